From an optimization exercise on the open Yosys and OpenROAD flow, aimed at small area and a short achievable clock period; shortcuts taken in it are not production practice.
At most, simulation tests tie the RTL to the original design; equivalence was not proved.
Order is by start time. A run may have started before the one above it ended, and the first run may already hold edits.
The series may have gaps, and a smaller design here may also do less where the tests do not look.
No functional check of the RTL was part of runs 2 to 5, 10 to 15, 19, 20, 23, 24, 57 and 58.
No activity file was given, so power comes from the tool's default toggle rates.

### flow/run.sh
#!/bin/bash
# synth_recipe.tcl (not shown) runs the flow's synth.tcl, then flattens the netlist and writes it again
# the make line also repeats each setting of config.mk as NAME=value (left out here)
make -C /OpenROAD-flow-scripts/flow DESIGN_CONFIG=/design/flow/config.mk WORK_HOME=/design/flow/orfs CLKGATE_MAP_FILE= SYNTH_SCRIPT=/design/flow/synth_recipe.tcl finish
### flow/design.v
module TMDS_Encoder (
    input  wire       PixelClk,
    output reg  [9:0] pDataOutRaw,    
    input  wire [7:0] pDataOut,       
    input  wire       pC0,
    input  wire       pC1,
    input  wire       pVde
);
localparam [9:0] kCtlTkn0 = 10'b1101010100;
localparam [9:0] kCtlTkn1 = 10'b0010101011;
localparam [9:0] kCtlTkn2 = 10'b0101010100;
localparam [9:0] kCtlTkn3 = 10'b1010101011;
function [3:0] sum_bits8;
    input [7:0] u;
    integer i;
    begin
        sum_bits8 = 4'd0;
        for (i = 0; i < 8; i = i + 1)
            sum_bits8 = sum_bits8 + {3'b000, u[i]};
    end
endfunction
reg  [7:0] pDataOut_1;
reg  [3:0] n1d_1;
reg        pC0_1, pC1_1, pVde_1;
reg  [8:0] q_m_2;
reg  [3:0] n1q_m_2, n0q_m_2;
reg        pC0_2, pC1_2, pVde_2;
reg  signed [4:0] cnt_t_3;
wire [8:0] q_m_xor_1, q_m_xnor_1, q_m_1;
wire [3:0] n1q_m_1;
always @(posedge PixelClk) begin
    pVde_1     <= pVde;
    n1d_1      <= sum_bits8(pDataOut);
    pDataOut_1 <= pDataOut;
    pC0_1      <= pC0;
    pC1_1      <= pC1;
end
assign q_m_xor_1[0]  = pDataOut_1[0];
assign q_m_xnor_1[0] = pDataOut_1[0];
genvar gi;
generate
    for (gi = 1; gi < 8; gi = gi + 1) begin : encode
        assign q_m_xor_1[gi]  = q_m_xor_1[gi-1] ^ pDataOut_1[gi];
        assign q_m_xnor_1[gi] = ~(q_m_xnor_1[gi-1] ^ pDataOut_1[gi]);
    end
endgenerate
assign q_m_xor_1[8]  = 1'b1;
assign q_m_xnor_1[8] = 1'b0;
assign q_m_1 = (n1d_1 > 4'd4 || (n1d_1 == 4'd4 && pDataOut_1[0] == 1'b0)) ?
               q_m_xnor_1 : q_m_xor_1;
assign n1q_m_1 = sum_bits8(q_m_1[7:0]);
always @(posedge PixelClk) begin
    n1q_m_2 <= n1q_m_1;
    n0q_m_2 <= 4'd8 - n1q_m_1;
    q_m_2   <= q_m_1;
    pC0_2   <= pC0_1;
    pC1_2   <= pC1_1;
    pVde_2  <= pVde_1;
end
wire cond_balanced_2     = (cnt_t_3 == 5'sd0) || (n1q_m_2 == 4'd4);
wire cond_not_balanced_2 = (cnt_t_3 > 5'sd0 && n1q_m_2 > 4'd4) ||
                           (cnt_t_3 < 5'sd0 && n1q_m_2 < 4'd4);
wire [9:0] control_token_2 = (!pC1_2 && !pC0_2) ? kCtlTkn0 :
                             (!pC1_2 &&  pC0_2) ? kCtlTkn1 :
                             ( pC1_2 && !pC0_2) ? kCtlTkn2 :
                                                  kCtlTkn3;
wire [9:0] q_out_2 =
    !pVde_2                            ? control_token_2 :
    (cond_balanced_2 && !q_m_2[8])     ? {~q_m_2[8], q_m_2[8], ~q_m_2[7:0]} :
    (cond_balanced_2 &&  q_m_2[8])     ? {~q_m_2[8], q_m_2[8],  q_m_2[7:0]} :
    cond_not_balanced_2                ? {1'b1,      q_m_2[8], ~q_m_2[7:0]} :
                                         {1'b0,      q_m_2[8],  q_m_2[7:0]};
wire signed [4:0] dc_bias_2 = $signed({1'b0, n0q_m_2}) - $signed({1'b0, n1q_m_2});
wire signed [4:0] cnt_t_2 =
    !pVde_2                        ? 5'sd0 :
    (cond_balanced_2 && !q_m_2[8]) ? cnt_t_3 + dc_bias_2 :
    (cond_balanced_2 &&  q_m_2[8]) ? cnt_t_3 - dc_bias_2 :
    cond_not_balanced_2            ? cnt_t_3 + $signed({3'b000,  q_m_2[8], 1'b0}) + dc_bias_2 :
                                     cnt_t_3 - $signed({3'b000, ~q_m_2[8], 1'b0}) - dc_bias_2;
always @(posedge PixelClk) begin
    cnt_t_3     <= cnt_t_2;
    pDataOutRaw <= q_out_2;    
end
endmodule
module rgb2dvi (
    input  wire        PixelClk,
    input  wire [23:0] vid_pData,
    input  wire        vid_pVDE,
    input  wire        vid_pHSync,
    input  wire        vid_pVSync,
    output wire [9:0]  pDataOutRaw0,    
    output wire [9:0]  pDataOutRaw1,    
    output wire [9:0]  pDataOutRaw2     
);
TMDS_Encoder DataEncoder0 (
    .PixelClk(PixelClk), .pDataOutRaw(pDataOutRaw0),
    .pDataOut(vid_pData[15:8]), .pC0(vid_pHSync), .pC1(vid_pVSync), .pVde(vid_pVDE));
TMDS_Encoder DataEncoder1 (
    .PixelClk(PixelClk), .pDataOutRaw(pDataOutRaw1),
    .pDataOut(vid_pData[7:0]), .pC0(1'b0), .pC1(1'b0), .pVde(vid_pVDE));
TMDS_Encoder DataEncoder2 (
    .PixelClk(PixelClk), .pDataOutRaw(pDataOutRaw2),
    .pDataOut(vid_pData[23:16]), .pC0(1'b0), .pC1(1'b0), .pVde(vid_pVDE));
endmodule
### flow/constraint.sdc
create_clock -name core_clock -period 4.0 [get_ports {PixelClk}]
set_input_delay 0.8000 -clock core_clock [delete_from_list [all_inputs] [get_ports {PixelClk}]]
set_output_delay 0.8000 -clock core_clock [all_outputs]
set_load 0.01 [all_outputs]
### flow/config.mk
export PLATFORM = sky130hd
export DESIGN_NAME = rgb2dvi
export DESIGN_NICKNAME = rgb2dvi
export VERILOG_FILES = /design/flow/design.v
export SDC_FILE = /design/flow/constraint.sdc
export NUM_CORES = 4
export LEC_CHECK = 0
export CAP_MARGIN = 20
export CORE_MARGIN = 2
export CORE_UTILIZATION = 40
export SLEW_MARGIN = 20
==> out/results.ini, run 1 <==
[global_route]
antenna_found_initial=0
grt.overflow.total=0
grt_use_total_pct=14.6
grt_pass1_vias=5200
grt_max_degree=33
grt_pass1_wl_um=23300

[synthesis]
synth_top_area_share_pct=36.8
yosysTopAreaCell=dfxtp_1
synth_ff_type=dfxtp_1
synth_cell_types=59
seq_area_frac_synth_pct=36.8
postSynthCellCount=722
async_flop_share_pct=0
avgSynthCellArea_um2=10.2
yosysMostFrequentCell=dfxtp_1
synth_edf_count=0
yosys_warnings=1
synthTopCellsByArea=dfxtp_1 37%, ha_1 15%, fa_1 9.8%
synth_common_cells=135 x dfxtp_1, 123 x inv_1, 87 x ha_1
synth_nets=873
ys_seq_elements=135
netlist_area_mm2=0.00735

[sta]
relSlewSlack_pct=39.5
finalCritPeriodShare_pct=94.0
rsz0062_at_grt=false
slew_viol_final=0
skew_ns=0.00764
timing.fmax_mhz=266
finalSetupViolCount=0
setup_tns_ns=0
tightest_slew_ns=0.907
post-route-min-period_ns=3.76
finalHoldViolCount=0

[min_path]
hold_path_startpoint=DataEncoder0.pC1_1
hold_path_end=DataEncoder0.pC1_2
hp-class=reg -> reg
whs_path_depth=0

[floorplanning]
fp.dieH_um=140
start_util_pct=40.8
die_x_um=140
num_io_pins=58
row_count=49
die_area_mm2=0.0195
core_area_mm2=0.0180

[critical_path]
reg2reg_from=DataEncoder1.pDataOut_1[0]
worstSetupStartpointType=flop
path_buf_inv=2
endpoint_kind=flop
cp_max_fo=4
cp_top_family=adder cells
crit_path_frequent_cell=fa_1
cp_slowest_cell=fa_1
max_stage_delay_ns=0.54
r2r_end=DataEncoder1.n0q_m_2[3]
critical_path.cell_chain=nand2_1 > a21oi_2 > xnor2_1 > ha_1 > fa_1 > inv_1 > fa_1 > fa_1 > fa_1 > inv_1 > nor3_1 > xor2_1
reg2regPathDepth=12
arrival_ns=4.10
required_ns=4.34
path_class=reg -> reg
reg2reg_setup_slack_ns=0.24
crit_start=DataEncoder1.pDataOut_1[0]

[clock_network]
ctsLongestPathBuffers=2
htree_levels=4
cts_root_buf=clkbuf_16
cts_tree=built
cts_sinks=135
cts_hold_buf=0
cts_inserted_buffers=17
cts.reportedPaths.clkPinSlew_ns=0.06
clk_latency_ns=0.41

[final_layout]
final_nets=948
antenna_cells=0
multi_input_area_mm2=0.00416
syn2layout_area_growth_pct=19.8
register_area_mm2=0.00270
drive_above_1_share_pct=7.78
fill_cells=1675

[place]
hpwl_um=10400
port_buffers=57
gp_congestion=0.815

[detailed_routing]
postRouteAntennaNets=0
drt-initial-drc-count=243
drc_errors=0
wl_um=13300
avgRoutedWirePerCell_um=12.8
vias=4816
first_pass_iters=4
viasPerCell=4.64

[run]
maxCapViolCount=0

[outcome]
status=finished clean

-- registers in the layout, summed over array words and instances, names as in the netlist, 8 cells and up, named ones only --
name	count
DataEncoder2.q_m_2	9
DataEncoder0.q_m_2	9
DataEncoder1.q_m_2	9
DataEncoder2.pDataOut_1	8
DataEncoder2.pDataOutRaw	10
DataEncoder1.pDataOutRaw	10
DataEncoder0.pDataOutRaw	10
DataEncoder0.pDataOut_1	8
DataEncoder1.pDataOut_1	8
-- what timing repair did --
item                                    CTS  global route
gates resized for setup                   0             4
endpoints found under the setup margin    0             2
buffers inserted                          0             1
-- metal layers --
metal / up-vias / routed length, um / global-route usage [%]
met4: 0 / 205 / 5.37
li1: 2463 / - / -
met1: 2288 / 5950 / 17.2
met3: 16 / 325 / 3.13
met5: - / 0 / 0
met2: 49 / 6850 / 26.2
-- worst max path at each step --
stage | end | depth (start not counted) | slack (ns)
floorplan | DataEncoder1.n0q_m_2[3] | 12 | 0.20
global placement | DataEncoder0.n0q_m_2[3] | 12 | 0.29
detailed placement | DataEncoder0.n0q_m_2[3] | 12 | 0.12
CTS | DataEncoder0.n0q_m_2[3] | 12 | 0.12
global route | DataEncoder1.n0q_m_2[3] | 12 | 0.03
finish | DataEncoder1.n0q_m_2[3] | 12 | 0.24
-- worst register-to-register path, delay by kind of cell (launching register included) --
family                     cells  cell delay (ns)
DFF                            1             0.41
adders and majority gates      5             2.34
AOI/OAI and AO/OA              1             0.19
and+or+nand+nor                2             0.33
xor gates and xnor gates       2             0.32
buffers and inverters          2             0.12
-- cells by family (layout without fill, tap and decap cells) --
group                      count (synthesis)  in the layout  synth area share (%)
AOI/OAI and AO/OA                         99             99                  8.94
and+or+nand+nor                          127            127                  8.63
adders and majority gates                123            123                  24.6
muxes                                      7              7                 0.988
xor gates and xnor gates                  99             99                  13.2
buffers and inverters                    132            220                  6.81
DFF                                      135            135                  36.8
-- layout by cell type, fill, tap and decap left out, types with 5 or more instances in the layout --
master	count
nor2b_1	12
clkbuf_16	17
a21oi_1	22
clkdlybuf4s50_1	57
o21a_1	8
nand2_1	32
xor2_1	41
nor3_1	12
nor3b_1	5
nand2b_1	5
nor2_1	39
ha_1	87
fa_1	36
o21ai_0	21
inv_1	123
mux2i_1	5
xnor2_1	46
buf_4	7
dfxtp_1	134
o211ai_1	5
nand3_1	5
xnor2_2	6
a21o_1	7
-- metrics by stage --
step | util [%] | hold WS (ns) | instances | worst slack, ns | area (um^2)
floorplan | - | 0.310 | 722 | 0.199 | 7350
global placement | 45.6 | 0.313 | 1006 | 0.294 | 8220
detailed placement | 45.6 | 0.316 | 1006 | 0.120 | 8220
CTS | 48.7 | 0.336 | 1038 | 0.117 | 8780
global route | 48.8 | 0.340 | 1039 | 0.0272 | 8800
finish | 48.8 | 0.331 | 1039 | 0.241 | 8800
-- area by class of cell --
type                       instances  share of cell area, %
multi-input combinational        455                   47.3
sequential                       135                   30.7
timing repair buffer              64                   7.08
inverter                         124                   5.29
clock buffer                      20                   5.07
tap                              229                   3.25
clock inverter                    12                   1.35
Power of run 1 is not shown: default switching activity piles up to over one toggle a cycle in this logic, so the estimate is an artifact.
==> run 2, diff against run 1 <==
==> flow/design.v (replaced) <==
module TMDS_Encoder #(
    parameter SYNC = 0               
) (
    input  wire       PixelClk,
    output reg  [9:0] pDataOutRaw,
    input  wire [7:0] pDataOut,
    input  wire       pC0,
    input  wire       pC1,
    input  wire       pVde,          
    input  wire       pVde_1,        
    input  wire       pVde_2         
);
function [3:0] sum_bits8;
    input [7:0] u;
    integer i;
    begin
        sum_bits8 = 4'd0;
        for (i = 0; i < 8; i = i + 1)
            sum_bits8 = sum_bits8 + {3'b000, u[i]};
    end
endfunction
wire [3:0] n1d = sum_bits8(pDataOut);
wire       xn  = (n1d > 4'd4) || (n1d == 4'd4 && !pDataOut[0]);
wire [7:0] q_m;
assign q_m[0] = pDataOut[0];
genvar gi;
generate
    for (gi = 1; gi < 8; gi = gi + 1) begin : encode
        assign q_m[gi] = q_m[gi-1] ^ pDataOut[gi] ^ xn;
    end
endgenerate
reg [8:0] q_m_1;
always @(posedge PixelClk) begin
    q_m_1[8]   <= ~xn;
    q_m_1[7:2] <= q_m[7:2];
    if (SYNC && !pVde) q_m_1[1:0] <= {pC1, pC0};
    else               q_m_1[1:0] <= q_m[1:0];
end
reg [8:0]        q_m_2;
reg signed [3:0] h_2;
always @(posedge PixelClk) begin
    q_m_2 <= q_m_1;
    h_2   <= $signed(sum_bits8(q_m_1[7:0]) - 4'd4);
end
reg signed [3:0] c_3;
wire c_zero = (c_3 == 4'sd0);
wire h_zero = (h_2 == 4'sd0);
wire q8     = q_m_2[8];
wire inv    = (c_zero || h_zero) ? ~q8 : (c_3[3] == h_2[3]);
wire signed [3:0] delta = inv ? ($signed({3'b000, q8}) - h_2)
                              : (h_2 - $signed({3'b000, ~q8}));
wire [9:0] tok = {~(q_m_2[1] ^ q_m_2[0]), ~q_m_2[0], {8'b01010100 ^ {8{q_m_2[0]}}}};
wire [9:0] tok0 = 10'b1101010100;
always @(posedge PixelClk) begin
    c_3 <= pVde_2 ? c_3 + delta : 4'sd0;
    if (pVde_2)
        pDataOutRaw <= {inv, q8, q_m_2[7:0] ^ {8{inv}}};
    else
        pDataOutRaw <= SYNC ? tok : tok0;
end
endmodule
module rgb2dvi (
    input  wire        PixelClk,
    input  wire [23:0] vid_pData,
    input  wire        vid_pVDE,
    input  wire        vid_pHSync,
    input  wire        vid_pVSync,
    output wire [9:0]  pDataOutRaw0,    
    output wire [9:0]  pDataOutRaw1,    
    output wire [9:0]  pDataOutRaw2     
);
reg pVde_1, pVde_2;
always @(posedge PixelClk) begin
    pVde_1 <= vid_pVDE;
    pVde_2 <= pVde_1;
end
TMDS_Encoder #(.SYNC(1)) DataEncoder0 (
    .PixelClk(PixelClk), .pDataOutRaw(pDataOutRaw0),
    .pDataOut(vid_pData[15:8]), .pC0(vid_pHSync), .pC1(vid_pVSync),
    .pVde(vid_pVDE), .pVde_1(pVde_1), .pVde_2(pVde_2));
TMDS_Encoder #(.SYNC(0)) DataEncoder1 (
    .PixelClk(PixelClk), .pDataOutRaw(pDataOutRaw1),
    .pDataOut(vid_pData[7:0]), .pC0(1'b0), .pC1(1'b0),
    .pVde(vid_pVDE), .pVde_1(pVde_1), .pVde_2(pVde_2));
TMDS_Encoder #(.SYNC(0)) DataEncoder2 (
    .PixelClk(PixelClk), .pDataOutRaw(pDataOutRaw2),
    .pDataOut(vid_pData[23:16]), .pC0(1'b0), .pC1(1'b0),
    .pVde(vid_pVDE), .pVde_1(pVde_1), .pVde_2(pVde_2));
endmodule
==> run 2 against run 1 <==
Net effect:
- synthesized cell count down 40%
- register-to-register slack improved by 0.80 ns
- still clean on timing, DRC and antenna
- largest cell class unchanged
- utilization grew 2.0 points
==> out/results.ini, run 2 <==
[outcome]
status=finished clean  ; unchanged

[floorplanning]
num_io_pins=58  ; unchanged
core_area_mm2=0.0120  ; was 0.0180 mm^2
die_x_um=115  ; was 140 um
row_count=40  ; was 49
start_util_pct=40.9  ; was 40.8%

[detailed_routing]
postRouteAntennaNets=0  ; unchanged
first_pass_iters=4  ; unchanged
wl_um=7700  ; was 13,300 um
drt-initial-drc-count=75  ; was 243
met1_length_um=3330  ; was 5950 um
avgRoutedWirePerCell_um=11.6  ; was 12.8 um
wl_met2_um=3970  ; was 6850 um
viasPerCell=4.48  ; was 4.64
met3_length_um=236  ; was 325 um
drc_errors=0  ; unchanged
highest_layer=met4  ; unchanged

[sta]
finalSetupViolCount=0  ; unchanged
setup_tns_ns=0  ; unchanged
finalHoldViolCount=0  ; unchanged
rsz0062_at_grt=false  ; unchanged
timing.fmax_mhz=258  ; was 266 MHz
tightest_slew_ns=0.480  ; was 0.907 ns
relSlewSlack_pct=67.7  ; was 39.5%
skew_ns=0.00655  ; was 0.00764 ns
finalCritPeriodShare_pct=96.7  ; was 94.0%
post-route-min-period_ns=3.87  ; was 3.76 ns
slew_viol_final=0  ; unchanged

[synthesis]
async_flop_share_pct=0  ; unchanged
synth_common_cells=110 x dfxtp_1, 65 x inv_1, 39 x ha_1  ; was 135 x dfxtp_1, 123 x inv_1, 87 x ha_1
yosysMostFrequentCell=dfxtp_1  ; unchanged
synthTopCellsByArea=dfxtp_1 45%, fa_1 12%, ha_1 9.9%  ; was dfxtp_1 37%, ha_1 15%, fa_1 9.8%
synth_top_area_share_pct=44.8  ; was 36.8%
synth_nets=533  ; was 873
yosys_warnings=3  ; was 1
ys_seq_elements=110  ; was 135
postSynthCellCount=436  ; was 722
avgSynthCellArea_um2=11.3  ; was 10.2 um^2
netlist_area_mm2=0.00492  ; was 0.00735 mm^2
synth_edf_count=0  ; unchanged

[global_route]
antenna_found_initial=0  ; unchanged
grt_pass1_wl_um=13400  ; was 23,300 um
grt.overflow.total=0  ; unchanged
grt_max_degree=45  ; was 33
grt_pass1_vias=3099  ; was 5,200

[place]
gp_congestion=0.828  ; was 0.815
dp_worst_setup_slack_ns=-0.414  ; was 0.120 ns

[final_layout]
mostFrequentLayoutCell=dfxtp_1  ; unchanged
syn2layout_area_growth_pct=24.1  ; was 19.8%
drive_above_1_share_pct=10.5  ; was 7.78%
final_nets=608  ; was 948
final_cell_mix=110 x dfxtp_1, 65 x inv_1, 53 x clkdlybuf4s50_1, 38 x xnor2_1, 36 x ha_1  ; was 134 x dfxtp_1, 123 x inv_1, 87 x ha_1, 57 x clkdlybuf4s50_1, 46 x xnor2_1
largest_registers=DataEncoder0.pDataOutRaw: 10 flops, DataEncoder1.pDataOutRaw: 10 flops, DataEncoder2.pDataOutRaw: 10 flops  ; unchanged
antenna_cells=0  ; unchanged

[critical_path]
arrival_ns=4.09  ; was 4.10 ns
critical_path.cell_chain=clkdlybuf4s50_1 > ha_4 > inv_1 > fa_1 > fa_1 > inv_1 > fa_2 > fa_1 > nor3b_2 > nor3b_1 > a21oi_2 > buf_4 > xor2_1  ; was nand2_1 > a21oi_2 > xnor2_1 > ha_1 > fa_1 > inv_1 > fa_1 > fa_1 > fa_1 > inv_1 > nor3_1 > xor2_1
worstSetupStartpointType=primary input  ; was flop
path_class=in -> reg  ; was reg -> reg
cp_max_fo=4  ; unchanged
endpoint_kind=flop  ; unchanged
cp_slowest_cell=fa_1  ; unchanged

[clock_network]
ctsLongestPathBuffers=2  ; unchanged
cts_root_buf=clkbuf_16  ; unchanged
cts_inserted_buffers=9  ; was 17
cts.reportedPaths.clkPinSlew_ns=0.07  ; was 0.06 ns
cts_tree=built  ; unchanged
htree_levels=3  ; was 4
clk_latency_ns=0.34  ; was 0.41 ns
cts_sinks=110  ; was 135

[min_path]
hp-class=reg -> reg  ; unchanged

[run]
maxCapViolCount=0  ; unchanged

run 2: per-layer routing:
layer | GRT usage (%) | vias to the layer above
met5 | 0 | -
li1 | - | 1517
met1 | 15.1 | 1389
met2 | 22.0 | 44
met3 | 3.64 | 14
met4 | 5.54 | 0
run 2: metrics by stage:
step | cells | cell area (um^2)
after global placement | 646 | 5730
after floorplan | 436 | 4930
after global routing | 662 | 6100
final | 662 | 6100
after detailed placement | 646 | 5730
after CTS | 661 | 6040
run 2: logic make-up after synthesis:
kind of cell               synth area share, %
adders and majority gates                 22.1
xor gates and xnor gates                  12.5
and+or+nand+nor                           8.40
AOI/OAI and AO/OA                         5.27
buffers and inverters                     6.49
DFF                                       44.8
muxes                                    0.458
run 2: worst paths after layout:
kind | startpoint | end | slack (ns) | cells after the start
min reg2reg | DataEncoder1.q_m_1[8] | DataEncoder1.q_m_2[8] | 0.33 | 0
min | DataEncoder1.q_m_1[8] | DataEncoder1.q_m_2[8] | 0.33 | 0
max reg2reg | DataEncoder1.c_3[1] | DataEncoder1.c_3[3] | 1.04 | 10
max | vid_pData[17] | DataEncoder2.q_m_1[5] | 0.13 | 13
run 2: timing repair:
item                                    4_1_cts  5_1_grt
endpoints found under the setup margin        8       12
pin swaps                                     2        9
gates resized for setup                       4       12
hold buffers                                  0        0
buffers inserted                              0        1
run 2: final cells by class:
| cell class | instances | area, um^2 |
|---|---|---|
| clock buffers | 9 | 225 |
| clock inverters | 6 | 71.3 |
| fillers | 1090 | 5910 |
| inverters | 65 | 244 |
| multi-input cells | 251 | 2470 |
| flip-flops and latches | 110 | 2200 |
| well taps | 147 | 184 |
| repair buffers | 74 | 708 |
Power of run 2 is not shown: the default activity estimate is doubtful for this run.
==> run 3, diff against run 2 <==
--- a/flow/config.mk
+++ b/flow/config.mk
@@ -5,7 +5,8 @@
 export SDC_FILE = /design/flow/constraint.sdc
 export NUM_CORES = 4
 export LEC_CHECK = 0
+export ABC_CLOCK_PERIOD_IN_PS = 1500
 export CAP_MARGIN = 20
 export CORE_MARGIN = 2
-export CORE_UTILIZATION = 40
+export CORE_UTILIZATION = 60
 export SLEW_MARGIN = 20
==> run 3 against run 2 <==
Net effect:
- synthesized cell count unchanged
- largest cell class unchanged
- final cell count is 6.0% lower
- critical path depth up 1
- via count fell by 1.7%
- worst hold slack improved by 0.0027 ns
- still clean
- critical endpoint is now DataEncoder0.q_m_1[7]
==> out/results.ini, run 3 <==
[synthesis]
synth_cell_types=32  ; unchanged
synth_nets=533  ; unchanged
synth_ff_type=dfxtp_1  ; unchanged
async_flop_share_pct=0  ; unchanged
yosys_warnings=3  ; unchanged
postSynthCellCount=436  ; unchanged
synth_top_area_share_pct=44.8  ; unchanged
synth_common_cells=110 x dfxtp_1, 65 x inv_1, 39 x ha_1  ; unchanged
avgSynthCellArea_um2=11.3  ; unchanged
netlist_area_mm2=0.00492  ; unchanged
yosysTopAreaCell=dfxtp_1  ; unchanged
synthTopCellsByArea=dfxtp_1 45%, fa_1 12%, ha_1 9.9%  ; unchanged
synth_edf_count=0  ; unchanged

[clock_network]
ctsLongestPathBuffers=2  ; unchanged
cts_inserted_buffers=9  ; unchanged
cts_sinks=110  ; unchanged
cts_hold_buf=0  ; unchanged
clk_latency_ns=0.36  ; was 0.34 ns
cts_root_buf=clkbuf_8  ; was clkbuf_16
cts_tree=built  ; unchanged

[critical_path]
crit_end=DataEncoder0.q_m_1[7]  ; was DataEncoder2.q_m_1[5]
r2r_end=DataEncoder1.c_3[3]  ; unchanged
crit_start=vid_pData[8]  ; was vid_pData[17]
reg2regPathDepth=10  ; unchanged
path_class=in -> reg  ; unchanged
arrival_ns=4.18  ; was 4.09 ns
worstSetupStartpointType=primary input  ; unchanged
cp_max_fo=3  ; was 4
endpoint_kind=flop  ; unchanged
reg2reg_from=DataEncoder1.c_3[1]  ; unchanged

[floorplanning]
num_io_pins=58  ; unchanged
die_x_um=94.5  ; was 115 um
core_area_mm2=0.00809  ; was 0.0120 mm^2
start_util_pct=60.8  ; was 40.9%
fp.dieH_um=94.5  ; was 115 um
row_count=33  ; was 40

[min_path]
hold_path_end=DataEncoder1.q_m_2[8]  ; unchanged
hp-class=reg -> reg  ; unchanged
whs_path_depth=0  ; unchanged

[outcome]
status=finished clean  ; unchanged

[sta]
rsz0062_at_grt=false  ; unchanged
skew_ns=0.0130  ; was 0.00655 ns
hold_slack_ns=0.332  ; was 0.330 ns
tightest_slew_ns=0.478  ; was 0.480 ns
slew_viol_final=0  ; unchanged
setup_tns_ns=0  ; unchanged
post-route-min-period_ns=3.88  ; was 3.87 ns
relSlewSlack_pct=68.1  ; was 67.7%
finalHoldViolCount=0  ; unchanged

[detailed_routing]
first_pass_iters=6  ; was 4
drt-initial-drc-count=32  ; was 75
drc_errors=0  ; unchanged
wl_um=7840  ; was 7700 um
vias=2914  ; was 2,964
avgRoutedWirePerCell_um=12.6  ; was 11.6 um
viasPerCell=4.68  ; was 4.48

[final_layout]
drive_above_1_share_pct=10.6  ; was 10.5%
antenna_cells=0  ; unchanged
final_cell_mix=110 x dfxtp_1, 64 x inv_1, 55 x clkdlybuf4s50_1, 38 x xnor2_1, 38 x ha_1  ; was 110 x dfxtp_1, 65 x inv_1, 53 x clkdlybuf4s50_1, 38 x xnor2_1, 36 x ha_1
syn2layout_area_growth_pct=20.6  ; was 24.1%
largest_registers=DataEncoder0.pDataOutRaw: 10 flops, DataEncoder1.pDataOutRaw: 10 flops, DataEncoder2.pDataOutRaw: 10 flops  ; unchanged
mostFrequentLayoutCell=dfxtp_1  ; unchanged

[place]
dp_worst_setup_slack_ns=-0.475  ; was -0.414 ns
hpwl_um=6040  ; was 6010 um
gp_congestion=0.842  ; was 0.828

[global_route]
grt_max_degree=32  ; was 45
grt_use_total_pct=19.0  ; was 12.9%
grt_pass1_vias=3060  ; was 3,099
antenna_found_initial=0  ; unchanged
grt_pass1_wl_um=13000  ; was 13,400 um
grt.overflow.total=0  ; unchanged

run 3: timing repair:
action / in CTS / in global routing
cloned: 0 / 0
pin swaps: 9 / 10
gates resized for setup: 7 / 8
endpoints found under the setup margin: 3 / 13
buffers inserted: 1 / 0
run 3: metrics by stage:
| stage | instance area (um^2) | instances | util [%] |
|---|---|---|---|
| 2_1_floorplan | 4930 | 436 | - |
| 3_3_place_gp | 5680 | 605 | 70.2 |
| 3_5_place_dp | 5680 | 605 | 70.2 |
| 4_1_cts | 5910 | 622 | 73.0 |
| 5_1_grt | 5930 | 622 | 73.3 |
| 6_report | 5930 | 622 | 73.3 |
run 3: layout make-up:
type                    instances  area [um^2]
clock inverters                 6         68.8
inverters                      65          244
multi-input cells             251         2450
repair buffers                 75          707
well taps                     105          131
fillers                       620         2160
clock buffers                  10          128
flip-flops and latches        110         2200
run 3: kinds of logic after synthesis:
kind of cell | Yosys count | share of synthesized area, %
DFF | 110 | 44.8
adders and majority gates | 69 | 22.1
muxes | 2 | 0.458
buffers and inverters | 75 | 6.49
AOI/OAI and AO/OA | 42 | 5.27
xor gates and xnor gates | 70 | 12.5
and+or+nand+nor | 68 | 8.40
run 3: routing by layer:
metal / global-route usage, % / part of all wire [%] / up-vias
met2: 31.4 / 47 / 48
met1: 24.0 / 48 / 1335
met4: 7.85 / 1.7 / 0
met5: 0 / 0 / -
met3: 4.47 / 3.2 / 10
li1: - / - / 1521
run 3: critical path: stages:
cell and delay [ns]:
dlygate4sd2_1 0.26, ha_4 0.28, inv_2 0.03, fa_1 0.47, fa_1 0.56, inv_1 0.05, fa_2 0.35, fa_1 0.46
nor3b_2 0.25, o21ai_1 0.11, a21oi_2 0.17, buf_4 0.15, xnor2_1 0.12, xnor2_1 0.12
Power of run 3 is not shown: the default activity estimate is doubtful for this run.
==> run 4, diff against run 3 <==
--- a/flow/config.mk
+++ b/flow/config.mk
@@ -9,4 +9,5 @@
 export CAP_MARGIN = 20
 export CORE_MARGIN = 2
 export CORE_UTILIZATION = 60
+export SETUP_SLACK_MARGIN = 2.2
 export SLEW_MARGIN = 20
==> run 4 against run 3 <==
Net effect:
- synthesized cell count stayed put
- maximum frequency grew 6.5%
- worst setup slack improved by 0.24 ns
- utilization up 11 points
- die area did not move
- sequential cell count stayed put
==> out/results.ini, run 4 <==
[outcome]
status=finished clean  ; unchanged

[place]
gp_congestion=0.868  ; was 0.842
dp_worst_setup_slack_ns=-0.385  ; was -0.475 ns
dp_cells=602  ; was 605
hpwl_um=6300  ; was 6040 um
port_buffers=57  ; unchanged

[final_layout]
final_nets=645  ; was 609
antenna_cells=0  ; unchanged
drive_above_1_share_pct=35.3  ; was 10.6%
utilization_pct=84.7  ; was 73.3%
finalInstanceArea_mm2=0.00686  ; was 0.00593 mm^2
final_cell_mix=97 x dfxtp_1, 50 x inv_1, 44 x buf_4, 27 x dlygate4sd2_1, 26 x xor2_1  ; was 110 x dfxtp_1, 64 x inv_1, 55 x clkdlybuf4s50_1, 38 x xnor2_1, 38 x ha_1
syn2layout_area_growth_pct=39.4  ; was 20.6%
mostFrequentLayoutCell=dfxtp_1  ; unchanged
fill_cells=453  ; was 620
largest_registers=DataEncoder0.pDataOutRaw: 10 flops, DataEncoder1.pDataOutRaw: 10 flops, DataEncoder2.pDataOutRaw: 10 flops  ; unchanged

[synthesis]
async_flop_share_pct=0  ; unchanged
synth_cell_types=32  ; unchanged
synth_common_cells=110 x dfxtp_1, 65 x inv_1, 39 x ha_1  ; unchanged
synth_nets=533  ; unchanged
yosysTopAreaCell=dfxtp_1  ; unchanged
netlist_area_mm2=0.00492  ; unchanged
synth_ff_type=dfxtp_1  ; unchanged
synth_edf_count=0  ; unchanged
ys_seq_elements=110  ; unchanged
seq_area_frac_synth_pct=44.8  ; unchanged
yosysMostFrequentCell=dfxtp_1  ; unchanged

[clock_network]
cts_hold_buf=0  ; unchanged
cts_root_buf=clkbuf_8  ; unchanged
cts_inserted_buffers=9  ; unchanged
cts_sinks=110  ; unchanged
cts_tree=built  ; unchanged
htree_levels=3  ; unchanged

[critical_path]
endpoint_kind=flop  ; unchanged
r2r_end=DataEncoder1.h_2[2]  ; was DataEncoder1.c_3[3]
reg2reg_from=DataEncoder1.q_m_1[1]  ; was DataEncoder1.c_3[1]
path_class=in -> reg  ; unchanged
worstSetupStartpointType=primary input  ; unchanged
cp_max_fo=3  ; unchanged
crit_path_frequent_cell=fa_1  ; unchanged
reg2regPathDepth=8  ; was 10
arrival_ns=3.91  ; was 4.18 ns
reg2reg_setup_slack_ns=1.37  ; was 1.02 ns
cp_slowest_cell=fa_1  ; unchanged

[run]
maxCapViolCount=0  ; unchanged

[global_route]
antenna_found_initial=0  ; unchanged
grt_pass1_wl_um=15000  ; was 13,000 um
grt.overflow.total=0  ; unchanged
grt-busiest-layer=met2  ; unchanged
grt_use_total_pct=21.9  ; was 19.0%
met2_usage_pct=40.4  ; was 31.4%

[detailed_routing]
wl_um=9780  ; was 7840 um
vias=3202  ; was 2,914
viasPerCell=4.87  ; was 4.68
drt-initial-drc-count=62  ; was 32
avgRoutedWirePerCell_um=14.9  ; was 12.6 um

[floorplanning]
row_count=33  ; unchanged
core_area_mm2=0.00809  ; unchanged
start_util_pct=60.8  ; unchanged
die_x_um=94.5  ; unchanged
num_io_pins=58  ; unchanged
fp.dieH_um=94.5  ; unchanged
die_area_mm2=0.00894  ; unchanged

[min_path]
hp-class=reg -> reg  ; unchanged
hold_path_startpoint=pVde_1  ; was DataEncoder1.q_m_1[8]

[sta]
hold_slack_ns=0.336  ; was 0.332 ns
rsz0062_at_grt=true  ; was false
setup_tns_ns=0  ; unchanged
slew_viol_final=0  ; unchanged
finalSetupViolCount=0  ; unchanged
fin_ws_ns=0.356  ; was 0.120 ns

-- run 4: timing repair --
| action | in CTS | in global routing |
|---|---|---|
| pin swaps | 57 | 46 |
| endpoints found under the setup margin | 75 | 62 |
| setup buffers | 29 | 11 |
| endpoints found under the hold margin | 0 | 0 |
| gates resized for setup | 112 | 52 |
-- run 4: critical path, delay by kind of cell --
kind	cells	cell delay (ns)
adder cells (fa/ha/maj)	5	2.03
multiplexers	1	0.25
AND/OR/NAND/NOR	1	0.23
buffers and inverters	3	0.17
AO/OA/AOI/OAI	2	0.33
XOR/XNOR	1	0.09
-- run 4: worst max path at each step --
stage	end	slack (ns)	start	cells past startpoint
global route	DataEncoder0.q_m_1[1]	0.27	vid_pData[8]	13
floorplan	DataEncoder0.q_m_1[1]	0.18	vid_pData[9]	12
detailed placement	DataEncoder0.q_m_1[1]	-0.39	vid_pData[8]	13
finish	DataEncoder0.q_m_1[1]	0.36	vid_pData[8]	13
global placement	DataEncoder0.q_m_1[1]	-0.28	vid_pData[8]	13
CTS	DataEncoder0.q_m_1[1]	0.21	vid_pData[8]	13
-- run 4: cell families (layout without fill, tap and decap cells) --
family	after synthesis	in the layout	share of synthesized area [%]
flip-flops	110	110	44.8
buffers and inverters	75	192	6.49
XOR/XNOR	70	70	12.5
adder cells (fa/ha/maj)	69	69	22.1
AND/OR/NAND/NOR	68	68	8.40
AO/OA/AOI/OAI	42	42	5.27
multiplexers	2	2	0.458
-- run 4: final cells by class --
class / instances / area [um^2] / share of cell area [%]
inverters: 65 / 244 / 3.56
clock buffers: 9 / 124 / 1.81
clock inverters: 7 / 72.6 / 1.06
well taps: 105 / 131 / 1.92
flip-flops and latches: 110 / 2230 / 32.5
repair buffers: 111 / 1000 / 14.6
multi-input cells: 251 / 3050 / 44.5
-- run 4: per-layer routing --
layer	vias to the layer above	routed length [um]
li1	1586	-
met1	1548	3940
met2	51	5370
met3	17	265
met4	0	210
met5	-	0
Power of run 4 is not shown: the default activity estimate is doubtful for this run.
==> run 5, diff against run 4 <==
==> flow/design.v (replaced) <==
module TMDS_Encoder #(
    parameter SYNC = 0               
) (
    input  wire       PixelClk,
    output reg  [9:0] pDataOutRaw,
    input  wire [7:0] pDataOut,
    input  wire       pC0,
    input  wire       pC1,
    input  wire       pVde,          
    input  wire       pVde_1,        
    input  wire       pVde_2         
);
function [3:0] hfun;
    input [7:0] q;
    begin
        case (q)
        8'd0: hfun = 4'd12;
        8'd1: hfun = 4'd13;
        8'd2: hfun = 4'd13;
        8'd3: hfun = 4'd14;
        8'd4: hfun = 4'd13;
        8'd5: hfun = 4'd14;
        8'd6: hfun = 4'd14;
        8'd7: hfun = 4'd15;
        8'd8: hfun = 4'd13;
        8'd9: hfun = 4'd14;
        8'd10: hfun = 4'd14;
        8'd11: hfun = 4'd15;
        8'd12: hfun = 4'd14;
        8'd13: hfun = 4'd15;
        8'd14: hfun = 4'd15;
        8'd15: hfun = 4'd0;
        8'd16: hfun = 4'd13;
        8'd17: hfun = 4'd14;
        8'd18: hfun = 4'd14;
        8'd19: hfun = 4'd15;
        8'd20: hfun = 4'd14;
        8'd21: hfun = 4'd15;
        8'd22: hfun = 4'd15;
        8'd23: hfun = 4'd0;
        8'd24: hfun = 4'd14;
        8'd25: hfun = 4'd15;
        8'd26: hfun = 4'd15;
        8'd27: hfun = 4'd0;
        8'd28: hfun = 4'd15;
        8'd29: hfun = 4'd0;
        8'd30: hfun = 4'd0;
        8'd31: hfun = 4'd1;
        8'd32: hfun = 4'd13;
        8'd33: hfun = 4'd14;
        8'd34: hfun = 4'd14;
        8'd35: hfun = 4'd15;
        8'd36: hfun = 4'd14;
        8'd37: hfun = 4'd15;
        8'd38: hfun = 4'd15;
        8'd39: hfun = 4'd0;
        8'd40: hfun = 4'd14;
        8'd41: hfun = 4'd15;
        8'd42: hfun = 4'd15;
        8'd43: hfun = 4'd0;
        8'd44: hfun = 4'd15;
        8'd45: hfun = 4'd0;
        8'd46: hfun = 4'd0;
        8'd47: hfun = 4'd1;
        8'd48: hfun = 4'd14;
        8'd49: hfun = 4'd15;
        8'd50: hfun = 4'd15;
        8'd51: hfun = 4'd0;
        8'd52: hfun = 4'd15;
        8'd53: hfun = 4'd0;
        8'd54: hfun = 4'd0;
        8'd55: hfun = 4'd1;
        8'd56: hfun = 4'd15;
        8'd57: hfun = 4'd0;
        8'd58: hfun = 4'd0;
        8'd59: hfun = 4'd1;
        8'd60: hfun = 4'd0;
        8'd61: hfun = 4'd1;
        8'd62: hfun = 4'd1;
        8'd63: hfun = 4'd2;
        8'd64: hfun = 4'd13;
        8'd65: hfun = 4'd14;
        8'd66: hfun = 4'd14;
        8'd67: hfun = 4'd15;
        8'd68: hfun = 4'd14;
        8'd69: hfun = 4'd15;
        8'd70: hfun = 4'd15;
        8'd71: hfun = 4'd0;
        8'd72: hfun = 4'd14;
        8'd73: hfun = 4'd15;
        8'd74: hfun = 4'd15;
        8'd75: hfun = 4'd0;
        8'd76: hfun = 4'd15;
        8'd77: hfun = 4'd0;
        8'd78: hfun = 4'd0;
        8'd79: hfun = 4'd1;
        8'd80: hfun = 4'd14;
        8'd81: hfun = 4'd15;
        8'd82: hfun = 4'd15;
        8'd83: hfun = 4'd0;
        8'd84: hfun = 4'd15;
        8'd85: hfun = 4'd0;
        8'd86: hfun = 4'd0;
        8'd87: hfun = 4'd1;
        8'd88: hfun = 4'd15;
        8'd89: hfun = 4'd0;
        8'd90: hfun = 4'd0;
        8'd91: hfun = 4'd1;
        8'd92: hfun = 4'd0;
        8'd93: hfun = 4'd1;
        8'd94: hfun = 4'd1;
        8'd95: hfun = 4'd2;
        8'd96: hfun = 4'd14;
        8'd97: hfun = 4'd15;
        8'd98: hfun = 4'd15;
        8'd99: hfun = 4'd0;
        8'd100: hfun = 4'd15;
        8'd101: hfun = 4'd0;
        8'd102: hfun = 4'd0;
        8'd103: hfun = 4'd1;
        8'd104: hfun = 4'd15;
        8'd105: hfun = 4'd0;
        8'd106: hfun = 4'd0;
        8'd107: hfun = 4'd1;
        8'd108: hfun = 4'd0;
        8'd109: hfun = 4'd1;
        8'd110: hfun = 4'd1;
        8'd111: hfun = 4'd2;
        8'd112: hfun = 4'd15;
        8'd113: hfun = 4'd0;
        8'd114: hfun = 4'd0;
        8'd115: hfun = 4'd1;
        8'd116: hfun = 4'd0;
        8'd117: hfun = 4'd1;
        8'd118: hfun = 4'd1;
        8'd119: hfun = 4'd2;
        8'd120: hfun = 4'd0;
        8'd121: hfun = 4'd1;
        8'd122: hfun = 4'd1;
        8'd123: hfun = 4'd2;
        8'd124: hfun = 4'd1;
        8'd125: hfun = 4'd2;
        8'd126: hfun = 4'd2;
        8'd127: hfun = 4'd3;
        8'd128: hfun = 4'd13;
        8'd129: hfun = 4'd14;
        8'd130: hfun = 4'd14;
        8'd131: hfun = 4'd15;
        8'd132: hfun = 4'd14;
        8'd133: hfun = 4'd15;
        8'd134: hfun = 4'd15;
        8'd135: hfun = 4'd0;
        8'd136: hfun = 4'd14;
        8'd137: hfun = 4'd15;
        8'd138: hfun = 4'd15;
        8'd139: hfun = 4'd0;
        8'd140: hfun = 4'd15;
        8'd141: hfun = 4'd0;
        8'd142: hfun = 4'd0;
        8'd143: hfun = 4'd1;
        8'd144: hfun = 4'd14;
        8'd145: hfun = 4'd15;
        8'd146: hfun = 4'd15;
        8'd147: hfun = 4'd0;
        8'd148: hfun = 4'd15;
        8'd149: hfun = 4'd0;
        8'd150: hfun = 4'd0;
        8'd151: hfun = 4'd1;
        8'd152: hfun = 4'd15;
        8'd153: hfun = 4'd0;
        8'd154: hfun = 4'd0;
        8'd155: hfun = 4'd1;
        8'd156: hfun = 4'd0;
        8'd157: hfun = 4'd1;
        8'd158: hfun = 4'd1;
        8'd159: hfun = 4'd2;
        8'd160: hfun = 4'd14;
        8'd161: hfun = 4'd15;
        8'd162: hfun = 4'd15;
        8'd163: hfun = 4'd0;
        8'd164: hfun = 4'd15;
        8'd165: hfun = 4'd0;
        8'd166: hfun = 4'd0;
        8'd167: hfun = 4'd1;
        8'd168: hfun = 4'd15;
        8'd169: hfun = 4'd0;
        8'd170: hfun = 4'd0;
        8'd171: hfun = 4'd1;
        8'd172: hfun = 4'd0;
        8'd173: hfun = 4'd1;
        8'd174: hfun = 4'd1;
        8'd175: hfun = 4'd2;
        8'd176: hfun = 4'd15;
        8'd177: hfun = 4'd0;
        8'd178: hfun = 4'd0;
        8'd179: hfun = 4'd1;
        8'd180: hfun = 4'd0;
        8'd181: hfun = 4'd1;
        8'd182: hfun = 4'd1;
        8'd183: hfun = 4'd2;
        8'd184: hfun = 4'd0;
        8'd185: hfun = 4'd1;
        8'd186: hfun = 4'd1;
        8'd187: hfun = 4'd2;
        8'd188: hfun = 4'd1;
        8'd189: hfun = 4'd2;
        8'd190: hfun = 4'd2;
        8'd191: hfun = 4'd3;
        8'd192: hfun = 4'd14;
        8'd193: hfun = 4'd15;
        8'd194: hfun = 4'd15;
        8'd195: hfun = 4'd0;
        8'd196: hfun = 4'd15;
        8'd197: hfun = 4'd0;
        8'd198: hfun = 4'd0;
        8'd199: hfun = 4'd1;
        8'd200: hfun = 4'd15;
        8'd201: hfun = 4'd0;
        8'd202: hfun = 4'd0;
        8'd203: hfun = 4'd1;
        8'd204: hfun = 4'd0;
        8'd205: hfun = 4'd1;
        8'd206: hfun = 4'd1;
        8'd207: hfun = 4'd2;
        8'd208: hfun = 4'd15;
        8'd209: hfun = 4'd0;
        8'd210: hfun = 4'd0;
        8'd211: hfun = 4'd1;
        8'd212: hfun = 4'd0;
        8'd213: hfun = 4'd1;
        8'd214: hfun = 4'd1;
        8'd215: hfun = 4'd2;
        8'd216: hfun = 4'd0;
        8'd217: hfun = 4'd1;
        8'd218: hfun = 4'd1;
        8'd219: hfun = 4'd2;
        8'd220: hfun = 4'd1;
        8'd221: hfun = 4'd2;
        8'd222: hfun = 4'd2;
        8'd223: hfun = 4'd3;
        8'd224: hfun = 4'd15;
        8'd225: hfun = 4'd0;
        8'd226: hfun = 4'd0;
        8'd227: hfun = 4'd1;
        8'd228: hfun = 4'd0;
        8'd229: hfun = 4'd1;
        8'd230: hfun = 4'd1;
        8'd231: hfun = 4'd2;
        8'd232: hfun = 4'd0;
        8'd233: hfun = 4'd1;
        8'd234: hfun = 4'd1;
        8'd235: hfun = 4'd2;
        8'd236: hfun = 4'd1;
        8'd237: hfun = 4'd2;
        8'd238: hfun = 4'd2;
        8'd239: hfun = 4'd3;
        8'd240: hfun = 4'd0;
        8'd241: hfun = 4'd1;
        8'd242: hfun = 4'd1;
        8'd243: hfun = 4'd2;
        8'd244: hfun = 4'd1;
        8'd245: hfun = 4'd2;
        8'd246: hfun = 4'd2;
        8'd247: hfun = 4'd3;
        8'd248: hfun = 4'd1;
        8'd249: hfun = 4'd2;
        8'd250: hfun = 4'd2;
        8'd251: hfun = 4'd3;
        8'd252: hfun = 4'd2;
        8'd253: hfun = 4'd3;
        8'd254: hfun = 4'd3;
        8'd255: hfun = 4'd4;
        default: hfun = 4'd0;
        endcase
    end
endfunction
function [4:0] lfun;
    input [8:0] a;
    begin
        case (a)
        9'd0: lfun = 5'd16;
        9'd1: lfun = 5'd0;
        9'd2: lfun = 5'd31;
        9'd3: lfun = 5'd1;
        9'd4: lfun = 5'd30;
        9'd5: lfun = 5'd2;
        9'd6: lfun = 5'd29;
        9'd7: lfun = 5'd3;
        9'd8: lfun = 5'd28;
        9'd9: lfun = 5'd4;
        9'd10: lfun = 5'd27;
        9'd11: lfun = 5'd5;
        9'd12: lfun = 5'd26;
        9'd13: lfun = 5'd6;
        9'd14: lfun = 5'd25;
        9'd15: lfun = 5'd7;
        9'd16: lfun = 5'd24;
        9'd17: lfun = 5'd8;
        9'd18: lfun = 5'd23;
        9'd19: lfun = 5'd9;
        9'd20: lfun = 5'd22;
        9'd21: lfun = 5'd10;
        9'd22: lfun = 5'd21;
        9'd23: lfun = 5'd11;
        9'd24: lfun = 5'd20;
        9'd25: lfun = 5'd12;
        9'd26: lfun = 5'd19;
        9'd27: lfun = 5'd13;
        9'd28: lfun = 5'd18;
        9'd29: lfun = 5'd14;
        9'd30: lfun = 5'd17;
        9'd31: lfun = 5'd15;
        9'd32: lfun = 5'd17;
        9'd33: lfun = 5'd1;
        9'd34: lfun = 5'd16;
        9'd35: lfun = 5'd17;
        9'd36: lfun = 5'd31;
        9'd37: lfun = 5'd16;
        9'd38: lfun = 5'd30;
        9'd39: lfun = 5'd31;
        9'd40: lfun = 5'd29;
        9'd41: lfun = 5'd30;
        9'd42: lfun = 5'd28;
        9'd43: lfun = 5'd29;
        9'd44: lfun = 5'd27;
        9'd45: lfun = 5'd28;
        9'd46: lfun = 5'd26;
        9'd47: lfun = 5'd27;
        9'd48: lfun = 5'd8;
        9'd49: lfun = 5'd9;
        9'd50: lfun = 5'd9;
        9'd51: lfun = 5'd10;
        9'd52: lfun = 5'd10;
        9'd53: lfun = 5'd11;
        9'd54: lfun = 5'd11;
        9'd55: lfun = 5'd12;
        9'd56: lfun = 5'd12;
        9'd57: lfun = 5'd13;
        9'd58: lfun = 5'd13;
        9'd59: lfun = 5'd14;
        9'd60: lfun = 5'd14;
        9'd61: lfun = 5'd15;
        9'd62: lfun = 5'd15;
        9'd63: lfun = 5'd0;
        9'd64: lfun = 5'd18;
        9'd65: lfun = 5'd2;
        9'd66: lfun = 5'd17;
        9'd67: lfun = 5'd18;
        9'd68: lfun = 5'd16;
        9'd69: lfun = 5'd17;
        9'd70: lfun = 5'd31;
        9'd71: lfun = 5'd16;
        9'd72: lfun = 5'd30;
        9'd73: lfun = 5'd31;
        9'd74: lfun = 5'd29;
        9'd75: lfun = 5'd30;
        9'd76: lfun = 5'd28;
        9'd77: lfun = 5'd29;
        9'd78: lfun = 5'd27;
        9'd79: lfun = 5'd28;
        9'd80: lfun = 5'd9;
        9'd81: lfun = 5'd10;
        9'd82: lfun = 5'd10;
        9'd83: lfun = 5'd11;
        9'd84: lfun = 5'd11;
        9'd85: lfun = 5'd12;
        9'd86: lfun = 5'd12;
        9'd87: lfun = 5'd13;
        9'd88: lfun = 5'd13;
        9'd89: lfun = 5'd14;
        9'd90: lfun = 5'd14;
        9'd91: lfun = 5'd15;
        9'd92: lfun = 5'd15;
        9'd93: lfun = 5'd0;
        9'd94: lfun = 5'd0;
        9'd95: lfun = 5'd1;
        9'd96: lfun = 5'd19;
        9'd97: lfun = 5'd3;
        9'd98: lfun = 5'd18;
        9'd99: lfun = 5'd19;
        9'd100: lfun = 5'd17;
        9'd101: lfun = 5'd18;
        9'd102: lfun = 5'd16;
        9'd103: lfun = 5'd17;
        9'd104: lfun = 5'd31;
        9'd105: lfun = 5'd16;
        9'd106: lfun = 5'd30;
        9'd107: lfun = 5'd31;
        9'd108: lfun = 5'd29;
        9'd109: lfun = 5'd30;
        9'd110: lfun = 5'd28;
        9'd111: lfun = 5'd29;
        9'd112: lfun = 5'd10;
        9'd113: lfun = 5'd11;
        9'd114: lfun = 5'd11;
        9'd115: lfun = 5'd12;
        9'd116: lfun = 5'd12;
        9'd117: lfun = 5'd13;
        9'd118: lfun = 5'd13;
        9'd119: lfun = 5'd14;
        9'd120: lfun = 5'd14;
        9'd121: lfun = 5'd15;
        9'd122: lfun = 5'd15;
        9'd123: lfun = 5'd0;
        9'd124: lfun = 5'd0;
        9'd125: lfun = 5'd1;
        9'd126: lfun = 5'd1;
        9'd127: lfun = 5'd2;
        9'd128: lfun = 5'd20;
        9'd129: lfun = 5'd4;
        9'd130: lfun = 5'd19;
        9'd131: lfun = 5'd20;
        9'd132: lfun = 5'd18;
        9'd133: lfun = 5'd19;
        9'd134: lfun = 5'd17;
        9'd135: lfun = 5'd18;
        9'd136: lfun = 5'd16;
        9'd137: lfun = 5'd17;
        9'd138: lfun = 5'd31;
        9'd139: lfun = 5'd16;
        9'd140: lfun = 5'd30;
        9'd141: lfun = 5'd31;
        9'd142: lfun = 5'd29;
        9'd143: lfun = 5'd30;
        9'd144: lfun = 5'd11;
        9'd145: lfun = 5'd12;
        9'd146: lfun = 5'd12;
        9'd147: lfun = 5'd13;
        9'd148: lfun = 5'd13;
        9'd149: lfun = 5'd14;
        9'd150: lfun = 5'd14;
        9'd151: lfun = 5'd15;
        9'd152: lfun = 5'd15;
        9'd153: lfun = 5'd0;
        9'd154: lfun = 5'd0;
        9'd155: lfun = 5'd1;
        9'd156: lfun = 5'd1;
        9'd157: lfun = 5'd2;
        9'd158: lfun = 5'd2;
        9'd159: lfun = 5'd3;
        9'd160: lfun = 5'd21;
        9'd161: lfun = 5'd5;
        9'd162: lfun = 5'd20;
        9'd163: lfun = 5'd21;
        9'd164: lfun = 5'd19;
        9'd165: lfun = 5'd20;
        9'd166: lfun = 5'd18;
        9'd167: lfun = 5'd19;
        9'd168: lfun = 5'd17;
        9'd169: lfun = 5'd18;
        9'd170: lfun = 5'd16;
        9'd171: lfun = 5'd17;
        9'd172: lfun = 5'd31;
        9'd173: lfun = 5'd16;
        9'd174: lfun = 5'd30;
        9'd175: lfun = 5'd31;
        9'd176: lfun = 5'd12;
        9'd177: lfun = 5'd13;
        9'd178: lfun = 5'd13;
        9'd179: lfun = 5'd14;
        9'd180: lfun = 5'd14;
        9'd181: lfun = 5'd15;
        9'd182: lfun = 5'd15;
        9'd183: lfun = 5'd0;
        9'd184: lfun = 5'd0;
        9'd185: lfun = 5'd1;
        9'd186: lfun = 5'd1;
        9'd187: lfun = 5'd2;
        9'd188: lfun = 5'd2;
        9'd189: lfun = 5'd3;
        9'd190: lfun = 5'd3;
        9'd191: lfun = 5'd4;
        9'd192: lfun = 5'd22;
        9'd193: lfun = 5'd6;
        9'd194: lfun = 5'd21;
        9'd195: lfun = 5'd22;
        9'd196: lfun = 5'd20;
        9'd197: lfun = 5'd21;
        9'd198: lfun = 5'd19;
        9'd199: lfun = 5'd20;
        9'd200: lfun = 5'd18;
        9'd201: lfun = 5'd19;
        9'd202: lfun = 5'd17;
        9'd203: lfun = 5'd18;
        9'd204: lfun = 5'd16;
        9'd205: lfun = 5'd17;
        9'd206: lfun = 5'd31;
        9'd207: lfun = 5'd16;
        9'd208: lfun = 5'd13;
        9'd209: lfun = 5'd14;
        9'd210: lfun = 5'd14;
        9'd211: lfun = 5'd15;
        9'd212: lfun = 5'd15;
        9'd213: lfun = 5'd0;
        9'd214: lfun = 5'd0;
        9'd215: lfun = 5'd1;
        9'd216: lfun = 5'd1;
        9'd217: lfun = 5'd2;
        9'd218: lfun = 5'd2;
        9'd219: lfun = 5'd3;
        9'd220: lfun = 5'd3;
        9'd221: lfun = 5'd4;
        9'd222: lfun = 5'd4;
        9'd223: lfun = 5'd5;
        9'd224: lfun = 5'd23;
        9'd225: lfun = 5'd7;
        9'd226: lfun = 5'd22;
        9'd227: lfun = 5'd23;
        9'd228: lfun = 5'd21;
        9'd229: lfun = 5'd22;
        9'd230: lfun = 5'd20;
        9'd231: lfun = 5'd21;
        9'd232: lfun = 5'd19;
        9'd233: lfun = 5'd20;
        9'd234: lfun = 5'd18;
        9'd235: lfun = 5'd19;
        9'd236: lfun = 5'd17;
        9'd237: lfun = 5'd18;
        9'd238: lfun = 5'd16;
        9'd239: lfun = 5'd17;
        9'd240: lfun = 5'd14;
        9'd241: lfun = 5'd15;
        9'd242: lfun = 5'd15;
        9'd243: lfun = 5'd0;
        9'd244: lfun = 5'd0;
        9'd245: lfun = 5'd1;
        9'd246: lfun = 5'd1;
        9'd247: lfun = 5'd2;
        9'd248: lfun = 5'd2;
        9'd249: lfun = 5'd3;
        9'd250: lfun = 5'd3;
        9'd251: lfun = 5'd4;
        9'd252: lfun = 5'd4;
        9'd253: lfun = 5'd5;
        9'd254: lfun = 5'd5;
        9'd255: lfun = 5'd6;
        9'd256: lfun = 5'd24;
        9'd257: lfun = 5'd8;
        9'd258: lfun = 5'd8;
        9'd259: lfun = 5'd9;
        9'd260: lfun = 5'd9;
        9'd261: lfun = 5'd10;
        9'd262: lfun = 5'd10;
        9'd263: lfun = 5'd11;
        9'd264: lfun = 5'd11;
        9'd265: lfun = 5'd12;
        9'd266: lfun = 5'd12;
        9'd267: lfun = 5'd13;
        9'd268: lfun = 5'd13;
        9'd269: lfun = 5'd14;
        9'd270: lfun = 5'd14;
        9'd271: lfun = 5'd15;
        9'd272: lfun = 5'd16;
        9'd273: lfun = 5'd17;
        9'd274: lfun = 5'd31;
        9'd275: lfun = 5'd16;
        9'd276: lfun = 5'd30;
        9'd277: lfun = 5'd31;
        9'd278: lfun = 5'd29;
        9'd279: lfun = 5'd30;
        9'd280: lfun = 5'd28;
        9'd281: lfun = 5'd29;
        9'd282: lfun = 5'd27;
        9'd283: lfun = 5'd28;
        9'd284: lfun = 5'd26;
        9'd285: lfun = 5'd27;
        9'd286: lfun = 5'd25;
        9'd287: lfun = 5'd26;
        9'd288: lfun = 5'd25;
        9'd289: lfun = 5'd9;
        9'd290: lfun = 5'd9;
        9'd291: lfun = 5'd10;
        9'd292: lfun = 5'd10;
        9'd293: lfun = 5'd11;
        9'd294: lfun = 5'd11;
        9'd295: lfun = 5'd12;
        9'd296: lfun = 5'd12;
        9'd297: lfun = 5'd13;
        9'd298: lfun = 5'd13;
        9'd299: lfun = 5'd14;
        9'd300: lfun = 5'd14;
        9'd301: lfun = 5'd15;
        9'd302: lfun = 5'd15;
        9'd303: lfun = 5'd0;
        9'd304: lfun = 5'd17;
        9'd305: lfun = 5'd18;
        9'd306: lfun = 5'd16;
        9'd307: lfun = 5'd17;
        9'd308: lfun = 5'd31;
        9'd309: lfun = 5'd16;
        9'd310: lfun = 5'd30;
        9'd311: lfun = 5'd31;
        9'd312: lfun = 5'd29;
        9'd313: lfun = 5'd30;
        9'd314: lfun = 5'd28;
        9'd315: lfun = 5'd29;
        9'd316: lfun = 5'd27;
        9'd317: lfun = 5'd28;
        9'd318: lfun = 5'd26;
        9'd319: lfun = 5'd27;
        9'd320: lfun = 5'd26;
        9'd321: lfun = 5'd10;
        9'd322: lfun = 5'd10;
        9'd323: lfun = 5'd11;
        9'd324: lfun = 5'd11;
        9'd325: lfun = 5'd12;
        9'd326: lfun = 5'd12;
        9'd327: lfun = 5'd13;
        9'd328: lfun = 5'd13;
        9'd329: lfun = 5'd14;
        9'd330: lfun = 5'd14;
        9'd331: lfun = 5'd15;
        9'd332: lfun = 5'd15;
        9'd333: lfun = 5'd0;
        9'd334: lfun = 5'd0;
        9'd335: lfun = 5'd1;
        9'd336: lfun = 5'd18;
        9'd337: lfun = 5'd19;
        9'd338: lfun = 5'd17;
        9'd339: lfun = 5'd18;
        9'd340: lfun = 5'd16;
        9'd341: lfun = 5'd17;
        9'd342: lfun = 5'd31;
        9'd343: lfun = 5'd16;
        9'd344: lfun = 5'd30;
        9'd345: lfun = 5'd31;
        9'd346: lfun = 5'd29;
        9'd347: lfun = 5'd30;
        9'd348: lfun = 5'd28;
        9'd349: lfun = 5'd29;
        9'd350: lfun = 5'd27;
        9'd351: lfun = 5'd28;
        9'd352: lfun = 5'd27;
        9'd353: lfun = 5'd11;
        9'd354: lfun = 5'd11;
        9'd355: lfun = 5'd12;
        9'd356: lfun = 5'd12;
        9'd357: lfun = 5'd13;
        9'd358: lfun = 5'd13;
        9'd359: lfun = 5'd14;
        9'd360: lfun = 5'd14;
        9'd361: lfun = 5'd15;
        9'd362: lfun = 5'd15;
        9'd363: lfun = 5'd0;
        9'd364: lfun = 5'd0;
        9'd365: lfun = 5'd1;
        9'd366: lfun = 5'd1;
        9'd367: lfun = 5'd2;
        9'd368: lfun = 5'd19;
        9'd369: lfun = 5'd20;
        9'd370: lfun = 5'd18;
        9'd371: lfun = 5'd19;
        9'd372: lfun = 5'd17;
        9'd373: lfun = 5'd18;
        9'd374: lfun = 5'd16;
        9'd375: lfun = 5'd17;
        9'd376: lfun = 5'd31;
        9'd377: lfun = 5'd16;
        9'd378: lfun = 5'd30;
        9'd379: lfun = 5'd31;
        9'd380: lfun = 5'd29;
        9'd381: lfun = 5'd30;
        9'd382: lfun = 5'd28;
        9'd383: lfun = 5'd29;
        9'd384: lfun = 5'd28;
        9'd385: lfun = 5'd12;
        9'd386: lfun = 5'd12;
        9'd387: lfun = 5'd13;
        9'd388: lfun = 5'd13;
        9'd389: lfun = 5'd14;
        9'd390: lfun = 5'd14;
        9'd391: lfun = 5'd15;
        9'd392: lfun = 5'd15;
        9'd393: lfun = 5'd0;
        9'd394: lfun = 5'd0;
        9'd395: lfun = 5'd1;
        9'd396: lfun = 5'd1;
        9'd397: lfun = 5'd2;
        9'd398: lfun = 5'd2;
        9'd399: lfun = 5'd3;
        9'd400: lfun = 5'd20;
        9'd401: lfun = 5'd21;
        9'd402: lfun = 5'd19;
        9'd403: lfun = 5'd20;
        9'd404: lfun = 5'd18;
        9'd405: lfun = 5'd19;
        9'd406: lfun = 5'd17;
        9'd407: lfun = 5'd18;
        9'd408: lfun = 5'd16;
        9'd409: lfun = 5'd17;
        9'd410: lfun = 5'd31;
        9'd411: lfun = 5'd16;
        9'd412: lfun = 5'd30;
        9'd413: lfun = 5'd31;
        9'd414: lfun = 5'd29;
        9'd415: lfun = 5'd30;
        9'd416: lfun = 5'd29;
        9'd417: lfun = 5'd13;
        9'd418: lfun = 5'd13;
        9'd419: lfun = 5'd14;
        9'd420: lfun = 5'd14;
        9'd421: lfun = 5'd15;
        9'd422: lfun = 5'd15;
        9'd423: lfun = 5'd0;
        9'd424: lfun = 5'd0;
        9'd425: lfun = 5'd1;
        9'd426: lfun = 5'd1;
        9'd427: lfun = 5'd2;
        9'd428: lfun = 5'd2;
        9'd429: lfun = 5'd3;
        9'd430: lfun = 5'd3;
        9'd431: lfun = 5'd4;
        9'd432: lfun = 5'd21;
        9'd433: lfun = 5'd22;
        9'd434: lfun = 5'd20;
        9'd435: lfun = 5'd21;
        9'd436: lfun = 5'd19;
        9'd437: lfun = 5'd20;
        9'd438: lfun = 5'd18;
        9'd439: lfun = 5'd19;
        9'd440: lfun = 5'd17;
        9'd441: lfun = 5'd18;
        9'd442: lfun = 5'd16;
        9'd443: lfun = 5'd17;
        9'd444: lfun = 5'd31;
        9'd445: lfun = 5'd16;
        9'd446: lfun = 5'd30;
        9'd447: lfun = 5'd31;
        9'd448: lfun = 5'd30;
        9'd449: lfun = 5'd14;
        9'd450: lfun = 5'd14;
        9'd451: lfun = 5'd15;
        9'd452: lfun = 5'd15;
        9'd453: lfun = 5'd0;
        9'd454: lfun = 5'd0;
        9'd455: lfun = 5'd1;
        9'd456: lfun = 5'd1;
        9'd457: lfun = 5'd2;
        9'd458: lfun = 5'd2;
        9'd459: lfun = 5'd3;
        9'd460: lfun = 5'd3;
        9'd461: lfun = 5'd4;
        9'd462: lfun = 5'd4;
        9'd463: lfun = 5'd5;
        9'd464: lfun = 5'd22;
        9'd465: lfun = 5'd23;
        9'd466: lfun = 5'd21;
        9'd467: lfun = 5'd22;
        9'd468: lfun = 5'd20;
        9'd469: lfun = 5'd21;
        9'd470: lfun = 5'd19;
        9'd471: lfun = 5'd20;
        9'd472: lfun = 5'd18;
        9'd473: lfun = 5'd19;
        9'd474: lfun = 5'd17;
        9'd475: lfun = 5'd18;
        9'd476: lfun = 5'd16;
        9'd477: lfun = 5'd17;
        9'd478: lfun = 5'd31;
        9'd479: lfun = 5'd16;
        9'd480: lfun = 5'd31;
        9'd481: lfun = 5'd15;
        9'd482: lfun = 5'd15;
        9'd483: lfun = 5'd0;
        9'd484: lfun = 5'd0;
        9'd485: lfun = 5'd1;
        9'd486: lfun = 5'd1;
        9'd487: lfun = 5'd2;
        9'd488: lfun = 5'd2;
        9'd489: lfun = 5'd3;
        9'd490: lfun = 5'd3;
        9'd491: lfun = 5'd4;
        9'd492: lfun = 5'd4;
        9'd493: lfun = 5'd5;
        9'd494: lfun = 5'd5;
        9'd495: lfun = 5'd6;
        9'd496: lfun = 5'd23;
        9'd497: lfun = 5'd24;
        9'd498: lfun = 5'd22;
        9'd499: lfun = 5'd23;
        9'd500: lfun = 5'd21;
        9'd501: lfun = 5'd22;
        9'd502: lfun = 5'd20;
        9'd503: lfun = 5'd21;
        9'd504: lfun = 5'd19;
        9'd505: lfun = 5'd20;
        9'd506: lfun = 5'd18;
        9'd507: lfun = 5'd19;
        9'd508: lfun = 5'd17;
        9'd509: lfun = 5'd18;
        9'd510: lfun = 5'd16;
        9'd511: lfun = 5'd17;
        default: lfun = 5'd0;
        endcase
    end
endfunction
function mfun;
    input [6:0] u;
    begin
        case (u)
        7'd0: mfun = 1'b0;
        7'd1: mfun = 1'b0;
        7'd2: mfun = 1'b0;
        7'd3: mfun = 1'b0;
        7'd4: mfun = 1'b0;
        7'd5: mfun = 1'b0;
        7'd6: mfun = 1'b0;
        7'd7: mfun = 1'b0;
        7'd8: mfun = 1'b0;
        7'd9: mfun = 1'b0;
        7'd10: mfun = 1'b0;
        7'd11: mfun = 1'b0;
        7'd12: mfun = 1'b0;
        7'd13: mfun = 1'b0;
        7'd14: mfun = 1'b0;
        7'd15: mfun = 1'b1;
        7'd16: mfun = 1'b0;
        7'd17: mfun = 1'b0;
        7'd18: mfun = 1'b0;
        7'd19: mfun = 1'b0;
        7'd20: mfun = 1'b0;
        7'd21: mfun = 1'b0;
        7'd22: mfun = 1'b0;
        7'd23: mfun = 1'b1;
        7'd24: mfun = 1'b0;
        7'd25: mfun = 1'b0;
        7'd26: mfun = 1'b0;
        7'd27: mfun = 1'b1;
        7'd28: mfun = 1'b0;
        7'd29: mfun = 1'b1;
        7'd30: mfun = 1'b1;
        7'd31: mfun = 1'b1;
        7'd32: mfun = 1'b0;
        7'd33: mfun = 1'b0;
        7'd34: mfun = 1'b0;
        7'd35: mfun = 1'b0;
        7'd36: mfun = 1'b0;
        7'd37: mfun = 1'b0;
        7'd38: mfun = 1'b0;
        7'd39: mfun = 1'b1;
        7'd40: mfun = 1'b0;
        7'd41: mfun = 1'b0;
        7'd42: mfun = 1'b0;
        7'd43: mfun = 1'b1;
        7'd44: mfun = 1'b0;
        7'd45: mfun = 1'b1;
        7'd46: mfun = 1'b1;
        7'd47: mfun = 1'b1;
        7'd48: mfun = 1'b0;
        7'd49: mfun = 1'b0;
        7'd50: mfun = 1'b0;
        7'd51: mfun = 1'b1;
        7'd52: mfun = 1'b0;
        7'd53: mfun = 1'b1;
        7'd54: mfun = 1'b1;
        7'd55: mfun = 1'b1;
        7'd56: mfun = 1'b0;
        7'd57: mfun = 1'b1;
        7'd58: mfun = 1'b1;
        7'd59: mfun = 1'b1;
        7'd60: mfun = 1'b1;
        7'd61: mfun = 1'b1;
        7'd62: mfun = 1'b1;
        7'd63: mfun = 1'b1;
        7'd64: mfun = 1'b0;
        7'd65: mfun = 1'b0;
        7'd66: mfun = 1'b0;
        7'd67: mfun = 1'b0;
        7'd68: mfun = 1'b0;
        7'd69: mfun = 1'b0;
        7'd70: mfun = 1'b0;
        7'd71: mfun = 1'b1;
        7'd72: mfun = 1'b0;
        7'd73: mfun = 1'b0;
        7'd74: mfun = 1'b0;
        7'd75: mfun = 1'b1;
        7'd76: mfun = 1'b0;
        7'd77: mfun = 1'b1;
        7'd78: mfun = 1'b1;
        7'd79: mfun = 1'b1;
        7'd80: mfun = 1'b0;
        7'd81: mfun = 1'b0;
        7'd82: mfun = 1'b0;
        7'd83: mfun = 1'b1;
        7'd84: mfun = 1'b0;
        7'd85: mfun = 1'b1;
        7'd86: mfun = 1'b1;
        7'd87: mfun = 1'b1;
        7'd88: mfun = 1'b0;
        7'd89: mfun = 1'b1;
        7'd90: mfun = 1'b1;
        7'd91: mfun = 1'b1;
        7'd92: mfun = 1'b1;
        7'd93: mfun = 1'b1;
        7'd94: mfun = 1'b1;
        7'd95: mfun = 1'b1;
        7'd96: mfun = 1'b0;
        7'd97: mfun = 1'b0;
        7'd98: mfun = 1'b0;
        7'd99: mfun = 1'b1;
        7'd100: mfun = 1'b0;
        7'd101: mfun = 1'b1;
        7'd102: mfun = 1'b1;
        7'd103: mfun = 1'b1;
        7'd104: mfun = 1'b0;
        7'd105: mfun = 1'b1;
        7'd106: mfun = 1'b1;
        7'd107: mfun = 1'b1;
        7'd108: mfun = 1'b1;
        7'd109: mfun = 1'b1;
        7'd110: mfun = 1'b1;
        7'd111: mfun = 1'b1;
        7'd112: mfun = 1'b0;
        7'd113: mfun = 1'b1;
        7'd114: mfun = 1'b1;
        7'd115: mfun = 1'b1;
        7'd116: mfun = 1'b1;
        7'd117: mfun = 1'b1;
        7'd118: mfun = 1'b1;
        7'd119: mfun = 1'b1;
        7'd120: mfun = 1'b1;
        7'd121: mfun = 1'b1;
        7'd122: mfun = 1'b1;
        7'd123: mfun = 1'b1;
        7'd124: mfun = 1'b1;
        7'd125: mfun = 1'b1;
        7'd126: mfun = 1'b1;
        7'd127: mfun = 1'b1;
        default: mfun = 1'b0;
        endcase
    end
endfunction
wire       xn = mfun(pDataOut[7:1]);
wire [7:0] q_m;
assign q_m[0] = pDataOut[0];
genvar gi;
generate
    for (gi = 1; gi < 8; gi = gi + 1) begin : encode
        assign q_m[gi] = ^pDataOut[gi:0] ^ (xn & gi[0]);
    end
endgenerate
reg [8:0] q_m_1;
always @(posedge PixelClk) begin
    q_m_1[8]   <= ~xn;
    q_m_1[7:2] <= q_m[7:2];
    if (SYNC && !pVde) q_m_1[1:0] <= {pC1, pC0};
    else               q_m_1[1:0] <= q_m[1:0];
end
reg [8:0] q_m_2;
reg [3:0] h_2;
always @(posedge PixelClk) begin
    q_m_2 <= q_m_1;
    h_2   <= hfun(q_m_1[7:0]);
end
reg  [3:0] c_3;
wire [4:0] upd = lfun({c_3, h_2, q_m_2[8]});
wire       inv = upd[4];
wire [9:0] tok  = {~(q_m_2[1] ^ q_m_2[0]), ~q_m_2[0], {8'b01010100 ^ {8{q_m_2[0]}}}};
wire [9:0] tok0 = 10'b1101010100;
always @(posedge PixelClk) begin
    c_3 <= pVde_2 ? upd[3:0] : 4'd0;
    if (pVde_2)
        pDataOutRaw <= {inv, q_m_2[8], q_m_2[7:0] ^ {8{inv}}};
    else
        pDataOutRaw <= SYNC ? tok : tok0;
end
endmodule
module rgb2dvi (
    input  wire        PixelClk,
    input  wire [23:0] vid_pData,
    input  wire        vid_pVDE,
    input  wire        vid_pHSync,
    input  wire        vid_pVSync,
    output wire [9:0]  pDataOutRaw0,    
    output wire [9:0]  pDataOutRaw1,    
    output wire [9:0]  pDataOutRaw2     
);
reg pVde_1, pVde_2;
always @(posedge PixelClk) begin
    pVde_1 <= vid_pVDE;
    pVde_2 <= pVde_1;
end
TMDS_Encoder #(.SYNC(1)) DataEncoder0 (
    .PixelClk(PixelClk), .pDataOutRaw(pDataOutRaw0),
    .pDataOut(vid_pData[15:8]), .pC0(vid_pHSync), .pC1(vid_pVSync),
    .pVde(vid_pVDE), .pVde_1(pVde_1), .pVde_2(pVde_2));
TMDS_Encoder #(.SYNC(0)) DataEncoder1 (
    .PixelClk(PixelClk), .pDataOutRaw(pDataOutRaw1),
    .pDataOut(vid_pData[7:0]), .pC0(1'b0), .pC1(1'b0),
    .pVde(vid_pVDE), .pVde_1(pVde_1), .pVde_2(pVde_2));
TMDS_Encoder #(.SYNC(0)) DataEncoder2 (
    .PixelClk(PixelClk), .pDataOutRaw(pDataOutRaw2),
    .pDataOut(vid_pData[23:16]), .pC0(1'b0), .pC1(1'b0),
    .pVde(vid_pVDE), .pVde_1(pVde_1), .pVde_2(pVde_2));
endmodule
==> flow/config.mk (replaced) <==
export PLATFORM = sky130hd
export DESIGN_NAME = rgb2dvi
export DESIGN_NICKNAME = rgb2dvi
export VERILOG_FILES = /design/flow/design.v
export SDC_FILE = /design/flow/constraint.sdc
export NUM_CORES = 4
export LEC_CHECK = 0
export CAP_MARGIN = 20
export CORE_MARGIN = 2
export CORE_UTILIZATION = 60
export SLEW_MARGIN = 20
==> run 5 against run 4 <==
Net effect:
- non-clock buffer count fell by 39
- final cell count rose by 100%
- wire length rose by 140%
- global-route usage rose by 6.4 points
- utilization fell by 18 points
- synthesized cell count rose to 2.7 times the previous value
- sequential share of layout area fell by 11 points
- synthesized area rose by 89%
==> out/results.ini, run 5 <==
[global_route]
antenna_found_initial=1  ; was 0
grt_pass1_vias=7675  ; was 3,336
grt_pass1_wl_um=38100  ; was 15,000 um
grt_use_total_pct=28.2  ; was 21.9%

[synthesis]
synth_edf_count=0  ; unchanged
synth_nets=1223  ; was 533
synth_common_cells=110 x dfxtp_1, 88 x a21oi_1, 84 x nand2_1  ; was 110 x dfxtp_1, 65 x inv_1, 39 x ha_1
yosysTopAreaCell=dfxtp_1  ; unchanged
avgSynthCellArea_um2=8.03  ; was 11.3 um^2
yosysMostFrequentCell=dfxtp_1  ; unchanged
postSynthCellCount=1159  ; was 436
async_flop_share_pct=0  ; unchanged
synth_mux_area_share_pct=7.66  ; was 0.458%
yosys_warnings=3  ; unchanged
netlist_area_mm2=0.00931  ; was 0.00492 mm^2
ys_seq_elements=110  ; unchanged
synth_compound_area_share_pct=30.1  ; was 5.27%

[place]
dp_cells=1311  ; was 602
gp_congestion=0.905  ; was 0.868

[floorplanning]
row_count=45  ; was 33
num_io_pins=58  ; unchanged
start_util_pct=61.2  ; was 60.8%
die_area_mm2=0.0165  ; was 0.00894 mm^2
core_area_mm2=0.0152  ; was 0.00809 mm^2

[detailed_routing]
avgRoutedWirePerCell_um=17.5  ; was 14.9 um
wl_um=23300  ; was 9780 um
vias=8722  ; was 3,202
postRouteAntennaNets=0  ; unchanged
viasPerCell=6.58  ; was 4.87

[outcome]
status=finished clean  ; unchanged

[critical_path]
path_buf_inv=1  ; was 3
path_class=reg -> reg  ; was in -> reg
cp_slowest_cell=dfxtp_1  ; was fa_1
cp_top_family=compound AO/OA/AOI/OAI gates  ; was adder cells
crit_start=DataEncoder0.q_m_2[8]  ; was vid_pData[8]
reg2reg_from=DataEncoder0.q_m_2[8]  ; was DataEncoder1.q_m_1[1]

[clock_network]
cts_root_buf=clkbuf_16  ; was clkbuf_8
ctsLongestPathBuffers=2  ; unchanged
cts_resized=0  ; was 112
postCtsSetupBuffers=0  ; was 29

[final_layout]
stdcell_count=1326  ; was 658
final_nets=1198  ; was 645
final_cell_mix=110 x dfxtp_1, 88 x a21oi_1, 84 x nand2_1, 81 x nor2_1, 62 x o21ai_0  ; was 97 x dfxtp_1, 50 x inv_1, 44 x buf_4, 27 x dlygate4sd2_1, 26 x xor2_1

[run]
maxCapViolCount=0  ; unchanged

[sta]
finalSetupViolCount=0  ; unchanged
slew_viol_final=0  ; unchanged
tightest_slew_ns=1.01  ; was 0.413 ns
rsz0062_at_grt=false  ; was true

[min_path]
hold_path_startpoint=pVde_1  ; unchanged

## run 5: cell types whose count changed after synthesis, sizes merged, moves of 35 or more
cell    change
nor2       +79
o21ai      +47
buf        +35
a21oi      +80
clkbuf     +63
nand2      +70
## run 5: cell type report
cell class,instances,area [um^2],share of cell area (%)
inverter,49,184,1.82
timing repair buffer,72,683,6.78
clock inverter,6,71.3,0.707
clock buffer,9,225,2.23
tap,188,235,2.33
multi-input combinational,892,6480,64.3
sequential,110,2200,21.8
## run 5: worst max path at each step
stage	endpoint	slack, ns	cells after the start
3_5_place_dp	DataEncoder2.q_m_1[3]	1.07	7
5_1_grt	DataEncoder2.c_3[2]	1.22	6
3_3_place_gp	DataEncoder2.q_m_1[1]	1.14	7
2_1_floorplan	DataEncoder2.q_m_1[5]	1.71	6
6_report	DataEncoder0.c_3[2]	1.36	8
4_1_cts	DataEncoder2.c_3[2]	1.39	6
## run 5: kinds of logic after synthesis
logic type / count (synthesis)
flops: 110
mux: 42
fa+ha+maj: 45
compound gates: 395
xor+xnor: 74
simple gates: 336
buf+inv: 157
## run 5: through the flow
step                      hold WS [ns]  power, mW  utilization [%]  instance area [um^2]  setup slack [ns]
after floorplan                  0.310       6.58                -                  9310              1.71
after global placement           0.311       7.84             64.4                  9780              1.14
after detailed placement         0.316       7.86             64.4                  9780              1.07
after CTS                        0.333       8.79             66.3                 10100              1.39
after global routing             0.335       9.57             66.3                 10100              1.22
final                            0.332       8.87             66.3                 10100              1.36
## run 5: report_power, final
part | leakage, nW | switching (mW) | internal (mW)
combinational | 2.73 | 3.04 | 2.65
clock | 0.143 | 0.417 | 0.488
sequential | 0.925 | 0.762 | 1.51
total | 3.80 | 4.22 | 4.65
## run 5: layer usage
layer	wire (um)	track usage, %	part of all wire [%]
met3	1930	6.44	8.3
met2	10600	45.6	46
met1	10200	38.2	44
met5	13	0	0.056
met4	529	8.12	2.3
==> run 6, diff against run 5 <==
==> flow/design.v (replaced) <==
module TMDS_Encoder #(
    parameter SYNC = 0               
) (
    input  wire       PixelClk,
    output reg  [9:0] pDataOutRaw,
    input  wire [7:0] pDataOut,
    input  wire       pC0,
    input  wire       pC1,
    input  wire       pVde,          
    input  wire       pVde_1,        
    input  wire       pVde_2         
);
wire [7:0] d = pDataOut;
wire a1 = d[1] | d[2] | d[3];
wire a2 = (d[1] & d[2]) | (d[1] & d[3]) | (d[2] & d[3]);
wire a3 = d[1] & d[2] & d[3];
wire b1 = d[4] | d[5] | d[6] | d[7];
wire b2 = ((d[4] | d[5]) & (d[6] | d[7])) | (d[4] & d[5]) | (d[6] & d[7]);
wire b3 = ((d[4] & d[5]) & (d[6] | d[7])) | ((d[6] & d[7]) & (d[4] | d[5]));
wire b4 = d[4] & d[5] & d[6] & d[7];
wire sel = b4 | (a1 & b3) | (a2 & b2) | (a3 & b1);
wire [7:0] P;
genvar gi;
generate
    for (gi = 0; gi < 8; gi = gi + 1) begin : parity
        assign P[gi] = ^d[gi:0];
    end
endgenerate
reg [7:0] P_1;
reg       sel_1;
always @(posedge PixelClk) begin
    sel_1    <= sel;
    P_1[7:2] <= P[7:2];
    if (SYNC && !pVde) P_1[1:0] <= {pC1, pC0};
    else               P_1[1:0] <= P[1:0];
end
wire [7:0] q1 = P_1 ^ {4{sel_1, 1'b0}};
wire [3:0] n1 = q1[0] + q1[1] + q1[2] + q1[3] + q1[4] + q1[5] + q1[6] + q1[7];
reg [7:0] P_2;
reg       sel_2;
reg [3:0] X_2;
always @(posedge PixelClk) begin
    P_2   <= P_1;
    sel_2 <= sel_1;
    X_2   <= 4'd4 - n1;
end
reg  [3:0] c_3;
wire       q8  = ~sel_2;
wire       z   = (c_3 == 4'd0) || (X_2 == 4'd0);
wire       inv = z ? sel_2 : (c_3[3] ^ X_2[3]);
wire [3:0] Y   = X_2 ^ {4{~inv}};
wire [3:0] c_n = c_3 + Y + {3'b000, q8};
wire [7:0] q2   = P_2 ^ {4{sel_2, 1'b0}};
wire [9:0] tok  = {~(P_2[1] ^ P_2[0]), ~P_2[0], {8'b01010100 ^ {8{P_2[0]}}}};
wire [9:0] tok0 = 10'b1101010100;
always @(posedge PixelClk) begin
    c_3 <= pVde_2 ? c_n : 4'd0;
    if (pVde_2)
        pDataOutRaw <= {inv, q8, q2 ^ {8{inv}}};
    else
        pDataOutRaw <= SYNC ? tok : tok0;
end
endmodule
module rgb2dvi (
    input  wire        PixelClk,
    input  wire [23:0] vid_pData,
    input  wire        vid_pVDE,
    input  wire        vid_pHSync,
    input  wire        vid_pVSync,
    output wire [9:0]  pDataOutRaw0,    
    output wire [9:0]  pDataOutRaw1,    
    output wire [9:0]  pDataOutRaw2     
);
reg pVde_1, pVde_2;
always @(posedge PixelClk) begin
    pVde_1 <= vid_pVDE;
    pVde_2 <= pVde_1;
end
TMDS_Encoder #(.SYNC(1)) DataEncoder0 (
    .PixelClk(PixelClk), .pDataOutRaw(pDataOutRaw0),
    .pDataOut(vid_pData[15:8]), .pC0(vid_pHSync), .pC1(vid_pVSync),
    .pVde(vid_pVDE), .pVde_1(pVde_1), .pVde_2(pVde_2));
TMDS_Encoder #(.SYNC(0)) DataEncoder1 (
    .PixelClk(PixelClk), .pDataOutRaw(pDataOutRaw1),
    .pDataOut(vid_pData[7:0]), .pC0(1'b0), .pC1(1'b0),
    .pVde(vid_pVDE), .pVde_1(pVde_1), .pVde_2(pVde_2));
TMDS_Encoder #(.SYNC(0)) DataEncoder2 (
    .PixelClk(PixelClk), .pDataOutRaw(pDataOutRaw2),
    .pDataOut(vid_pData[23:16]), .pC0(1'b0), .pC1(1'b0),
    .pVde(vid_pVDE), .pVde_1(pVde_1), .pVde_2(pVde_2));
endmodule
==> run 6 against run 5 <==
Net effect:
- critical endpoint is now DataEncoder0.X_2[2]
- clock skew rose by 0.0055 ns
- die area down 46%
- final cell count shrank 53%
- worst hold slack improved by 0.0061 ns
- largest power group unchanged
- still clean
- first-iteration DRC count decreased by 90%
- highest routed layer is now met4
- sequential share of layout area is 17 points higher
- non-clock buffer count fell by 13
- clock power is 33% lower
- clock-buffer cell count is the same
==> out/results.ini, run 6 <==
[outcome]
status=finished clean  ; unchanged

[detailed_routing]
avgRoutedWirePerCell_um=12.9  ; was 17.5 um
viasPerCell=5.06  ; was 6.58
postRouteAntennaNets=0  ; unchanged
wl_um=8060  ; was 23,300 um
first_pass_iters=4  ; was 6
drt-initial-drc-count=95  ; was 956
vias=3155  ; was 8,722
drc_errors=0  ; unchanged

[synthesis]
seq_area_frac_synth_pct=45.0  ; was 23.7%
avgSynthCellArea_um2=10.8  ; was 8.03 um^2
synth_nets=540  ; was 1,223
synth_edf_count=0  ; unchanged
synth_top_area_share_pct=45.0  ; was 23.7%
synth_common_cells=110 x dfxtp_1, 59 x inv_1, 39 x ha_1  ; was 110 x dfxtp_1, 88 x a21oi_1, 84 x nand2_1
postSynthCellCount=455  ; was 1,159
async_flop_share_pct=0  ; unchanged
yosysMostFrequentCell=dfxtp_1  ; unchanged
synthTopCellsByArea=dfxtp_1 45%, ha_1 10%, fa_1 7.4%  ; was dfxtp_1 24%, mux4_2 5.6%, ha_1 4.8%
netlist_area_mm2=0.00489  ; was 0.00931 mm^2
synth_ff_type=dfxtp_1  ; unchanged
synth_cell_types=43  ; was 82

[critical_path]
cp_top_family=adder cells  ; was compound AO/OA/AOI/OAI gates
path_class=reg -> reg  ; unchanged
cp_max_fo=5  ; was 8
path_buf_inv=2  ; was 1
worstSetupStartpointType=flop  ; unchanged
endpoint_kind=flop  ; unchanged
crit_path_frequent_cell=fa_1
max_stage_delay_ns=0.50  ; was 0.55 ns

[final_layout]
mostFrequentLayoutCell=dfxtp_1  ; unchanged
finalInstanceArea_mm2=0.00574  ; was 0.0101 mm^2
syn2layout_area_growth_pct=17.4  ; was 8.28%
final_nets=603  ; was 1,198
largest_registers=DataEncoder0.pDataOutRaw: 10 flops, DataEncoder1.pDataOutRaw: 10 flops, DataEncoder2.pDataOutRaw: 10 flops  ; unchanged
stdcell_count=624  ; was 1,326
final_cell_mix=110 x dfxtp_1, 59 x inv_1, 57 x clkdlybuf4s50_1, 39 x ha_1, 33 x xnor2_1  ; was 110 x dfxtp_1, 88 x a21oi_1, 84 x nand2_1, 81 x nor2_1, 62 x o21ai_0

[clock_network]
cts_resized=0  ; unchanged
cts_sinks=110  ; unchanged
cts_tree=built  ; unchanged
cts_root_buf=clkbuf_8  ; was clkbuf_16
cts.reportedPaths.clkPinSlew_ns=0.11  ; was 0.07 ns
cts_hold_buf=0  ; unchanged
htree_levels=3  ; unchanged
postCtsSetupBuffers=0  ; unchanged

[floorplanning]
die_area_mm2=0.00889  ; was 0.0165 mm^2
core_area_mm2=0.00781  ; was 0.0152 mm^2
row_count=32  ; was 45
start_util_pct=62.7  ; was 61.2%
die_x_um=94.3  ; was 129 um

[sta]
finalSetupViolCount=0  ; unchanged
finalCritPeriodShare_pct=70.2  ; was 66.0%
skew_ns=0.0165  ; was 0.0109 ns
tightest_slew_ns=1.03  ; was 1.01 ns
fin_ws_ns=1.19  ; was 1.36 ns
setup_tns_ns=0  ; unchanged
post-route-min-period_ns=2.81  ; was 2.64 ns
rsz0062_at_grt=false  ; unchanged
finalHoldViolCount=0  ; unchanged
relSlewSlack_pct=31.2  ; was 32.9%
timing.fmax_mhz=356  ; was 379 MHz

[min_path]
hp-class=reg -> reg  ; unchanged

[power_and_ir_drop]
power_mw=4.85  ; was 8.87 mW

[global_route]
antenna_found_initial=0  ; was 1
grt_pass1_vias=3163  ; was 7,675
grt_use_total_pct=19.6  ; was 28.2%
grt_pass1_wl_um=13700  ; was 38,100 um
grt.overflow.total=0  ; unchanged

[place]
dp_worst_setup_slack_ns=1.19  ; was 1.07 ns
gp_congestion=0.783  ; was 0.905

[run]
maxCapViolCount=0  ; unchanged

## run 6: cell types whose count changed after synthesis, moves of 23 or more
cell,delta
mux4_2,-23
nand2_1,-62
nor2_1,-70
nor2b_1,-35
a21oi_1,-72
o21ai_0,-44
clkbuf_1,-63
a211oi_1,-24
buf_2,-28
## run 6: power by group
group	internal, mW	switching, mW
clock network	0.235	0.373
logic	1.28	1.19
registers	1.51	0.259
total	3.03	1.82
## run 6: per-stage QoR
step	util (%)	hold WS, ns
3_5_place_dp	71.2	0.319
2_1_floorplan	-	0.310
4_1_cts	73.5	0.342
3_3_place_gp	71.2	0.313
5_1_grt	73.5	0.344
6_report	73.5	0.338
## run 6: final cells by class
class	count	area [um^2]
Clock buffer	9	124
Clock inverter	6	56.3
Fill cell	558	2070
Inverter	59	221
Multi-Input combinational cell	279	2420
Sequential cell	110	2200
Tap cell	102	128
Timing Repair Buffer	59	586
## run 6: logic make-up after synthesis
group	after synthesis	synth area share (%)
adders and majority gates	57	17.3
muxes	17	3.66
and+or+nand+nor	91	10.4
DFF	110	45.0
xor gates and xnor gates	57	10.6
AOI/OAI and AO/OA	57	7.57
buffers and inverters	66	5.42
## run 6: final timing paths
kind	from	endpoint	slack, ns	depth (start not counted)
max	DataEncoder0.sel_1	DataEncoder0.X_2[2]	1.19	8
min	pVde_1	pVde_2	0.34	0
max reg2reg	DataEncoder0.sel_1	DataEncoder0.X_2[2]	1.19	8
min reg2reg	pVde_1	pVde_2	0.34	0
## run 6: per-layer routing
layer  up-vias  global-route usage [%]  wire length (um)
met5         -                       0                 0
met2        55                    33.7              3800
met3         8                    4.57               301
li1       1617                       -                 -
met1      1475                    25.1              3860
met4         0                    4.83                92
==> run 7, diff against run 6 <==
--- a/flow/config.mk
+++ b/flow/config.mk
@@ -8,4 +8,5 @@
 export CAP_MARGIN = 20
 export CORE_MARGIN = 2
 export CORE_UTILIZATION = 60
+export SETUP_SLACK_MARGIN = 2.2
 export SLEW_MARGIN = 20
==> run 7 against run 6 <==
Net effect:
- still clean on timing, DRC and antenna
- worst setup slack better by 0.17 ns
- final cell count is 5.3% higher
- cell area grew 12%
- first-iteration DRC count is 9.5% lower
- sequential power up 3%
- largest power group unchanged
==> out/results.ini, run 7 <==
[outcome]
status=finished clean  ; unchanged

[sta]
tightest_slew_ns=0.538  ; was 1.03 ns
hold_slack_ns=0.344  ; was 0.338 ns
slew_viol_final=0  ; unchanged
finalHoldViolCount=0  ; unchanged
relSlewSlack_pct=63.9  ; was 31.2%
timing.fmax_mhz=380  ; was 356 MHz
finalSetupViolCount=0  ; unchanged
post-route-min-period_ns=2.63  ; was 2.81 ns

[final_layout]
final_nets=635  ; was 603
syn2layout_area_growth_pct=30.9  ; was 17.4%
final_cell_mix=88 x dfxtp_1, 53 x inv_1, 36 x dlygate4sd2_1, 30 x ha_1, 23 x xnor2_1  ; was 110 x dfxtp_1, 59 x inv_1, 57 x clkdlybuf4s50_1, 39 x ha_1, 33 x xnor2_1
largest_registers=DataEncoder0.pDataOutRaw: 10 flops, DataEncoder1.pDataOutRaw: 10 flops, DataEncoder2.pDataOutRaw: 10 flops  ; unchanged
drive_above_1_share_pct=26.7  ; was 7.09%
antenna_cells=0  ; unchanged
mostFrequentLayoutCell=dfxtp_1  ; unchanged

[power_and_ir_drop]
switching_share_pct=37.6  ; was 37.5%
p_seq_share_pct=32.1  ; was 36.5%
internal_power_mw=3.56  ; was 3.03 mW
clockPowerShare_pct=11.9  ; was 12.5%
power_switching_mw=2.15  ; was 1.82 mW
combPwrFrac_pct=56.0  ; was 51.0%

[critical_path]
endpoint_kind=flop  ; unchanged
reg2reg_setup_slack_ns=1.37  ; was 1.19 ns
path_class=reg -> reg  ; unchanged
reg2reg_from=DataEncoder2.sel_1  ; was DataEncoder0.sel_1
critical_path.cell_chain=xnor2_2 > fa_1 > inv_2 > ha_4 > fa_1 > inv_2 > fa_2 > fa_2  ; was xnor2_1 > fa_1 > ha_1 > inv_1 > fa_1 > inv_1 > fa_1 > fa_1
cp_top_family=adder cells  ; unchanged
path_buf_inv=2  ; unchanged
worstSetupStartpointType=flop  ; unchanged
crit_start=DataEncoder2.sel_1  ; was DataEncoder0.sel_1
arrival_ns=2.94  ; was 3.06 ns
crit_end=DataEncoder2.X_2[2]  ; was DataEncoder0.X_2[2]
cp_max_fo=3  ; was 5
r2r_end=DataEncoder2.X_2[2]  ; was DataEncoder0.X_2[2]

[clock_network]
cts_root_buf=clkbuf_8  ; unchanged
cts_tree=built  ; unchanged
cts_sinks=110  ; unchanged
clk_latency_ns=0.36  ; about the same
cts_inserted_buffers=9  ; unchanged

[floorplanning]
start_util_pct=62.7  ; unchanged
num_io_pins=58  ; unchanged
die_x_um=94.3  ; unchanged

[global_route]
grt_pass1_wl_um=15200  ; was 13,700 um
grt_max_degree=32  ; was 30
grt_use_total_pct=22.4  ; was 19.6%
grt_pass1_vias=3417  ; was 3,163

[min_path]
whs_path_depth=0  ; unchanged

[synthesis]
seq_area_frac_synth_pct=45.0  ; unchanged
netlist_area_mm2=0.00489  ; unchanged
postSynthCellCount=455  ; unchanged
yosys_warnings=3  ; unchanged
synth_top_area_share_pct=45.0  ; unchanged
synth_edf_count=0  ; unchanged
yosysTopAreaCell=dfxtp_1  ; unchanged
synth_nets=540  ; unchanged
async_flop_share_pct=0  ; unchanged
synth_ff_type=dfxtp_1  ; unchanged
synthTopCellsByArea=dfxtp_1 45%, ha_1 10%, fa_1 7.4%  ; unchanged
avgSynthCellArea_um2=10.8  ; unchanged

[detailed_routing]
drc_errors=0  ; unchanged
wl_um=9430  ; was 8060 um
avgRoutedWirePerCell_um=14.4  ; was 12.9 um
viasPerCell=5.16  ; was 5.06
vias=3387  ; was 3,155
first_pass_iters=4  ; unchanged
postRouteAntennaNets=0  ; unchanged

[run]
maxCapViolCount=0  ; unchanged

[place]
port_buffers=57  ; unchanged
gp_congestion=0.800  ; was 0.783
hpwl_um=6370  ; was 6500 um

==> run 7: stage by stage <==
step	total power [mW]	worst slack [ns]	utilization [%]	area (um^2)	std cells
floorplan	3.67	1.46	-	5040	455
global placement	4.28	1.44	73.1	5700	608
detailed placement	4.41	1.35	73.1	5700	608
CTS	5.43	1.36	80.0	6240	650
global route	6.16	1.30	82.0	6400	657
finish	5.71	1.37	82.0	6400	657
==> run 7: repair_timing <==
| item | 4_1_cts | 5_1_grt |
|---|---|---|
| resized for setup | 95 | 41 |
| buffers inserted | 26 | 7 |
| pin swaps | 26 | 8 |
| endpoints found under the setup margin | 72 | 52 |
==> run 7: cell families after synthesis <==
group	count (synthesis)	share of synthesized area (%)
AOI/OAI and AO/OA	57	7.57
muxes	17	3.66
DFF	110	45.0
buffers and inverters	66	5.42
adders and majority gates	57	17.3
and+or+nand+nor	91	10.4
xor gates and xnor gates	57	10.6
==> run 7: routing by layer <==
layer	up-vias	routed length [um]	GRT usage (%)
li1	1673	-	-
met1	1622	4260	27.5
met2	76	4650	38.6
met3	16	361	4.90
met4	0	162	7.97
met5	-	0	0
==> run 7: power groups by stage <==
stage | sequential (mW) | clock, mW | combinational (mW)
5_1_grt | 1.88 | 0.742 | 3.54
4_1_cts | 1.82 | 0.691 | 2.92
3_3_place_gp | 1.82 | 0 | 2.46
2_1_floorplan | 1.84 | 0 | 1.84
6_report | 1.83 | 0.680 | 3.20
3_5_place_dp | 1.84 | 0 | 2.57
==> run 7: how the worst min path moves through the flow <==
stage	from	to	slack, ns
finish	pVde_1	pVde_2	0.34
global route	pVde_1	pVde_2	0.36
CTS	pVde_1	pVde_2	0.36
detailed placement	pVde_1	pVde_2	0.33
global placement	pVde_1	pVde_2	0.31
floorplan	pVde_1	pVde_2	0.31
==> run 7: area by class of cell <==
cell class	instances	area share (%)
inverters	59	3.46
clock buffers	10	1.99
repair buffers	91	12.9
clock inverters	6	1.19
well taps	102	1.99
flip-flops and latches	110	35.0
multi-input cells	279	43.4
==> run 8, diff against run 7 <==
==> flow/flow/run.sh (new file) <==
#!/bin/bash
# Standard layout, with the adder cells left out of synthesis (plain gates
# for ABC) and ABC's area script.
set -e
bash standard.sh ADDER_MAP_FILE= ABC_AREA=1 > standard.log 2>&1
==> flow/standard.sh (new file) <==
#!/bin/bash
# synth_recipe.tcl (not shown) runs the flow's synth.tcl, then flattens the netlist and writes it again
# the make line also repeats each setting of config.mk as NAME=value (left out here)
make -C /OpenROAD-flow-scripts/flow DESIGN_CONFIG=/design/flow/config.mk WORK_HOME=/design/flow/orfs CLKGATE_MAP_FILE= SYNTH_SCRIPT=/design/flow/synth_recipe.tcl "${@:-finish}"
--- a/flow/config.mk
+++ b/flow/config.mk
@@ -8,5 +8,4 @@
 export CAP_MARGIN = 20
 export CORE_MARGIN = 2
 export CORE_UTILIZATION = 60
-export SETUP_SLACK_MARGIN = 2.2
 export SLEW_MARGIN = 20
removed: flow/run.sh
==> run 8 against run 7 <==
Net effect:
- worst hold slack got worse by 0.0093 ns
- utilization is 9.8 points lower
- clock power increased by 2%
- register-to-register slack better by 0.55 ns
- synthesized cell count rose by 50%
- sequential share of layout area increased by 2.5 points
- sequential power shrank 7%
- first-iteration DRC count up 70%
- final cell count rose by 29%
- largest power group unchanged
==> out/results.ini, run 8 <==
[clock_network]
htree_levels=3  ; unchanged
cts_inserted_buffers=9  ; unchanged
cts_tree=built  ; unchanged
ctsLongestPathBuffers=2  ; unchanged
cts_hold_buf=0  ; unchanged
postCtsSetupBuffers=0  ; was 26
cts_sinks=110  ; unchanged
cts_resized=0  ; was 95

[critical_path]
reg2reg_from=DataEncoder1.c_3[3]  ; was DataEncoder2.sel_1
required_ns=4.30  ; was 4.31 ns
cp_max_fo=4  ; was 3
reg2regPathDepth=12  ; was 8
path_class=in -> reg  ; was reg -> reg
crit_start=vid_pData[17]  ; was DataEncoder2.sel_1
endpoint_kind=flop  ; unchanged
worstSetupStartpointType=primary input  ; was flop
arrival_ns=2.47  ; was 2.94 ns

[run]
maxCapViolCount=0  ; unchanged

[global_route]
grt_pass1_wl_um=15700  ; was 15,200 um
grt_use_total_pct=21.7  ; was 22.4%
grt_max_degree=44  ; was 32
antenna_found_initial=0  ; unchanged

[floorplanning]
core_area_mm2=0.00813  ; was 0.00781 mm^2
row_count=33  ; was 32
fp.dieH_um=95.4  ; was 94.3 um
start_util_pct=61.6  ; was 62.7%
num_io_pins=58  ; unchanged
die_x_um=95.4  ; was 94.3 um

[power_and_ir_drop]
p_seq_mw=1.70  ; was 1.83 mW
switching_share_pct=42.6  ; was 37.6%
power_switching_mw=2.08  ; was 2.15 mW
comb_power_mw=2.51  ; was 3.20 mW
clockPowerShare_pct=14.1  ; was 11.9%
clock_power_uw=692  ; was 680 uW
combPwrFrac_pct=51.2  ; was 56.0%
internal_power_mw=2.81  ; was 3.56 mW
p_seq_share_pct=34.6  ; was 32.1%

[detailed_routing]
viasPerCell=5.02  ; was 5.16
drt-initial-drc-count=146  ; was 86
wl_um=9180  ; was 9430 um
postRouteAntennaNets=0  ; unchanged
first_pass_iters=4  ; unchanged

[final_layout]
antenna_cells=0  ; unchanged
mostFrequentLayoutCell=nand2_1  ; was dfxtp_1
syn2layout_area_growth_pct=17.3  ; was 30.9%
final_nets=765  ; was 635

[synthesis]
synth_common_cells=196 x nand2_1, 110 x dfxtp_1, 82 x inv_1  ; was 110 x dfxtp_1, 59 x inv_1, 39 x ha_1
synth_edf_count=0  ; unchanged
async_flop_share_pct=0  ; unchanged
yosysTopAreaCell=dfxtp_1  ; unchanged
netlist_area_mm2=0.00501  ; was 0.00489 mm^2
synth_cell_types=28  ; was 43
yosys_warnings=3  ; unchanged
yosysMostFrequentCell=nand2_1  ; was dfxtp_1
synth_nets=710  ; was 540
synth_top_area_share_pct=44.0  ; was 45.0%

[min_path]
hp-class=reg -> reg  ; unchanged
whs_path_depth=0  ; unchanged
hold_path_end=pVde_2  ; unchanged

[sta]
hold_slack_ns=0.335  ; was 0.344 ns
relSlewSlack_pct=71.7  ; was 63.9%
finalHoldViolCount=0  ; unchanged
tightest_slew_ns=0.420  ; was 0.538 ns
post-route-min-period_ns=2.17  ; was 2.63 ns
rsz0062_at_grt=false  ; was true
skew_ns=0.0110  ; was 0.00906 ns
setup_tns_ns=0  ; unchanged

[outcome]
status=finished clean  ; unchanged

[place]
gp_congestion=0.883  ; was 0.800
hpwl_um=6980  ; was 6370 um
port_buffers=57  ; unchanged

==> run 8: final cells by class <==
cell class / instances / area [um^2]
clock buffer: 11 / 151
tap: 105 / 131
timing repair buffer: 58 / 578
clock inverter: 5 / 63.8
fill: 653 / 2260
multi-input combinational: 476 / 2440
sequential: 110 / 2200
inverter: 82 / 308
==> run 8: per-layer routing <==
metal  wire [um]  vias up  global-route usage [%]
li1            -     2259                       -
met1        3990     1897                    24.0
met2        4740       86                    40.7
met3         330       10                    3.64
met4         121        0                    8.82
met5           0        -                       0
==> run 8: stage by stage <==
| step | cell area [um^2] | total power, mW | utilization, % | setup slack [ns] |
|---|---|---|---|---|
| 2_1_floorplan | 5010 | 3.58 | - | 2.08 |
| 3_3_place_gp | 5660 | 4.10 | 69.6 | 1.53 |
| 3_5_place_dp | 5660 | 4.21 | 69.6 | 1.43 |
| 4_1_cts | 5870 | 4.91 | 72.2 | 1.83 |
| 5_1_grt | 5870 | 5.40 | 72.2 | 1.66 |
| 6_report | 5870 | 4.90 | 72.2 | 1.83 |
==> run 8: worst max path at each step <==
stage / depth (start not counted) / slack [ns] / endpoint
floorplan: 5 / 2.08 / DataEncoder0.P_1[7]
global placement: 6 / 1.53 / DataEncoder0.P_1[7]
detailed placement: 6 / 1.43 / DataEncoder1.P_1[6]
CTS: 6 / 1.83 / DataEncoder1.P_1[6]
global route: 12 / 1.66 / DataEncoder2.c_3[3]
finish: 6 / 1.83 / DataEncoder2.P_1[6]
==> run 8: critical path, cell delays in order <==
cell and delay, ns:
clkdlybuf4s50_1 0.58, xor2_2 0.22, xor2_2 0.21, xor2_2 0.26
xor2_2 0.23, xor2_1 0.18
==> run 8: cells by family after synthesis <==
group / synth area share, %
buffers and inverters: 7.34
adders and majority gates: 0.400
AOI/OAI and AO/OA: 9.89
xor gates and xnor gates: 11.1
DFF: 44.0
and+or+nand+nor: 27.3
==> run 9, diff against run 8 <==
==> flow/flow/run.sh (replaced) <==
#!/bin/bash
# Standard layout, with the adder cells left out of synthesis (plain gates
# for ABC), ABC's area script, and the smallest buffer on the ports.
set -e
bash standard.sh ADDER_MAP_FILE= ABC_AREA=1 "BUFFER_PORTS_ARGS=-buffer_cell sky130_fd_sc_hd__buf_1" > standard.log 2>&1
==> run 9 against run 8 <==
Net effect:
- die area unchanged
- via count down 1.8%
- sequential share of layout area up 2.5 points
- critical path depth up 6
- critical path type is now reg -> reg
- first-iteration DRC count down 6.2%
- register-to-register slack about the same
- final cell count unchanged
- highest routed layer unchanged
- largest cell class unchanged
- clock skew down 0.00094 ns
- worst setup slack better by 0.099 ns
- synthesized area unchanged
==> out/results.ini, run 9 <==
[place]
dpl-instance-area_mm2=0.00530  ; was 0.00566 mm^2
hpwl_um=6720  ; was 6980 um
dp_cells=831  ; unchanged
gp_congestion=0.845  ; was 0.883
port_buffers=57  ; unchanged
dp_worst_setup_slack_ns=1.81  ; was 1.43 ns

[synthesis]
seq_area_frac_synth_pct=44.0  ; unchanged
yosys_warnings=3  ; unchanged
postSynthCellCount=682  ; unchanged
synth_edf_count=0  ; unchanged
synth_cell_types=28  ; unchanged
synth_top_area_share_pct=44.0  ; unchanged
async_flop_share_pct=0  ; unchanged
synthTopCellsByArea=dfxtp_1 44%, nand2_1 15%, inv_1 6.1%  ; unchanged
avgSynthCellArea_um2=7.34  ; unchanged
synth_common_cells=196 x nand2_1, 110 x dfxtp_1, 82 x inv_1  ; unchanged
netlist_area_mm2=0.00501  ; unchanged
yosysMostFrequentCell=nand2_1  ; unchanged

[detailed_routing]
wl_um=8620  ; was 9180 um
vias=4176  ; was 4,252
first_pass_iters=7  ; was 4
drc_errors=0  ; unchanged
drt-initial-drc-count=137  ; was 146
avgRoutedWirePerCell_um=10.2  ; was 10.8 um

[clock_network]
htree_levels=3  ; unchanged
clk_latency_ns=0.37  ; about the same
cts_hold_buf=0  ; unchanged
cts_tree=built  ; unchanged
cts.reportedPaths.clkPinSlew_ns=0.10  ; about the same
ctsLongestPathBuffers=2  ; unchanged
cts_resized=0  ; unchanged

[global_route]
antenna_found_initial=0  ; unchanged
grt_pass1_wl_um=15100  ; was 15,700 um
grt.overflow.total=0  ; unchanged
grt_pass1_vias=3730  ; was 3,932
grt_use_total_pct=20.7  ; was 21.7%
grt_max_degree=23  ; was 44

[floorplanning]
num_io_pins=58  ; unchanged
row_count=33  ; unchanged
die_x_um=95.4  ; unchanged

[final_layout]
fill_cells=686  ; was 653
antenna_cells=0  ; unchanged
drive_above_1_share_pct=4.99  ; was 5.12%
final_nets=765  ; unchanged
final_cell_mix=196 x nand2_1, 110 x dfxtp_1, 82 x inv_1, 61 x nand3_1, 57 x buf_1  ; was 196 x nand2_1, 110 x dfxtp_1, 82 x inv_1, 61 x nand3_1, 57 x clkdlybuf4s50_1
mostFrequentLayoutCell=nand2_1  ; unchanged
utilization_pct=67.6  ; was 72.2%
syn2layout_area_growth_pct=9.82  ; was 17.3%
stdcell_count=847  ; unchanged

[critical_path]
required_ns=4.27  ; was 4.30 ns
cp_slowest_cell=o21ai_0  ; was clkdlybuf4s50_1
max_stage_delay_ns=0.38  ; was 0.58 ns
path_class=reg -> reg  ; was in -> reg
critical_path.cell_chain=nor2_1 > nand3_1 > nand2_1 > nand2_1 > nand2_1 > nand2_1 > nand2_1 > nor2_1 > o21ai_0 > nand2_1 > a21oi_1 > nor2_1  ; was clkdlybuf4s50_1 > xor2_2 > xor2_2 > xor2_2 > xor2_2 > xor2_1
cp_max_fo=11  ; was 4
cp_top_family=simple AND/OR/NAND/NOR gates  ; was XOR/XNOR gates
arrival_ns=2.34  ; was 2.47 ns
crit_path_frequent_cell=nand2_1  ; was xor2_2

[sta]
rsz0062_at_grt=false  ; unchanged
relSlewSlack_pct=51.6  ; was 71.7%
finalHoldViolCount=0  ; unchanged
tightest_slew_ns=0.725  ; was 0.420 ns
slew_viol_final=0  ; unchanged
setup_tns_ns=0  ; unchanged
finalCritPeriodShare_pct=51.8  ; was 54.3%
fin_ws_ns=1.93  ; was 1.83 ns
timing.fmax_mhz=483  ; was 461 MHz

[run]
maxCapViolCount=0  ; unchanged

[min_path]
hp-class=reg -> reg  ; unchanged

[outcome]
status=finished clean  ; unchanged

[power_and_ir_drop]
power_mw=4.68  ; was 4.90 mW

## run 9: cell counts after synthesis
Identical to the previous run, type by type.
## run 9: where the power goes
group / internal [mW] / total (mW) / switching [mW] / leakage (nW)
Clock: 0.295 / 0.660 / 0.364 / 0.0984
Sequential: 1.48 / 1.69 / 0.204 / 0.926
Combinational: 0.824 / 2.33 / 1.51 / 1.71
## run 9: cell type report
type	instances	area (um^2)	area share (%)
multi-input combinational	476	2440	44.3
inverter	82	308	5.60
clock inverter	6	71.3	1.30
tap	105	131	2.39
sequential	110	2200	40.0
timing repair buffer	58	221	4.03
clock buffer	10	128	2.32
## run 9: cell families after synthesis
group / count (synthesis) / synth area share (%)
adders and majority gates: 2 / 0.400
and+or+nand+nor: 328 / 27.3
xor gates and xnor gates: 56 / 11.1
DFF: 110 / 44.0
buffers and inverters: 96 / 7.34
AOI/OAI and AO/OA: 90 / 9.89
## run 9: final timing paths
| check | startpoint | endpoint | slack, ns | cells after the start |
|---|---|---|---|---|
| hold / removal | pVde_1 | pVde_2 | 0.34 | 0 |
| setup / recovery | DataEncoder2.X_2[3] | DataEncoder2.c_3[3] | 1.93 | 12 |
| setup reg to reg | DataEncoder2.X_2[3] | DataEncoder2.c_3[3] | 1.93 | 12 |
| hold reg to reg | pVde_1 | pVde_2 | 0.34 | 0 |
## run 9: worst register-to-register path: stages (launching register included)
cell and delay [ns]:
dfxtp_1 0.35, nor2_1 0.12, nand3_1 0.12, nand2_1 0.10, nand2_1 0.07, nand2_1 0.26, nand2_1 0.09, nand2_1 0.09
nor2_1 0.06, o21ai_0 0.38, nand2_1 0.15, a21oi_1 0.15, nor2_1 0.05
## run 9: metal layers
metal / vias to the layer above / routed length, um / track usage, %
met5: - / 0 / 0
met2: 71 / 3990 / 36.4
li1: 2254 / - / -
met4: 0 / 159 / 8.57
met3: 14 / 299 / 3.40
met1: 1837 / 4160 / 25.0
==> run 10, diff against run 9 <==
--- a/flow/design.v
+++ b/flow/design.v
@@ -19,44 +19,59 @@
 wire b3 = ((d[4] & d[5]) & (d[6] | d[7])) | ((d[6] & d[7]) & (d[4] | d[5]));
 wire b4 = d[4] & d[5] & d[6] & d[7];
 wire sel = b4 | (a1 & b3) | (a2 & b2) | (a3 & b1);
-wire [7:0] P;
-genvar gi;
+wire x12 = d[1] ^ d[2];
+wire x34 = d[3] ^ d[4];
+wire x56 = d[5] ^ d[6];
+wire p2  = d[0] ^ x12;
+wire p4  = p2 ^ x34;
+wire p6  = p2 ^ (x34 ^ x56);
+reg [3:0] pe_1;      
+reg [3:0] do_1;      
+reg       sel_1;
+always @(posedge PixelClk) begin
+    sel_1     <= sel;
+    pe_1[3:1] <= {p6, p4, p2};
+    do_1[3:1] <= {d[7], d[5], d[3]};
+    if (SYNC && !pVde) {do_1[0], pe_1[0]} <= {pC1, pC0};
+    else               {do_1[0], pe_1[0]} <= {d[1], d[0]};
+end
+wire [3:0] nz  = ~(do_1 ^ {4{sel_1}});      
+wire [3:0] pos = nz & ~pe_1;
+wire [3:0] neg = nz &  pe_1;
+wire [2:0] npos = pos[0] + pos[1] + pos[2] + pos[3];
+wire [2:0] nneg = neg[0] + neg[1] + neg[2] + neg[3];
+wire [3:0] X    = {1'b0, npos} - {1'b0, nneg};
+wire [7:0] q1;
+genvar gk;
 generate
-    for (gi = 0; gi < 8; gi = gi + 1) begin : parity
-        assign P[gi] = ^d[gi:0];
+    for (gk = 0; gk < 4; gk = gk + 1) begin : qm
+        assign q1[2*gk]   = pe_1[gk];
+        assign q1[2*gk+1] = pe_1[gk] ^ do_1[gk] ^ sel_1;
     end
 endgenerate
-reg [7:0] P_1;
-reg       sel_1;
-always @(posedge PixelClk) begin
-    sel_1    <= sel;
-    P_1[7:2] <= P[7:2];
-    if (SYNC && !pVde) P_1[1:0] <= {pC1, pC0};
-    else               P_1[1:0] <= P[1:0];
-end
-wire [7:0] q1 = P_1 ^ {4{sel_1, 1'b0}};
-wire [3:0] n1 = q1[0] + q1[1] + q1[2] + q1[3] + q1[4] + q1[5] + q1[6] + q1[7];
-reg [7:0] P_2;
+reg [7:0] q_2;
 reg       sel_2;
 reg [3:0] X_2;
 always @(posedge PixelClk) begin
-    P_2   <= P_1;
-    sel_2 <= sel_1;
-    X_2   <= 4'd4 - n1;
+    sel_2   <= sel_1;
+    X_2     <= X;
+    q_2[0]  <= q1[0];
+    q_2[7:2] <= q1[7:2];
+    if (SYNC && !pVde_1) q_2[1] <= do_1[0];    
+    else                 q_2[1] <= q1[1];
 end
 reg  [3:0] c_3;
 wire       q8  = ~sel_2;
 wire       z   = (c_3 == 4'd0) || (X_2 == 4'd0);
 wire       inv = z ? sel_2 : (c_3[3] ^ X_2[3]);
-wire [3:0] Y   = X_2 ^ {4{~inv}};
-wire [3:0] c_n = c_3 + Y + {3'b000, q8};
-wire [7:0] q2   = P_2 ^ {4{sel_2, 1'b0}};
-wire [9:0] tok  = {~(P_2[1] ^ P_2[0]), ~P_2[0], {8'b01010100 ^ {8{P_2[0]}}}};
+wire [3:0] s1  = c_3 + X_2 + {3'b000, q8};
+wire [3:0] s0  = c_3 + ~X_2 + {3'b000, q8};
+wire [9:0] tok  = {~(q_2[1] ^ q_2[0]), ~q_2[0], {8'b01010100 ^ {8{q_2[0]}}}};
 wire [9:0] tok0 = 10'b1101010100;
 always @(posedge PixelClk) begin
-    c_3 <= pVde_2 ? c_n : 4'd0;
+    c_3 <= pVde_2 ? (inv ? s1 : s0) : 4'd0;
     if (pVde_2)
-        pDataOutRaw <= {inv, q8, q2 ^ {8{inv}}};
+        pDataOutRaw <= {inv, q8, q_2 ^ {8{inv}}};
     else
         pDataOutRaw <= SYNC ? tok : tok0;
 end
==> flow/flow/run.sh (replaced) <==
#!/bin/bash
# Standard layout, with the adder cells left out of synthesis (plain gates
# for ABC), ABC run with flow/abc.script, and the smallest buffer on the ports.
set -e
SD=$PWD/scripts_abc
rm -rf "$SD"
cp -r "$FLOW_HOME/scripts" "$SD"
cp flow/abc.script "$SD/abc_area.script"
bash standard.sh SCRIPTS_DIR="$SD" ADDER_MAP_FILE= ABC_AREA=1 "BUFFER_PORTS_ARGS=-buffer_cell sky130_fd_sc_hd__buf_1" > standard.log 2>&1
==> flow/flow/abc.script (new file) <==
strash
dc2
dch -f
amap
--- a/flow/config.mk
+++ b/flow/config.mk
@@ -8,4 +8,5 @@
 export CAP_MARGIN = 20
 export CORE_MARGIN = 2
 export CORE_UTILIZATION = 60
+export SETUP_SLACK_MARGIN = 2.3
 export SLEW_MARGIN = 20
==> run 10 against run 9 <==
Net effect:
- clock skew rose by 0.012 ns
- non-clock buffer count rose by 71
- worst setup slack got worse by 0.59 ns
==> out/results.ini, run 10 <==
[critical_path]
path_buf_inv=2  ; was 0
reg2regPathDepth=15  ; was 12
path_class=reg -> reg  ; unchanged

[synthesis]
synth_ff_type=dfxtp_1  ; unchanged
synth_edf_count=0  ; unchanged
synthTopCellsByArea=dfxtp_1 51%, nor2_1 6.8%, nand2_1 6.1%  ; was dfxtp_1 44%, nand2_1 15%, inv_1 6.1%
postSynthCellCount=534  ; was 682
synth_nets=562  ; was 710
seq_area_frac_synth_pct=50.8  ; was 44.0%
post_synth_and_or_nand_nor_area_fraction_pct=18.0  ; was 27.3%
synth_mux_area_share_pct=0  ; unchanged
async_flop_share_pct=0  ; unchanged
synth_common_cells=110 x dfxtp_1, 78 x nor2_1, 70 x nand2_1  ; was 196 x nand2_1, 110 x dfxtp_1, 82 x inv_1
synth_top_area_share_pct=50.8  ; was 44.0%
avgSynthCellArea_um2=8.12  ; was 7.34 um^2

[sta]
finalSetupViolCount=0  ; unchanged
finalHoldViolCount=0  ; unchanged
tightest_slew_ns=0.687  ; was 0.725 ns
hold_slack_ns=0.378  ; was 0.338 ns
timing.fmax_mhz=376  ; was 483 MHz

[final_layout]
largest_registers=DataEncoder0.pDataOutRaw: 10 flops, DataEncoder1.pDataOutRaw: 10 flops, DataEncoder2.pDataOutRaw: 10 flops  ; unchanged
final_cell_mix=84 x dfxtp_1, 64 x buf_4, 50 x nor2_1, 47 x buf_1, 40 x nand2_1  ; was 196 x nand2_1, 110 x dfxtp_1, 82 x inv_1, 61 x nand3_1, 57 x buf_1
utilization_pct=92.6  ; was 67.6%
multi_input_area_mm2=0.00277  ; was 0.00244 mm^2
syn2layout_area_growth_pct=47.5  ; was 9.82%

[global_route]
antenna_found_initial=0  ; unchanged
grt_max_degree=24  ; was 23
grt_pass1_wl_um=18500  ; was 15,100 um

[power_and_ir_drop]
switching_share_pct=44.6  ; was 44.3%
comb_power_mw=2.97  ; was 2.33 mW
combPwrFrac_pct=54.2  ; was 49.8%
p_seq_mw=1.81  ; was 1.69 mW
power_leader=combinational cells  ; unchanged
p_seq_share_pct=33.1  ; was 36.1%

[clock_network]
cts_inserted_buffers=9  ; unchanged
cts_hold_buf=0  ; unchanged
cts_root_buf=clkbuf_8  ; unchanged
cts_sinks=110  ; unchanged
htree_levels=3  ; unchanged
ctsLongestPathBuffers=2  ; unchanged
clk_latency_ns=0.39  ; was 0.37 ns

[detailed_routing]
first_pass_iters=5  ; was 7
wl_um=16700  ; was 8620 um
drc_errors=0  ; unchanged
drt-initial-drc-count=437  ; was 137

[min_path]
hold_path_startpoint=DataEncoder1.sel_1  ; was pVde_1

[outcome]
status=finished clean  ; unchanged

[floorplanning]
num_io_pins=58  ; unchanged
row_count=30  ; was 33

==> run 10: routing by layer <==
| layer | wire (um) | global-route usage, % | share of wire (%) | up-vias |
|---|---|---|---|---|
| met4 | 1140 | 11.5 | 6.8 | 0 |
| met2 | 8390 | 54.1 | 50 | 423 |
| li1 | - | - | - | 2156 |
| met5 | 0 | 0 | 0 | - |
| met3 | 1250 | 5.45 | 7.5 | 120 |
| met1 | 5890 | 34.8 | 35 | 2334 |
==> run 10: final cells by class <==
| type | instances | share of cell area, % |
|---|---|---|
| multi-input combinational | 373 | 43.3 |
| sequential | 110 | 35.3 |
| timing repair buffer | 129 | 12.6 |
| inverter | 51 | 3.87 |
| clock inverter | 4 | 0.861 |
| tap | 96 | 1.88 |
| clock buffer | 11 | 2.21 |
==> run 10: logic make-up (layout without fill, tap and decap cells) <==
| logic type | after synthesis | in the layout |
|---|---|---|
| AO/OA/AOI/OAI | 185 | 185 |
| flip-flops | 110 | 110 |
| XOR/XNOR | 3 | 3 |
| AND/OR/NAND/NOR | 185 | 185 |
| buffers and inverters | 51 | 195 |
==> run 10: timing repair <==
action                     4_1_cts  5_1_grt
setup buffers                   43       29
pin swaps                       43       58
resized for setup               83      172
setup endpoints to repair       30       45
==> run 10: worst max-delay path by stage <==
stage / slack (ns) / to / cells after the start / startpoint
after CTS: 1.69 / DataEncoder1.X_2[3] / 17 / DataEncoder1.sel_1
final: 1.34 / DataEncoder1.X_2[3] / 15 / DataEncoder1.sel_1
after detailed placement: 1.57 / DataEncoder0.X_2[3] / 16 / DataEncoder0.sel_1
after global placement: 1.74 / DataEncoder0.X_2[3] / 16 / DataEncoder0.sel_1
after floorplan: 1.87 / DataEncoder0.X_2[3] / 16 / DataEncoder0.sel_1
after global routing: 1.31 / DataEncoder1.X_2[3] / 15 / DataEncoder1.sel_1
==> run 11, diff against run 10 <==
==> flow/flow/abc.script (replaced) <==
strash
dc2
&get -n
&dch -f
&nf
&put
buffer -c
topo
stime -c
upsize -c
dnsize -c
--- a/flow/config.mk
+++ b/flow/config.mk
@@ -8,5 +8,4 @@
 export CAP_MARGIN = 20
 export CORE_MARGIN = 2
 export CORE_UTILIZATION = 60
-export SETUP_SLACK_MARGIN = 2.3
 export SLEW_MARGIN = 20
==> run 11 against run 10 <==
Net effect:
- still clean on timing, DRC and antenna
- synthesized area increased by 8.9%
- clock-buffer cell count is the same
- sequential cell count did not move
- clock skew fell by 0.013 ns
- cell area fell by 18%
- clock power fell by 1%
==> out/results.ini, run 11 <==
[synthesis]
synth_nets=480  ; was 562
synth_top_area_share_pct=46.6  ; was 50.8%
synth_cell_types=41  ; was 26
async_flop_share_pct=0  ; unchanged
yosys_warnings=3  ; unchanged
avgSynthCellArea_um2=10.5  ; was 8.12 um^2
yosysTopAreaCell=dfxtp_1  ; unchanged
postSynthCellCount=452  ; was 534
synthTopCellsByArea=dfxtp_1 47%, xnor2_1 12%, o21ai_0 3.6%  ; was dfxtp_1 51%, nor2_1 6.8%, nand2_1 6.1%
ys_seq_elements=110  ; unchanged
seq_area_frac_synth_pct=46.6  ; was 50.8%
netlist_area_mm2=0.00472  ; was 0.00434 mm^2

[critical_path]
reg2reg_from=DataEncoder1.sel_1  ; unchanged
worstSetupStartpointType=flop  ; unchanged
r2r_end=DataEncoder1.X_2[3]  ; unchanged
required_ns=4.30  ; was 4.33 ns
endpoint_kind=flop  ; unchanged
crit_end=DataEncoder1.X_2[3]  ; unchanged
reg2reg_setup_slack_ns=1.69  ; was 1.34 ns
crit_start=DataEncoder1.sel_1  ; unchanged
cp_max_fo=6  ; was 7
reg2regPathDepth=7  ; was 15
path_class=reg -> reg  ; unchanged

[detailed_routing]
wl_um=7680  ; was 16,700 um
highest_layer=met4  ; unchanged
first_pass_iters=4  ; was 5
met3_length_um=245  ; was 1250 um
drt-initial-drc-count=60  ; was 437
postRouteAntennaNets=0  ; unchanged
met1_length_um=3680  ; was 5890 um
avgRoutedWirePerCell_um=12.5  ; was 21.5 um

[sta]
timing.fmax_mhz=433  ; was 376 MHz
post-route-min-period_ns=2.31  ; was 2.66 ns
tightest_slew_ns=0.785  ; was 0.687 ns
finalHoldViolCount=0  ; unchanged
slew_viol_final=0  ; unchanged
skew_ns=0.00914  ; was 0.0220 ns
setup_tns_ns=0  ; unchanged
rsz0062_at_grt=false  ; was true
relSlewSlack_pct=47.6  ; was 54.0%

[global_route]
grt_max_degree=25  ; was 24
grt_pass1_vias=3003  ; was 4,094
antenna_found_initial=0  ; unchanged
grt.overflow.total=0  ; unchanged
grt_use_total_pct=19.7  ; was 29.8%
grt_use_met1_pct=24.7  ; was 34.8%

[power_and_ir_drop]
switching_share_pct=37.0  ; was 44.6%
clockPowerShare_pct=15.9  ; was 12.8%
p_seq_share_pct=39.9  ; was 33.1%
internal_power_mw=2.73  ; was 3.03 mW

[clock_network]
clk_latency_ns=0.37  ; was 0.39 ns
cts.reportedPaths.clkPinSlew_ns=0.10  ; was 0.12 ns
cts_hold_buf=0  ; unchanged
postCtsSetupBuffers=0  ; was 43
cts_resized=0  ; was 83

[final_layout]
largest_registers=DataEncoder0.pDataOutRaw: 10 flops, DataEncoder1.pDataOutRaw: 10 flops, DataEncoder2.pDataOutRaw: 10 flops  ; unchanged
multi_input_area_mm2=0.00239  ; was 0.00277 mm^2
final_cell_mix=110 x dfxtp_1, 66 x xnor2_1, 57 x buf_1, 34 x o21ai_0, 33 x a21oi_1  ; was 84 x dfxtp_1, 64 x buf_4, 50 x nor2_1, 47 x buf_1, 40 x nand2_1
mostFrequentLayoutCell=dfxtp_1  ; unchanged
syn2layout_area_growth_pct=10.8  ; was 47.5%
register_area_mm2=0.00220  ; was 0.00226 mm^2

[floorplanning]
die_x_um=92.7  ; was 89.0 um
fp.dieH_um=92.7  ; was 89.0 um
core_area_mm2=0.00769  ; was 0.00691 mm^2
start_util_pct=61.5  ; was 62.8%
row_count=32  ; was 30
die_area_mm2=0.00860  ; was 0.00792 mm^2

[outcome]
status=finished clean  ; unchanged

[min_path]
hp-class=reg -> reg  ; unchanged

[place]
hpwl_um=5820  ; was 6480 um
gp_congestion=0.831  ; was 0.834

run 11: cell types whose count changed in the layout (fill, tap and decap cells not counted), sizes merged, moves of 12 or more:
cell	previous run	this run
clkinv	33	2
o22ai	24	3
xnor2	2	72
o21a	21	3
a21oi	45	33
maj3	0	21
nand2	70	31
nor2	78	8
o21ai	47	35
buf	119	60
xor2	1	22
a211oi	21	0
run 11: layout make-up:
type / count / area share [%]
tap: 102 / 2.44
inverter: 17 / 1.22
timing repair buffer: 60 / 4.52
clock inverter: 5 / 1.24
clock buffer: 11 / 2.89
multi-input combinational: 312 / 45.6
sequential: 110 / 42.1
run 11: stage by stage:
stage	hold slack [ns]	std cells	instance area [um^2]	utilization (%)	setup WS, ns
after floorplan	0.351	452	4720	-	2.00
after global placement	0.357	601	5020	65.3	1.84
after detailed placement	0.365	601	5020	65.3	1.75
after CTS	0.379	617	5240	68.1	1.69
after global routing	0.387	617	5240	68.1	1.56
final	0.379	617	5240	68.1	1.69
run 11: worst max-delay path, stage by stage, from the launching register on:
cell	delay [ns]
dfxtp_1	0.60
xnor2_1	0.24
nor2b_1	0.31
xnor3_2	0.33
xor2_2	0.21
nand2_2	0.09
maj3_2	0.33
a21boi_2	0.13
run 11: power groups by stage:
stage | clock, mW | combinational (mW) | sequential [mW]
2_1_floorplan | 0 | 1.52 | 1.76
3_3_place_gp | 0 | 1.86 | 1.75
3_5_place_dp | 0 | 1.92 | 1.76
4_1_cts | 0.713 | 1.93 | 1.74
5_1_grt | 0.761 | 2.16 | 1.79
6_report | 0.689 | 1.91 | 1.73
run 11: logic make-up after synthesis:
logic type | synth area share [%]
muxes | 2.70
AOI/OAI and AO/OA | 10.6
and+or+nand+nor | 10.2
xor gates and xnor gates | 22.3
buffers and inverters | 2.91
DFF | 46.6
adders and majority gates | 4.63
run 11: worst min-delay path by stage:
stage	to	depth (start not counted)
after CTS	pVde_2	0
after floorplan	DataEncoder0.sel_2	0
after global routing	pVde_2	0
after global placement	pVde_2	0
final	pVde_2	0
after detailed placement	pVde_2	0
==> run 12, diff against run 11 <==
--- a/flow/config.mk
+++ b/flow/config.mk
@@ -8,4 +8,5 @@
 export CAP_MARGIN = 20
 export CORE_MARGIN = 2
 export CORE_UTILIZATION = 60
+export SETUP_SLACK_MARGIN = 2.3
 export SLEW_MARGIN = 20
==> run 12 against run 11 <==
Net effect:
- synthesized area stayed put
- first-iteration DRC count is 27% higher
- worst hold slack improved by 0.0025 ns
- largest cell class unchanged
- maximum frequency is 14% higher
- still clean on timing, DRC and antenna
- worst setup slack better by 0.29 ns
- largest power group unchanged
- register-to-register slack improved by 0.29 ns
==> out/results.ini, run 12 <==
[outcome]
status=finished clean  ; unchanged

[global_route]
grt_pass1_vias=3170  ; was 3,003
use_met3_pct=3.25  ; was 4.39%
grt.overflow.total=0  ; unchanged
grt-busiest-layer=met2  ; unchanged
grt_pass1_wl_um=14400  ; was 13,500 um
grt_use_met1_pct=25.1  ; was 24.7%

[min_path]
hold_path_end=pVde_2  ; unchanged
hp-class=reg -> reg  ; unchanged
whs_path_depth=0  ; unchanged

[synthesis]
yosys_warnings=3  ; unchanged
yosysTopAreaCell=dfxtp_1  ; unchanged
avgSynthCellArea_um2=10.5  ; unchanged
ys_seq_elements=110  ; unchanged
synth_cell_types=41  ; unchanged
seq_area_frac_synth_pct=46.6  ; unchanged
synth_edf_count=0  ; unchanged
synth_top_area_share_pct=46.6  ; unchanged
netlist_area_mm2=0.00472  ; unchanged
synthTopCellsByArea=dfxtp_1 47%, xnor2_1 12%, o21ai_0 3.6%  ; unchanged
async_flop_share_pct=0  ; unchanged

[place]
dpl-instance-area_mm2=0.00513  ; was 0.00502 mm^2
hpwl_um=5890  ; was 5820 um
port_buffers=57  ; unchanged
dp_cells=601  ; unchanged

[floorplanning]
core_area_mm2=0.00769  ; unchanged
fp.dieH_um=92.7  ; unchanged
die_x_um=92.7  ; unchanged
die_area_mm2=0.00860  ; unchanged
num_io_pins=58  ; unchanged

[power_and_ir_drop]
power_mw=5.19  ; was 4.33 mW
switching_share_pct=38.1  ; was 37.0%
internal_power_mw=3.21  ; was 2.73 mW
combPwrFrac_pct=52.8  ; was 44.2%
clockPowerShare_pct=12.0  ; was 15.9%
p_seq_share_pct=35.2  ; was 39.9%

[sta]
slew_viol_final=0  ; unchanged
timing.fmax_mhz=496  ; was 433 MHz
finalSetupViolCount=0  ; unchanged
relSlewSlack_pct=66.0  ; was 47.6%
finalHoldViolCount=0  ; unchanged
fin_ws_ns=1.98  ; was 1.69 ns
hold_slack_ns=0.381  ; was 0.379 ns
setup_tns_ns=0  ; unchanged

[critical_path]
crit_start=DataEncoder0.do_1[1]  ; was DataEncoder1.sel_1
path_class=reg -> reg  ; unchanged
worstSetupStartpointType=flop  ; unchanged
crit_end=DataEncoder0.X_2[3]  ; was DataEncoder1.X_2[3]
reg2reg_from=DataEncoder0.do_1[1]  ; was DataEncoder1.sel_1
arrival_ns=2.33  ; was 2.61 ns
r2r_end=DataEncoder0.X_2[3]  ; was DataEncoder1.X_2[3]
endpoint_kind=flop  ; unchanged
reg2regPathDepth=7  ; unchanged
required_ns=4.31  ; was 4.30 ns
cp_max_fo=3  ; was 6

[clock_network]
cts_tree=built  ; unchanged
cts.reportedPaths.clkPinSlew_ns=0.10  ; about the same
htree_levels=3  ; unchanged
cts_inserted_buffers=9  ; unchanged
ctsLongestPathBuffers=2  ; unchanged

[detailed_routing]
viasPerCell=5.13  ; was 5.08
wl_um=9350  ; was 7680 um
postRouteAntennaNets=0  ; unchanged
vias=3361  ; was 3,133

[final_layout]
syn2layout_area_growth_pct=26.6  ; was 10.8%
antenna_cells=0  ; unchanged
final_cell_mix=90 x dfxtp_1, 53 x xnor2_1, 52 x buf_1, 32 x buf_4, 31 x a21oi_1  ; was 110 x dfxtp_1, 66 x xnor2_1, 57 x buf_1, 34 x o21ai_0, 33 x a21oi_1
utilization_pct=77.8  ; was 68.1%
final_nets=576  ; was 538
drive_above_1_share_pct=30.9  ; was 11.1%
largest_registers=DataEncoder0.pDataOutRaw: 10 flops, DataEncoder1.pDataOutRaw: 10 flops, DataEncoder2.pDataOutRaw: 10 flops  ; unchanged

## run 12: cell types whose count changed in the layout (fill, tap and decap cells not counted), moves of 7 or more
cell,change
buf_4,+29
buf_6,+7
dfxtp_1,-20
dfxtp_2,+14
maj3_1,-7
maj3_2,+7
o21ai_0,-10
xnor2_1,-13
xnor2_4,+9
## run 12: timing repair
item	4_1_cts	5_1_grt
cloned	0	1
hold buffers	0	0
gates resized for setup	41	53
endpoints found under the hold margin	0	0
setup buffers	27	10
pin swaps	18	18
endpoints found under the setup margin	34	50
## run 12: layout make-up
type,count,area [um^2],share of cell area (%)
sequential,110,2240,37.5
timing repair buffer,98,579,9.69
clock buffer,9,124,2.07
multi-input combinational,312,2790,46.6
clock inverter,7,55.1,0.921
inverter,17,63.8,1.07
tap,102,128,2.13
## run 12: worst max-delay path, cell delays in order, from the launching register on
cell      delay (ns)
dfxtp_1         0.43
xnor2_4         0.15
nor2b_4         0.19
xnor3_2         0.47
xor2_2          0.20
nand2_2         0.08
maj3_2          0.33
a21boi_2        0.11
## run 12: cells by family (layout without fill, tap and decap cells)
logic type	count (synthesis)	after routing	share of synthesized area [%]
fa+ha+maj	21	21	4.63
mux	12	12	2.70
compound gates	88	88	10.6
simple gates	91	91	10.2
flops	110	110	46.6
xor+xnor	100	100	22.3
buf+inv	30	131	2.91
## run 12: power by group through the flow
stage	Combinational (mW)	Sequential, mW	Clock [mW]
final	2.74	1.83	0.621
after global routing	2.97	1.87	0.680
after CTS	2.27	1.79	0.636
after detailed placement	1.95	1.78	0
after global placement	1.90	1.77	0
after floorplan	1.57	1.78	0
## run 12: per-layer routing
metal / vias up / wire length (um)
li1: 1736 / -
met1: 1558 / 3930
met2: 55 / 5040
met3: 12 / 235
met4: 0 / 149
met5: - / 0
==> run 13, diff against run 12 <==
--- a/flow/design.v
+++ b/flow/design.v
@@ -36,11 +36,13 @@
     else               {do_1[0], pe_1[0]} <= {d[1], d[0]};
 end
 wire [3:0] nz  = ~(do_1 ^ {4{sel_1}});      
-wire [3:0] pos = nz & ~pe_1;
-wire [3:0] neg = nz &  pe_1;
-wire [2:0] npos = pos[0] + pos[1] + pos[2] + pos[3];
-wire [2:0] nneg = neg[0] + neg[1] + neg[2] + neg[3];
-wire [3:0] X    = {1'b0, npos} - {1'b0, nneg};
+wire [3:0] neg = nz & pe_1;
+wire       m0  = ^nz;
+wire       m1  = (nz[0] & nz[1]) ^ (nz[2] & nz[3]) ^ ((nz[0] ^ nz[1]) & (nz[2] ^ nz[3]));
+wire       m2  = &nz;
+wire [2:0] n   = neg[0] + neg[1] + neg[2] + neg[3];
+wire [2:0] xh  = {1'b0, m2, m1} - n;
+wire [3:0] X   = {xh, m0};
 wire [7:0] q1;
 genvar gk;
 generate
==> flow/flow/run.sh (replaced) <==
#!/bin/bash
# Standard layout (standard.sh) with these ORFS settings on top:
#  ADDER_MAP_FILE= : no adder cells in synthesis, ABC maps the adders as plain gates
#  ABC_AREA=1 with a copy of ORFS's scripts whose abc_area.script is flow/abc.script
#  BUFFER_PORTS_ARGS : the smallest buffer on each port
set -e
SD=$PWD/scripts_abc
rm -rf "$SD"
cp -r "$FLOW_HOME/scripts" "$SD"
cp flow/abc.script "$SD/abc_area.script"
bash standard.sh SCRIPTS_DIR="$SD" ADDER_MAP_FILE= ABC_AREA=1 "BUFFER_PORTS_ARGS=-buffer_cell sky130_fd_sc_hd__buf_1" > standard.log 2>&1
==> flow/flow/abc.script (replaced) <==
strash
dc2
dch -f
amap
--- a/flow/config.mk
+++ b/flow/config.mk
@@ -8,5 +8,4 @@
 export CAP_MARGIN = 20
 export CORE_MARGIN = 2
 export CORE_UTILIZATION = 60
-export SETUP_SLACK_MARGIN = 2.3
 export SLEW_MARGIN = 20
==> run 13 against run 12 <==
Net effect:
- global-route usage increased by 0.99 points
- sequential cell count unchanged
- clock skew is essentially flat
- register-to-register slack worse by 0.45 ns
- largest power group is now registers
- still clean
- worst setup slack worse by 0.45 ns
==> out/results.ini, run 13 <==
[global_route]
grt.overflow.total=0  ; unchanged
antenna_found_initial=0  ; unchanged
grt_use_total_pct=22.0  ; was 21.0%
grt_pass1_wl_um=13500  ; was 14,400 um
grt_pass1_vias=3244  ; was 3,170

[final_layout]
syn2layout_area_growth_pct=14.2  ; was 26.6%
final_nets=635  ; was 576
stdcell_count=708  ; was 655
antenna_cells=0  ; unchanged
finalInstanceArea_mm2=0.00490  ; was 0.00598 mm^2

[sta]
finalHoldViolCount=0  ; unchanged
hold_slack_ns=0.372  ; was 0.381 ns
rsz0062_at_grt=false  ; was true
tightest_slew_ns=0.655  ; was 0.508 ns
fin_ws_ns=1.53  ; was 1.98 ns
relSlewSlack_pct=56.1  ; was 66.0%
setup_tns_ns=0  ; unchanged
timing.fmax_mhz=405  ; was 496 MHz
slew_viol_final=0  ; unchanged
finalSetupViolCount=0  ; unchanged

[clock_network]
cts_sinks=110  ; unchanged
postCtsSetupBuffers=0  ; was 27
cts_tree=built  ; unchanged
cts.reportedPaths.clkPinSlew_ns=0.10  ; about the same
cts_resized=0  ; was 41
cts_root_buf=clkbuf_8  ; unchanged
cts_hold_buf=0  ; unchanged
ctsLongestPathBuffers=2  ; unchanged
clk_latency_ns=0.37  ; about the same

[detailed_routing]
vias=3743  ; was 3,361
drt-initial-drc-count=168  ; was 76
viasPerCell=5.29  ; was 5.13
postRouteAntennaNets=0  ; unchanged
avgRoutedWirePerCell_um=11.3  ; was 14.3 um

[power_and_ir_drop]
power_switching_mw=1.43  ; was 1.98 mW
power_mw=3.80  ; was 5.19 mW
power_leader=registers  ; was combinational cells
p_seq_mw=1.59  ; was 1.83 mW
internal_power_mw=2.37  ; was 3.21 mW
clock_power_uw=778  ; was 621 uW

[synthesis]
synth_nets=563  ; was 480
seq_area_frac_synth_pct=51.3  ; was 46.6%
synth_cell_types=28  ; was 41
synth_edf_count=0  ; unchanged
yosys_warnings=3  ; unchanged
avgSynthCellArea_um2=8.02  ; was 10.5 um^2
synthTopCellsByArea=dfxtp_1 51%, nor2_1 7.0%, o21ai_0 7.0%  ; was dfxtp_1 47%, xnor2_1 12%, o21ai_0 3.6%
netlist_area_mm2=0.00429  ; was 0.00472 mm^2
synth_top_area_share_pct=51.3  ; was 46.6%
postSynthCellCount=535  ; was 452
synth_common_cells=110 x dfxtp_1, 80 x nor2_1, 72 x nand2_1  ; was 110 x dfxtp_1, 66 x xnor2_1, 34 x o21ai_0
yosysTopAreaCell=dfxtp_1  ; unchanged

[min_path]
hp-class=reg -> reg  ; unchanged
hold_path_startpoint=DataEncoder0.pe_1[3]  ; was pVde_1

[floorplanning]
row_count=30  ; was 32
start_util_pct=62.4  ; was 61.5%
die_x_um=88.6  ; was 92.7 um
num_io_pins=58  ; unchanged
die_area_mm2=0.00784  ; was 0.00860 mm^2

[place]
port_buffers=57  ; unchanged
dp_worst_setup_slack_ns=1.61  ; was 1.75 ns
gp_congestion=0.856  ; was 0.834
hpwl_um=5940  ; was 5890 um
dpl-instance-area_mm2=0.00465  ; was 0.00513 mm^2
dp_cells=692  ; was 601

[outcome]
status=finished clean  ; unchanged

[critical_path]
cp_max_fo=7  ; was 3
endpoint_kind=flop  ; unchanged
reg2reg_setup_slack_ns=1.53  ; was 1.98 ns
required_ns=4.27  ; was 4.31 ns
arrival_ns=2.74  ; was 2.33 ns

## run 13: changes by cell type in the layout (fill, tap and decap cells not counted), moves of 21 or more
cell | previous run | this run
o22ai_1 | 3 | 27
xnor2_1 | 53 | 1
clkinv_1 | 0 | 52
o21ai_0 | 24 | 59
nor2_1 | 7 | 80
buf_4 | 32 | 4
a21oi_1 | 31 | 52
nand2_1 | 27 | 72
a211oi_1 | 0 | 21
## run 13: layout make-up
| cell class | count | area (um^2) | area share (%) |
|---|---|---|---|
| clock buffers | 9 | 124 | 2.53 |
| clock inverters | 7 | 120 | 2.45 |
| inverters | 52 | 195 | 3.99 |
| multi-input cells | 373 | 1890 | 38.6 |
| flip-flops and latches | 110 | 2200 | 45.0 |
| well taps | 96 | 120 | 2.45 |
| repair buffers | 61 | 244 | 4.98 |
## run 13: per-layer routing
metal | up-vias | wire length (um) | GRT usage [%]
li1 | 2048 | - | -
met4 | 0 | 118 | 10.2
met1 | 1608 | 3760 | 26.7
met5 | - | 0 | 0
met3 | 12 | 360 | 5.13
met2 | 75 | 3740 | 37.0
## run 13: worst max-delay path, stage by stage, from the launching register on
cell and delay (ns):
dfxtp_1 0.37, clkinv_1 0.16, a21oi_1 0.35, nand4_1 0.31, nor2_1 0.18, a21oi_1 0.06
o21ai_0 0.29, o21ai_0 0.18, o22ai_1 0.20, and2_0 0.19, o21ai_0 0.07
## run 13: worst paths after layout
kind / endpoint / cells past startpoint
worst min-delay path: DataEncoder0.q_2[6] / 0
worst max-delay path: DataEncoder2.X_2[3] / 10
worst min register to register: DataEncoder0.q_2[6] / 0
worst max register to register: DataEncoder2.X_2[3] / 10
## run 13: cells by family after synthesis
| kind of cell | synth area share, % |
|---|---|
| simple gates | 16.5 |
| compound gates | 27.5 |
| xor+xnor | 0.204 |
| buf+inv | 4.55 |
| flops | 51.3 |
==> run 14, diff against run 13 <==
--- a/flow/config.mk
+++ b/flow/config.mk
@@ -8,4 +8,5 @@
 export CAP_MARGIN = 20
 export CORE_MARGIN = 2
 export CORE_UTILIZATION = 60
+export SETUP_SLACK_MARGIN = 2.2
 export SLEW_MARGIN = 20
==> run 14 against run 13 <==
Net effect:
- synthesized area unchanged
- still clean on timing, DRC and antenna
- synthesized cell count unchanged
- utilization up 12 points
- maximum frequency up 22%
- register-to-register slack better by 0.45 ns
- clock-buffer cell count up 1
- combinational power up 45%
- sequential share of layout area down 5.7 points
- clock power down 15%
- critical path type unchanged
- die area unchanged
- cell area up 16%
- critical path depth up 2
==> out/results.ini, run 14 <==
[clock_network]
ctsLongestPathBuffers=2  ; unchanged
cts_inserted_buffers=9  ; unchanged
cts.reportedPaths.clkPinSlew_ns=0.10  ; about the same
cts_sinks=110  ; unchanged
cts_root_buf=clkbuf_8  ; unchanged

[floorplanning]
start_util_pct=62.4  ; unchanged
core_area_mm2=0.00687  ; unchanged
die_area_mm2=0.00784  ; unchanged
row_count=30  ; unchanged

[min_path]
hold_path_startpoint=DataEncoder1.pe_1[1]  ; was DataEncoder0.pe_1[3]
hp-class=reg -> reg  ; unchanged

[sta]
finalCritPeriodShare_pct=50.6  ; was 61.7%
fin_ws_ns=1.98  ; was 1.53 ns
tightest_slew_ns=0.471  ; was 0.655 ns
finalSetupViolCount=0  ; unchanged

[power_and_ir_drop]
power_switching_mw=1.85  ; was 1.43 mW
power_leader=combinational cells  ; was registers
p_seq_share_pct=38.1  ; was 42.0%
combPwrFrac_pct=46.9  ; was 37.6%
internal_power_mw=2.56  ; was 2.37 mW
comb_power_mw=2.07  ; was 1.43 mW
p_seq_mw=1.68  ; was 1.59 mW

[synthesis]
ys_seq_elements=110  ; unchanged
yosys_warnings=3  ; unchanged
async_flop_share_pct=0  ; unchanged
synth_nets=563  ; unchanged
yosysMostFrequentCell=dfxtp_1  ; unchanged
postSynthCellCount=535  ; unchanged

[global_route]
grt.overflow.total=0  ; unchanged
grt_pass1_wl_um=15700  ; was 13,500 um
grt_max_degree=24  ; unchanged
antenna_found_initial=0  ; unchanged

[critical_path]
max_stage_delay_ns=0.39  ; was 0.37 ns
cp_max_fo=5  ; was 7
crit_path_frequent_cell=o21ai_2  ; was o21ai_0
crit_start=DataEncoder2.sel_1  ; unchanged
endpoint_kind=flop  ; unchanged
arrival_ns=2.32  ; was 2.74 ns
path_class=reg -> reg  ; unchanged

[place]
dp_worst_setup_slack_ns=1.74  ; was 1.61 ns
gp_congestion=0.762  ; was 0.856
hpwl_um=6720  ; was 5940 um
port_buffers=57  ; unchanged

[final_layout]
largest_registers=DataEncoder0.pDataOutRaw: 10 flops, DataEncoder1.pDataOutRaw: 10 flops, DataEncoder2.pDataOutRaw: 10 flops  ; unchanged
register_area_mm2=0.00224  ; was 0.00220 mm^2

[detailed_routing]
vias=4178  ; was 3,743
wl_um=10800  ; was 7980 um
avgRoutedWirePerCell_um=14.7  ; was 11.3 um

[outcome]
status=finished clean  ; unchanged

-- run 14: path summary, 6_finish.rpt --
path / end / slack, ns / cells past startpoint
min reg2reg: DataEncoder1.q_2[2] / 0.37 / 0
max reg2reg: DataEncoder2.X_2[3] / 1.98 / 12
max: DataEncoder2.X_2[3] / 1.98 / 12
min: DataEncoder1.q_2[2] / 0.37 / 0
-- run 14: worst max-delay path: cells and delay by family, from the launching register on --
kind,cells,cell delay (ns)
and+or+nand+nor,5,0.75
AOI/OAI and AO/OA,7,0.83
DFF,1,0.39
-- run 14: cells by family (layout without fill, tap and decap cells) --
group / after synthesis / after routing / share of synthesized area [%]
buffers and inverters: 52 / 156 / 4.55
flip-flops: 110 / 110 / 51.3
AND/OR/NAND/NOR: 174 / 174 / 16.5
AO/OA/AOI/OAI: 198 / 198 / 27.5
XOR/XNOR: 1 / 1 / 0.204
-- run 14: area by class of cell --
cell class,count,share of cell area [%]
flip-flops and latches,110,39.3
inverters,52,4.05
multi-input cells,373,43.1
clock inverters,6,1.23
repair buffers,88,7.92
clock buffers,10,2.24
well taps,96,2.11
-- run 14: metrics by stage --
stage                     power (mW)  cell area, um^2  utilization, %  hold WS, ns  std cells
after floorplan                 2.74             4510               -        0.346        535
after global placement          3.04             4850            70.6        0.355        689
after detailed placement        3.11             4850            70.6        0.355        689
after CTS                       3.95             5310            77.3        0.364        722
after global routing            4.68             5690            82.8        0.385        735
final                           4.41             5690            82.8        0.370        735
-- run 14: metal layers --
layer / up-vias / GRT usage, % / wire length (um)
li1: 2102 / - / -
met1: 1937 / 28.0 / 4170
met2: 115 / 48.3 / 5930
met3: 24 / 6.34 / 437
met4: 0 / 7.58 / 233
met5: - / 0 / 0
-- run 14: repair_timing --
action,in CTS,in global routing
pin swaps,32,36
resized for setup,30,88
setup endpoints to repair,29,26
setup buffers,17,13
==> run 15, diff against run 14 <==
==> flow/flow/abc.script (replaced) <==
strash
dc2
&get -n
&dch -f
&nf
&put
buffer -c
topo
stime -c
upsize -c
dnsize -c
--- a/flow/config.mk
+++ b/flow/config.mk
@@ -8,5 +8,4 @@
 export CAP_MARGIN = 20
 export CORE_MARGIN = 2
 export CORE_UTILIZATION = 60
-export SETUP_SLACK_MARGIN = 2.2
 export SLEW_MARGIN = 20
==> run 15 against run 14 <==
Net effect:
- still clean
- clock power down 8.0%
- die area up 6.9%
- final cell count down 17%
- clock-buffer cell count down 1
- synthesized area up 7.3%
- combinational power down 19%
- first-iteration DRC count down 60%
- worst setup slack worse by 0.073 ns
- critical path type unchanged
- largest power group is now registers
- highest routed layer unchanged
==> out/results.ini, run 15 <==
[outcome]
status=finished clean  ; unchanged

[final_layout]
antenna_cells=0  ; unchanged
syn2layout_area_growth_pct=10.3  ; was 32.7%
utilization_pct=69.2  ; was 82.8%
largest_registers=DataEncoder0.pDataOutRaw: 10 flops, DataEncoder1.pDataOutRaw: 10 flops, DataEncoder2.pDataOutRaw: 10 flops  ; unchanged
mostFrequentLayoutCell=dfxtp_1  ; unchanged
drive_above_1_share_pct=9.23  ; was 26.4%
final_nets=532  ; was 662

[sta]
timing.fmax_mhz=477  ; was 494 MHz
skew_ns=0.0123  ; was 0.0118 ns
finalCritPeriodShare_pct=52.4  ; was 50.6%
setup_tns_ns=0  ; unchanged
tightest_slew_ns=0.731  ; was 0.471 ns
finalSetupViolCount=0  ; unchanged
hold_slack_ns=0.386  ; was 0.370 ns

[clock_network]
cts_hold_buf=0  ; unchanged
cts_resized=0  ; was 30
cts.reportedPaths.clkPinSlew_ns=0.11  ; was 0.10 ns
cts_root_buf=clkbuf_8  ; unchanged
cts_tree=built  ; unchanged
ctsLongestPathBuffers=2  ; unchanged
htree_levels=3  ; unchanged

[global_route]
grt.overflow.total=0  ; unchanged
grt_max_degree=23  ; was 24
grt_pass1_wl_um=13400  ; was 15,700 um
grt_pass1_vias=3049  ; was 3,725
antenna_found_initial=0  ; unchanged

[power_and_ir_drop]
power_switching_mw=1.51  ; was 1.85 mW
p_seq_share_pct=42.8  ; was 38.1%
clockPowerShare_pct=15.2  ; was 15.0%
internal_power_mw=2.48  ; was 2.56 mW
switching_share_pct=37.9  ; was 42.0%
power_mw=3.99  ; was 4.41 mW
combPwrFrac_pct=42.0  ; was 46.9%

[critical_path]
required_ns=4.25  ; was 4.30 ns
cp_max_fo=5  ; unchanged
reg2reg_setup_slack_ns=1.90  ; was 1.98 ns
endpoint_kind=flop  ; unchanged
arrival_ns=2.35  ; was 2.32 ns

[place]
hpwl_um=5930  ; was 6720 um
gp_congestion=0.875  ; was 0.762
dp_worst_setup_slack_ns=1.95  ; was 1.74 ns
dpl-instance-area_mm2=0.00489  ; was 0.00485 mm^2
port_buffers=57  ; unchanged
dp_cells=592  ; was 689

[detailed_routing]
wl_um=7810  ; was 10,800 um
postRouteAntennaNets=0  ; unchanged
vias=3168  ; was 4,178
avgRoutedWirePerCell_um=12.8  ; was 14.7 um
drc_errors=0  ; unchanged

[floorplanning]
num_io_pins=58  ; unchanged
die_area_mm2=0.00838  ; was 0.00784 mm^2
die_x_um=91.6  ; was 88.6 um
core_area_mm2=0.00733  ; was 0.00687 mm^2
start_util_pct=62.8  ; was 62.4%
fp.dieH_um=91.6  ; was 88.6 um

[synthesis]
avgSynthCellArea_um2=10.3  ; was 8.02 um^2
synth_top_area_share_pct=47.9  ; was 51.3%
seq_area_frac_synth_pct=47.9  ; was 51.3%
yosysMostFrequentCell=dfxtp_1  ; unchanged
synth_nets=475  ; was 563
yosys_warnings=3  ; unchanged
netlist_area_mm2=0.00460  ; was 0.00429 mm^2
synthTopCellsByArea=dfxtp_1 48%, xnor2_1 13%, xor2_1 3.8%  ; was dfxtp_1 51%, nor2_1 7.0%, o21ai_0 7.0%
synth_common_cells=110 x dfxtp_1, 67 x xnor2_1, 34 x a21oi_1  ; was 110 x dfxtp_1, 80 x nor2_1, 72 x nand2_1
synth_cell_types=56  ; was 28
ys_seq_elements=110  ; unchanged
postSynthCellCount=447  ; was 535
async_flop_share_pct=0  ; unchanged

[run]
maxCapViolCount=0  ; unchanged

[min_path]
hp-class=reg -> reg  ; unchanged

run 15: cell types whose count changed in the layout (fill, tap and decap cells not counted), sizes merged, moves of 29 or more:
cell / before / now
o21ai: 60 / 31
xnor2: 1 / 75
nor2: 80 / 21
nand2: 72 / 28
clkinv: 42 / 2
buf: 88 / 58
run 15: worst paths after layout:
kind,to,cells past startpoint,startpoint
setup / recovery,DataEncoder2.X_2[3],7,DataEncoder2.sel_1
hold / removal,DataEncoder0.q_2[0],0,DataEncoder0.pe_1[0]
hold reg to reg,DataEncoder0.q_2[0],0,DataEncoder0.pe_1[0]
setup reg to reg,DataEncoder2.X_2[3],7,DataEncoder2.sel_1
run 15: cell families after synthesis:
group | after synthesis | synth area share [%]
buffers and inverters | 23 | 2.09
AO/OA/AOI/OAI | 93 | 11.9
multiplexers | 12 | 2.91
flip-flops | 110 | 47.9
adder cells (fa/ha/maj) | 14 | 3.18
XOR/XNOR | 101 | 21.9
AND/OR/NAND/NOR | 94 | 10.2
run 15: final cells by class:
type | count | area (um^2)
clock inverter | 7 | 57.6
clock buffer | 9 | 124
multi-input combinational | 314 | 2300
timing repair buffer | 58 | 221
fill | 580 | 2260
sequential | 110 | 2200
tap | 99 | 124
inverter | 11 | 41.3
run 15: per-layer routing:
metal,up-vias,share of wire [%],GRT usage (%)
li1,1645,-,-
met1,1462,45,23.9
met2,46,50,34.6
met3,15,2.7,4.15
met4,0,2.2,8.71
met5,-,0,0
run 15: worst max-delay path, cell delays in order (launching register included):
cell,delay (ns)
dfxtp_1,0.51
xnor2_1,0.23
nand2_1,0.16
xor2_1,0.35
xnor2_1,0.15
or2_0,0.26
a21oi_1,0.22
o32ai_1,0.10
run 15: power groups by stage:
stage / clock network (mW) / logic, mW / registers (mW)
floorplan: 0 / 1.33 / 1.74
global placement: 0 / 1.63 / 1.73
detailed placement: 0 / 1.68 / 1.74
CTS: 0.624 / 1.69 / 1.71
global route: 0.671 / 1.89 / 1.76
finish: 0.608 / 1.68 / 1.71
==> run 16, diff against run 15 <==
--- a/flow/design.v
+++ b/flow/design.v
@@ -26,20 +26,21 @@
 wire p4  = p2 ^ x34;
 wire p6  = p2 ^ (x34 ^ x56);
 reg [3:0] pe_1;      
-reg [3:0] do_1;      
+reg [3:0] nz_1;      
 reg       sel_1;
+wire [3:0] nz = ~({d[7], d[5], d[3], d[1]} ^ {4{sel}});
 always @(posedge PixelClk) begin
     sel_1     <= sel;
     pe_1[3:1] <= {p6, p4, p2};
-    do_1[3:1] <= {d[7], d[5], d[3]};
-    if (SYNC && !pVde) {do_1[0], pe_1[0]} <= {pC1, pC0};
-    else               {do_1[0], pe_1[0]} <= {d[1], d[0]};
+    nz_1[3:1] <= nz[3:1];
+    if (SYNC && !pVde) {nz_1[0], pe_1[0]} <= {pC1, pC0};
+    else               {nz_1[0], pe_1[0]} <= {nz[0], d[0]};
 end
-wire [3:0] nz  = ~(do_1 ^ {4{sel_1}});      
-wire [3:0] neg = nz & pe_1;
-wire       m0  = ^nz;
-wire       m1  = (nz[0] & nz[1]) ^ (nz[2] & nz[3]) ^ ((nz[0] ^ nz[1]) & (nz[2] ^ nz[3]));
-wire       m2  = &nz;
+wire [3:0] nz2 = nz_1;
+wire [3:0] neg = nz2 & pe_1;
+wire       m0  = ^nz2;
+wire       m1  = (nz2[0] & nz2[1]) ^ (nz2[2] & nz2[3]) ^ ((nz2[0] ^ nz2[1]) & (nz2[2] ^ nz2[3]));
+wire       m2  = &nz2;
 wire [2:0] n   = neg[0] + neg[1] + neg[2] + neg[3];
 wire [2:0] xh  = {1'b0, m2, m1} - n;
 wire [3:0] X   = {xh, m0};
@@ -48,7 +49,7 @@
 generate
     for (gk = 0; gk < 4; gk = gk + 1) begin : qm
         assign q1[2*gk]   = pe_1[gk];
-        assign q1[2*gk+1] = pe_1[gk] ^ do_1[gk] ^ sel_1;
+        assign q1[2*gk+1] = ~(pe_1[gk] ^ nz_1[gk]);
     end
 endgenerate
 reg [7:0] q_2;
@@ -59,7 +60,7 @@
     X_2     <= X;
     q_2[0]  <= q1[0];
     q_2[7:2] <= q1[7:2];
-    if (SYNC && !pVde_1) q_2[1] <= do_1[0];    
+    if (SYNC && !pVde_1) q_2[1] <= nz_1[0];    
     else                 q_2[1] <= q1[1];
 end
 reg  [3:0] c_3;
==> flow/flow/abc.script (replaced) <==
strash
dc2
dch -f
amap
==> run 16 against run 15 <==
Net effect:
- still clean
- synthesized cell count grew 20%
- non-clock buffer count rose by 3
- sequential share of layout area increased by 1.7 points
- via count rose by 19%
- register-to-register slack worse by 0.20 ns
- combinational power decreased by 19%
- critical endpoint is now DataEncoder0.nz_1[0]
- largest cell class is now sequential cells
==> out/results.ini, run 16 <==
[synthesis]
synthTopCellsByArea=dfxtp_1 51%, nor2_1 7.6%, nand2_1 6.4%  ; was dfxtp_1 48%, xnor2_1 13%, xor2_1 3.8%
post_synth_and_or_nand_nor_area_fraction_pct=16.2  ; was 10.2%
yosysTopAreaCell=dfxtp_1  ; unchanged
avgSynthCellArea_um2=8.03  ; was 10.3 um^2
ys_seq_elements=110  ; unchanged
synth_top_family_by_area=compound AO/OA/AOI/OAI gates  ; was XOR/XNOR gates
synth_edf_count=0  ; unchanged
seq_area_frac_synth_pct=51.1  ; was 47.9%
async_flop_share_pct=0  ; unchanged

[clock_network]
cts_tree=built  ; unchanged
ctsLongestPathBuffers=2  ; unchanged
cts_root_buf=clkbuf_8  ; unchanged
postCtsSetupBuffers=0  ; unchanged
cts_hold_buf=0  ; unchanged

[power_and_ir_drop]
p_seq_share_pct=44.1  ; was 42.8%
internal_power_mw=2.26  ; was 2.48 mW
power_mw=3.64  ; was 3.99 mW
power_leader=registers  ; unchanged

[final_layout]
final_cell_mix=110 x dfxtp_1, 87 x nor2_1, 73 x nand2_1, 57 x buf_1, 56 x clkinv_1  ; was 110 x dfxtp_1, 67 x xnor2_1, 57 x buf_1, 34 x a21oi_1, 28 x o21ai_0
multi_input_area_mm2=0.00189  ; was 0.00230 mm^2
finalInstanceArea_mm2=0.00488  ; was 0.00507 mm^2
final_nets=636  ; was 532
register_area_mm2=0.00220  ; unchanged
syn2layout_area_growth_pct=13.4  ; was 10.3%

[critical_path]
critical_path.cell_chain=buf_1 > nor2_1 > nor2_1 > o32a_1 > a211oi_1 > clkinv_1 > o22ai_1 > a21oi_1  ; was xnor2_1 > nand2_1 > xor2_1 > xnor2_1 > or2_0 > a21oi_1 > o32ai_1
path_class=in -> reg  ; was reg -> reg
worstSetupStartpointType=primary input  ; was flop
arrival_ns=2.58  ; was 2.35 ns
max_stage_delay_ns=0.54  ; was 0.51 ns
endpoint_kind=flop  ; unchanged

[floorplanning]
row_count=30  ; was 31
start_util_pct=62.7  ; was 62.8%

[sta]
rsz0062_at_grt=false  ; unchanged
timing.fmax_mhz=430  ; was 477 MHz
finalCritPeriodShare_pct=58.2  ; was 52.4%
skew_ns=0.00826  ; was 0.0123 ns
slew_viol_final=0  ; unchanged

[detailed_routing]
wl_um=8000  ; was 7810 um
vias=3756  ; was 3,168
drt-initial-drc-count=193  ; was 69
met3_length_um=335  ; was 210 um
first_pass_iters=5  ; was 4
wl_met2_um=3580  ; was 3890 um

[min_path]
hp-class=reg -> reg  ; unchanged

[place]
port_buffers=57  ; unchanged
hpwl_um=6020  ; was 5930 um

[global_route]
grt_max_degree=27  ; was 23
grt.overflow.total=0  ; unchanged

[outcome]
status=finished clean  ; unchanged

-- run 16: changes by cell type after synthesis, moves of 9 or more --
cell,previous run,this run
maj3_1,9,0
nand2_1,26,73
a211oi_1,1,23
clkinv_1,0,56
o22ai_1,4,33
inv_1,10,0
xnor2_1,67,0
nor2_1,21,87
o21ai_0,28,54
xor2_1,20,0
-- run 16: cell type report --
cell class	count	share of cell area [%]
Inverter	56	4.31
Sequential cell	110	45.1
Clock buffer	14	3.54
Multi-Input combinational cell	370	38.8
Tap cell	96	2.46
Clock inverter	2	0.795
Timing Repair Buffer	61	5.00
-- run 16: worst paths after layout --
check | endpoint | from | slack, ns | cells after the start
worst max register to register | DataEncoder0.c_3[2] | DataEncoder0.X_2[1] | 1.70 | 7
worst min-delay path | DataEncoder1.sel_2 | DataEncoder1.sel_1 | 0.33 | 0
worst max-delay path | DataEncoder0.nz_1[0] | vid_pData[15] | 1.67 | 8
worst min register to register | DataEncoder1.sel_2 | DataEncoder1.sel_1 | 0.33 | 0
-- run 16: layer usage --
layer | track usage [%] | vias to the layer above
met5 | 0 | -
li1 | - | 2058
met2 | 35.2 | 88
met1 | 28.6 | 1597
met3 | 4.01 | 13
met4 | 9.78 | 0
-- run 16: stage by stage --
step           cells  setup slack, ns  hold WS [ns]  util [%]
2_1_floorplan    536             1.33         0.310         -
3_3_place_gp     693             1.44         0.311      68.0
3_5_place_dp     693             1.32         0.312      68.0
4_1_cts          709             1.73         0.332      71.1
5_1_grt          709             1.42         0.341      71.1
6_report         709             1.67         0.333      71.1
-- run 16: critical path: cells and delay by family --
kind,cells,cell delay [ns]
AO/OA/AOI/OAI,4,1.13
AND/OR/NAND/NOR,2,0.26
buffers and inverters,2,0.39
-- run 16: logic make-up (layout without fill, tap and decap cells) --
kind of cell           Yosys count  after routing
AOI/OAI and AO/OA              194            194
and+or+nand+nor                176            176
DFF                            110            110
buffers and inverters           56            133
==> run 17, diff against run 16 <==
==> flow/flow/abc.script (replaced) <==
strash
dc2
&get -n
&dch -f
&nf
&put
buffer -c
topo
stime -c
upsize -c
dnsize -c
==> run 17 against run 16 <==
Net effect:
- final cell count fell by 13%
- synthesized cell count fell by 13%
- critical path type is now reg -> reg
- sequential cell count did not move
- via count is 12% lower
- still clean
- sequential share of layout area decreased by 1.1 points
- cell area increased by 2.5%
- non-clock buffer count decreased by 4
- wire length shrank 0.46%
- die area rose by 6.3%
- combinational power grew 25%
- synthesized area is 6.6% higher
==> out/results.ini, run 17 <==
[sta]
setup_tns_ns=0  ; unchanged
fin_ws_ns=2.05  ; was 1.67 ns
tightest_slew_ns=0.717  ; was 0.728 ns
rsz0062_at_grt=false  ; unchanged
relSlewSlack_pct=50.8  ; was 51.4%
finalHoldViolCount=0  ; unchanged
finalSetupViolCount=0  ; unchanged
timing.fmax_mhz=514  ; was 430 MHz
hold_slack_ns=0.333  ; about the same
skew_ns=0.0123  ; was 0.00826 ns

[place]
gp_congestion=0.820  ; was 0.810
dp_worst_setup_slack_ns=1.72  ; was 1.32 ns
port_buffers=57  ; unchanged

[power_and_ir_drop]
p_seq_mw=1.78  ; was 1.60 mW
comb_power_mw=1.70  ; was 1.36 mW
power_leader=registers  ; unchanged
combPwrFrac_pct=42.0  ; was 37.3%
switching_share_pct=38.2  ; was 37.9%
clockPowerShare_pct=13.8  ; was 18.6%
power_switching_mw=1.54  ; was 1.38 mW

[critical_path]
cp_max_fo=7  ; was 5
reg2regPathDepth=6  ; was 7
worstSetupStartpointType=flop  ; was primary input
arrival_ns=2.19  ; was 2.58 ns
endpoint_kind=flop  ; unchanged

[final_layout]
mostFrequentLayoutCell=dfxtp_1  ; unchanged
final_nets=542  ; was 636
register_area_mm2=0.00220  ; about the same
largest_registers=DataEncoder0.pDataOutRaw: 10 flops, DataEncoder1.pDataOutRaw: 10 flops, DataEncoder2.pDataOutRaw: 10 flops  ; unchanged
finalInstanceArea_mm2=0.00500  ; was 0.00488 mm^2
multi_input_area_mm2=0.00226  ; was 0.00189 mm^2
fill_cells=634  ; was 585
syn2layout_area_growth_pct=9.02  ; was 13.4%

[detailed_routing]
wl_um=7970  ; was 8000 um
met3_length_um=203  ; was 335 um
viasPerCell=5.38  ; was 5.30
highest_layer=met4  ; unchanged
met1_length_um=3750  ; was 3930 um
first_pass_iters=4  ; was 5
postRouteAntennaNets=0  ; unchanged
wl_met2_um=3820  ; was 3580 um

[floorplanning]
die_area_mm2=0.00836  ; was 0.00787 mm^2
num_io_pins=58  ; unchanged
fp.dieH_um=91.5  ; was 88.7 um
core_area_mm2=0.00733  ; was 0.00687 mm^2

[clock_network]
cts_sinks=110  ; unchanged
cts_hold_buf=0  ; unchanged
cts_resized=0  ; unchanged
postCtsSetupBuffers=0  ; unchanged
clk_latency_ns=0.36  ; about the same
cts_root_buf=clkbuf_8  ; unchanged
htree_levels=3  ; unchanged
cts_inserted_buffers=9  ; unchanged
ctsLongestPathBuffers=2  ; unchanged

[outcome]
status=finished clean  ; unchanged

[synthesis]
synth_edf_count=0  ; unchanged
synth_top_area_share_pct=48.0  ; was 51.1%
postSynthCellCount=464  ; was 536
avgSynthCellArea_um2=9.89  ; was 8.03 um^2
async_flop_share_pct=0  ; unchanged
synth_nets=492  ; was 564
yosys_warnings=3  ; unchanged
ys_seq_elements=110  ; unchanged
yosysTopAreaCell=dfxtp_1  ; unchanged
yosysMostFrequentCell=dfxtp_1  ; unchanged
netlist_area_mm2=0.00459  ; was 0.00431 mm^2
synth_cell_types=47  ; was 28

[global_route]
grt_max_degree=36  ; was 27
antenna_found_initial=0  ; unchanged

[run]
maxCapViolCount=0  ; unchanged

[min_path]
hp-class=reg -> reg  ; unchanged

==> run 17: changes by cell type in the layout (fill, tap and decap cells not counted), moves of 7 or more <==
cell	delta
nor2_1	-67
o22ai_1	-26
mux2i_1	+9
nand2_1	-44
inv_1	+11
o21ai_0	-17
a211oi_1	-23
xor2_1	+31
o21a_1	-8
maj3_1	+7
and2_1	+7
clkinv_1	-55
xnor2_1	+56
==> run 17: worst paths after layout <==
path | startpoint | endpoint | slack (ns)
max reg2reg | DataEncoder2.nz_1[1] | DataEncoder2.X_2[3] | 2.05
min | DataEncoder2.sel_1 | DataEncoder2.sel_2 | 0.33
max | DataEncoder2.nz_1[1] | DataEncoder2.X_2[3] | 2.05
min reg2reg | DataEncoder2.sel_1 | DataEncoder2.sel_2 | 0.33
==> run 17: layout make-up <==
cell class | instances | share of cell area [%]
inverter | 12 | 0.900
clock buffer | 11 | 2.63
tap | 99 | 2.48
timing repair buffer | 57 | 4.28
multi-input combinational | 324 | 45.2
sequential | 110 | 44.0
clock inverter | 3 | 0.475
==> run 17: per-layer routing <==
metal / global-route usage [%] / vias to the layer above
li1: - / 1713
met1: 25.1 / 1544
met2: 34.1 / 43
met3: 4.98 / 15
met4: 8.46 / 0
met5: 0 / -
==> run 17: kinds of logic after synthesis <==
group	share of synthesized area (%)
flops	48.0
buf+inv	2.73
mux	3.24
xor+xnor	18.1
simple gates	10.0
compound gates	15.2
fa+ha+maj	2.75
==> run 17: worst max-delay path, cell delays in order (launching register included) <==
cell and delay [ns]:
dfxtp_1 0.48, nand4_1 0.24, and2_1 0.25, maj3_1 0.41
xnor2_1 0.16, a21oi_1 0.20, o22ai_1 0.10
==> run 17: metrics by stage <==
step	cells	util, %
floorplan	464	-
global placement	602	66.1
detailed placement	602	66.1
CTS	616	68.2
global route	616	68.3
finish	616	68.3
==> run 18, diff against run 17 <==
--- a/flow/flow/run.sh
+++ b/flow/flow/run.sh
@@ -8,4 +8,4 @@
 rm -rf "$SD"
 cp -r "$FLOW_HOME/scripts" "$SD"
 cp flow/abc.script "$SD/abc_area.script"
-bash standard.sh SCRIPTS_DIR="$SD" ADDER_MAP_FILE= ABC_AREA=1 "BUFFER_PORTS_ARGS=-buffer_cell sky130_fd_sc_hd__buf_1" > standard.log 2>&1
+bash standard.sh SCRIPTS_DIR="$SD" ADDER_MAP_FILE= ABC_AREA=1 "BUFFER_PORTS_ARGS=-buffer_cell sky130_fd_sc_hd__buf_1" "CTS_ARGS=-sink_clustering_enable -repair_clock_nets -dont_use_dummy_load -sink_clustering_size 28" > standard.log 2>&1
==> run 18 against run 17 <==
Net effect:
- clock power down 8.8%
- critical path type unchanged
- worst setup slack better by 0.019 ns
- global-route usage about the same
- maximum frequency up 1.0%
- clock skew up 0.013 ns
- critical endpoint is now DataEncoder0.X_2[3]
- register-to-register slack better by 0.02 ns
- via count down 0.87%
- clock-buffer cell count down 2
- highest routed layer unchanged
- sequential cell count unchanged
- sequential power about the same
- synthesized cell count unchanged
==> out/results.ini, run 18 <==
[outcome]
status=finished clean  ; unchanged

[detailed_routing]
drc_errors=0  ; unchanged
avgRoutedWirePerCell_um=12.9  ; about the same
postRouteAntennaNets=0  ; unchanged
wl_um=7890  ; was 7970 um
drt-initial-drc-count=80  ; was 77
vias=3286  ; was 3,315

[min_path]
hp-class=reg -> reg  ; unchanged
hold_path_end=DataEncoder1.sel_2  ; was DataEncoder2.sel_2

[synthesis]
post_synth_and_or_nand_nor_area_fraction_pct=10.0  ; unchanged
yosysMostFrequentCell=dfxtp_1  ; unchanged
synth_compound_area_share_pct=15.2  ; unchanged
netlist_area_mm2=0.00459  ; unchanged
synth_common_cells=110 x dfxtp_1, 56 x xnor2_1, 44 x a21oi_1  ; unchanged
synth_adder_area_share_pct=2.75  ; unchanged
synth_mux_area_share_pct=3.24  ; unchanged
synth_nets=492  ; unchanged
postSynthCellCount=464  ; unchanged
synth_edf_count=0  ; unchanged
seq_area_frac_synth_pct=48.0  ; unchanged
synth_xor_area_share_pct=18.1  ; unchanged
synth_ff_type=dfxtp_1  ; unchanged
synth_top_area_share_pct=48.0  ; unchanged
synth_cell_types=47  ; unchanged
synthTopCellsByArea=dfxtp_1 48%, xnor2_1 11%, xor2_1 5.9%  ; unchanged
avgSynthCellArea_um2=9.89  ; unchanged

[critical_path]
reg2reg_setup_slack_ns=2.07  ; was 2.05 ns
worstSetupStartpointType=flop  ; unchanged
reg2regPathDepth=6  ; unchanged
cp_max_fo=7  ; unchanged
arrival_ns=2.15  ; was 2.19 ns
endpoint_kind=flop  ; unchanged

[sta]
timing.fmax_mhz=519  ; was 514 MHz
fin_ws_ns=2.07  ; was 2.05 ns
relSlewSlack_pct=51.0  ; was 50.8%
slew_viol_final=0  ; unchanged
tightest_slew_ns=0.715  ; was 0.717 ns
post-route-min-period_ns=1.93  ; was 1.95 ns
finalCritPeriodShare_pct=48.2  ; was 48.6%
rsz0062_at_grt=false  ; unchanged

[clock_network]
clk_latency_ns=0.37  ; was 0.36 ns
htree_levels=3  ; unchanged
cts.reportedPaths.clkPinSlew_ns=0.09  ; about the same
cts_inserted_buffers=9  ; unchanged
ctsLongestPathBuffers=2  ; unchanged
cts_sinks=110  ; unchanged
cts_root_buf=clkbuf_8  ; unchanged
postCtsSetupBuffers=0  ; unchanged

[floorplanning]
num_io_pins=58  ; unchanged
start_util_pct=62.6  ; unchanged
die_x_um=91.5  ; unchanged
die_area_mm2=0.00836  ; unchanged
taps=99  ; unchanged
core_area_mm2=0.00733  ; unchanged

[final_layout]
syn2layout_area_growth_pct=8.34  ; was 9.02%
register_area_mm2=0.00220  ; unchanged
multi_input_gates=324  ; unchanged
final_nets=542  ; unchanged
antenna_cells=0  ; unchanged
final_cell_mix=109 x dfxtp_1, 57 x buf_1, 56 x xnor2_1, 44 x a21oi_1, 37 x o21ai_0  ; unchanged
inverters=12  ; unchanged
fill_cells=639  ; was 634
seq_share_pct=44.3  ; was 44.0%

[global_route]
antenna_found_initial=0  ; unchanged
grt.overflow.total=0  ; unchanged
grt_max_degree=36  ; unchanged
grt_use_total_pct=20.4  ; about the same
grt_pass1_wl_um=13800  ; about the same

[place]
gp_congestion=0.820  ; unchanged
dp_worst_setup_slack_ns=1.72  ; unchanged

[run]
maxCapViolCount=0  ; unchanged

run 18: stage by stage:
step	power (mW)	instance area, um^2	hold slack [ns]	utilization [%]	cells
floorplan	3.13	4590	0.310	-	464
global placement	3.44	4850	0.312	66.1	602
detailed placement	3.50	4850	0.318	66.1	602
CTS	4.01	4970	0.334	67.8	611
global route	4.32	4970	0.340	67.8	611
finish	3.99	4970	0.330	67.8	611
run 18: layer usage:
| layer | global-route usage, % | vias up | routed length, um |
|---|---|---|---|
| met5 | 0 | - | 0 |
| met4 | 6.82 | 0 | 153 |
| met3 | 5.98 | 14 | 249 |
| met2 | 34.1 | 47 | 3800 |
| met1 | 25.1 | 1519 | 3690 |
| li1 | - | 1706 | - |
run 18: worst max path at each step:
stage | startpoint | endpoint | depth (start not counted) | slack (ns)
2_1_floorplan | vid_pData[10] | DataEncoder0.nz_1[0] | 5 | 2.01
3_3_place_gp | vid_pData[9] | DataEncoder0.nz_1[0] | 6 | 1.83
3_5_place_dp | pVde_2 | DataEncoder2.pDataOutRaw[2] | 3 | 1.72
4_1_cts | pVde_2 | DataEncoder2.pDataOutRaw[2] | 3 | 1.72
5_1_grt | DataEncoder0.nz_1[2] | DataEncoder0.X_2[3] | 6 | 1.89
6_report | DataEncoder0.nz_1[2] | DataEncoder0.X_2[3] | 6 | 2.07
run 18: cell families after synthesis:
kind of cell	count (synthesis)
fa+ha+maj	12
buf+inv	30
xor+xnor	90
flops	110
simple gates	91
mux	14
compound gates	117
run 18: where the power goes:
group          switching, mW  leakage (nW)  internal, mW
clock network          0.308        0.0647         0.203
logic                  0.906         0.902         0.788
registers              0.292         0.926          1.49
total                   1.51          1.89          2.48
run 18: critical path, cell delays in order, from the launching register on:
cell     delay, ns
dfxtp_1       0.48
nand4_1       0.23
and2_1        0.24
maj3_1        0.38
xnor2_1       0.15
a21oi_1       0.19
o32ai_1       0.11
==> run 19, diff against run 18 <==
--- a/flow/design.v
+++ b/flow/design.v
@@ -64,15 +64,20 @@
     else                 q_2[1] <= q1[1];
 end
 reg  [3:0] c_3;
-wire       q8  = ~sel_2;
-wire       z   = (c_3 == 4'd0) || (X_2 == 4'd0);
-wire       inv = z ? sel_2 : (c_3[3] ^ X_2[3]);
-wire [3:0] s1  = c_3 + X_2 + {3'b000, q8};
-wire [3:0] s0  = c_3 + ~X_2 + {3'b000, q8};
+wire       q8   = ~sel_2;
+wire       cz   = (c_3 == 4'd0);
+wire       xz   = (X_2 == 4'd0);
+wire       invb = xz ? sel_2 : (c_3[3] ^ X_2[3]);
+wire       inv  = cz ? sel_2 : invb;
+wire [3:0] s1   = c_3 + X_2 + {3'b000, q8};
+wire [3:0] s0   = c_3 + ~X_2 + {3'b000, q8};
+wire [3:0] cnb  = invb ? s1 : s0;
+wire [3:0] cnz  = sel_2 ? X_2 : (4'd0 - X_2);
+wire [3:0] c_n  = cz ? cnz : cnb;
 wire [9:0] tok  = {~(q_2[1] ^ q_2[0]), ~q_2[0], {8'b01010100 ^ {8{q_2[0]}}}};
 wire [9:0] tok0 = 10'b1101010100;
 always @(posedge PixelClk) begin
-    c_3 <= pVde_2 ? (inv ? s1 : s0) : 4'd0;
+    c_3 <= pVde_2 ? c_n : 4'd0;
     if (pVde_2)
         pDataOutRaw <= {inv, q8, q_2 ^ {8{inv}}};
     else
==> run 19 against run 18 <==
Net effect:
- sequential cell count did not move
- clock-buffer cell count did not move
- worst setup slack got worse by 0.19 ns
- maximum frequency fell by 9.1%
- utilization fell by 1.0 points
- sequential share of layout area fell by 2.1 points
- synthesized cell count rose by 14%
- final cell count rose by 9.8%
- sequential power rose by 2%
- first-iteration DRC count rose by 94%
- non-clock buffer count rose by 1
- critical path type unchanged
- largest cell class unchanged
==> out/results.ini, run 19 <==
[clock_network]
cts_resized=0  ; unchanged
cts_hold_buf=0  ; unchanged
cts.reportedPaths.clkPinSlew_ns=0.08  ; was 0.09 ns
ctsLongestPathBuffers=2  ; unchanged
cts_inserted_buffers=9  ; unchanged
htree_levels=3  ; unchanged
postCtsSetupBuffers=0  ; unchanged
clk_latency_ns=0.36  ; was 0.37 ns
cts_tree=built  ; unchanged
cts_sinks=110  ; unchanged

[critical_path]
cp_top_family=simple AND/OR/NAND/NOR gates  ; was flip-flops
worstSetupStartpointType=flop  ; unchanged
cp_slowest_cell=mux2i_1  ; was dfxtp_1
path_depth=6  ; unchanged
endpoint_kind=flop  ; unchanged
max_stage_delay_ns=0.50  ; was 0.48 ns
required_ns=4.21  ; was 4.22 ns
path_class=reg -> reg  ; unchanged
reg2reg_from=DataEncoder1.X_2[0]  ; was DataEncoder0.nz_1[2]
crit_start=DataEncoder1.X_2[0]  ; was DataEncoder0.nz_1[2]
critical_path.cell_chain=nor4_1 > mux2i_1 > nand2_1 > o21a_1 > xnor2_1 > nand2_1  ; was nand4_1 > and2_1 > maj3_1 > xnor2_1 > a21oi_1 > o32ai_1
r2r_end=DataEncoder1.pDataOutRaw[6]  ; was DataEncoder0.X_2[3]
path_buf_inv=0  ; unchanged

[final_layout]
final_nets=599  ; was 542
fill_cells=687  ; was 639
register_area_mm2=0.00220  ; about the same
drive_above_1_share_pct=4.57  ; was 5.08%
syn2layout_area_growth_pct=7.25  ; was 8.34%
mostFrequentLayoutCell=dfxtp_1  ; unchanged
largest_registers=DataEncoder0.pDataOutRaw: 10 flops, DataEncoder1.pDataOutRaw: 10 flops, DataEncoder2.pDataOutRaw: 10 flops  ; unchanged
stdcell_count=671  ; was 611
multi_input_area_mm2=0.00249  ; was 0.00226 mm^2

[detailed_routing]
avgRoutedWirePerCell_um=12.5  ; was 12.9 um
wl_um=8360  ; was 7890 um
vias=3607  ; was 3,286
drc_errors=0  ; unchanged
postRouteAntennaNets=0  ; unchanged
first_pass_iters=4  ; was 5

[floorplanning]
num_io_pins=58  ; unchanged
core_area_mm2=0.00781  ; was 0.00733 mm^2
row_count=32  ; was 31
fp.dieH_um=94.0  ; was 91.5 um
die_x_um=94.0  ; was 91.5 um
start_util_pct=62.3  ; was 62.6%

[sta]
relSlewSlack_pct=53.1  ; was 51.0%
timing.fmax_mhz=472  ; was 519 MHz
slew_viol_final=0  ; unchanged
rsz0062_at_grt=false  ; unchanged
post-route-min-period_ns=2.12  ; was 1.93 ns
finalCritPeriodShare_pct=53.0  ; was 48.2%
skew_ns=0.0234  ; was 0.0256 ns

[global_route]
antenna_found_initial=0  ; unchanged
grt_pass1_wl_um=14500  ; was 13,800 um
grt.overflow.total=0  ; unchanged

[synthesis]
postSynthCellCount=528  ; was 464
synth_nets=556  ; was 492
ys_seq_elements=110  ; unchanged
synthTopCellsByArea=dfxtp_1 45%, xnor2_1 12%, xor2_1 7.2%  ; was dfxtp_1 48%, xnor2_1 11%, xor2_1 5.9%
synth_top_area_share_pct=45.3  ; was 48.0%
yosysTopAreaCell=dfxtp_1  ; unchanged
yosys_warnings=3  ; unchanged
yosysMostFrequentCell=dfxtp_1  ; unchanged

[min_path]
hold_path_end=DataEncoder2.sel_2  ; was DataEncoder1.sel_2
whs_path_depth=0  ; unchanged
hp-class=reg -> reg  ; unchanged

[place]
port_buffers=57  ; unchanged
gp_congestion=0.880  ; was 0.820
hpwl_um=6220  ; was 5940 um
dp_cells=662  ; was 602

[run]
maxCapViolCount=0  ; unchanged

[outcome]
status=finished clean  ; unchanged

==> run 19: changes by cell type after synthesis, sizes merged, moves of 7 or more <==
cell	before	now
mux2i	10	3
nand2	29	44
nor2	20	40
xnor2	56	64
xor2	31	40
==> run 19: kinds of logic (layout without fill, tap and decap cells) <==
family | after synthesis | count (layout) | synth area share (%)
AO/OA/AOI/OAI | 125 | 125 | 15.6
XOR/XNOR | 104 | 104 | 18.7
adder cells (fa/ha/maj) | 10 | 10 | 2.13
buffers and inverters | 39 | 80 | 3.47
flip-flops | 110 | 110 | 45.3
multiplexers | 6 | 6 | 1.31
AND/OR/NAND/NOR | 134 | 134 | 13.5
==> run 19: through the flow <==
step | util [%] | setup WS (ns) | cell area, um^2
after floorplan | - | 2.05 | 4860
after global placement | 65.2 | 1.92 | 5090
after detailed placement | 65.2 | 1.85 | 5090
after CTS | 66.8 | 1.84 | 5220
after global routing | 66.8 | 1.61 | 5220
final | 66.8 | 1.88 | 5220
==> run 19: worst max path at each step <==
| stage | end | slack (ns) |
|---|---|---|
| finish | DataEncoder1.pDataOutRaw[6] | 1.88 |
| global route | DataEncoder1.pDataOutRaw[2] | 1.61 |
| CTS | DataEncoder1.pDataOutRaw[6] | 1.84 |
| detailed placement | DataEncoder0.nz_1[0] | 1.85 |
| global placement | DataEncoder1.nz_1[1] | 1.92 |
| floorplan | DataEncoder0.nz_1[0] | 2.05 |
==> run 19: cell type report <==
class                   count  share of cell area [%]
clock buffers               9                    2.37
inverters                  13                   0.935
multi-input cells         379                    47.8
flip-flops and latches    110                    42.2
well taps                 102                    2.45
repair buffers             58                    4.24
==> run 19: per-layer routing <==
metal	wire length, um	share of wire [%]	GRT usage, %
met5	0	0	0
met4	87	1.0	7.25
met3	324	3.9	3.93
met2	4110	49	36.1
met1	3840	46	24.1
==> run 19: report_power, final <==
part           switching (mW)  total (mW)  internal (mW)
Combinational            1.07        1.96          0.882
Clock                   0.304       0.506          0.203
Sequential              0.332        1.82           1.48
==> run 20, diff against run 19 <==
--- a/flow/design.v
+++ b/flow/design.v
@@ -36,14 +36,18 @@
     if (SYNC && !pVde) {nz_1[0], pe_1[0]} <= {pC1, pC0};
     else               {nz_1[0], pe_1[0]} <= {nz[0], d[0]};
 end
-wire [3:0] nz2 = nz_1;
-wire [3:0] neg = nz2 & pe_1;
-wire       m0  = ^nz2;
-wire       m1  = (nz2[0] & nz2[1]) ^ (nz2[2] & nz2[3]) ^ ((nz2[0] ^ nz2[1]) & (nz2[2] ^ nz2[3]));
-wire       m2  = &nz2;
-wire [2:0] n   = neg[0] + neg[1] + neg[2] + neg[3];
-wire [2:0] xh  = {1'b0, m2, m1} - n;
-wire [3:0] X   = {xh, m0};
+function [2:0] psum;
+    input [1:0] nz;
+    input [1:0] pe;
+    begin
+        psum[0] = nz[0] ^ nz[1];
+        psum[2] = (nz[0] & pe[0] & (~nz[1] | pe[1])) | (nz[1] & pe[1] & (~nz[0] | pe[0]));
+        psum[1] = (nz[0] & nz[1] & ~(pe[0] ^ pe[1])) | (psum[0] & (nz[0] ? pe[0] : pe[1]));
+    end
+endfunction
+wire [2:0] wa = psum(nz_1[1:0], pe_1[1:0]);
+wire [2:0] wb = psum(nz_1[3:2], pe_1[3:2]);
+wire [3:0] X  = {wa[2], wa} + {wb[2], wb};
 wire [7:0] q1;
 genvar gk;
 generate
==> run 20 against run 19 <==
Net effect:
- first-iteration DRC count shrank 21%
- register-to-register slack about the same
- clock power increased by 1%
- critical path type unchanged
==> out/results.ini, run 20 <==
[final_layout]
final_nets=593  ; was 599
stdcell_count=665  ; was 671
syn2layout_area_growth_pct=8.32  ; was 7.25%
final_cell_mix=110 x dfxtp_1, 60 x xnor2_1, 57 x buf_1, 56 x a21oi_1, 35 x nor2_1  ; was 110 x dfxtp_1, 64 x xnor2_1, 57 x buf_1, 47 x a21oi_1, 44 x nand2_1
finalInstanceArea_mm2=0.00523  ; was 0.00522 mm^2
largest_registers=DataEncoder0.pDataOutRaw: 10 flops, DataEncoder1.pDataOutRaw: 10 flops, DataEncoder2.pDataOutRaw: 10 flops  ; unchanged
antenna_cells=0  ; unchanged

[synthesis]
synth_top_area_share_pct=45.6  ; was 45.3%
ys_seq_elements=110  ; unchanged
synth_xor_area_share_pct=16.7  ; was 18.7%
synth_compound_area_share_pct=17.2  ; was 15.6%
async_flop_share_pct=0  ; unchanged
synth_ff_type=dfxtp_1  ; unchanged
synth_edf_count=0  ; unchanged
synth_top_family_by_area=compound AO/OA/AOI/OAI gates  ; was XOR/XNOR gates
netlist_area_mm2=0.00483  ; was 0.00486 mm^2
synth_nets=536  ; was 556
yosysTopAreaCell=dfxtp_1  ; unchanged
synth_common_cells=110 x dfxtp_1, 60 x xnor2_1, 56 x a21oi_1  ; was 110 x dfxtp_1, 64 x xnor2_1, 47 x a21oi_1
synth_cell_types=55  ; was 47
synth_adder_area_share_pct=1.50  ; was 2.13%
synth_mux_area_share_pct=1.32  ; was 1.31%
post_synth_and_or_nand_nor_area_fraction_pct=14.6  ; was 13.5%
avgSynthCellArea_um2=9.50  ; was 9.21 um^2
yosysMostFrequentCell=dfxtp_1  ; unchanged
seq_area_frac_synth_pct=45.6  ; was 45.3%

[critical_path]
worstSetupStartpointType=flop  ; unchanged
required_ns=4.24  ; was 4.21 ns
cp_max_fo=10  ; was 14
reg2reg_from=DataEncoder0.X_2[0]  ; was DataEncoder1.X_2[0]
endpoint_kind=flop  ; unchanged
max_stage_delay_ns=0.53  ; was 0.50 ns
path_class=reg -> reg  ; unchanged
crit_start=DataEncoder0.X_2[0]  ; was DataEncoder1.X_2[0]

[floorplanning]
num_io_pins=58  ; unchanged
row_count=32  ; unchanged
core_area_mm2=0.00777  ; was 0.00781 mm^2
die_area_mm2=0.00878  ; was 0.00884 mm^2
start_util_pct=62.2  ; was 62.3%

[sta]
post-route-min-period_ns=2.11  ; was 2.12 ns
hold_slack_ns=0.345  ; was 0.346 ns
setup_tns_ns=0  ; unchanged
finalCritPeriodShare_pct=52.7  ; was 53.0%
timing.fmax_mhz=475  ; was 472 MHz
tightest_slew_ns=0.800  ; was 0.697 ns
relSlewSlack_pct=46.6  ; was 53.1%
skew_ns=0.0381  ; was 0.0234 ns

[global_route]
grt.overflow.total=0  ; unchanged
antenna_found_initial=0  ; unchanged
grt_max_degree=27  ; was 23
grt_use_total_pct=19.4  ; was 20.2%

[place]
gp_congestion=0.824  ; was 0.880
dpl-instance-area_mm2=0.00511  ; was 0.00509 mm^2
hpwl_um=5830  ; was 6220 um
dp_cells=656  ; was 662

[clock_network]
cts_hold_buf=0  ; unchanged
ctsLongestPathBuffers=2  ; unchanged
cts_resized=0  ; unchanged
postCtsSetupBuffers=0  ; unchanged
cts.reportedPaths.clkPinSlew_ns=0.09  ; was 0.08 ns
cts_tree=built  ; unchanged
htree_levels=3  ; unchanged
cts_root_buf=clkbuf_8  ; unchanged

[detailed_routing]
vias=3501  ; was 3,607
avgRoutedWirePerCell_um=12.1  ; was 12.5 um
wl_um=8040  ; was 8360 um
first_pass_iters=4  ; unchanged
drc_errors=0  ; unchanged
drt-initial-drc-count=123  ; was 155

[power_and_ir_drop]
power_mw=4.37  ; was 4.28 mW

[outcome]
status=finished clean  ; unchanged

[run 20: changes by cell type in the layout (fill, tap and decap cells not counted), sizes merged, moves of 5 or more]
cell | before | now
nor2b | 6 | 18
nand2 | 44 | 34
xor2 | 40 | 30
a21oi | 49 | 58
nand4 | 9 | 0
inv | 13 | 21
nand2b | 4 | 12
a211oi | 4 | 10
a22oi | 6 | 0
o21ai | 33 | 39
o22ai | 10 | 5
[run 20: final timing paths]
check | cells past startpoint | to | slack, ns
worst max-delay path | 7 | DataEncoder0.pDataOutRaw[7] | 1.89
worst min-delay path | 0 | DataEncoder0.sel_2 | 0.35
worst max register to register | 7 | DataEncoder0.pDataOutRaw[7] | 1.89
worst min register to register | 0 | DataEncoder0.sel_2 | 0.35
[run 20: power breakdown]
| group | leakage (nW) | total (mW) | switching, mW | internal (mW) |
|---|---|---|---|---|
| Combinational | 1.00 | 2.06 | 1.11 | 0.946 |
| Sequential | 0.925 | 1.80 | 0.318 | 1.48 |
| Clock | 0.0647 | 0.511 | 0.309 | 0.203 |
[run 20: kinds of logic (layout without fill, tap and decap cells)]
group | after synthesis | after routing
flops | 110 | 110
fa+ha+maj | 7 | 7
buf+inv | 33 | 88
xor+xnor | 91 | 91
compound gates | 132 | 132
simple gates | 130 | 130
mux | 5 | 5
[run 20: cell type report]
type,instances,area [um^2]
Sequential cell,110,2200
Clock buffer,9,124
Fill cell,668,2540
Multi-Input combinational cell,365,2480
Tap cell,102,128
Timing Repair Buffer,58,221
Inverter,21,78.8
[run 20: per-layer routing]
metal | vias up | track usage, % | part of all wire [%]
li1 | 1825 | - | -
met2 | 64 | 33.2 | 47
met5 | - | 0 | 0
met1 | 1598 | 23.5 | 47
met3 | 14 | 4.74 | 4.3
met4 | 0 | 7.61 | 1.5
[run 20: critical path, delay by kind of cell, from the launching register on]
| family | cells | cell delay (ns) |
|---|---|---|
| DFF | 1 | 0.41 |
| muxes | 1 | 0.53 |
| AOI/OAI and AO/OA | 3 | 0.48 |
| and+or+nand+nor | 3 | 0.58 |
==> run 21, diff against run 20 <==
--- a/flow/design.v
+++ b/flow/design.v
@@ -36,18 +36,14 @@
     if (SYNC && !pVde) {nz_1[0], pe_1[0]} <= {pC1, pC0};
     else               {nz_1[0], pe_1[0]} <= {nz[0], d[0]};
 end
-function [2:0] psum;
-    input [1:0] nz;
-    input [1:0] pe;
-    begin
-        psum[0] = nz[0] ^ nz[1];
-        psum[2] = (nz[0] & pe[0] & (~nz[1] | pe[1])) | (nz[1] & pe[1] & (~nz[0] | pe[0]));
-        psum[1] = (nz[0] & nz[1] & ~(pe[0] ^ pe[1])) | (psum[0] & (nz[0] ? pe[0] : pe[1]));
-    end
-endfunction
-wire [2:0] wa = psum(nz_1[1:0], pe_1[1:0]);
-wire [2:0] wb = psum(nz_1[3:2], pe_1[3:2]);
-wire [3:0] X  = {wa[2], wa} + {wb[2], wb};
+wire [3:0] nz2 = nz_1;
+wire [3:0] neg = nz2 & pe_1;
+wire       m0  = ^nz2;
+wire       m1  = (nz2[0] & nz2[1]) ^ (nz2[2] & nz2[3]) ^ ((nz2[0] ^ nz2[1]) & (nz2[2] ^ nz2[3]));
+wire       m2  = &nz2;
+wire [2:0] n   = neg[0] + neg[1] + neg[2] + neg[3];
+wire [2:0] xh  = {1'b0, m2, m1} - n;
+wire [3:0] X   = {xh, m0};
 wire [7:0] q1;
 genvar gk;
 generate
@@ -68,20 +64,15 @@
     else                 q_2[1] <= q1[1];
 end
 reg  [3:0] c_3;
-wire       q8   = ~sel_2;
-wire       cz   = (c_3 == 4'd0);
-wire       xz   = (X_2 == 4'd0);
-wire       invb = xz ? sel_2 : (c_3[3] ^ X_2[3]);
-wire       inv  = cz ? sel_2 : invb;
-wire [3:0] s1   = c_3 + X_2 + {3'b000, q8};
-wire [3:0] s0   = c_3 + ~X_2 + {3'b000, q8};
-wire [3:0] cnb  = invb ? s1 : s0;
-wire [3:0] cnz  = sel_2 ? X_2 : (4'd0 - X_2);
-wire [3:0] c_n  = cz ? cnz : cnb;
+wire       q8  = ~sel_2;
+wire       z   = (c_3 == 4'd0) || (X_2 == 4'd0);
+wire       inv = z ? sel_2 : (c_3[3] ^ X_2[3]);
+wire [3:0] s1  = c_3 + X_2 + {3'b000, q8};
+wire [3:0] s0  = c_3 + ~X_2 + {3'b000, q8};
 wire [9:0] tok  = {~(q_2[1] ^ q_2[0]), ~q_2[0], {8'b01010100 ^ {8{q_2[0]}}}};
 wire [9:0] tok0 = 10'b1101010100;
 always @(posedge PixelClk) begin
-    c_3 <= pVde_2 ? c_n : 4'd0;
+    c_3 <= pVde_2 ? (inv ? s1 : s0) : 4'd0;
     if (pVde_2)
         pDataOutRaw <= {inv, q8, q_2 ^ {8{inv}}};
     else
--- a/flow/config.mk
+++ b/flow/config.mk
@@ -8,4 +8,5 @@
 export CAP_MARGIN = 20
 export CORE_MARGIN = 2
 export CORE_UTILIZATION = 60
+export SETUP_SLACK_MARGIN = 2.1
 export SLEW_MARGIN = 20
==> run 21 against run 20 <==
Net effect:
- non-clock buffer count up 6
- clock power about the same
- wire length about the same
- maximum frequency up 15%
- largest power group unchanged
- highest routed layer unchanged
- combinational power down 9%
- register-to-register slack better by 0.28 ns
- utilization up 2.9 points
- largest cell class unchanged
- clock skew down 0.021 ns
- first-iteration DRC count down 20%
==> out/results.ini, run 21 <==
[synthesis]
synth_top_area_share_pct=48.0  ; was 45.6%
netlist_area_mm2=0.00459  ; was 0.00483 mm^2
ys_seq_elements=110  ; unchanged
synth_common_cells=110 x dfxtp_1, 56 x xnor2_1, 44 x a21oi_1  ; was 110 x dfxtp_1, 60 x xnor2_1, 56 x a21oi_1
synthTopCellsByArea=dfxtp_1 48%, xnor2_1 11%, xor2_1 5.9%  ; was dfxtp_1 46%, xnor2_1 11%, a21oi_1 5.8%
synth_cell_types=47  ; was 55
yosysTopAreaCell=dfxtp_1  ; unchanged
synth_edf_count=0  ; unchanged
yosysMostFrequentCell=dfxtp_1  ; unchanged
postSynthCellCount=464  ; was 508
synth_ff_type=dfxtp_1  ; unchanged

[outcome]
status=finished clean  ; unchanged

[clock_network]
clk_latency_ns=0.36  ; was 0.37 ns
cts.reportedPaths.clkPinSlew_ns=0.08  ; was 0.09 ns
htree_levels=3  ; unchanged
cts_root_buf=clkbuf_8  ; unchanged

[detailed_routing]
viasPerCell=5.35  ; was 5.26
postRouteAntennaNets=0  ; unchanged
wl_um=8040  ; about the same
drc_errors=0  ; unchanged
vias=3309  ; was 3,501
avgRoutedWirePerCell_um=13.0  ; was 12.1 um
drt-initial-drc-count=98  ; was 123

[critical_path]
crit_start=DataEncoder2.c_3[0]  ; was DataEncoder0.X_2[0]
worstSetupStartpointType=flop  ; unchanged
critical_path.cell_chain=xnor2_2 > o21ai_0 > maj3_1 > a211o_1 > a21oi_1 > nor3b_2  ; was nor4_4 > mux2i_2 > nor2_2 > a21oi_2 > nor2b_2 > a211oi_2 > a21oi_1
crit_end=DataEncoder2.c_3[3]  ; was DataEncoder0.pDataOutRaw[7]
r2r_end=DataEncoder2.c_3[3]  ; was DataEncoder0.pDataOutRaw[7]
max_stage_delay_ns=0.43  ; was 0.53 ns
arrival_ns=2.07  ; was 2.35 ns
reg2regPathDepth=6  ; was 7
cp_slowest_cell=maj3_1  ; was mux2i_2

[final_layout]
drive_above_1_share_pct=12.5  ; was 7.46%
syn2layout_area_growth_pct=12.2  ; was 8.32%
antenna_cells=0  ; unchanged
register_area_mm2=0.00223  ; was 0.00220 mm^2
stdcell_count=618  ; was 665
finalInstanceArea_mm2=0.00515  ; was 0.00523 mm^2
largest_registers=DataEncoder0.pDataOutRaw: 10 flops, DataEncoder1.pDataOutRaw: 10 flops, DataEncoder2.pDataOutRaw: 10 flops  ; unchanged
mostFrequentLayoutCell=dfxtp_1  ; unchanged

[place]
dp_cells=602  ; was 656
port_buffers=57  ; unchanged
hpwl_um=5730  ; was 5830 um
dp_worst_setup_slack_ns=1.87  ; was 1.78 ns

[power_and_ir_drop]
p_seq_share_pct=43.3  ; was 41.2%
power_switching_mw=1.60  ; was 1.74 mW
combPwrFrac_pct=44.5  ; was 47.1%
power_mw=4.20  ; was 4.37 mW
switching_share_pct=37.9  ; was 39.8%

[sta]
tightest_slew_ns=0.606  ; was 0.800 ns
relSlewSlack_pct=59.6  ; was 46.6%
finalHoldViolCount=0  ; unchanged
finalCritPeriodShare_pct=45.8  ; was 52.7%
slew_viol_final=0  ; unchanged
timing.fmax_mhz=546  ; was 475 MHz
post-route-min-period_ns=1.83  ; was 2.11 ns
hold_slack_ns=0.331  ; was 0.345 ns
finalSetupViolCount=0  ; unchanged
fin_ws_ns=2.17  ; was 1.89 ns

[floorplanning]
die_x_um=91.5  ; was 93.7 um
fp.dieH_um=91.5  ; was 93.7 um
start_util_pct=62.6  ; was 62.2%
core_area_mm2=0.00733  ; was 0.00777 mm^2
row_count=31  ; was 32
num_io_pins=58  ; unchanged

[global_route]
grt.overflow.total=0  ; unchanged
grt_max_degree=36  ; was 27
antenna_found_initial=0  ; unchanged

[run]
maxCapViolCount=0  ; unchanged

[min_path]
hold_path_end=DataEncoder1.sel_2  ; was DataEncoder0.sel_2
hp-class=reg -> reg  ; unchanged

-- run 21: changes by cell type in the layout (fill, tap and decap cells not counted), sizes merged, moves of 7 or more --
cell | before | now
nor2 | 36 | 20
nor2b | 18 | 2
a21oi | 58 | 44
inv | 21 | 11
a211oi | 10 | 2
nand4 | 0 | 8
mux2i | 3 | 10
-- run 21: what timing repair did --
item | CTS | global route
pin swaps | 0 | 5
setup buffers | 0 | 7
setup endpoints to repair | 11 | 20
resized for setup | 3 | 34
-- run 21: final cells by class --
cell class	count	area share [%]
multi-input cells	324	45.9
flip-flops and latches	110	43.3
repair buffers	64	5.18
clock buffers	9	2.41
well taps	99	2.41
inverters	12	0.875
-- run 21: cell families after synthesis --
group,share of synthesized area [%]
simple gates,10.0
buf+inv,2.73
fa+ha+maj,2.75
mux,3.24
compound gates,15.2
xor+xnor,18.1
flops,48.0
-- run 21: routing by layer --
metal	global-route usage [%]	up-vias	share of wire, %
met5	0	-	0
met2	33.1	58	48
li1	-	1712	-
met4	8.59	0	2.1
met3	3.90	15	2.8
met1	25.9	1524	47
-- run 21: critical path: cells and delay by family (launching register included) --
family                   cells  cell delay, ns
XOR/XNOR                     1            0.19
AO/OA/AOI/OAI                3            0.67
adder cells (fa/ha/maj)      1            0.43
AND/OR/NAND/NOR              1            0.06
flip-flops                   1            0.38
-- run 21: power groups by stage --
stage / logic [mW] / clock network (mW) / registers, mW
2_1_floorplan: 1.36 / 0 / 1.77
3_3_place_gp: 1.64 / 0 / 1.80
3_5_place_dp: 1.69 / 0 / 1.80
4_1_cts: 1.72 / 0.527 / 1.78
5_1_grt: 2.09 / 0.568 / 1.88
6_report: 1.87 / 0.514 / 1.82
==> run 22, diff against run 21 <==
--- a/flow/config.mk
+++ b/flow/config.mk
@@ -8,5 +8,5 @@
 export CAP_MARGIN = 20
 export CORE_MARGIN = 2
 export CORE_UTILIZATION = 60
-export SETUP_SLACK_MARGIN = 2.1
+export SETUP_SLACK_MARGIN = 2.25
 export SLEW_MARGIN = 20
==> run 22 against run 21 <==
Net effect:
- register-to-register slack improved by 0.04 ns
- synthesized area unchanged
- cell area increased by 6.8%
- sequential cell count unchanged
- sequential share of layout area decreased by 2.3 points
- maximum frequency increased by 2.5%
- synthesized cell count unchanged
- total power increased by 5.9%
- sequential power increased by 2%
- critical path depth unchanged
- combinational power increased by 11%
- utilization increased by 4.7 points
- critical path type unchanged
- critical endpoint is now DataEncoder0.c_3[3]
==> out/results.ini, run 22 <==
[sta]
finalCritPeriodShare_pct=44.6  ; was 45.8%
finalSetupViolCount=0  ; unchanged
setup_tns_ns=0  ; unchanged
finalHoldViolCount=0  ; unchanged
timing.fmax_mhz=560  ; was 546 MHz
fin_ws_ns=2.21  ; was 2.17 ns

[synthesis]
seq_area_frac_synth_pct=48.0  ; unchanged
yosysTopAreaCell=dfxtp_1  ; unchanged
synth_cell_types=47  ; unchanged
avgSynthCellArea_um2=9.89  ; unchanged
synthTopCellsByArea=dfxtp_1 48%, xnor2_1 11%, xor2_1 5.9%  ; unchanged
synth_common_cells=110 x dfxtp_1, 56 x xnor2_1, 44 x a21oi_1  ; unchanged
async_flop_share_pct=0  ; unchanged
synth_ff_type=dfxtp_1  ; unchanged
synth_edf_count=0  ; unchanged

[critical_path]
cp_max_fo=5  ; was 4
critical_path.cell_chain=inv_2 > maj3_2 > maj3_2 > maj3_2 > a211oi_2 > nor3b_2  ; was xnor2_2 > o21ai_0 > maj3_1 > a211o_1 > a21oi_1 > nor3b_2
reg2reg_setup_slack_ns=2.21  ; was 2.17 ns
path_buf_inv=1  ; was 0
endpoint_kind=flop  ; unchanged
cp_slowest_cell=dfxtp_4  ; was maj3_1
crit_path_frequent_cell=maj3_2

[min_path]
hold_path_end=DataEncoder2.sel_2  ; was DataEncoder1.sel_2

[final_layout]
largest_registers=DataEncoder0.pDataOutRaw: 10 flops, DataEncoder1.pDataOutRaw: 10 flops, DataEncoder2.pDataOutRaw: 10 flops  ; unchanged
finalInstanceArea_mm2=0.00550  ; was 0.00515 mm^2
fill_cells=522  ; was 562
mostFrequentLayoutCell=dfxtp_1  ; unchanged
antenna_cells=0  ; unchanged
multi_input_area_mm2=0.00255  ; was 0.00236 mm^2

[global_route]
grt_use_met1_pct=22.1  ; was 25.9%
grt_pass1_wl_um=13300  ; was 13,800 um
grt_max_degree=36  ; unchanged
met2_usage_pct=36.0  ; was 33.1%

[place]
gp_congestion=0.853  ; was 0.850
port_buffers=57  ; unchanged

[detailed_routing]
drt-initial-drc-count=105  ; was 98
first_pass_iters=4  ; unchanged
drc_errors=0  ; unchanged
wl_um=8550  ; was 8040 um

[clock_network]
ctsLongestPathBuffers=2  ; unchanged
clk_latency_ns=0.35  ; was 0.36 ns
cts.reportedPaths.clkPinSlew_ns=0.09  ; was 0.08 ns
htree_levels=3  ; unchanged
cts_sinks=110  ; unchanged

[floorplanning]
start_util_pct=62.6  ; unchanged
die_area_mm2=0.00836  ; unchanged
core_area_mm2=0.00733  ; unchanged
row_count=31  ; unchanged

[outcome]
status=finished clean  ; unchanged

## run 22: cell counts after synthesis
Identical to the previous run, type by type.
## run 22: worst max-delay path by stage
stage	depth (start not counted)	end	slack, ns
finish	6	DataEncoder0.c_3[3]	2.21
floorplan	5	DataEncoder0.nz_1[0]	2.08
detailed placement	6	DataEncoder0.nz_1[0]	1.89
CTS	6	DataEncoder1.c_3[2]	2.17
global placement	6	DataEncoder0.nz_1[0]	1.92
global route	6	DataEncoder0.c_3[3]	2.16
## run 22: layout make-up
| cell class | instances | share of cell area [%] |
|---|---|---|
| Sequential cell | 110 | 41.0 |
| Timing Repair Buffer | 78 | 7.24 |
| Clock buffer | 9 | 2.25 |
| Tap cell | 99 | 2.25 |
| Inverter | 12 | 0.819 |
| Multi-Input combinational cell | 324 | 46.4 |
## run 22: kinds of logic (layout without fill, tap and decap cells)
logic type	after synthesis	after routing	synth area share (%)
adder cells (fa/ha/maj)	12	12	2.75
AND/OR/NAND/NOR	91	91	10.0
multiplexers	14	14	3.24
AO/OA/AOI/OAI	117	117	15.2
flip-flops	110	110	48.0
buffers and inverters	30	99	2.73
XOR/XNOR	90	90	18.1
## run 22: power by group
| group | internal [mW] | total (mW) | switching [mW] |
|---|---|---|---|
| Sequential | 1.52 | 1.86 | 0.343 |
| Clock | 0.203 | 0.507 | 0.305 |
| Combinational | 1.04 | 2.08 | 1.04 |
| Total | 2.76 | 4.45 | 1.69 |
## run 22: what timing repair did
action,CTS,global route
setup endpoints to repair,17,35
gates resized for setup,30,74
setup buffers,2,18
pin swaps,3,32
## run 22: per-stage QoR
step	cells	hold slack (ns)	utilization (%)
2_1_floorplan	464	0.310	-
3_3_place_gp	603	0.318	66.6
3_5_place_dp	603	0.322	66.6
4_1_cts	614	0.318	69.6
5_1_grt	632	0.325	75.0
6_report	632	0.323	75.0
## run 22: metal layers
metal | part of all wire (%) | routed length, um
met5 | 0 | 0
met3 | 3.1 | 261
met1 | 43 | 3710
met2 | 51 | 4400
met4 | 2.0 | 175
==> run 23, diff against run 22 <==
--- a/flow/design.v
+++ b/flow/design.v
@@ -55,9 +55,11 @@
 reg [7:0] q_2;
 reg       sel_2;
 reg [3:0] X_2;
+reg       xz_2;      
 always @(posedge PixelClk) begin
     sel_2   <= sel_1;
     X_2     <= X;
+    xz_2    <= (X == 4'd0);
     q_2[0]  <= q1[0];
     q_2[7:2] <= q1[7:2];
     if (SYNC && !pVde_1) q_2[1] <= nz_1[0];    
@@ -65,14 +67,17 @@
 end
 reg  [3:0] c_3;
 wire       q8  = ~sel_2;
-wire       z   = (c_3 == 4'd0) || (X_2 == 4'd0);
-wire       inv = z ? sel_2 : (c_3[3] ^ X_2[3]);
+wire       z   = (c_3 == 4'd0) || xz_2;
+wire       t   = c_3[3] ^ X_2[3];
+wire       inv = z ? sel_2 : t;
 wire [3:0] s1  = c_3 + X_2 + {3'b000, q8};
 wire [3:0] s0  = c_3 + ~X_2 + {3'b000, q8};
+wire [3:0] sa  = sel_2 ? s1 : s0;      
+wire [3:0] sb  = t ? s1 : s0;          
 wire [9:0] tok  = {~(q_2[1] ^ q_2[0]), ~q_2[0], {8'b01010100 ^ {8{q_2[0]}}}};
 wire [9:0] tok0 = 10'b1101010100;
 always @(posedge PixelClk) begin
-    c_3 <= pVde_2 ? (inv ? s1 : s0) : 4'd0;
+    c_3 <= pVde_2 ? (z ? sa : sb) : 4'd0;
     if (pVde_2)
         pDataOutRaw <= {inv, q8, q_2 ^ {8{inv}}};
     else
--- a/flow/config.mk
+++ b/flow/config.mk
@@ -8,5 +8,4 @@
 export CAP_MARGIN = 20
 export CORE_MARGIN = 2
 export CORE_UTILIZATION = 60
-export SETUP_SLACK_MARGIN = 2.25
 export SLEW_MARGIN = 20
==> run 23 against run 22 <==
Net effect:
- maximum frequency decreased by 18%
- cell area decreased by 0.86%
- critical path depth unchanged
- die area increased by 4.3%
- register-to-register slack got worse by 0.38 ns
- synthesized area increased by 4.6%
- highest routed layer unchanged
- non-clock buffer count decreased by 20
- global-route usage increased by 1.0 points
- final cell count increased by 2.8%
- sequential power decreased by 3%
- worst setup slack got worse by 0.38 ns
- utilization decreased by 4.5 points
==> out/results.ini, run 23 <==
[outcome]
status=finished clean  ; unchanged

[global_route]
grt_max_degree=38  ; was 36
grt.overflow.total=0  ; unchanged
grt_pass1_wl_um=14100  ; was 13,300 um

[clock_network]
cts_hold_buf=0  ; unchanged
cts.reportedPaths.clkPinSlew_ns=0.05  ; was 0.09 ns
cts_sinks=113  ; was 110

[sta]
post-route-min-period_ns=2.17  ; was 1.79 ns
setup_tns_ns=0  ; unchanged
finalSetupViolCount=0  ; unchanged
skew_ns=0.0174  ; was 0.0169 ns
timing.fmax_mhz=461  ; was 560 MHz
finalHoldViolCount=0  ; unchanged
relSlewSlack_pct=48.0  ; was 61.1%
slew_viol_final=0  ; unchanged

[final_layout]
stdcell_count=650  ; was 632
fill_cells=607  ; was 522
final_cell_mix=113 x dfxtp_1, 57 x buf_1, 54 x xnor2_1, 43 x xor2_1, 39 x a21oi_1  ; was 81 x dfxtp_1, 51 x xnor2_1, 51 x buf_1, 40 x a21oi_1, 33 x o21ai_0
largest_registers=DataEncoder0.pDataOutRaw: 10 flops, DataEncoder1.pDataOutRaw: 10 flops, DataEncoder2.pDataOutRaw: 10 flops  ; unchanged
mostFrequentLayoutCell=dfxtp_1  ; unchanged
antenna_cells=0  ; unchanged
multi_input_area_mm2=0.00237  ; was 0.00255 mm^2

[synthesis]
ys_seq_elements=113  ; was 110
synth_edf_count=0  ; unchanged
yosysTopAreaCell=dfxtp_1  ; unchanged
avgSynthCellArea_um2=9.65  ; was 9.89 um^2
synth_cell_types=52  ; was 47
synth_top_area_share_pct=47.1  ; was 48.0%
yosysMostFrequentCell=dfxtp_1  ; unchanged
synth_common_cells=113 x dfxtp_1, 54 x xnor2_1, 43 x xor2_1  ; was 110 x dfxtp_1, 56 x xnor2_1, 44 x a21oi_1
synthTopCellsByArea=dfxtp_1 47%, xnor2_1 9.9%, xor2_1 7.8%  ; was dfxtp_1 48%, xnor2_1 11%, xor2_1 5.9%

[detailed_routing]
drc_errors=0  ; unchanged
viasPerCell=5.36  ; was 5.33

[floorplanning]
row_count=32  ; was 31
fp.dieH_um=93.4  ; was 91.5 um
num_io_pins=58  ; unchanged
die_area_mm2=0.00873  ; was 0.00836 mm^2
die_x_um=93.4  ; was 91.5 um

[power_and_ir_drop]
power_mw=4.81  ; was 4.45 mW

[min_path]
hp-class=reg -> reg  ; unchanged

[place]
hpwl_um=5920  ; was 5730 um
dp_cells=633  ; was 603

[critical_path]
required_ns=4.34  ; was 4.23 ns
reg2reg_from=DataEncoder0.c_3[1]  ; was DataEncoder0.c_3[0]
cp_max_fo=8  ; was 5
arrival_ns=2.51  ; was 2.02 ns
crit_start=DataEncoder0.c_3[1]  ; was DataEncoder0.c_3[0]
max_stage_delay_ns=0.61  ; was 0.39 ns

[run]
maxCapViolCount=0  ; unchanged

[run 23: cell types whose count changed after synthesis, moves of 5 or more]
cell,change
nor2_1,+5
o21ai_0,-12
nand2_1,+9
xor2_1,+12
a21oi_1,-5
nor3_1,+9
mux2i_1,-5
[run 23: where the power goes]
group	switching (mW)	internal, mW	total [mW]
registers	0.277	1.53	1.81
clock network	0.398	0.698	1.10
logic	1.03	0.876	1.91
[run 23: final timing paths]
path | to | slack (ns) | cells past startpoint
setup / recovery | DataEncoder0.pDataOutRaw[0] | 1.83 | 6
hold / removal | DataEncoder0.sel_2 | 0.32 | 0
hold reg to reg | DataEncoder0.sel_2 | 0.32 | 0
setup reg to reg | DataEncoder0.pDataOutRaw[0] | 1.83 | 6
[run 23: kinds of logic (layout without fill, tap and decap cells)]
logic type	count (synthesis)	in the layout	share of synthesized area, %
buf+inv	38	89	3.52
compound gates	113	113	14.5
simple gates	115	115	11.7
mux	6	6	1.30
xor+xnor	100	100	19.1
flops	113	113	47.1
fa+ha+maj	12	12	2.66
[run 23: layer usage]
| metal | routed length [um] | global-route usage [%] | vias to the layer above | part of all wire [%] |
|---|---|---|---|---|
| met1 | 3620 | 23.3 | 1594 | 45 |
| met2 | 4170 | 35.8 | 80 | 51 |
| met3 | 268 | 6.12 | 4 | 3.3 |
| li1 | - | - | 1806 | - |
| met5 | 0 | 0 | - | 0 |
| met4 | 59 | 8.70 | 0 | 0.73 |
[run 23: through the flow]
| step | hold WS, ns | setup WS, ns |
|---|---|---|
| 2_1_floorplan | 0.310 | 1.91 |
| 3_3_place_gp | 0.313 | 1.70 |
| 3_5_place_dp | 0.313 | 1.59 |
| 4_1_cts | 0.324 | 1.81 |
| 5_1_grt | 0.328 | 1.66 |
| 6_report | 0.324 | 1.83 |
[run 23: cell type report]
class	instances	share of cell area (%)
Timing Repair Buffer	58	4.06
Inverter	14	0.964
Multi-Input combinational cell	346	43.5
Clock buffer	17	7.60
Tap cell	102	2.34
Sequential cell	113	41.5
==> run 24, diff against run 23 <==
--- a/flow/config.mk
+++ b/flow/config.mk
@@ -8,4 +8,5 @@
 export CAP_MARGIN = 20
 export CORE_MARGIN = 2
 export CORE_UTILIZATION = 60
+export SETUP_SLACK_MARGIN = 2.1
 export SLEW_MARGIN = 20
==> run 24 against run 23 <==
Net effect:
- combinational power is 7% higher
- synthesized area unchanged
- still clean on timing, DRC and antenna
- largest power group unchanged
- synthesized cell count is the same
- highest routed layer unchanged
==> out/results.ini, run 24 <==
[power_and_ir_drop]
switching_share_pct=36.0  ; was 35.5%
power_leader=combinational cells  ; unchanged
clockPowerShare_pct=22.1  ; was 22.8%
clock_power_mw=1.10  ; about the same
combPwrFrac_pct=41.2  ; was 39.6%

[sta]
relSlewSlack_pct=64.0  ; was 48.0%
fin_ws_ns=2.06  ; was 1.83 ns
rsz0062_at_grt=true  ; was false
hold_slack_ns=0.324  ; about the same
post-route-min-period_ns=1.94  ; was 2.17 ns
slew_viol_final=0  ; unchanged
setup_tns_ns=0  ; unchanged
finalHoldViolCount=0  ; unchanged
tightest_slew_ns=0.538  ; was 0.779 ns
timing.fmax_mhz=516  ; was 461 MHz

[final_layout]
register_area_mm2=0.00229  ; was 0.00226 mm^2
antenna_cells=0  ; unchanged
syn2layout_area_growth_pct=17.0  ; was 13.6%
utilization_pct=72.7  ; was 70.5%
multi_input_area_mm2=0.00247  ; was 0.00237 mm^2
mostFrequentLayoutCell=dfxtp_1  ; unchanged
stdcell_count=655  ; was 650

[critical_path]
r2r_end=DataEncoder0.c_3[3]  ; was DataEncoder0.pDataOutRaw[0]
reg2regPathDepth=6  ; unchanged
cp_slowest_cell=dfxtp_2  ; was a21oi_1
cp_top_family=adder cells  ; was compound AO/OA/AOI/OAI gates
arrival_ns=2.31  ; was 2.51 ns
crit_start=DataEncoder0.sel_2  ; was DataEncoder0.c_3[1]
critical_path.cell_chain=maj3_2 > maj3_2 > maj3_2 > a211o_1 > nand3_1 > a21oi_1  ; was nor3_1 > a21o_1 > nor2b_1 > a21oi_1 > nor2_1 > xor2_1
endpoint_kind=flop  ; unchanged
max_stage_delay_ns=0.37  ; was 0.61 ns
reg2reg_from=DataEncoder0.sel_2  ; was DataEncoder0.c_3[1]
cp_max_fo=7  ; was 8

[run]
maxCapViolCount=0  ; unchanged

[floorplanning]
die_area_mm2=0.00873  ; unchanged
die_x_um=93.4  ; unchanged
start_util_pct=62.1  ; unchanged
num_io_pins=58  ; unchanged
core_area_mm2=0.00773  ; unchanged

[synthesis]
postSynthCellCount=497  ; unchanged
synthTopCellsByArea=dfxtp_1 47%, xnor2_1 9.9%, xor2_1 7.8%  ; unchanged
yosysTopAreaCell=dfxtp_1  ; unchanged
async_flop_share_pct=0  ; unchanged
yosys_warnings=3  ; unchanged
synth_top_area_share_pct=47.1  ; unchanged
seq_area_frac_synth_pct=47.1  ; unchanged
ys_seq_elements=113  ; unchanged
yosysMostFrequentCell=dfxtp_1  ; unchanged
synth_common_cells=113 x dfxtp_1, 54 x xnor2_1, 43 x xor2_1  ; unchanged
synth_nets=525  ; unchanged
synth_cell_types=52  ; unchanged

[place]
dp_cells=633  ; unchanged
hpwl_um=6120  ; was 5920 um
port_buffers=57  ; unchanged
gp_congestion=0.875  ; was 0.892

[clock_network]
cts_hold_buf=0  ; unchanged
cts_root_buf=clkbuf_8  ; unchanged
cts_sinks=113  ; unchanged
clk_latency_ns=0.51  ; was 0.49 ns
cts_tree=built  ; unchanged
htree_levels=4  ; unchanged

[global_route]
grt_pass1_vias=3333  ; was 3,315
grt_max_degree=38  ; unchanged
grt_use_total_pct=20.9  ; was 20.6%
antenna_found_initial=0  ; unchanged
grt.overflow.total=0  ; unchanged

[detailed_routing]
viasPerCell=5.36  ; about the same
avgRoutedWirePerCell_um=12.9  ; was 12.5 um
drt-initial-drc-count=127  ; was 124
drc_errors=0  ; unchanged

[outcome]
status=finished clean  ; unchanged

run 24: metal layers:
metal / track usage (%) / wire [um] / vias to the layer above / part of all wire (%)
met5: 0 / 0 / - / 0
met4: 8.95 / 120 / 0 / 1.4
met3: 6.12 / 331 / 11 / 3.9
met2: 35.6 / 4170 / 63 / 49
met1: 24.5 / 3850 / 1619 / 45
li1: - / - / 1817 / -
run 24: how the worst max path moves through the flow:
| stage | endpoint | slack (ns) | cells past startpoint |
|---|---|---|---|
| 2_1_floorplan | DataEncoder1.nz_1[0] | 2.04 | 5 |
| 3_3_place_gp | DataEncoder1.nz_1[2] | 1.84 | 6 |
| 3_5_place_dp | DataEncoder1.nz_1[1] | 1.78 | 6 |
| 4_1_cts | DataEncoder0.c_3[3] | 2.09 | 6 |
| 5_1_grt | DataEncoder0.xz_2 | 1.99 | 7 |
| 6_report | DataEncoder0.c_3[3] | 2.06 | 6 |
run 24: cells by family (layout without fill, tap and decap cells):
kind of cell / Yosys count / count (layout) / synth area share (%)
DFF: 113 / 113 / 47.1
and+or+nand+nor: 115 / 115 / 11.7
muxes: 6 / 6 / 1.30
AOI/OAI and AO/OA: 113 / 113 / 14.5
adders and majority gates: 12 / 12 / 2.66
buffers and inverters: 38 / 94 / 3.52
xor gates and xnor gates: 100 / 100 / 19.1
run 24: what timing repair did:
action                                  CTS  global route
resized for setup                        17            21
endpoints found under the setup margin   23            17
setup buffers                             4             1
pin swaps                                 6             5
run 24: layout make-up:
type	instances	share of cell area, %
Timing Repair Buffer	63	4.61
Sequential cell	113	40.8
Inverter	14	0.936
Multi-Input combinational cell	346	44.0
Clock buffer	17	7.38
Tap cell	102	2.27
run 24: stage by stage:
step                instance area (um^2)  total power, mW
floorplan                           4820             3.35
global placement                    5050             3.67
detailed placement                  5050             3.74
CTS                                 5540             4.92
global route                        5620             5.34
finish                              5620             4.98
==> run 25, diff against run 24 <==
--- a/flow/design.v
+++ b/flow/design.v
@@ -55,11 +55,9 @@
 reg [7:0] q_2;
 reg       sel_2;
 reg [3:0] X_2;
-reg       xz_2;      
 always @(posedge PixelClk) begin
     sel_2   <= sel_1;
     X_2     <= X;
-    xz_2    <= (X == 4'd0);
     q_2[0]  <= q1[0];
     q_2[7:2] <= q1[7:2];
     if (SYNC && !pVde_1) q_2[1] <= nz_1[0];    
@@ -67,17 +65,14 @@
 end
 reg  [3:0] c_3;
 wire       q8  = ~sel_2;
-wire       z   = (c_3 == 4'd0) || xz_2;
-wire       t   = c_3[3] ^ X_2[3];
-wire       inv = z ? sel_2 : t;
+wire       z   = (c_3 == 4'd0) || (X_2 == 4'd0);
+wire       inv = z ? sel_2 : (c_3[3] ^ X_2[3]);
 wire [3:0] s1  = c_3 + X_2 + {3'b000, q8};
 wire [3:0] s0  = c_3 + ~X_2 + {3'b000, q8};
-wire [3:0] sa  = sel_2 ? s1 : s0;      
-wire [3:0] sb  = t ? s1 : s0;          
 wire [9:0] tok  = {~(q_2[1] ^ q_2[0]), ~q_2[0], {8'b01010100 ^ {8{q_2[0]}}}};
 wire [9:0] tok0 = 10'b1101010100;
 always @(posedge PixelClk) begin
-    c_3 <= pVde_2 ? (z ? sa : sb) : 4'd0;
+    c_3 <= pVde_2 ? (inv ? s1 : s0) : 4'd0;
     if (pVde_2)
         pDataOutRaw <= {inv, q8, q_2 ^ {8{inv}}};
     else
--- a/flow/flow/run.sh
+++ b/flow/flow/run.sh
@@ -8,4 +8,4 @@
 rm -rf "$SD"
 cp -r "$FLOW_HOME/scripts" "$SD"
 cp flow/abc.script "$SD/abc_area.script"
-bash standard.sh SCRIPTS_DIR="$SD" ADDER_MAP_FILE= ABC_AREA=1 "BUFFER_PORTS_ARGS=-buffer_cell sky130_fd_sc_hd__buf_1" "CTS_ARGS=-sink_clustering_enable -repair_clock_nets -dont_use_dummy_load -sink_clustering_size 28" > standard.log 2>&1
+bash standard.sh SCRIPTS_DIR="$SD" ADDER_MAP_FILE= ABC_AREA=1 "BUFFER_PORTS_ARGS=-buffer_cell sky130_fd_sc_hd__buf_1" "CTS_ARGS=-repair_clock_nets -dont_use_dummy_load" > standard.log 2>&1
==> run 25 against run 24 <==
Net effect:
- worst setup slack improved by 0.11 ns
- worst hold slack gained 0.0068 ns
- largest cell class unchanged
- largest power group unchanged
- critical path depth unchanged
- clock-buffer cell count is 8 lower
==> out/results.ini, run 25 <==
[floorplanning]
num_io_pins=58  ; unchanged
core_area_mm2=0.00733  ; was 0.00773 mm^2
row_count=31  ; was 32
start_util_pct=62.6  ; was 62.1%
fp.dieH_um=91.5  ; was 93.4 um
die_x_um=91.5  ; was 93.4 um

[critical_path]
arrival_ns=2.07  ; was 2.31 ns
required_ns=4.24  ; was 4.37 ns
endpoint_kind=flop  ; unchanged
path_class=reg -> reg  ; unchanged
max_stage_delay_ns=0.43  ; was 0.37 ns
path_buf_inv=0  ; unchanged
critical_path.cell_chain=xnor2_2 > o21ai_0 > maj3_1 > a211o_1 > a21oi_1 > nor3b_2  ; was maj3_2 > maj3_2 > maj3_2 > a211o_1 > nand3_1 > a21oi_1
cp_max_fo=4  ; was 7
cp_top_family=compound AO/OA/AOI/OAI gates  ; was adder cells
worstSetupStartpointType=flop  ; unchanged
cp_slowest_cell=maj3_1  ; was dfxtp_2

[synthesis]
synth_edf_count=0  ; unchanged
synth_cell_types=47  ; was 52
netlist_area_mm2=0.00459  ; was 0.00480 mm^2
yosys_warnings=3  ; unchanged
synth_ff_type=dfxtp_1  ; unchanged
yosysTopAreaCell=dfxtp_1  ; unchanged
synth_nets=492  ; was 525
synthTopCellsByArea=dfxtp_1 48%, xnor2_1 11%, xor2_1 5.9%  ; was dfxtp_1 47%, xnor2_1 9.9%, xor2_1 7.8%
async_flop_share_pct=0  ; unchanged
ys_seq_elements=110  ; was 113
synth_top_area_share_pct=48.0  ; was 47.1%
synth_common_cells=110 x dfxtp_1, 56 x xnor2_1, 44 x a21oi_1  ; was 113 x dfxtp_1, 54 x xnor2_1, 43 x xor2_1
postSynthCellCount=464  ; was 497

[outcome]
status=finished clean  ; unchanged

[detailed_routing]
postRouteAntennaNets=0  ; unchanged
avgRoutedWirePerCell_um=13.0  ; was 12.9 um
first_pass_iters=4  ; was 5
viasPerCell=5.35  ; was 5.36
wl_um=8040  ; was 8470 um
vias=3309  ; was 3,510

[global_route]
grt_use_total_pct=20.2  ; was 20.9%
grt_pass1_wl_um=13800  ; was 14,300 um
grt_pass1_vias=3093  ; was 3,333

[sta]
hold_slack_ns=0.331  ; was 0.324 ns
setup_tns_ns=0  ; unchanged
timing.fmax_mhz=546  ; was 516 MHz
finalCritPeriodShare_pct=45.8  ; was 48.4%
tightest_slew_ns=0.606  ; was 0.538 ns
fin_ws_ns=2.17  ; was 2.06 ns
finalSetupViolCount=0  ; unchanged
finalHoldViolCount=0  ; unchanged
post-route-min-period_ns=1.83  ; was 1.94 ns
relSlewSlack_pct=59.6  ; was 64.0%
slew_viol_final=0  ; unchanged
rsz0062_at_grt=false  ; was true

[min_path]
hp-class=reg -> reg  ; unchanged

[clock_network]
cts_sinks=110  ; was 113
cts.reportedPaths.clkPinSlew_ns=0.08  ; was 0.05 ns
clk_latency_ns=0.36  ; was 0.51 ns
cts_root_buf=clkbuf_8  ; unchanged
cts_hold_buf=0  ; unchanged
cts_tree=built  ; unchanged
ctsLongestPathBuffers=2  ; unchanged
htree_levels=3  ; was 4

[final_layout]
utilization_pct=70.2  ; was 72.7%
final_cell_mix=91 x dfxtp_1, 57 x buf_1, 53 x xnor2_1, 43 x a21oi_1, 37 x o21ai_0  ; was 94 x dfxtp_1, 57 x buf_1, 50 x xnor2_1, 43 x xor2_1, 38 x nand2_1
antenna_cells=0  ; unchanged
syn2layout_area_growth_pct=12.2  ; was 17.0%
drive_above_1_share_pct=12.5  ; was 14.1%
mostFrequentLayoutCell=dfxtp_1  ; unchanged
fill_cells=562  ; was 574

[place]
gp_congestion=0.850  ; was 0.875
hpwl_um=5730  ; was 6120 um
dp_worst_setup_slack_ns=1.87  ; was 1.78 ns

## run 25: area by class of cell
| class | count | area [um^2] | area share [%] |
|---|---|---|---|
| tap | 99 | 124 | 2.41 |
| sequential | 110 | 2230 | 43.3 |
| clock buffer | 9 | 124 | 2.41 |
| timing repair buffer | 64 | 267 | 5.18 |
| multi-input combinational | 324 | 2360 | 45.9 |
| inverter | 12 | 45.0 | 0.875 |
## run 25: path summary, 6_finish.rpt
kind              depth (start not counted)           startpoint  slack (ns)                   to
setup / recovery                          6  DataEncoder2.c_3[0]        2.17  DataEncoder2.c_3[3]
hold / removal                            0   DataEncoder1.sel_1        0.33   DataEncoder1.sel_2
setup reg to reg                          6  DataEncoder2.c_3[0]        2.17  DataEncoder2.c_3[3]
hold reg to reg                           0   DataEncoder1.sel_1        0.33   DataEncoder1.sel_2
## run 25: cells by family (layout without fill, tap and decap cells)
kind of cell | count (synthesis) | after routing | synth area share, %
simple gates | 91 | 91 | 10.0
buf+inv | 30 | 85 | 2.73
xor+xnor | 90 | 90 | 18.1
compound gates | 117 | 117 | 15.2
flops | 110 | 110 | 48.0
fa+ha+maj | 12 | 12 | 2.75
mux | 14 | 14 | 3.24
## run 25: per-stage QoR
stage / power [mW] / cell area [um^2] / cells
global placement: 3.44 / 4860 / 602
CTS: 4.02 / 4990 / 611
detailed placement: 3.50 / 4860 / 602
global route: 4.53 / 5150 / 618
floorplan: 3.13 / 4600 / 464
finish: 4.20 / 5150 / 618
## run 25: what timing repair did
action	in CTS	in global routing
setup buffers	0	7
setup endpoints to repair	11	20
resized for setup	3	34
pin swaps	0	5
## run 25: where the power goes
group	internal [mW]	leakage (nW)	switching [mW]
clock network	0.203	0.0647	0.311
logic	0.904	0.959	0.967
registers	1.50	0.926	0.317
## run 25: metal layers
layer  share of wire, %  GRT usage, %  vias up
met5                  0             0        -
met4                2.1          8.59        0
met3                2.8          3.90       15
met1                 47          25.9     1524
li1                   -             -     1712
met2                 48          33.1       58
==> run 26, diff against run 25 <==
--- a/flow/flow/run.sh
+++ b/flow/flow/run.sh
@@ -8,4 +8,4 @@
 rm -rf "$SD"
 cp -r "$FLOW_HOME/scripts" "$SD"
 cp flow/abc.script "$SD/abc_area.script"
-bash standard.sh SCRIPTS_DIR="$SD" ADDER_MAP_FILE= ABC_AREA=1 "BUFFER_PORTS_ARGS=-buffer_cell sky130_fd_sc_hd__buf_1" "CTS_ARGS=-repair_clock_nets -dont_use_dummy_load" > standard.log 2>&1
+bash standard.sh SCRIPTS_DIR="$SD" ADDER_MAP_FILE= ABC_AREA=1 "BUFFER_PORTS_ARGS=-buffer_cell sky130_fd_sc_hd__buf_1" "CTS_ARGS=-sink_clustering_enable -repair_clock_nets -dont_use_dummy_load -sink_clustering_size 40 -sink_clustering_max_diameter 300" > standard.log 2>&1
==> run 26 against run 25 <==
Net effect:
- worst setup slack unchanged
- highest routed layer unchanged
- via count unchanged
- global-route usage unchanged
- critical path depth unchanged
- largest power group unchanged
- wire length unchanged
- combinational power about the same
- cell area unchanged
- worst hold slack unchanged
- synthesized area unchanged
- maximum frequency unchanged
- final cell count unchanged
- clock-buffer cell count unchanged
==> out/results.ini, run 26 <==
[outcome]
status=finished clean  ; unchanged

[detailed_routing]
avgRoutedWirePerCell_um=13.0  ; unchanged
first_pass_iters=4  ; unchanged
viasPerCell=5.35  ; unchanged
drt-initial-drc-count=98  ; unchanged
wl_um=8040  ; unchanged
postRouteAntennaNets=0  ; unchanged
drc_errors=0  ; unchanged

[final_layout]
multi_input_area_mm2=0.00236  ; unchanged
drive_above_1_share_pct=12.5  ; unchanged
final_nets=549  ; unchanged
finalInstanceArea_mm2=0.00515  ; unchanged
register_area_mm2=0.00223  ; unchanged
final_cell_mix=91 x dfxtp_1, 57 x buf_1, 53 x xnor2_1, 43 x a21oi_1, 37 x o21ai_0  ; unchanged
largest_registers=DataEncoder0.pDataOutRaw: 10 flops, DataEncoder1.pDataOutRaw: 10 flops, DataEncoder2.pDataOutRaw: 10 flops  ; unchanged
fill_cells=562  ; unchanged
mostFrequentLayoutCell=dfxtp_1  ; unchanged
syn2layout_area_growth_pct=12.2  ; unchanged

[critical_path]
endpoint_kind=flop  ; unchanged
arrival_ns=2.07  ; about the same
required_ns=4.24  ; about the same
path_class=reg -> reg  ; unchanged
worstSetupStartpointType=flop  ; unchanged
cp_max_fo=4  ; unchanged

[sta]
finalSetupViolCount=0  ; unchanged
timing.fmax_mhz=546  ; unchanged
rsz0062_at_grt=false  ; unchanged
tightest_slew_ns=0.606  ; unchanged
setup_tns_ns=0  ; unchanged
slew_viol_final=0  ; unchanged
relSlewSlack_pct=59.6  ; unchanged
finalHoldViolCount=0  ; unchanged
skew_ns=0.0170  ; unchanged

[synthesis]
seq_area_frac_synth_pct=48.0  ; unchanged
synth_cell_types=47  ; unchanged
yosys_warnings=3  ; unchanged
synth_edf_count=0  ; unchanged
synth_nets=492  ; unchanged
synth_common_cells=110 x dfxtp_1, 56 x xnor2_1, 44 x a21oi_1  ; unchanged
synth_ff_type=dfxtp_1  ; unchanged
yosysTopAreaCell=dfxtp_1  ; unchanged
avgSynthCellArea_um2=9.89  ; unchanged
postSynthCellCount=464  ; unchanged
synth_top_area_share_pct=48.0  ; unchanged
synthTopCellsByArea=dfxtp_1 48%, xnor2_1 11%, xor2_1 5.9%  ; unchanged
yosysMostFrequentCell=dfxtp_1  ; unchanged
async_flop_share_pct=0  ; unchanged
ys_seq_elements=110  ; unchanged

[floorplanning]
row_count=31  ; unchanged
die_area_mm2=0.00836  ; unchanged
start_util_pct=62.6  ; unchanged
die_x_um=91.5  ; unchanged
core_area_mm2=0.00733  ; unchanged
num_io_pins=58  ; unchanged

[global_route]
grt_use_total_pct=20.2  ; unchanged
grt_max_degree=36  ; unchanged
grt_pass1_wl_um=13800  ; unchanged
grt.overflow.total=0  ; unchanged
grt_pass1_vias=3093  ; unchanged

[min_path]
hp-class=reg -> reg  ; unchanged

[place]
dpl-instance-area_mm2=0.00486  ; unchanged
gp_congestion=0.850  ; unchanged
hpwl_um=5730  ; unchanged

[clock_network]
htree_levels=3  ; unchanged
cts_inserted_buffers=9  ; unchanged
cts_tree=built  ; unchanged
ctsLongestPathBuffers=2  ; unchanged
cts_root_buf=clkbuf_8  ; unchanged
cts_sinks=110  ; unchanged
cts.reportedPaths.clkPinSlew_ns=0.08  ; about the same

[run]
maxCapViolCount=0  ; unchanged

-- run 26: kinds of logic after synthesis --
logic type / synth area share [%]
fa+ha+maj: 2.75
flops: 48.0
xor+xnor: 18.1
compound gates: 15.2
buf+inv: 2.73
mux: 3.24
simple gates: 10.0
-- run 26: per-stage QoR --
step,setup slack [ns],utilization [%],power [mW],cells
2_1_floorplan,2.08,-,3.13,464
3_3_place_gp,1.91,66.3,3.44,602
3_5_place_dp,1.87,66.3,3.50,602
4_1_cts,2.12,68.1,4.02,611
5_1_grt,2.06,70.2,4.53,618
6_report,2.17,70.2,4.20,618
-- run 26: area by class of cell --
cell class              instances  share of cell area, %
clock buffers                   9                   2.41
inverters                      12                  0.875
multi-input cells             324                   45.9
flip-flops and latches        110                   43.3
well taps                      99                   2.41
repair buffers                 64                   5.18
-- run 26: power breakdown --
part	switching (mW)	internal, mW
clock	0.311	0.203
combinational	0.967	0.904
sequential	0.317	1.50
total	1.60	2.61
-- run 26: timing repair --
action,4_1_cts,5_1_grt
resized for setup,3,34
buffers inserted,0,7
pin swaps,0,5
hold buffers,0,0
setup endpoints to repair,11,20
-- run 26: critical path: stages, from the launching register on --
cell	delay, ns
dfxtp_4	0.38
xnor2_2	0.19
o21ai_0	0.16
maj3_1	0.43
a211o_1	0.33
a21oi_1	0.18
nor3b_2	0.06
-- run 26: per-layer routing --
layer  part of all wire, %  track usage, %
met1                    47            25.9
met5                     0               0
met4                   2.1            8.59
met3                   2.8            3.90
met2                    48            33.1
-- run 26: worst paths after layout --
path / start / to / slack, ns / depth (start not counted)
hold / removal: DataEncoder1.sel_1 / DataEncoder1.sel_2 / 0.33 / 0
setup / recovery: DataEncoder2.c_3[0] / DataEncoder2.c_3[3] / 2.17 / 6
setup reg to reg: DataEncoder2.c_3[0] / DataEncoder2.c_3[3] / 2.17 / 6
hold reg to reg: DataEncoder1.sel_1 / DataEncoder1.sel_2 / 0.33 / 0
==> run 27, diff against run 26 <==
==> flow/flow/run.sh (replaced) <==
#!/bin/bash
# Standard layout (standard.sh) with these ORFS settings on top:
#  ADDER_MAP_FILE= : no adder cells in synthesis, ABC maps the adders as plain gates
#  ABC_AREA=1 with a copy of ORFS's scripts whose abc_area.script is flow/abc.script
#  BUFFER_PORTS_ARGS : the smallest buffer on each port
set -e
SD=$PWD/scripts_abc
rm -rf "$SD"
cp -r "$FLOW_HOME/scripts" "$SD"
cp flow/abc.script "$SD/abc_area.script"
bash standard.sh SCRIPTS_DIR="$SD" ADDER_MAP_FILE= ABC_AREA=1 "BUFFER_PORTS_ARGS=-buffer_cell sky130_fd_sc_hd__buf_1" "CTS_ARGS=-sink_clustering_enable -repair_clock_nets -dont_use_dummy_load -sink_clustering_size 28 -buf_list {sky130_fd_sc_hd__clkbuf_4 sky130_fd_sc_hd__clkbuf_8}" > standard.log 2>&1
==> run 27 against run 26 <==
Net effect:
- synthesized cell count is the same
- register-to-register slack is essentially flat
- via count is the same
- synthesized area is the same
- cell area is the same
- clock skew is the same
- final cell count is the same
- worst hold slack is the same
- utilization is the same
- combinational power is essentially flat
- maximum frequency is the same
- sequential share of layout area is the same
- critical path type unchanged
- critical endpoint unchanged
- largest power group unchanged
- highest routed layer unchanged
==> out/results.ini, run 27 <==
[outcome]
status=finished clean  ; unchanged

[sta]
finalHoldViolCount=0  ; unchanged
finalSetupViolCount=0  ; unchanged
skew_ns=0.0170  ; unchanged
relSlewSlack_pct=59.6  ; unchanged
timing.fmax_mhz=546  ; unchanged
finalCritPeriodShare_pct=45.8  ; unchanged
post-route-min-period_ns=1.83  ; unchanged
fin_ws_ns=2.17  ; unchanged
rsz0062_at_grt=false  ; unchanged
setup_tns_ns=0  ; unchanged
tightest_slew_ns=0.606  ; unchanged
slew_viol_final=0  ; unchanged

[critical_path]
cp_max_fo=4  ; unchanged
max_stage_delay_ns=0.43  ; about the same
arrival_ns=2.07  ; about the same
reg2reg_from=DataEncoder2.c_3[0]  ; unchanged
cp_slowest_cell=maj3_1  ; unchanged
critical_path.cell_chain=xnor2_2 > o21ai_0 > maj3_1 > a211o_1 > a21oi_1 > nor3b_2  ; unchanged
path_class=reg -> reg  ; unchanged
reg2regPathDepth=6  ; unchanged
endpoint_kind=flop  ; unchanged
worstSetupStartpointType=flop  ; unchanged
required_ns=4.24  ; about the same

[global_route]
grt_use_total_pct=20.2  ; unchanged
grt_pass1_wl_um=13800  ; unchanged
grt_max_degree=36  ; unchanged
grt.overflow.total=0  ; unchanged
antenna_found_initial=0  ; unchanged

[place]
gp_congestion=0.850  ; unchanged
hpwl_um=5730  ; unchanged
dpl-instance-area_mm2=0.00486  ; unchanged
dp_worst_setup_slack_ns=1.87  ; unchanged

[power_and_ir_drop]
switching_share_pct=37.9  ; unchanged
power_mw=4.20  ; unchanged
combPwrFrac_pct=44.5  ; about the same
power_switching_mw=1.60  ; unchanged
p_seq_mw=1.82  ; about the same
clock_power_uw=514  ; about the same

[floorplanning]
core_area_mm2=0.00733  ; unchanged
fp.dieH_um=91.5  ; unchanged
num_io_pins=58  ; unchanged
start_util_pct=62.6  ; unchanged

[synthesis]
synth_cell_types=47  ; unchanged
netlist_area_mm2=0.00459  ; unchanged
synthTopCellsByArea=dfxtp_1 48%, xnor2_1 11%, xor2_1 5.9%  ; unchanged
avgSynthCellArea_um2=9.89  ; unchanged
synth_edf_count=0  ; unchanged
yosysMostFrequentCell=dfxtp_1  ; unchanged
postSynthCellCount=464  ; unchanged
yosysTopAreaCell=dfxtp_1  ; unchanged
synth_ff_type=dfxtp_1  ; unchanged

[final_layout]
largest_registers=DataEncoder0.pDataOutRaw: 10 flops, DataEncoder1.pDataOutRaw: 10 flops, DataEncoder2.pDataOutRaw: 10 flops  ; unchanged
final_nets=549  ; unchanged
mostFrequentLayoutCell=dfxtp_1  ; unchanged
multi_input_area_mm2=0.00236  ; unchanged
register_area_mm2=0.00223  ; unchanged
stdcell_count=618  ; unchanged
antenna_cells=0  ; unchanged
final_cell_mix=91 x dfxtp_1, 57 x buf_1, 53 x xnor2_1, 43 x a21oi_1, 37 x o21ai_0  ; unchanged

[min_path]
hold_path_end=DataEncoder1.sel_2  ; unchanged

[clock_network]
cts_root_buf=clkbuf_8  ; unchanged
clk_latency_ns=0.36  ; about the same
cts.reportedPaths.clkPinSlew_ns=0.08  ; about the same
cts_tree=built  ; unchanged

[detailed_routing]
first_pass_iters=4  ; unchanged
vias=3309  ; unchanged
drc_errors=0  ; unchanged
wl_um=8040  ; unchanged
postRouteAntennaNets=0  ; unchanged
avgRoutedWirePerCell_um=13.0  ; unchanged

==> run 27: cell counts after synthesis <==
Identical to the previous run, type by type.
==> run 27: layout make-up <==
class | instances | area share, %
clock buffer | 9 | 2.41
sequential | 110 | 43.3
multi-input combinational | 324 | 45.9
timing repair buffer | 64 | 5.18
inverter | 12 | 0.875
tap | 99 | 2.41
==> run 27: layer usage <==
layer / part of all wire (%) / up-vias / global-route usage, % / routed length (um)
met1: 47 / 1524 / 25.9 / 3770
met4: 2.1 / 0 / 8.59 / 170
li1: - / 1712 / - / -
met2: 48 / 58 / 33.1 / 3870
met5: 0 / - / 0 / 0
met3: 2.8 / 15 / 3.90 / 225
==> run 27: worst max-delay path: cells and delay by family (launching register included) <==
family	cells	cell delay, ns
AOI/OAI and AO/OA	3	0.67
adders and majority gates	1	0.43
DFF	1	0.38
xor gates and xnor gates	1	0.19
and+or+nand+nor	1	0.06
==> run 27: worst max path at each step <==
| stage | start | to | slack (ns) | depth (start not counted) |
|---|---|---|---|---|
| global placement | vid_pData[9] | DataEncoder0.nz_1[0] | 1.91 | 6 |
| finish | DataEncoder2.c_3[0] | DataEncoder2.c_3[3] | 2.17 | 6 |
| CTS | DataEncoder0.nz_1[3] | DataEncoder0.X_2[3] | 2.12 | 6 |
| detailed placement | pVde_2 | DataEncoder1.pDataOutRaw[6] | 1.87 | 3 |
| global route | DataEncoder0.c_3[2] | DataEncoder0.c_3[3] | 2.06 | 6 |
| floorplan | vid_pData[10] | DataEncoder0.nz_1[0] | 2.08 | 5 |
==> run 27: repair_timing <==
item                       4_1_cts  5_1_grt
pin swaps                        0        5
setup endpoints to repair       11       20
gates resized for setup          3       34
setup buffers                    0        7
==> run 27: logic make-up after synthesis <==
family	share of synthesized area, %
compound gates	15.2
flops	48.0
simple gates	10.0
xor+xnor	18.1
buf+inv	2.73
mux	3.24
fa+ha+maj	2.75
==> run 28, diff against run 27 <==
--- a/flow/design.v
+++ b/flow/design.v
@@ -31,10 +31,10 @@
 wire [3:0] nz = ~({d[7], d[5], d[3], d[1]} ^ {4{sel}});
 always @(posedge PixelClk) begin
     sel_1     <= sel;
-    pe_1[3:1] <= {p6, p4, p2};
-    nz_1[3:1] <= nz[3:1];
-    if (SYNC && !pVde) {nz_1[0], pe_1[0]} <= {pC1, pC0};
-    else               {nz_1[0], pe_1[0]} <= {nz[0], d[0]};
+    pe_1[3:2] <= {p6, p4};
+    nz_1      <= nz;
+    if (SYNC && !pVde) pe_1[1:0] <= {pC1, pC0};
+    else               pe_1[1:0] <= {p2, d[0]};
 end
 wire [3:0] nz2 = nz_1;
 wire [3:0] neg = nz2 & pe_1;
@@ -60,7 +60,7 @@
     X_2     <= X;
     q_2[0]  <= q1[0];
     q_2[7:2] <= q1[7:2];
-    if (SYNC && !pVde_1) q_2[1] <= nz_1[0];    
+    if (SYNC && !pVde_1) q_2[1] <= pe_1[1];    
     else                 q_2[1] <= q1[1];
 end
 reg  [3:0] c_3;
==> flow/flow/run.sh (replaced) <==
#!/bin/bash
# Standard layout (standard.sh) with these ORFS settings on top:
#  ADDER_MAP_FILE= : no adder cells in synthesis, ABC maps the adders as plain gates
#  ABC_AREA=1 with a copy of ORFS's scripts whose abc_area.script is flow/abc.script
#  BUFFER_PORTS_ARGS : the smallest buffer on each port
set -e
SD=$PWD/scripts_abc
rm -rf "$SD"
cp -r "$FLOW_HOME/scripts" "$SD"
cp flow/abc.script "$SD/abc_area.script"
bash standard.sh SCRIPTS_DIR="$SD" ADDER_MAP_FILE= ABC_AREA=1 "BUFFER_PORTS_ARGS=-buffer_cell sky130_fd_sc_hd__buf_1" > standard.log 2>&1
==> run 28 against run 27 <==
Net effect:
- non-clock buffer count is 1 lower
- synthesized cell count stayed put
- critical path type unchanged
- critical path depth stayed put
- largest power group unchanged
==> out/results.ini, run 28 <==
[outcome]
status=finished clean  ; unchanged

[synthesis]
synth_xor_area_share_pct=18.2  ; was 18.1%
synth_ff_type=dfxtp_1  ; unchanged
synth_common_cells=110 x dfxtp_1, 53 x xnor2_1, 41 x a21oi_1  ; was 110 x dfxtp_1, 56 x xnor2_1, 44 x a21oi_1
synth_nets=492  ; unchanged
synthTopCellsByArea=dfxtp_1 48%, xnor2_1 10%, xor2_1 6.7%  ; was dfxtp_1 48%, xnor2_1 11%, xor2_1 5.9%
async_flop_share_pct=0  ; unchanged
synth_mux_area_share_pct=2.86  ; was 3.24%
yosysMostFrequentCell=dfxtp_1  ; unchanged
postSynthCellCount=464  ; unchanged
synth_top_area_share_pct=47.9  ; was 48.0%
ys_seq_elements=110  ; unchanged
synth_compound_area_share_pct=15.0  ; was 15.2%
synth_top_family_by_area=XOR/XNOR gates  ; unchanged
synth_cell_types=49  ; was 47
yosysTopAreaCell=dfxtp_1  ; unchanged
synth_edf_count=0  ; unchanged
seq_area_frac_synth_pct=47.9  ; was 48.0%

[final_layout]
antenna_cells=0  ; unchanged
finalInstanceArea_mm2=0.00522  ; was 0.00515 mm^2
fill_cells=577  ; was 562
syn2layout_area_growth_pct=13.4  ; was 12.2%
mostFrequentLayoutCell=dfxtp_1  ; unchanged
final_cell_mix=98 x dfxtp_1, 57 x buf_1, 52 x xnor2_1, 40 x a21oi_1, 35 x xor2_1  ; was 91 x dfxtp_1, 57 x buf_1, 53 x xnor2_1, 43 x a21oi_1, 37 x o21ai_0
stdcell_count=621  ; was 618
drive_above_1_share_pct=11.9  ; was 12.5%

[clock_network]
cts_tree=built  ; unchanged
cts_root_buf=clkbuf_8  ; unchanged
cts_hold_buf=0  ; unchanged
cts_inserted_buffers=9  ; unchanged
cts_sinks=110  ; unchanged
clk_latency_ns=0.37  ; was 0.36 ns

[sta]
finalHoldViolCount=0  ; unchanged
hold_slack_ns=0.334  ; was 0.331 ns
finalCritPeriodShare_pct=45.1  ; was 45.8%
timing.fmax_mhz=554  ; was 546 MHz
post-route-min-period_ns=1.80  ; was 1.83 ns
rsz0062_at_grt=true  ; was false
setup_tns_ns=0  ; unchanged
slew_viol_final=0  ; unchanged

[place]
dpl-instance-area_mm2=0.00486  ; unchanged
port_buffers=57  ; unchanged
hpwl_um=5810  ; was 5730 um

[floorplanning]
core_area_mm2=0.00733  ; unchanged
num_io_pins=58  ; unchanged
fp.dieH_um=91.6  ; was 91.5 um
start_util_pct=62.8  ; was 62.6%

[critical_path]
cp_max_fo=4  ; unchanged
path_class=reg -> reg  ; unchanged
worstSetupStartpointType=flop  ; unchanged
arrival_ns=2.09  ; was 2.07 ns

[global_route]
grt-busiest-layer=met2  ; unchanged
use_met3_pct=5.23  ; was 3.90%
grt_max_degree=22  ; was 36
grt.overflow.total=0  ; unchanged
grt_pass1_wl_um=13200  ; was 13,800 um

[detailed_routing]
postRouteAntennaNets=0  ; unchanged
drc_errors=0  ; unchanged
first_pass_iters=6  ; was 4
wl_met2_um=3920  ; was 3870 um
viasPerCell=5.32  ; was 5.35
highest_layer=met4  ; unchanged
avgRoutedWirePerCell_um=12.9  ; was 13.0 um
drt-initial-drc-count=112  ; was 98
met1_length_um=3700  ; was 3770 um
wl_um=8040  ; about the same

[power_and_ir_drop]
combPwrFrac_pct=42.3  ; was 44.5%
clockPowerShare_pct=16.2  ; was 12.2%
internal_power_mw=2.75  ; was 2.61 mW
power_switching_mw=1.65  ; was 1.60 mW

[run]
maxCapViolCount=0  ; unchanged

[run 28: cell types whose count changed after synthesis, moves of 3 or more]
cell | previous run | this run
a21oi_1 | 44 | 41
inv_1 | 11 | 8
maj3_1 | 7 | 4
xnor2_1 | 56 | 53
xor2_1 | 31 | 35
[run 28: worst max-delay path, stage by stage (launching register included)]
cell and delay [ns]:
dfxtp_1 0.35, nor4_1 0.37, nor2_2 0.12, mux2_4 0.33
a221o_1 0.29, nand3_1 0.09, nor3b_1 0.18
[run 28: layout make-up]
type | instances | area share, %
clock buffers | 10 | 2.64
inverters | 10 | 0.719
well taps | 99 | 2.37
repair buffers | 63 | 4.96
multi-input cells | 324 | 45.2
clock inverters | 5 | 1.61
flip-flops and latches | 110 | 42.5
[run 28: final timing paths]
check | from | slack [ns] | cells past startpoint | end
worst max-delay path | DataEncoder1.c_3[1] | 2.20 | 6 | DataEncoder1.c_3[3]
worst min-delay path | DataEncoder0.sel_1 | 0.33 | 0 | DataEncoder0.sel_2
worst max register to register | DataEncoder1.c_3[1] | 2.20 | 6 | DataEncoder1.c_3[3]
worst min register to register | DataEncoder0.sel_1 | 0.33 | 0 | DataEncoder0.sel_2
[run 28: cells by family after synthesis]
logic type	count (synthesis)
AO/OA/AOI/OAI	114
multiplexers	12
adder cells (fa/ha/maj)	11
buffers and inverters	30
XOR/XNOR	91
flip-flops	110
AND/OR/NAND/NOR	96
[run 28: power by group through the flow]
stage	Sequential [mW]	Combinational, mW	Clock, mW
6_report	1.82	1.86	0.714
5_1_grt	1.87	2.07	0.780
4_1_cts	1.79	1.74	0.735
3_5_place_dp	1.81	1.72	0
3_3_place_gp	1.80	1.66	0
2_1_floorplan	1.78	1.38	0
[run 28: timing repair]
action                                 CTS  global route
resized for setup                        1            26
pin swaps                                0             3
endpoints found under the hold margin    0             0
buffers inserted                         0             5
setup endpoints to repair                1            15
==> run 29, diff against run 28 <==
--- a/flow/flow/run.sh
+++ b/flow/flow/run.sh
@@ -8,4 +8,4 @@
 rm -rf "$SD"
 cp -r "$FLOW_HOME/scripts" "$SD"
 cp flow/abc.script "$SD/abc_area.script"
-bash standard.sh SCRIPTS_DIR="$SD" ADDER_MAP_FILE= ABC_AREA=1 "BUFFER_PORTS_ARGS=-buffer_cell sky130_fd_sc_hd__buf_1" > standard.log 2>&1
+bash standard.sh SCRIPTS_DIR="$SD" ADDER_MAP_FILE= ABC_AREA=1 "BUFFER_PORTS_ARGS=-buffer_cell sky130_fd_sc_hd__buf_1" "DONT_USE_CELLS=sky130_fd_sc_hd__probe_p_8 sky130_fd_sc_hd__probec_p_8 sky130_fd_sc_hd__lpflow_bleeder_1 sky130_fd_sc_hd__lpflow_clkbufkapwr_1 sky130_fd_sc_hd__lpflow_clkbufkapwr_16 sky130_fd_sc_hd__lpflow_clkbufkapwr_2 sky130_fd_sc_hd__lpflow_clkbufkapwr_4 sky130_fd_sc_hd__lpflow_clkbufkapwr_8 sky130_fd_sc_hd__lpflow_clkinvkapwr_1 sky130_fd_sc_hd__lpflow_clkinvkapwr_16 sky130_fd_sc_hd__lpflow_clkinvkapwr_2 sky130_fd_sc_hd__lpflow_clkinvkapwr_4 sky130_fd_sc_hd__lpflow_clkinvkapwr_8 sky130_fd_sc_hd__lpflow_decapkapwr_12 sky130_fd_sc_hd__lpflow_decapkapwr_3 sky130_fd_sc_hd__lpflow_decapkapwr_4 sky130_fd_sc_hd__lpflow_decapkapwr_6 sky130_fd_sc_hd__lpflow_decapkapwr_8 sky130_fd_sc_hd__lpflow_inputiso0n_1 sky130_fd_sc_hd__lpflow_inputiso0p_1 sky130_fd_sc_hd__lpflow_inputiso1n_1 sky130_fd_sc_hd__lpflow_inputiso1p_1 sky130_fd_sc_hd__lpflow_inputisolatch_1 sky130_fd_sc_hd__lpflow_isobufsrc_1 sky130_fd_sc_hd__lpflow_isobufsrc_16 sky130_fd_sc_hd__lpflow_isobufsrc_2 sky130_fd_sc_hd__lpflow_isobufsrc_4 sky130_fd_sc_hd__lpflow_isobufsrc_8 sky130_fd_sc_hd__lpflow_isobufsrckapwr_16 sky130_fd_sc_hd__lpflow_lsbuf_lh_hl_isowell_tap_1 sky130_fd_sc_hd__lpflow_lsbuf_lh_hl_isowell_tap_2 sky130_fd_sc_hd__lpflow_lsbuf_lh_hl_isowell_tap_4 sky130_fd_sc_hd__lpflow_lsbuf_lh_isowell_4 sky130_fd_sc_hd__lpflow_lsbuf_lh_isowell_tap_1 sky130_fd_sc_hd__lpflow_lsbuf_lh_isowell_tap_2 sky130_fd_sc_hd__lpflow_lsbuf_lh_isowell_tap_4 sky130_fd_sc_hd__fill_1 sky130_fd_sc_hd__fill_2 sky130_fd_sc_hd__fill_4 sky130_fd_sc_hd__fill_8  sky130_fd_sc_hd__maj3_1 sky130_fd_sc_hd__maj3_2 sky130_fd_sc_hd__maj3_4" > standard.log 2>&1
==> run 29 against run 28 <==
Net effect:
- cell area is 2.2% lower
- critical path depth is 1 lower
- register-to-register slack worse by 0.08 ns
- via count is 1.7% higher
- sequential share of layout area is 0.64 points higher
- global-route usage is 0.55 points lower
- combinational power hardly changed
- wire length stayed put
- worst setup slack worse by 0.080 ns
- critical path type unchanged
==> out/results.ini, run 29 <==
[synthesis]
synth_ff_type=dfxtp_1  ; unchanged
ys_seq_elements=110  ; unchanged
seq_area_frac_synth_pct=48.2  ; was 47.9%
avgSynthCellArea_um2=9.45  ; was 9.92 um^2
yosysTopAreaCell=dfxtp_1  ; unchanged
netlist_area_mm2=0.00457  ; was 0.00460 mm^2
synth_common_cells=110 x dfxtp_1, 56 x xnor2_1, 49 x o21ai_0  ; was 110 x dfxtp_1, 53 x xnor2_1, 41 x a21oi_1
synth_edf_count=0  ; unchanged
synth_top_area_share_pct=48.2  ; was 47.9%
synth_nets=511  ; was 492
synth_cell_types=45  ; was 49
async_flop_share_pct=0  ; unchanged
postSynthCellCount=483  ; was 464

[critical_path]
cp_top_family=compound AO/OA/AOI/OAI gates  ; was simple AND/OR/NAND/NOR gates
critical_path.cell_chain=xnor2_1 > o31ai_4 > a221oi_1 > o21ai_0 > nor3b_1  ; was nor4_1 > nor2_2 > mux2_4 > a221o_1 > nand3_1 > nor3b_1
required_ns=4.26  ; was 4.28 ns
cp_slowest_cell=xnor2_1  ; was nor4_1
arrival_ns=2.15  ; was 2.09 ns
endpoint_kind=flop  ; unchanged
path_class=reg -> reg  ; unchanged
max_stage_delay_ns=0.52  ; was 0.37 ns
cp_max_fo=11  ; was 4
path_buf_inv=0  ; unchanged
worstSetupStartpointType=flop  ; unchanged

[global_route]
grt_use_total_pct=19.2  ; was 19.7%
grt_pass1_vias=2979  ; was 2,984

[detailed_routing]
first_pass_iters=4  ; was 6
viasPerCell=5.23  ; was 5.32
met3_length_um=272  ; was 280 um
drc_errors=0  ; unchanged
wl_met2_um=4010  ; was 3920 um
wl_um=8040  ; unchanged
avgRoutedWirePerCell_um=12.5  ; was 12.9 um
postRouteAntennaNets=0  ; unchanged
highest_layer=met4  ; unchanged

[sta]
finalSetupViolCount=0  ; unchanged
slew_viol_final=0  ; unchanged
post-route-min-period_ns=1.88  ; was 1.80 ns
hold_slack_ns=0.335  ; was 0.334 ns
tightest_slew_ns=0.790  ; was 0.584 ns
finalHoldViolCount=0  ; unchanged
skew_ns=0.00693  ; was 0.0112 ns
finalCritPeriodShare_pct=47.1  ; was 45.1%
timing.fmax_mhz=531  ; was 554 MHz
rsz0062_at_grt=true  ; unchanged

[clock_network]
cts_hold_buf=0  ; unchanged
cts_root_buf=clkbuf_8  ; unchanged
cts_inserted_buffers=9  ; unchanged
clk_latency_ns=0.37  ; about the same
cts_sinks=110  ; unchanged
cts_tree=built  ; unchanged
postCtsSetupBuffers=0  ; unchanged
ctsLongestPathBuffers=2  ; unchanged
htree_levels=3  ; unchanged

[power_and_ir_drop]
power_mw=4.23  ; was 4.40 mW

[final_layout]
finalInstanceArea_mm2=0.00510  ; was 0.00522 mm^2
drive_above_1_share_pct=6.45  ; was 11.9%
final_cell_mix=110 x dfxtp_1, 57 x buf_1, 56 x xnor2_1, 47 x o21ai_0, 43 x nand2_1  ; was 98 x dfxtp_1, 57 x buf_1, 52 x xnor2_1, 40 x a21oi_1, 35 x xor2_1
final_nets=567  ; was 546
largest_registers=DataEncoder0.pDataOutRaw: 10 flops, DataEncoder1.pDataOutRaw: 10 flops, DataEncoder2.pDataOutRaw: 10 flops  ; unchanged
syn2layout_area_growth_pct=11.8  ; was 13.4%
stdcell_count=642  ; was 621

[floorplanning]
fp.dieH_um=91.2  ; was 91.6 um
die_x_um=91.2  ; was 91.6 um
num_io_pins=58  ; unchanged
row_count=31  ; unchanged
start_util_pct=62.6  ; was 62.8%

[outcome]
status=finished clean  ; unchanged

[place]
port_buffers=57  ; unchanged
dp_cells=626  ; was 601
dpl-instance-area_mm2=0.00486  ; about the same

==> run 29: final cells by class <==
class	instances	area, um^2
clock inverters	6	47.5
clock buffers	9	124
flip-flops and latches	110	2200
inverters	5	18.8
well taps	99	124
fillers	603	2190
repair buffers	59	233
multi-input cells	354	2360
==> run 29: timing repair <==
item	CTS	global route
setup endpoints to repair	2	4
gates cloned	0	1
pin swaps	0	1
gates resized for setup	2	10
hold endpoints to repair	0	0
==> run 29: report_power, final <==
part | total [mW] | switching (mW) | internal, mW
Combinational | 1.84 | 0.996 | 0.843
Sequential | 1.80 | 0.311 | 1.49
Clock | 0.591 | 0.363 | 0.228
Total | 4.23 | 1.67 | 2.56
==> run 29: routing by layer <==
metal	global-route usage [%]	vias to the layer above
li1	-	1775
met1	22.8	1511
met2	33.3	62
met3	4.07	11
met4	8.33	0
met5	0	-
==> run 29: final timing paths <==
| check | startpoint | to | slack, ns | cells after the start |
|---|---|---|---|---|
| max reg2reg | DataEncoder1.X_2[3] | DataEncoder1.c_3[3] | 2.12 | 5 |
| max | DataEncoder1.X_2[3] | DataEncoder1.c_3[3] | 2.12 | 5 |
| min reg2reg | DataEncoder1.sel_1 | DataEncoder1.sel_2 | 0.34 | 0 |
| min | DataEncoder1.sel_1 | DataEncoder1.sel_2 | 0.34 | 0 |
==> run 29: kinds of logic (layout without fill, tap and decap cells) <==
family          after synthesis  in the layout  share of synthesized area, %
simple gates                126            126                          13.8
compound gates              124            125                          15.7
flops                       110            110                          48.2
xor+xnor                     95             95                          18.2
buf+inv                      20             79                          2.14
mux                           8              8                          1.89
==> run 30, diff against run 29 <==
==> flow/flow/run.sh (replaced) <==
#!/bin/bash
# Standard layout (standard.sh) with these ORFS settings on top:
#  ADDER_MAP_FILE= : no adder cells in synthesis, ABC maps the adders as plain gates
#  ABC_AREA=1 with a copy of ORFS's scripts whose abc_area.script is flow/abc.script
#  BUFFER_PORTS_ARGS : the smallest buffer on each port
set -e
SD=$PWD/scripts_abc
rm -rf "$SD"
cp -r "$FLOW_HOME/scripts" "$SD"
cp flow/abc.script "$SD/abc_area.script"
bash standard.sh SCRIPTS_DIR="$SD" ADDER_MAP_FILE= ABC_AREA=1 "BUFFER_PORTS_ARGS=-buffer_cell sky130_fd_sc_hd__buf_1" > standard.log 2>&1
==> flow/flow/abc.script (replaced) <==
strash
dc2
dch -f
amap
==> run 30 against run 29 <==
Net effect:
- sequential share of layout area shrank 0.49 points
- highest routed layer unchanged
- sequential cell count is the same
- wire length is 13% higher
- combinational power down 9%
- non-clock buffer count is 8 higher
- total power down 5.5%
==> out/results.ini, run 30 <==
[clock_network]
cts_sinks=110  ; unchanged
cts.reportedPaths.clkPinSlew_ns=0.10  ; about the same
cts_root_buf=clkbuf_8  ; unchanged
cts_tree=built  ; unchanged
ctsLongestPathBuffers=2  ; unchanged
cts_hold_buf=0  ; unchanged
cts_inserted_buffers=9  ; unchanged

[sta]
relSlewSlack_pct=69.3  ; was 47.0%
rsz0062_at_grt=true  ; unchanged
setup_tns_ns=0  ; unchanged
skew_ns=0.0130  ; was 0.00693 ns
tightest_slew_ns=0.461  ; was 0.790 ns
hold_slack_ns=0.331  ; was 0.335 ns
timing.fmax_mhz=550  ; was 531 MHz

[global_route]
grt_pass1_wl_um=14600  ; was 12,800 um
antenna_found_initial=0  ; unchanged
grt_use_total_pct=23.6  ; was 19.2%
grt_pass1_vias=3379  ; was 2,979
grt.overflow.total=0  ; unchanged

[place]
port_buffers=57  ; unchanged
gp_congestion=0.884  ; was 0.808
hpwl_um=6290  ; was 5780 um
dp_worst_setup_slack_ns=1.60  ; was 1.90 ns
dpl-instance-area_mm2=0.00468  ; was 0.00486 mm^2
dp_cells=686  ; was 626

[min_path]
hp-class=reg -> reg  ; unchanged

[final_layout]
utilization_pct=75.9  ; was 70.0%
final_cell_mix=94 x dfxtp_1, 76 x nor2_1, 66 x nand2_1, 57 x buf_1, 43 x clkinv_1  ; was 110 x dfxtp_1, 57 x buf_1, 56 x xnor2_1, 47 x o21ai_0, 43 x nand2_1
antenna_cells=0  ; unchanged
multi_input_area_mm2=0.00216  ; was 0.00236 mm^2
stdcell_count=711  ; was 642
final_nets=638  ; was 567
register_area_mm2=0.00222  ; was 0.00220 mm^2
fill_cells=504  ; was 603
mostFrequentLayoutCell=dfxtp_1  ; unchanged

[synthesis]
synth_top_area_share_pct=51.2  ; was 48.2%
synth_common_cells=110 x dfxtp_1, 87 x nor2_1, 70 x nand2_1  ; was 110 x dfxtp_1, 56 x xnor2_1, 49 x o21ai_0
ys_seq_elements=110  ; unchanged
yosysMostFrequentCell=dfxtp_1  ; unchanged
synth_adder_area_share_pct=0  ; unchanged
avgSynthCellArea_um2=8.08  ; was 9.45 um^2
seq_area_frac_synth_pct=51.2  ; was 48.2%
synth_edf_count=0  ; unchanged
yosysTopAreaCell=dfxtp_1  ; unchanged
postSynthCellCount=532  ; was 483
synth_nets=560  ; was 511
synth_xor_area_share_pct=0  ; was 18.2%
yosys_warnings=3  ; unchanged
synthTopCellsByArea=dfxtp_1 51%, nor2_1 7.6%, nand2_1 6.1%  ; was dfxtp_1 48%, xnor2_1 11%, xor2_1 7.5%
post_synth_and_or_nand_nor_area_fraction_pct=15.8  ; was 13.8%
async_flop_share_pct=0  ; unchanged

[detailed_routing]
vias=3978  ; was 3,359
drc_errors=0  ; unchanged
wl_um=9070  ; was 8040 um
viasPerCell=5.59  ; was 5.23

[floorplanning]
row_count=30  ; was 31
start_util_pct=62.6  ; about the same
die_x_um=88.6  ; was 91.2 um
fp.dieH_um=88.6  ; was 91.2 um
num_io_pins=58  ; unchanged

[outcome]
status=finished clean  ; unchanged

[critical_path]
max_stage_delay_ns=0.35  ; was 0.52 ns
cp_slowest_cell=dfxtp_1  ; was xnor2_1
worstSetupStartpointType=flop  ; unchanged
path_buf_inv=0  ; unchanged
reg2reg_setup_slack_ns=2.18  ; was 2.12 ns
cp_top_family=simple AND/OR/NAND/NOR gates  ; was compound AO/OA/AOI/OAI gates
endpoint_kind=flop  ; unchanged
cp_max_fo=3  ; was 11
required_ns=4.29  ; was 4.26 ns
reg2reg_from=DataEncoder2.pe_1[2]  ; was DataEncoder1.X_2[3]

## run 30: changes by cell type in the layout (fill, tap and decap cells not counted), moves of 21 or more
cell | previous run | this run
xnor2_1 | 56 | 0
nand2_1 | 43 | 66
xor2_1 | 39 | 0
nor2_1 | 27 | 76
a211oi_1 | 0 | 21
clkinv_1 | 0 | 43
o22ai_1 | 4 | 30
## run 30: logic make-up (layout without fill, tap and decap cells)
| kind of cell | after synthesis | after routing |
|---|---|---|
| AND/OR/NAND/NOR | 172 | 172 |
| AO/OA/AOI/OAI | 195 | 195 |
| flip-flops | 110 | 110 |
| buffers and inverters | 55 | 138 |
## run 30: worst paths after layout
| check | endpoint | cells after the start |
|---|---|---|
| setup reg to reg | DataEncoder2.X_2[2] | 12 |
| hold / removal | DataEncoder2.sel_2 | 0 |
| setup / recovery | DataEncoder2.X_2[2] | 12 |
| hold reg to reg | DataEncoder2.sel_2 | 0 |
## run 30: final cells by class
class	instances	area share, %
inverter	55	4.15
timing repair buffer	67	5.54
sequential	110	42.6
clock inverter	6	1.34
multi-input combinational	367	41.4
clock buffer	10	2.64
tap	96	2.30
## run 30: timing repair
item / CTS / global route
gates resized for setup: 16 / 71
buffers inserted: 5 / 4
setup endpoints to repair: 23 / 33
pin swaps: 3 / 10
## run 30: power breakdown
| part | switching, mW | internal (mW) | leakage, nW | total [mW] |
|---|---|---|---|---|
| clock | 0.357 | 0.311 | 0.107 | 0.668 |
| combinational | 1.02 | 0.656 | 0.914 | 1.68 |
| sequential | 0.227 | 1.42 | 0.926 | 1.65 |
## run 30: per-layer routing
layer | GRT usage (%) | share of wire [%]
met5 | 0 | 0
met4 | 7.99 | 1.8
met3 | 6.44 | 5.5
met2 | 39.1 | 48
met1 | 29.7 | 44
==> run 31, diff against run 30 <==
==> flow/flow/abc.script (replaced) <==
strash
&get -n
&st
&syn2
&b -d
&dch -f
&nf
&put
buffer -c
topo
stime -c
upsize -c
dnsize -c
--- a/flow/config.mk
+++ b/flow/config.mk
@@ -8,5 +8,4 @@
 export CAP_MARGIN = 20
 export CORE_MARGIN = 2
 export CORE_UTILIZATION = 60
-export SETUP_SLACK_MARGIN = 2.1
 export SLEW_MARGIN = 20
==> run 31 against run 30 <==
Net effect:
- die area up 4.3%
- non-clock buffer count down 9
- synthesized cell count shrank 13%
- maximum frequency shrank 9.4%
- total power is 9.0% higher
- utilization shrank 6.8 points
- sequential share of layout area increased by 1.3 points
- critical path type unchanged
- clock skew is 0.0061 ns lower
- register-to-register slack worse by 0.19 ns
- largest cell class unchanged
- via count down 20%
- sequential cell count unchanged
==> out/results.ini, run 31 <==
[clock_network]
htree_levels=3  ; unchanged
cts_sinks=110  ; unchanged
cts_tree=built  ; unchanged
clk_latency_ns=0.37  ; about the same
cts_inserted_buffers=9  ; unchanged
cts.reportedPaths.clkPinSlew_ns=0.10  ; about the same
cts_hold_buf=0  ; unchanged
cts_root_buf=clkbuf_8  ; unchanged

[place]
hpwl_um=5560  ; was 6290 um
gp_congestion=0.855  ; was 0.884

[final_layout]
nFlopsAndLatches=110  ; unchanged
antenna_cells=0  ; unchanged
multi_input_area_mm2=0.00220  ; was 0.00216 mm^2
clkbuf_count=9  ; was 10
mostFrequentLayoutCell=dfxtp_1  ; unchanged
nonClockBufferCount=58  ; was 67
drive_above_1_share_pct=5.33  ; was 16.3%
seq_share_pct=43.9  ; was 42.6%
inverters=7  ; was 55
clkCellAreaFrac_pct=4.79  ; was 3.98%

[floorplanning]
row_count=31  ; was 30
core_area_mm2=0.00725  ; was 0.00687 mm^2
fp.dieH_um=90.5  ; was 88.6 um
die_area_mm2=0.00819  ; was 0.00786 mm^2
num_io_pins=58  ; unchanged
taps=99  ; was 96
start_util_pct=61.9  ; was 62.6%
die_x_um=90.5  ; was 88.6 um

[synthesis]
netlist_area_mm2=0.00449  ; was 0.00430 mm^2
synth_top_area_share_pct=49.1  ; was 51.2%
yosys_warnings=3  ; unchanged
seq_area_frac_synth_pct=49.1  ; was 51.2%
yosysMostFrequentCell=dfxtp_1  ; unchanged
synth_ff_type=dfxtp_1  ; unchanged
synth_nets=491  ; was 560
avgSynthCellArea_um2=9.70  ; was 8.08 um^2
yosysTopAreaCell=dfxtp_1  ; unchanged
async_flop_share_pct=0  ; unchanged
synthTopCellsByArea=dfxtp_1 49%, xnor2_1 12%, xor2_1 9.0%  ; was dfxtp_1 51%, nor2_1 7.6%, nand2_1 6.1%

[power_and_ir_drop]
power_mw=4.36  ; was 4.00 mW
power_leader=combinational cells  ; unchanged
internal_power_mw=2.75  ; was 2.39 mW
comb_power_mw=1.82  ; was 1.68 mW
p_seq_mw=1.76  ; was 1.65 mW
switching_share_pct=36.9  ; was 40.1%
clock_power_uw=776  ; was 668 uW

[sta]
setup_tns_ns=0  ; unchanged
finalSetupViolCount=0  ; unchanged
timing.fmax_mhz=498  ; was 550 MHz
finalHoldViolCount=0  ; unchanged
tightest_slew_ns=0.735  ; was 0.461 ns
rsz0062_at_grt=false  ; was true
skew_ns=0.00695  ; was 0.0130 ns
finalCritPeriodShare_pct=50.2  ; was 45.4%

[critical_path]
required_ns=4.30  ; was 4.29 ns
cp_max_fo=13  ; was 3
max_stage_delay_ns=0.58  ; was 0.35 ns
endpoint_kind=flop  ; unchanged
arrival_ns=2.31  ; was 2.11 ns

[detailed_routing]
wl_um=7560  ; was 9070 um
drc_errors=0  ; unchanged
vias=3172  ; was 3,978
first_pass_iters=4  ; unchanged
viasPerCell=5.08  ; was 5.59
drt-initial-drc-count=88  ; was 187

[run]
maxCapViolCount=0  ; unchanged

[outcome]
status=finished clean  ; unchanged

[min_path]
hp-class=reg -> reg  ; unchanged

[global_route]
grt_max_degree=30  ; was 28
grt_pass1_wl_um=12700  ; was 14,600 um
grt.overflow.total=0  ; unchanged

[run 31: changes by cell type in the layout (fill, tap and decap cells not counted), moves of 17 or more]
cell / previous run / this run
o21ai_0: 40 / 13
a211oi_1: 21 / 2
nor2_1: 76 / 38
xnor2_1: 0 / 61
o22ai_1: 30 / 5
xor2_1: 0 / 46
clkinv_1: 43 / 0
a21oi_1: 35 / 18
[run 31: cells by family (layout without fill, tap and decap cells)]
kind of cell | Yosys count | after routing | synth area share, %
DFF | 110 | 110 | 49.1
and+or+nand+nor | 136 | 136 | 13.6
xor gates and xnor gates | 107 | 107 | 20.9
adders and majority gates | 7 | 7 | 1.56
buffers and inverters | 18 | 80 | 1.92
AOI/OAI and AO/OA | 80 | 80 | 11.8
muxes | 5 | 5 | 1.25
[run 31: worst paths after layout]
kind	start	slack [ns]	endpoint
worst max-delay path	DataEncoder1.c_3[0]	1.99	DataEncoder1.c_3[2]
worst min-delay path	DataEncoder0.sel_1	0.35	DataEncoder0.sel_2
worst max register to register	DataEncoder1.c_3[0]	1.99	DataEncoder1.c_3[2]
worst min register to register	DataEncoder0.sel_1	0.35	DataEncoder0.sel_2
[run 31: per-layer routing]
metal | vias up | part of all wire [%] | track usage (%)
met2 | 63 | 51 | 35.0
met3 | 6 | 3.7 | 5.26
met4 | 0 | 0.93 | 6.15
met1 | 1437 | 44 | 21.8
met5 | - | 0 | 0
li1 | 1666 | - | -
[run 31: stage by stage]
step | setup slack [ns] | cell area [um^2] | hold WS, ns | cells | utilization, %
floorplan | 2.08 | 4490 | 0.310 | 463 | -
finish | 1.99 | 5010 | 0.353 | 624 | 69.1
CTS | 1.96 | 5010 | 0.353 | 624 | 69.1
global placement | 1.88 | 4770 | 0.337 | 609 | 65.8
global route | 1.72 | 5010 | 0.355 | 624 | 69.1
detailed placement | 1.77 | 4770 | 0.332 | 609 | 65.8
[run 31: critical path, delay by kind of cell, from the launching register on]
family	cells	cell delay (ns)
flops	1	0.39
simple gates	2	0.43
mux	1	0.32
compound gates	3	0.81
==> run 32, diff against run 31 <==
--- a/flow/config.mk
+++ b/flow/config.mk
@@ -8,4 +8,5 @@
 export CAP_MARGIN = 20
 export CORE_MARGIN = 2
 export CORE_UTILIZATION = 60
+export SETUP_SLACK_MARGIN = 2.1
 export SLEW_MARGIN = 20
==> run 32 against run 31 <==
Net effect:
- utilization fell by 0.12 points
- largest cell class is now multi-input gates
- clock skew rose by 0.0046 ns
- synthesized cell count did not move
- worst setup slack improved by 0.23 ns
- total power fell by 2.2%
- maximum frequency rose by 13%
- worst hold slack got worse by 0.010 ns
- global-route usage fell by 0.54 points
==> out/results.ini, run 32 <==
[synthesis]
yosysTopAreaCell=dfxtp_1  ; unchanged
postSynthCellCount=463  ; unchanged
synthTopCellsByArea=dfxtp_1 49%, xnor2_1 12%, xor2_1 9.0%  ; unchanged
synth_nets=491  ; unchanged
synth_common_cells=110 x dfxtp_1, 62 x nand2_1, 61 x xnor2_1  ; unchanged
seq_area_frac_synth_pct=49.1  ; unchanged
synth_cell_types=46  ; unchanged
yosysMostFrequentCell=dfxtp_1  ; unchanged
synth_edf_count=0  ; unchanged
yosys_warnings=3  ; unchanged
avgSynthCellArea_um2=9.70  ; unchanged
synth_top_area_share_pct=49.1  ; unchanged

[clock_network]
cts.reportedPaths.clkPinSlew_ns=0.10  ; about the same
ctsLongestPathBuffers=2  ; unchanged
htree_levels=3  ; unchanged
cts_inserted_buffers=9  ; unchanged
clk_latency_ns=0.36  ; was 0.37 ns
cts_hold_buf=0  ; unchanged
cts_sinks=110  ; unchanged
postCtsSetupBuffers=0  ; unchanged

[global_route]
antenna_found_initial=0  ; unchanged
use_met3_pct=5.09  ; was 5.26%
grt_use_total_pct=18.7  ; was 19.3%
grt-busiest-layer=met2  ; unchanged
grt.overflow.total=0  ; unchanged
grt_pass1_vias=2879  ; was 2,936

[critical_path]
required_ns=4.25  ; was 4.30 ns
arrival_ns=2.03  ; was 2.31 ns
crit_start=vid_pData[11]  ; was DataEncoder1.c_3[0]
worstSetupStartpointType=primary input  ; was flop
reg2regPathDepth=6  ; unchanged
reg2reg_from=DataEncoder0.c_3[2]  ; was DataEncoder1.c_3[0]
reg2reg_setup_slack_ns=2.24  ; was 1.99 ns

[place]
dp_cells=609  ; unchanged
hpwl_um=5550  ; was 5560 um
gp_congestion=0.836  ; was 0.855
dp_worst_setup_slack_ns=1.81  ; was 1.77 ns

[final_layout]
antenna_cells=0  ; unchanged
final_cell_mix=110 x dfxtp_1, 62 x nand2_1, 61 x xnor2_1, 56 x buf_1, 46 x xor2_1  ; was 110 x dfxtp_1, 62 x nand2_1, 61 x xnor2_1, 57 x buf_1, 46 x xor2_1
stdcell_count=630  ; was 624
mostFrequentLayoutCell=dfxtp_1  ; unchanged
utilization_pct=69.0  ; was 69.1%
largest_registers=DataEncoder0.pDataOutRaw: 10 flops, DataEncoder1.pDataOutRaw: 10 flops, DataEncoder2.pDataOutRaw: 10 flops  ; unchanged
drive_above_1_share_pct=7.16  ; was 5.33%

[sta]
finalSetupViolCount=0  ; unchanged
relSlewSlack_pct=61.3  ; was 51.0%
fin_ws_ns=2.22  ; was 1.99 ns
setup_tns_ns=0  ; unchanged
timing.fmax_mhz=562  ; was 498 MHz

[detailed_routing]
viasPerCell=5.05  ; was 5.08
wl_um=7380  ; was 7560 um
drc_errors=0  ; unchanged
met3_length_um=263  ; was 281 um
first_pass_iters=4  ; unchanged
drt-initial-drc-count=128  ; was 88
met1_length_um=3280  ; was 3320 um
highest_layer=met4  ; unchanged

[power_and_ir_drop]
internal_power_mw=2.64  ; was 2.75 mW
clockPowerShare_pct=13.6  ; was 17.8%
combPwrFrac_pct=45.0  ; was 41.7%
power_switching_mw=1.62  ; was 1.61 mW

[min_path]
hold_path_end=DataEncoder2.sel_2  ; was DataEncoder0.sel_2
hp-class=reg -> reg  ; unchanged
hold_path_startpoint=DataEncoder2.sel_1  ; was DataEncoder0.sel_1
whs_path_depth=0  ; unchanged

[outcome]
status=finished clean  ; unchanged

[floorplanning]
core_area_mm2=0.00725  ; unchanged
row_count=31  ; unchanged
fp.dieH_um=90.5  ; unchanged
num_io_pins=58  ; unchanged

[run]
maxCapViolCount=0  ; unchanged

## run 32: cell count changes in the layout (fill, tap and decap cells not counted), moves of 2 or more
cell / change
o21ai_4: +2
o21a_2: +3
bufinv_16: -3
o21a_1: -3
clkinvlp_4: +3
buf_4: +5
o21ai_2: -2
clkinv_2: +2
## run 32: cell families (layout without fill, tap and decap cells)
| kind of cell | after synthesis | count (layout) | share of synthesized area [%] |
|---|---|---|---|
| and+or+nand+nor | 136 | 136 | 13.6 |
| DFF | 110 | 110 | 49.1 |
| xor gates and xnor gates | 107 | 107 | 20.9 |
| AOI/OAI and AO/OA | 80 | 80 | 11.8 |
| buffers and inverters | 18 | 86 | 1.92 |
| adders and majority gates | 7 | 7 | 1.56 |
| muxes | 5 | 5 | 1.25 |
## run 32: through the flow
step | cell area (um^2) | power, mW | hold slack (ns)
after floorplan | 4490 | 3.30 | 0.310
final | 5010 | 4.26 | 0.343
after CTS | 4970 | 4.21 | 0.348
after detailed placement | 4780 | 3.61 | 0.325
after global placement | 4780 | 3.54 | 0.316
after global routing | 5010 | 4.61 | 0.352
## run 32: worst max-delay path, cell delays in order
cell and delay [ns]:
buf_1 0.21, maj3_1 0.24, o21ai_0 0.10, a22oi_1 0.20, a31oi_1 0.06, o21a_2 0.27, xor2_1 0.15
## run 32: final cells by class
cell class / count / area, um^2
Fill cell: 601 / 2250
Clock buffer: 9 / 124
Tap cell: 99 / 124
Multi-Input combinational cell: 335 / 2220
Clock inverter: 7 / 50.0
Sequential cell: 110 / 2200
Timing Repair Buffer: 63 / 260
Inverter: 7 / 26.3
## run 32: power by group through the flow
stage               clock network, mW  logic [mW]  registers [mW]
finish                          0.581        1.92            1.76
global route                    0.642        2.16            1.80
CTS                             0.599        1.85            1.76
detailed placement                  0        1.82            1.79
global placement                    0        1.76            1.78
floorplan                           0        1.52            1.78
==> run 33, diff against run 32 <==
--- a/flow/config.mk
+++ b/flow/config.mk
@@ -8,5 +8,5 @@
 export CAP_MARGIN = 20
 export CORE_MARGIN = 2
 export CORE_UTILIZATION = 60
-export SETUP_SLACK_MARGIN = 2.1
+export SETUP_SLACK_MARGIN = 2.3
 export SLEW_MARGIN = 20
==> run 33 against run 32 <==
Net effect:
- still clean
- worst setup slack improved by 0.090 ns
- clock skew shrank 0.0032 ns
- maximum frequency is 5.3% higher
- synthesized cell count did not move
- register-to-register slack improved by 0.10 ns
- total power increased by 12%
- sequential share of layout area down 2.9 points
- sequential power is 5% higher
- synthesized area is the same
- non-clock buffer count grew 5
- critical endpoint is now DataEncoder2.nz_1[1]
- largest cell class unchanged
- largest power group unchanged
==> out/results.ini, run 33 <==
[detailed_routing]
first_pass_iters=4  ; unchanged
highest_layer=met4  ; unchanged
met3_length_um=290  ; was 263 um
avgRoutedWirePerCell_um=12.7  ; was 11.7 um
drt-initial-drc-count=108  ; was 128
vias=3300  ; was 3,180
drc_errors=0  ; unchanged
viasPerCell=5.20  ; was 5.05
wl_um=8070  ; was 7380 um

[critical_path]
max_stage_delay_ns=0.30  ; was 0.27 ns
critical_path.cell_chain=buf_8 > maj3_2 > o21ai_1 > a22oi_1 > a31oi_1 > o21a_2 > xor2_1  ; was buf_1 > maj3_1 > o21ai_0 > a22oi_1 > a31oi_1 > o21a_2 > xor2_1
reg2reg_setup_slack_ns=2.34  ; was 2.24 ns
arrival_ns=1.98  ; was 2.03 ns
cp_slowest_cell=maj3_2  ; was o21a_2
worstSetupStartpointType=primary input  ; unchanged
required_ns=4.29  ; was 4.25 ns
endpoint_kind=flop  ; unchanged

[synthesis]
synth_edf_count=0  ; unchanged
postSynthCellCount=463  ; unchanged
synth_nets=491  ; unchanged
async_flop_share_pct=0  ; unchanged
ys_seq_elements=110  ; unchanged
synth_top_area_share_pct=49.1  ; unchanged
synth_common_cells=110 x dfxtp_1, 62 x nand2_1, 61 x xnor2_1  ; unchanged
yosysMostFrequentCell=dfxtp_1  ; unchanged
avgSynthCellArea_um2=9.70  ; unchanged
yosysTopAreaCell=dfxtp_1  ; unchanged
synth_cell_types=46  ; unchanged
netlist_area_mm2=0.00449  ; unchanged
seq_area_frac_synth_pct=49.1  ; unchanged

[floorplanning]
fp.dieH_um=90.5  ; unchanged
die_x_um=90.5  ; unchanged
die_area_mm2=0.00819  ; unchanged
core_area_mm2=0.00725  ; unchanged
row_count=31  ; unchanged
start_util_pct=61.9  ; unchanged

[global_route]
grt.overflow.total=0  ; unchanged
use_met3_pct=5.01  ; was 5.09%
grt_pass1_vias=3014  ; was 2,879
grt_max_degree=29  ; unchanged
grt_use_total_pct=19.2  ; was 18.7%
grt_pass1_wl_um=13000  ; was 12,500 um
grt_use_met1_pct=21.5  ; was 21.2%
met2_usage_pct=35.6  ; was 33.8%

[final_layout]
finalInstanceArea_mm2=0.00541  ; was 0.00501 mm^2
final_nets=559  ; was 554
stdcell_count=635  ; was 630
largest_registers=DataEncoder0.pDataOutRaw: 10 flops, DataEncoder1.pDataOutRaw: 10 flops, DataEncoder2.pDataOutRaw: 10 flops  ; unchanged
final_cell_mix=94 x dfxtp_1, 62 x nand2_1, 55 x xnor2_1, 47 x buf_1, 41 x xor2_1  ; was 110 x dfxtp_1, 62 x nand2_1, 61 x xnor2_1, 56 x buf_1, 46 x xor2_1
syn2layout_area_growth_pct=20.5  ; was 11.5%
drive_above_1_share_pct=18.3  ; was 7.16%
mostFrequentLayoutCell=dfxtp_1  ; unchanged
antenna_cells=0  ; unchanged

[sta]
relSlewSlack_pct=61.0  ; was 61.3%
skew_ns=0.00837  ; was 0.0115 ns
finalCritPeriodShare_pct=42.2  ; was 44.5%
tightest_slew_ns=0.584  ; was 0.580 ns
rsz0062_at_grt=true  ; was false
finalHoldViolCount=0  ; unchanged
timing.fmax_mhz=592  ; was 562 MHz

[clock_network]
cts_inserted_buffers=9  ; unchanged
postCtsSetupBuffers=8  ; was 0
htree_levels=3  ; unchanged
cts_resized=16  ; was 2
cts.reportedPaths.clkPinSlew_ns=0.10  ; about the same
cts_hold_buf=0  ; unchanged
cts_tree=built  ; unchanged
ctsLongestPathBuffers=2  ; unchanged

[place]
hpwl_um=5520  ; was 5550 um
gp_congestion=0.849  ; was 0.836

[outcome]
status=finished clean  ; unchanged

==> run 33: logic make-up (layout without fill, tap and decap cells) <==
| family | after synthesis | count (layout) | synth area share [%] |
|---|---|---|---|
| AOI/OAI and AO/OA | 80 | 80 | 11.8 |
| xor gates and xnor gates | 107 | 107 | 20.9 |
| adders and majority gates | 7 | 7 | 1.56 |
| buffers and inverters | 18 | 91 | 1.92 |
| DFF | 110 | 110 | 49.1 |
| muxes | 5 | 5 | 1.25 |
| and+or+nand+nor | 136 | 136 | 13.6 |
==> run 33: worst paths after layout <==
kind | depth (start not counted) | startpoint | end
max reg2reg | 5 | DataEncoder1.X_2[1] | DataEncoder1.c_3[3]
min | 0 | DataEncoder2.sel_1 | DataEncoder2.sel_2
max | 7 | vid_pData[18] | DataEncoder2.nz_1[1]
min reg2reg | 0 | DataEncoder2.sel_1 | DataEncoder2.sel_2
==> run 33: area by class of cell <==
class,instances,area [um^2]
fillers,542,1840
inverters,7,26.3
repair buffers,68,382
flip-flops and latches,110,2220
clock buffers,10,138
multi-input cells,335,2430
clock inverters,6,92.6
well taps,99,124
==> run 33: per-stage QoR <==
stage / power (mW) / hold WS [ns] / utilization (%) / worst slack [ns]
CTS: 4.53 / 0.344 / 70.7 / 2.30
finish: 4.78 / 0.336 / 74.6 / 2.31
floorplan: 3.30 / 0.310 / - / 2.22
global placement: 3.54 / 0.321 / 65.9 / 1.93
detailed placement: 3.61 / 0.321 / 65.9 / 1.84
global route: 5.11 / 0.350 / 74.6 / 2.20
==> run 33: worst register-to-register path: stages (launching register included) <==
cell	delay, ns
dfxtp_1	0.46
xnor2_1	0.21
a21oi_1	0.15
maj3_1	0.39
xnor2_1	0.13
a211oi_1	0.24
==> run 33: power breakdown <==
part           switching (mW)  leakage [nW]  internal (mW)
logic                    1.08          1.08           1.13
registers               0.343         0.927           1.50
clock network           0.350         0.110          0.374
total                    1.77          2.11           3.00
==> run 34, diff against run 33 <==
==> flow/flow/abc.script (replaced) <==
strash
&get -n
&st
&dc2
&b -d
&dch -f
&nf -R 1000
&put
buffer -c
topo
stime -c
upsize -c
dnsize -c
==> run 34 against run 33 <==
Net effect:
- critical path depth increased by 1
- register-to-register slack got worse by 0.02 ns
- largest cell class unchanged
- total power is 2.6% lower
- combinational power about the same
- non-clock buffer count rose by 11
- still clean on timing, DRC and antenna
- critical endpoint is now DataEncoder0.c_3[1]
- synthesized cell count is 1.5% higher
- utilization about the same
- synthesized area increased by 1.0%
- worst setup slack gained 0.0070 ns
==> out/results.ini, run 34 <==
[run]
maxCapViolCount=0  ; unchanged

[sta]
tightest_slew_ns=0.631  ; was 0.584 ns
slew_viol_final=0  ; unchanged
hold_slack_ns=0.331  ; was 0.336 ns
skew_ns=0.0133  ; was 0.00837 ns
post-route-min-period_ns=1.68  ; was 1.69 ns
finalSetupViolCount=0  ; unchanged
timing.fmax_mhz=594  ; was 592 MHz
rsz0062_at_grt=true  ; unchanged

[final_layout]
register_area_mm2=0.00225  ; was 0.00222 mm^2
drive_above_1_share_pct=21.6  ; was 18.3%
multi_input_area_share_pct=43.8  ; was 44.8%
mostFrequentLayoutCell=dfxtp_1  ; unchanged
finalInstanceArea_mm2=0.00544  ; was 0.00541 mm^2
syn2layout_area_growth_pct=19.9  ; was 20.5%
antenna_cells=0  ; unchanged
nonClockBufferCount=79  ; was 68
nFlopsAndLatches=110  ; unchanged
utilization_pct=74.6  ; about the same
clkbuf_count=10  ; unchanged
largest_registers=DataEncoder0.pDataOutRaw: 10 flops, DataEncoder1.pDataOutRaw: 10 flops, DataEncoder2.pDataOutRaw: 10 flops  ; unchanged
multi_input_gates=321  ; was 335

[detailed_routing]
met1_length_um=3490  ; was 3240 um
wl_met2_um=4030  ; was 4390 um
avgRoutedWirePerCell_um=12.1  ; was 12.7 um
first_pass_iters=4  ; unchanged
highest_layer=met4  ; unchanged
postRouteAntennaNets=0  ; unchanged
drc_errors=0  ; unchanged
viasPerCell=5.09  ; was 5.20

[critical_path]
worstSetupStartpointType=flop  ; was primary input
max_stage_delay_ns=0.36  ; was 0.30 ns
arrival_ns=1.99  ; was 1.98 ns
cp_max_fo=4  ; was 5
cp_top_family=simple AND/OR/NAND/NOR gates  ; was compound AO/OA/AOI/OAI gates
crit_path_frequent_cell=a21oi_1
path_buf_inv=1  ; unchanged
critical_path.cell_chain=nor4_4 > nor2_4 > mux2i_4 > buf_4 > nor2_1 > a21oi_1 > o21ai_0 > a21oi_1  ; was buf_8 > maj3_2 > o21ai_1 > a22oi_1 > a31oi_1 > o21a_2 > xor2_1
cp_slowest_cell=dfxtp_1  ; was maj3_2
path_class=reg -> reg  ; was in -> reg

[synthesis]
synth_nets=498  ; was 491
synth_ff_type=dfxtp_1  ; unchanged
synth_edf_count=0  ; unchanged
synth_cell_types=42  ; was 46
ys_seq_elements=110  ; unchanged
avgSynthCellArea_um2=9.65  ; was 9.70 um^2
async_flop_share_pct=0  ; unchanged

[floorplanning]
row_count=31  ; unchanged
core_area_mm2=0.00729  ; was 0.00725 mm^2
die_x_um=90.9  ; was 90.5 um
fp.dieH_um=90.9  ; was 90.5 um
start_util_pct=62.2  ; was 61.9%

[global_route]
grt_pass1_vias=2892  ; was 3,014
antenna_found_initial=0  ; unchanged
grt_max_degree=44  ; was 29
grt.overflow.total=0  ; unchanged
grt_use_total_pct=18.5  ; was 19.2%
grt-busiest-layer=met2  ; unchanged
grt_pass1_wl_um=12300  ; was 13,000 um

[clock_network]
cts_tree=built  ; unchanged
cts_root_buf=clkbuf_8  ; unchanged
clk_latency_ns=0.37  ; was 0.36 ns
cts_inserted_buffers=9  ; unchanged
ctsLongestPathBuffers=2  ; unchanged

[place]
gp_congestion=0.840  ; was 0.849
port_buffers=57  ; unchanged

[power_and_ir_drop]
combPwrFrac_pct=47.7  ; was 46.2%
power_switching_mw=1.82  ; was 1.77 mW
power_mw=4.65  ; was 4.78 mW

[min_path]
hp-class=reg -> reg  ; unchanged

[outcome]
status=finished clean  ; unchanged

-- run 34: power by group through the flow --
stage | registers [mW] | clock network (mW) | logic [mW]
after global placement | 1.77 | 0 | 1.73
final | 1.84 | 0.592 | 2.22
after floorplan | 1.79 | 0 | 1.45
after CTS | 1.77 | 0.607 | 2.01
after global routing | 1.89 | 0.645 | 2.44
after detailed placement | 1.78 | 0 | 1.78
-- run 34: cells by family (layout without fill, tap and decap cells) --
| group | Yosys count | in the layout | share of synthesized area (%) |
|---|---|---|---|
| flip-flops | 110 | 110 | 48.6 |
| AO/OA/AOI/OAI | 109 | 109 | 13.5 |
| XOR/XNOR | 95 | 95 | 19.5 |
| AND/OR/NAND/NOR | 94 | 94 | 9.35 |
| buffers and inverters | 40 | 124 | 3.89 |
| adder cells (fa/ha/maj) | 15 | 15 | 3.50 |
| multiplexers | 7 | 8 | 1.66 |
-- run 34: through the flow --
stage,instances,setup WS (ns)
final,654,2.32
after global routing,654,2.21
after CTS,642,2.31
after detailed placement,618,1.97
after global placement,618,2.03
after floorplan,470,2.28
-- run 34: repair_timing --
item                       in CTS  in global routing
pin swaps                       3                 19
buffers inserted                7                 12
resized for setup              14                 59
setup endpoints to repair      21                 42
cloned                          1                  0
-- run 34: worst paths after layout --
path / from / end / cells past startpoint
hold reg to reg: DataEncoder1.sel_1 / DataEncoder1.sel_2 / 0
hold / removal: DataEncoder1.sel_1 / DataEncoder1.sel_2 / 0
setup / recovery: DataEncoder0.c_3[3] / DataEncoder0.c_3[1] / 8
setup reg to reg: DataEncoder0.c_3[3] / DataEncoder0.c_3[1] / 8
-- run 34: worst register-to-register path, stage by stage, from the launching register on --
cell and delay, ns:
dfxtp_1 0.36, nor4_4 0.35, nor2_4 0.09, mux2i_4 0.23, buf_4 0.17, nor2_1 0.04, a21oi_1 0.16, o21ai_0 0.10
a21oi_1 0.13
==> run 35, diff against run 34 <==
--- a/flow/config.mk
+++ b/flow/config.mk
@@ -8,5 +8,5 @@
 export CAP_MARGIN = 20
 export CORE_MARGIN = 2
 export CORE_UTILIZATION = 60
-export SETUP_SLACK_MARGIN = 2.3
+export SETUP_SLACK_MARGIN = 2.2
 export SLEW_MARGIN = 20
==> run 35 against run 34 <==
Net effect:
- still clean on timing, DRC and antenna
- clock skew is 0.0050 ns higher
- synthesized area stayed put
- register-to-register slack worse by 0.05 ns
- critical path type unchanged
- largest cell class unchanged
- highest routed layer unchanged
==> out/results.ini, run 35 <==
[outcome]
status=finished clean  ; unchanged

[sta]
tightest_slew_ns=0.643  ; was 0.631 ns
slew_viol_final=0  ; unchanged
post-route-min-period_ns=1.73  ; was 1.68 ns
relSlewSlack_pct=57.0  ; was 57.8%
setup_tns_ns=0  ; unchanged
timing.fmax_mhz=578  ; was 594 MHz
hold_slack_ns=0.335  ; was 0.331 ns
skew_ns=0.0183  ; was 0.0133 ns
finalSetupViolCount=0  ; unchanged
finalCritPeriodShare_pct=43.2  ; was 42.1%
rsz0062_at_grt=true  ; unchanged

[final_layout]
fill_cells=562  ; was 544
stdcell_count=643  ; was 654
largest_registers=DataEncoder0.pDataOutRaw: 10 flops, DataEncoder1.pDataOutRaw: 10 flops, DataEncoder2.pDataOutRaw: 10 flops  ; unchanged
drive_above_1_share_pct=15.4  ; was 21.6%
antenna_cells=0  ; unchanged
final_cell_mix=95 x dfxtp_1, 57 x buf_1, 45 x a21oi_1, 44 x xor2_1, 42 x xnor2_1  ; was 84 x dfxtp_1, 55 x buf_1, 43 x xor2_1, 43 x a21oi_1, 41 x xnor2_1
syn2layout_area_growth_pct=15.7  ; was 19.9%
final_nets=567  ; was 578
utilization_pct=72.0  ; was 74.6%
finalInstanceArea_mm2=0.00525  ; was 0.00544 mm^2

[synthesis]
yosysMostFrequentCell=dfxtp_1  ; unchanged
async_flop_share_pct=0  ; unchanged
yosys_warnings=3  ; unchanged
ys_seq_elements=110  ; unchanged
synthTopCellsByArea=dfxtp_1 49%, xnor2_1 8.5%, xor2_1 8.5%  ; unchanged
synth_edf_count=0  ; unchanged
synth_nets=498  ; unchanged
synth_cell_types=42  ; unchanged
seq_area_frac_synth_pct=48.6  ; unchanged
synth_top_area_share_pct=48.6  ; unchanged
netlist_area_mm2=0.00454  ; unchanged
yosysTopAreaCell=dfxtp_1  ; unchanged
synth_common_cells=110 x dfxtp_1, 47 x a21oi_1, 44 x xnor2_1, 44 x xor2_1, 40 x nand2_1  ; unchanged

[global_route]
grt-busiest-layer=met2  ; unchanged
use_met3_pct=3.24  ; unchanged
grt_pass1_wl_um=12500  ; was 12,300 um
met2_usage_pct=33.4  ; was 32.0%
grt_pass1_vias=2970  ; was 2,892
grt_max_degree=44  ; unchanged
grt_use_met1_pct=21.7  ; was 21.8%

[floorplanning]
die_area_mm2=0.00827  ; unchanged
num_io_pins=58  ; unchanged
fp.dieH_um=90.9  ; unchanged
start_util_pct=62.2  ; unchanged
core_area_mm2=0.00729  ; unchanged
die_x_um=90.9  ; unchanged

[place]
port_buffers=57  ; unchanged
hpwl_um=5530  ; was 5360 um
dp_cells=618  ; unchanged

[clock_network]
cts_sinks=110  ; unchanged
cts_inserted_buffers=9  ; unchanged
cts_tree=built  ; unchanged
cts_root_buf=clkbuf_8  ; unchanged
ctsLongestPathBuffers=2  ; unchanged

[detailed_routing]
avgRoutedWirePerCell_um=12.2  ; was 12.1 um
vias=3297  ; was 3,329
wl_um=7850  ; was 7940 um
postRouteAntennaNets=0  ; unchanged
drc_errors=0  ; unchanged
drt-initial-drc-count=115  ; was 94
highest_layer=met4  ; unchanged
viasPerCell=5.13  ; was 5.09

[min_path]
hp-class=reg -> reg  ; unchanged

[critical_path]
cp_max_fo=5  ; was 4
required_ns=4.24  ; was 4.31 ns
path_class=reg -> reg  ; unchanged
worstSetupStartpointType=flop  ; unchanged
endpoint_kind=flop  ; unchanged

[run]
maxCapViolCount=0  ; unchanged

-- run 35: cell type report --
type | instances | area, um^2 | share of cell area [%]
Clock buffer | 11 | 131 | 2.50
Clock inverter | 5 | 36.3 | 0.691
Inverter | 29 | 109 | 2.07
Multi-Input combinational cell | 320 | 2310 | 44.1
Sequential cell | 110 | 2220 | 42.4
Tap cell | 99 | 124 | 2.36
Timing Repair Buffer | 69 | 312 | 5.94
-- run 35: final timing paths --
| check | start | to | slack (ns) | cells past startpoint |
|---|---|---|---|---|
| worst max register to register | DataEncoder2.X_2[1] | DataEncoder2.c_3[3] | 2.27 | 9 |
| worst min-delay path | DataEncoder1.sel_1 | DataEncoder1.sel_2 | 0.33 | 0 |
| worst min register to register | DataEncoder1.sel_1 | DataEncoder1.sel_2 | 0.33 | 0 |
| worst max-delay path | DataEncoder2.X_2[1] | DataEncoder2.c_3[3] | 2.27 | 9 |
-- run 35: logic make-up (layout without fill, tap and decap cells) --
family / after synthesis / after routing / share of synthesized area [%]
AND/OR/NAND/NOR: 94 / 94 / 9.35
adder cells (fa/ha/maj): 15 / 15 / 3.50
buffers and inverters: 40 / 114 / 3.89
XOR/XNOR: 95 / 95 / 19.5
flip-flops: 110 / 110 / 48.6
multiplexers: 7 / 7 / 1.66
AO/OA/AOI/OAI: 109 / 109 / 13.5
-- run 35: what timing repair did --
item,in CTS,in global routing
endpoints found under the setup margin,12,28
hold buffers,0,0
buffers inserted,4,5
pin swaps,0,8
gates resized for setup,7,33
-- run 35: critical path, cell delays in order (launching register included) --
cell	delay [ns]
dfxtp_2	0.36
nor4_4	0.38
o21ai_2	0.13
o31ai_4	0.11
buf_6	0.17
o21ai_0	0.07
nor2_1	0.16
a21oi_2	0.06
o21ai_1	0.13
a21oi_1	0.05
-- run 35: report_power, final --
group	leakage (nW)	total, mW	internal [mW]	switching (mW)
combinational	1.12	2.06	0.983	1.08
sequential	0.927	1.82	1.50	0.316
clock	0.0755	0.579	0.227	0.352
==> run 36, diff against run 35 <==
==> flow/flow/abc.script (replaced) <==
strash
&get -n
&st
&syn2
&b -d
&dch -f
&nf
&put
buffer -c
topo
stime -c
upsize -c
dnsize -c
==> run 36 against run 35 <==
Net effect:
- sequential share of layout area is 0.94 points higher
- still clean
- sequential power is 2% lower
- critical path depth is 2 lower
- utilization is 1.7 points lower
- non-clock buffer count is 4 lower
- wire length is 5.7% lower
- first-iteration DRC count is 5.2% higher
- clock power is 8.1% higher
- largest power group unchanged
- synthesized area is 1.0% lower
- cell area is 2.9% lower
- via count is 1.5% lower
==> out/results.ini, run 36 <==
[final_layout]
final_nets=556  ; was 567
drive_above_1_share_pct=10.7  ; was 15.4%
stdcell_count=632  ; was 643
mostFrequentLayoutCell=dfxtp_1  ; unchanged
syn2layout_area_growth_pct=13.5  ; was 15.7%
antenna_cells=0  ; unchanged
fill_cells=589  ; was 562
final_cell_mix=107 x dfxtp_1, 62 x nand2_1, 60 x xnor2_1, 51 x buf_1, 46 x xor2_1  ; was 95 x dfxtp_1, 57 x buf_1, 45 x a21oi_1, 44 x xor2_1, 42 x xnor2_1
multi_input_area_mm2=0.00225  ; was 0.00231 mm^2
register_area_mm2=0.00221  ; was 0.00222 mm^2

[synthesis]
synth_mux_area_share_pct=1.25  ; was 1.66%
synthTopCellsByArea=dfxtp_1 49%, xnor2_1 12%, xor2_1 9.0%  ; was dfxtp_1 49%, xnor2_1 8.5%, xor2_1 8.5%
avgSynthCellArea_um2=9.70  ; was 9.65 um^2
yosysTopAreaCell=dfxtp_1  ; unchanged
synth_adder_area_share_pct=1.56  ; was 3.50%
post_synth_and_or_nand_nor_area_fraction_pct=13.6  ; was 9.35%
async_flop_share_pct=0  ; unchanged
synth_top_area_share_pct=49.1  ; was 48.6%
synth_edf_count=0  ; unchanged
synth_nets=491  ; was 498
synth_top_family_by_area=XOR/XNOR gates  ; unchanged
postSynthCellCount=463  ; was 470
netlist_area_mm2=0.00449  ; was 0.00454 mm^2
synth_cell_types=46  ; was 42
seq_area_frac_synth_pct=49.1  ; was 48.6%
yosysMostFrequentCell=dfxtp_1  ; unchanged

[critical_path]
required_ns=4.26  ; was 4.24 ns
endpoint_kind=flop  ; unchanged
cp_max_fo=5  ; unchanged
reg2reg_setup_slack_ns=2.32  ; was 2.27 ns
reg2reg_from=DataEncoder2.c_3[1]  ; was DataEncoder2.X_2[1]
worstSetupStartpointType=primary input  ; was flop
arrival_ns=1.96  ; was 1.97 ns

[outcome]
status=finished clean  ; unchanged

[sta]
skew_ns=0.0156  ; was 0.0183 ns
setup_tns_ns=0  ; unchanged
relSlewSlack_pct=60.0  ; was 57.0%
tightest_slew_ns=0.599  ; was 0.643 ns
timing.fmax_mhz=589  ; was 578 MHz
hold_slack_ns=0.342  ; was 0.335 ns
finalHoldViolCount=0  ; unchanged

[place]
gp_congestion=0.842  ; was 0.818

[clock_network]
clk_latency_ns=0.37  ; about the same
cts_root_buf=clkbuf_8  ; unchanged
cts_resized=3  ; was 7
cts_hold_buf=0  ; unchanged
cts_sinks=110  ; unchanged
cts.reportedPaths.clkPinSlew_ns=0.11  ; was 0.09 ns
cts_tree=built  ; unchanged
cts_inserted_buffers=9  ; unchanged

[detailed_routing]
viasPerCell=5.14  ; was 5.13
met3_length_um=292  ; was 226 um
first_pass_iters=4  ; unchanged
met1_length_um=3240  ; was 3500 um
wl_um=7400  ; was 7850 um
postRouteAntennaNets=0  ; unchanged
wl_met2_um=3730  ; was 3960 um

[min_path]
whs_path_depth=0  ; unchanged
hp-class=reg -> reg  ; unchanged

[floorplanning]
core_area_mm2=0.00725  ; was 0.00729 mm^2
num_io_pins=58  ; unchanged
row_count=31  ; unchanged
die_x_um=90.5  ; was 90.9 um

[run]
maxCapViolCount=0  ; unchanged

[global_route]
met2_usage_pct=32.3  ; was 33.4%
use_met3_pct=3.84  ; was 3.24%
grt_pass1_wl_um=12200  ; was 12,500 um
grt_use_total_pct=18.4  ; was 18.7%
grt_use_met1_pct=21.0  ; was 21.7%
grt_max_degree=30  ; was 44
grt-busiest-layer=met2  ; unchanged

[run 36: cell types whose count changed after synthesis, moves of 9 or more]
cell,before,now
a21oi_1,47,18
inv_1,29,7
nand2_1,40,62
o21ai_0,33,13
xnor2_1,44,61
nor2_1,27,38
nor2b_1,1,10
[run 36: power by group]
part           internal, mW  switching, mW
logic                  1.00           1.00
registers              1.49          0.290
clock network         0.253          0.373
total                  2.74           1.66
[run 36: kinds of logic (layout without fill, tap and decap cells)]
| kind of cell | count (synthesis) | after routing |
|---|---|---|
| DFF | 110 | 110 |
| and+or+nand+nor | 136 | 136 |
| muxes | 5 | 5 |
| AOI/OAI and AO/OA | 80 | 80 |
| adders and majority gates | 7 | 7 |
| xor gates and xnor gates | 107 | 107 |
| buffers and inverters | 18 | 88 |
[run 36: per-stage QoR]
step                util [%]  setup slack [ns]
global placement        65.9              1.92
finish                  70.2              2.30
CTS                     69.4              2.23
floorplan                  -              2.22
global route            70.2              2.18
detailed placement      65.9              1.81
[run 36: worst max-delay path by stage]
stage / startpoint / to / slack (ns) / cells after the start
final: vid_pData[2] / DataEncoder1.nz_1[3] / 2.30 / 7
after global routing: DataEncoder0.c_3[2] / DataEncoder0.pDataOutRaw[5] / 2.18 / 6
after CTS: vid_pData[1] / DataEncoder1.nz_1[3] / 2.23 / 7
after detailed placement: vid_pData[3] / DataEncoder1.nz_1[1] / 1.81 / 7
after global placement: vid_pData[3] / DataEncoder1.nz_1[1] / 1.92 / 7
after floorplan: vid_pData[11] / DataEncoder0.nz_1[0] / 2.22 / 6
[run 36: layout make-up]
class                           instances  share of cell area [%]
Inverter                                7                   0.516
Tap cell                               99                    2.43
Sequential cell                       110                    43.3
Multi-Input combinational cell        335                    44.3
Clock buffer                           10                    2.70
Timing Repair Buffer                   65                    5.77
Clock inverter                          6                    1.03
[run 36: worst max-delay path: stages]
cell	delay, ns
buf_1	0.16
maj3_2	0.22
o21ai_1	0.06
a22oi_1	0.21
a31oi_1	0.07
o21a_2	0.26
xor2_1	0.17
==> run 37, diff against run 36 <==
--- a/flow/config.mk
+++ b/flow/config.mk
@@ -8,5 +8,5 @@
 export CAP_MARGIN = 20
 export CORE_MARGIN = 2
 export CORE_UTILIZATION = 60
-export SETUP_SLACK_MARGIN = 2.2
+export SETUP_SLACK_MARGIN = 2.15
 export SLEW_MARGIN = 20
==> run 37 against run 36 <==
Net effect:
- non-clock buffer count decreased by 1
- maximum frequency down 2.7%
- sequential cell count is the same
- via count down 2.6%
- die area is the same
- sequential share of layout area up 0.37 points
- synthesized cell count stayed put
- worst setup slack worse by 0.047 ns
- cell area decreased by 0.91%
- total power is 2.2% lower
- clock-buffer cell count increased by 1
==> out/results.ini, run 37 <==
[outcome]
status=finished clean  ; unchanged

[global_route]
grt_use_total_pct=18.4  ; about the same
grt_use_met1_pct=22.6  ; was 21.0%
antenna_found_initial=0  ; unchanged
grt-busiest-layer=met2  ; unchanged

[synthesis]
post_synth_and_or_nand_nor_area_fraction_pct=13.6  ; unchanged
ys_seq_elements=110  ; unchanged
synth_ff_type=dfxtp_1  ; unchanged
postSynthCellCount=463  ; unchanged
synth_compound_area_share_pct=11.8  ; unchanged
avgSynthCellArea_um2=9.70  ; unchanged
yosys_warnings=3  ; unchanged
netlist_area_mm2=0.00449  ; unchanged
synth_cell_types=46  ; unchanged
yosysMostFrequentCell=dfxtp_1  ; unchanged
seq_area_frac_synth_pct=49.1  ; unchanged
synth_xor_area_share_pct=20.9  ; unchanged
synth_adder_area_share_pct=1.56  ; unchanged
synth_top_area_share_pct=49.1  ; unchanged
synth_common_cells=110 x dfxtp_1, 62 x nand2_1, 61 x xnor2_1  ; unchanged

[sta]
hold_slack_ns=0.345  ; was 0.342 ns
tightest_slew_ns=0.574  ; was 0.599 ns
timing.fmax_mhz=573  ; was 589 MHz
finalSetupViolCount=0  ; unchanged
finalCritPeriodShare_pct=43.7  ; was 42.5%
finalHoldViolCount=0  ; unchanged
slew_viol_final=0  ; unchanged
fin_ws_ns=2.25  ; was 2.30 ns

[floorplanning]
core_area_mm2=0.00725  ; unchanged
fp.dieH_um=90.5  ; unchanged
num_io_pins=58  ; unchanged
die_x_um=90.5  ; unchanged

[critical_path]
reg2reg_from=DataEncoder0.c_3[1]  ; was DataEncoder2.c_3[1]
path_class=in -> reg  ; unchanged
crit_start=vid_pData[11]  ; was vid_pData[2]
crit_end=DataEncoder0.nz_1[2]  ; was DataEncoder1.nz_1[3]
worstSetupStartpointType=primary input  ; unchanged
reg2reg_setup_slack_ns=2.30  ; was 2.32 ns
arrival_ns=2.04  ; was 1.96 ns
r2r_end=DataEncoder0.c_3[3]  ; was DataEncoder2.pDataOutRaw[3]

[final_layout]
antenna_cells=0  ; unchanged
mostFrequentLayoutCell=dfxtp_1  ; unchanged
fill_cells=602  ; was 589
final_cell_mix=108 x dfxtp_1, 62 x nand2_1, 61 x xnor2_1, 54 x buf_1, 46 x xor2_1  ; was 107 x dfxtp_1, 62 x nand2_1, 60 x xnor2_1, 51 x buf_1, 46 x xor2_1
finalInstanceArea_mm2=0.00505  ; was 0.00509 mm^2
drive_above_1_share_pct=8.46  ; was 10.7%
stdcell_count=631  ; was 632

[detailed_routing]
first_pass_iters=4  ; unchanged
drt-initial-drc-count=103  ; was 121
wl_um=7290  ; was 7400 um
vias=3164  ; was 3,247
postRouteAntennaNets=0  ; unchanged
drc_errors=0  ; unchanged
avgRoutedWirePerCell_um=11.6  ; was 11.7 um
viasPerCell=5.01  ; was 5.14

[power_and_ir_drop]
clock_power_uw=604  ; was 626 uW
p_seq_share_pct=41.1  ; was 40.3%
power_switching_mw=1.62  ; was 1.66 mW
clockPowerShare_pct=14.0  ; was 14.2%
power_mw=4.31  ; was 4.40 mW
p_seq_mw=1.77  ; was 1.78 mW
power_leader=combinational cells  ; unchanged

[place]
dpl-instance-area_mm2=0.00478  ; about the same
hpwl_um=5420  ; was 5430 um
port_buffers=57  ; unchanged

[clock_network]
clk_latency_ns=0.36  ; was 0.37 ns
cts_tree=built  ; unchanged
cts_hold_buf=0  ; unchanged

[run]
maxCapViolCount=0  ; unchanged

[min_path]
whs_path_depth=0  ; unchanged
hp-class=reg -> reg  ; unchanged

-- run 37: final cells by class --
class | instances | area [um^2] | share of cell area, %
Clock buffer | 11 | 141 | 2.80
Clock inverter | 5 | 43.8 | 0.867
Inverter | 7 | 26.3 | 0.520
Multi-Input combinational cell | 335 | 2240 | 44.3
Sequential cell | 110 | 2200 | 43.7
Tap cell | 99 | 124 | 2.45
Timing Repair Buffer | 64 | 270 | 5.35
-- run 37: how the worst min path moves through the flow --
stage	slack (ns)	start	end
2_1_floorplan	0.31	DataEncoder0.sel_1	DataEncoder0.sel_2
5_1_grt	0.35	DataEncoder2.sel_1	DataEncoder2.sel_2
3_3_place_gp	0.33	DataEncoder2.sel_1	DataEncoder2.sel_2
6_report	0.35	DataEncoder2.sel_1	DataEncoder2.sel_2
3_5_place_dp	0.33	DataEncoder2.sel_1	DataEncoder2.sel_2
4_1_cts	0.35	DataEncoder2.sel_1	DataEncoder2.sel_2
-- run 37: what timing repair did --
action | 4_1_cts | 5_1_grt
pin swaps | 0 | 4
hold endpoints to repair | 0 | 0
setup buffers | 0 | 6
endpoints found under the setup margin | 5 | 22
resized for setup | 2 | 8
-- run 37: per-layer routing --
metal / wire length (um) / part of all wire, %
met4: 115 / 1.6
met2: 3610 / 49
met5: 0 / 0
met3: 237 / 3.3
met1: 3330 / 46
-- run 37: cells by family (layout without fill, tap and decap cells) --
logic type               count (synthesis)  in the layout
AND/OR/NAND/NOR                        136            136
multiplexers                             5              5
buffers and inverters                   18             87
adder cells (fa/ha/maj)                  7              7
flip-flops                             110            110
AO/OA/AOI/OAI                           80             80
XOR/XNOR                               107            107
-- run 37: worst max-delay path, stage by stage --
cell and delay [ns]:
clkbuf_2 0.13, maj3_1 0.38, o21ai_1 0.10, a22oi_1 0.11, a31oi_1 0.15, o21a_2 0.23
xor2_1 0.15
==> run 38, diff against run 37 <==
--- a/flow/config.mk
+++ b/flow/config.mk
@@ -8,5 +8,5 @@
 export CAP_MARGIN = 20
 export CORE_MARGIN = 2
 export CORE_UTILIZATION = 60
-export SETUP_SLACK_MARGIN = 2.15
+export SETUP_SLACK_MARGIN = 2.25
 export SLEW_MARGIN = 20
==> run 38 against run 37 <==
Net effect:
- sequential share of layout area fell by 1.4 points
- worst hold slack lost 0.010 ns
- die area did not move
- cell area rose by 3.7%
- largest cell class unchanged
- clock-buffer cell count fell by 1
- clock power up about 20%
- final cell count is 0.32% higher
- wire length rose by 4.9%
- maximum frequency up 0.90%
- clock skew rose by 0.0026 ns
- synthesized cell count unchanged
==> out/results.ini, run 38 <==
[clock_network]
ctsLongestPathBuffers=2  ; unchanged
cts_root_buf=clkbuf_8  ; unchanged
postCtsSetupBuffers=8  ; was 0
cts_hold_buf=0  ; unchanged
cts_resized=6  ; was 2
cts_tree=built  ; unchanged
clk_latency_ns=0.36  ; about the same
htree_levels=3  ; unchanged
cts_inserted_buffers=9  ; unchanged
cts.reportedPaths.clkPinSlew_ns=0.10  ; was 0.09 ns

[synthesis]
synth_common_cells=110 x dfxtp_1, 62 x nand2_1, 61 x xnor2_1  ; unchanged
synth_top_area_share_pct=49.1  ; unchanged
avgSynthCellArea_um2=9.70  ; unchanged
postSynthCellCount=463  ; unchanged
synth_cell_types=46  ; unchanged
yosys_warnings=3  ; unchanged
yosysTopAreaCell=dfxtp_1  ; unchanged
synth_edf_count=0  ; unchanged
yosysMostFrequentCell=dfxtp_1  ; unchanged
seq_area_frac_synth_pct=49.1  ; unchanged
ys_seq_elements=110  ; unchanged
synth_ff_type=dfxtp_1  ; unchanged
synthTopCellsByArea=dfxtp_1 49%, xnor2_1 12%, xor2_1 9.0%  ; unchanged
async_flop_share_pct=0  ; unchanged

[global_route]
grt_pass1_wl_um=13000  ; was 12,300 um
antenna_found_initial=0  ; unchanged
grt_use_total_pct=19.1  ; was 18.4%
grt_max_degree=29  ; was 30
grt_pass1_vias=2995  ; was 2,832
grt.overflow.total=0  ; unchanged

[sta]
tightest_slew_ns=0.587  ; was 0.574 ns
post-route-min-period_ns=1.73  ; was 1.75 ns
timing.fmax_mhz=578  ; was 573 MHz
setup_tns_ns=0  ; unchanged
relSlewSlack_pct=60.8  ; was 61.7%
rsz0062_at_grt=true  ; was false
skew_ns=0.00834  ; was 0.00575 ns
slew_viol_final=0  ; unchanged

[final_layout]
largest_registers=DataEncoder0.pDataOutRaw: 10 flops, DataEncoder1.pDataOutRaw: 10 flops, DataEncoder2.pDataOutRaw: 10 flops  ; unchanged
drive_above_1_share_pct=14.2  ; was 8.46%
mostFrequentLayoutCell=dfxtp_1  ; unchanged
finalInstanceArea_mm2=0.00524  ; was 0.00505 mm^2
antenna_cells=0  ; unchanged
utilization_pct=72.2  ; was 69.6%
final_nets=557  ; was 555
final_cell_mix=101 x dfxtp_1, 61 x nand2_1, 59 x xnor2_1, 48 x buf_1, 44 x xor2_1  ; was 108 x dfxtp_1, 62 x nand2_1, 61 x xnor2_1, 54 x buf_1, 46 x xor2_1

[critical_path]
path_class=in -> reg  ; unchanged
endpoint_kind=flop  ; unchanged
cp_max_fo=5  ; unchanged
required_ns=4.29  ; was 4.30 ns
arrival_ns=2.02  ; was 2.04 ns

[place]
dp_worst_setup_slack_ns=1.84  ; was 1.88 ns
port_buffers=57  ; unchanged
hpwl_um=5520  ; was 5420 um
dpl-instance-area_mm2=0.00478  ; about the same

[detailed_routing]
wl_um=7650  ; was 7290 um
vias=3267  ; was 3,164
postRouteAntennaNets=0  ; unchanged
viasPerCell=5.16  ; was 5.01
avgRoutedWirePerCell_um=12.1  ; was 11.6 um
first_pass_iters=4  ; unchanged
drc_errors=0  ; unchanged
drt-initial-drc-count=99  ; was 103

[floorplanning]
die_x_um=90.5  ; unchanged
die_area_mm2=0.00819  ; unchanged
core_area_mm2=0.00725  ; unchanged
fp.dieH_um=90.5  ; unchanged
row_count=31  ; unchanged
start_util_pct=61.9  ; unchanged

[run]
maxCapViolCount=0  ; unchanged

[outcome]
status=finished clean  ; unchanged

-- run 38: stage by stage --
step	power (mW)	hold slack, ns	std cells
3_5_place_dp	3.61	0.321	609
2_1_floorplan	3.30	0.310	463
3_3_place_gp	3.54	0.321	609
5_1_grt	4.97	0.350	633
6_report	4.63	0.335	633
4_1_cts	4.52	0.344	633
-- run 38: power breakdown --
| part | total, mW | switching [mW] | internal, mW | leakage (nW) |
|---|---|---|---|---|
| clock network | 0.725 | 0.351 | 0.374 | 0.110 |
| logic | 2.09 | 1.04 | 1.05 | 1.01 |
| registers | 1.81 | 0.319 | 1.49 | 0.926 |
-- run 38: cells by family (layout without fill, tap and decap cells) --
logic type	count (synthesis)	in the layout	synth area share (%)
AO/OA/AOI/OAI	80	80	11.8
XOR/XNOR	107	107	20.9
adder cells (fa/ha/maj)	7	7	1.56
buffers and inverters	18	89	1.92
flip-flops	110	110	49.1
multiplexers	5	5	1.25
AND/OR/NAND/NOR	136	136	13.6
-- run 38: path summary, 6_finish.rpt --
path	startpoint	endpoint	slack, ns	depth (start not counted)
max	vid_pData[19]	DataEncoder2.nz_1[1]	2.27	7
min	DataEncoder2.sel_1	DataEncoder2.sel_2	0.34	0
max reg2reg	DataEncoder0.X_2[3]	DataEncoder0.c_3[1]	2.30	5
min reg2reg	DataEncoder2.sel_1	DataEncoder2.sel_2	0.34	0
-- run 38: worst max-delay path, stage by stage --
cell and delay (ns):
buf_4 0.13, maj3_2 0.33, o21ai_2 0.07, a22oi_2 0.09, a31oi_1 0.18, o21a_2 0.24, xor2_1 0.16
-- run 38: layout make-up --
class	instances	area, um^2
Sequential cell	110	2210
Inverter	7	26.3
Clock inverter	6	92.6
Tap cell	99	124
Timing Repair Buffer	66	310
Clock buffer	10	138
Fill cell	573	2020
Multi-Input combinational cell	335	2330
-- run 38: per-layer routing --
metal  GRT usage, %  vias up  part of all wire (%)
li1               -     1680                     -
met5              0        -                     0
met2           35.3       56                    53
met1           21.6     1525                    43
met4           5.64        0                  0.89
met3           5.01        6                   3.2
==> run 39, diff against run 38 <==
--- a/flow/config.mk
+++ b/flow/config.mk
@@ -7,6 +7,6 @@
 export LEC_CHECK = 0
 export CAP_MARGIN = 20
 export CORE_MARGIN = 2
-export CORE_UTILIZATION = 60
-export SETUP_SLACK_MARGIN = 2.25
+export CORE_UTILIZATION = 70
+export SETUP_SLACK_MARGIN = 2.2
 export SLEW_MARGIN = 20
==> run 39 against run 38 <==
Net effect:
- utilization rose by 9.0 points
- total power fell by 1.9%
- worst setup slack barely moved
- non-clock buffer count fell by 2
- sequential share of layout area rose by 0.98 points
- final cell count fell by 3.9%
- synthesized cell count did not move
- cell area fell by 2.6%
- clock power fell by 3.6%
- worst hold slack barely moved
- sequential cell count did not move
- highest routed layer unchanged
==> out/results.ini, run 39 <==
[final_layout]
syn2layout_area_growth_pct=13.6  ; was 16.6%
final_nets=555  ; was 557
mostFrequentLayoutCell=dfxtp_1  ; unchanged
finalInstanceArea_mm2=0.00510  ; was 0.00524 mm^2
largest_registers=DataEncoder0.pDataOutRaw: 10 flops, DataEncoder1.pDataOutRaw: 10 flops, DataEncoder2.pDataOutRaw: 10 flops  ; unchanged
antenna_cells=0  ; unchanged
utilization_pct=81.2  ; was 72.2%
fill_cells=416  ; was 573
stdcell_count=608  ; was 633

[floorplanning]
die_area_mm2=0.00707  ; was 0.00819 mm^2
die_x_um=84.1  ; was 90.5 um
row_count=29  ; was 31
start_util_pct=71.5  ; was 61.9%

[sta]
fin_ws_ns=2.27  ; about the same
slew_viol_final=0  ; unchanged
tightest_slew_ns=0.581  ; was 0.587 ns
relSlewSlack_pct=61.2  ; was 60.8%
timing.fmax_mhz=578  ; about the same
hold_slack_ns=0.336  ; was 0.335 ns
finalHoldViolCount=0  ; unchanged
post-route-min-period_ns=1.73  ; about the same
skew_ns=0.0107  ; was 0.00834 ns
setup_tns_ns=0  ; unchanged
rsz0062_at_grt=false  ; was true

[detailed_routing]
postRouteAntennaNets=0  ; unchanged
wl_met2_um=4120  ; was 4060 um
wl_um=7830  ; was 7650 um
met3_length_um=267  ; was 242 um
drc_errors=0  ; unchanged
highest_layer=met4  ; unchanged
first_pass_iters=6  ; was 4

[critical_path]
critical_path.cell_chain=buf_1 > maj3_2 > o21ai_1 > a22oi_1 > a31oi_1 > o21a_2 > xor2_1  ; was buf_4 > maj3_2 > o21ai_2 > a22oi_2 > a31oi_1 > o21a_2 > xor2_1
path_buf_inv=1  ; unchanged
path_class=in -> reg  ; unchanged
worstSetupStartpointType=primary input  ; unchanged
max_stage_delay_ns=0.26  ; was 0.33 ns
cp_max_fo=5  ; unchanged
cp_top_family=compound AO/OA/AOI/OAI gates  ; unchanged
cp_slowest_cell=o21a_2  ; was maj3_2
arrival_ns=1.97  ; was 2.02 ns
required_ns=4.24  ; was 4.29 ns

[synthesis]
async_flop_share_pct=0  ; unchanged
ys_seq_elements=110  ; unchanged
synth_nets=491  ; unchanged
synth_ff_type=dfxtp_1  ; unchanged
synth_top_area_share_pct=49.1  ; unchanged
seq_area_frac_synth_pct=49.1  ; unchanged
yosysTopAreaCell=dfxtp_1  ; unchanged
synth_edf_count=0  ; unchanged
netlist_area_mm2=0.00449  ; unchanged
synth_cell_types=46  ; unchanged
synthTopCellsByArea=dfxtp_1 49%, xnor2_1 12%, xor2_1 9.0%  ; unchanged
yosysMostFrequentCell=dfxtp_1  ; unchanged
avgSynthCellArea_um2=9.70  ; unchanged
postSynthCellCount=463  ; unchanged

[global_route]
grt_max_degree=29  ; unchanged
grt.overflow.total=0  ; unchanged
grt_use_total_pct=22.5  ; was 19.1%
grt_pass1_vias=3134  ; was 2,995

[place]
port_buffers=57  ; unchanged
dpl-instance-area_mm2=0.00475  ; was 0.00478 mm^2
dp_worst_setup_slack_ns=1.83  ; was 1.84 ns
dp_cells=587  ; was 609
hpwl_um=5460  ; was 5520 um

[clock_network]
cts_root_buf=clkbuf_8  ; unchanged
cts_hold_buf=0  ; unchanged
cts.reportedPaths.clkPinSlew_ns=0.09  ; was 0.10 ns
htree_levels=3  ; unchanged

[outcome]
status=finished clean  ; unchanged

[power_and_ir_drop]
power_mw=4.54  ; was 4.63 mW

[min_path]
hp-class=reg -> reg  ; unchanged

## run 39: cell counts after synthesis
No cell type changed its count.
## run 39: cell families (layout without fill, tap and decap cells)
kind of cell / after synthesis / count (layout) / share of synthesized area (%)
AO/OA/AOI/OAI: 80 / 80 / 11.8
multiplexers: 5 / 5 / 1.25
AND/OR/NAND/NOR: 136 / 136 / 13.6
adder cells (fa/ha/maj): 7 / 7 / 1.56
flip-flops: 110 / 110 / 49.1
XOR/XNOR: 107 / 107 / 20.9
buffers and inverters: 18 / 86 / 1.92
## run 39: metal layers
metal,up-vias,GRT usage (%)
li1,1675,-
met1,1516,25.2
met2,76,41.2
met3,12,5.84
met4,0,7.48
met5,-,0
## run 39: final timing paths
check | from | endpoint | slack (ns) | depth (start not counted)
setup / recovery | vid_pData[10] | DataEncoder0.nz_1[3] | 2.27 | 7
setup reg to reg | DataEncoder0.X_2[2] | DataEncoder0.c_3[2] | 2.29 | 6
hold reg to reg | DataEncoder1.sel_1 | DataEncoder1.sel_2 | 0.34 | 0
hold / removal | DataEncoder1.sel_1 | DataEncoder1.sel_2 | 0.34 | 0
## run 39: layout make-up
class                      instances  area [um^2]  share of cell area (%)
tap                               77         96.3                    1.89
clock inverter                     3         68.8                    1.35
timing repair buffer              64          299                    5.87
sequential                       110         2210                    43.3
clock buffer                      12          145                    2.85
multi-input combinational        335         2260                    44.3
inverter                           7         26.3                   0.515
## run 39: worst register-to-register path, delay by kind of cell (launching register included)
family          cells  cell delay [ns]
simple gates        2             0.46
compound gates      2             0.24
mux                 2             0.54
flops               1             0.37
## run 39: what timing repair did
action	4_1_cts	5_1_grt
buffers inserted	3	3
gates resized for setup	2	15
endpoints found under the setup margin	11	25
pin swaps	2	0
## run 39: power by group
group / switching, mW / internal, mW / total [mW]
sequential: 0.295 / 1.49 / 1.78
combinational: 1.04 / 1.02 / 2.06
clock: 0.331 / 0.368 / 0.699
total: 1.67 / 2.87 / 4.54
==> run 40, diff against run 39 <==
==> flow/flow/abc.script (replaced) <==
strash
&get -n
&st
&syn2
&b
&dch -f
&nf
&put
buffer -c
topo
stime -c
upsize -c
dnsize -c
--- a/flow/config.mk
+++ b/flow/config.mk
@@ -7,6 +7,6 @@
 export LEC_CHECK = 0
 export CAP_MARGIN = 20
 export CORE_MARGIN = 2
-export CORE_UTILIZATION = 70
+export CORE_UTILIZATION = 60
 export SETUP_SLACK_MARGIN = 2.2
 export SLEW_MARGIN = 20
==> run 40 against run 39 <==
Net effect:
- global-route usage shrank 2.6 points
- via count is 0.18% higher
- utilization is 9.9 points lower
- maximum frequency down 4.5%
- clock-buffer cell count down 2
- total power grew 0.95%
- first-iteration DRC count fell by 53%
- critical path type is now reg -> reg
- critical endpoint is now DataEncoder0.c_3[3]
==> out/results.ini, run 40 <==
[outcome]
status=finished clean  ; unchanged

[critical_path]
path_buf_inv=0  ; was 1
arrival_ns=2.10  ; was 1.97 ns
cp_max_fo=6  ; was 5
required_ns=4.29  ; was 4.24 ns
path_depth=6  ; was 7
cp_top_family=multiplexers  ; was compound AO/OA/AOI/OAI gates

[power_and_ir_drop]
clockPowerShare_pct=15.8  ; was 15.4%
power_leader=combinational cells  ; unchanged
p_seq_share_pct=39.2  ; about the same
comb_power_mw=2.06  ; about the same
combPwrFrac_pct=44.9  ; was 45.4%
internal_power_mw=2.87  ; about the same

[sta]
rsz0062_at_grt=true  ; was false
finalCritPeriodShare_pct=45.3  ; was 43.3%
relSlewSlack_pct=64.7  ; was 61.2%
setup_tns_ns=0  ; unchanged
post-route-min-period_ns=1.81  ; was 1.73 ns
skew_ns=0.00541  ; was 0.0107 ns

[floorplanning]
core_area_mm2=0.00725  ; was 0.00628 mm^2
die_x_um=90.6  ; was 84.1 um
row_count=31  ; was 29
die_area_mm2=0.00821  ; was 0.00707 mm^2

[final_layout]
largest_registers=DataEncoder0.pDataOutRaw: 10 flops, DataEncoder1.pDataOutRaw: 10 flops, DataEncoder2.pDataOutRaw: 10 flops  ; unchanged
final_cell_mix=106 x dfxtp_1, 66 x nand2_1, 59 x xnor2_1, 51 x buf_1, 45 x xor2_1  ; was 107 x dfxtp_1, 62 x nand2_1, 61 x xnor2_1, 51 x buf_1, 45 x xor2_1
mostFrequentLayoutCell=dfxtp_1  ; unchanged
antenna_cells=0  ; unchanged
drive_above_1_share_pct=11.3  ; was 9.79%

[synthesis]
synth_nets=497  ; was 491
synth_edf_count=0  ; unchanged
avgSynthCellArea_um2=9.60  ; was 9.70 um^2
yosysTopAreaCell=dfxtp_1  ; unchanged
async_flop_share_pct=0  ; unchanged
postSynthCellCount=469  ; was 463
synth_cell_types=46  ; unchanged
synth_common_cells=110 x dfxtp_1, 66 x nand2_1, 60 x xnor2_1  ; was 110 x dfxtp_1, 62 x nand2_1, 61 x xnor2_1

[min_path]
whs_path_depth=0  ; unchanged

[global_route]
grt_pass1_wl_um=13200  ; was 13,000 um
grt_use_total_pct=19.9  ; was 22.5%
grt_max_degree=30  ; was 29
grt_pass1_vias=3015  ; was 3,134

[place]
dpl-instance-area_mm2=0.00477  ; was 0.00475 mm^2

[clock_network]
htree_levels=3  ; unchanged
cts_hold_buf=0  ; unchanged
cts_root_buf=clkbuf_8  ; unchanged
cts_inserted_buffers=9  ; unchanged

[detailed_routing]
viasPerCell=5.16  ; was 5.39
wl_um=8010  ; was 7830 um

[run]
maxCapViolCount=0  ; unchanged

[run 40: kinds of logic (layout without fill, tap and decap cells)]
kind of cell,count (synthesis),after routing,share of synthesized area (%)
and+or+nand+nor,138,138,13.8
DFF,110,110,48.9
xor gates and xnor gates,105,105,20.4
AOI/OAI and AO/OA,80,80,11.4
buffers and inverters,24,93,2.59
adders and majority gates,6,6,1.33
muxes,6,6,1.45
[run 40: worst paths after layout]
path | to | start | slack (ns)
worst max register to register | DataEncoder0.c_3[3] | DataEncoder0.c_3[2] | 2.19
worst min register to register | DataEncoder0.sel_2 | DataEncoder0.sel_1 | 0.34
worst max-delay path | DataEncoder0.c_3[3] | DataEncoder0.c_3[2] | 2.19
worst min-delay path | DataEncoder0.sel_2 | DataEncoder0.sel_1 | 0.34
[run 40: through the flow]
step	setup WS, ns	hold WS (ns)	total power, mW	instances
after detailed placement	1.86	0.315	3.57	610
after global routing	2.11	0.347	4.93	637
after global placement	1.91	0.310	3.52	610
after floorplan	2.22	0.310	3.26	469
final	2.19	0.336	4.59	637
after CTS	2.25	0.337	4.48	635
[run 40: worst reg2reg max path: cells and delay by family, from the launching register on]
family	cells	cell delay, ns
flip-flops	1	0.37
AO/OA/AOI/OAI	2	0.33
AND/OR/NAND/NOR	2	0.52
multiplexers	2	0.53
[run 40: what timing repair did]
action                                  4_1_cts  5_1_grt
cloned                                        0        0
pin swaps                                     2        1
gates resized for setup                       3       22
hold endpoints to repair                      0        0
endpoints found under the setup margin       35       42
buffers inserted                              9        2
[run 40: layout make-up]
| class | instances | area (um^2) |
|---|---|---|
| inverters | 8 | 30.0 |
| multi-input cells | 335 | 2270 |
| well taps | 99 | 124 |
| repair buffers | 69 | 312 |
| fillers | 576 | 2080 |
| flip-flops and latches | 110 | 2210 |
| clock inverters | 6 | 85.1 |
| clock buffers | 10 | 138 |
[run 40: layer usage]
layer,share of wire [%],global-route usage (%)
met5,0,0
met4,2.5,10.8
met3,3.1,3.34
met2,50,34.7
met1,45,23.3
==> run 41, diff against run 40 <==
==> flow/flow/abc.script (replaced) <==
strash
&get -n
&st
&syn2
&b -d
&dch -f
&nf -R 1000
&put
buffer -c
topo
stime -c
upsize -c
dnsize -c
==> run 41 against run 40 <==
Net effect:
- still clean
- worst setup slack improved by 0.042 ns
- die area fell by 1.6%
- utilization fell by 1.3 points
- clock skew barely moved
- first-iteration DRC count is 59% higher
- worst hold slack gained 0.0046 ns
- critical path type unchanged
- critical endpoint is now DataEncoder1.c_3[2]
- largest power group unchanged
- highest routed layer unchanged
==> out/results.ini, run 41 <==
[min_path]
hp-class=reg -> reg  ; unchanged

[detailed_routing]
viasPerCell=5.03  ; was 5.16
drc_errors=0  ; unchanged
vias=3225  ; was 3,285
drt-initial-drc-count=113  ; was 71
postRouteAntennaNets=0  ; unchanged
wl_um=7650  ; was 8010 um

[sta]
finalCritPeriodShare_pct=44.3  ; was 45.3%
skew_ns=0.00583  ; was 0.00541 ns
finalSetupViolCount=0  ; unchanged
post-route-min-period_ns=1.77  ; was 1.81 ns
tightest_slew_ns=0.419  ; was 0.529 ns
timing.fmax_mhz=565  ; was 552 MHz
hold_slack_ns=0.341  ; was 0.336 ns

[clock_network]
postCtsSetupBuffers=0  ; was 9
cts_tree=built  ; unchanged
clk_latency_ns=0.37  ; was 0.36 ns
ctsLongestPathBuffers=2  ; unchanged
htree_levels=3  ; unchanged
cts_sinks=110  ; unchanged

[final_layout]
register_area_mm2=0.00221  ; about the same
nFlopsAndLatches=110  ; unchanged
clkCellAreaFrac_pct=3.79  ; was 4.31%
nonClockBufferCount=68  ; was 69
multi_input_gates=324  ; was 335
antenna_cells=0  ; unchanged
clkbuf_count=9  ; was 10
inverters=24  ; was 8
seq_share_pct=43.9  ; was 42.7%
largest_registers=DataEncoder0.pDataOutRaw: 10 flops, DataEncoder1.pDataOutRaw: 10 flops, DataEncoder2.pDataOutRaw: 10 flops  ; unchanged
final_cell_mix=102 x dfxtp_1, 58 x xnor2_1, 57 x nand2_1, 51 x buf_1, 40 x a21oi_1  ; was 106 x dfxtp_1, 66 x nand2_1, 59 x xnor2_1, 51 x buf_1, 45 x xor2_1
mostFrequentLayoutCell=dfxtp_1  ; unchanged

[synthesis]
synth_top_family_by_area=XOR/XNOR gates  ; unchanged
seq_area_frac_synth_pct=49.8  ; was 48.9%
synthTopCellsByArea=dfxtp_1 50%, xnor2_1 11%, xor2_1 6.5%  ; was dfxtp_1 49%, xnor2_1 12%, xor2_1 8.8%
synth_edf_count=0  ; unchanged
yosys_warnings=3  ; unchanged
synth_compound_area_share_pct=14.3  ; was 11.4%
synth_adder_area_share_pct=2.32  ; was 1.33%
ys_seq_elements=110  ; unchanged
postSynthCellCount=470  ; was 469
yosysTopAreaCell=dfxtp_1  ; unchanged
synth_ff_type=dfxtp_1  ; unchanged
async_flop_share_pct=0  ; unchanged
synth_mux_area_share_pct=1.73  ; was 1.45%
synth_common_cells=110 x dfxtp_1, 58 x xnor2_1, 57 x nand2_1  ; was 110 x dfxtp_1, 66 x nand2_1, 60 x xnor2_1
netlist_area_mm2=0.00442  ; was 0.00450 mm^2
avgSynthCellArea_um2=9.41  ; was 9.60 um^2

[critical_path]
cp_max_fo=7  ; was 6
required_ns=4.30  ; was 4.29 ns
worstSetupStartpointType=flop  ; unchanged
path_class=reg -> reg  ; unchanged

[global_route]
grt_pass1_wl_um=12300  ; was 13,200 um
grt.overflow.total=0  ; unchanged
grt_pass1_vias=2915  ; was 3,015
grt_max_degree=45  ; was 30
grt_use_total_pct=18.8  ; was 19.9%

[outcome]
status=finished clean  ; unchanged

[floorplanning]
num_io_pins=58  ; unchanged
fp.dieH_um=89.9  ; was 90.6 um
row_count=31  ; unchanged
die_area_mm2=0.00807  ; was 0.00821 mm^2
core_area_mm2=0.00721  ; was 0.00725 mm^2

[power_and_ir_drop]
internal_power_mw=2.64  ; was 2.87 mW
clockPowerShare_pct=14.7  ; was 15.8%
power_leader=combinational cells  ; unchanged
combPwrFrac_pct=43.6  ; was 44.9%
p_seq_mw=1.78  ; was 1.80 mW
clock_power_uw=623  ; was 726 uW

[run]
maxCapViolCount=0  ; unchanged

[place]
gp_congestion=0.842  ; was 0.810

-- run 41: cell types whose count changed after synthesis, moves of 5 or more --
cell,before,now
nor2_1,30,25
nand2b_1,6,0
nor2b_1,7,2
nand2_1,66,57
xor2_1,45,33
and2_1,0,5
clkbuf_2,5,0
o21ai_0,16,37
a21oi_1,18,40
inv_1,8,24
-- run 41: final timing paths --
kind / to / start / cells after the start / slack, ns
worst max-delay path: DataEncoder1.c_3[2] / DataEncoder1.c_3[1] / 6 / 2.23
worst min-delay path: DataEncoder2.sel_2 / DataEncoder2.sel_1 / 0 / 0.34
worst max register to register: DataEncoder1.c_3[2] / DataEncoder1.c_3[1] / 6 / 2.23
worst min register to register: DataEncoder2.sel_2 / DataEncoder2.sel_1 / 0 / 0.34
-- run 41: per-stage QoR --
| stage | utilization [%] | worst slack (ns) | cell area, um^2 | cells | power [mW] |
|---|---|---|---|---|---|
| global route | 70.0 | 2.13 | 5050 | 641 | 4.57 |
| floorplan | - | 2.22 | 4430 | 470 | 3.11 |
| detailed placement | 65.4 | 1.80 | 4720 | 617 | 3.42 |
| CTS | 68.1 | 2.20 | 4920 | 633 | 4.06 |
| global placement | 65.4 | 1.91 | 4720 | 617 | 3.37 |
| finish | 70.0 | 2.23 | 5050 | 641 | 4.25 |
-- run 41: worst max-delay path, stage by stage (launching register included) --
cell	delay, ns
dfxtp_1	0.37
nor4_2	0.35
nor2_2	0.10
mux2i_4	0.29
mux2i_1	0.27
o21ai_0	0.13
a21oi_1	0.18
-- run 41: routing by layer --
| metal | GRT usage [%] | wire [um] | vias up |
|---|---|---|---|
| li1 | - | - | 1708 |
| met1 | 22.9 | 3520 | 1449 |
| met2 | 30.9 | 3710 | 51 |
| met3 | 3.69 | 211 | 17 |
| met4 | 11.3 | 218 | 0 |
| met5 | 0 | 0 | - |
==> run 42, diff against run 41 <==
--- a/flow/flow/run.sh
+++ b/flow/flow/run.sh
@@ -8,4 +8,4 @@
 rm -rf "$SD"
 cp -r "$FLOW_HOME/scripts" "$SD"
 cp flow/abc.script "$SD/abc_area.script"
-bash standard.sh SCRIPTS_DIR="$SD" ADDER_MAP_FILE= ABC_AREA=1 "BUFFER_PORTS_ARGS=-buffer_cell sky130_fd_sc_hd__buf_1" > standard.log 2>&1
+bash standard.sh SCRIPTS_DIR="$SD" ADDER_MAP_FILE= ABC_AREA=1 "BUFFER_PORTS_ARGS=-buffer_cell sky130_fd_sc_hd__buf_1" "CTS_ARGS=-sink_clustering_enable -repair_clock_nets -dont_use_dummy_load" > standard.log 2>&1
==> flow/flow/abc.script (replaced) <==
strash
&get -n
&st
&syn2
&b -d
&dch -f
&nf
&put
buffer -c
topo
stime -c
upsize -c
dnsize -c
--- a/flow/config.mk
+++ b/flow/config.mk
@@ -8,5 +8,6 @@
 export CAP_MARGIN = 20
 export CORE_MARGIN = 2
 export CORE_UTILIZATION = 60
+export GPL_TIMING_DRIVEN = 1
 export SETUP_SLACK_MARGIN = 2.2
 export SLEW_MARGIN = 20
==> run 42 against run 41 <==
Net effect:
- critical endpoint is now DataEncoder0.nz_1[3]
- highest routed layer unchanged
- register-to-register slack improved by 0.08 ns
- utilization fell by 0.84 points
- still clean on timing, DRC and antenna
- final cell count fell by 2.3%
- synthesized area rose by 1.5%
- largest power group unchanged
- sequential power barely moved
- worst setup slack improved by 0.061 ns
- synthesized cell count fell by 1.5%
- via count rose by 0.37%
- sequential share of layout area rose by 0.096 points
- critical path depth rose by 1
- non-clock buffer count fell by 2
==> out/results.ini, run 42 <==
[outcome]
status=finished clean  ; unchanged

[detailed_routing]
viasPerCell=5.17  ; was 5.03
first_pass_iters=4  ; unchanged
postRouteAntennaNets=0  ; unchanged

[sta]
post-route-min-period_ns=1.71  ; was 1.77 ns
rsz0062_at_grt=true  ; was false
slew_viol_final=0  ; unchanged
finalSetupViolCount=0  ; unchanged
tightest_slew_ns=0.584  ; was 0.419 ns
relSlewSlack_pct=61.1  ; was 72.1%
finalCritPeriodShare_pct=42.8  ; was 44.3%

[critical_path]
crit_start=vid_pData[10]  ; was DataEncoder1.c_3[1]
endpoint_kind=flop  ; unchanged
reg2reg_from=DataEncoder1.X_2[0]  ; was DataEncoder1.c_3[1]
max_stage_delay_ns=0.25  ; was 0.37 ns
cp_top_family=compound AO/OA/AOI/OAI gates  ; was multiplexers
cp_slowest_cell=o21a_2  ; was dfxtp_1
critical_path.cell_chain=buf_1 > maj3_2 > o21ai_1 > a22oi_1 > a31oi_1 > o21a_2 > xor2_1  ; was nor4_2 > nor2_2 > mux2i_4 > mux2i_1 > o21ai_0 > a21oi_1

[synthesis]
yosysTopAreaCell=dfxtp_1  ; unchanged
synth_compound_area_share_pct=11.8  ; was 14.3%
postSynthCellCount=463  ; was 470
synth_top_area_share_pct=49.1  ; was 49.8%
synth_cell_types=46  ; was 37
synth_mux_area_share_pct=1.25  ; was 1.73%
async_flop_share_pct=0  ; unchanged
synth_ff_type=dfxtp_1  ; unchanged
netlist_area_mm2=0.00449  ; was 0.00442 mm^2
synth_common_cells=110 x dfxtp_1, 62 x nand2_1, 61 x xnor2_1  ; was 110 x dfxtp_1, 58 x xnor2_1, 57 x nand2_1
yosys_warnings=3  ; unchanged
synth_xor_area_share_pct=20.9  ; was 18.0%
synthTopCellsByArea=dfxtp_1 49%, xnor2_1 12%, xor2_1 9.0%  ; was dfxtp_1 50%, xnor2_1 11%, xor2_1 6.5%

[clock_network]
cts_root_buf=clkbuf_8  ; unchanged
htree_levels=3  ; unchanged
cts_tree=built  ; unchanged
cts_sinks=110  ; unchanged

[final_layout]
antenna_cells=0  ; unchanged
drive_above_1_share_pct=9.49  ; was 12.0%
final_cell_mix=108 x dfxtp_1, 62 x nand2_1, 61 x xnor2_1, 50 x buf_1, 46 x xor2_1  ; was 102 x dfxtp_1, 58 x xnor2_1, 57 x nand2_1, 51 x buf_1, 40 x a21oi_1
stdcell_count=626  ; was 641

[power_and_ir_drop]
clock_power_uw=505  ; was 623 uW
switching_share_pct=37.3  ; was 37.9%
comb_power_mw=1.99  ; was 1.85 mW
p_seq_mw=1.77  ; was 1.78 mW

[floorplanning]
fp.dieH_um=90.5  ; was 89.9 um
die_area_mm2=0.00819  ; was 0.00807 mm^2

[global_route]
grt_pass1_wl_um=12200  ; was 12,300 um
antenna_found_initial=0  ; unchanged

[place]
port_buffers=57  ; unchanged
gp_congestion=0.842  ; about the same

[run 42: cell count changes in the layout (fill, tap and decap cells not counted), moves of 5 or more]
cell     previous run  this run
a21oi_1            40        18
o21ai_0            30        10
inv_1              24         7
nor2_1             23        38
xor2_1             33        46
dfxtp_1           102       108
nor2b_1             2         8
dfxtp_2             7         2
nand2_1            57        62
[run 42: cell type report]
class / instances / area [um^2] / area share [%]
inverter: 7 / 26.3 / 0.524
timing repair buffer: 66 / 290 / 5.79
clock buffer: 9 / 124 / 2.47
multi-input combinational: 335 / 2250 / 44.8
tap: 99 / 124 / 2.47
sequential: 110 / 2200 / 44.0
[run 42: final timing paths]
check | to | cells after the start
worst max register to register | DataEncoder1.c_3[3] | 6
worst max-delay path | DataEncoder0.nz_1[3] | 7
worst min-delay path | DataEncoder2.sel_2 | 0
worst min register to register | DataEncoder2.sel_2 | 0
[run 42: what timing repair did]
action                     CTS  global route
gates resized for setup      3            13
buffers inserted             5             3
setup endpoints to repair   17            28
pin swaps                    2             0
cloned                       0             0
[run 42: cells by family (layout without fill, tap and decap cells)]
family	count (synthesis)	count (layout)
simple gates	136	136
flops	110	110
xor+xnor	107	107
compound gates	80	80
buf+inv	18	82
fa+ha+maj	7	7
mux	5	5
[run 42: stage by stage]
step	hold WS [ns]	cell area, um^2	worst slack, ns	util, %
finish	0.335	5010	2.29	69.1
global route	0.341	5010	2.17	69.1
CTS	0.336	4960	2.22	68.4
detailed placement	0.319	4780	1.81	65.9
global placement	0.322	4780	1.92	65.9
floorplan	0.310	4500	2.22	-
[run 42: metal layers]
| metal | share of wire (%) | GRT usage (%) | routed length, um | vias up |
|---|---|---|---|---|
| li1 | - | - | - | 1678 |
| met2 | 51 | 32.3 | 3720 | 64 |
| met5 | 0 | 0 | 0 | - |
| met3 | 3.8 | 3.84 | 275 | 9 |
| met4 | 1.8 | 8.59 | 128 | 0 |
| met1 | 44 | 20.9 | 3180 | 1486 |
==> run 43, diff against run 42 <==
--- a/flow/config.mk
+++ b/flow/config.mk
@@ -8,6 +8,5 @@
 export CAP_MARGIN = 20
 export CORE_MARGIN = 2
 export CORE_UTILIZATION = 60
-export GPL_TIMING_DRIVEN = 1
-export SETUP_SLACK_MARGIN = 2.2
+export SETUP_SLACK_MARGIN = 2.1
 export SLEW_MARGIN = 20
==> run 43 against run 42 <==
Net effect:
- clock-buffer cell count is the same
- final cell count shrank 0.32%
- sequential power is essentially flat
- clock power shrank 0.8%
- sequential share of layout area grew 0.40 points
- synthesized cell count is the same
- maximum frequency shrank 4.3%
- via count shrank 1.7%
- first-iteration DRC count grew 8.5%
- critical path type unchanged
- largest power group unchanged
==> out/results.ini, run 43 <==
[synthesis]
postSynthCellCount=463  ; unchanged
ys_seq_elements=110  ; unchanged
synth_adder_area_share_pct=1.56  ; unchanged
post_synth_and_or_nand_nor_area_fraction_pct=13.6  ; unchanged
seq_area_frac_synth_pct=49.1  ; unchanged
synth_edf_count=0  ; unchanged
yosysMostFrequentCell=dfxtp_1  ; unchanged
synth_common_cells=110 x dfxtp_1, 62 x nand2_1, 61 x xnor2_1  ; unchanged
synth_nets=491  ; unchanged
synth_top_area_share_pct=49.1  ; unchanged

[critical_path]
worstSetupStartpointType=primary input  ; unchanged
required_ns=4.28  ; was 4.22 ns
critical_path.cell_chain=buf_1 > maj3_1 > o21ai_0 > a22oi_1 > a31oi_1 > o21a_2 > xor2_1  ; was buf_1 > maj3_2 > o21ai_1 > a22oi_1 > a31oi_1 > o21a_2 > xor2_1
reg2regPathDepth=6  ; unchanged
arrival_ns=2.07  ; was 1.93 ns
path_buf_inv=1  ; unchanged

[detailed_routing]
wl_um=7400  ; was 7310 um
met3_length_um=249  ; was 275 um
met1_length_um=3270  ; was 3180 um
drc_errors=0  ; unchanged
highest_layer=met4  ; unchanged
avgRoutedWirePerCell_um=11.9  ; was 11.7 um

[sta]
finalHoldViolCount=0  ; unchanged
finalSetupViolCount=0  ; unchanged
finalCritPeriodShare_pct=44.7  ; was 42.8%
relSlewSlack_pct=61.5  ; was 61.1%
fin_ws_ns=2.21  ; was 2.29 ns
timing.fmax_mhz=560  ; was 585 MHz

[final_layout]
fill_cells=602  ; was 601
antenna_cells=0  ; unchanged
final_nets=555  ; was 557
mostFrequentLayoutCell=dfxtp_1  ; unchanged
final_cell_mix=110 x dfxtp_1, 62 x nand2_1, 61 x xnor2_1, 56 x buf_1, 46 x xor2_1  ; was 108 x dfxtp_1, 62 x nand2_1, 61 x xnor2_1, 50 x buf_1, 46 x xor2_1

[min_path]
hp-class=reg -> reg  ; unchanged
hold_path_end=DataEncoder1.sel_2  ; was DataEncoder2.sel_2
whs_path_depth=0  ; unchanged

[floorplanning]
start_util_pct=61.9  ; unchanged
row_count=31  ; unchanged
fp.dieH_um=90.5  ; unchanged

[global_route]
antenna_found_initial=0  ; unchanged
grt_pass1_vias=2864  ; was 2,863
grt_pass1_wl_um=12300  ; was 12,200 um
grt.overflow.total=0  ; unchanged

[place]
port_buffers=57  ; unchanged
hpwl_um=5550  ; was 5430 um

[clock_network]
cts_sinks=110  ; unchanged
clk_latency_ns=0.37  ; about the same

[run]
maxCapViolCount=0  ; unchanged

[outcome]
status=finished clean  ; unchanged

## run 43: cell types whose count changed in the layout (fill, tap and decap cells not counted), moves of 3 or more
cell	previous run	this run
buf_1	50	56
maj3_2	3	0
clkbuf_2	6	1
maj3_1	4	7
## run 43: cell type report
type	instances	area [um^2]	share of cell area (%)
multi-input combinational	335	2220	44.7
sequential	110	2200	44.4
timing repair buffer	64	268	5.39
clock buffer	9	124	2.50
tap	99	124	2.50
inverter	7	26.3	0.529
## run 43: logic make-up after synthesis
group,count (synthesis)
AND/OR/NAND/NOR,136
flip-flops,110
XOR/XNOR,107
AO/OA/AOI/OAI,80
buffers and inverters,18
adder cells (fa/ha/maj),7
multiplexers,5
## run 43: per-layer routing
layer	GRT usage [%]	vias to the layer above
met5	0	-
met2	33.3	61
li1	-	1668
met4	5.77	0
met1	21.1	1447
met3	5.34	7
## run 43: how the worst max path moves through the flow
stage | cells past startpoint | endpoint
2_1_floorplan | 6 | DataEncoder0.nz_1[0]
5_1_grt | 5 | DataEncoder0.c_3[1]
4_1_cts | 6 | DataEncoder1.c_3[2]
3_5_place_dp | 7 | DataEncoder2.nz_1[2]
6_report | 7 | DataEncoder1.nz_1[3]
3_3_place_gp | 7 | DataEncoder1.nz_1[1]
## run 43: where the power goes
group	internal, mW	switching [mW]	leakage [nW]
clock	0.202	0.299	0.0647
combinational	0.945	0.993	0.939
sequential	1.48	0.277	0.925
## run 43: timing repair
item	4_1_cts	5_1_grt
resized for setup	2	2
endpoints found under the setup margin	5	11
pin swaps	0	6
hold buffers	0	0
buffers inserted	0	6
## run 43: through the flow
step / util [%] / cells / instance area [um^2]
5_1_grt: 68.4 / 624 / 4960
4_1_cts: 67.8 / 618 / 4920
6_report: 68.4 / 624 / 4960
2_1_floorplan: - / 463 / 4490
3_5_place_dp: 65.9 / 609 / 4780
3_3_place_gp: 65.9 / 609 / 4780
==> run 44, diff against run 43 <==
--- a/flow/config.mk
+++ b/flow/config.mk
@@ -7,6 +7,6 @@
 export LEC_CHECK = 0
 export CAP_MARGIN = 20
 export CORE_MARGIN = 2
-export CORE_UTILIZATION = 60
-export SETUP_SLACK_MARGIN = 2.1
+export CORE_UTILIZATION = 65
+export SETUP_SLACK_MARGIN = 2.2
 export SLEW_MARGIN = 20
==> run 44 against run 43 <==
Net effect:
- critical path depth down 1
- global-route usage is 2.2 points higher
- clock power increased by 1%
- clock-buffer cell count stayed put
- sequential cell count did not move
- worst hold slack improved by 0.0088 ns
- worst setup slack better by 0.067 ns
- sequential share of layout area down 0.29 points
- register-to-register slack better by 0.04 ns
- clock skew rose by 0.0026 ns
- wire length up 3.7%
- largest power group unchanged
- highest routed layer unchanged
==> out/results.ini, run 44 <==
[final_layout]
antenna_cells=0  ; unchanged
fill_cells=516  ; was 602
drive_above_1_share_pct=9.13  ; was 6.10%
register_area_mm2=0.00220  ; about the same
stdcell_count=606  ; was 624
final_cell_mix=109 x dfxtp_1, 62 x nand2_1, 60 x xnor2_1, 50 x buf_1, 45 x xor2_1  ; was 110 x dfxtp_1, 62 x nand2_1, 61 x xnor2_1, 56 x buf_1, 46 x xor2_1
mostFrequentLayoutCell=dfxtp_1  ; unchanged

[critical_path]
cp_max_fo=8  ; was 5
arrival_ns=1.95  ; was 2.07 ns
critical_path.cell_chain=nor4_2 > nor2_1 > mux2_4 > buf_4 > xnor2_1 > a21oi_1  ; was buf_1 > maj3_1 > o21ai_0 > a22oi_1 > a31oi_1 > o21a_2 > xor2_1
path_class=reg -> reg  ; was in -> reg
max_stage_delay_ns=0.36  ; was 0.38 ns
worstSetupStartpointType=flop  ; was primary input

[sta]
slew_viol_final=0  ; unchanged
finalHoldViolCount=0  ; unchanged
skew_ns=0.0257  ; was 0.0232 ns
finalSetupViolCount=0  ; unchanged
post-route-min-period_ns=1.72  ; was 1.79 ns
finalCritPeriodShare_pct=43.0  ; was 44.7%

[synthesis]
netlist_area_mm2=0.00449  ; unchanged
avgSynthCellArea_um2=9.70  ; unchanged
synthTopCellsByArea=dfxtp_1 49%, xnor2_1 12%, xor2_1 9.0%  ; unchanged
synth_cell_types=46  ; unchanged
synth_nets=491  ; unchanged
ys_seq_elements=110  ; unchanged
synth_top_area_share_pct=49.1  ; unchanged
async_flop_share_pct=0  ; unchanged
synth_ff_type=dfxtp_1  ; unchanged
yosys_warnings=3  ; unchanged
yosysTopAreaCell=dfxtp_1  ; unchanged

[global_route]
grt_use_total_pct=20.7  ; was 18.5%
grt.overflow.total=0  ; unchanged
grt_pass1_wl_um=12300  ; about the same

[detailed_routing]
first_pass_iters=4  ; unchanged
drc_errors=0  ; unchanged
viasPerCell=5.31  ; was 5.10
vias=3215  ; was 3,183

[clock_network]
cts_sinks=110  ; unchanged
ctsLongestPathBuffers=2  ; unchanged
cts_root_buf=clkbuf_8  ; unchanged
cts_tree=built  ; unchanged
cts_hold_buf=0  ; unchanged
clk_latency_ns=0.37  ; about the same

[power_and_ir_drop]
power_mw=4.29  ; was 4.20 mW

[floorplanning]
num_io_pins=58  ; unchanged
fp.dieH_um=87.1  ; was 90.5 um

[min_path]
hold_path_startpoint=DataEncoder0.sel_1  ; was DataEncoder1.sel_1

[outcome]
status=finished clean  ; unchanged

[place]
port_buffers=57  ; unchanged

[run 44: changes by cell type in the layout (fill, tap and decap cells not counted), moves of 3 or more]
cell / change
buf_1: -6
clkbuf_2: +6
maj3_1: -3
maj3_2: +3
[run 44: cells by family after synthesis]
logic type | Yosys count | share of synthesized area (%)
mux | 5 | 1.25
flops | 110 | 49.1
compound gates | 80 | 11.8
simple gates | 136 | 13.6
buf+inv | 18 | 1.92
fa+ha+maj | 7 | 1.56
xor+xnor | 107 | 20.9
[run 44: layout make-up]
type,instances,share of cell area (%)
repair buffers,65,5.66
multi-input cells,335,45.3
inverters,7,0.526
well taps,80,2.00
flip-flops and latches,110,44.1
clock buffers,9,2.48
[run 44: report_power, final]
| group | switching [mW] | internal [mW] | total [mW] |
|---|---|---|---|
| clock | 0.304 | 0.203 | 0.507 |
| combinational | 1.02 | 0.976 | 1.99 |
| sequential | 0.302 | 1.48 | 1.79 |
[run 44: per-layer routing]
layer | part of all wire, % | GRT usage, % | vias to the layer above
met3 | 3.3 | 4.27 | 16
met1 | 44 | 25.0 | 1461
met5 | 0 | 0 | -
li1 | - | - | 1674
met4 | 2.0 | 8.67 | 0
met2 | 51 | 35.7 | 64
[run 44: stage by stage]
stage,hold WS (ns),utilization [%]
final,0.340,74.0
after global routing,0.342,74.0
after CTS,0.335,73.3
after detailed placement,0.317,70.4
after global placement,0.323,70.4
after floorplan,0.310,-
[run 44: worst paths after layout]
path / to / slack (ns) / depth (start not counted)
setup / recovery: DataEncoder0.pDataOutRaw[3] / 2.28 / 6
hold / removal: DataEncoder0.sel_2 / 0.34 / 0
setup reg to reg: DataEncoder0.pDataOutRaw[3] / 2.28 / 6
hold reg to reg: DataEncoder0.sel_2 / 0.34 / 0
[run 44: repair_timing]
item,in CTS,in global routing
pin swaps,2,0
setup endpoints to repair,11,25
gates resized for setup,2,14
setup buffers,7,0
==> run 45, diff against run 44 <==
--- a/flow/config.mk
+++ b/flow/config.mk
@@ -7,6 +7,6 @@
 export LEC_CHECK = 0
 export CAP_MARGIN = 20
 export CORE_MARGIN = 2
-export CORE_UTILIZATION = 65
+export CORE_UTILIZATION = 60
 export SETUP_SLACK_MARGIN = 2.2
 export SLEW_MARGIN = 20
==> run 45 against run 44 <==
Net effect:
- still clean
- total power shrank 0.63%
- sequential power is essentially flat
- die area grew 7.9%
- synthesized area is the same
- clock skew grew 0.0068 ns
- cell area grew 0.33%
- critical path type is now in -> reg
- highest routed layer unchanged
==> out/results.ini, run 45 <==
[sta]
relSlewSlack_pct=61.1  ; was 61.4%
tightest_slew_ns=0.584  ; was 0.578 ns
rsz0062_at_grt=true  ; was false
fin_ws_ns=2.29  ; was 2.28 ns
post-route-min-period_ns=1.71  ; was 1.72 ns
timing.fmax_mhz=585  ; was 581 MHz
finalCritPeriodShare_pct=42.8  ; was 43.0%
setup_tns_ns=0  ; unchanged
hold_slack_ns=0.335  ; was 0.340 ns

[final_layout]
antenna_cells=0  ; unchanged
syn2layout_area_growth_pct=11.7  ; was 11.3%
utilization_pct=69.1  ; was 74.0%
final_nets=557  ; was 556
drive_above_1_share_pct=9.49  ; was 9.13%
mostFrequentLayoutCell=dfxtp_1  ; unchanged
fill_cells=601  ; was 516
final_cell_mix=108 x dfxtp_1, 62 x nand2_1, 61 x xnor2_1, 50 x buf_1, 46 x xor2_1  ; was 109 x dfxtp_1, 62 x nand2_1, 60 x xnor2_1, 50 x buf_1, 45 x xor2_1
finalInstanceArea_mm2=0.00501  ; was 0.00500 mm^2

[global_route]
antenna_found_initial=0  ; unchanged
grt.overflow.total=0  ; unchanged
grt_max_degree=30  ; unchanged
grt_pass1_wl_um=12200  ; was 12,300 um
grt_use_total_pct=18.3  ; was 20.7%

[power_and_ir_drop]
power_switching_mw=1.59  ; was 1.62 mW
power_mw=4.26  ; was 4.29 mW
clockPowerShare_pct=11.9  ; was 11.8%
internal_power_mw=2.67  ; was 2.66 mW
combPwrFrac_pct=46.6  ; was 46.5%

[critical_path]
crit_end=DataEncoder0.nz_1[3]  ; was DataEncoder0.pDataOutRaw[3]
crit_start=vid_pData[10]  ; was DataEncoder0.X_2[2]
required_ns=4.22  ; was 4.23 ns
reg2reg_setup_slack_ns=2.31  ; was 2.28 ns
arrival_ns=1.93  ; was 1.95 ns
path_class=in -> reg  ; was reg -> reg
worstSetupStartpointType=primary input  ; was flop
cp_max_fo=5  ; was 8

[floorplanning]
die_x_um=90.5  ; was 87.1 um
num_io_pins=58  ; unchanged
start_util_pct=61.9  ; was 66.4%
row_count=31  ; was 30

[clock_network]
clk_latency_ns=0.37  ; about the same
cts_root_buf=clkbuf_8  ; unchanged
ctsLongestPathBuffers=2  ; unchanged
postCtsSetupBuffers=5  ; was 7
cts_resized=3  ; was 2
cts_sinks=110  ; unchanged
cts_hold_buf=0  ; unchanged
cts_inserted_buffers=9  ; unchanged

[synthesis]
yosysTopAreaCell=dfxtp_1  ; unchanged
synth_ff_type=dfxtp_1  ; unchanged
async_flop_share_pct=0  ; unchanged
yosysMostFrequentCell=dfxtp_1  ; unchanged
seq_area_frac_synth_pct=49.1  ; unchanged
synthTopCellsByArea=dfxtp_1 49%, xnor2_1 12%, xor2_1 9.0%  ; unchanged
ys_seq_elements=110  ; unchanged
avgSynthCellArea_um2=9.70  ; unchanged
synth_nets=491  ; unchanged
synth_common_cells=110 x dfxtp_1, 62 x nand2_1, 61 x xnor2_1  ; unchanged
netlist_area_mm2=0.00449  ; unchanged

[detailed_routing]
first_pass_iters=4  ; unchanged
drt-initial-drc-count=106  ; was 112
viasPerCell=5.17  ; was 5.31
avgRoutedWirePerCell_um=11.7  ; was 12.7 um
postRouteAntennaNets=0  ; unchanged
wl_um=7310  ; was 7680 um

[place]
port_buffers=57  ; unchanged
dp_cells=609  ; was 590
gp_congestion=0.842  ; about the same
dpl-instance-area_mm2=0.00478  ; was 0.00476 mm^2

[outcome]
status=finished clean  ; unchanged

[run]
maxCapViolCount=0  ; unchanged

==> run 45: power groups by stage <==
stage | registers, mW | clock network, mW | logic (mW)
detailed placement | 1.79 | 0 | 1.81
global placement | 1.78 | 0 | 1.76
floorplan | 1.78 | 0 | 1.52
global route | 1.82 | 0.565 | 2.22
CTS | 1.76 | 0.522 | 1.93
finish | 1.77 | 0.505 | 1.99
==> run 45: layer usage <==
layer  routed length (um)  track usage (%)  share of wire [%]
met5                    0                0                  0
met4                  128             8.59                1.8
met3                  275             3.84                3.8
met2                 3720             32.3                 51
met1                 3180             20.9                 44
==> run 45: cell families (layout without fill, tap and decap cells) <==
kind of cell	Yosys count	count (layout)	share of synthesized area, %
buffers and inverters	18	82	1.92
muxes	5	5	1.25
xor gates and xnor gates	107	107	20.9
AOI/OAI and AO/OA	80	80	11.8
and+or+nand+nor	136	136	13.6
adders and majority gates	7	7	1.56
DFF	110	110	49.1
==> run 45: final cells by class <==
cell class                      count  area, um^2  area share [%]
Clock buffer                        9         124            2.47
Inverter                            7        26.3           0.524
Tap cell                           99         124            2.47
Multi-Input combinational cell    335        2250            44.8
Timing Repair Buffer               66         290            5.79
Sequential cell                   110        2200            44.0
==> run 45: worst min-delay path by stage <==
stage | from | endpoint | slack (ns) | cells after the start
3_5_place_dp | DataEncoder2.sel_1 | DataEncoder2.sel_2 | 0.32 | 0
3_3_place_gp | DataEncoder2.sel_1 | DataEncoder2.sel_2 | 0.32 | 0
2_1_floorplan | DataEncoder0.sel_1 | DataEncoder0.sel_2 | 0.31 | 0
4_1_cts | DataEncoder2.sel_1 | DataEncoder2.sel_2 | 0.34 | 0
5_1_grt | DataEncoder0.sel_1 | DataEncoder0.sel_2 | 0.34 | 0
6_report | DataEncoder2.sel_1 | DataEncoder2.sel_2 | 0.34 | 0
==> run 45: worst max-delay path: stages <==
cell and delay [ns]:
buf_1 0.17, maj3_2 0.23, o21ai_1 0.06, a22oi_1 0.19, a31oi_1 0.06, o21a_2 0.25
xor2_1 0.17
==> run 46, diff against run 45 <==
--- a/flow/config.mk
+++ b/flow/config.mk
@@ -5,8 +5,8 @@
 export SDC_FILE = /design/flow/constraint.sdc
 export NUM_CORES = 4
 export LEC_CHECK = 0
-export CAP_MARGIN = 20
+export CAP_MARGIN = 10
 export CORE_MARGIN = 2
 export CORE_UTILIZATION = 60
 export SETUP_SLACK_MARGIN = 2.2
-export SLEW_MARGIN = 20
+export SLEW_MARGIN = 10
==> run 46 against run 45 <==
Net effect:
- largest cell class unchanged
- worst setup slack unchanged
- critical path depth unchanged
- non-clock buffer count unchanged
- wire length is the same
- worst hold slack unchanged
==> out/results.ini, run 46 <==
[sta]
setup_tns_ns=0  ; unchanged
finalHoldViolCount=0  ; unchanged
fin_ws_ns=2.29  ; unchanged
tightest_slew_ns=0.584  ; unchanged
slew_viol_final=0  ; unchanged

[synthesis]
yosysMostFrequentCell=dfxtp_1  ; unchanged
avgSynthCellArea_um2=9.70  ; unchanged
ys_seq_elements=110  ; unchanged
yosysTopAreaCell=dfxtp_1  ; unchanged
postSynthCellCount=463  ; unchanged
synth_top_area_share_pct=49.1  ; unchanged
synth_edf_count=0  ; unchanged
seq_area_frac_synth_pct=49.1  ; unchanged
synth_nets=491  ; unchanged
async_flop_share_pct=0  ; unchanged
synthTopCellsByArea=dfxtp_1 49%, xnor2_1 12%, xor2_1 9.0%  ; unchanged
netlist_area_mm2=0.00449  ; unchanged

[floorplanning]
fp.dieH_um=90.5  ; unchanged
num_io_pins=58  ; unchanged
die_area_mm2=0.00819  ; unchanged
row_count=31  ; unchanged
start_util_pct=61.9  ; unchanged
core_area_mm2=0.00725  ; unchanged

[clock_network]
clk_latency_ns=0.37  ; about the same
cts_hold_buf=0  ; unchanged
cts_resized=3  ; unchanged
postCtsSetupBuffers=5  ; unchanged
htree_levels=3  ; unchanged
ctsLongestPathBuffers=2  ; unchanged

[global_route]
grt_use_total_pct=18.3  ; unchanged
grt_max_degree=30  ; unchanged
grt-busiest-layer=met2  ; unchanged
met2_usage_pct=32.3  ; unchanged
grt_pass1_wl_um=12200  ; unchanged
antenna_found_initial=0  ; unchanged
grt_pass1_vias=2863  ; unchanged
grt_use_met1_pct=20.9  ; unchanged
grt.overflow.total=0  ; unchanged

[min_path]
hold_path_startpoint=DataEncoder2.sel_1  ; unchanged
hold_path_end=DataEncoder2.sel_2  ; unchanged
whs_path_depth=0  ; unchanged

[final_layout]
final_cell_mix=108 x dfxtp_1, 62 x nand2_1, 61 x xnor2_1, 50 x buf_1, 46 x xor2_1  ; unchanged
mostFrequentLayoutCell=dfxtp_1  ; unchanged
stdcell_count=626  ; unchanged
final_nets=557  ; unchanged
antenna_cells=0  ; unchanged
drive_above_1_share_pct=9.49  ; unchanged

[detailed_routing]
wl_um=7310  ; unchanged
wl_met2_um=3720  ; unchanged
highest_layer=met4  ; unchanged
met1_length_um=3180  ; unchanged
postRouteAntennaNets=0  ; unchanged
vias=3237  ; unchanged
drt-initial-drc-count=106  ; unchanged
viasPerCell=5.17  ; unchanged
first_pass_iters=4  ; unchanged

[place]
port_buffers=57  ; unchanged
dp_cells=609  ; unchanged
gp_congestion=0.842  ; unchanged
dp_worst_setup_slack_ns=1.81  ; unchanged

[critical_path]
path_class=in -> reg  ; unchanged
reg2reg_setup_slack_ns=2.31  ; about the same
endpoint_kind=flop  ; unchanged
critical_path.cell_chain=buf_1 > maj3_2 > o21ai_1 > a22oi_1 > a31oi_1 > o21a_2 > xor2_1  ; unchanged
cp_max_fo=5  ; unchanged
cp_slowest_cell=o21a_2  ; unchanged
max_stage_delay_ns=0.25  ; about the same
cp_top_family=compound AO/OA/AOI/OAI gates  ; unchanged
path_buf_inv=1  ; unchanged

[outcome]
status=finished clean  ; unchanged

[run]
maxCapViolCount=0  ; unchanged

## run 46: cell counts in the layout (fill, tap and decap cells not counted)
Identical to the previous run, type by type.
## run 46: how the worst max path moves through the flow
| stage | startpoint | end | slack (ns) |
|---|---|---|---|
| 6_report | vid_pData[10] | DataEncoder0.nz_1[3] | 2.29 |
| 5_1_grt | DataEncoder1.c_3[1] | DataEncoder1.c_3[2] | 2.17 |
| 4_1_cts | vid_pData[1] | DataEncoder1.nz_1[3] | 2.22 |
| 3_5_place_dp | vid_pData[3] | DataEncoder1.nz_1[1] | 1.81 |
| 3_3_place_gp | vid_pData[3] | DataEncoder1.nz_1[1] | 1.92 |
| 2_1_floorplan | vid_pData[11] | DataEncoder0.nz_1[0] | 2.22 |
## run 46: power by group
| part | leakage, nW | switching [mW] | total (mW) | internal, mW |
|---|---|---|---|---|
| logic | 0.975 | 1.01 | 1.99 | 0.981 |
| registers | 0.925 | 0.282 | 1.77 | 1.49 |
| clock network | 0.0647 | 0.303 | 0.505 | 0.203 |
| total | 1.97 | 1.59 | 4.26 | 2.67 |
## run 46: per-stage QoR
stage	hold slack, ns	util [%]	area (um^2)	total power, mW
floorplan	0.310	-	4500	3.30
global placement	0.322	65.9	4780	3.54
detailed placement	0.319	65.9	4780	3.60
CTS	0.336	68.4	4960	4.21
global route	0.341	69.1	5010	4.60
finish	0.335	69.1	5010	4.26
## run 46: final cells by class
| cell class | instances | area, um^2 |
|---|---|---|
| Multi-Input combinational cell | 335 | 2250 |
| Fill cell | 601 | 2240 |
| Sequential cell | 110 | 2200 |
| Timing Repair Buffer | 66 | 290 |
| Clock buffer | 9 | 124 |
| Tap cell | 99 | 124 |
| Inverter | 7 | 26.3 |
## run 46: cell families after synthesis
group | Yosys count | synth area share [%]
adder cells (fa/ha/maj) | 7 | 1.56
AND/OR/NAND/NOR | 136 | 13.6
multiplexers | 5 | 1.25
XOR/XNOR | 107 | 20.9
flip-flops | 110 | 49.1
AO/OA/AOI/OAI | 80 | 11.8
buffers and inverters | 18 | 1.92
==> run 47, diff against run 46 <==
--- a/flow/config.mk
+++ b/flow/config.mk
@@ -5,8 +5,9 @@
 export SDC_FILE = /design/flow/constraint.sdc
 export NUM_CORES = 4
 export LEC_CHECK = 0
-export CAP_MARGIN = 10
+export CAP_MARGIN = 20
 export CORE_MARGIN = 2
 export CORE_UTILIZATION = 60
+export PLACE_DENSITY = 0.7
 export SETUP_SLACK_MARGIN = 2.2
-export SLEW_MARGIN = 10
+export SLEW_MARGIN = 20
==> run 47 against run 46 <==
Net effect:
- still clean
- via count decreased by 0.71%
- global-route usage increased by 0.22 points
- non-clock buffer count decreased by 1
- first-iteration DRC count decreased by 24%
- utilization increased by 0.34 points
- critical path depth decreased by 1
- sequential power about the same
- synthesized cell count unchanged
- critical endpoint is now DataEncoder2.c_3[3]
==> out/results.ini, run 47 <==
[clock_network]
htree_levels=3  ; unchanged
cts_sinks=110  ; unchanged
cts_hold_buf=0  ; unchanged
cts_root_buf=clkbuf_8  ; unchanged
cts.reportedPaths.clkPinSlew_ns=0.11  ; was 0.07 ns
ctsLongestPathBuffers=2  ; unchanged
cts_inserted_buffers=9  ; unchanged

[sta]
slew_viol_final=0  ; unchanged
finalSetupViolCount=0  ; unchanged
skew_ns=0.0335  ; was 0.0325 ns
rsz0062_at_grt=true  ; unchanged
hold_slack_ns=0.332  ; was 0.335 ns
finalHoldViolCount=0  ; unchanged
timing.fmax_mhz=581  ; was 585 MHz
relSlewSlack_pct=59.7  ; was 61.1%

[synthesis]
synth_edf_count=0  ; unchanged
postSynthCellCount=463  ; unchanged
avgSynthCellArea_um2=9.70  ; unchanged
yosys_warnings=3  ; unchanged
synthTopCellsByArea=dfxtp_1 49%, xnor2_1 12%, xor2_1 9.0%  ; unchanged
synth_ff_type=dfxtp_1  ; unchanged
synth_top_area_share_pct=49.1  ; unchanged
synth_nets=491  ; unchanged
seq_area_frac_synth_pct=49.1  ; unchanged
synth_cell_types=46  ; unchanged
netlist_area_mm2=0.00449  ; unchanged
ys_seq_elements=110  ; unchanged
synth_common_cells=110 x dfxtp_1, 62 x nand2_1, 61 x xnor2_1  ; unchanged

[detailed_routing]
wl_um=7470  ; was 7310 um
drt-initial-drc-count=81  ; was 106
met3_length_um=246  ; was 275 um
drc_errors=0  ; unchanged
highest_layer=met4  ; unchanged
postRouteAntennaNets=0  ; unchanged

[critical_path]
cp_top_family=compound AO/OA/AOI/OAI gates  ; unchanged
arrival_ns=1.97  ; was 1.93 ns
worstSetupStartpointType=flop  ; was primary input
r2r_end=DataEncoder2.c_3[3]  ; was DataEncoder1.c_3[3]
path_class=reg -> reg  ; was in -> reg
path_buf_inv=0  ; was 1
cp_slowest_cell=dfxtp_2  ; was o21a_2
endpoint_kind=flop  ; unchanged

[place]
port_buffers=57  ; unchanged
gp_congestion=0.842  ; about the same
hpwl_um=5550  ; was 5430 um
dp_cells=609  ; unchanged

[global_route]
use_met3_pct=4.42  ; was 3.84%
met2_usage_pct=32.8  ; was 32.3%
grt_use_met1_pct=21.7  ; was 20.9%
grt_max_degree=29  ; was 30
grt-busiest-layer=met2  ; unchanged
grt_use_total_pct=18.5  ; was 18.3%

[final_layout]
final_cell_mix=107 x dfxtp_1, 62 x nand2_1, 61 x xnor2_1, 50 x buf_1, 46 x xor2_1  ; was 108 x dfxtp_1, 62 x nand2_1, 61 x xnor2_1, 50 x buf_1, 46 x xor2_1
syn2layout_area_growth_pct=12.3  ; was 11.7%
stdcell_count=625  ; was 626
drive_above_1_share_pct=9.70  ; was 9.49%

[min_path]
hold_path_end=DataEncoder1.sel_2  ; was DataEncoder2.sel_2
whs_path_depth=0  ; unchanged
hp-class=reg -> reg  ; unchanged

[power_and_ir_drop]
p_seq_share_pct=41.5  ; about the same
clockPowerShare_pct=11.7  ; was 11.9%
power_switching_mw=1.62  ; was 1.59 mW
switching_share_pct=37.6  ; was 37.3%

[floorplanning]
start_util_pct=61.9  ; unchanged
die_x_um=90.5  ; unchanged
num_io_pins=58  ; unchanged
fp.dieH_um=90.5  ; unchanged
die_area_mm2=0.00819  ; unchanged
core_area_mm2=0.00725  ; unchanged
row_count=31  ; unchanged

[outcome]
status=finished clean  ; unchanged

-- run 47: cell counts after synthesis --
Identical to the previous run, type by type.
-- run 47: final cells by class --
class | instances | area (um^2)
multi-input cells | 335 | 2260
clock buffers | 9 | 124
repair buffers | 65 | 295
inverters | 7 | 26.3
flip-flops and latches | 110 | 2210
fillers | 632 | 2210
well taps | 99 | 124
-- run 47: worst max-delay path by stage --
stage / start / to / slack [ns] / depth (start not counted)
after floorplan: vid_pData[11] / DataEncoder0.nz_1[0] / 2.22 / 6
after global placement: vid_pData[3] / DataEncoder1.nz_1[1] / 1.92 / 7
after detailed placement: vid_pData[19] / DataEncoder2.nz_1[1] / 1.85 / 7
after CTS: vid_pData[19] / DataEncoder2.nz_1[2] / 2.22 / 7
after global routing: vid_pData[2] / DataEncoder1.nz_1[3] / 2.17 / 7
final: DataEncoder2.c_3[0] / DataEncoder2.c_3[3] / 2.28 / 6
-- run 47: cell families (layout without fill, tap and decap cells) --
group	count (synthesis)	after routing	share of synthesized area, %
compound gates	80	80	11.8
xor+xnor	107	107	20.9
fa+ha+maj	7	7	1.56
buf+inv	18	81	1.92
flops	110	110	49.1
mux	5	5	1.25
simple gates	136	136	13.6
-- run 47: power by group through the flow --
stage / Combinational [mW] / Clock, mW / Sequential (mW)
2_1_floorplan: 1.52 / 0 / 1.78
3_3_place_gp: 1.76 / 0 / 1.78
3_5_place_dp: 1.83 / 0 / 1.79
4_1_cts: 1.91 / 0.520 / 1.76
5_1_grt: 2.24 / 0.560 / 1.84
6_report: 2.02 / 0.503 / 1.79
-- run 47: timing repair --
item / in CTS / in global routing
resized for setup: 2 / 17
setup endpoints to repair: 17 / 29
pin swaps: 2 / 0
buffers inserted: 3 / 4
endpoints found under the hold margin: 0 / 0
-- run 47: stage by stage --
step	setup slack, ns	utilization [%]	area, um^2
final	2.28	69.5	5040
after global routing	2.17	69.5	5040
after CTS	2.22	68.2	4940
after detailed placement	1.85	65.9	4780
after global placement	1.92	65.9	4780
after floorplan	2.22	-	4500
==> run 48, diff against run 47 <==
--- a/flow/flow/run.sh
+++ b/flow/flow/run.sh
@@ -8,4 +8,4 @@
 rm -rf "$SD"
 cp -r "$FLOW_HOME/scripts" "$SD"
 cp flow/abc.script "$SD/abc_area.script"
-bash standard.sh SCRIPTS_DIR="$SD" ADDER_MAP_FILE= ABC_AREA=1 "BUFFER_PORTS_ARGS=-buffer_cell sky130_fd_sc_hd__buf_1" "CTS_ARGS=-sink_clustering_enable -repair_clock_nets -dont_use_dummy_load" > standard.log 2>&1
+bash standard.sh SCRIPTS_DIR="$SD" ADDER_MAP_FILE= ABC_AREA=1 "BUFFER_PORTS_ARGS=-buffer_cell sky130_fd_sc_hd__buf_1" "CTS_ARGS=-sink_clustering_enable -repair_clock_nets -dont_use_dummy_load" "DONT_USE_CELLS=sky130_fd_sc_hd__probe_p_8 sky130_fd_sc_hd__probec_p_8 sky130_fd_sc_hd__lpflow_bleeder_1 sky130_fd_sc_hd__lpflow_clkbufkapwr_1 sky130_fd_sc_hd__lpflow_clkbufkapwr_16 sky130_fd_sc_hd__lpflow_clkbufkapwr_2 sky130_fd_sc_hd__lpflow_clkbufkapwr_4 sky130_fd_sc_hd__lpflow_clkbufkapwr_8 sky130_fd_sc_hd__lpflow_clkinvkapwr_1 sky130_fd_sc_hd__lpflow_clkinvkapwr_16 sky130_fd_sc_hd__lpflow_clkinvkapwr_2 sky130_fd_sc_hd__lpflow_clkinvkapwr_4 sky130_fd_sc_hd__lpflow_clkinvkapwr_8 sky130_fd_sc_hd__lpflow_decapkapwr_12 sky130_fd_sc_hd__lpflow_decapkapwr_3 sky130_fd_sc_hd__lpflow_decapkapwr_4 sky130_fd_sc_hd__lpflow_decapkapwr_6 sky130_fd_sc_hd__lpflow_decapkapwr_8 sky130_fd_sc_hd__lpflow_inputiso0n_1 sky130_fd_sc_hd__lpflow_inputiso0p_1 sky130_fd_sc_hd__lpflow_inputiso1n_1 sky130_fd_sc_hd__lpflow_inputiso1p_1 sky130_fd_sc_hd__lpflow_inputisolatch_1 sky130_fd_sc_hd__lpflow_isobufsrc_1 sky130_fd_sc_hd__lpflow_isobufsrc_16 sky130_fd_sc_hd__lpflow_isobufsrc_2 sky130_fd_sc_hd__lpflow_isobufsrc_4 sky130_fd_sc_hd__lpflow_isobufsrc_8 sky130_fd_sc_hd__lpflow_isobufsrckapwr_16 sky130_fd_sc_hd__lpflow_lsbuf_lh_hl_isowell_tap_1 sky130_fd_sc_hd__lpflow_lsbuf_lh_hl_isowell_tap_2 sky130_fd_sc_hd__lpflow_lsbuf_lh_hl_isowell_tap_4 sky130_fd_sc_hd__lpflow_lsbuf_lh_isowell_4 sky130_fd_sc_hd__lpflow_lsbuf_lh_isowell_tap_1 sky130_fd_sc_hd__lpflow_lsbuf_lh_isowell_tap_2 sky130_fd_sc_hd__lpflow_lsbuf_lh_isowell_tap_4 sky130_fd_sc_hd__fill_1 sky130_fd_sc_hd__fill_2 sky130_fd_sc_hd__fill_4 sky130_fd_sc_hd__fill_8  sky130_fd_sc_hd__maj3_1 sky130_fd_sc_hd__maj3_2 sky130_fd_sc_hd__maj3_4" > standard.log 2>&1
--- a/flow/config.mk
+++ b/flow/config.mk
@@ -8,6 +8,5 @@
 export CAP_MARGIN = 20
 export CORE_MARGIN = 2
 export CORE_UTILIZATION = 60
-export PLACE_DENSITY = 0.7
 export SETUP_SLACK_MARGIN = 2.2
 export SLEW_MARGIN = 20
==> run 48 against run 47 <==
Net effect:
- still clean
- sequential share of layout area shrank 0.50 points
- cell area is 1.0% higher
- clock-buffer cell count stayed put
- combinational power rose by 6%
- largest cell class unchanged
==> out/results.ini, run 48 <==
[sta]
hold_slack_ns=0.334  ; was 0.332 ns
post-route-min-period_ns=1.75  ; was 1.72 ns
timing.fmax_mhz=572  ; was 581 MHz
skew_ns=0.0215  ; was 0.0335 ns
finalHoldViolCount=0  ; unchanged
tightest_slew_ns=0.483  ; was 0.604 ns
finalCritPeriodShare_pct=43.7  ; was 43.1%
rsz0062_at_grt=false  ; was true
relSlewSlack_pct=67.8  ; was 59.7%
finalSetupViolCount=0  ; unchanged

[floorplanning]
fp.dieH_um=90.8  ; was 90.5 um
start_util_pct=62.0  ; was 61.9%
die_area_mm2=0.00825  ; was 0.00819 mm^2
row_count=31  ; unchanged
num_io_pins=58  ; unchanged
core_area_mm2=0.00729  ; was 0.00725 mm^2

[detailed_routing]
viasPerCell=5.06  ; was 5.14
vias=3191  ; was 3,214
first_pass_iters=4  ; was 6
drc_errors=0  ; unchanged
postRouteAntennaNets=0  ; unchanged
avgRoutedWirePerCell_um=12.0  ; was 11.9 um

[critical_path]
worstSetupStartpointType=flop  ; unchanged
required_ns=4.24  ; was 4.25 ns
arrival_ns=1.99  ; was 1.97 ns
path_class=reg -> reg  ; unchanged
crit_start=DataEncoder0.sel_2  ; was DataEncoder2.c_3[0]
reg2regPathDepth=6  ; unchanged
cp_max_fo=7  ; was 8

[place]
gp_congestion=0.891  ; was 0.842
dp_cells=614  ; was 609
hpwl_um=5550  ; about the same

[synthesis]
synth_edf_count=0  ; unchanged
synth_adder_area_share_pct=0  ; was 1.56%
postSynthCellCount=470  ; was 463
synth_ff_type=dfxtp_1  ; unchanged
synth_compound_area_share_pct=13.2  ; was 11.8%
yosysMostFrequentCell=dfxtp_1  ; unchanged
avgSynthCellArea_um2=9.62  ; was 9.70 um^2
synth_top_family_by_area=XOR/XNOR gates  ; unchanged
yosys_warnings=3  ; unchanged
seq_area_frac_synth_pct=48.7  ; was 49.1%
yosysTopAreaCell=dfxtp_1  ; unchanged
synth_top_area_share_pct=48.7  ; was 49.1%
synth_nets=498  ; was 491
synth_xor_area_share_pct=21.1  ; was 20.9%
synth_mux_area_share_pct=0.913  ; was 1.25%
post_synth_and_or_nand_nor_area_fraction_pct=14.5  ; was 13.6%
async_flop_share_pct=0  ; unchanged

[final_layout]
largest_registers=DataEncoder0.pDataOutRaw: 10 flops, DataEncoder1.pDataOutRaw: 10 flops, DataEncoder2.pDataOutRaw: 10 flops  ; unchanged
final_nets=562  ; was 556
mostFrequentLayoutCell=dfxtp_1  ; unchanged
stdcell_count=631  ; was 625
antenna_cells=0  ; unchanged
syn2layout_area_growth_pct=12.6  ; was 12.3%

[global_route]
grt_pass1_wl_um=12600  ; was 12,300 um
grt_use_total_pct=19.0  ; was 18.5%
grt_max_degree=20  ; was 29
grt_pass1_vias=2826  ; was 2,904

[clock_network]
cts_sinks=110  ; unchanged
cts_tree=built  ; unchanged
cts_inserted_buffers=9  ; unchanged
cts.reportedPaths.clkPinSlew_ns=0.08  ; was 0.11 ns
htree_levels=3  ; unchanged
cts_root_buf=clkbuf_8  ; unchanged
ctsLongestPathBuffers=2  ; unchanged

[outcome]
status=finished clean  ; unchanged

[min_path]
hp-class=reg -> reg  ; unchanged
hold_path_startpoint=DataEncoder2.sel_1  ; was DataEncoder1.sel_1
whs_path_depth=0  ; unchanged

[power_and_ir_drop]
power_mw=4.43  ; was 4.30 mW

## run 48: report_power, final
group | internal [mW] | switching (mW)
registers | 1.49 | 0.307
logic | 1.04 | 1.09
clock network | 0.202 | 0.298
## run 48: worst max-delay path: stages, from the launching register on
cell and delay [ns]:
dfxtp_1 0.51, a21boi_0 0.15, o31ai_1 0.39, nor2_1 0.07, o21ai_0 0.20, xor2_1 0.10
o211a_1 0.22
## run 48: cells by family (layout without fill, tap and decap cells)
family / Yosys count / count (layout)
AOI/OAI and AO/OA: 87 / 87
and+or+nand+nor: 145 / 145
buffers and inverters: 15 / 77
muxes: 4 / 4
DFF: 110 / 110
xor gates and xnor gates: 109 / 109
## run 48: per-stage QoR
stage	util, %	instance area, um^2	setup WS, ns
global placement	65.9	4800	1.97
finish	69.8	5090	2.25
global route	69.8	5090	2.18
floorplan	-	4540	2.16
detailed placement	65.9	4800	1.87
CTS	68.8	5010	2.26
## run 48: layout make-up
type                            instances  area (um^2)
Timing Repair Buffer                   66          294
Multi-Input combinational cell        345         2340
Fill cell                             594         2200
Sequential cell                       110         2200
Inverter                                2         7.51
Clock buffer                            9          124
Tap cell                               99          124
## run 48: timing repair
action                     in CTS  in global routing
setup endpoints to repair      24                 26
hold endpoints to repair        0                  0
resized for setup               2                 13
hold buffers                    0                  0
setup buffers                   8                  0
pin swaps                       2                  2
## run 48: final timing paths
check,endpoint
setup reg to reg,DataEncoder0.c_3[3]
setup / recovery,DataEncoder0.c_3[3]
hold reg to reg,DataEncoder2.sel_2
hold / removal,DataEncoder2.sel_2
## run 48: metal layers
layer,part of all wire [%],wire [um],global-route usage [%],up-vias
met4,1.2,91,6.44,0
met3,4.5,338,4.84,8
met5,0,0,0,-
met1,51,3850,26.4,1408
li1,-,-,-,1705
met2,43,3290,29.0,70
==> run 49, diff against run 48 <==
==> flow/flow/run.sh (replaced) <==
#!/bin/bash
# Standard layout (standard.sh) with these ORFS settings on top:
#  ADDER_MAP_FILE= : no adder cells in synthesis, ABC maps the adders as plain gates
#  ABC_AREA=1 with a copy of ORFS's scripts whose abc_area.script is flow/abc.script
#  BUFFER_PORTS_ARGS : the smallest buffer on each port
set -e
SD=$PWD/scripts_abc
rm -rf "$SD"
cp -r "$FLOW_HOME/scripts" "$SD"
cp flow/abc.script "$SD/abc_area.script"
bash standard.sh SCRIPTS_DIR="$SD" ADDER_MAP_FILE= ABC_AREA=1 "BUFFER_PORTS_ARGS=-buffer_cell sky130_fd_sc_hd__buf_1" "CTS_ARGS=-sink_clustering_enable -repair_clock_nets -dont_use_dummy_load" > standard.log 2>&1
==> flow/flow/abc.script (replaced) <==
strash
&get -n
&st
&dc2
&b -d
&dc2
&b -d
&dch -f
&nf
&put
buffer -c
topo
stime -c
upsize -c
dnsize -c
==> run 49 against run 48 <==
Net effect:
- die area rose by 1.5%
- clock-buffer cell count did not move
- via count rose by 3.4%
- global-route usage fell by 0.44 points
- worst setup slack got worse by 0.10 ns
- critical endpoint is now DataEncoder1.c_3[3]
- largest cell class unchanged
- highest routed layer unchanged
==> out/results.ini, run 49 <==
[synthesis]
synth_compound_area_share_pct=13.4  ; was 13.2%
netlist_area_mm2=0.00459  ; was 0.00452 mm^2
synth_xor_area_share_pct=17.0  ; was 21.1%
synth_cell_types=49  ; was 44
yosysMostFrequentCell=dfxtp_1  ; unchanged
synth_edf_count=0  ; unchanged
avgSynthCellArea_um2=9.86  ; was 9.62 um^2
synth_adder_area_share_pct=1.36  ; was 0%
yosysTopAreaCell=dfxtp_1  ; unchanged
seq_area_frac_synth_pct=47.9  ; was 48.7%

[clock_network]
cts.reportedPaths.clkPinSlew_ns=0.09  ; was 0.08 ns
ctsLongestPathBuffers=2  ; unchanged
clk_latency_ns=0.36  ; about the same

[sta]
fin_ws_ns=2.15  ; was 2.25 ns
finalHoldViolCount=0  ; unchanged
post-route-min-period_ns=1.85  ; was 1.75 ns
tightest_slew_ns=0.606  ; was 0.483 ns
timing.fmax_mhz=540  ; was 572 MHz
finalSetupViolCount=0  ; unchanged
rsz0062_at_grt=true  ; was false
skew_ns=0.0244  ; was 0.0215 ns

[power_and_ir_drop]
combPwrFrac_pct=47.4  ; was 48.2%
p_seq_mw=1.81  ; was 1.79 mW
clock_power_uw=503  ; was 501 uW
power_leader=combinational cells  ; unchanged

[place]
dp_worst_setup_slack_ns=1.84  ; was 1.87 ns
dpl-instance-area_mm2=0.00491  ; was 0.00480 mm^2

[detailed_routing]
postRouteAntennaNets=0  ; unchanged
wl_um=7790  ; was 7560 um
avgRoutedWirePerCell_um=12.2  ; was 12.0 um
drt-initial-drc-count=72  ; was 87

[floorplanning]
row_count=31  ; unchanged
num_io_pins=58  ; unchanged
die_area_mm2=0.00837  ; was 0.00825 mm^2
core_area_mm2=0.00733  ; was 0.00729 mm^2

[final_layout]
final_nets=569  ; was 562
fill_cells=573  ; was 594
drive_above_1_share_pct=15.6  ; was 6.77%
largest_registers=DataEncoder0.pDataOutRaw: 10 flops, DataEncoder1.pDataOutRaw: 10 flops, DataEncoder2.pDataOutRaw: 10 flops  ; unchanged
utilization_pct=72.1  ; was 69.8%
final_cell_mix=89 x dfxtp_1, 57 x buf_1, 53 x xnor2_1, 39 x a21oi_1, 35 x xor2_1  ; was 109 x dfxtp_1, 73 x xnor2_1, 61 x nand2_1, 57 x buf_1, 42 x nor2_1

[outcome]
status=finished clean  ; unchanged

[global_route]
grt_pass1_wl_um=12600  ; about the same
antenna_found_initial=0  ; unchanged

[critical_path]
worstSetupStartpointType=flop  ; unchanged
reg2regPathDepth=6  ; unchanged
path_class=reg -> reg  ; unchanged
cp_top_family=compound AO/OA/AOI/OAI gates  ; unchanged

[run]
maxCapViolCount=0  ; unchanged

## run 49: cell types whose count changed after synthesis, sizes merged, moves of 5 or more
cell,previous run,this run
nand2,61,32
xnor2,73,53
a21oi,20,39
nor2,43,25
inv,2,17
mux2i,3,12
o21ai,22,31
a22oi,0,8
maj3,0,6
and4,0,5
mux2,1,6
nand2b,7,12
nand3,0,5
## run 49: routing by layer
metal	track usage, %	part of all wire (%)	vias up	wire, um
met2	31.6	49	69	3810
met3	4.23	3.6	18	282
li1	-	-	1730	-
met4	7.83	2.5	0	195
met5	0	0	-	0
met1	22.5	45	1482	3510
## run 49: worst max-delay path by stage
stage | start | end | slack (ns) | cells after the start
4_1_cts | DataEncoder1.X_2[2] | DataEncoder1.c_3[1] | 2.17 | 6
5_1_grt | DataEncoder1.c_3[0] | DataEncoder1.c_3[3] | 2.16 | 6
3_5_place_dp | DataEncoder1.X_2[2] | DataEncoder1.c_3[3] | 1.84 | 6
6_report | DataEncoder1.c_3[0] | DataEncoder1.c_3[3] | 2.15 | 6
2_1_floorplan | vid_pData[15] | DataEncoder0.nz_1[0] | 2.26 | 5
3_3_place_gp | DataEncoder1.X_2[2] | DataEncoder1.c_3[3] | 1.94 | 6
## run 49: per-stage QoR
step                hold slack [ns]  instances
finish                        0.332        638
global route                  0.352        638
CTS                           0.337        628
detailed placement            0.317        615
global placement              0.312        615
floorplan                     0.310        466
## run 49: final cells by class
type | count | area, um^2 | share of cell area (%)
Timing Repair Buffer | 72 | 327 | 6.18
Inverter | 17 | 63.8 | 1.21
Multi-Input combinational cell | 331 | 2420 | 45.7
Tap cell | 99 | 124 | 2.34
Sequential cell | 110 | 2230 | 42.2
Clock buffer | 9 | 124 | 2.34
## run 49: timing repair
action / in CTS / in global routing
cloned: 0 / 0
pin swaps: 2 / 11
buffers inserted: 4 / 10
setup endpoints to repair: 16 / 14
hold buffers: 0 / 0
gates resized for setup: 5 / 42
==> run 50, diff against run 49 <==
==> flow/flow/abc.script (replaced) <==
strash
&get -n
&st
&dc2
&b -d
&dch -f
&nf -R 1000
&put
buffer -c
topo
stime -c
upsize -c
dnsize -c
==> run 50 against run 49 <==
Net effect:
- clock-buffer cell count stayed put
- clock power is 1% higher
- die area is 1.2% lower
- final cell count stayed put
- global-route usage is 0.16 points higher
- synthesized cell count is 0.86% higher
- sequential power hardly changed
- non-clock buffer count is 1 lower
- first-iteration DRC count is 46% higher
- cell area is 1.1% lower
- via count is 0.33% lower
==> out/results.ini, run 50 <==
[outcome]
status=finished clean  ; unchanged

[power_and_ir_drop]
p_seq_share_pct=41.1  ; about the same
power_switching_mw=1.71  ; was 1.64 mW
internal_power_mw=2.72  ; was 2.75 mW
switching_share_pct=38.6  ; was 37.4%
clockPowerShare_pct=11.5  ; was 11.4%

[synthesis]
async_flop_share_pct=0  ; unchanged
yosys_warnings=3  ; unchanged
synthTopCellsByArea=dfxtp_1 49%, xnor2_1 8.5%, xor2_1 8.5%  ; was dfxtp_1 48%, xnor2_1 10%, xor2_1 6.9%
yosysMostFrequentCell=dfxtp_1  ; unchanged
synth_xor_area_share_pct=19.5  ; was 17.0%
netlist_area_mm2=0.00454  ; was 0.00459 mm^2
avgSynthCellArea_um2=9.65  ; was 9.86 um^2
synth_compound_area_share_pct=13.5  ; was 13.4%
post_synth_and_or_nand_nor_area_fraction_pct=9.35  ; was 13.6%
synth_ff_type=dfxtp_1  ; unchanged

[final_layout]
stdcell_count=638  ; unchanged
mostFrequentLayoutCell=dfxtp_1  ; unchanged
utilization_pct=71.7  ; was 72.1%
fill_cells=564  ; was 573
final_nets=569  ; unchanged
syn2layout_area_growth_pct=15.3  ; was 15.1%

[sta]
finalSetupViolCount=0  ; unchanged
fin_ws_ns=2.27  ; was 2.15 ns
relSlewSlack_pct=56.8  ; was 59.5%
post-route-min-period_ns=1.73  ; was 1.85 ns
timing.fmax_mhz=578  ; was 540 MHz
hold_slack_ns=0.332  ; about the same
finalCritPeriodShare_pct=43.3  ; was 46.3%
finalHoldViolCount=0  ; unchanged
skew_ns=0.0228  ; was 0.0244 ns
setup_tns_ns=0  ; unchanged
tightest_slew_ns=0.646  ; was 0.606 ns

[clock_network]
htree_levels=3  ; unchanged
cts_root_buf=clkbuf_8  ; unchanged
ctsLongestPathBuffers=2  ; unchanged
cts_hold_buf=0  ; unchanged
cts_tree=built  ; unchanged
clk_latency_ns=0.37  ; was 0.36 ns
cts.reportedPaths.clkPinSlew_ns=0.08  ; was 0.09 ns
cts_sinks=110  ; unchanged

[place]
hpwl_um=5530  ; was 5640 um
port_buffers=57  ; unchanged
dp_worst_setup_slack_ns=1.97  ; was 1.84 ns

[detailed_routing]
vias=3288  ; was 3,299
first_pass_iters=4  ; unchanged
drt-initial-drc-count=105  ; was 72
drc_errors=0  ; unchanged

[min_path]
hold_path_end=DataEncoder1.sel_2  ; unchanged
whs_path_depth=0  ; unchanged
hold_path_startpoint=DataEncoder1.sel_1  ; unchanged

[floorplanning]
row_count=31  ; unchanged
fp.dieH_um=90.9  ; was 91.5 um
start_util_pct=62.2  ; was 62.7%
core_area_mm2=0.00729  ; was 0.00733 mm^2
die_x_um=90.9  ; was 91.5 um
die_area_mm2=0.00827  ; was 0.00837 mm^2

[critical_path]
reg2reg_setup_slack_ns=2.27  ; was 2.15 ns
r2r_end=DataEncoder1.c_3[2]  ; was DataEncoder1.c_3[3]
cp_max_fo=4  ; unchanged
path_class=reg -> reg  ; unchanged
required_ns=4.23  ; was 4.26 ns
endpoint_kind=flop  ; unchanged
reg2regPathDepth=7  ; was 6
crit_end=DataEncoder1.c_3[2]  ; was DataEncoder1.c_3[3]
crit_start=DataEncoder1.c_3[0]  ; unchanged

[global_route]
grt.overflow.total=0  ; unchanged
grt_pass1_wl_um=12600  ; unchanged
grt_use_total_pct=18.7  ; was 18.6%
antenna_found_initial=0  ; unchanged

[run]
maxCapViolCount=0  ; unchanged

==> run 50: changes by cell type after synthesis, moves of 8 or more <==
cell and delta:
xnor2_1 -9, inv_1 +12, nor2b_1 -8, nand2b_1 -11, xor2_1 +8, nand2_1 +8
a21oi_1 +8
==> run 50: final cells by class <==
type	count	area share [%]
tap	99	2.37
inverter	29	2.08
clock buffer	9	2.37
multi-input combinational	320	44.3
sequential	110	42.6
timing repair buffer	71	6.25
==> run 50: cells by family (layout without fill, tap and decap cells) <==
family,after synthesis,count (layout)
muxes,7,7
and+or+nand+nor,94,94
AOI/OAI and AO/OA,109,109
buffers and inverters,40,109
adders and majority gates,15,15
DFF,110,110
xor gates and xnor gates,95,95
==> run 50: critical path, stage by stage (launching register included) <==
cell	delay (ns)
dfxtp_2	0.36
xnor2_1	0.27
o21ai_0	0.18
maj3_1	0.39
nor2_1	0.10
a21oi_1	0.07
o21ai_0	0.18
a21oi_1	0.07
==> run 50: stage by stage <==
step	power (mW)	instance area [um^2]
6_report	4.43	5230
5_1_grt	4.75	5230
4_1_cts	4.18	5040
3_5_place_dp	3.56	4850
3_3_place_gp	3.50	4850
2_1_floorplan	3.23	4540
==> run 50: power groups by stage <==
stage	combinational [mW]	clock, mW	sequential (mW)
after detailed placement	1.78	0	1.78
after global placement	1.73	0	1.77
after global routing	2.32	0.561	1.87
final	2.10	0.510	1.82
after CTS	1.89	0.525	1.76
after floorplan	1.44	0	1.79
==> run 50: timing repair <==
action,CTS,global route
pin swaps,0,12
gates resized for setup,7,38
setup endpoints to repair,12,25
hold endpoints to repair,0,0
setup buffers,4,7
==> run 50: routing by layer <==
layer  global-route usage, %  routed length, um  up-vias
li1                        -                  -     1704
met1                    21.5               3410     1493
met2                    33.7               3880       68
met3                    3.24                263       23
met4                    8.71                204        0
met5                       0                  0        -
==> run 51, diff against run 50 <==
==> flow/flow/abc.script (replaced) <==
strash
&get -n
&st
&dc2
&b -d
&dch -f
&nf
&put
buffer -c
topo
stime -c
upsize -c
dnsize -c
==> run 51 against run 50 <==
Net effect:
- critical endpoint is now DataEncoder0.c_3[3]
- critical path type unchanged
- via count shrank 5.7%
- die area increased by 0.40%
- highest routed layer unchanged
- worst hold slack improved by 0.0025 ns
==> out/results.ini, run 51 <==
[clock_network]
cts_hold_buf=0  ; unchanged
cts_tree=built  ; unchanged
cts.reportedPaths.clkPinSlew_ns=0.09  ; was 0.08 ns
clk_latency_ns=0.36  ; was 0.37 ns
cts_root_buf=clkbuf_8  ; unchanged
cts_inserted_buffers=9  ; unchanged
cts_sinks=110  ; unchanged
htree_levels=3  ; unchanged

[synthesis]
synth_top_area_share_pct=48.4  ; was 48.6%
synth_cell_types=51  ; was 42
yosys_warnings=3  ; unchanged
synth_nets=472  ; was 498
seq_area_frac_synth_pct=48.4  ; was 48.6%
postSynthCellCount=444  ; was 470
yosysMostFrequentCell=dfxtp_1  ; unchanged
ys_seq_elements=110  ; unchanged
synth_ff_type=dfxtp_1  ; unchanged
synth_common_cells=110 x dfxtp_1, 63 x xnor2_1, 38 x xor2_1  ; was 110 x dfxtp_1, 47 x a21oi_1, 44 x xnor2_1, 44 x xor2_1, 40 x nand2_1

[power_and_ir_drop]
switching_share_pct=37.0  ; was 38.6%
power_switching_mw=1.59  ; was 1.71 mW
clockPowerShare_pct=11.7  ; was 11.5%
clock_power_uw=504  ; was 510 uW
p_seq_mw=1.77  ; was 1.82 mW
internal_power_mw=2.71  ; was 2.72 mW
power_leader=combinational cells  ; unchanged
power_mw=4.30  ; was 4.43 mW
p_seq_share_pct=41.1  ; about the same

[min_path]
hp-class=reg -> reg  ; unchanged
whs_path_depth=0  ; unchanged

[floorplanning]
num_io_pins=58  ; unchanged
fp.dieH_um=91.1  ; was 90.9 um
core_area_mm2=0.00729  ; unchanged
start_util_pct=62.5  ; was 62.2%

[critical_path]
arrival_ns=2.00  ; was 1.96 ns
cp_max_fo=5  ; was 4
path_class=reg -> reg  ; unchanged
reg2reg_from=DataEncoder0.c_3[0]  ; was DataEncoder1.c_3[0]
required_ns=4.25  ; was 4.23 ns
reg2reg_setup_slack_ns=2.24  ; was 2.27 ns
r2r_end=DataEncoder0.c_3[3]  ; was DataEncoder1.c_3[2]

[detailed_routing]
drc_errors=0  ; unchanged
postRouteAntennaNets=0  ; unchanged
drt-initial-drc-count=125  ; was 105
vias=3099  ; was 3,288
viasPerCell=5.09  ; was 5.15

[global_route]
grt.overflow.total=0  ; unchanged
grt_pass1_vias=2857  ; was 2,951
grt_max_degree=30  ; was 44
grt_use_total_pct=18.5  ; was 18.7%
antenna_found_initial=0  ; unchanged

[final_layout]
fill_cells=612  ; was 564
finalInstanceArea_mm2=0.00509  ; was 0.00523 mm^2
antenna_cells=0  ; unchanged
final_nets=540  ; was 569
utilization_pct=69.8  ; was 71.7%
final_cell_mix=101 x dfxtp_1, 59 x xnor2_1, 57 x buf_1, 38 x xor2_1, 37 x nand2_1  ; was 94 x dfxtp_1, 57 x buf_1, 45 x a21oi_1, 44 x xor2_1, 42 x xnor2_1
register_area_mm2=0.00222  ; was 0.00223 mm^2

[sta]
finalCritPeriodShare_pct=43.9  ; was 43.3%
tightest_slew_ns=0.455  ; was 0.646 ns
finalHoldViolCount=0  ; unchanged
rsz0062_at_grt=true  ; unchanged
finalSetupViolCount=0  ; unchanged
fin_ws_ns=2.24  ; was 2.27 ns
slew_viol_final=0  ; unchanged
skew_ns=0.0220  ; was 0.0228 ns

[place]
dp_worst_setup_slack_ns=2.02  ; was 1.97 ns
port_buffers=57  ; unchanged
gp_congestion=0.805  ; was 0.818
hpwl_um=5330  ; was 5530 um

[run]
maxCapViolCount=0  ; unchanged

[outcome]
status=finished clean  ; unchanged

## run 51: changes by cell type after synthesis, sizes merged, moves of 7 or more
cell | before | now
inv | 29 | 9
xor2 | 46 | 38
a21oi | 51 | 27
nor2 | 27 | 37
o21ai | 36 | 21
mux2i | 6 | 13
xnor2 | 49 | 66
## run 51: per-layer routing
metal  track usage [%]  share of wire, %
met5                 0                 0
met4              9.09               2.5
met3              3.40               2.9
met2              30.0                47
met1              23.6                48
## run 51: layout make-up
cell class | instances | area share, %
sequential | 110 | 43.6
tap | 99 | 2.43
inverter | 10 | 0.812
timing repair buffer | 63 | 5.09
multi-input combinational | 318 | 45.7
clock buffer | 9 | 2.43
## run 51: worst max-delay path by stage
stage	startpoint	to	slack [ns]	depth (start not counted)
after floorplan	vid_pData[23]	DataEncoder2.nz_1[0]	2.26	5
after global placement	vid_pData[21]	DataEncoder2.nz_1[2]	2.07	6
after detailed placement	vid_pData[7]	DataEncoder1.nz_1[0]	2.02	7
after CTS	DataEncoder1.X_2[2]	DataEncoder1.c_3[1]	2.20	6
after global routing	DataEncoder1.nz_1[1]	DataEncoder1.X_2[3]	2.17	6
final	DataEncoder0.c_3[0]	DataEncoder0.c_3[3]	2.24	6
## run 51: kinds of logic after synthesis
| kind of cell | Yosys count | synth area share [%] |
|---|---|---|
| xor+xnor | 104 | 20.5 |
| flops | 110 | 48.4 |
| compound gates | 78 | 10.8 |
| mux | 19 | 5.03 |
| fa+ha+maj | 12 | 2.72 |
| buf+inv | 16 | 1.65 |
| simple gates | 105 | 10.9 |
## run 51: critical path, cell delays in order (launching register included)
cell,delay [ns]
dfxtp_1,0.44
inv_1,0.08
maj3_2,0.31
maj3_2,0.33
a211oi_2,0.25
o21bai_1,0.10
nor3b_2,0.15
## run 51: metrics by stage
step                      cells  hold slack, ns
after floorplan             444           0.310
final                       609           0.335
after detailed placement    595           0.321
after global routing        609           0.349
after global placement      595           0.322
after CTS                   604           0.341
==> run 52, diff against run 51 <==
==> flow/flow/abc.script (replaced) <==
strash
&get -n
&st
&synch2
&b -d
&dch -f
&nf
&put
buffer -c
topo
stime -c
upsize -c
dnsize -c
==> run 52 against run 51 <==
Net effect:
- die area decreased by 0.34%
- critical path depth increased by 1
- sequential power increased by 2%
- total power decreased by 0.82%
- synthesized area decreased by 0.36%
- critical path type is now in -> reg
- final cell count increased by 3.9%
- via count increased by 4.6%
- utilization decreased by 0.22 points
- non-clock buffer count increased by 3
- global-route usage increased by 0.12 points
- combinational power decreased by 4%
==> out/results.ini, run 52 <==
[synthesis]
yosysMostFrequentCell=dfxtp_1  ; unchanged
yosysTopAreaCell=dfxtp_1  ; unchanged
synth_edf_count=0  ; unchanged
synth_ff_type=dfxtp_1  ; unchanged
avgSynthCellArea_um2=9.47  ; was 10.3 um^2
postSynthCellCount=479  ; was 444
synth_nets=507  ; was 472
ys_seq_elements=110  ; unchanged
synthTopCellsByArea=dfxtp_1 49%, xnor2_1 9.1%, xor2_1 6.9%  ; was dfxtp_1 48%, xnor2_1 12%, xor2_1 7.3%
synth_mux_area_share_pct=1.87  ; was 5.03%
synth_cell_types=51  ; unchanged
synth_xor_area_share_pct=16.0  ; was 20.5%

[global_route]
antenna_found_initial=0  ; unchanged
grt_pass1_wl_um=12500  ; was 12,400 um
grt.overflow.total=0  ; unchanged

[clock_network]
cts_inserted_buffers=9  ; unchanged
cts_root_buf=clkbuf_8  ; unchanged
clk_latency_ns=0.35  ; was 0.36 ns
cts_hold_buf=0  ; unchanged

[sta]
post-route-min-period_ns=1.72  ; was 1.76 ns
skew_ns=0.0212  ; was 0.0220 ns
finalCritPeriodShare_pct=42.9  ; was 43.9%
tightest_slew_ns=0.436  ; was 0.455 ns
finalHoldViolCount=0  ; unchanged
slew_viol_final=0  ; unchanged
finalSetupViolCount=0  ; unchanged

[critical_path]
worstSetupStartpointType=primary input  ; was flop
path_buf_inv=1  ; unchanged
cp_slowest_cell=o21a_2  ; was dfxtp_1
reg2reg_from=DataEncoder0.c_3[2]  ; was DataEncoder0.c_3[0]
crit_start=vid_pData[2]  ; was DataEncoder0.c_3[0]

[floorplanning]
row_count=31  ; unchanged
num_io_pins=58  ; unchanged

[final_layout]
syn2layout_area_growth_pct=11.7  ; about the same
register_area_mm2=0.00220  ; was 0.00222 mm^2
final_nets=564  ; was 540
finalInstanceArea_mm2=0.00507  ; was 0.00509 mm^2
mostFrequentLayoutCell=dfxtp_1  ; unchanged
stdcell_count=633  ; was 609
multi_input_area_mm2=0.00223  ; was 0.00232 mm^2
final_cell_mix=108 x dfxtp_1, 51 x buf_1, 47 x xnor2_1, 41 x nand2_1, 38 x a21oi_1  ; was 101 x dfxtp_1, 59 x xnor2_1, 57 x buf_1, 38 x xor2_1, 37 x nand2_1

[place]
hpwl_um=5380  ; was 5330 um
gp_congestion=0.804  ; was 0.805

[run]
maxCapViolCount=0  ; unchanged

[detailed_routing]
drc_errors=0  ; unchanged
vias=3241  ; was 3,099
wl_um=7410  ; was 7280 um
first_pass_iters=6  ; was 4

[outcome]
status=finished clean  ; unchanged

-- run 52: cell types whose count changed after synthesis, sizes merged, moves of 8 or more --
cell | before | now
nor2 | 37 | 29
a21oi | 27 | 39
nand4 | 1 | 9
xnor2 | 66 | 47
o21ai | 21 | 34
inv | 9 | 21
clkbuf | 4 | 17
-- run 52: worst max path at each step --
stage,endpoint,slack (ns),cells after the start
final,DataEncoder1.nz_1[0],2.28,7
after global routing,DataEncoder2.c_3[2],2.14,6
after CTS,DataEncoder1.nz_1[0],2.20,7
after detailed placement,DataEncoder1.nz_1[0],1.83,7
after global placement,DataEncoder1.nz_1[0],1.91,7
after floorplan,DataEncoder1.nz_1[1],2.20,6
-- run 52: layout make-up --
| type | count | area share [%] |
|---|---|---|
| clock buffer | 9 | 2.44 |
| inverter | 21 | 1.55 |
| multi-input combinational | 328 | 44.1 |
| sequential | 110 | 43.5 |
| tap | 99 | 2.44 |
| timing repair buffer | 66 | 6.02 |
-- run 52: worst register-to-register path, stage by stage (launching register included) --
cell,delay (ns)
dfxtp_1,0.35
nor4_2,0.33
nor2_2,0.11
mux2i_4,0.31
mux2i_1,0.27
o21ai_0,0.11
a21oi_1,0.12
-- run 52: report_power, final --
part | switching [mW] | internal [mW] | total (mW)
Combinational | 1.00 | 0.946 | 1.95
Clock | 0.303 | 0.203 | 0.506
Sequential | 0.315 | 1.49 | 1.81
Total | 1.62 | 2.64 | 4.26
-- run 52: cell families (layout without fill, tap and decap cells) --
group	count (synthesis)	count (layout)
multiplexers	8	8
XOR/XNOR	83	83
adder cells (fa/ha/maj)	6	6
flip-flops	110	110
AND/OR/NAND/NOR	117	117
buffers and inverters	41	96
AO/OA/AOI/OAI	114	114
-- run 52: per-layer routing --
metal	track usage (%)	vias up	part of all wire, %
met3	4.65	10	4.0
li1	-	1731	-
met1	25.5	1433	51
met5	0	-	0
met4	6.82	0	1.4
met2	28.5	67	43
==> run 53, diff against run 52 <==
==> flow/flow/abc.script (replaced) <==
strash
&get -n
&st
&syn2
&b -d
&dch -f
&nf -R 50
&put
buffer -c
topo
stime -c
upsize -c
dnsize -c
--- a/flow/config.mk
+++ b/flow/config.mk
@@ -8,5 +8,5 @@
 export CAP_MARGIN = 20
 export CORE_MARGIN = 2
 export CORE_UTILIZATION = 60
-export SETUP_SLACK_MARGIN = 2.2
+export SETUP_SLACK_MARGIN = 2.1
 export SLEW_MARGIN = 20
==> run 53 against run 52 <==
Net effect:
- die area shrank 2.0%
- synthesized area down 2.1%
- critical path depth stayed put
- sequential cell count unchanged
- maximum frequency fell by 6.2%
- largest cell class is now sequential cells
==> out/results.ini, run 53 <==
[synthesis]
synth_nets=500  ; was 507
synthTopCellsByArea=dfxtp_1 50%, xnor2_1 11%, xor2_1 6.9%  ; was dfxtp_1 49%, xnor2_1 9.1%, xor2_1 6.9%
synth_common_cells=110 x dfxtp_1, 61 x nand2_1, 57 x xnor2_1  ; was 110 x dfxtp_1, 47 x xnor2_1, 41 x nand2_1
yosysTopAreaCell=dfxtp_1  ; unchanged
yosysMostFrequentCell=dfxtp_1  ; unchanged
ys_seq_elements=110  ; unchanged
seq_area_frac_synth_pct=49.6  ; was 48.5%
async_flop_share_pct=0  ; unchanged
synth_top_area_share_pct=49.6  ; was 48.5%
yosys_warnings=3  ; unchanged
avgSynthCellArea_um2=9.41  ; was 9.47 um^2
netlist_area_mm2=0.00444  ; was 0.00454 mm^2

[floorplanning]
fp.dieH_um=90.1  ; was 91.0 um
die_x_um=90.1  ; was 91.0 um
start_util_pct=61.6  ; was 62.2%
num_io_pins=58  ; unchanged
row_count=31  ; unchanged

[run]
maxCapViolCount=0  ; unchanged

[clock_network]
cts.reportedPaths.clkPinSlew_ns=0.09  ; about the same
htree_levels=3  ; unchanged
clk_latency_ns=0.36  ; was 0.35 ns
cts_hold_buf=0  ; unchanged

[sta]
hold_slack_ns=0.336  ; was 0.341 ns
skew_ns=0.0164  ; was 0.0212 ns
tightest_slew_ns=1.03  ; was 0.436 ns
post-route-min-period_ns=1.83  ; was 1.72 ns
timing.fmax_mhz=546  ; was 582 MHz
finalHoldViolCount=0  ; unchanged
fin_ws_ns=2.17  ; was 2.28 ns
slew_viol_final=0  ; unchanged
finalSetupViolCount=0  ; unchanged
setup_tns_ns=0  ; unchanged
rsz0062_at_grt=false  ; was true
relSlewSlack_pct=30.9  ; was 70.8%

[critical_path]
reg2reg_setup_slack_ns=2.17  ; was 2.34 ns
r2r_end=DataEncoder2.pDataOutRaw[4]  ; was DataEncoder0.c_3[1]
reg2regPathDepth=7  ; was 6
crit_end=DataEncoder2.pDataOutRaw[4]  ; was DataEncoder1.nz_1[0]
crit_start=DataEncoder2.c_3[1]  ; was vid_pData[2]
arrival_ns=2.02  ; was 1.94 ns
path_class=reg -> reg  ; was in -> reg
worstSetupStartpointType=flop  ; was primary input
cp_max_fo=11  ; was 5
reg2reg_from=DataEncoder2.c_3[1]  ; was DataEncoder0.c_3[2]
max_stage_delay_ns=0.36  ; was 0.27 ns

[min_path]
hp-class=reg -> reg  ; unchanged
hold_path_end=DataEncoder0.sel_2  ; was DataEncoder1.sel_2

[detailed_routing]
avgRoutedWirePerCell_um=11.6  ; was 11.7 um
drt-initial-drc-count=112  ; was 100
drc_errors=0  ; unchanged
wl_um=7310  ; was 7410 um
first_pass_iters=4  ; was 6

[power_and_ir_drop]
p_seq_share_pct=43.9  ; was 42.4%
power_mw=4.06  ; was 4.26 mW
combPwrFrac_pct=43.6  ; was 45.8%
internal_power_mw=2.53  ; was 2.64 mW

[global_route]
antenna_found_initial=0  ; unchanged
grt_max_degree=32  ; was 24
grt_pass1_wl_um=13100  ; was 12,500 um
grt_use_total_pct=19.3  ; was 18.6%
grt.overflow.total=0  ; unchanged

[final_layout]
stdcell_count=629  ; was 633
utilization_pct=68.1  ; was 69.5%
final_nets=560  ; was 564
final_cell_mix=107 x dfxtp_1, 61 x nand2_1, 57 x xnor2_1, 57 x buf_1, 40 x a21oi_1  ; was 108 x dfxtp_1, 51 x buf_1, 47 x xnor2_1, 41 x nand2_1, 38 x a21oi_1
mostFrequentLayoutCell=dfxtp_1  ; unchanged
antenna_cells=0  ; unchanged
drive_above_1_share_pct=6.79  ; was 10.1%

[outcome]
status=finished clean  ; unchanged

[place]
dpl-instance-area_mm2=0.00473  ; was 0.00480 mm^2
gp_congestion=0.832  ; was 0.804

[run 53: cell types whose count changed in the layout (fill, tap and decap cells not counted), moves of 5 or more]
cell | previous run | this run
nor2b_1 | 6 | 1
o21ai_0 | 18 | 28
xnor2_1 | 47 | 57
nor2_1 | 28 | 22
nand4_1 | 9 | 1
nand2b_1 | 7 | 0
clkbuf_2 | 5 | 0
buf_1 | 51 | 57
nand2_1 | 41 | 61
o22ai_1 | 0 | 5
[run 53: per-layer routing]
metal | up-vias | global-route usage [%] | part of all wire [%]
li1 | 1693 | - | -
met3 | 11 | 5.87 | 4.0
met5 | - | 0 | 0
met2 | 58 | 33.8 | 49
met4 | 0 | 6.03 | 1.5
met1 | 1488 | 22.8 | 46
[run 53: area by class of cell]
cell class / count / area, um^2
clock buffers: 9 / 124
well taps: 99 / 124
inverters: 24 / 90.1
multi-input cells: 325 / 2120
flip-flops and latches: 110 / 2210
fillers: 624 / 2300
repair buffers: 62 / 255
[run 53: power groups by stage]
stage	clock network, mW	logic, mW	registers (mW)
after floorplan	0	1.37	1.79
after global placement	0	1.64	1.79
after detailed placement	0	1.68	1.79
after CTS	0.527	1.73	1.77
after global routing	0.571	1.99	1.84
final	0.506	1.77	1.79
[run 53: what timing repair did]
action,in CTS,in global routing
resized for setup,3,8
buffers inserted,1,1
pin swaps,0,1
setup endpoints to repair,4,5
hold endpoints to repair,0,0
[run 53: critical path, delay by kind of cell, from the launching register on]
kind / cells / cell delay [ns]
mux: 1 / 0.30
buf+inv: 2 / 0.37
simple gates: 3 / 0.46
flops: 1 / 0.36
xor+xnor: 1 / 0.17
[run 53: cells by family (layout without fill, tap and decap cells)]
| group | Yosys count | count (layout) | synth area share (%) |
|---|---|---|---|
| xor+xnor | 92 | 92 | 18.1 |
| fa+ha+maj | 9 | 9 | 2.14 |
| mux | 6 | 6 | 1.38 |
| simple gates | 103 | 103 | 10.1 |
| flops | 110 | 110 | 49.6 |
| compound gates | 115 | 115 | 15.1 |
| buf+inv | 37 | 95 | 3.60 |
==> run 54, diff against run 53 <==
--- a/flow/config.mk
+++ b/flow/config.mk
@@ -8,5 +8,5 @@
 export CAP_MARGIN = 20
 export CORE_MARGIN = 2
 export CORE_UTILIZATION = 60
-export SETUP_SLACK_MARGIN = 2.1
+export SETUP_SLACK_MARGIN = 2.2
 export SLEW_MARGIN = 20
==> run 54 against run 53 <==
Net effect:
- synthesized area unchanged
- still clean
- global-route usage fell by 0.74 points
- critical path type is now in -> reg
- critical endpoint is now DataEncoder0.nz_1[3]
- largest power group is now combinational cells
- cell area is 1.8% higher
==> out/results.ini, run 54 <==
[outcome]
status=finished clean  ; unchanged

[floorplanning]
die_x_um=90.1  ; unchanged
start_util_pct=61.6  ; unchanged
fp.dieH_um=90.1  ; unchanged
row_count=31  ; unchanged
core_area_mm2=0.00721  ; unchanged

[critical_path]
cp_max_fo=5  ; was 11
max_stage_delay_ns=0.25  ; was 0.36 ns
worstSetupStartpointType=primary input  ; was flop
cp_top_family=compound AO/OA/AOI/OAI gates  ; was simple AND/OR/NAND/NOR gates
reg2regPathDepth=7  ; unchanged
path_class=in -> reg  ; was reg -> reg
critical_path.cell_chain=buf_1 > maj3_2 > o21ai_1 > a22oi_1 > a31oi_1 > o21a_2 > xor2_1  ; was nor4_2 > nor2_1 > mux2i_2 > buf_6 > buf_4 > xor2_1 > nand2_1
reg2reg_setup_slack_ns=2.29  ; was 2.17 ns
arrival_ns=1.94  ; was 2.02 ns

[clock_network]
cts_hold_buf=0  ; unchanged
cts.reportedPaths.clkPinSlew_ns=0.10  ; was 0.09 ns
ctsLongestPathBuffers=2  ; unchanged
cts_tree=built  ; unchanged
cts_root_buf=clkbuf_8  ; unchanged
htree_levels=3  ; unchanged

[final_layout]
drive_above_1_share_pct=10.7  ; was 6.79%
fill_cells=598  ; was 624
finalInstanceArea_mm2=0.00500  ; was 0.00492 mm^2
largest_registers=DataEncoder0.pDataOutRaw: 10 flops, DataEncoder1.pDataOutRaw: 10 flops, DataEncoder2.pDataOutRaw: 10 flops  ; unchanged
register_area_mm2=0.00221  ; about the same
final_nets=565  ; was 560
final_cell_mix=103 x dfxtp_1, 61 x nand2_1, 57 x xnor2_1, 50 x buf_1, 40 x a21oi_1  ; was 107 x dfxtp_1, 61 x nand2_1, 57 x xnor2_1, 57 x buf_1, 40 x a21oi_1
stdcell_count=634  ; was 629
multi_input_area_mm2=0.00216  ; was 0.00212 mm^2
syn2layout_area_growth_pct=12.6  ; was 10.6%
antenna_cells=0  ; unchanged

[synthesis]
synth_xor_area_share_pct=18.1  ; unchanged
synth_ff_type=dfxtp_1  ; unchanged
post_synth_and_or_nand_nor_area_fraction_pct=10.1  ; unchanged
yosysTopAreaCell=dfxtp_1  ; unchanged
synthTopCellsByArea=dfxtp_1 50%, xnor2_1 11%, xor2_1 6.9%  ; unchanged
synth_common_cells=110 x dfxtp_1, 61 x nand2_1, 57 x xnor2_1  ; unchanged
synth_top_family_by_area=XOR/XNOR gates  ; unchanged
synth_edf_count=0  ; unchanged
seq_area_frac_synth_pct=49.6  ; unchanged
postSynthCellCount=472  ; unchanged
async_flop_share_pct=0  ; unchanged
synth_adder_area_share_pct=2.14  ; unchanged
synth_nets=500  ; unchanged
synth_compound_area_share_pct=15.1  ; unchanged
synth_top_area_share_pct=49.6  ; unchanged
netlist_area_mm2=0.00444  ; unchanged
synth_mux_area_share_pct=1.38  ; unchanged

[run]
maxCapViolCount=0  ; unchanged

[detailed_routing]
first_pass_iters=4  ; unchanged
postRouteAntennaNets=0  ; unchanged
drc_errors=0  ; unchanged
drt-initial-drc-count=135  ; was 112

[sta]
finalHoldViolCount=0  ; unchanged
slew_viol_final=0  ; unchanged
finalCritPeriodShare_pct=42.9  ; was 45.8%
rsz0062_at_grt=true  ; was false
post-route-min-period_ns=1.72  ; was 1.83 ns
relSlewSlack_pct=60.3  ; was 30.9%
timing.fmax_mhz=583  ; was 546 MHz
tightest_slew_ns=0.594  ; was 1.03 ns

[min_path]
whs_path_depth=0  ; unchanged
hold_path_startpoint=DataEncoder0.sel_1  ; unchanged
hp-class=reg -> reg  ; unchanged

[global_route]
grt_pass1_wl_um=12400  ; was 13,100 um
antenna_found_initial=0  ; unchanged

[place]
dp_cells=618  ; unchanged
gp_congestion=0.815  ; was 0.832
port_buffers=57  ; unchanged
hpwl_um=5350  ; was 5390 um

run 54: how the worst max path moves through the flow:
stage	startpoint	to	slack, ns	cells after the start
final	vid_pData[10]	DataEncoder0.nz_1[3]	2.28	7
after detailed placement	vid_pData[11]	DataEncoder0.nz_1[1]	1.82	7
after floorplan	vid_pData[11]	DataEncoder0.nz_1[0]	2.22	6
after CTS	DataEncoder0.X_2[2]	DataEncoder0.c_3[1]	2.21	8
after global routing	DataEncoder2.sel_2	DataEncoder2.c_3[3]	2.14	7
after global placement	vid_pData[11]	DataEncoder0.nz_1[0]	1.90	7
run 54: per-stage QoR:
stage | hold slack (ns) | util [%]
after floorplan | 0.310 | -
after global placement | 0.332 | 65.7
after detailed placement | 0.324 | 65.7
after CTS | 0.331 | 67.7
after global routing | 0.337 | 69.4
final | 0.321 | 69.4
run 54: cell type report:
type,count,area share (%)
timing repair buffer,67,5.98
inverter,24,1.80
sequential,110,44.2
multi-input combinational,325,43.1
clock buffer,9,2.48
tap,99,2.48
run 54: repair_timing:
item | 4_1_cts | 5_1_grt
pin swaps | 0 | 2
hold endpoints to repair | 0 | 0
resized for setup | 5 | 23
buffers inserted | 0 | 6
setup endpoints to repair | 18 | 28
gates cloned | 0 | 1
run 54: power by group:
group	total (mW)	switching [mW]	internal (mW)
logic	1.88	0.962	0.919
clock network	0.506	0.303	0.203
registers	1.80	0.308	1.49
total	4.19	1.57	2.62
run 54: worst register-to-register path: cells and delay by family (launching register included):
family                     cells  cell delay, ns
and+or+nand+nor                1            0.09
AOI/OAI and AO/OA              4            0.38
DFF                            1            0.47
adders and majority gates      2            0.65
run 54: per-layer routing:
metal | share of wire [%] | GRT usage (%)
met4 | 1.1 | 5.77
met1 | 44 | 21.9
met2 | 51 | 33.5
met3 | 3.6 | 4.36
met5 | 0 | 0
==> run 55, diff against run 54 <==
--- a/flow/config.mk
+++ b/flow/config.mk
@@ -7,6 +7,6 @@
 export LEC_CHECK = 0
 export CAP_MARGIN = 20
 export CORE_MARGIN = 2
-export CORE_UTILIZATION = 60
+export CORE_UTILIZATION = 65
 export SETUP_SLACK_MARGIN = 2.2
 export SLEW_MARGIN = 20
==> run 55 against run 54 <==
Net effect:
- still clean on timing, DRC and antenna
- utilization rose by 5.4 points
- non-clock buffer count is 4 higher
- sequential cell count unchanged
- via count is 0.92% higher
- global-route usage rose by 2.3 points
- total power up 2.9%
- critical path type unchanged
- largest cell class unchanged
- highest routed layer unchanged
==> out/results.ini, run 55 <==
[critical_path]
max_stage_delay_ns=0.25  ; about the same
endpoint_kind=flop  ; unchanged
required_ns=4.23  ; was 4.22 ns
cp_top_family=compound AO/OA/AOI/OAI gates  ; unchanged
reg2reg_from=DataEncoder1.c_3[1]  ; was DataEncoder2.sel_2
cp_slowest_cell=o21a_2  ; unchanged
critical_path.cell_chain=buf_1 > maj3_2 > o21ai_1 > a22oi_1 > a31oi_1 > o21a_2 > xor2_1  ; unchanged
path_buf_inv=1  ; unchanged
reg2reg_setup_slack_ns=2.30  ; was 2.29 ns

[detailed_routing]
first_pass_iters=4  ; unchanged
highest_layer=met4  ; unchanged
wl_met2_um=3910  ; was 3810 um
wl_um=7790  ; was 7500 um
vias=3286  ; was 3,256
drc_errors=0  ; unchanged
viasPerCell=5.31  ; was 5.14
drt-initial-drc-count=79  ; was 135

[final_layout]
mostFrequentLayoutCell=dfxtp_1  ; unchanged
fill_cells=511  ; was 598
utilization_pct=74.8  ; was 69.4%
largest_registers=DataEncoder0.pDataOutRaw: 10 flops, DataEncoder1.pDataOutRaw: 10 flops, DataEncoder2.pDataOutRaw: 10 flops  ; unchanged
stdcell_count=619  ; was 634
final_nets=569  ; was 565
drive_above_1_share_pct=12.2  ; was 10.7%
final_cell_mix=98 x dfxtp_1, 61 x nand2_1, 57 x xnor2_1, 53 x buf_1, 39 x a21oi_1  ; was 103 x dfxtp_1, 61 x nand2_1, 57 x xnor2_1, 50 x buf_1, 40 x a21oi_1
antenna_cells=0  ; unchanged

[synthesis]
yosysMostFrequentCell=dfxtp_1  ; unchanged
synth_top_area_share_pct=49.6  ; unchanged
ys_seq_elements=110  ; unchanged
seq_area_frac_synth_pct=49.6  ; unchanged
post_synth_and_or_nand_nor_area_fraction_pct=10.1  ; unchanged
synth_adder_area_share_pct=2.14  ; unchanged
netlist_area_mm2=0.00444  ; unchanged
async_flop_share_pct=0  ; unchanged
synthTopCellsByArea=dfxtp_1 50%, xnor2_1 11%, xor2_1 6.9%  ; unchanged
synth_cell_types=39  ; unchanged
synth_mux_area_share_pct=1.38  ; unchanged
synth_top_family_by_area=XOR/XNOR gates  ; unchanged
synth_xor_area_share_pct=18.1  ; unchanged
yosysTopAreaCell=dfxtp_1  ; unchanged

[floorplanning]
start_util_pct=66.1  ; was 61.6%
fp.dieH_um=86.7  ; was 90.1 um
die_x_um=86.7  ; was 90.1 um
row_count=30  ; was 31
num_io_pins=58  ; unchanged

[sta]
finalHoldViolCount=0  ; unchanged
finalCritPeriodShare_pct=44.5  ; was 42.9%
relSlewSlack_pct=58.7  ; was 60.3%
skew_ns=0.0265  ; was 0.0218 ns
post-route-min-period_ns=1.78  ; was 1.72 ns
finalSetupViolCount=0  ; unchanged
rsz0062_at_grt=true  ; unchanged
tightest_slew_ns=0.619  ; was 0.594 ns
setup_tns_ns=0  ; unchanged

[power_and_ir_drop]
power_mw=4.31  ; was 4.19 mW

[global_route]
antenna_found_initial=0  ; unchanged
grt_pass1_vias=2931  ; was 2,907
grt.overflow.total=0  ; unchanged
grt_use_total_pct=20.9  ; was 18.6%

[place]
port_buffers=57  ; unchanged
dp_cells=599  ; was 618
hpwl_um=5450  ; was 5350 um

[run]
maxCapViolCount=0  ; unchanged

[min_path]
hold_path_startpoint=DataEncoder0.sel_1  ; unchanged
whs_path_depth=0  ; unchanged
hold_path_end=DataEncoder0.sel_2  ; unchanged

[clock_network]
cts_sinks=110  ; unchanged
clk_latency_ns=0.36  ; was 0.35 ns
cts_hold_buf=0  ; unchanged
cts_inserted_buffers=9  ; unchanged

[outcome]
status=finished clean  ; unchanged

==> run 55: cell counts after synthesis <==
No cell type changed its count.
==> run 55: per-layer routing <==
metal  vias to the layer above  track usage [%]
li1                       1710                -
met4                         0             7.39
met3                         8             6.19
met1                      1512             24.3
met2                        56             36.6
met5                         -                0
==> run 55: report_power, final <==
| group | internal, mW | switching, mW | leakage [nW] | total (mW) |
|---|---|---|---|---|
| registers | 1.50 | 0.318 | 0.927 | 1.82 |
| logic | 0.977 | 1.00 | 1.01 | 1.98 |
| clock network | 0.203 | 0.310 | 0.0647 | 0.513 |
==> run 55: final cells by class <==
cell class              instances  area, um^2  area share, %
clock buffers                   9         124           2.47
inverters                      24        90.1           1.79
multi-input cells             325        2170           43.1
flip-flops and latches        110        2220           44.1
well taps                      80         100           1.99
repair buffers                 71         327           6.50
==> run 55: through the flow <==
step / hold slack, ns / worst slack [ns] / area [um^2]
floorplan: 0.310 / 2.22 / 4450
global placement: 0.340 / 1.91 / 4710
detailed placement: 0.338 / 1.83 / 4710
CTS: 0.328 / 2.21 / 4840
global route: 0.343 / 2.14 / 5020
finish: 0.322 / 2.22 / 5020
==> run 55: worst max path at each step <==
stage                              from                   end  slack (ns)  depth (start not counted)
global placement          vid_pData[11]  DataEncoder0.nz_1[1]        1.91                          7
detailed placement         vid_pData[3]  DataEncoder1.nz_1[1]        1.83                          7
global route        DataEncoder1.c_3[0]   DataEncoder1.c_3[3]        2.14                          8
floorplan                 vid_pData[11]  DataEncoder0.nz_1[0]        2.22                          6
CTS                 DataEncoder1.X_2[1]   DataEncoder1.c_3[3]        2.21                          8
finish                     vid_pData[9]  DataEncoder0.nz_1[3]        2.22                          7
==> run 55: timing repair <==
item                                    4_1_cts  5_1_grt
gates resized for setup                       1       31
pin swaps                                     1        5
endpoints found under the setup margin        1       21
buffers inserted                              0        9
cloned                                        0        2
==> run 56, diff against run 55 <==
--- a/flow/config.mk
+++ b/flow/config.mk
@@ -7,6 +7,6 @@
 export LEC_CHECK = 0
 export CAP_MARGIN = 20
 export CORE_MARGIN = 2
-export CORE_UTILIZATION = 65
-export SETUP_SLACK_MARGIN = 2.2
+export CORE_UTILIZATION = 60
+export SETUP_SLACK_MARGIN = 2.25
 export SLEW_MARGIN = 20
==> run 56 against run 55 <==
Net effect:
- cell area is 1.8% higher
- maximum frequency rose by 4.0%
- synthesized cell count stayed put
- critical path type is now reg -> reg
- critical endpoint is now DataEncoder0.c_3[3]
- highest routed layer unchanged
==> out/results.ini, run 56 <==
[synthesis]
synth_compound_area_share_pct=15.1  ; unchanged
yosysMostFrequentCell=dfxtp_1  ; unchanged
avgSynthCellArea_um2=9.41  ; unchanged
synth_xor_area_share_pct=18.1  ; unchanged
postSynthCellCount=472  ; unchanged
synth_nets=500  ; unchanged
synth_edf_count=0  ; unchanged
yosysTopAreaCell=dfxtp_1  ; unchanged
synth_common_cells=110 x dfxtp_1, 61 x nand2_1, 57 x xnor2_1  ; unchanged
synth_ff_type=dfxtp_1  ; unchanged
async_flop_share_pct=0  ; unchanged
yosys_warnings=3  ; unchanged
seq_area_frac_synth_pct=49.6  ; unchanged
synth_mux_area_share_pct=1.38  ; unchanged
synthTopCellsByArea=dfxtp_1 50%, xnor2_1 11%, xor2_1 6.9%  ; unchanged
synth_adder_area_share_pct=2.14  ; unchanged
synth_top_area_share_pct=49.6  ; unchanged
synth_cell_types=39  ; unchanged

[place]
gp_congestion=0.819  ; was 0.820
hpwl_um=5190  ; was 5450 um
dp_worst_setup_slack_ns=1.84  ; was 1.83 ns

[sta]
hold_slack_ns=0.347  ; was 0.322 ns
tightest_slew_ns=0.425  ; was 0.619 ns
finalHoldViolCount=0  ; unchanged
finalCritPeriodShare_pct=42.8  ; was 44.5%
skew_ns=0.0234  ; was 0.0265 ns
setup_tns_ns=0  ; unchanged
relSlewSlack_pct=71.7  ; was 58.7%
slew_viol_final=0  ; unchanged

[floorplanning]
fp.dieH_um=90.1  ; was 86.7 um
row_count=31  ; was 30
num_io_pins=58  ; unchanged
start_util_pct=61.6  ; was 66.1%
die_x_um=90.1  ; was 86.7 um
die_area_mm2=0.00811  ; was 0.00751 mm^2

[critical_path]
r2r_end=DataEncoder0.c_3[3]  ; was DataEncoder1.c_3[3]
cp_max_fo=4  ; was 5
reg2reg_from=DataEncoder0.X_2[1]  ; was DataEncoder1.c_3[1]
reg2regPathDepth=7  ; was 8
worstSetupStartpointType=flop  ; was primary input
required_ns=4.27  ; was 4.23 ns

[power_and_ir_drop]
power_mw=4.33  ; was 4.31 mW

[clock_network]
cts_tree=built  ; unchanged
htree_levels=3  ; unchanged
cts.reportedPaths.clkPinSlew_ns=0.09  ; was 0.10 ns
clk_latency_ns=0.36  ; about the same
ctsLongestPathBuffers=2  ; unchanged

[global_route]
grt_pass1_vias=2943  ; was 2,931
grt-busiest-layer=met2  ; unchanged
grt.overflow.total=0  ; unchanged
grt_pass1_wl_um=12800  ; was 12,400 um
grt_max_degree=45  ; was 25
use_met3_pct=3.94  ; was 6.19%
grt_use_total_pct=19.1  ; was 20.9%
antenna_found_initial=0  ; unchanged

[final_layout]
final_nets=569  ; unchanged
largest_registers=DataEncoder0.pDataOutRaw: 10 flops, DataEncoder1.pDataOutRaw: 10 flops, DataEncoder2.pDataOutRaw: 10 flops  ; unchanged
mostFrequentLayoutCell=dfxtp_1  ; unchanged
fill_cells=587  ; was 511
drive_above_1_share_pct=14.1  ; was 12.2%
syn2layout_area_growth_pct=15.2  ; was 13.1%
multi_input_area_mm2=0.00221  ; was 0.00217 mm^2
stdcell_count=638  ; was 619

[detailed_routing]
vias=3260  ; was 3,286
first_pass_iters=4  ; unchanged
wl_um=7640  ; was 7790 um
postRouteAntennaNets=0  ; unchanged

[min_path]
hold_path_end=DataEncoder2.sel_2  ; was DataEncoder0.sel_2
hold_path_startpoint=DataEncoder2.sel_1  ; was DataEncoder0.sel_1
hp-class=reg -> reg  ; unchanged

[outcome]
status=finished clean  ; unchanged

-- run 56: cell counts after synthesis --
No cell type changed its count.
-- run 56: cell type report --
cell class	count	share of cell area, %
Sequential cell	110	43.6
Multi-Input combinational cell	325	43.2
Timing Repair Buffer	71	6.63
Inverter	24	1.76
Tap cell	99	2.42
Clock buffer	9	2.42
-- run 56: what timing repair did --
item,CTS,global route
hold buffers,0,0
pin swaps,0,13
resized for setup,5,51
cloned,1,0
hold endpoints to repair,0,0
buffers inserted,2,8
endpoints found under the setup margin,9,22
-- run 56: worst max-delay path by stage --
| stage | from | to | slack [ns] | cells past startpoint |
|---|---|---|---|---|
| 2_1_floorplan | vid_pData[11] | DataEncoder0.nz_1[0] | 2.22 | 6 |
| 3_3_place_gp | vid_pData[11] | DataEncoder0.nz_1[0] | 1.91 | 7 |
| 3_5_place_dp | vid_pData[3] | DataEncoder1.nz_1[1] | 1.84 | 7 |
| 4_1_cts | DataEncoder1.X_2[0] | DataEncoder1.c_3[3] | 2.25 | 8 |
| 5_1_grt | DataEncoder0.X_2[1] | DataEncoder0.c_3[3] | 2.18 | 7 |
| 6_report | DataEncoder0.X_2[1] | DataEncoder0.c_3[3] | 2.29 | 7 |
-- run 56: routing by layer --
metal / share of wire [%] / up-vias
met4: 1.4 / 0
met3: 3.0 / 10
met1: 46 / 1488
met2: 50 / 50
li1: - / 1712
met5: 0 / -
-- run 56: worst max-delay path, stage by stage, from the launching register on --
cell     delay, ns
dfxtp_1       0.46
xor2_2        0.22
o21ai_1       0.11
o21ai_1       0.25
o21ai_1       0.14
a32oi_2       0.25
o21ai_1       0.08
a21oi_1       0.12
-- run 56: power breakdown --
| part | leakage (nW) | switching (mW) | internal (mW) |
|---|---|---|---|
| combinational | 1.03 | 1.01 | 0.975 |
| clock | 0.0647 | 0.302 | 0.203 |
| sequential | 0.928 | 0.328 | 1.51 |
| total | 2.03 | 1.64 | 2.69 |
==> run 57, diff against run 56 <==
--- a/flow/design.v
+++ b/flow/design.v
@@ -11,14 +11,14 @@
     input  wire       pVde_2         
 );
 wire [7:0] d = pDataOut;
-wire a1 = d[1] | d[2] | d[3];
-wire a2 = (d[1] & d[2]) | (d[1] & d[3]) | (d[2] & d[3]);
-wire a3 = d[1] & d[2] & d[3];
-wire b1 = d[4] | d[5] | d[6] | d[7];
-wire b2 = ((d[4] | d[5]) & (d[6] | d[7])) | (d[4] & d[5]) | (d[6] & d[7]);
-wire b3 = ((d[4] & d[5]) & (d[6] | d[7])) | ((d[6] & d[7]) & (d[4] | d[5]));
-wire b4 = d[4] & d[5] & d[6] & d[7];
-wire sel = b4 | (a1 & b3) | (a2 & b2) | (a3 & b1);
+wire t1 = d[5] | d[6] | d[7];
+wire t2 = (d[5] & d[6]) | (d[5] & d[7]) | (d[6] & d[7]);
+wire t3 = d[5] & d[6] & d[7];
+wire u1 = d[1] | d[2] | d[3] | d[4];
+wire u2 = ((d[1] | d[2]) & (d[3] | d[4])) | (d[1] & d[2]) | (d[3] & d[4]);
+wire u3 = ((d[1] & d[2]) & (d[3] | d[4])) | ((d[3] & d[4]) & (d[1] | d[2]));
+wire u4 = d[1] & d[2] & d[3] & d[4];
+wire sel = u4 | (t1 & u3) | (t2 & u2) | (t3 & u1);
 wire x12 = d[1] ^ d[2];
 wire x34 = d[3] ^ d[4];
 wire x56 = d[5] ^ d[6];
==> flow/flow/abc.script (replaced) <==
strash
&get -n
&st
&syn2
&b -d
&dch -f
&nf
&put
buffer -c
topo
stime -c
upsize -c
dnsize -c
--- a/flow/config.mk
+++ b/flow/config.mk
@@ -8,5 +8,5 @@
 export CAP_MARGIN = 20
 export CORE_MARGIN = 2
 export CORE_UTILIZATION = 60
-export SETUP_SLACK_MARGIN = 2.25
+export SETUP_SLACK_MARGIN = 2.2
 export SLEW_MARGIN = 20
==> run 57 against run 56 <==
Net effect:
- sequential power decreased by 4%
- wire length shrank 4.3%
- register-to-register slack is essentially flat
- synthesized cell count decreased by 1.3%
- worst setup slack barely moved
- clock power about the same
- highest routed layer unchanged
==> out/results.ini, run 57 <==
[floorplanning]
core_area_mm2=0.00729  ; was 0.00721 mm^2
fp.dieH_um=90.8  ; was 90.1 um
row_count=31  ; unchanged
start_util_pct=62.0  ; was 61.6%
die_x_um=90.8  ; was 90.1 um

[synthesis]
synth_edf_count=0  ; unchanged
ys_seq_elements=110  ; unchanged
synth_nets=494  ; was 500
yosysMostFrequentCell=dfxtp_1  ; unchanged
netlist_area_mm2=0.00452  ; was 0.00444 mm^2
async_flop_share_pct=0  ; unchanged
synth_cell_types=48  ; was 39
synthTopCellsByArea=dfxtp_1 49%, xnor2_1 13%, xor2_1 8.9%  ; was dfxtp_1 50%, xnor2_1 11%, xor2_1 6.9%
seq_area_frac_synth_pct=48.7  ; was 49.6%
synth_common_cells=110 x dfxtp_1, 65 x xnor2_1, 57 x nand2_1  ; was 110 x dfxtp_1, 61 x nand2_1, 57 x xnor2_1

[power_and_ir_drop]
clock_power_uw=508  ; was 505 uW
clockPowerShare_pct=11.7  ; about the same
internal_power_mw=2.72  ; was 2.69 mW
combPwrFrac_pct=47.4  ; was 45.9%
power_leader=combinational cells  ; unchanged
comb_power_mw=2.06  ; was 1.99 mW
p_seq_share_pct=40.9  ; was 42.4%
p_seq_mw=1.77  ; was 1.84 mW

[final_layout]
nonClkBufAreaFrac_pct=6.06  ; was 6.63%
nFlopsAndLatches=110  ; unchanged
antenna_cells=0  ; unchanged
clkCellAreaFrac_pct=2.45  ; was 2.42%
largest_registers=DataEncoder0.pDataOutRaw: 10 flops, DataEncoder1.pDataOutRaw: 10 flops, DataEncoder2.pDataOutRaw: 10 flops  ; unchanged
nonClockBufferCount=65  ; was 71
fill_cells=648  ; was 587
seq_share_pct=43.6  ; about the same
register_area_mm2=0.00220  ; was 0.00223 mm^2
final_nets=555  ; was 569
mostFrequentLayoutCell=dfxtp_1  ; unchanged
multi_input_area_mm2=0.00227  ; was 0.00221 mm^2
largest_class=multi-input gates  ; was sequential cells
final_cell_mix=108 x dfxtp_1, 65 x xnor2_1, 57 x nand2_1, 51 x buf_1, 46 x xor2_1  ; was 95 x dfxtp_1, 61 x nand2_1, 57 x xnor2_1, 50 x buf_1, 38 x a21oi_1

[critical_path]
reg2reg_from=DataEncoder0.X_2[2]  ; was DataEncoder0.X_2[1]
required_ns=4.24  ; was 4.27 ns
cp_max_fo=5  ; was 4
path_class=in -> reg  ; was reg -> reg
worstSetupStartpointType=primary input  ; was flop
r2r_end=DataEncoder0.c_3[0]  ; was DataEncoder0.c_3[3]
endpoint_kind=flop  ; unchanged

[sta]
relSlewSlack_pct=57.1  ; was 71.7%
finalCritPeriodShare_pct=42.8  ; about the same
skew_ns=0.0297  ; was 0.0234 ns
finalSetupViolCount=0  ; unchanged
setup_tns_ns=0  ; unchanged
slew_viol_final=0  ; unchanged
tightest_slew_ns=0.643  ; was 0.425 ns
fin_ws_ns=2.29  ; about the same
rsz0062_at_grt=true  ; unchanged

[min_path]
hold_path_end=DataEncoder1.sel_2  ; was DataEncoder2.sel_2
whs_path_depth=0  ; unchanged

[place]
gp_congestion=0.809  ; was 0.819
port_buffers=57  ; unchanged

[clock_network]
cts_resized=2  ; was 5
ctsLongestPathBuffers=2  ; unchanged
cts_tree=built  ; unchanged
htree_levels=3  ; unchanged
cts.reportedPaths.clkPinSlew_ns=0.08  ; was 0.09 ns
cts_hold_buf=0  ; unchanged

[global_route]
antenna_found_initial=0  ; unchanged
grt_pass1_vias=2978  ; was 2,943
grt.overflow.total=0  ; unchanged
grt_use_total_pct=18.8  ; was 19.1%
grt_pass1_wl_um=12600  ; was 12,800 um

[detailed_routing]
drt-initial-drc-count=84  ; was 89
drc_errors=0  ; unchanged

[outcome]
status=finished clean  ; unchanged

run 57: cell types whose count changed after synthesis, sizes merged, moves of 3 or more:
cell / previous run / this run
inv: 24 / 7
nor2: 22 / 36
nand2b: 0 / 3
o21ai: 41 / 21
a21oi: 40 / 17
nor2b: 1 / 10
nand2: 61 / 57
xor2: 35 / 46
xnor2: 57 / 65
run 57: worst max-delay path, cell delays in order:
cell and delay (ns):
buf_1 0.17, maj3_2 0.23, o21ai_1 0.06, a22oi_1 0.20
a31oi_1 0.06, o21a_2 0.26, xor2_1 0.17
run 57: kinds of logic after synthesis:
| family | Yosys count | share of synthesized area (%) |
|---|---|---|
| simple gates | 131 | 13.1 |
| xor+xnor | 111 | 21.5 |
| flops | 110 | 48.7 |
| compound gates | 80 | 11.6 |
| buf+inv | 22 | 2.35 |
| fa+ha+maj | 7 | 1.55 |
| mux | 5 | 1.24 |
run 57: stage by stage:
stage	std cells	utilization, %	power (mW)	hold WS, ns
after floorplan	466	-	3.31	0.310
after global placement	608	65.8	3.55	0.313
after detailed placement	608	65.8	3.62	0.323
after CTS	621	68.3	4.25	0.343
after global routing	624	69.4	4.68	0.354
final	624	69.4	4.34	0.339
run 57: how the worst max path moves through the flow:
stage,start,end,slack (ns),cells past startpoint
4_1_cts,DataEncoder0.X_2[2],DataEncoder0.c_3[1],2.22,6
3_5_place_dp,vid_pData[13],DataEncoder0.nz_1[2],1.88,7
2_1_floorplan,vid_pData[15],DataEncoder0.nz_1[0],2.22,6
5_1_grt,DataEncoder2.X_2[1],DataEncoder2.c_3[2],2.15,6
3_3_place_gp,vid_pData[13],DataEncoder0.nz_1[2],1.95,7
6_report,vid_pData[14],DataEncoder0.nz_1[1],2.29,7
run 57: per-layer routing:
layer  GRT usage (%)  wire [um]  vias to the layer above
met1            21.6       3340                     1465
met4            9.22        157                        0
met3            4.01        224                       11
li1                -          -                     1669
met2            33.1       3600                       54
met5               0          0                        -
==> run 58, diff against run 57 <==
==> flow/flow/abc.script (replaced) <==
strash
&get -n
&st
&syn2
&b -d
&dch -f
&nf -R 50
&put
buffer -c
topo
stime -c
upsize -c
dnsize -c
==> run 58 against run 57 <==
Net effect:
- maximum frequency fell by 2.6%
- wire length up 4.8%
- synthesized area decreased by 0.94%
- via count increased by 1.5%
- die area is 0.90% lower
- worst hold slack got worse by 0.015 ns
- largest cell class is now sequential cells
==> out/results.ini, run 58 <==
[outcome]
status=finished clean  ; unchanged

[sta]
slew_viol_final=0  ; unchanged
fin_ws_ns=2.24  ; was 2.29 ns
setup_tns_ns=0  ; unchanged
tightest_slew_ns=0.562  ; was 0.643 ns
post-route-min-period_ns=1.76  ; was 1.71 ns
relSlewSlack_pct=61.8  ; was 57.1%
rsz0062_at_grt=true  ; unchanged
skew_ns=0.0304  ; was 0.0297 ns
finalHoldViolCount=0  ; unchanged
finalCritPeriodShare_pct=44.0  ; was 42.8%

[clock_network]
cts_inserted_buffers=9  ; unchanged
clk_latency_ns=0.36  ; was 0.37 ns
cts_hold_buf=0  ; unchanged
htree_levels=3  ; unchanged
cts_sinks=110  ; unchanged
cts_tree=built  ; unchanged
cts_root_buf=clkbuf_8  ; unchanged

[synthesis]
ys_seq_elements=110  ; unchanged
yosysTopAreaCell=dfxtp_1  ; unchanged
synth_ff_type=dfxtp_1  ; unchanged
yosysMostFrequentCell=dfxtp_1  ; unchanged
synth_xor_area_share_pct=18.6  ; was 21.5%
synth_edf_count=0  ; unchanged
synth_compound_area_share_pct=14.6  ; was 11.6%
post_synth_and_or_nand_nor_area_fraction_pct=9.94  ; was 13.1%
synth_top_family_by_area=XOR/XNOR gates  ; unchanged
synth_adder_area_share_pct=2.18  ; was 1.55%
synth_top_area_share_pct=49.1  ; was 48.7%
postSynthCellCount=476  ; was 466
netlist_area_mm2=0.00448  ; was 0.00452 mm^2
synth_cell_types=41  ; was 48
async_flop_share_pct=0  ; unchanged

[place]
port_buffers=57  ; unchanged
dpl-instance-area_mm2=0.00474  ; was 0.00480 mm^2

[run]
maxCapViolCount=0  ; unchanged

[final_layout]
antenna_cells=0  ; unchanged
final_cell_mix=98 x dfxtp_1, 58 x nand2_1, 58 x xnor2_1, 54 x buf_1, 39 x a21oi_1  ; was 108 x dfxtp_1, 65 x xnor2_1, 57 x nand2_1, 51 x buf_1, 46 x xor2_1
finalInstanceArea_mm2=0.00507  ; was 0.00506 mm^2
largest_registers=DataEncoder0.pDataOutRaw: 10 flops, DataEncoder1.pDataOutRaw: 10 flops, DataEncoder2.pDataOutRaw: 10 flops  ; unchanged
syn2layout_area_growth_pct=13.2  ; was 11.8%
drive_above_1_share_pct=12.6  ; was 9.52%

[min_path]
hold_path_startpoint=DataEncoder0.sel_1  ; was DataEncoder1.sel_1
hold_path_end=DataEncoder0.sel_2  ; was DataEncoder1.sel_2

[critical_path]
reg2reg_setup_slack_ns=2.30  ; about the same
crit_end=DataEncoder0.nz_1[1]  ; unchanged
required_ns=4.22  ; was 4.24 ns
endpoint_kind=flop  ; unchanged
cp_max_fo=5  ; unchanged
reg2regPathDepth=8  ; was 6
worstSetupStartpointType=primary input  ; unchanged

[power_and_ir_drop]
power_mw=4.30  ; was 4.34 mW
internal_power_mw=2.68  ; was 2.72 mW
switching_share_pct=37.6  ; was 37.3%
p_seq_share_pct=42.3  ; was 40.9%
power_switching_mw=1.62  ; about the same
combPwrFrac_pct=45.8  ; was 47.4%
clockPowerShare_pct=11.9  ; was 11.7%

[detailed_routing]
first_pass_iters=4  ; unchanged
viasPerCell=5.09  ; was 5.13
wl_um=7660  ; was 7310 um
postRouteAntennaNets=0  ; unchanged
drt-initial-drc-count=128  ; was 84

[global_route]
grt_pass1_vias=2939  ; was 2,978
grt_use_total_pct=18.8  ; about the same
antenna_found_initial=0  ; unchanged
grt_pass1_wl_um=12600  ; about the same

[floorplanning]
core_area_mm2=0.00725  ; was 0.00729 mm^2
die_area_mm2=0.00818  ; was 0.00825 mm^2
start_util_pct=61.8  ; was 62.0%
fp.dieH_um=90.4  ; was 90.8 um

==> run 58: cell count changes after synthesis, moves of 5 or more <==
cell	previous run	this run
a21oi_1	17	39
inv_1	7	24
maj3_2	0	6
nor2_1	36	20
nor2b_1	10	1
o21ai_0	18	13
o21ai_1	1	30
xnor2_1	65	58
xor2_1	46	37
==> run 58: through the flow <==
| stage | hold WS (ns) | instances | utilization [%] |
|---|---|---|---|
| 2_1_floorplan | 0.310 | 476 | - |
| 3_3_place_gp | 0.314 | 617 | 65.4 |
| 3_5_place_dp | 0.315 | 617 | 65.4 |
| 4_1_cts | 0.323 | 630 | 67.9 |
| 5_1_grt | 0.334 | 638 | 70.0 |
| 6_report | 0.324 | 638 | 70.0 |
==> run 58: power by group through the flow <==
stage	sequential [mW]	combinational (mW)	clock [mW]
2_1_floorplan	1.78	1.40	0
3_3_place_gp	1.79	1.64	0
3_5_place_dp	1.80	1.68	0
4_1_cts	1.77	1.79	0.528
5_1_grt	1.87	2.20	0.564
6_report	1.82	1.97	0.511
==> run 58: what timing repair did <==
action / 4_1_cts / 5_1_grt
pin swaps: 0 / 4
setup endpoints to repair: 14 / 17
hold endpoints to repair: 0 / 0
resized for setup: 3 / 29
setup buffers: 3 / 7
cloned: 1 / 1
==> run 58: cell type report <==
class	count	area, um^2
Multi-Input combinational cell	326	2200
Tap cell	99	124
Inverter	24	90.1
Timing Repair Buffer	70	317
Clock buffer	9	124
Sequential cell	110	2220
Fill cell	587	2180
==> run 58: worst max-delay path, cell delays in order <==
cell     delay, ns
buf_1         0.18
maj3_2        0.25
o21ai_1       0.06
a22oi_1       0.20
a31oi_1       0.06
o21a_2        0.26
xor2_1        0.16
==> run 58: layer usage <==
metal	wire length [um]	track usage, %
met1	3370	21.0
met2	4000	34.6
met3	200	4.42
met4	98	7.31
met5	0	0
==> run 59, diff against run 58 <==
--- a/flow/design.v
+++ b/flow/design.v
@@ -11,14 +11,16 @@
     input  wire       pVde_2         
 );
 wire [7:0] d = pDataOut;
-wire t1 = d[5] | d[6] | d[7];
-wire t2 = (d[5] & d[6]) | (d[5] & d[7]) | (d[6] & d[7]);
-wire t3 = d[5] & d[6] & d[7];
-wire u1 = d[1] | d[2] | d[3] | d[4];
-wire u2 = ((d[1] | d[2]) & (d[3] | d[4])) | (d[1] & d[2]) | (d[3] & d[4]);
-wire u3 = ((d[1] & d[2]) & (d[3] | d[4])) | ((d[3] & d[4]) & (d[1] | d[2]));
-wire u4 = d[1] & d[2] & d[3] & d[4];
-wire sel = u4 | (t1 & u3) | (t2 & u2) | (t3 & u1);
+wire a1 = d[1] | d[2] | d[3];
+wire a2 = (d[1] & d[2]) | (d[1] & d[3]) | (d[2] & d[3]);
+wire a3 = d[1] & d[2] & d[3];
+wire e1 = d[4] | d[5], e2 = d[4] & d[5];
+wire f1 = d[6] | d[7], f2 = d[6] & d[7];
+wire b1 = e1 | f1;
+wire b2 = e2 | f2 | (e1 & f1);
+wire b3 = (e2 & f1) | (f2 & e1);
+wire b4 = e2 & f2;
+wire sel = b4 | (a1 & b3) | (a2 & b2) | (a3 & b1);
 wire x12 = d[1] ^ d[2];
 wire x34 = d[3] ^ d[4];
 wire x56 = d[5] ^ d[6];
==> run 59 against run 58 <==
Net effect:
- critical endpoint is now DataEncoder1.nz_1[0]
- register-to-register slack about the same
- wire length fell by 1.1%
- first-iteration DRC count shrank 23%
- die area shrank 1.0%
- via count shrank 1.2%
- synthesized cell count increased by 0.42%
==> out/results.ini, run 59 <==
[sta]
fin_ws_ns=2.27  ; was 2.24 ns
slew_viol_final=0  ; unchanged
hold_slack_ns=0.343  ; was 0.324 ns
tightest_slew_ns=0.413  ; was 0.562 ns
finalSetupViolCount=0  ; unchanged
finalHoldViolCount=0  ; unchanged
rsz0062_at_grt=true  ; unchanged
setup_tns_ns=0  ; unchanged
post-route-min-period_ns=1.73  ; was 1.76 ns
relSlewSlack_pct=72.4  ; was 61.8%

[synthesis]
yosysTopAreaCell=dfxtp_1  ; unchanged
synth_adder_area_share_pct=1.38  ; was 2.18%
synth_edf_count=0  ; unchanged
post_synth_and_or_nand_nor_area_fraction_pct=11.3  ; was 9.94%
synth_compound_area_share_pct=14.6  ; about the same
netlist_area_mm2=0.00443  ; was 0.00448 mm^2
synth_nets=506  ; was 504
ys_seq_elements=110  ; unchanged
async_flop_share_pct=0  ; unchanged
synth_top_area_share_pct=49.7  ; was 49.1%
yosys_warnings=3  ; unchanged
synth_mux_area_share_pct=1.27  ; was 1.37%
synth_ff_type=dfxtp_1  ; unchanged
synth_cell_types=44  ; was 41
postSynthCellCount=478  ; was 476
yosysMostFrequentCell=dfxtp_1  ; unchanged

[critical_path]
required_ns=4.23  ; was 4.22 ns
cp_max_fo=5  ; unchanged
reg2regPathDepth=7  ; was 8
worstSetupStartpointType=primary input  ; unchanged
path_class=in -> reg  ; unchanged
endpoint_kind=flop  ; unchanged
crit_start=vid_pData[1]  ; was vid_pData[15]
arrival_ns=1.96  ; was 1.97 ns

[place]
port_buffers=57  ; unchanged
gp_congestion=0.810  ; was 0.790
dp_cells=621  ; was 617
dp_worst_setup_slack_ns=1.85  ; was 1.76 ns
dpl-instance-area_mm2=0.00472  ; was 0.00474 mm^2

[floorplanning]
core_area_mm2=0.00721  ; was 0.00725 mm^2
die_area_mm2=0.00809  ; was 0.00818 mm^2
num_io_pins=58  ; unchanged
start_util_pct=61.5  ; was 61.8%
fp.dieH_um=90.0  ; was 90.4 um

[final_layout]
final_cell_mix=100 x dfxtp_1, 62 x nand2_1, 60 x xnor2_1, 52 x buf_1, 44 x a21oi_1  ; was 98 x dfxtp_1, 58 x nand2_1, 58 x xnor2_1, 54 x buf_1, 39 x a21oi_1
mostFrequentLayoutCell=dfxtp_1  ; unchanged
antenna_cells=0  ; unchanged
drive_above_1_share_pct=9.89  ; was 12.6%
finalInstanceArea_mm2=0.00495  ; was 0.00507 mm^2
final_nets=566  ; was 569
stdcell_count=635  ; was 638
largest_registers=DataEncoder0.pDataOutRaw: 10 flops, DataEncoder1.pDataOutRaw: 10 flops, DataEncoder2.pDataOutRaw: 10 flops  ; unchanged

[clock_network]
clk_latency_ns=0.36  ; about the same
cts_tree=built  ; unchanged
htree_levels=3  ; unchanged
cts_sinks=110  ; unchanged
cts_inserted_buffers=9  ; unchanged
cts_root_buf=clkbuf_8  ; unchanged
ctsLongestPathBuffers=2  ; unchanged

[run]
maxCapViolCount=0  ; unchanged

[global_route]
grt_pass1_vias=2958  ; was 2,939
grt_pass1_wl_um=13000  ; was 12,600 um
grt_max_degree=32  ; was 45
grt.overflow.total=0  ; unchanged

[outcome]
status=finished clean  ; unchanged

[detailed_routing]
wl_um=7580  ; was 7660 um
drt-initial-drc-count=98  ; was 128
avgRoutedWirePerCell_um=11.9  ; was 12.0 um
first_pass_iters=4  ; unchanged
postRouteAntennaNets=0  ; unchanged

[min_path]
hp-class=reg -> reg  ; unchanged

[run 59: cell types whose count changed after synthesis, moves of 3 or more]
cell / previous run / this run
nor2b_1: 1 / 4
a21oi_1: 39 / 44
o21a_2: 3 / 0
o21ai_1: 30 / 1
maj3_2: 6 / 1
o21a_1: 0 / 3
nand2b_1: 0 / 3
xor2_1: 37 / 33
nand2_1: 58 / 62
inv_1: 24 / 21
o21ai_0: 13 / 39
[run 59: routing by layer]
layer | vias up | track usage [%] | routed length [um]
li1 | 1715 | - | -
met1 | 1426 | 23.6 | 3420
met2 | 52 | 33.6 | 3740
met3 | 13 | 6.12 | 282
met4 | 0 | 6.41 | 137
met5 | - | 0 | 0
[run 59: per-stage QoR]
step	power, mW	util [%]
after floorplan	3.11	-
after global placement	3.37	65.5
after detailed placement	3.43	65.5
after CTS	3.99	67.6
after global routing	4.43	68.6
final	4.08	68.6
[run 59: timing repair]
item,4_1_cts,5_1_grt
setup endpoints to repair,16,37
cloned,1,0
hold buffers,0,0
gates resized for setup,2,24
buffers inserted,1,3
endpoints found under the hold margin,0,0
pin swaps,2,2
[run 59: layout make-up]
cell class              count  area (um^2)
flip-flops and latches    110         2220
fillers                   614         2260
well taps                  99          124
multi-input cells         333         2140
repair buffers             63          269
clock buffers               9          124
inverters                  21         78.8
[run 59: worst paths after layout]
kind | to | slack (ns)
worst max register to register | DataEncoder0.c_3[1] | 2.29
worst min-delay path | DataEncoder1.sel_2 | 0.34
worst min register to register | DataEncoder1.sel_2 | 0.34
worst max-delay path | DataEncoder1.nz_1[0] | 2.27
[run 59: critical path: stages]
cell,delay [ns]
buf_1,0.20
maj3_2,0.24
o21ai_1,0.06
a22oi_1,0.18
a31oi_1,0.06
o21a_2,0.25
xor2_1,0.17
[run 59: where the power goes]
part / switching [mW] / leakage (nW) / internal [mW]
logic: 0.963 / 0.955 / 0.823
clock network: 0.305 / 0.0647 / 0.203
registers: 0.285 / 0.927 / 1.50
==> run 60, diff against run 59 <==
--- a/flow/config.mk
+++ b/flow/config.mk
@@ -8,5 +8,5 @@
 export CAP_MARGIN = 20
 export CORE_MARGIN = 2
 export CORE_UTILIZATION = 60
-export SETUP_SLACK_MARGIN = 2.2
+export SETUP_SLACK_MARGIN = 2.25
 export SLEW_MARGIN = 20
==> run 60 against run 59 <==
Net effect:
- sequential cell count stayed put
- sequential share of layout area is 1.1 points lower
- clock skew is 0.0030 ns lower
- non-clock buffer count is 4 higher
- sequential power hardly changed
- synthesized cell count stayed put
- cell area is 2.9% higher
- via count is 0.50% higher
- wire length is 1.9% lower
- critical path type unchanged
- critical endpoint is now DataEncoder0.nz_1[2]
- highest routed layer unchanged
==> out/results.ini, run 60 <==
[sta]
rsz0062_at_grt=true  ; unchanged
finalHoldViolCount=0  ; unchanged
finalSetupViolCount=0  ; unchanged
tightest_slew_ns=0.422  ; was 0.413 ns
setup_tns_ns=0  ; unchanged
skew_ns=0.0283  ; was 0.0313 ns
fin_ws_ns=2.31  ; was 2.27 ns

[global_route]
grt_use_total_pct=19.3  ; was 19.6%
grt_max_degree=33  ; was 32
antenna_found_initial=0  ; unchanged
grt_pass1_wl_um=12900  ; was 13,000 um

[synthesis]
synth_nets=506  ; unchanged
yosysMostFrequentCell=dfxtp_1  ; unchanged
seq_area_frac_synth_pct=49.7  ; unchanged
yosysTopAreaCell=dfxtp_1  ; unchanged
synth_edf_count=0  ; unchanged
synth_top_area_share_pct=49.7  ; unchanged
ys_seq_elements=110  ; unchanged
yosys_warnings=3  ; unchanged
avgSynthCellArea_um2=9.28  ; unchanged

[place]
dpl-instance-area_mm2=0.00472  ; unchanged
hpwl_um=5360  ; was 5480 um
gp_congestion=0.783  ; was 0.810

[critical_path]
worstSetupStartpointType=primary input  ; unchanged
max_stage_delay_ns=0.25  ; about the same
required_ns=4.22  ; was 4.23 ns
path_buf_inv=1  ; unchanged
path_class=in -> reg  ; unchanged
reg2regPathDepth=7  ; unchanged
endpoint_kind=flop  ; unchanged
arrival_ns=1.91  ; was 1.96 ns
reg2reg_setup_slack_ns=2.33  ; was 2.29 ns
cp_max_fo=5  ; unchanged

[final_layout]
nFlopsAndLatches=110  ; unchanged
inverters=21  ; unchanged
mostFrequentLayoutCell=dfxtp_1  ; unchanged
antenna_cells=0  ; unchanged
multi_input_area_share_pct=43.6  ; was 43.2%
finalInstanceArea_mm2=0.00509  ; was 0.00495 mm^2
syn2layout_area_growth_pct=14.9  ; was 11.7%
multi_input_gates=333  ; unchanged
utilization_pct=70.6  ; was 68.6%
clkbuf_count=9  ; unchanged
register_area_mm2=0.00222  ; about the same
drive_above_1_share_pct=13.7  ; was 9.89%

[detailed_routing]
drt-initial-drc-count=102  ; was 98
highest_layer=met4  ; unchanged
wl_met2_um=3640  ; was 3740 um
avgRoutedWirePerCell_um=11.6  ; was 11.9 um
vias=3222  ; was 3,206
postRouteAntennaNets=0  ; unchanged

[power_and_ir_drop]
clockPowerShare_pct=11.9  ; was 12.5%
switching_share_pct=38.0  ; was 38.1%
power_mw=4.25  ; was 4.08 mW
p_seq_mw=1.81  ; was 1.78 mW
clock_power_uw=505  ; was 508 uW
p_seq_share_pct=42.7  ; was 43.7%
power_leader=combinational cells  ; unchanged
combPwrFrac_pct=45.4  ; was 43.8%

[clock_network]
cts_tree=built  ; unchanged
htree_levels=3  ; unchanged
ctsLongestPathBuffers=2  ; unchanged
clk_latency_ns=0.36  ; about the same
cts_hold_buf=0  ; unchanged
cts.reportedPaths.clkPinSlew_ns=0.10  ; was 0.08 ns

[floorplanning]
start_util_pct=61.5  ; unchanged
fp.dieH_um=90.0  ; unchanged

[min_path]
hold_path_end=DataEncoder1.sel_2  ; unchanged
hp-class=reg -> reg  ; unchanged

[outcome]
status=finished clean  ; unchanged

[run]
maxCapViolCount=0  ; unchanged

==> run 60: cell count changes in the layout (fill, tap and decap cells not counted), moves of 2 or more <==
| cell | delta |
|---|---|
| o21ai_2 | +2 |
| buf_4 | +3 |
| dfxtp_4 | +2 |
| buf_6 | +4 |
| clkbuf_2 | -2 |
| buf_1 | -2 |
| o21ai_1 | +4 |
| nand2_2 | +2 |
| o21ai_0 | -6 |
| nor4_4 | +2 |
| nand2_1 | -2 |
==> run 60: metal layers <==
metal	GRT usage (%)	vias to the layer above
li1	-	1721
met1	23.7	1447
met3	5.70	6
met4	4.62	0
met5	0	-
met2	33.6	48
==> run 60: kinds of logic after synthesis <==
| group | count (synthesis) | synth area share [%] |
|---|---|---|
| AOI/OAI and AO/OA | 115 | 14.6 |
| and+or+nand+nor | 113 | 11.3 |
| DFF | 110 | 49.7 |
| xor gates and xnor gates | 93 | 18.4 |
| buffers and inverters | 36 | 3.41 |
| adders and majority gates | 6 | 1.38 |
| muxes | 5 | 1.27 |
==> run 60: worst max path at each step <==
stage / from / to / slack [ns] / depth (start not counted)
after floorplan: vid_pData[11] / DataEncoder0.nz_1[0] / 2.22 / 6
after global placement: vid_pData[11] / DataEncoder0.nz_1[2] / 1.92 / 7
after detailed placement: vid_pData[11] / DataEncoder0.nz_1[2] / 1.85 / 7
after CTS: vid_pData[3] / DataEncoder1.nz_1[1] / 2.26 / 7
after global routing: DataEncoder2.c_3[1] / DataEncoder2.c_3[3] / 2.23 / 7
final: vid_pData[10] / DataEncoder0.nz_1[2] / 2.31 / 7
==> run 60: timing repair <==
| action | in CTS | in global routing |
|---|---|---|
| setup buffers | 4 | 4 |
| gates resized for setup | 8 | 56 |
| cloned | 1 | 0 |
| pin swaps | 2 | 11 |
| endpoints found under the setup margin | 24 | 34 |
==> run 61, diff against run 60 <==
--- a/flow/config.mk
+++ b/flow/config.mk
@@ -8,5 +8,5 @@
 export CAP_MARGIN = 20
 export CORE_MARGIN = 2
 export CORE_UTILIZATION = 60
-export SETUP_SLACK_MARGIN = 2.25
+export SETUP_SLACK_MARGIN = 2.15
 export SLEW_MARGIN = 20
==> run 61 against run 60 <==
Net effect:
- still clean on timing, DRC and antenna
- die area is the same
- non-clock buffer count is 2 lower
- via count is 0.78% higher
- wire length increased by 2.0%
==> out/results.ini, run 61 <==
[critical_path]
endpoint_kind=flop  ; unchanged
cp_max_fo=5  ; unchanged
arrival_ns=2.08  ; was 1.91 ns
required_ns=4.27  ; was 4.22 ns
path_class=in -> reg  ; unchanged
reg2reg_setup_slack_ns=2.26  ; was 2.33 ns
worstSetupStartpointType=primary input  ; unchanged

[floorplanning]
start_util_pct=61.5  ; unchanged
row_count=31  ; unchanged
die_x_um=90.0  ; unchanged
core_area_mm2=0.00721  ; unchanged
fp.dieH_um=90.0  ; unchanged

[sta]
finalCritPeriodShare_pct=45.2  ; was 42.2%
skew_ns=0.0248  ; was 0.0283 ns
post-route-min-period_ns=1.81  ; was 1.69 ns
setup_tns_ns=0  ; unchanged
rsz0062_at_grt=true  ; unchanged
finalSetupViolCount=0  ; unchanged
finalHoldViolCount=0  ; unchanged
timing.fmax_mhz=553  ; was 593 MHz
slew_viol_final=0  ; unchanged

[synthesis]
synth_common_cells=110 x dfxtp_1, 62 x nand2_1, 60 x xnor2_1  ; unchanged
async_flop_share_pct=0  ; unchanged
ys_seq_elements=110  ; unchanged
postSynthCellCount=478  ; unchanged
netlist_area_mm2=0.00443  ; unchanged
yosysMostFrequentCell=dfxtp_1  ; unchanged
yosysTopAreaCell=dfxtp_1  ; unchanged
synth_nets=506  ; unchanged
yosys_warnings=3  ; unchanged
seq_area_frac_synth_pct=49.7  ; unchanged
avgSynthCellArea_um2=9.28  ; unchanged
synthTopCellsByArea=dfxtp_1 50%, xnor2_1 12%, xor2_1 6.5%  ; unchanged
synth_ff_type=dfxtp_1  ; unchanged
synth_cell_types=44  ; unchanged
synth_top_area_share_pct=49.7  ; unchanged

[place]
port_buffers=57  ; unchanged
dpl-instance-area_mm2=0.00472  ; about the same

[detailed_routing]
postRouteAntennaNets=0  ; unchanged
first_pass_iters=4  ; unchanged
drt-initial-drc-count=83  ; was 102
wl_um=7590  ; was 7440 um
vias=3247  ; was 3,222

[power_and_ir_drop]
clockPowerShare_pct=12.4  ; was 11.9%
internal_power_mw=2.56  ; was 2.63 mW
p_seq_mw=1.77  ; was 1.81 mW
combPwrFrac_pct=44.5  ; was 45.4%
power_switching_mw=1.55  ; was 1.61 mW
comb_power_mw=1.83  ; was 1.93 mW
power_leader=combinational cells  ; unchanged
clock_power_uw=507  ; was 505 uW
switching_share_pct=37.7  ; was 38.0%

[clock_network]
cts.reportedPaths.clkPinSlew_ns=0.07  ; was 0.10 ns
postCtsSetupBuffers=0  ; was 4
cts_tree=built  ; unchanged
clk_latency_ns=0.35  ; was 0.36 ns
ctsLongestPathBuffers=2  ; unchanged
htree_levels=3  ; unchanged
cts_inserted_buffers=9  ; unchanged
cts_resized=2  ; was 8
cts_sinks=110  ; unchanged

[final_layout]
syn2layout_area_growth_pct=11.4  ; was 14.9%
drive_above_1_share_pct=7.43  ; was 13.7%
mostFrequentLayoutCell=dfxtp_1  ; unchanged
final_nets=568  ; was 570

[global_route]
grt_pass1_wl_um=12900  ; about the same
grt_use_total_pct=19.5  ; was 19.3%
antenna_found_initial=0  ; unchanged

[min_path]
hp-class=reg -> reg  ; unchanged

[outcome]
status=finished clean  ; unchanged

[run]
maxCapViolCount=0  ; unchanged

[run 61: logic make-up after synthesis]
logic type,count (synthesis),synth area share [%]
AOI/OAI and AO/OA,115,14.6
and+or+nand+nor,113,11.3
DFF,110,49.7
xor gates and xnor gates,93,18.4
buffers and inverters,36,3.41
adders and majority gates,6,1.38
muxes,5,1.27
[run 61: final cells by class]
| class | count | area (um^2) | share of cell area (%) |
|---|---|---|---|
| clock buffer | 9 | 124 | 2.51 |
| inverter | 21 | 78.8 | 1.60 |
| multi-input combinational | 333 | 2110 | 42.8 |
| sequential | 110 | 2210 | 44.7 |
| tap | 99 | 124 | 2.51 |
| timing repair buffer | 65 | 292 | 5.90 |
[run 61: worst max-delay path: stages]
cell,delay (ns)
buf_1,0.15
maj3_1,0.39
o21ai_1,0.09
a22oi_1,0.10
a31oi_1,0.17
o21a_2,0.22
xor2_1,0.15
[run 61: layer usage]
layer | wire, um | vias up | global-route usage (%)
li1 | - | 1717 | -
met1 | 3440 | 1473 | 22.5
met2 | 3790 | 48 | 35.7
met3 | 226 | 9 | 5.11
met4 | 132 | 0 | 5.64
met5 | 0 | - | 0
[run 61: path summary, 6_finish.rpt]
path,startpoint,end,cells after the start
hold reg to reg,DataEncoder0.sel_1,DataEncoder0.sel_2,0
hold / removal,DataEncoder0.sel_1,DataEncoder0.sel_2,0
setup reg to reg,DataEncoder1.c_3[1],DataEncoder1.c_3[0],8
setup / recovery,vid_pData[11],DataEncoder0.nz_1[3],7
[run 61: per-stage QoR]
step | std cells | total power [mW] | setup WS, ns | utilization (%)
2_1_floorplan | 478 | 3.10 | 2.15 | -
3_3_place_gp | 621 | 3.36 | 1.94 | 65.4
3_5_place_dp | 621 | 3.43 | 1.84 | 65.4
4_1_cts | 631 | 3.97 | 2.17 | 67.4
5_1_grt | 637 | 4.43 | 2.13 | 68.5
6_report | 637 | 4.10 | 2.19 | 68.5
==> run 62, diff against run 61 <==
==> flow/flow/abc.script (replaced) <==
strash
&get -n
&st
&syn2
&b -d
&dch -f
&nf
&put
buffer -c
topo
stime -c
upsize -c
dnsize -c
--- a/flow/config.mk
+++ b/flow/config.mk
@@ -8,5 +8,5 @@
 export CAP_MARGIN = 20
 export CORE_MARGIN = 2
 export CORE_UTILIZATION = 60
-export SETUP_SLACK_MARGIN = 2.15
+export SETUP_SLACK_MARGIN = 2.2
 export SLEW_MARGIN = 20
==> run 62 against run 61 <==
Net effect:
- clock power down 1%
- die area rose by 0.89%
- first-iteration DRC count grew 89%
- total power grew 3.0%
- utilization increased by 0.74 points
- maximum frequency grew 4.6%
- non-clock buffer count stayed put
- via count down 1.5%
- register-to-register slack gained 0.02 ns
- critical path type unchanged
- largest cell class is now multi-input gates
- largest power group unchanged
==> out/results.ini, run 62 <==
[clock_network]
cts_root_buf=clkbuf_8  ; unchanged
cts.reportedPaths.clkPinSlew_ns=0.09  ; was 0.07 ns
clk_latency_ns=0.35  ; about the same
ctsLongestPathBuffers=2  ; unchanged
cts_inserted_buffers=9  ; unchanged

[global_route]
antenna_found_initial=0  ; unchanged
met2_usage_pct=33.0  ; was 35.7%
grt_max_degree=30  ; was 33
use_met3_pct=5.26  ; was 5.11%
grt_pass1_vias=2841  ; was 3,020
grt_use_total_pct=18.0  ; was 19.5%
grt.overflow.total=0  ; unchanged
grt_pass1_wl_um=12000  ; was 12,900 um

[critical_path]
reg2reg_from=DataEncoder2.c_3[1]  ; was DataEncoder1.c_3[1]
max_stage_delay_ns=0.26  ; was 0.39 ns
cp_slowest_cell=o21a_2  ; was maj3_1
required_ns=4.22  ; was 4.27 ns
reg2reg_setup_slack_ns=2.28  ; was 2.26 ns
cp_max_fo=5  ; unchanged
path_class=in -> reg  ; unchanged
arrival_ns=1.95  ; was 2.08 ns
worstSetupStartpointType=primary input  ; unchanged
endpoint_kind=flop  ; unchanged

[synthesis]
netlist_area_mm2=0.00448  ; was 0.00443 mm^2
synth_top_area_share_pct=49.2  ; was 49.7%
yosys_warnings=3  ; unchanged
synth_nets=492  ; was 506
avgSynthCellArea_um2=9.65  ; was 9.28 um^2
synth_edf_count=0  ; unchanged
seq_area_frac_synth_pct=49.2  ; was 49.7%
yosysTopAreaCell=dfxtp_1  ; unchanged
synth_ff_type=dfxtp_1  ; unchanged
ys_seq_elements=110  ; unchanged
synth_cell_types=46  ; was 44
synth_common_cells=110 x dfxtp_1, 70 x xnor2_1, 55 x nand2_1  ; was 110 x dfxtp_1, 62 x nand2_1, 60 x xnor2_1

[detailed_routing]
vias=3198  ; was 3,247
viasPerCell=5.13  ; was 5.10
first_pass_iters=4  ; unchanged
wl_um=7170  ; was 7590 um
postRouteAntennaNets=0  ; unchanged
avgRoutedWirePerCell_um=11.5  ; was 11.9 um

[power_and_ir_drop]
clockPowerShare_pct=11.8  ; was 12.4%
comb_power_mw=1.96  ; was 1.83 mW
p_seq_mw=1.76  ; was 1.77 mW
power_switching_mw=1.54  ; was 1.55 mW
clock_power_uw=500  ; was 507 uW
combPwrFrac_pct=46.5  ; was 44.5%
switching_share_pct=36.5  ; was 37.7%

[final_layout]
antenna_cells=0  ; unchanged
mostFrequentLayoutCell=dfxtp_1  ; unchanged
final_nets=555  ; was 568
syn2layout_area_growth_pct=12.2  ; was 11.4%
final_cell_mix=107 x dfxtp_1, 70 x xnor2_1, 55 x nand2_1, 51 x buf_1  ; was 106 x dfxtp_1, 62 x nand2_1, 60 x xnor2_1, 56 x buf_1, 44 x a21oi_1
fill_cells=591  ; was 629
largest_registers=DataEncoder0.pDataOutRaw: 10 flops, DataEncoder1.pDataOutRaw: 10 flops, DataEncoder2.pDataOutRaw: 10 flops  ; unchanged

[floorplanning]
fp.dieH_um=90.4  ; was 90.0 um
row_count=31  ; unchanged
start_util_pct=61.7  ; was 61.5%
core_area_mm2=0.00725  ; was 0.00721 mm^2
num_io_pins=58  ; unchanged
die_x_um=90.4  ; was 90.0 um

[sta]
finalHoldViolCount=0  ; unchanged
relSlewSlack_pct=62.8  ; was 72.0%
slew_viol_final=0  ; unchanged
finalSetupViolCount=0  ; unchanged
skew_ns=0.0197  ; was 0.0248 ns
rsz0062_at_grt=false  ; was true

[outcome]
status=finished clean  ; unchanged

[place]
gp_congestion=0.848  ; was 0.866

[min_path]
hold_path_startpoint=DataEncoder1.sel_1  ; was DataEncoder0.sel_1
hp-class=reg -> reg  ; unchanged

## run 62: kinds of logic (layout without fill, tap and decap cells)
kind of cell / count (synthesis) / count (layout) / synth area share (%)
flops: 110 / 110 / 49.2
compound gates: 80 / 80 / 11.4
xor+xnor: 105 / 105 / 20.5
simple gates: 135 / 135 / 13.8
buf+inv: 21 / 82 / 1.93
mux: 7 / 7 / 1.73
fa+ha+maj: 6 / 6 / 1.34
## run 62: path summary, 6_finish.rpt
| path | to | cells past startpoint |
|---|---|---|
| worst max register to register | DataEncoder2.c_3[3] | 6 |
| worst min register to register | DataEncoder1.sel_2 | 0 |
| worst max-delay path | DataEncoder1.nz_1[2] | 7 |
| worst min-delay path | DataEncoder1.sel_2 | 0 |
## run 62: critical path, delay by kind of cell
family	cells	cell delay [ns]
compound gates	4	0.56
fa+ha+maj	1	0.24
buf+inv	1	0.19
xor+xnor	1	0.17
## run 62: timing repair
| item | CTS | global route |
|---|---|---|
| setup endpoints to repair | 15 | 21 |
| buffers inserted | 0 | 7 |
| pin swaps | 0 | 1 |
| cloned | 0 | 0 |
| gates resized for setup | 5 | 14 |
## run 62: metal layers
layer,vias up,wire length (um)
met1,1454,3210
met5,-,0
met2,59,3620
met3,8,255
met4,0,89
li1,1677,-
## run 62: layout make-up
class	instances	area, um^2	area share, %
Tap cell	99	124	2.47
Sequential cell	110	2210	43.9
Clock buffer	9	124	2.47
Timing Repair Buffer	65	294	5.86
Inverter	8	30.0	0.598
Multi-Input combinational cell	333	2240	44.7
## run 62: stage by stage
stage / util (%) / instance area, um^2 / total power, mW / setup slack (ns) / cells
2_1_floorplan: - / 4480 / 3.21 / 2.22 / 464
3_3_place_gp: 65.8 / 4770 / 3.50 / 1.78 / 608
3_5_place_dp: 65.8 / 4770 / 3.53 / 1.71 / 608
4_1_cts: 67.7 / 4910 / 4.06 / 2.19 / 617
5_1_grt: 69.2 / 5020 / 4.56 / 2.17 / 624
6_report: 69.2 / 5020 / 4.23 / 2.27 / 624

==> re-timing with driven ports <==
In the flow no input, the clock included, has a driving cell. The finished layouts below were timed again as built, in two steps. Step 1 sets driving cells, clkbuf_16 on the clock port and buf_2 on the other inputs (assumed; they add their load-dependent delay and slew). Step 2 also shifts input and output timing later by t, the mid clock arrival at the registers, as if the neighbouring blocks saw the same clock. Slacks: ideal / step 1 / step 2; pairs: ideal / step 1.
run	shift t [ns]	setup WS [ns]	latest minus earliest clock arrival (ns)
run 1	0.448	0.241 / 0.241 / 0.241	0.009 / 0.009
run 2	0.379	0.131 / 0.143 / -0.236	0.008 / 0.007
run 3	0.394	0.120 / 0.136 / -0.257	0.014 / 0.013
run 4	0.395	0.356 / 0.343 / -0.052	0.008 / 0.008
run 5	0.397	1.359 / 1.359 / 1.072	0.012 / 0.011
run 6	0.383	1.194 / 1.194 / 1.194	0.018 / 0.018
run 7	0.392	1.367 / 1.367 / 1.367	0.010 / 0.010
run 8	0.394	1.830 / 1.834 / 1.440	0.011 / 0.011
run 9	0.392	1.928 / 1.928 / 1.825	0.010 / 0.010
run 10	0.412	1.340 / 1.340 / 1.340	0.022 / 0.023
run 11	0.394	1.692 / 1.692 / 1.692	0.010 / 0.010
run 12	0.399	1.983 / 1.983 / 1.983	0.015 / 0.015
run 13	0.397	1.533 / 1.533 / 1.533	0.011 / 0.010
run 14	0.390	1.978 / 1.978 / 1.978	0.012 / 0.012
run 15	0.399	1.904 / 1.904 / 1.904	0.015 / 0.015
run 16	0.386	1.673 / 1.683 / 1.298	0.009 / 0.009
run 17	0.388	2.054 / 2.054 / 1.786	0.013 / 0.013
run 18	0.384	2.074 / 2.074 / 1.785	0.025 / 0.026
run 19	0.380	1.880 / 1.880 / 1.809	0.032 / 0.032
run 20	0.386	1.893 / 1.893 / 1.735	0.039 / 0.038
run 21	0.382	2.170 / 2.170 / 1.878	0.017 / 0.017
run 22	0.373	2.214 / 2.214 / 1.897	0.017 / 0.017
run 23	0.516	1.831 / 1.831 / 1.569	0.020 / 0.020
run 24	0.530	2.063 / 2.063 / 1.771	0.020 / 0.020
run 25	0.382	2.170 / 2.170 / 1.878	0.017 / 0.017
run 26	0.382	2.170 / 2.170 / 1.878	0.017 / 0.017
run 27	0.382	2.170 / 2.170 / 1.878	0.017 / 0.017
run 28	0.391	2.196 / 2.196 / 1.894	0.017 / 0.017
run 29	0.399	2.116 / 2.116 / 1.860	0.010 / 0.009
run 30	0.394	2.182 / 2.182 / 1.825	0.013 / 0.014
run 31	0.392	1.993 / 1.993 / 1.788	0.010 / 0.010
run 32	0.391	2.220 / 2.229 / 1.838	0.013 / 0.014
run 33	0.386	2.310 / 2.296 / 1.910	0.010 / 0.010
run 34	0.394	2.318 / 2.304 / 2.018	0.014 / 0.014
run 35	0.394	2.271 / 2.271 / 1.947	0.019 / 0.019
run 36	0.398	2.301 / 2.308 / 1.912	0.017 / 0.017
run 37	0.390	2.254 / 2.266 / 1.876	0.007 / 0.007
run 38	0.385	2.270 / 2.282 / 1.897	0.010 / 0.011
run 39	0.382	2.269 / 2.276 / 1.894	0.011 / 0.011
run 40	0.395	2.187 / 2.187 / 1.923	0.007 / 0.007
run 41	0.401	2.229 / 2.229 / 1.903	0.006 / 0.006
run 42	0.384	2.289 / 2.301 / 1.918	0.033 / 0.033
run 43	0.388	2.213 / 2.218 / 1.830	0.028 / 0.028
run 44	0.383	2.280 / 2.280 / 1.929	0.025 / 0.026
run 45	0.384	2.289 / 2.301 / 1.918	0.033 / 0.033
run 46	0.384	2.289 / 2.301 / 1.918	0.033 / 0.033
run 47	0.381	2.278 / 2.278 / 1.914	0.033 / 0.033
run 48	0.378	2.253 / 2.253 / 1.916	0.023 / 0.023
run 49	0.383	2.149 / 2.149 / 1.983	0.025 / 0.024
run 50	0.388	2.268 / 2.268 / 1.961	0.024 / 0.023
run 51	0.381	2.243 / 2.243 / 2.009	0.027 / 0.027
run 52	0.377	2.283 / 2.295 / 1.918	0.022 / 0.022
run 53	0.385	2.169 / 2.169 / 1.832	0.018 / 0.018
run 54	0.374	2.285 / 2.291 / 1.918	0.023 / 0.023
run 55	0.384	2.218 / 2.229 / 1.846	0.027 / 0.027
run 56	0.378	2.286 / 2.286 / 1.926	0.024 / 0.024
run 57	0.385	2.287 / 2.296 / 1.912	0.029 / 0.030
run 58	0.380	2.241 / 2.250 / 1.870	0.031 / 0.030
run 59	0.381	2.274 / 2.286 / 1.906	0.032 / 0.031
run 60	0.376	2.313 / 2.305 / 1.944	0.029 / 0.029
run 61	0.372	2.193 / 2.206 / 1.834	0.026 / 0.026
run 62	0.374	2.271 / 2.279 / 1.908	0.027 / 0.027
With both steps, setup timing fails in run 2, run 3 and run 4, where it was met with ideal ports. For run 4, which loses most, drivers alone change the setup slack by -0.013 ns; drivers and shift together by -0.408 ns.
